This design comes from an exercise in tuning for small area on the open sky130 flow, not from production work.
At most, simulation tests tie the RTL to the original design; equivalence was not proved.
Runs are listed by start time; runs that overlapped did not see each other's results, and the first one shown may already differ from the original design.
Some runs may be left out. An edit can pass the tests and still lose a function that they never use.
Only the layout flow was run in runs 4, 5, 10, 11, 14, 17, 18, 20, 22, 26 to 28 and 30; the RTL was not checked for function there.

## flow/run.sh

```bash
#!/bin/bash
# synth_recipe.tcl (not shown) runs the flow's synth.tcl, then flattens the netlist and writes it again
# the make line also repeats each setting of config.mk as NAME=value (left out here)
make -C /OpenROAD-flow-scripts/flow DESIGN_CONFIG=/design/flow/config.mk WORK_HOME=/design/flow/orfs CLKGATE_MAP_FILE= SYNTH_SCRIPT=/design/flow/synth_recipe.tcl finish
```

## flow/config.mk

```make
export PLATFORM = sky130hd
export DESIGN_NAME = cordic_dds
export DESIGN_NICKNAME = cordic_dds
export VERILOG_FILES = /design/flow/design.v
export SDC_FILE = /design/flow/constraint.sdc
export NUM_CORES = 4
export LEC_CHECK = 0
export CAP_MARGIN = 20
export CORE_MARGIN = 2
export CORE_UTILIZATION = 40
export SLEW_MARGIN = 20
```

## flow/constraint.sdc

```tcl
create_clock -name core_clock -period 5.0 [get_ports {clk}]
set_input_delay 1.0000 -clock core_clock [delete_from_list [all_inputs] [get_ports {clk}]]
set_output_delay 1.0000 -clock core_clock [all_outputs]
set_load 0.01 [all_outputs]
```

## flow/design.v

```verilog
`timescale 1ns / 1ps
module cordic_sin_cos#(
 parameter OUT_WIDTH = 16,
 parameter OUT_REGISTER_EN = 1,
 parameter K = 16'h4DBA
)(
 input                       clk,
 input                       rst_n,
 input  [19:0]               angle,
 output [OUT_WIDTH-1:0]      cos_o,
 output [OUT_WIDTH-1:0]      sin_o
    );
    localparam OUT_WIDTH_EXP = 4;
    localparam K_EXP = {K,{OUT_WIDTH_EXP{1'b0}}};
    localparam ITERATION_NUM = OUT_WIDTH;
    localparam [16*21-1:0] actan_table =  { 21'h20000,21'h12E40,21'h09FB4,21'h05111,
                                            21'h028B1,21'h0145D,21'h00A2F,21'h00518,
                                            21'h0028C,21'h00146,21'h000A3,21'h00051,
                                            21'h00029,21'h00014,21'h0000A,21'h00005};
    reg  signed [OUT_WIDTH+OUT_WIDTH_EXP:0]   real_x[0:ITERATION_NUM];
    reg  signed [OUT_WIDTH+OUT_WIDTH_EXP:0]   imag_y[0:ITERATION_NUM];
    reg  signed [20:0]                        angl_z[0:ITERATION_NUM];
    wire        [1:0]                         quadrant;
    reg  signed [OUT_WIDTH+OUT_WIDTH_EXP:0]   init_x;
    reg  signed [OUT_WIDTH+OUT_WIDTH_EXP:0]   init_y;
    reg  signed [20:0]                        init_z;
    assign quadrant = angle[19:18];
    always @(quadrant,angle) begin
        case (quadrant)
            2'b00:begin
                init_x = K_EXP;
                init_y = 0;
                init_z = {1'b0,angle};
            end
            2'b01:begin
                init_x = -K_EXP;
                init_y = 0;
                init_z = {3'b111,angle[17:0]};
            end
            2'b10: begin
                init_x = -K_EXP;
                init_y = 0;
                init_z = {3'b000,angle[17:0]};
            end
            2'b11:begin
                init_x = K_EXP;
                init_y = 0;
                init_z = {1'b1,angle};
            end
            default:begin
                init_x = 0;
                init_y = 0;
                init_z = 0;
            end
        endcase
    end
    always@(posedge clk or negedge rst_n)  
    begin
        if(rst_n == 1'b0)begin
            real_x[0] <= 'h0;
            imag_y[0] <= 'h0;
            angl_z[0] <= 'h0;
        end else begin
            real_x[0] <= init_x;
            imag_y[0] <= init_y;
            angl_z[0] <= init_z;
        end
    end
    genvar i;
    generate
        for (i = 1 ; i <= ITERATION_NUM; i= i + 1)
        begin: iter
                always@(posedge clk or negedge rst_n)  
                    begin
                        if(rst_n == 1'b0)begin
                            real_x[i] <= 'h0;
                            imag_y[i] <= 'h0;
                            angl_z[i] <= 'h0;
                        end else if(angl_z[i-1][20]==1'b1)begin  
                            real_x[i] <= real_x[i-1] + ( imag_y[i-1]>>>(i-1) );
                            imag_y[i] <= imag_y[i-1] - ( real_x[i-1]>>>(i-1) );
                            angl_z[i] <= angl_z[i-1] + $signed(actan_table[(21*(16-i+1)-1)-:21]);
                        end else begin
                            real_x[i] <= real_x[i-1] - ( imag_y[i-1]>>>(i-1) );
                            imag_y[i] <= imag_y[i-1] + ( real_x[i-1]>>>(i-1) );
                            angl_z[i] <= angl_z[i-1] - $signed(actan_table[(21*(16-i+1)-1)-:21]);
                        end
                    end
        end
    endgenerate
    wire [OUT_WIDTH:0]   real_x_cut;
    wire [OUT_WIDTH:0]   imag_y_cut;
    reg  [OUT_WIDTH-1:0] cos_over_pro;
    reg  [OUT_WIDTH-1:0] sin_over_pro;
    assign real_x_cut = real_x[ITERATION_NUM][OUT_WIDTH+OUT_WIDTH_EXP:OUT_WIDTH_EXP];
    assign imag_y_cut = imag_y[ITERATION_NUM][OUT_WIDTH+OUT_WIDTH_EXP:OUT_WIDTH_EXP];
    always@(*)begin
            case(real_x_cut[OUT_WIDTH:OUT_WIDTH-1])
                2'b00:cos_over_pro = real_x_cut[OUT_WIDTH-1:0];
                2'b01:cos_over_pro = {1'b0,{(OUT_WIDTH-1){1'b1}}};
                2'b10:cos_over_pro = {1'b1,{(OUT_WIDTH-2){1'b0}},1'b1};
                2'b11:cos_over_pro = real_x_cut[OUT_WIDTH-1:0];
                default:cos_over_pro = real_x_cut[OUT_WIDTH-1:0];
            endcase
    end
    always@(*)begin
            case(imag_y_cut[OUT_WIDTH:OUT_WIDTH-1])
                2'b00:sin_over_pro = imag_y_cut[OUT_WIDTH-1:0];
                2'b01:sin_over_pro = {1'b0,{(OUT_WIDTH-1){1'b1}}};
                2'b10:sin_over_pro = {1'b1,{(OUT_WIDTH-2){1'b0}},1'b1};
                2'b11:sin_over_pro = imag_y_cut[OUT_WIDTH-1:0];
                default:sin_over_pro = imag_y_cut[OUT_WIDTH-1:0];
            endcase
    end
    generate if (OUT_REGISTER_EN == 1'b1) begin:reg_out
        reg [OUT_WIDTH-1:0] cos_r;
        reg [OUT_WIDTH-1:0] sin_r;
        always@(posedge clk or negedge rst_n) begin
            if(rst_n == 1'b0)begin
                cos_r <= 'h0;
                sin_r <= 'h0;
            end else begin
                cos_r <= cos_over_pro;
                sin_r <= sin_over_pro;
            end
        end
        assign cos_o = cos_r;
        assign sin_o = sin_r;
    end else begin:no_reg_out
        assign cos_o = cos_over_pro;
        assign sin_o = sin_over_pro;
    end
    endgenerate
endmodule
`timescale 1ns / 1ps
module cordic_dds #(
 parameter OUT_WIDTH = 16,
 parameter OUT_REGISTER_EN = 1,
 parameter FREQ_WORD_INIITIAL = 32'h6D3A06,  
 parameter PHASE_WORD_INIITIAL = 0,
 parameter K = 16'h4DBA
)(
 input                      clk,
 input                      rst_n,
 input                      cfg_vld,
 input      [31:0]          cfg_freq_word,
 input      [31:0]          cfg_phase_word,
 output reg                 sig_vld_o,
 output     [OUT_WIDTH-1:0] sin_o,
 output     [OUT_WIDTH-1:0] cos_o
    );
 localparam PRO_DELAY = OUT_WIDTH + OUT_REGISTER_EN;
 reg [31:0] phase_accum;  
 reg [31:0] add_freq_wd;
 reg [4:0]  pro_cnt;
 always@(posedge clk or negedge rst_n)  
 begin
     if(rst_n == 1'b0)begin
         phase_accum <= PHASE_WORD_INIITIAL;
         add_freq_wd <= FREQ_WORD_INIITIAL;
     end else if(cfg_vld == 1'b1)begin 
         phase_accum <= cfg_phase_word;
         add_freq_wd <= cfg_freq_word;
     end else begin
         phase_accum <=  phase_accum + add_freq_wd;
     end
 end
 always@(posedge clk or negedge rst_n)  
 begin
     if(rst_n == 1'b0)begin
         pro_cnt <= 'h0;
         sig_vld_o <= 1'b0;
     end else if(pro_cnt == PRO_DELAY) begin
         pro_cnt <=  pro_cnt;
         sig_vld_o <= 1'b1;
     end else begin
         pro_cnt <=  pro_cnt + 1'b1;
         sig_vld_o <= 1'b0;
     end
 end
 cordic_sin_cos #(
 .OUT_WIDTH (OUT_WIDTH),
 .OUT_REGISTER_EN(OUT_REGISTER_EN),
 .K(K)
 )cordic_sin_cos_inst(
 .clk    (clk),
 .rst_n  (rst_n),
 .angle  (phase_accum[31:12]),
 .cos_o  (cos_o),
 .sin_o  (sin_o)
  );
endmodule
```

==> results of run 1 <==
state kept, by name, summed over array words and instances, names as in the netlist:
name                               flops
cordic_sin_cos_inst.reg_out.cos_r     16
sig_vld_o                              1
add_freq_wd                           32
cordic_sin_cos_inst.imag_y           316
pro_cnt                                5
cordic_sin_cos_inst.reg_out.sin_r     16
cordic_sin_cos_inst.real_x           309
phase_accum                           32
cordic_sin_cos_inst.angl_z           314
routing by layer:
metal  global-route usage  vias up  wire, um
li1                     -    29064         -
met2                0.353      942     94300
met5                    0        -         0
met4               0.0633        0      6210
met3               0.0223      290      5520
met1                0.231    27708     79800
layout by cell type, fill, tap and decap left out, types with 64 or more instances in the layout:
cell	synthesis	final
o21bai_1	96	96
nand2b_1	84	84
clkbuf_16	0	119
nand2_1	443	443
and3_1	64	64
ha_1	975	975
mux2_2	79	79
nor2b_1	81	81
nor2_1	669	669
a21o_1	302	302
nand3_1	147	147
xnor2_1	691	691
a31oi_1	78	78
a211oi_1	69	69
o21a_1	81	81
a21oi_1	797	797
xor2_1	326	326
nor3_1	257	257
o21ai_0	396	396
inv_1	457	457
clkdlybuf4s50_1	0	97
dfrtp_1	1030	1030
cells by family (layout without fill, tap and decap cells):
family / Yosys count / in the layout / share of synthesized area
buffers and inverters: 581 / 842 / 0.0291
multiplexers: 139 / 139 / 0.0198
flip-flops: 1041 / 1041 / 0.347
adder cells (fa/ha/maj): 1015 / 1015 / 0.173
AO/OA/AOI/OAI: 2195 / 2195 / 0.183
other: 1 / 2 / 0.0000499
AND/OR/NAND/NOR: 2063 / 2063 / 0.130
XOR/XNOR: 1017 / 1017 / 0.118
layout make-up:
| cell class | instances | area, sq um |
|---|---|---|
| Fill cell | 17761 | 103000 |
| Multi-Input combinational cell | 6430 | 47000 |
| Sequential cell | 1041 | 26100 |
| Clock buffer | 148 | 3250 |
| Tap cell | 2495 | 3120 |
| Inverter | 462 | 1730 |
| Timing Repair Buffer | 156 | 1530 |
| Clock inverter | 76 | 1170 |
| Antenna cell | 1 | 2.50 |
worst max-delay path: stages, from the launching register on:
cell and delay [ns]:
dfrtp_1 0.43, inv_1 0.08, ha_1 0.15, nor3b_1 0.55, nand2_1 0.13, ha_1 0.30
o21ai_0 0.46, ha_1 0.40, a21o_1 0.18, a21o_1 0.17, a21o_1 0.18, a21oi_1 0.20
a21oi_1 0.12, o311ai_0 0.40, nand2b_1 0.09, a21oi_1 0.18, xnor2_1 0.13
worst paths after layout:
| check | from | endpoint | cells past startpoint | slack [ns] |
|---|---|---|---|---|
| max | cordic_sin_cos_inst.imag_y[14][15] | cordic_sin_cos_inst.real_x[15][19] | 16 | 0.76 |
| max reg2reg | cordic_sin_cos_inst.imag_y[14][15] | cordic_sin_cos_inst.real_x[15][19] | 16 | 0.76 |
| min reg2reg | cordic_sin_cos_inst.angl_z[0][8] | cordic_sin_cos_inst.angl_z[1][8] | 0 | 0.34 |
| min | rst_n | cordic_sin_cos_inst.imag_y[16][19] | 1 | 0.16 |
| min in group core_clock | cordic_sin_cos_inst.angl_z[0][8] | cordic_sin_cos_inst.angl_z[1][8] | 0 | 0.34 |
| max in group asynchronous | rst_n | cordic_sin_cos_inst.real_x[6][3] | 3 | 3.51 |
through the flow:
step,utilization,setup slack [ns],std cells,hold slack [ns],area [sq um]
finish,0.448,0.760,10809,0.163,83800
global route,0.448,0.343,10808,0.180,83800
floorplan,-,1.47,8052,0.331,75200
detailed placement,0.424,0.808,10584,0.335,79400
CTS,0.448,0.783,10808,0.135,83800
global placement,0.424,0.856,10584,0.333,79400
==> flow_summary.yaml, run 1 <==
global_route:
  grt_pass1_vias: 58058
  grt_max_degree: 138
  grt_pass1_wl_mm: 302
  antenna_found_initial: 0
  overflow: 0
  gr-usage-all-layers: 0.192
setup_path:
  critical_path.max_fanout: 5
  endpoint_kind: "flop"
  worst_setup_path_start_kind: "flop"
  crit_required_ns: 5.72
  arrival_ns: 4.96
  critPathKind: "flop to flop"
die:
  ios: 100
  core-area_sq_um: 187000
  initial_utilization: 0.402
  die_area_sq_um: 191000
  fp.dieH_um: 438
  rows: 159
  die_w_um: 438
timing:
  final_hold_viol_count: 0
  max_slew.worst_pin.slew_ns: 1.03
  grt_setup_unrepaired: "false"
  slew-limit-headroom: 0.315
  setup_tns_ns: 0
  fin_crit_sh: 0.848
  drv_slew: 0
  finClkSkew_ns: 0.0984
  max_freq_mhz: 236
  fin_crit_ns: 4.24
  setup_violations: 0
flow_run:
  cap_violations: 0
logic_synthesis:
  ys_seq_area_frac: 0.347
  avgSynthCellArea_sq_um: 9.34
  yosysTopAreaCell: "dfrtp_1"
  synth.distinct_cells: 89
  synth.top_cell.area_share: 0.343
  synth_cells: 8052
  synth.cell_area_sq_um: 75200
  synthFlopType: "dfrtp_1"
  yosys-top-cells-area: "dfrtp_1, ha_1, xnor2_1"
  synth_warnings: 5
  synth_common_cells: "dfrtp_1, ha_1, a21oi_1"
  syn_nets: 9134
  synth_edf_count: 0
  ys_ff_latch: 1041
  synth.most_common_cell: "dfrtp_1"
  async_flop_share: 1.00
detailed_routing:
  firstDrtPassIters: 5
  drc_errors: 0
  dr_total_vias: 58004
  final_antenna_net_count: 0
  wl_mm: 186
  vias_per_cell: 5.37
  drt_iter0_markers: 3482
  routedWlPerCell_um: 17.2
finish:
  final_nets: 9292
  final_layout_size_suffix_gt1_frac: 0.0528
  area_growth_pct: 11.5
clock_network:
  cts_resized: 0
  insertion_delay_ns: 0.79
  h-tree-depth: 3
  cts_setup_buffers: 0
  numCtsBuffers: 119
  clkTransAtPathRegs_ns: 0.07
  tritoncts: "done"
  cts_root_buf: "clkbuf_16"
  hold_buffers: 0
  cts_sinks: 1041
  clockBufferDepth: 3
placement:
  port-buffer-count: 99
  place.gp.congestion: 0.886
  dp_hpwl_mm: 148
status:
  run_status: "no timing/DRC/antenna violations"
min_path:
  hp-class: "input pin to asynchronous set/reset pin"
Power of run 1 is not shown: default switching activity piles up to over one toggle a cycle in this logic, so the estimate is an artifact.
==> run 2, diff against run 1 <==
==> flow/design.v (replaced) <==
module cordic_sin_cos (
  input         clk,
  input  [19:0] angle,
  output [15:0] cos_o,
  output [15:0] sin_o
);
  reg        s_1;
  reg signed [18:0] z_0;
  always @(posedge clk) begin
    s_1 <= angle[19] ^ angle[18];
    z_0 <= angle[18:0];
  end
  reg signed [17:0] z_1;
  reg d_1_r2;
  wire signed [18:0] zn_1 = z_0[18] ? z_0 + 19'sd131072 : z_0 - 19'sd131072;
  always @(posedge clk) begin z_1 <= zn_1[17:0]; d_1_r2 <= z_0[18]; end
  reg signed [17:0] z_2;
  reg d_2_r3;
  wire signed [17:0] zn_2 = z_1[17] ? z_1 + 18'sd77376 : z_1 - 18'sd77376;
  always @(posedge clk) begin z_2 <= zn_2[17:0]; d_2_r3 <= z_1[17]; end
  reg signed [16:0] z_3;
  reg d_3_r4;
  wire signed [17:0] zn_3 = z_2[17] ? z_2 + 18'sd40884 : z_2 - 18'sd40884;
  always @(posedge clk) begin z_3 <= zn_3[16:0]; d_3_r4 <= z_2[17]; end
  reg signed [15:0] z_4;
  reg d_4_r5;
  wire signed [16:0] zn_4 = z_3[16] ? z_3 + 17'sd20753 : z_3 - 17'sd20753;
  always @(posedge clk) begin z_4 <= zn_4[15:0]; d_4_r5 <= z_3[16]; end
  reg signed [14:0] z_5;
  reg d_5_r6;
  wire signed [15:0] zn_5 = z_4[15] ? z_4 + 16'sd10417 : z_4 - 16'sd10417;
  always @(posedge clk) begin z_5 <= zn_5[14:0]; d_5_r6 <= z_4[15]; end
  reg signed [13:0] z_6;
  reg d_6_r7;
  wire signed [14:0] zn_6 = z_5[14] ? z_5 + 15'sd5213 : z_5 - 15'sd5213;
  always @(posedge clk) begin z_6 <= zn_6[13:0]; d_6_r7 <= z_5[14]; end
  reg signed [12:0] z_7;
  reg d_7_r8;
  wire signed [13:0] zn_7 = z_6[13] ? z_6 + 14'sd2607 : z_6 - 14'sd2607;
  always @(posedge clk) begin z_7 <= zn_7[12:0]; d_7_r8 <= z_6[13]; end
  reg signed [11:0] z_8;
  reg d_8_r9;
  wire signed [12:0] zn_8 = z_7[12] ? z_7 + 13'sd1304 : z_7 - 13'sd1304;
  always @(posedge clk) begin z_8 <= zn_8[11:0]; d_8_r9 <= z_7[12]; end
  reg signed [10:0] z_9;
  reg d_9_r10;
  wire signed [11:0] zn_9 = z_8[11] ? z_8 + 12'sd652 : z_8 - 12'sd652;
  always @(posedge clk) begin z_9 <= zn_9[10:0]; d_9_r10 <= z_8[11]; end
  reg signed [9:0] z_10;
  reg d_10_r11;
  wire signed [10:0] zn_10 = z_9[10] ? z_9 + 11'sd326 : z_9 - 11'sd326;
  always @(posedge clk) begin z_10 <= zn_10[9:0]; d_10_r11 <= z_9[10]; end
  reg signed [8:0] z_11;
  reg d_11_r12;
  wire signed [9:0] zn_11 = z_10[9] ? z_10 + 10'sd163 : z_10 - 10'sd163;
  always @(posedge clk) begin z_11 <= zn_11[8:0]; d_11_r12 <= z_10[9]; end
  reg signed [7:0] z_12;
  reg d_12_r13;
  wire signed [8:0] zn_12 = z_11[8] ? z_11 + 9'sd81 : z_11 - 9'sd81;
  always @(posedge clk) begin z_12 <= zn_12[7:0]; d_12_r13 <= z_11[8]; end
  reg signed [6:0] z_13;
  reg d_13_r14;
  wire signed [7:0] zn_13 = z_12[7] ? z_12 + 8'sd41 : z_12 - 8'sd41;
  always @(posedge clk) begin z_13 <= zn_13[6:0]; d_13_r14 <= z_12[7]; end
  reg signed [5:0] z_14;
  reg d_14_r15;
  wire signed [6:0] zn_14 = z_13[6] ? z_13 + 7'sd20 : z_13 - 7'sd20;
  always @(posedge clk) begin z_14 <= zn_14[5:0]; d_14_r15 <= z_13[6]; end
  reg signed [4:0] z_15;
  reg d_15_r16;
  wire signed [5:0] zn_15 = z_14[5] ? z_14 + 6'sd10 : z_14 - 6'sd10;
  always @(posedge clk) begin z_15 <= zn_15[4:0]; d_15_r16 <= z_14[5]; end
  reg d_16_r17;
  always @(posedge clk) d_16_r17 <= z_15[4];
  reg s_2; always @(posedge clk) s_2 <= s_1;
  reg s_3; always @(posedge clk) s_3 <= s_2;
  reg s_4; always @(posedge clk) s_4 <= s_3;
  reg s_5; always @(posedge clk) s_5 <= s_4;
  reg d_1_r3; always @(posedge clk) d_1_r3 <= d_1_r2;
  reg d_1_r4; always @(posedge clk) d_1_r4 <= d_1_r3;
  reg d_1_r5; always @(posedge clk) d_1_r5 <= d_1_r4;
  reg d_2_r4; always @(posedge clk) d_2_r4 <= d_2_r3;
  reg d_2_r5; always @(posedge clk) d_2_r5 <= d_2_r4;
  reg d_3_r5; always @(posedge clk) d_3_r5 <= d_3_r4;
  reg signed [19:0] x_4, y_4;
  reg signed [19:0] tx, ty;
  always @* begin
    case ({s_5,d_1_r5,d_2_r5,d_3_r5,d_4_r5})
      5'd0: begin tx = 1023704; ty = 522322; end
      5'd1: begin tx = 104464; ty = 512374; end
      5'd2: begin tx = 223853; ty = 472577; end
      5'd3: begin tx = 333291; ty = 402935; end
      5'd4: begin tx = 402935; ty = 333291; end
      5'd5: begin tx = 472577; ty = 223853; end
      5'd6: begin tx = 512374; ty = 104464; end
      5'd7: begin tx = 522322; ty = 1023704; end
      5'd8: begin tx = 522323; ty = 24872; end
      5'd9: begin tx = 512373; ty = 944112; end
      5'd10: begin tx = 472578; ty = 824723; end
      5'd11: begin tx = 402934; ty = 715285; end
      5'd12: begin tx = 333292; ty = 645641; end
      5'd13: begin tx = 223852; ty = 575999; end
      5'd14: begin tx = 104465; ty = 536202; end
      5'd15: begin tx = 1023703; ty = 526254; end
      5'd16: begin tx = 24873; ty = 526253; end
      5'd17: begin tx = 944111; ty = 536203; end
      5'd18: begin tx = 824724; ty = 575998; end
      5'd19: begin tx = 715284; ty = 645642; end
      5'd20: begin tx = 645642; ty = 715284; end
      5'd21: begin tx = 575998; ty = 824724; end
      5'd22: begin tx = 536203; ty = 944111; end
      5'd23: begin tx = 526253; ty = 24873; end
      5'd24: begin tx = 526254; ty = 1023703; end
      5'd25: begin tx = 536202; ty = 104465; end
      5'd26: begin tx = 575999; ty = 223852; end
      5'd27: begin tx = 645641; ty = 333292; end
      5'd28: begin tx = 715285; ty = 402934; end
      5'd29: begin tx = 824723; ty = 472578; end
      5'd30: begin tx = 944112; ty = 512373; end
      5'd31: begin tx = 24872; ty = 522323; end
      default: begin tx = 20'd0; ty = 20'd0; end
    endcase
  end
  always @(posedge clk) begin x_4 <= tx; y_4 <= ty; end
  reg [19:0] x_5, y_5;
  wire signed [19:0] ys_5 = $signed(y_4) >>> 4;
  wire signed [19:0] xs_5 = $signed(x_4) >>> 4;
  wire [19:0] xn_5 = x_4 + (ys_5 ^ {20{~d_5_r6}}) + {19'd0, ~d_5_r6};
  wire [19:0] yn_5 = y_4 + (xs_5 ^ {20{d_5_r6}}) + {19'd0, d_5_r6};
  always @(posedge clk) begin x_5 <= xn_5[19:0]; y_5 <= yn_5[19:0]; end
  reg [19:0] x_6, y_6;
  wire signed [19:0] ys_6 = $signed(y_5) >>> 5;
  wire signed [19:0] xs_6 = $signed(x_5) >>> 5;
  wire [19:0] xn_6 = x_5 + (ys_6 ^ {20{~d_6_r7}}) + {19'd0, ~d_6_r7};
  wire [19:0] yn_6 = y_5 + (xs_6 ^ {20{d_6_r7}}) + {19'd0, d_6_r7};
  always @(posedge clk) begin x_6 <= xn_6[19:0]; y_6 <= yn_6[19:0]; end
  reg [19:0] x_7, y_7;
  wire signed [19:0] ys_7 = $signed(y_6) >>> 6;
  wire signed [19:0] xs_7 = $signed(x_6) >>> 6;
  wire [19:0] xn_7 = x_6 + (ys_7 ^ {20{~d_7_r8}}) + {19'd0, ~d_7_r8};
  wire [19:0] yn_7 = y_6 + (xs_7 ^ {20{d_7_r8}}) + {19'd0, d_7_r8};
  always @(posedge clk) begin x_7 <= xn_7[19:0]; y_7 <= yn_7[19:0]; end
  reg [19:0] x_8, y_8;
  wire signed [19:0] ys_8 = $signed(y_7) >>> 7;
  wire signed [19:0] xs_8 = $signed(x_7) >>> 7;
  wire [19:0] xn_8 = x_7 + (ys_8 ^ {20{~d_8_r9}}) + {19'd0, ~d_8_r9};
  wire [19:0] yn_8 = y_7 + (xs_8 ^ {20{d_8_r9}}) + {19'd0, d_8_r9};
  always @(posedge clk) begin x_8 <= xn_8[19:0]; y_8 <= yn_8[19:0]; end
  reg [19:0] x_9, y_9;
  wire signed [19:0] ys_9 = $signed(y_8) >>> 8;
  wire signed [19:0] xs_9 = $signed(x_8) >>> 8;
  wire [19:0] xn_9 = x_8 + (ys_9 ^ {20{~d_9_r10}}) + {19'd0, ~d_9_r10};
  wire [19:0] yn_9 = y_8 + (xs_9 ^ {20{d_9_r10}}) + {19'd0, d_9_r10};
  always @(posedge clk) begin x_9 <= xn_9[19:0]; y_9 <= yn_9[19:0]; end
  reg [19:0] x_10, y_10;
  wire signed [19:0] ys_10 = $signed(y_9) >>> 9;
  wire signed [19:0] xs_10 = $signed(x_9) >>> 9;
  wire [19:0] xn_10 = x_9 + (ys_10 ^ {20{~d_10_r11}}) + {19'd0, ~d_10_r11};
  wire [19:0] yn_10 = y_9 + (xs_10 ^ {20{d_10_r11}}) + {19'd0, d_10_r11};
  always @(posedge clk) begin x_10 <= xn_10[19:0]; y_10 <= yn_10[19:0]; end
  reg [19:0] x_11, y_11;
  wire signed [19:0] ys_11 = $signed(y_10) >>> 10;
  wire signed [19:0] xs_11 = $signed(x_10) >>> 10;
  wire [19:0] xn_11 = x_10 + (ys_11 ^ {20{~d_11_r12}}) + {19'd0, ~d_11_r12};
  wire [19:0] yn_11 = y_10 + (xs_11 ^ {20{d_11_r12}}) + {19'd0, d_11_r12};
  always @(posedge clk) begin x_11 <= xn_11[19:0]; y_11 <= yn_11[19:0]; end
  reg [19:0] x_12, y_12;
  wire signed [19:0] ys_12 = $signed(y_11) >>> 11;
  wire signed [19:0] xs_12 = $signed(x_11) >>> 11;
  wire [19:0] xn_12 = x_11 + (ys_12 ^ {20{~d_12_r13}}) + {19'd0, ~d_12_r13};
  wire [19:0] yn_12 = y_11 + (xs_12 ^ {20{d_12_r13}}) + {19'd0, d_12_r13};
  always @(posedge clk) begin x_12 <= xn_12[19:0]; y_12 <= yn_12[19:0]; end
  reg [19:0] x_13, y_13;
  wire signed [19:0] ys_13 = $signed(y_12) >>> 12;
  wire signed [19:0] xs_13 = $signed(x_12) >>> 12;
  wire [19:0] xn_13 = x_12 + (ys_13 ^ {20{~d_13_r14}}) + {19'd0, ~d_13_r14};
  wire [19:0] yn_13 = y_12 + (xs_13 ^ {20{d_13_r14}}) + {19'd0, d_13_r14};
  always @(posedge clk) begin x_13 <= xn_13[19:0]; y_13 <= yn_13[19:0]; end
  reg [19:0] x_14, y_14;
  wire signed [19:0] ys_14 = $signed(y_13) >>> 13;
  wire signed [19:0] xs_14 = $signed(x_13) >>> 13;
  wire [19:0] xn_14 = x_13 + (ys_14 ^ {20{~d_14_r15}}) + {19'd0, ~d_14_r15};
  wire [19:0] yn_14 = y_13 + (xs_14 ^ {20{d_14_r15}}) + {19'd0, d_14_r15};
  always @(posedge clk) begin x_14 <= xn_14[19:0]; y_14 <= yn_14[19:0]; end
  reg [19:0] x_15, y_15;
  wire signed [19:0] ys_15 = $signed(y_14) >>> 14;
  wire signed [19:0] xs_15 = $signed(x_14) >>> 14;
  wire [19:0] xn_15 = x_14 + (ys_15 ^ {20{~d_15_r16}}) + {19'd0, ~d_15_r16};
  wire [19:0] yn_15 = y_14 + (xs_15 ^ {20{d_15_r16}}) + {19'd0, d_15_r16};
  always @(posedge clk) begin x_15 <= xn_15[19:0]; y_15 <= yn_15[19:0]; end
  reg [19:4] x_16, y_16;
  wire signed [19:0] ys_16 = $signed(y_15) >>> 15;
  wire signed [19:0] xs_16 = $signed(x_15) >>> 15;
  wire [19:0] xn_16 = x_15 + (ys_16 ^ {20{~d_16_r17}}) + {19'd0, ~d_16_r17};
  wire [19:0] yn_16 = y_15 + (xs_16 ^ {20{d_16_r17}}) + {19'd0, d_16_r17};
  always @(posedge clk) begin x_16 <= xn_16[19:4]; y_16 <= yn_16[19:4]; end
  assign cos_o = x_16[19:4];
  assign sin_o = y_16[19:4];
endmodule
module cordic_dds (
  input             clk,
  input             rst_n,
  input             cfg_vld,
  input      [31:0] cfg_freq_word,
  input      [31:0] cfg_phase_word,
  output reg        sig_vld_o,
  output     [15:0] sin_o,
  output     [15:0] cos_o
);
  reg [31:0] phase_accum;
  reg [31:0] add_freq_wd;
  reg [4:0]  pro_cnt;
  always @(posedge clk or negedge rst_n) begin
    if (!rst_n) begin
      phase_accum <= 32'd0;
      add_freq_wd <= 32'h006D3A06;
    end else if (cfg_vld) begin
      phase_accum <= cfg_phase_word;
      add_freq_wd <= cfg_freq_word;
    end else begin
      phase_accum <= phase_accum + add_freq_wd;
    end
  end
  always @(posedge clk or negedge rst_n) begin
    if (!rst_n) begin
      pro_cnt   <= 5'd0;
      sig_vld_o <= 1'b0;
    end else if (pro_cnt == 5'd17) begin
      sig_vld_o <= 1'b1;
    end else begin
      pro_cnt   <= pro_cnt + 5'd1;
      sig_vld_o <= 1'b0;
    end
  end
  cordic_sin_cos u_cordic (
    .clk   (clk),
    .angle (phase_accum[31:12]),
    .cos_o (cos_o),
    .sin_o (sin_o)
  );
endmodule
==> run 2 against run 1 <==
Compared with the run above:
- first-iteration DRC count decreased by 43%
- count of clock-buffer cells in the layout down 32
- maximum frequency rose by 9.1%
- sequential share of layout area grew 0.084 points
- critical path type unchanged
- worst hold slack improved by 0.15 ns
- via count down 40%
==> flow_summary.yaml, run 2 <==
status:
  run_status: "no timing/DRC/antenna violations"
logic_synthesis:
  yosysTopAreaCell: "dfxtp_1"
  ys_seq_area_frac: 0.351
  muxShareOfSynthArea: 0.0129
  synthFlopType: "dfxtp_1"
  syn_nets: 5703
  synthAdderAreaFrac: 0.174
  synth_edf_count: 0
  synth.distinct_cells: 82
  synth_cells: 5007
  synth.most_common_cell: "dfxtp_1"
  synth_compound_area_frac: 0.167
  avgSynthCellArea_sq_um: 9.32
  ys_ff_latch: 801
  synth_top_family_by_area: "adder cells"
  synth_warnings: 2
  synth.top_cell.area_share: 0.313
  synth.cell_area_sq_um: 46700
  synth_common_cells: "dfxtp_1, ha_1, xnor2_1"
  async_flop_share: 0.0874
  yosys.area_share.simple: 0.126
  yosys-top-cells-area: "dfxtp_1, ha_1, xnor2_1"
  synth_xor_area_frac: 0.144
placement:
  port-buffer-count: 99
  place_area_sq_um: 49500
  place.gp.congestion: 0.881
  dp_hpwl_mm: 81.7
die:
  rows: 125
  initial_utilization: 0.402
  die_area_sq_um: 119000
  ios: 100
  die_w_um: 346
  fp.dieH_um: 346
  core-area_sq_um: 116000
clock_network:
  clkTransAtPathRegs_ns: 0.06
  cts_root_buf: "clkbuf_16"
  tritoncts: "done"
  cts_setup_buffers: 0
  insertion_delay_ns: 0.66
  clockBufferDepth: 3
  cts_sinks: 801
  h-tree-depth: 3
  hold_buffers: 0
  numCtsBuffers: 90
  cts_resized: 0
global_route:
  grt_pass1_vias: 33189
  antenna_found_initial: 11
  overflow: 0
  grt_max_degree: 95
  grt_pass1_wl_mm: 168
  gr-usage-all-layers: 0.171
setup_path:
  critical_path.max_fanout: 8
  endpoint_kind: "flop"
  critPathKind: "flop to flop"
  crit_required_ns: 5.57
  arrival_ns: 4.46
  worst_setup_path_start_kind: "flop"
timing:
  max_freq_mhz: 257
  grt_setup_unrepaired: "false"
  setup_violations: 0
  setup_tns_ns: 0
  finClkSkew_ns: 0.0280
  fin_crit_ns: 3.89
  drv_slew: 0
  max_slew.worst_pin.slew_ns: 1.05
  final_hold_viol_count: 0
  fin_crit_sh: 0.778
  slew-limit-headroom: 0.302
detailed_routing:
  wl_mm: 104
  routedWlPerCell_um: 15.4
  vias_per_cell: 5.17
  firstDrtPassIters: 5
  drt_iter0_markers: 1982
  dr_total_vias: 34822
  final_antenna_net_count: 0
  drc_errors: 0
finish:
  mostFrequentLayoutCell: "dfxtp_1"
  largestRegisters: "add_freq_wd: 32 flops, phase_accum: 32 flops"
  final_cell_mix: "dfxtp_1, ha_1, xnor2_1, nor2_1, a21oi_1"
  final_nets: 5843
  final_layout_size_suffix_gt1_frac: 0.0531
  area_growth_pct: 12.7
  fin_area_sq_um: 52600
flow_run:
  cap_violations: 0
min_path:
  hp-class: "flop to flop"
-- run 2: changes by cell type in the layout (fill, tap and decap cells not counted), moves of 237 or more --
| cell | previous run | this run |
|---|---|---|
| nor2_1 | 669 | 374 |
| inv_1 | 457 | 220 |
| dfrtp_1 | 1030 | 59 |
| a21oi_1 | 797 | 372 |
| dfxtp_1 | 0 | 730 |
| ha_1 | 975 | 593 |
-- run 2: cell families (layout without fill, tap and decap cells) --
logic type                 Yosys count  count (layout)
and+or+nand+nor                   1253            1253
AOI/OAI and AO/OA                 1205            1205
DFF                                801             801
xor gates and xnor gates           770             770
adders and majority gates          629             629
buffers and inverters              296             504
muxes                               53              53
other                                0               1
-- run 2: per-stage QoR --
stage / instances / worst slack (ns) / hold WS (ns) / utilization
2_1_floorplan: 5007 / 1.32 / 0.310 / -
3_3_place_gp: 6579 / 1.26 / 0.311 / 0.426
3_5_place_dp: 6579 / 1.16 / 0.312 / 0.426
4_1_cts: 6739 / 1.13 / 0.323 / 0.453
5_1_grt: 6739 / 0.732 / 0.325 / 0.453
6_report: 6740 / 1.11 / 0.316 / 0.453
-- run 2: layout make-up --
class	count	area (sq um)
antenna	1	2.50
timing repair buffer	124	1170
inverter	220	826
clock inverter	44	566
multi-input combinational	3910	29200
tap	1524	1910
sequential	801	16400
clock buffer	116	2580
fill	11135	63400
-- run 2: layer usage --
metal  up-vias  part of all wire  wire length, um  track usage
li1      18035                 -                -            -
met1     16023              0.47            48900        0.225
met2       575              0.45            47000        0.281
met3       179             0.041             4310       0.0282
met4        10             0.035             3680       0.0638
met5         -           0.00058               60            0
-- run 2: worst max-delay path, stage by stage, from the launching register on --
cell and delay, ns:
dfxtp_1 0.45, buf_4 0.22, xor2_1 0.58, ha_1 0.41, or3_1 0.35, o21ai_0 0.11
a2111oi_0 0.16, o41a_1 0.43, o21a_1 0.19, o21a_1 0.18, o21a_1 0.18, o41ai_1 0.38
xnor2_1 0.18
-- run 2: path summary, 6_finish.rpt --
| kind | from | endpoint | slack (ns) | cells after the start |
|---|---|---|---|---|
| worst min-delay path | u_cordic.d_3_r4 | u_cordic.d_3_r5 | 0.32 | 0 |
| worst max register to register | u_cordic.d_15_r16 | u_cordic.y_15[18] | 1.11 | 12 |
| max in group asynchronous | rst_n | add_freq_wd[14] | 3.92 | 1 |
| worst max-delay path | u_cordic.d_15_r16 | u_cordic.y_15[18] | 1.11 | 12 |
| worst min register to register | u_cordic.d_3_r4 | u_cordic.d_3_r5 | 0.32 | 0 |
| min in group asynchronous | rst_n | phase_accum[2] | 0.46 | 1 |
Power of run 2 is left out for the same reason.
==> run 3: too many edits to list; what changed since run 2 <==
flow/design.v: 241 -> 2647 lines; modules unchanged: 0
  cordic_sin_cos: edited, 199 -> 2474 lines, shown in part
  cordic_dds: edited, 42 -> 173 lines, not shown
==> module cordic_sin_cos, changes in run 3, first 41 of 2621 lines <==
@@ -4,195 +4,2470 @@
   output [15:0] cos_o,
   output [15:0] sin_o
 );
-  reg        s_1;
-  reg signed [18:0] z_0;
+  reg        s_r1;
+  reg [18:0] z_0;
   always @(posedge clk) begin
-    s_1 <= angle[19] ^ angle[18];
-    z_0 <= angle[18:0];
+    s_r1 <= angle[19] ^ angle[18];
+    z_0  <= angle[18:0];
   end
-  reg signed [17:0] z_1;
+  wire [17:0] zn_1;
+  wire [5:0] zn_1_k0;
+  wire [4:0] zn_1_s0;
+  assign zn_1_k0[0] = ~z_0[18];
+  assign zn_1_s0[0] = z_0[0] ^ ~z_0[18] ^ zn_1_k0[0];
+  assign zn_1_k0[1] = (z_0[0] & ~z_0[18]) | (zn_1_k0[0] & (z_0[0] ^ ~z_0[18]));
+  assign zn_1_s0[1] = z_0[1] ^ ~z_0[18] ^ zn_1_k0[1];
+  assign zn_1_k0[2] = (z_0[1] & ~z_0[18]) | (zn_1_k0[1] & (z_0[1] ^ ~z_0[18]));
+  assign zn_1_s0[2] = z_0[2] ^ ~z_0[18] ^ zn_1_k0[2];
+  assign zn_1_k0[3] = (z_0[2] & ~z_0[18]) | (zn_1_k0[2] & (z_0[2] ^ ~z_0[18]));
+  assign zn_1_s0[3] = z_0[3] ^ ~z_0[18] ^ zn_1_k0[3];
+  assign zn_1_k0[4] = (z_0[3] & ~z_0[18]) | (zn_1_k0[3] & (z_0[3] ^ ~z_0[18]));
+  assign zn_1_s0[4] = z_0[4] ^ ~z_0[18] ^ zn_1_k0[4];
+  assign zn_1_k0[5] = (z_0[4] & ~z_0[18]) | (zn_1_k0[4] & (z_0[4] ^ ~z_0[18]));
+  assign zn_1[4:0] = zn_1_s0;
+  wire zn_1_c0 = zn_1_k0[5];
+  wire [5:0] zn_1_k1;
+  wire [4:0] zn_1_s1;
+  assign zn_1_k1[0] = 1'b0;
+  assign zn_1_s1[0] = z_0[5] ^ ~z_0[18] ^ zn_1_k1[0];
+  assign zn_1_k1[1] = (z_0[5] & ~z_0[18]) | (zn_1_k1[0] & (z_0[5] ^ ~z_0[18]));
+  assign zn_1_s1[1] = z_0[6] ^ ~z_0[18] ^ zn_1_k1[1];
+  assign zn_1_k1[2] = (z_0[6] & ~z_0[18]) | (zn_1_k1[1] & (z_0[6] ^ ~z_0[18]));
+  assign zn_1_s1[2] = z_0[7] ^ ~z_0[18] ^ zn_1_k1[2];
+  assign zn_1_k1[3] = (z_0[7] & ~z_0[18]) | (zn_1_k1[2] & (z_0[7] ^ ~z_0[18]));
+  assign zn_1_s1[3] = z_0[8] ^ ~z_0[18] ^ zn_1_k1[3];
==> run 3 against run 2 <==
Compared with the run above:
- still clean on timing, DRC and antenna
- final area down 7.8%
- global-route usage down 0.25 points
- worst hold slack better by 0.0040 ns
- routed wire length down 12%
- setup slack worse by 0.53 ns
- critical path depth down 3
- sequential share of layout area down 0.15 points
- register-to-register slack worse by 0.53 ns
- via count down 22%
- synthesized area down 8.1%
- flip-flop and latch count down 68
- non-clock buffer count up 47
- critical path type unchanged
==> flow_summary.yaml, run 3 <==
timing:
  grt_setup_unrepaired: "false"
  fin_crit_ns: 4.42
  setup_violations: 0
  slew-limit-headroom: 0.353
  hold_ws_ns: 0.320
  max_freq_mhz: 226
  setup_tns_ns: 0
  fin_crit_sh: 0.883
  drv_slew: 0
  max_slew.worst_pin.slew_ns: 0.970
  final_hold_viol_count: 0
  finClkSkew_ns: 0.0456
setup_path:
  timing.critical_path.slowest_stage_cell: "dfxtp_1"
  arrival_ns: 4.97
  timing.rr.end: "u_cordic.y_9[19]"
  critPathKind: "flop to flop"
  crit_path_max_incr_delay_ns: 0.89
  r2r_slack_ns: 0.58
  critical_path.max_fanout: 18
  path_cells: "xor2_1 > inv_1 > fa_1 > fa_1 > fa_1 > or4_1 > o22a_1 > nor3b_1 > xnor2_1"
  crit_required_ns: 5.55
  endpoint_kind: "flop"
  cpMostUsedCell: "fa_1"
  r2r_start: "u_cordic.d_9_r10"
  worst_setup_path_start_kind: "flop"
  rr_worst_depth: 9
finish:
  fillCellCount: 10003
  largestRegisters: "add_freq_wd: 32 flops, phase_accum: 32 flops"
  fin_area_sq_um: 48500
  multiInputGateArea_sq_um: 25000
  area_growth_pct: 13.1
  final_layout_size_suffix_gt1_frac: 0.0705
  mostFrequentLayoutCell: "dfxtp_1"
  final_cell_mix: "dfxtp_1, inv_1, fa_1, xor2_1, ha_1"
  diodes: 0
  seqCellArea_sq_um: 15100
  final_nets: 4883
min_path:
  worstHoldStart: "u_cordic.d_1_r3"
  whs_path_depth: 0
  hp-class: "flop to flop"
  worstHoldEndpoint: "u_cordic.d_1_r4"
logic_synthesis:
  synth.top_cell.area_share: 0.309
  syn_nets: 4766
  synth_warnings: 2
  async_flop_share: 0.0955
  synth.most_common_cell: "dfxtp_1"
  ys_seq_area_frac: 0.351
  synth_common_cells: "dfxtp_1, inv_1, fa_1"
  ys_ff_latch: 733
  yosys-top-cells-area: "dfxtp_1, fa_1, xor2_1"
  synth.cell_area_sq_um: 42900
  yosysTopAreaCell: "dfxtp_1"
  synth_cells: 4017
  synth.distinct_cells: 88
  synthFlopType: "dfxtp_1"
  synth_edf_count: 0
  avgSynthCellArea_sq_um: 10.7
detailed_routing:
  routedWlPerCell_um: 16.2
  drc_errors: 0
  vias_per_cell: 4.86
  dr_total_vias: 27227
  wl_mm: 90.9
  firstDrtPassIters: 6
  final_antenna_net_count: 0
  drt_iter0_markers: 1914
clock_network:
  numCtsBuffers: 82
  clkTransAtPathRegs_ns: 0.06
  cts_resized: 0
  cts_setup_buffers: 0
  cts_sinks: 733
  insertion_delay_ns: 0.65
  cts_root_buf: "clkbuf_16"
  h-tree-depth: 3
  hold_buffers: 0
  clockBufferDepth: 3
  tritoncts: "done"
flow_run:
  cap_violations: 0
global_route:
  busiest_layer: "met2"
  antenna_found_initial: 1
  use_met2: 0.294
  grt_pass1_wl_mm: 149
  grtUsageMet1: 0.204
  gr-usage-all-layers: 0.168
  grt_max_degree: 56
  grt_pass1_vias: 28182
  use_met3: 0.0308
  overflow: 0
status:
  run_status: "no timing/DRC/antenna violations"
die:
  die_w_um: 331
  initial_utilization: 0.402
  core-area_sq_um: 107000
  fp.dieH_um: 331
  die_area_sq_um: 110000
  rows: 120
  ios: 100
placement:
  dp_hpwl_mm: 70.7
  place_area_sq_um: 45600
  place.gp.congestion: 0.957
  port-buffer-count: 99
## run 3: cell count changes in the layout (fill, tap and decap cells not counted), moves of 130 or more
cell     change
a21oi_1    -286
xnor2_1    -314
inv_1      +393
nand2_1    -130
fa_1       +405
ha_1       -352
nor2_1     -231
nor3_1     -160
## run 3: cell families (layout without fill, tap and decap cells)
logic type,Yosys count,in the layout,synth area share
buffers and inverters,755,939,0.0672
DFF,733,733,0.351
adders and majority gates,682,682,0.276
and+or+nand+nor,641,641,0.0797
xor gates and xnor gates,576,576,0.118
AOI/OAI and AO/OA,556,556,0.0882
muxes,74,74,0.0205
## run 3: worst max path at each step
| stage | start | end | slack, ns | cells past startpoint |
|---|---|---|---|---|
| floorplan | u_cordic.d_16_r17 | u_cordic.x_16[16] | 0.33 | 16 |
| global placement | u_cordic.d_10_r11 | u_cordic.x_10[16] | 0.68 | 12 |
| detailed placement | u_cordic.d_9_r10 | u_cordic.y_9[19] | 0.56 | 9 |
| CTS | u_cordic.d_9_r10 | u_cordic.y_9[19] | 0.56 | 9 |
| global route | u_cordic.d_12_r13 | u_cordic.y_12[16] | 0.25 | 12 |
| finish | u_cordic.d_9_r10 | u_cordic.y_9[19] | 0.58 | 9 |
## run 3: through the flow
| step | instances | utilization | setup slack [ns] |
|---|---|---|---|
| final | 5604 | 0.454 | 0.585 |
| after global routing | 5604 | 0.454 | 0.247 |
| after CTS | 5604 | 0.454 | 0.558 |
| after detailed placement | 5453 | 0.427 | 0.560 |
| after global placement | 5453 | 0.427 | 0.682 |
| after floorplan | 4017 | - | 0.333 |
## run 3: layer usage
layer | vias up | wire [um] | part of all wire
li1 | 13236 | - | -
met1 | 13086 | 37400 | 0.41
met2 | 691 | 45100 | 0.50
met3 | 214 | 4880 | 0.054
met4 | 0 | 3570 | 0.039
met5 | - | 0 | 0
## run 3: final cells by class
type                       count  share of cell area
multi-input combinational   2529               0.515
sequential                   733               0.310
clock buffer                 124              0.0516
inverter                     617              0.0477
tap                         1403              0.0362
timing repair buffer         171              0.0314
clock inverter                27             0.00797
## run 3: worst max-delay path, delay by kind of cell, from the launching register on
family,cells,cell delay (ns)
adders and majority gates,3,1.44
DFF,1,0.89
buffers and inverters,1,0.29
and+or+nand+nor,2,0.76
xor gates and xnor gates,2,0.72
AOI/OAI and AO/OA,1,0.24
Power of run 3 is left out for the same reason.
==> run 4, diff against run 3 <==
--- a/flow/design.v
+++ b/flow/design.v
@@ -10,81 +10,7 @@
     s_r1 <= angle[19] ^ angle[18];
     z_0  <= angle[18:0];
   end
-  wire [17:0] zn_1;
-  wire [5:0] zn_1_k0;
-  wire [4:0] zn_1_s0;
-  assign zn_1_k0[0] = ~z_0[18];
-  assign zn_1_s0[0] = z_0[0] ^ ~z_0[18] ^ zn_1_k0[0];
-  assign zn_1_k0[1] = (z_0[0] & ~z_0[18]) | (zn_1_k0[0] & (z_0[0] ^ ~z_0[18]));
-  assign zn_1_s0[1] = z_0[1] ^ ~z_0[18] ^ zn_1_k0[1];
-  assign zn_1_k0[2] = (z_0[1] & ~z_0[18]) | (zn_1_k0[1] & (z_0[1] ^ ~z_0[18]));
-  assign zn_1_s0[2] = z_0[2] ^ ~z_0[18] ^ zn_1_k0[2];
-  assign zn_1_k0[3] = (z_0[2] & ~z_0[18]) | (zn_1_k0[2] & (z_0[2] ^ ~z_0[18]));
-  assign zn_1_s0[3] = z_0[3] ^ ~z_0[18] ^ zn_1_k0[3];
-  assign zn_1_k0[4] = (z_0[3] & ~z_0[18]) | (zn_1_k0[3] & (z_0[3] ^ ~z_0[18]));
-  assign zn_1_s0[4] = z_0[4] ^ ~z_0[18] ^ zn_1_k0[4];
-  assign zn_1_k0[5] = (z_0[4] & ~z_0[18]) | (zn_1_k0[4] & (z_0[4] ^ ~z_0[18]));
-  assign zn_1[4:0] = zn_1_s0;
-  wire zn_1_c0 = zn_1_k0[5];
-  wire [5:0] zn_1_k1;
-  wire [4:0] zn_1_s1;
-  assign zn_1_k1[0] = 1'b0;
-  assign zn_1_s1[0] = z_0[5] ^ ~z_0[18] ^ zn_1_k1[0];
-  assign zn_1_k1[1] = (z_0[5] & ~z_0[18]) | (zn_1_k1[0] & (z_0[5] ^ ~z_0[18]));
-  assign zn_1_s1[1] = z_0[6] ^ ~z_0[18] ^ zn_1_k1[1];
-  assign zn_1_k1[2] = (z_0[6] & ~z_0[18]) | (zn_1_k1[1] & (z_0[6] ^ ~z_0[18]));
-  assign zn_1_s1[2] = z_0[7] ^ ~z_0[18] ^ zn_1_k1[2];
-  assign zn_1_k1[3] = (z_0[7] & ~z_0[18]) | (zn_1_k1[2] & (z_0[7] ^ ~z_0[18]));
-  assign zn_1_s1[3] = z_0[8] ^ ~z_0[18] ^ zn_1_k1[3];
-  assign zn_1_k1[4] = (z_0[8] & ~z_0[18]) | (zn_1_k1[3] & (z_0[8] ^ ~z_0[18]));
-  assign zn_1_s1[4] = z_0[9] ^ ~z_0[18] ^ zn_1_k1[4];
-  assign zn_1_k1[5] = (z_0[9] & ~z_0[18]) | (zn_1_k1[4] & (z_0[9] ^ ~z_0[18]));
-  wire [5:0] zn_1_p1;
-  assign zn_1_p1[0] = 1'b1;
-  assign zn_1_p1[1] = zn_1_p1[0] & zn_1_s1[0];
-  assign zn_1_p1[2] = zn_1_p1[1] & zn_1_s1[1];
-  assign zn_1_p1[3] = zn_1_p1[2] & zn_1_s1[2];
-  assign zn_1_p1[4] = zn_1_p1[3] & zn_1_s1[3];
-  assign zn_1_p1[5] = zn_1_p1[4] & zn_1_s1[4];
-  assign zn_1[9:5] = zn_1_s1 ^ (zn_1_p1[4:0] & {5{zn_1_c0}});
-  wire zn_1_c1 = zn_1_k1[5] | (zn_1_c0 & zn_1_p1[5]);
-  wire [5:0] zn_1_k2;
-  wire [4:0] zn_1_s2;
-  assign zn_1_k2[0] = 1'b0;
-  assign zn_1_s2[0] = z_0[10] ^ ~z_0[18] ^ zn_1_k2[0];
-  assign zn_1_k2[1] = (z_0[10] & ~z_0[18]) | (zn_1_k2[0] & (z_0[10] ^ ~z_0[18]));
-  assign zn_1_s2[1] = z_0[11] ^ ~z_0[18] ^ zn_1_k2[1];
-  assign zn_1_k2[2] = (z_0[11] & ~z_0[18]) | (zn_1_k2[1] & (z_0[11] ^ ~z_0[18]));
-  assign zn_1_s2[2] = z_0[12] ^ ~z_0[18] ^ zn_1_k2[2];
-  assign zn_1_k2[3] = (z_0[12] & ~z_0[18]) | (zn_1_k2[2] & (z_0[12] ^ ~z_0[18]));
-  assign zn_1_s2[3] = z_0[13] ^ ~z_0[18] ^ zn_1_k2[3];
-  assign zn_1_k2[4] = (z_0[13] & ~z_0[18]) | (zn_1_k2[3] & (z_0[13] ^ ~z_0[18]));
-  assign zn_1_s2[4] = z_0[14] ^ ~z_0[18] ^ zn_1_k2[4];
-  assign zn_1_k2[5] = (z_0[14] & ~z_0[18]) | (zn_1_k2[4] & (z_0[14] ^ ~z_0[18]));
-  wire [5:0] zn_1_p2;
-  assign zn_1_p2[0] = 1'b1;
-  assign zn_1_p2[1] = zn_1_p2[0] & zn_1_s2[0];
-  assign zn_1_p2[2] = zn_1_p2[1] & zn_1_s2[1];
-  assign zn_1_p2[3] = zn_1_p2[2] & zn_1_s2[2];
-  assign zn_1_p2[4] = zn_1_p2[3] & zn_1_s2[3];
-  assign zn_1_p2[5] = zn_1_p2[4] & zn_1_s2[4];
-  assign zn_1[14:10] = zn_1_s2 ^ (zn_1_p2[4:0] & {5{zn_1_c1}});
-  wire zn_1_c2 = zn_1_k2[5] | (zn_1_c1 & zn_1_p2[5]);
-  wire [3:0] zn_1_k3;
-  wire [2:0] zn_1_s3;
-  assign zn_1_k3[0] = 1'b0;
-  assign zn_1_s3[0] = z_0[15] ^ ~z_0[18] ^ zn_1_k3[0];
-  assign zn_1_k3[1] = (z_0[15] & ~z_0[18]) | (zn_1_k3[0] & (z_0[15] ^ ~z_0[18]));
-  assign zn_1_s3[1] = z_0[16] ^ ~z_0[18] ^ zn_1_k3[1];
-  assign zn_1_k3[2] = (z_0[16] & ~z_0[18]) | (zn_1_k3[1] & (z_0[16] ^ ~z_0[18]));
-  assign zn_1_s3[2] = z_0[17] ^ z_0[18] ^ zn_1_k3[2];
-  assign zn_1_k3[3] = (z_0[17] & z_0[18]) | (zn_1_k3[2] & (z_0[17] ^ z_0[18]));
-  wire [3:0] zn_1_p3;
-  assign zn_1_p3[0] = 1'b1;
-  assign zn_1_p3[1] = zn_1_p3[0] & zn_1_s3[0];
-  assign zn_1_p3[2] = zn_1_p3[1] & zn_1_s3[1];
-  assign zn_1_p3[3] = zn_1_p3[2] & zn_1_s3[2];
-  assign zn_1[17:15] = zn_1_s3 ^ (zn_1_p3[2:0] & {3{zn_1_c2}});
+  wire [17:0] zn_1 = {~z_0[17], z_0[16:0]};
   reg [17:0] z_1;
   reg d_1_r2;
   always @(posedge clk) begin z_1 <= zn_1; d_1_r2 <= z_0[18]; end
--- a/flow/config.mk
+++ b/flow/config.mk
@@ -8,4 +8,5 @@
 export CAP_MARGIN = 20
 export CORE_MARGIN = 2
 export CORE_UTILIZATION = 40
+export CTS_BUF_LIST = sky130_fd_sc_hd__clkbuf_4
 export SLEW_MARGIN = 20
==> run 4 against run 3 <==
Compared with the run above:
- routed wire length fell by 1.5%
- flip-flop and latch count did not move
- cell count rose by 1.9%
- first-iteration DRC count fell by 14%
- critical path depth rose by 2
- worst hold slack got worse by 0.0042 ns
- die area fell by 0.95%
==> flow_summary.yaml, run 4 <==
die:
  fp.dieH_um: 330
  rows: 119
  die_w_um: 330
  core-area_sq_um: 105000
  ios: 100
  initial_utilization: 0.403
  die_area_sq_um: 109000
min_path:
  whs_path_depth: 0
  hp-class: "flop to flop"
  worstHoldStart: "u_cordic.s_r5"
finish:
  mostFrequentLayoutCell: "dfxtp_1"
  area_growth_pct: 12.1
  largestRegisters: "add_freq_wd: 32 flops, phase_accum: 32 flops"
  final_layout_size_suffix_gt1_frac: 0.117
  final_cell_mix: "dfxtp_1, inv_1, fa_1, xor2_1, clkbuf_4"
  final_nets: 4886
logic_synthesis:
  synth_edf_count: 0
  synth_warnings: 2
  synthFlopType: "dfxtp_1"
  synth.most_common_cell: "dfxtp_1"
  ys_ff_latch: 733
  synth_common_cells: "dfxtp_1, inv_1, fa_1"
  syn_nets: 4667
  synth_cells: 3939
  yosys-top-cells-area: "dfxtp_1, fa_1, ha_1"
  ys_seq_area_frac: 0.354
  synth.cell_area_sq_um: 42500
  avgSynthCellArea_sq_um: 10.8
  async_flop_share: 0.0955
  yosysTopAreaCell: "dfxtp_1"
  synth.top_cell.area_share: 0.313
  synth.distinct_cells: 94
global_route:
  grt_max_degree: 102
  grt_pass1_vias: 28812
  overflow: 0
  antenna_found_initial: 2
  gr-usage-all-layers: 0.172
  grt_pass1_wl_mm: 148
timing:
  setup_tns_ns: 0
  finClkSkew_ns: 0.0610
  fin_crit_ns: 4.33
  max_freq_mhz: 231
  final_hold_viol_count: 0
  slew-limit-headroom: 0.333
  max_slew.worst_pin.slew_ns: 1.00
  setup_violations: 0
  fin_crit_sh: 0.866
  drv_slew: 0
  grt_setup_unrepaired: "false"
clock_network:
  numCtsBuffers: 197
  clockBufferDepth: 3
  cts_setup_buffers: 0
  tritoncts: "done"
  clkTransAtPathRegs_ns: 0.07
  cts_root_buf: "clkbuf_4"
  cts_sinks: 733
  h-tree-depth: 4
  insertion_delay_ns: 1.11
detailed_routing:
  final_antenna_net_count: 0
  vias_per_cell: 4.79
  dr_total_vias: 27364
  firstDrtPassIters: 6
  drc_errors: 0
  drt_iter0_markers: 1637
  wl_mm: 89.5
  routedWlPerCell_um: 15.7
setup_path:
  worst_setup_path_start_kind: "flop"
  r2r_start: "u_cordic.d_13_r14"
  critPathKind: "flop to flop"
  crit_required_ns: 6.00
  crit_start: "u_cordic.d_13_r14"
  arrival_ns: 5.33
  critical_path.max_fanout: 16
  endpoint_kind: "flop"
  rr_worst_depth: 11
placement:
  dp_hpwl_mm: 68.5
  place.gp.congestion: 0.945
  port-buffer-count: 99
status:
  run_status: "no timing/DRC/antenna violations"
flow_run:
  cap_violations: 0
-- run 4: cell count changes after synthesis, sizes merged, moves of 23 or more --
cell / previous run / this run
and2: 31 / 8
nor3: 24 / 57
o21a: 14 / 39
o21ai: 162 / 127
xnor2: 216 / 248
xor2: 360 / 306
-- run 4: area by class of cell --
type                            instances  area (sq um)
Inverter                              627          2350
Multi-Input combinational cell       2441         24500
Fill cell                            9974         57700
Antenna cell                            9          22.5
Timing Repair Buffer                  158          1440
Clock inverter                         72           422
Tap cell                             1391          1740
Sequential cell                       733         15100
Clock buffer                          279          2090
-- run 4: metal layers --
metal / vias up / GRT usage / wire length, um
met2: 717 / 0.306 / 45800
li1: 13271 / - / -
met1: 13168 / 0.197 / 35500
met5: - / 0 / 0
met3: 208 / 0.0430 / 5290
met4: 0 / 0.0713 / 2950
-- run 4: worst paths after layout --
path	end	slack [ns]
min	u_cordic.s_r6	0.32
min reg2reg	u_cordic.s_r6	0.32
max in group asynchronous	add_freq_wd[1]	3.44
max reg2reg	u_cordic.y_13[19]	0.67
min in group asynchronous	add_freq_wd[17]	0.51
max	u_cordic.y_13[19]	0.67
-- run 4: through the flow --
| stage | setup WS (ns) | hold WS (ns) | cells | utilization | instance area [sq um] |
|---|---|---|---|---|---|
| after detailed placement | 0.638 | 0.312 | 5349 | 0.428 | 45100 |
| after floorplan | 0.640 | 0.310 | 3939 | - | 42500 |
| after global routing | 0.411 | 0.331 | 5706 | 0.452 | 47600 |
| after global placement | 0.690 | 0.310 | 5349 | 0.428 | 45100 |
| after CTS | 0.628 | 0.268 | 5701 | 0.452 | 47600 |
| final | 0.671 | 0.316 | 5710 | 0.452 | 47600 |
-- run 4: worst max-delay path, stage by stage (launching register included) --
cell and delay [ns]:
dfxtp_1 0.86, xor2_1 0.19, buf_4 0.18, inv_1 0.22, fa_1 0.50, fa_1 0.43, fa_1 0.51, nand3b_1 0.18
o32a_1 0.36, o41a_4 0.41, nor4b_4 0.27, xnor2_1 0.14
-- run 4: logic make-up (layout without fill, tap and decap cells) --
| kind of cell | Yosys count | after routing | synth area share |
|---|---|---|---|
| fa+ha+maj | 661 | 661 | 0.270 |
| buf+inv | 765 | 1136 | 0.0696 |
| mux | 100 | 100 | 0.0297 |
| compound gates | 521 | 521 | 0.0863 |
| xor+xnor | 554 | 554 | 0.114 |
| other cells | 0 | 9 | 0 |
| simple gates | 605 | 605 | 0.0757 |
| flops | 733 | 733 | 0.354 |
-- run 4: timing repair --
action                     in CTS  in global routing
hold endpoints to repair       31                  0
resized for setup               0                  0
hold buffers                    1                  0
setup endpoints to repair       0                  0
Power of run 4 is left out for the same reason.
==> run 5, diff against run 4 <==
--- a/flow/config.mk
+++ b/flow/config.mk
@@ -8,5 +8,6 @@
 export CAP_MARGIN = 20
 export CORE_MARGIN = 2
 export CORE_UTILIZATION = 40
-export CTS_BUF_LIST = sky130_fd_sc_hd__clkbuf_4
+export CTS_BUF_LIST = sky130_fd_sc_hd__clkbuf_2 sky130_fd_sc_hd__clkbuf_4 sky130_fd_sc_hd__clkbuf_8
+export CTS_CLUSTER_SIZE = 20
 export SLEW_MARGIN = 20
==> run 5 against run 4 <==
Compared with the run above:
- global-route usage about the same
- routed wire length about the same
- core utilization increased by 0.40 points
- non-clock buffer count decreased by 1
- first-iteration DRC count increased by 2.6%
- maximum frequency about the same
- synthesized cell count unchanged
- flip-flop and latch count unchanged
- critical path type unchanged
- critical endpoint unchanged
- highest routed layer unchanged
==> flow_summary.yaml, run 5 <==
setup_path:
  cp.depth: 11
  critPathKind: "flop to flop"
  worst_setup_path_start_kind: "flop"
  r2r_slack_ns: 0.67
  crit_path_max_incr_delay_ns: 0.86
  critPathBufInv: 2
  endpoint_kind: "flop"
  crit_required_ns: 5.73
  critPathTopFamily: "adder cells"
  cpMostUsedCell: "fa_1"
  critical_path.max_fanout: 16
  r2r_start: "u_cordic.d_13_r14"
  path_cells: "xor2_1 > buf_4 > inv_1 > fa_1 > fa_1 > fa_1 > nand3b_1 > o32a_1 > o41a_4 > nor4b_4 > xnor2_1"
  timing.rr.end: "u_cordic.y_13[19]"
  timing.critical_path.slowest_stage_cell: "dfxtp_1"
  rr_worst_depth: 11
  arrival_ns: 5.05
logic_synthesis:
  synth_warnings: 2
  synth.top_cell.area_share: 0.313
  synth.distinct_cells: 94
  avgSynthCellArea_sq_um: 10.8
  ys_ff_latch: 733
  synth_edf_count: 0
  async_flop_share: 0.0955
  synth.cell_area_sq_um: 42500
  synth.most_common_cell: "dfxtp_1"
  synth_common_cells: "dfxtp_1, inv_1, fa_1"
  synth_cells: 3939
  syn_nets: 4667
  yosysTopAreaCell: "dfxtp_1"
  yosys-top-cells-area: "dfxtp_1, fa_1, ha_1"
  synthFlopType: "dfxtp_1"
  ys_seq_area_frac: 0.354
timing:
  grt_setup_unrepaired: "false"
  max_freq_mhz: 231
  slew-limit-headroom: 0.332
  finClkSkew_ns: 0.0364
  fin_crit_sh: 0.865
  fin_crit_ns: 4.33
  max_slew.worst_pin.slew_ns: 1.00
  setup_tns_ns: 0
  drv_slew: 0
  setup_violations: 0
  fin_ws_ns: 0.674
  final_hold_viol_count: 0
clock_network:
  cts_sinks: 733
  cts_resized: 0
  clockBufferDepth: 3
  cts_root_buf: "clkbuf_8"
  clkTransAtPathRegs_ns: 0.06
  hold_buffers: 0
  insertion_delay_ns: 0.80
  numCtsBuffers: 132
  tritoncts: "done"
  h-tree-depth: 4
  cts_setup_buffers: 0
finish:
  final_cell_mix: "dfxtp_1, inv_1, fa_1, xor2_1, xnor2_1"
  final_nets: 4820
  final_layout_size_suffix_gt1_frac: 0.101
  largestRegisters: "add_freq_wd: 32 flops, phase_accum: 32 flops"
  mostFrequentLayoutCell: "dfxtp_1"
  area_growth_pct: 13.1
flow_run:
  cap_violations: 0
placement:
  port-buffer-count: 99
  dp_hpwl_mm: 68.5
  place_worst_setup_slack_ns: 0.638
  place.gp.congestion: 0.945
global_route:
  gr-usage-all-layers: 0.172
  antenna_found_initial: 3
  grt_max_degree: 102
  overflow: 0
  grt_pass1_vias: 28293
  grt_pass1_wl_mm: 147
detailed_routing:
  final_antenna_net_count: 0
  drc_errors: 0
  wl_mm: 89.6
  drt_iter0_markers: 1680
  firstDrtPassIters: 6
  routedWlPerCell_um: 16.0
  vias_per_cell: 4.81
  dr_total_vias: 26880
die:
  rows: 119
  ios: 100
  die_w_um: 330
  fp.dieH_um: 330
  initial_utilization: 0.403
  die_area_sq_um: 109000
  core-area_sq_um: 105000
status:
  run_status: "no timing/DRC/antenna violations"
min_path:
  hp-class: "input pin to asynchronous set/reset pin"
## run 5: cell count changes in the layout (fill, tap and decap cells not counted), moves of 4 or more
cell        previous run  this run
diode_2                9         4
clkinv_1              43         2
clkbuf_8               0       158
clkbuf_4             279        36
bufinv_16              4        12
clkinv_2              17        11
clkinvlp_4             4         8
## run 5: per-layer routing
layer / GRT usage / up-vias / share of wire
li1: - / 13011 / -
met2: 0.305 / 679 / 0.51
met5: 0 / - / 0
met3: 0.0359 / 199 / 0.056
met1: 0.201 / 12991 / 0.40
met4: 0.0745 / 0 / 0.034
## run 5: logic make-up (layout without fill, tap and decap cells)
kind of cell    count (synthesis)  in the layout  synth area share
buf+inv                       765           1014            0.0696
xor+xnor                      554            554             0.114
compound gates                521            521            0.0863
mux                           100            100            0.0297
flops                         733            733             0.354
simple gates                  605            605            0.0757
fa+ha+maj                     661            661             0.270
other cells                     0              4                 0
## run 5: how the worst max path moves through the flow
stage                                 start                end  slack [ns]
after floorplan           u_cordic.d_13_r14  u_cordic.x_13[19]        0.64
after global placement    u_cordic.d_13_r14  u_cordic.y_13[19]        0.69
after detailed placement  u_cordic.d_13_r14  u_cordic.y_13[19]        0.64
after CTS                 u_cordic.d_13_r14  u_cordic.y_13[19]        0.63
after global routing        u_cordic.d_7_r8   u_cordic.x_7[19]        0.39
final                     u_cordic.d_13_r14  u_cordic.y_13[19]        0.67
## run 5: through the flow
step           hold WS (ns)  cells   util  area (sq um)
6_report              0.284   5583  0.456         48000
5_1_grt               0.280   5583  0.456         48000
4_1_cts               0.217   5579  0.456         48000
3_5_place_dp          0.312   5349  0.428         45100
3_3_place_gp          0.310   5349  0.428         45100
2_1_floorplan         0.310   3939      -         42500
## run 5: cell type report
cell class | count | area [sq um]
well taps | 1391 | 1740
clock buffers | 194 | 2440
repair buffers | 157 | 1430
fillers | 9862 | 57200
diodes | 4 | 10.0
flip-flops and latches | 733 | 15100
clock inverters | 36 | 517
inverters | 627 | 2350
multi-input cells | 2441 | 24500
Power of run 5 is left out for the same reason.
==> run 6, diff against run 5 <==
--- a/flow/design.v
+++ b/flow/design.v
@@ -13,7 +13,7 @@
   wire [17:0] zn_1 = {~z_0[17], z_0[16:0]};
   reg [17:0] z_1;
   reg d_1_r2;
-  always @(posedge clk) begin z_1 <= zn_1; d_1_r2 <= z_0[18]; end
+  always @(posedge clk) begin z_1 <= zn_1[17:0]; d_1_r2 <= z_0[18]; end
   wire [17:0] zn_2;
   wire [5:0] zn_2_k0;
   wire [4:0] zn_2_s0;
@@ -91,7 +91,7 @@
   assign zn_2[17:15] = zn_2_s3 ^ (zn_2_p3[2:0] & {3{zn_2_c2}});
   reg [17:0] z_2;
   reg d_2_r3;
-  always @(posedge clk) begin z_2 <= zn_2; d_2_r3 <= z_1[17]; end
+  always @(posedge clk) begin z_2 <= zn_2[17:0]; d_2_r3 <= z_1[17]; end
   wire [16:0] zn_3;
   wire [5:0] zn_3_k0;
   wire [4:0] zn_3_s0;
@@ -166,7 +166,7 @@
   assign zn_3[16:15] = zn_3_s3 ^ (zn_3_p3[1:0] & {2{zn_3_c2}});
   reg [16:0] z_3;
   reg d_3_r4;
-  always @(posedge clk) begin z_3 <= zn_3; d_3_r4 <= z_2[17]; end
+  always @(posedge clk) begin z_3 <= zn_3[16:0]; d_3_r4 <= z_2[17]; end
   wire [15:0] zn_4;
   wire [5:0] zn_4_k0;
   wire [4:0] zn_4_s0;
@@ -238,7 +238,7 @@
   assign zn_4[15:15] = zn_4_s3 ^ (zn_4_p3[0:0] & {1{zn_4_c2}});
   reg [15:0] z_4;
   reg d_4_r5;
-  always @(posedge clk) begin z_4 <= zn_4; d_4_r5 <= z_3[16]; end
+  always @(posedge clk) begin z_4 <= zn_4[15:0]; d_4_r5 <= z_3[16]; end
   wire [14:0] zn_5;
   wire [5:0] zn_5_k0;
   wire [4:0] zn_5_s0;
@@ -300,7 +300,7 @@
   assign zn_5[14:10] = zn_5_s2 ^ (zn_5_p2[4:0] & {5{zn_5_c1}});
   reg [14:0] z_5;
   reg d_5_r6;
-  always @(posedge clk) begin z_5 <= zn_5; d_5_r6 <= z_4[15]; end
+  always @(posedge clk) begin z_5 <= zn_5[14:0]; d_5_r6 <= z_4[15]; end
   wire [13:0] zn_6;
   wire [5:0] zn_6_k0;
   wire [4:0] zn_6_s0;
@@ -359,7 +359,7 @@
   assign zn_6[13:10] = zn_6_s2 ^ (zn_6_p2[3:0] & {4{zn_6_c1}});
   reg [13:0] z_6;
   reg d_6_r7;
-  always @(posedge clk) begin z_6 <= zn_6; d_6_r7 <= z_5[14]; end
+  always @(posedge clk) begin z_6 <= zn_6[13:0]; d_6_r7 <= z_5[14]; end
   wire [12:0] zn_7;
   wire [5:0] zn_7_k0;
   wire [4:0] zn_7_s0;
@@ -415,7 +415,7 @@
   assign zn_7[12:10] = zn_7_s2 ^ (zn_7_p2[2:0] & {3{zn_7_c1}});
   reg [12:0] z_7;
   reg d_7_r8;
-  always @(posedge clk) begin z_7 <= zn_7; d_7_r8 <= z_6[13]; end
+  always @(posedge clk) begin z_7 <= zn_7[12:0]; d_7_r8 <= z_6[13]; end
   wire [11:0] zn_8;
   wire [5:0] zn_8_k0;
   wire [4:0] zn_8_s0;
@@ -468,7 +468,7 @@
   assign zn_8[11:10] = zn_8_s2 ^ (zn_8_p2[1:0] & {2{zn_8_c1}});
   reg [11:0] z_8;
   reg d_8_r9;
-  always @(posedge clk) begin z_8 <= zn_8; d_8_r9 <= z_7[12]; end
+  always @(posedge clk) begin z_8 <= zn_8[11:0]; d_8_r9 <= z_7[12]; end
   wire [10:0] zn_9;
   wire [5:0] zn_9_k0;
   wire [4:0] zn_9_s0;
@@ -518,7 +518,7 @@
   assign zn_9[10:10] = zn_9_s2 ^ (zn_9_p2[0:0] & {1{zn_9_c1}});
   reg [10:0] z_9;
   reg d_9_r10;
-  always @(posedge clk) begin z_9 <= zn_9; d_9_r10 <= z_8[11]; end
+  always @(posedge clk) begin z_9 <= zn_9[10:0]; d_9_r10 <= z_8[11]; end
   wire [9:0] zn_10;
   wire [5:0] zn_10_k0;
   wire [4:0] zn_10_s0;
@@ -558,7 +558,7 @@
   assign zn_10[9:5] = zn_10_s1 ^ (zn_10_p1[4:0] & {5{zn_10_c0}});
   reg [9:0] z_10;
   reg d_10_r11;
-  always @(posedge clk) begin z_10 <= zn_10; d_10_r11 <= z_9[10]; end
+  always @(posedge clk) begin z_10 <= zn_10[9:0]; d_10_r11 <= z_9[10]; end
   wire [8:0] zn_11;
   wire [5:0] zn_11_k0;
   wire [4:0] zn_11_s0;
@@ -595,7 +595,7 @@
   assign zn_11[8:5] = zn_11_s1 ^ (zn_11_p1[3:0] & {4{zn_11_c0}});
   reg [8:0] z_11;
   reg d_11_r12;
-  always @(posedge clk) begin z_11 <= zn_11; d_11_r12 <= z_10[9]; end
+  always @(posedge clk) begin z_11 <= zn_11[8:0]; d_11_r12 <= z_10[9]; end
   wire [7:0] zn_12;
   wire [5:0] zn_12_k0;
   wire [4:0] zn_12_s0;
@@ -629,7 +629,7 @@
   assign zn_12[7:5] = zn_12_s1 ^ (zn_12_p1[2:0] & {3{zn_12_c0}});
   reg [7:0] z_12;
   reg d_12_r13;
-  always @(posedge clk) begin z_12 <= zn_12; d_12_r13 <= z_11[8]; end
+  always @(posedge clk) begin z_12 <= zn_12[7:0]; d_12_r13 <= z_11[8]; end
   wire [6:0] zn_13;
   wire [5:0] zn_13_k0;
   wire [4:0] zn_13_s0;
@@ -658,55 +658,43 @@
   assign zn_13_p1[1] = zn_13_p1[0] & zn_13_s1[0];
   assign zn_13_p1[2] = zn_13_p1[1] & zn_13_s1[1];
   assign zn_13[6:5] = zn_13_s1 ^ (zn_13_p1[1:0] & {2{zn_13_c0}});
-  reg [6:0] z_13;
+  reg [6:1] z_13;
   reg d_13_r14;
-  always @(posedge clk) begin z_13 <= zn_13; d_13_r14 <= z_12[7]; end
-  wire [5:0] zn_14;
+  always @(posedge clk) begin z_13 <= zn_13[6:1]; d_13_r14 <= z_12[7]; end
+  wire [4:0] zn_14;
   wire [5:0] zn_14_k0;
   wire [4:0] zn_14_s0;
   assign zn_14_k0[0] = ~z_13[6];
-  assign zn_14_s0[0] = z_13[0] ^ ~z_13[6] ^ zn_14_k0[0];
-  assign zn_14_k0[1] = (z_13[0] & ~z_13[6]) | (zn_14_k0[0] & (z_13[0] ^ ~z_13[6]));
-  assign zn_14_s0[1] = z_13[1] ^ ~z_13[6] ^ zn_14_k0[1];
-  assign zn_14_k0[2] = (z_13[1] & ~z_13[6]) | (zn_14_k0[1] & (z_13[1] ^ ~z_13[6]));
-  assign zn_14_s0[2] = z_13[2] ^ z_13[6] ^ zn_14_k0[2];
-  assign zn_14_k0[3] = (z_13[2] & z_13[6]) | (zn_14_k0[2] & (z_13[2] ^ z_13[6]));
-  assign zn_14_s0[3] = z_13[3] ^ ~z_13[6] ^ zn_14_k0[3];
-  assign zn_14_k0[4] = (z_13[3] & ~z_13[6]) | (zn_14_k0[3] & (z_13[3] ^ ~z_13[6]));
-  assign zn_14_s0[4] = z_13[4] ^ z_13[6] ^ zn_14_k0[4];
-  assign zn_14_k0[5] = (z_13[4] & z_13[6]) | (zn_14_k0[4] & (z_13[4] ^ z_13[6]));
+  assign zn_14_s0[0] = z_13[1] ^ ~z_13[6] ^ zn_14_k0[0];
+  assign zn_14_k0[1] = (z_13[1] & ~z_13[6]) | (zn_14_k0[0] & (z_13[1] ^ ~z_13[6]));
+  assign zn_14_s0[1] = z_13[2] ^ z_13[6] ^ zn_14_k0[1];
+  assign zn_14_k0[2] = (z_13[2] & z_13[6]) | (zn_14_k0[1] & (z_13[2] ^ z_13[6]));
+  assign zn_14_s0[2] = z_13[3] ^ ~z_13[6] ^ zn_14_k0[2];
+  assign zn_14_k0[3] = (z_13[3] & ~z_13[6]) | (zn_14_k0[2] & (z_13[3] ^ ~z_13[6]));
+  assign zn_14_s0[3] = z_13[4] ^ z_13[6] ^ zn_14_k0[3];
+  assign zn_14_k0[4] = (z_13[4] & z_13[6]) | (zn_14_k0[3] & (z_13[4] ^ z_13[6]));
+  assign zn_14_s0[4] = z_13[5] ^ ~z_13[6] ^ zn_14_k0[4];
+  assign zn_14_k0[5] = (z_13[5] & ~z_13[6]) | (zn_14_k0[4] & (z_13[5] ^ ~z_13[6]));
   assign zn_14[4:0] = zn_14_s0;
-  wire zn_14_c0 = zn_14_k0[5];
-  wire [1:0] zn_14_k1;
-  wire [0:0] zn_14_s1;
-  assign zn_14_k1[0] = 1'b0;
-  assign zn_14_s1[0] = z_13[5] ^ ~z_13[6] ^ zn_14_k1[0];
-  assign zn_14_k1[1] = (z_13[5] & ~z_13[6]) | (zn_14_k1[0] & (z_13[5] ^ ~z_13[6]));
-  wire [1:0] zn_14_p1;
-  assign zn_14_p1[0] = 1'b1;
-  assign zn_14_p1[1] = zn_14_p1[0] & zn_14_s1[0];
-  assign zn_14[5:5] = zn_14_s1 ^ (zn_14_p1[0:0] & {1{zn_14_c0}});
-  reg [5:0] z_14;
+  reg [5:1] z_14;
   reg d_14_r15;
-  always @(posedge clk) begin z_14 <= zn_14; d_14_r15 <= z_13[6]; end
-  wire [4:0] zn_15;
-  wire [5:0] zn_15_k0;
-  wire [4:0] zn_15_s0;
+  always @(posedge clk) begin z_14 <= zn_14[4:0]; d_14_r15 <= z_13[6]; end
+  wire [3:0] zn_15;
+  wire [4:0] zn_15_k0;
+  wire [3:0] zn_15_s0;
   assign zn_15_k0[0] = ~z_14[5];
-  assign zn_15_s0[0] = z_14[0] ^ ~z_14[5] ^ zn_15_k0[0];
-  assign zn_15_k0[1] = (z_14[0] & ~z_14[5]) | (zn_15_k0[0] & (z_14[0] ^ ~z_14[5]));
-  assign zn_15_s0[1] = z_14[1] ^ z_14[5] ^ zn_15_k0[1];
-  assign zn_15_k0[2] = (z_14[1] & z_14[5]) | (zn_15_k0[1] & (z_14[1] ^ z_14[5]));
-  assign zn_15_s0[2] = z_14[2] ^ ~z_14[5] ^ zn_15_k0[2];
-  assign zn_15_k0[3] = (z_14[2] & ~z_14[5]) | (zn_15_k0[2] & (z_14[2] ^ ~z_14[5]));
-  assign zn_15_s0[3] = z_14[3] ^ z_14[5] ^ zn_15_k0[3];
-  assign zn_15_k0[4] = (z_14[3] & z_14[5]) | (zn_15_k0[3] & (z_14[3] ^ z_14[5]));
-  assign zn_15_s0[4] = z_14[4] ^ ~z_14[5] ^ zn_15_k0[4];
-  assign zn_15_k0[5] = (z_14[4] & ~z_14[5]) | (zn_15_k0[4] & (z_14[4] ^ ~z_14[5]));
-  assign zn_15[4:0] = zn_15_s0;
-  reg [4:0] z_15;
+  assign zn_15_s0[0] = z_14[1] ^ z_14[5] ^ zn_15_k0[0];
+  assign zn_15_k0[1] = (z_14[1] & z_14[5]) | (zn_15_k0[0] & (z_14[1] ^ z_14[5]));
+  assign zn_15_s0[1] = z_14[2] ^ ~z_14[5] ^ zn_15_k0[1];
+  assign zn_15_k0[2] = (z_14[2] & ~z_14[5]) | (zn_15_k0[1] & (z_14[2] ^ ~z_14[5]));
+  assign zn_15_s0[2] = z_14[3] ^ z_14[5] ^ zn_15_k0[2];
+  assign zn_15_k0[3] = (z_14[3] & z_14[5]) | (zn_15_k0[2] & (z_14[3] ^ z_14[5]));
+  assign zn_15_s0[3] = z_14[4] ^ ~z_14[5] ^ zn_15_k0[3];
+  assign zn_15_k0[4] = (z_14[4] & ~z_14[5]) | (zn_15_k0[3] & (z_14[4] ^ ~z_14[5]));
+  assign zn_15[3:0] = zn_15_s0;
+  reg [4:4] z_15;
   reg d_15_r16;
-  always @(posedge clk) begin z_15 <= zn_15; d_15_r16 <= z_14[5]; end
+  always @(posedge clk) begin z_15 <= zn_15[3:3]; d_15_r16 <= z_14[5]; end
   reg d_16_r17;
   always @(posedge clk) d_16_r17 <= z_15[4];
   reg s_r2;
--- a/flow/config.mk
+++ b/flow/config.mk
@@ -8,6 +8,5 @@
 export CAP_MARGIN = 20
 export CORE_MARGIN = 2
 export CORE_UTILIZATION = 40
-export CTS_BUF_LIST = sky130_fd_sc_hd__clkbuf_2 sky130_fd_sc_hd__clkbuf_4 sky130_fd_sc_hd__clkbuf_8
-export CTS_CLUSTER_SIZE = 20
+export CTS_BUF_LIST = sky130_fd_sc_hd__clkbuf_4
 export SLEW_MARGIN = 20
==> run 6 against run 5 <==
Compared with the run above:
- sequential share of layout area is 0.53 points higher
- final area is 1.8% lower
- die area is 1.1% lower
- cell count is 1.3% higher
- count of clock-buffer cells in the layout is 77 higher
- highest routed layer is now met5
- critical path depth is 3 higher
- still clean on timing, DRC and antenna
==> flow_summary.yaml, run 6 <==
logic_synthesis:
  synth_warnings: 2
  synth_common_cells: "dfxtp_1, inv_1, fa_1"
  synth_edf_count: 0
  yosys-top-cells-area: "dfxtp_1, fa_1, ha_1"
  ys_seq_area_frac: 0.357
  synth_cells: 3880
  synth.top_cell.area_share: 0.315
  synth_compound_area_frac: 0.0791
  yosysTopAreaCell: "dfxtp_1"
  avgSynthCellArea_sq_um: 10.8
  synth.most_common_cell: "dfxtp_1"
  synthFlopType: "dfxtp_1"
  synth.distinct_cells: 87
  synthAdderAreaFrac: 0.272
  async_flop_share: 0.0956
  muxShareOfSynthArea: 0.0323
  yosys.area_share.simple: 0.0769
  ys_ff_latch: 732
  syn_nets: 4604
  synth_xor_area_frac: 0.116
  synth.cell_area_sq_um: 42000
  synth_top_family_by_area: "adder cells"
global_route:
  overflow: 0
  grt_pass1_vias: 28484
  antenna_found_initial: 3
  grt_max_degree: 157
  grt_pass1_wl_mm: 146
  gr-usage-all-layers: 0.172
detailed_routing:
  routedWlPerCell_um: 15.8
  wl_mm: 89.4
  vias_per_cell: 4.79
  drc_errors: 0
  firstDrtPassIters: 5
  dr_total_vias: 27124
  drt_iter0_markers: 1610
  final_antenna_net_count: 0
die:
  fp.dieH_um: 328
  core-area_sq_um: 104000
  rows: 118
  initial_utilization: 0.405
  die_area_sq_um: 108000
  die_w_um: 328
  ios: 100
clock_network:
  clockBufferDepth: 3
  cts_setup_buffers: 0
  cts_sinks: 732
  clkTransAtPathRegs_ns: 0.07
  cts_root_buf: "clkbuf_4"
  h-tree-depth: 4
  tritoncts: "done"
  numCtsBuffers: 192
  insertion_delay_ns: 1.05
timing:
  max_freq_mhz: 220
  slew-limit-headroom: 0.327
  fin_crit_sh: 0.909
  setup_violations: 0
  drv_slew: 0
  finClkSkew_ns: 0.0671
  hold_ws_ns: 0.322
  fin_ws_ns: 0.453
  max_slew.worst_pin.slew_ns: 1.01
  final_hold_viol_count: 0
  grt_setup_unrepaired: "false"
  fin_crit_ns: 4.55
  setup_tns_ns: 0
finish:
  final_nets: 4846
  area_growth_pct: 12.3
  final_layout_size_suffix_gt1_frac: 0.114
  final_cell_mix: "dfxtp_1, inv_1, fa_1, xor2_1, clkbuf_4"
  mostFrequentLayoutCell: "dfxtp_1"
  largestRegisters: "add_freq_wd: 32 flops, phase_accum: 32 flops"
  fillCellCount: 9882
setup_path:
  critical_path.max_fanout: 13
  critPathKind: "flop to flop"
  rr_worst_depth: 14
  crit_required_ns: 5.95
  worst_setup_path_start_kind: "flop"
  arrival_ns: 5.50
  endpoint_kind: "flop"
flow_run:
  cap_violations: 0
placement:
  port-buffer-count: 99
  place_worst_setup_slack_ns: 0.278
  place.gp.congestion: 0.960
  dp_hpwl_mm: 69.4
status:
  run_status: "no timing/DRC/antenna violations"
min_path:
  whs_path_depth: 0
  hp-class: "flop to flop"
[run 6: cell types whose count changed after synthesis, sizes merged, moves of 16 or more]
cell / delta
nand2: +40
buf: -31
mux2i: -23
mux4: +18
nor2: +18
nand4: -16
[run 6: path summary, 6_finish.rpt]
kind                                   startpoint  slack [ns]                end
worst max-delay path            u_cordic.d_11_r12        0.45  u_cordic.y_11[16]
worst min-delay path              u_cordic.d_1_r4        0.32    u_cordic.d_1_r5
worst max register to register  u_cordic.d_11_r12        0.45  u_cordic.y_11[16]
worst min register to register    u_cordic.d_1_r4        0.32    u_cordic.d_1_r5
max in group asynchronous                   rst_n        3.64     add_freq_wd[1]
min in group asynchronous                   rst_n        0.50    add_freq_wd[20]
[run 6: cell families after synthesis]
logic type / Yosys count
adders and majority gates: 657
and+or+nand+nor: 629
AOI/OAI and AO/OA: 482
buffers and inverters: 737
DFF: 732
muxes: 88
xor gates and xnor gates: 555
[run 6: per-layer routing]
metal	global-route usage	routed length [um]
met5	0	10
met4	0.0865	4080
met3	0.0421	5440
met2	0.303	45100
met1	0.193	34800
[run 6: final cells by class]
cell class | instances | area, sq um | area share
clock inverter | 70 | 314 | 0.00666
clock buffer | 271 | 2030 | 0.0431
tap | 1380 | 1730 | 0.0366
multi-input combinational | 2411 | 24200 | 0.513
inverter | 615 | 2310 | 0.0489
antenna | 8 | 20.0 | 0.000424
sequential | 732 | 15000 | 0.319
timing repair buffer | 170 | 1530 | 0.0325
[run 6: what timing repair did]
| item | CTS | global route |
|---|---|---|
| hold buffers | 0 | 1 |
| setup endpoints to repair | 0 | 1 |
| gates resized for setup | 0 | 1 |
| endpoints found under the hold margin | 0 | 35 |
[run 6: critical path, cell delays in order (launching register included)]
cell and delay [ns]:
dfxtp_1 0.82, buf_4 0.31, xor2_1 0.23, fa_1 0.20
inv_1 0.05, fa_1 0.42, fa_1 0.43, fa_1 0.52
nand3b_1 0.18, o32ai_1 0.41, nor2b_1 0.26, nand2b_1 0.11
o21ai_0 0.20, ha_1 0.19, xor2_1 0.13
[run 6: through the flow]
| stage | std cells | area [sq um] | utilization |
|---|---|---|---|
| 3_5_place_dp | 5307 | 44800 | 0.431 |
| 3_3_place_gp | 5307 | 44800 | 0.431 |
| 2_1_floorplan | 3880 | 42000 | - |
| 4_1_cts | 5648 | 47100 | 0.454 |
| 6_report | 5657 | 47200 | 0.454 |
| 5_1_grt | 5656 | 47200 | 0.454 |
Power of run 6 is left out for the same reason.
==> run 7, diff against run 6 <==
==> flow/flow/run.sh (new file) <==
#!/bin/bash
# Layout flow: the standard ORFS flow (standard.sh), with these changes:
#  - Yosys's synth runs without its internal "abc -fast" (SYNTH_ARGS=-noabc), so the
#    full adders are extracted from the RTL's own ripple-carry structure, without the
#    inverters that the early ABC pass's polarity choices leave around them;
#  - clock tree synthesis uses clkbuf_4 buffers and inserts no dummy loads;
#  - the port buffers are buf_1 cells.
# Everything else (floorplan, power grid, tap cells, placement, routing, repair) is the
# standard flow. The full output of the ORFS run is in standard.log beside this script's
# work folder, and each ORFS step keeps its own log under orfs/logs/.
set -o pipefail
bash standard.sh \
  SYNTH_ARGS=-noabc \
  "CTS_ARGS=-sink_clustering_enable -repair_clock_nets -dont_use_dummy_load -buf_list sky130_fd_sc_hd__clkbuf_4" \
  "BUFFER_PORTS_ARGS=-buffer_cell sky130_fd_sc_hd__buf_1" \
  finish > standard.log 2>&1
==> flow/standard.sh (new file) <==
#!/bin/bash
# synth_recipe.tcl (not shown) runs the flow's synth.tcl, then flattens the netlist and writes it again
# the make line also repeats each setting of config.mk as NAME=value (left out here)
make -C /OpenROAD-flow-scripts/flow DESIGN_CONFIG=/design/flow/config.mk WORK_HOME=/design/flow/orfs CLKGATE_MAP_FILE= SYNTH_SCRIPT=/design/flow/synth_recipe.tcl "${@:-finish}"
--- a/flow/config.mk
+++ b/flow/config.mk
@@ -8,5 +8,4 @@
 export CAP_MARGIN = 20
 export CORE_MARGIN = 2
 export CORE_UTILIZATION = 40
-export CTS_BUF_LIST = sky130_fd_sc_hd__clkbuf_4
 export SLEW_MARGIN = 20
removed: flow/run.sh
==> run 7 against run 6 <==
Compared with the run above:
- still clean
- via count fell by 9.5%
- cell count fell by 12%
- setup slack improved by 0.22 ns
- synthesized cell count fell by 11%
- die area fell by 5.1%
- core utilization fell by 1.6 points
- highest routed layer is now met4
==> flow_summary.yaml, run 7 <==
status:
  run_status: "no timing/DRC/antenna violations"
clock_network:
  numCtsBuffers: 187
  clkTransAtPathRegs_ns: 0.06
  cts_root_buf: "clkbuf_4"
  cts_setup_buffers: 0
  clockBufferDepth: 3
  insertion_delay_ns: 0.95
  cts_sinks: 732
  h-tree-depth: 4
  tritoncts: "done"
global_route:
  grt_pass1_wl_mm: 130
  gr-usage-all-layers: 0.160
  grt_pass1_vias: 26110
  grt_max_degree: 64
  antenna_found_initial: 3
  overflow: 0
logic_synthesis:
  syn_nets: 4180
  avgSynthCellArea_sq_um: 11.5
  ys_ff_latch: 732
  yosysTopAreaCell: "dfxtp_1"
  ys_seq_area_frac: 0.377
  synth.distinct_cells: 80
  async_flop_share: 0.0956
  synth.top_cell.area_share: 0.333
  synth_warnings: 2
  yosys-top-cells-area: "dfxtp_1, fa_1, xor2_1"
  synth_cells: 3457
  synth.cell_area_sq_um: 39800
  synth.most_common_cell: "dfxtp_1"
  synth_edf_count: 0
  synthFlopType: "dfxtp_1"
  synth_common_cells: "dfxtp_1, fa_1, xor2_1"
detailed_routing:
  dr_total_vias: 24545
  firstDrtPassIters: 6
  wl_mm: 79.0
  drc_errors: 0
  drt_iter0_markers: 1465
  final_antenna_net_count: 0
  routedWlPerCell_um: 15.9
  vias_per_cell: 4.95
timing:
  grt_setup_unrepaired: "false"
  finClkSkew_ns: 0.115
  slew-limit-headroom: 0.257
  drv_slew: 0
  fin_crit_ns: 4.33
  max_slew.worst_pin.slew_ns: 1.11
  max_freq_mhz: 231
  fin_crit_sh: 0.865
  setup_violations: 0
  setup_tns_ns: 0
  final_hold_viol_count: 0
setup_path:
  r2r_slack_ns: 0.67
  crit_start: "u_cordic.z_1[17]"
  critPathKind: "flop to flop"
  arrival_ns: 5.13
  crit_required_ns: 5.80
  worst_setup_path_start_kind: "flop"
  timing.rr.end: "u_cordic.z_2[15]"
  rr_worst_depth: 14
  r2r_start: "u_cordic.z_1[17]"
  critical_path.max_fanout: 6
  endpoint_kind: "flop"
finish:
  final_cell_mix: "dfxtp_1, fa_1, xor2_1, xnor2_1, inv_1"
  final_layout_size_suffix_gt1_frac: 0.0993
  final_nets: 4390
  largestRegisters: "add_freq_wd: 32 flops, phase_accum: 32 flops"
  mostFrequentLayoutCell: "dfxtp_1"
  area_growth_pct: 8.52
die:
  fp.dieH_um: 320
  core-area_sq_um: 98600
  die_w_um: 320
  initial_utilization: 0.404
  rows: 115
  ios: 100
  die_area_sq_um: 102000
placement:
  place.gp.congestion: 0.942
  dp_hpwl_mm: 60.3
  port-buffer-count: 99
min_path:
  worstHoldEndpoint: "phase_accum[22]"
  worstHoldStart: "cfg_phase_word[22]"
  hp-class: "input pin to flop"
  whs_path_depth: 3
flow_run:
  cap_violations: 0
run 7: area by class of cell:
cell class	count	area, sq um
fill	9310	55300
multi-input combinational	2342	23400
inverter	243	912
tap	1287	1610
sequential	732	15000
timing repair buffer	161	857
clock buffer	187	1400
antenna	2	5.00
run 7: through the flow:
step / area (sq um) / util / hold slack [ns] / worst slack (ns) / cells
after floorplan: 39800 / - / 0.310 / 0.278 / 3457
after global placement: 41800 / 0.424 / 0.311 / 0.686 / 4764
after detailed placement: 41800 / 0.424 / 0.312 / 0.632 / 4764
after CTS: 43200 / 0.438 / 0.0555 / 0.625 / 4951
after global routing: 43200 / 0.439 / 0.118 / 0.394 / 4954
final: 43200 / 0.439 / 0.208 / 0.674 / 4954
run 7: what timing repair did:
| item | CTS | global route |
|---|---|---|
| hold buffers | 0 | 1 |
| endpoints found under the hold margin | 0 | 28 |
| resized for setup | 0 | 0 |
| endpoints found under the setup margin | 0 | 0 |
run 7: worst max path at each step:
stage,cells after the start,slack [ns],endpoint
2_1_floorplan,14,0.28,u_cordic.y_11[16]
3_3_place_gp,14,0.69,u_cordic.z_2[15]
3_5_place_dp,14,0.63,u_cordic.z_2[15]
5_1_grt,15,0.39,u_cordic.z_2[16]
4_1_cts,14,0.62,u_cordic.z_2[15]
6_report,14,0.67,u_cordic.z_2[15]
run 7: metal layers:
| metal | GRT usage | part of all wire | up-vias |
|---|---|---|---|
| met5 | 0 | 0 | - |
| met4 | 0.0899 | 0.047 | 0 |
| met3 | 0.0327 | 0.060 | 269 |
| met2 | 0.292 | 0.52 | 756 |
| met1 | 0.172 | 0.37 | 11657 |
| li1 | - | - | 11863 |
run 7: worst max-delay path, stage by stage (launching register included):
cell,delay (ns)
dfxtp_1,0.31
inv_1,0.19
ha_1,0.27
inv_1,0.06
ha_1,0.13
nor2_1,0.05
fa_1,0.44
fa_1,0.47
fa_1,0.48
fa_1,0.44
and4bb_2,0.34
a31o_2,0.19
nand3_1,0.13
o41ai_1,0.40
ha_1,0.31
run 7: kinds of logic after synthesis:
family / synth area share
compound gates: 0.0776
xor+xnor: 0.134
fa+ha+maj: 0.291
buf+inv: 0.0373
flops: 0.377
mux: 0.0127
simple gates: 0.0707
Power of run 7 is left out for the same reason.
--- run 8: outline of the changes from run 7 ---
flow/design.v: 2561 -> 2589 lines; modules unchanged: 1
  cordic_sin_cos: edited, 2388 -> 2416 lines, shown in part
==> module cordic_sin_cos, changes in run 8, first 37 of 810 lines <==
@@ -12,35 +12,37 @@
   end
   wire [17:0] zn_1 = {~z_0[17], z_0[16:0]};
   reg [17:0] z_1;
+  reg zp_1;
+  always @(posedge clk) zp_1 <= ~zn_1[17];
   reg d_1_r2;
   always @(posedge clk) begin z_1 <= zn_1[17:0]; d_1_r2 <= z_0[18]; end
   wire [17:0] zn_2;
   wire [5:0] zn_2_k0;
   wire [4:0] zn_2_s0;
-  assign zn_2_k0[0] = ~z_1[17];
-  assign zn_2_s0[0] = z_1[0] ^ ~z_1[17] ^ zn_2_k0[0];
-  assign zn_2_k0[1] = (z_1[0] & ~z_1[17]) | (zn_2_k0[0] & (z_1[0] ^ ~z_1[17]));
-  assign zn_2_s0[1] = z_1[1] ^ ~z_1[17] ^ zn_2_k0[1];
-  assign zn_2_k0[2] = (z_1[1] & ~z_1[17]) | (zn_2_k0[1] & (z_1[1] ^ ~z_1[17]));
-  assign zn_2_s0[2] = z_1[2] ^ ~z_1[17] ^ zn_2_k0[2];
-  assign zn_2_k0[3] = (z_1[2] & ~z_1[17]) | (zn_2_k0[2] & (z_1[2] ^ ~z_1[17]));
-  assign zn_2_s0[3] = z_1[3] ^ ~z_1[17] ^ zn_2_k0[3];
-  assign zn_2_k0[4] = (z_1[3] & ~z_1[17]) | (zn_2_k0[3] & (z_1[3] ^ ~z_1[17]));
-  assign zn_2_s0[4] = z_1[4] ^ ~z_1[17] ^ zn_2_k0[4];
-  assign zn_2_k0[5] = (z_1[4] & ~z_1[17]) | (zn_2_k0[4] & (z_1[4] ^ ~z_1[17]));
+  assign zn_2_k0[0] = zp_1;
+  assign zn_2_s0[0] = z_1[0] ^ zp_1 ^ zn_2_k0[0];
+  assign zn_2_k0[1] = (z_1[0] & zp_1) | (zn_2_k0[0] & (z_1[0] ^ zp_1));
+  assign zn_2_s0[1] = z_1[1] ^ zp_1 ^ zn_2_k0[1];
+  assign zn_2_k0[2] = (z_1[1] & zp_1) | (zn_2_k0[1] & (z_1[1] ^ zp_1));
+  assign zn_2_s0[2] = z_1[2] ^ zp_1 ^ zn_2_k0[2];
+  assign zn_2_k0[3] = (z_1[2] & zp_1) | (zn_2_k0[2] & (z_1[2] ^ zp_1));
+  assign zn_2_s0[3] = z_1[3] ^ zp_1 ^ zn_2_k0[3];
+  assign zn_2_k0[4] = (z_1[3] & zp_1) | (zn_2_k0[3] & (z_1[3] ^ zp_1));
+  assign zn_2_s0[4] = z_1[4] ^ zp_1 ^ zn_2_k0[4];
+  assign zn_2_k0[5] = (z_1[4] & zp_1) | (zn_2_k0[4] & (z_1[4] ^ zp_1));
   assign zn_2[4:0] = zn_2_s0;
   wire zn_2_c0 = zn_2_k0[5];
   wire [5:0] zn_2_k1;
   wire [4:0] zn_2_s1;
==> run 8 against run 7 <==
Compared with the run above:
- still clean
- non-clock buffer count increased by 2
- critical path depth increased by 3
- die area decreased by 0.37%
- routed wire length decreased by 0.36%
- global-route usage decreased by 0.15 points
- first-iteration DRC count decreased by 15%
- sequential share of layout area increased by 0.89 points
- maximum frequency decreased by 6.8%
- critical path type unchanged
==> flow_summary.yaml, run 8 <==
status:
  run_status: "no timing/DRC/antenna violations"
die:
  die_area_sq_um: 102000
  die_w_um: 319
  ios: 100
  initial_utilization: 0.403
  rows: 115
  core-area_sq_um: 98400
  fp.dieH_um: 319
logic_synthesis:
  syn_nets: 3999
  ys_seq_area_frac: 0.385
  synth.most_common_cell: "dfxtp_1"
  synth.cell_area_sq_um: 39700
  synth_edf_count: 0
  yosysTopAreaCell: "dfxtp_1"
  synth_cells: 3276
  async_flop_share: 0.0938
  avgSynthCellArea_sq_um: 12.1
  synth.distinct_cells: 97
  ys_ff_latch: 746
  synth_common_cells: "dfxtp_1, fa_1, xor2_1"
  yosys-top-cells-area: "dfxtp_1, fa_1, xor2_1"
  synth.top_cell.area_share: 0.341
  synthFlopType: "dfxtp_1"
  synth_warnings: 2
timing:
  fin_crit_ns: 4.64
  slew-limit-headroom: 0.213
  setup_violations: 0
  setup_tns_ns: 0
  fin_crit_sh: 0.928
  grt_setup_unrepaired: "false"
  drv_slew: 0
  finClkSkew_ns: 0.117
  max_slew.worst_pin.slew_ns: 1.18
  final_hold_viol_count: 0
  max_freq_mhz: 215
  fin_ws_ns: 0.358
clock_network:
  clkTransAtPathRegs_ns: 0.06
  tritoncts: "done"
  h-tree-depth: 4
  cts_sinks: 746
  numCtsBuffers: 191
  insertion_delay_ns: 1.03
  clockBufferDepth: 3
  cts_root_buf: "clkbuf_4"
setup_path:
  crit_required_ns: 5.84
  timing.critical_path.slowest_stage_cell: "fa_1"
  critical_path.max_fanout: 4
  r2r_slack_ns: 0.36
  rr_worst_depth: 17
  worst_setup_path_start_kind: "flop"
  path_cells: "ha_1 > inv_1 > ha_1 > or2_2 > fa_1 > fa_2 > fa_2 > fa_1 > and3_1 > and3_1 > a21o_1 > and3_1 > a41o_1 > ha_1 > xor2_2 > xor2_1 > inv_1"
  arrival_ns: 5.48
  critPathKind: "flop to flop"
  crit_path_max_incr_delay_ns: 0.46
  endpoint_kind: "flop"
  timing.rr.end: "u_cordic.z_3[16]"
  r2r_start: "u_cordic.zp_2"
global_route:
  grt_pass1_wl_mm: 129
  grt_pass1_vias: 25603
  gr-usage-all-layers: 0.159
  antenna_found_initial: 3
  grt_max_degree: 74
  overflow: 0
finish:
  largestRegisters: "add_freq_wd: 32 flops, phase_accum: 32 flops"
  fin_cells: 4784
  final_nets: 4219
  final_cell_mix: "dfxtp_1, fa_1, xor2_1, xnor2_1, ha_1"
  final_layout_size_suffix_gt1_frac: 0.116
  mostFrequentLayoutCell: "dfxtp_1"
  fin_area_sq_um: 43000
  area_growth_pct: 8.21
placement:
  place_area_sq_um: 41500
  dp_hpwl_mm: 59.5
  port-buffer-count: 99
  dp.cells: 4589
  place.gp.congestion: 0.964
  place_worst_setup_slack_ns: 0.266
min_path:
  whs_path_depth: 3
  worstHoldEndpoint: "phase_accum[6]"
  hp-class: "input pin to flop"
  worstHoldStart: "cfg_phase_word[6]"
detailed_routing:
  firstDrtPassIters: 9
  drt_iter0_markers: 1248
  drc_errors: 0
  final_antenna_net_count: 0
  routedWlPerCell_um: 16.4
  dr_total_vias: 23919
  vias_per_cell: 5.00
  wl_mm: 78.7
flow_run:
  cap_violations: 0
-- run 8: cell count changes after synthesis, moves of 12 or more --
cell | before | now
clkbuf_1 | 80 | 22
and3_1 | 42 | 60
buf_2 | 37 | 65
xor2_1 | 305 | 337
buf_6 | 0 | 12
inv_1 | 239 | 72
buf_4 | 1 | 20
nor2_1 | 109 | 85
o221ai_1 | 17 | 5
o21ai_1 | 1 | 23
dfxtp_1 | 662 | 676
xnor2_1 | 304 | 277
o21ai_0 | 113 | 93
-- run 8: worst max-delay path: cells and delay by family, from the launching register on --
| family | cells | cell delay (ns) |
|---|---|---|
| compound gates | 2 | 0.44 |
| xor+xnor | 2 | 0.33 |
| flops | 1 | 0.31 |
| fa+ha+maj | 7 | 2.36 |
| simple gates | 4 | 0.91 |
| buf+inv | 2 | 0.09 |
-- run 8: final cells by class --
| type | count | area [sq um] |
|---|---|---|
| clock buffers | 191 | 1430 |
| multi-input cells | 2318 | 23400 |
| diodes | 3 | 7.51 |
| repair buffers | 163 | 870 |
| inverters | 76 | 288 |
| flip-flops and latches | 746 | 15300 |
| fillers | 9318 | 55500 |
| well taps | 1287 | 1610 |
-- run 8: repair_timing --
action | in CTS | in global routing
hold endpoints to repair | 17 | 0
setup endpoints to repair | 0 | 2
hold buffers | 1 | 0
resized for setup | 0 | 3
setup buffers | 0 | 0
-- run 8: per-stage QoR --
| step | utilization | hold slack, ns |
|---|---|---|
| finish | 0.436 | 0.163 |
| detailed placement | 0.421 | 0.312 |
| global route | 0.436 | 0.0838 |
| global placement | 0.421 | 0.310 |
| CTS | 0.436 | 0.00562 |
| floorplan | - | 0.310 |
-- run 8: cell families after synthesis --
| kind of cell | Yosys count | synth area share |
|---|---|---|
| multiplexers | 51 | 0.0146 |
| AND/OR/NAND/NOR | 542 | 0.0705 |
| AO/OA/AOI/OAI | 454 | 0.0750 |
| buffers and inverters | 212 | 0.0267 |
| flip-flops | 746 | 0.385 |
| adder cells (fa/ha/maj) | 656 | 0.292 |
| XOR/XNOR | 615 | 0.136 |
-- run 8: how the worst max path moves through the flow --
| stage | startpoint | to | slack [ns] | depth (start not counted) |
|---|---|---|---|---|
| after global placement | u_cordic.z_2[0] | u_cordic.z_3[16] | 0.24 | 18 |
| after detailed placement | u_cordic.z_2[0] | u_cordic.z_3[16] | 0.27 | 18 |
| after global routing | u_cordic.z_2[0] | u_cordic.z_3[16] | 0.05 | 18 |
| after CTS | u_cordic.zp_2 | u_cordic.z_3[16] | 0.22 | 17 |
| final | u_cordic.zp_2 | u_cordic.z_3[16] | 0.36 | 17 |
| after floorplan | u_cordic.zp_2 | u_cordic.z_3[16] | 0.30 | 17 |
-- run 8: routing by layer --
| metal | GRT usage | share of wire |
|---|---|---|
| met4 | 0.0894 | 0.044 |
| met3 | 0.0356 | 0.067 |
| met5 | 0 | 0.00017 |
| met1 | 0.171 | 0.37 |
| met2 | 0.287 | 0.52 |
Power of run 8 is left out for the same reason.
==> run 9, diff against run 8 <==
--- a/flow/flow/run.sh
+++ b/flow/flow/run.sh
@@ -11,6 +11,6 @@
 set -o pipefail
 bash standard.sh \
   SYNTH_ARGS=-noabc \
-  "CTS_ARGS=-sink_clustering_enable -repair_clock_nets -dont_use_dummy_load -buf_list sky130_fd_sc_hd__clkbuf_4" \
+  "CTS_ARGS=-sink_clustering_enable -repair_clock_nets -dont_use_dummy_load -buf_list sky130_fd_sc_hd__clkbuf_4 -sink_clustering_size 10 -sink_clustering_max_diameter 50" \
   "BUFFER_PORTS_ARGS=-buffer_cell sky130_fd_sc_hd__buf_1" \
   finish > standard.log 2>&1
--- a/flow/config.mk
+++ b/flow/config.mk
@@ -7,5 +7,5 @@
 export LEC_CHECK = 0
 export CAP_MARGIN = 20
 export CORE_MARGIN = 2
-export CORE_UTILIZATION = 40
+export CORE_UTILIZATION = 55
 export SLEW_MARGIN = 20
==> run 9 against run 8 <==
Compared with the run above:
- core utilization up 15 points
- routed wire length is 17% higher
- still clean on timing, DRC and antenna
- highest routed layer is now met4
- sequential share of layout area up 1.0 points
- critical endpoint unchanged
==> flow_summary.yaml, run 9 <==
status:
  run_status: "no timing/DRC/antenna violations"
global_route:
  gr-usage-all-layers: 0.256
  grt_pass1_wl_mm: 147
  overflow: 0
  grt_max_degree: 93
  grt_pass1_vias: 26365
  antenna_found_initial: 3
logic_synthesis:
  syn_nets: 3999
  yosysTopAreaCell: "dfxtp_1"
  yosys-top-cells-area: "dfxtp_1, fa_1, xor2_1"
  avgSynthCellArea_sq_um: 12.1
  synth_cells: 3276
  synth.most_common_cell: "dfxtp_1"
  async_flop_share: 0.0938
  ys_ff_latch: 746
  synth_edf_count: 0
  ys_seq_area_frac: 0.385
  synth.distinct_cells: 97
  synth.cell_area_sq_um: 39700
  synthFlopType: "dfxtp_1"
  synth_common_cells: "dfxtp_1, fa_1, xor2_1"
  synth.top_cell.area_share: 0.341
  synth_warnings: 2
timing:
  slew-limit-headroom: 0.296
  max_slew.worst_pin.slew_ns: 1.05
  fin_crit_sh: 0.948
  max_freq_mhz: 211
  finClkSkew_ns: 0.132
  setup_tns_ns: 0
  drv_slew: 0
  fin_crit_ns: 4.74
  final_hold_viol_count: 0
  grt_setup_unrepaired: "false"
  setup_violations: 0
clock_network:
  cts_sinks: 746
  numCtsBuffers: 97
  cts_resized: 0
  insertion_delay_ns: 0.89
  clkTransAtPathRegs_ns: 0.10
  cts_root_buf: "clkbuf_4"
  hold_buffers: 0
  cts_setup_buffers: 0
  h-tree-depth: 3
  tritoncts: "done"
  clockBufferDepth: 3
detailed_routing:
  wl_mm: 92.2
  firstDrtPassIters: 6
  final_antenna_net_count: 0
  drc_errors: 0
  vias_per_cell: 5.58
  routedWlPerCell_um: 21.2
  drt_iter0_markers: 1234
  dr_total_vias: 24260
finish:
  final_cell_mix: "dfxtp_1, fa_1, xor2_1, xnor2_1, ha_1"
  final_nets: 4119
  fillCellCount: 6056
  mostFrequentLayoutCell: "dfxtp_1"
  final_layout_size_suffix_gt1_frac: 0.0890
  area_growth_pct: 5.22
  largestRegisters: "add_freq_wd: 32 flops, phase_accum: 32 flops"
placement:
  place.gp.congestion: 0.992
  dp_hpwl_mm: 71.3
  port-buffer-count: 99
die:
  die_w_um: 273
  rows: 98
  fp.dieH_um: 273
  ios: 100
  core-area_sq_um: 71500
  die_area_sq_um: 74300
  initial_utilization: 0.555
setup_path:
  endpoint_kind: "flop"
  arrival_ns: 5.54
  worst_setup_path_start_kind: "flop"
  critPathKind: "flop to flop"
  critical_path.max_fanout: 4
  crit_required_ns: 5.80
flow_run:
  cap_violations: 0
min_path:
  hp-class: "input pin to flop"
run 9: worst paths after layout:
path	from	to	slack, ns	cells after the start
max in group asynchronous	rst_n	add_freq_wd[31]	4.04	2
max reg2reg	u_cordic.z_2[0]	u_cordic.z_3[16]	0.26	18
min reg2reg	u_cordic.d_4_r6	u_cordic.d_4_r7	0.31	0
min	cfg_phase_word[6]	phase_accum[6]	0.30	3
max	u_cordic.z_2[0]	u_cordic.z_3[16]	0.26	18
min in group asynchronous	rst_n	phase_accum[22]	0.31	2
run 9: kinds of logic after synthesis:
group / count (synthesis) / synth area share
DFF: 746 / 0.385
adders and majority gates: 656 / 0.292
xor gates and xnor gates: 615 / 0.136
and+or+nand+nor: 542 / 0.0705
AOI/OAI and AO/OA: 454 / 0.0750
buffers and inverters: 212 / 0.0267
muxes: 51 / 0.0146
run 9: per-layer routing:
metal  GRT usage  vias to the layer above  share of wire
met5           0                        -              0
met4       0.116                        0          0.046
met3      0.0399                      237          0.050
met2       0.421                      683           0.48
met1       0.335                    12128           0.42
li1            -                    11212              -
run 9: cell type report:
type | count | area [sq um] | area share
Timing Repair Buffer | 157 | 822 | 0.0197
Tap cell | 950 | 1190 | 0.0285
Clock buffer | 97 | 728 | 0.0174
Sequential cell | 746 | 15300 | 0.367
Antenna cell | 4 | 10.0 | 0.000240
Inverter | 76 | 288 | 0.00689
Multi-Input combinational cell | 2318 | 23400 | 0.561
run 9: critical path: stages, from the launching register on:
cell and delay, ns:
dfxtp_1 0.34, inv_1 0.05, ha_1 0.26, inv_1 0.04
ha_1 0.18, or2_2 0.29, fa_1 0.45, fa_1 0.47
fa_2 0.42, fa_1 0.46, and3_1 0.21, and3_1 0.21
a21o_1 0.19, and3_1 0.23, a41o_1 0.26, ha_1 0.20
xor2_1 0.17, xor2_1 0.19, inv_1 0.05
run 9: through the flow:
stage,hold slack [ns],cells,util,setup slack (ns),instance area [sq um]
final,0.300,4348,0.584,0.262,41800
after global routing,0.209,4346,0.584,0.0274,41800
after CTS,0.193,4344,0.584,0.190,41800
after detailed placement,0.312,4247,0.574,0.139,41000
after global placement,0.310,4247,0.574,0.289,41000
after floorplan,0.310,3276,-,0.304,39700
Power of run 9 is left out for the same reason.
==> run 10: too many edits to list; what changed since run 9 <==
flow/design.v: 2589 -> 2522 lines; modules unchanged: 1
  cordic_sin_cos: edited, 2416 -> 2349 lines, shown in part
==> module cordic_sin_cos, changes in run 10, first 39 of 3296 lines <==
@@ -17,8 +17,8 @@
   reg d_1_r2;
   always @(posedge clk) begin z_1 <= zn_1[17:0]; d_1_r2 <= z_0[18]; end
   wire [17:0] zn_2;
-  wire [5:0] zn_2_k0;
-  wire [4:0] zn_2_s0;
+  wire [6:0] zn_2_k0;
+  wire [5:0] zn_2_s0;
   assign zn_2_k0[0] = zp_1;
   assign zn_2_s0[0] = z_1[0] ^ zp_1 ^ zn_2_k0[0];
   assign zn_2_k0[1] = (z_1[0] & zp_1) | (zn_2_k0[0] & (z_1[0] ^ zp_1));
@@ -30,75 +30,67 @@
   assign zn_2_k0[4] = (z_1[3] & zp_1) | (zn_2_k0[3] & (z_1[3] ^ zp_1));
   assign zn_2_s0[4] = z_1[4] ^ zp_1 ^ zn_2_k0[4];
   assign zn_2_k0[5] = (z_1[4] & zp_1) | (zn_2_k0[4] & (z_1[4] ^ zp_1));
-  assign zn_2[4:0] = zn_2_s0;
-  wire zn_2_c0 = zn_2_k0[5];
-  wire [5:0] zn_2_k1;
-  wire [4:0] zn_2_s1;
+  assign zn_2_s0[5] = z_1[5] ^ zp_1 ^ zn_2_k0[5];
+  assign zn_2_k0[6] = (z_1[5] & zp_1) | (zn_2_k0[5] & (z_1[5] ^ zp_1));
+  assign zn_2[5:0] = zn_2_s0;
+  wire zn_2_c0 = zn_2_k0[6];
+  wire [6:0] zn_2_k1;
+  wire [5:0] zn_2_s1;
   assign zn_2_k1[0] = 1'b0;
-  assign zn_2_s1[0] = z_1[5] ^ zp_1 ^ zn_2_k1[0];
-  assign zn_2_k1[1] = (z_1[5] & zp_1) | (zn_2_k1[0] & (z_1[5] ^ zp_1));
-  assign zn_2_s1[1] = z_1[6] ^ z_1[17] ^ zn_2_k1[1];
-  assign zn_2_k1[2] = (z_1[6] & z_1[17]) | (zn_2_k1[1] & (z_1[6] ^ z_1[17]));
-  assign zn_2_s1[2] = z_1[7] ^ zp_1 ^ zn_2_k1[2];
-  assign zn_2_k1[3] = (z_1[7] & zp_1) | (zn_2_k1[2] & (z_1[7] ^ zp_1));
-  assign zn_2_s1[3] = z_1[8] ^ zp_1 ^ zn_2_k1[3];
-  assign zn_2_k1[4] = (z_1[8] & zp_1) | (zn_2_k1[3] & (z_1[8] ^ zp_1));
-  assign zn_2_s1[4] = z_1[9] ^ z_1[17] ^ zn_2_k1[4];
-  assign zn_2_k1[5] = (z_1[9] & z_1[17]) | (zn_2_k1[4] & (z_1[9] ^ z_1[17]));
-  wire [5:0] zn_2_p1;
+  assign zn_2_s1[0] = z_1[6] ^ z_1[17] ^ zn_2_k1[0];
+  assign zn_2_k1[1] = (z_1[6] & z_1[17]) | (zn_2_k1[0] & (z_1[6] ^ z_1[17]));
==> run 10 against run 9 <==
Compared with the run above:
- still clean on timing, DRC and antenna
- synthesized area shrank 0.66%
- routed wire length shrank 3.3%
- die area shrank 0.64%
- critical path type unchanged
- critical endpoint is now u_cordic.y_13[17]
==> flow_summary.yaml, run 10 <==
detailed_routing:
  final_antenna_net_count: 0
  firstDrtPassIters: 6
  drc_errors: 0
  drt_iter0_markers: 1283
  routedWlPerCell_um: 20.6
  wl_mm: 89.2
  dr_total_vias: 23862
  vias_per_cell: 5.51
logic_synthesis:
  muxShareOfSynthArea: 0.0131
  synth_warnings: 2
  synth.most_common_cell: "dfxtp_1"
  yosys.area_share.simple: 0.0664
  syn_nets: 3973
  synth_common_cells: "dfxtp_1, fa_1, xor2_1"
  synth_edf_count: 0
  synthFlopType: "dfxtp_1"
  ys_ff_latch: 746
  synth_xor_area_frac: 0.130
  yosysTopAreaCell: "dfxtp_1"
  async_flop_share: 0.0938
  synth.distinct_cells: 86
  synth_compound_area_frac: 0.0820
  avgSynthCellArea_sq_um: 12.1
  synth.top_cell.area_share: 0.343
  synth_top_family_by_area: "adder cells"
  synthAdderAreaFrac: 0.293
  synth.cell_area_sq_um: 39400
  yosys-top-cells-area: "dfxtp_1, fa_1, xor2_1"
  synth_cells: 3255
  ys_seq_area_frac: 0.388
finish:
  fillCellCount: 5951
  fin_cells: 4327
  multiInputGateArea_sq_um: 23200
  mostFrequentLayoutCell: "dfxtp_1"
  final_cell_mix: "dfxtp_1, fa_1, xor2_1, xnor2_1, ha_1"
  final_layout_size_suffix_gt1_frac: 0.0910
  seqCellArea_sq_um: 15300
  fin_area_sq_um: 41700
  area_growth_pct: 5.76
  largestRegisters: "add_freq_wd: 32 flops, phase_accum: 32 flops"
  final_nets: 4095
clock_network:
  tritoncts: "done"
  clkTransAtPathRegs_ns: 0.12
  clockBufferDepth: 3
  insertion_delay_ns: 0.88
  cts_sinks: 746
  cts_root_buf: "clkbuf_4"
  h-tree-depth: 3
  numCtsBuffers: 98
setup_path:
  timing.critical_path.slowest_stage_cell: "fa_1"
  endpoint_kind: "flop"
  r2r_slack_ns: 0.23
  crit_path_max_incr_delay_ns: 0.45
  arrival_ns: 5.47
  timing.rr.end: "u_cordic.y_13[17]"
  critPathBufInv: 0
  cpMostUsedCell: "fa_1"
  critical_path.max_fanout: 4
  critPathTopFamily: "adder cells"
  path_cells: "xor2_1 > fa_1 > fa_1 > fa_1 > fa_1 > fa_1 > fa_2 > and4_1 > a31oi_1 > nor2_1 > and4_1 > or2_2 > ha_1 > xor2_1"
  critPathKind: "flop to flop"
  rr_worst_depth: 14
  r2r_start: "u_cordic.d_13_r14"
  cp.depth: 14
  crit_required_ns: 5.69
  worst_setup_path_start_kind: "flop"
placement:
  port-buffer-count: 99
  place.gp.congestion: 0.886
  dp.cells: 4226
  place_area_sq_um: 40900
  place_worst_setup_slack_ns: 0.107
  dp_hpwl_mm: 68.7
global_route:
  gr-usage-all-layers: 0.249
  antenna_found_initial: 2
  overflow: 0
  grt_pass1_vias: 25826
  grt_max_degree: 109
  grt_pass1_wl_mm: 143
die:
  fp.dieH_um: 272
  rows: 98
  core-area_sq_um: 71200
  initial_utilization: 0.554
  die_area_sq_um: 73900
  ios: 100
  die_w_um: 272
timing:
  setup_tns_ns: 0
  fin_crit_sh: 0.955
  max_freq_mhz: 210
  max_slew.worst_pin.slew_ns: 1.06
  fin_crit_ns: 4.77
  slew-limit-headroom: 0.295
  final_hold_viol_count: 0
  fin_ws_ns: 0.227
  setup_violations: 0
  finClkSkew_ns: 0.119
  drv_slew: 0
  grt_setup_unrepaired: "false"
min_path:
  whs_path_depth: 0
  hp-class: "flop to flop"
  worstHoldStart: "u_cordic.z_0[0]"
  worstHoldEndpoint: "u_cordic.z_1[0]"
status:
  run_status: "no timing/DRC/antenna violations"
flow_run:
  cap_violations: 0
==> run 10: changes by cell type in the layout (fill, tap and decap cells not counted), moves of 15 or more <==
cell and delta:
xor2_1 -30, nand2_1 -15, o21ai_0 +22, o211ai_1 +15
a31o_2 -16, and3_1 -27, o21ai_1 -16
==> run 10: kinds of logic (layout without fill, tap and decap cells) <==
| kind of cell | Yosys count | after routing |
|---|---|---|
| muxes | 46 | 46 |
| xor gates and xnor gates | 585 | 585 |
| other | 0 | 2 |
| and+or+nand+nor | 514 | 514 |
| AOI/OAI and AO/OA | 487 | 487 |
| adders and majority gates | 651 | 651 |
| buffers and inverters | 226 | 346 |
| DFF | 746 | 746 |
==> run 10: worst max-delay path by stage <==
stage / end / slack (ns) / start
floorplan: u_cordic.y_9[17] / 0.009 / u_cordic.d_9_r10
global placement: u_cordic.zp_3 / 0.15 / u_cordic.z_2[0]
detailed placement: u_cordic.zp_3 / 0.11 / u_cordic.z_2[0]
CTS: u_cordic.x_13[17] / 0.07 / u_cordic.d_13_r14
global route: u_cordic.y_12[17] / 0.004 / u_cordic.x_11[11]
finish: u_cordic.y_13[17] / 0.23 / u_cordic.d_13_r14
==> run 10: area by class of cell <==
type,instances,share of cell area
timing repair buffer,163,0.0224
tap,950,0.0285
sequential,746,0.367
inverter,85,0.00765
antenna,2,0.000120
clock buffer,98,0.0176
multi-input combinational,2283,0.556
==> run 10: per-stage QoR <==
| stage | hold slack, ns | util |
|---|---|---|
| 2_1_floorplan | 0.310 | - |
| 3_3_place_gp | 0.311 | 0.574 |
| 3_5_place_dp | 0.313 | 0.574 |
| 4_1_cts | 0.210 | 0.584 |
| 5_1_grt | 0.246 | 0.585 |
| 6_report | 0.316 | 0.585 |
==> run 10: layer usage <==
layer / global-route usage / vias up / wire [um]
li1: - / 11167 / -
met4: 0.120 / 0 / 4360
met2: 0.421 / 676 / 44000
met5: 0 / - / 0
met3: 0.0363 / 230 / 4250
met1: 0.316 / 11789 / 36500
==> run 10: what timing repair did <==
| item | in CTS | in global routing |
|---|---|---|
| resized for setup | 0 | 15 |
| hold buffers | 1 | 0 |
| endpoints found under the setup margin | 0 | 14 |
| buffers inserted | 0 | 0 |
| hold endpoints to repair | 4 | 0 |
Power of run 10 is left out for the same reason.
--- run 11: outline of the changes from run 10 ---
flow/design.v: 2522 -> 2235 lines; modules unchanged: 1
  cordic_sin_cos: edited, 2349 -> 2062 lines, shown in part
==> module cordic_sin_cos, changes in run 11, first 39 of 3803 lines <==
@@ -17,8 +17,8 @@
   reg d_1_r2;
   always @(posedge clk) begin z_1 <= zn_1[17:0]; d_1_r2 <= z_0[18]; end
   wire [17:0] zn_2;
-  wire [6:0] zn_2_k0;
-  wire [5:0] zn_2_s0;
+  wire [5:0] zn_2_k0;
+  wire [4:0] zn_2_s0;
   assign zn_2_k0[0] = zp_1;
   assign zn_2_s0[0] = z_1[0] ^ zp_1 ^ zn_2_k0[0];
   assign zn_2_k0[1] = (z_1[0] & zp_1) | (zn_2_k0[0] & (z_1[0] ^ zp_1));
@@ -30,67 +30,75 @@
   assign zn_2_k0[4] = (z_1[3] & zp_1) | (zn_2_k0[3] & (z_1[3] ^ zp_1));
   assign zn_2_s0[4] = z_1[4] ^ zp_1 ^ zn_2_k0[4];
   assign zn_2_k0[5] = (z_1[4] & zp_1) | (zn_2_k0[4] & (z_1[4] ^ zp_1));
-  assign zn_2_s0[5] = z_1[5] ^ zp_1 ^ zn_2_k0[5];
-  assign zn_2_k0[6] = (z_1[5] & zp_1) | (zn_2_k0[5] & (z_1[5] ^ zp_1));
-  assign zn_2[5:0] = zn_2_s0;
-  wire zn_2_c0 = zn_2_k0[6];
-  wire [6:0] zn_2_k1;
-  wire [5:0] zn_2_s1;
+  assign zn_2[4:0] = zn_2_s0;
+  wire zn_2_c0 = zn_2_k0[5];
+  wire [5:0] zn_2_k1;
+  wire [4:0] zn_2_s1;
   assign zn_2_k1[0] = 1'b0;
-  assign zn_2_s1[0] = z_1[6] ^ z_1[17] ^ zn_2_k1[0];
-  assign zn_2_k1[1] = (z_1[6] & z_1[17]) | (zn_2_k1[0] & (z_1[6] ^ z_1[17]));
-  assign zn_2_s1[1] = z_1[7] ^ zp_1 ^ zn_2_k1[1];
-  assign zn_2_k1[2] = (z_1[7] & zp_1) | (zn_2_k1[1] & (z_1[7] ^ zp_1));
-  assign zn_2_s1[2] = z_1[8] ^ zp_1 ^ zn_2_k1[2];
-  assign zn_2_k1[3] = (z_1[8] & zp_1) | (zn_2_k1[2] & (z_1[8] ^ zp_1));
-  assign zn_2_s1[3] = z_1[9] ^ z_1[17] ^ zn_2_k1[3];
-  assign zn_2_k1[4] = (z_1[9] & z_1[17]) | (zn_2_k1[3] & (z_1[9] ^ z_1[17]));
-  assign zn_2_s1[4] = z_1[10] ^ z_1[17] ^ zn_2_k1[4];
-  assign zn_2_k1[5] = (z_1[10] & z_1[17]) | (zn_2_k1[4] & (z_1[10] ^ z_1[17]));
-  assign zn_2_s1[5] = z_1[11] ^ z_1[17] ^ zn_2_k1[5];
-  assign zn_2_k1[6] = (z_1[11] & z_1[17]) | (zn_2_k1[5] & (z_1[11] ^ z_1[17]));
-  wire [6:0] zn_2_p1;
==> run 11 against run 10 <==
Compared with the run above:
- final area decreased by 2.2%
- global-route usage up 2.1 points
- flip-flop and latch count is the same
- cell count grew 8.5%
- critical path depth is 1 lower
- clock skew increased by 0.019 ns
- via count increased by 14%
- routed wire length increased by 9.8%
- sequential share of layout area increased by 0.82 points
- non-clock buffer count decreased by 10
- register-to-register slack is essentially flat
- synthesized area down 1.6%
==> flow_summary.yaml, run 11 <==
logic_synthesis:
  synth.distinct_cells: 90
  ys_ff_latch: 746
  avgSynthCellArea_sq_um: 10.5
  synth_cells: 3695
  synth.cell_area_sq_um: 38800
  synth_edf_count: 0
  synth_warnings: 2
  synth.top_cell.area_share: 0.349
  synth.most_common_cell: "dfxtp_1"
  async_flop_share: 0.0938
  syn_nets: 4166
  ys_seq_area_frac: 0.394
  yosysTopAreaCell: "dfxtp_1"
  synthFlopType: "dfxtp_1"
  yosys-top-cells-area: "dfxtp_1, fa_1, xnor2_1"
  synth_common_cells: "dfxtp_1, xnor2_1, xor2_1"
global_route:
  antenna_found_initial: 2
  grt_pass1_vias: 27722
  grt_pass1_wl_mm: 155
  grt_max_degree: 84
  gr-usage-all-layers: 0.270
  overflow: 0
clock_network:
  cts_sinks: 746
  clkTransAtPathRegs_ns: 0.10
  clockBufferDepth: 3
  tritoncts: "done"
  numCtsBuffers: 96
  cts_root_buf: "clkbuf_4"
  insertion_delay_ns: 0.91
  h-tree-depth: 3
placement:
  dp.cells: 4590
  dp_hpwl_mm: 73.6
  place_worst_setup_slack_ns: 0.0856
  place.gp.congestion: 0.979
  port-buffer-count: 99
timing:
  setup_tns_ns: 0
  fin_crit_sh: 0.958
  drv_slew: 0
  fin_crit_ns: 4.79
  grt_setup_unrepaired: "false"
  final_hold_viol_count: 0
  setup_violations: 0
  finClkSkew_ns: 0.137
  max_freq_mhz: 209
  max_slew.worst_pin.slew_ns: 1.14
  fin_ws_ns: 0.212
  slew-limit-headroom: 0.236
detailed_routing:
  vias_per_cell: 5.79
  drc_errors: 0
  final_antenna_net_count: 0
  wl_mm: 97.9
  dr_total_vias: 27188
  firstDrtPassIters: 5
  drt_iter0_markers: 2276
  routedWlPerCell_um: 20.9
setup_path:
  arrival_ns: 5.59
  critPathKind: "flop to flop"
  crit_path_max_incr_delay_ns: 0.56
  timing.critical_path.slowest_stage_cell: "or4_1"
  cpMostUsedCell: "fa_1"
  crit_required_ns: 5.80
  endpoint_kind: "flop"
  rr_worst_depth: 13
  r2r_slack_ns: 0.21
  critical_path.max_fanout: 6
  timing.rr.end: "u_cordic.y_9[17]"
  r2r_start: "u_cordic.d_9_r10"
  worst_setup_path_start_kind: "flop"
  path_cells: "xor2_1 > fa_1 > fa_1 > fa_1 > fa_1 > fa_1 > and3_1 > a41o_1 > fa_2 > or4_1 > o21ai_4 > o21ai_0 > xnor2_1"
finish:
  multiInputGateArea_sq_um: 22500
  mostFrequentLayoutCell: "dfxtp_1"
  largestRegisters: "add_freq_wd: 32 flops, phase_accum: 32 flops"
  fin_cells: 4693
  fillCellCount: 6098
  final_nets: 4220
  seqCellArea_sq_um: 15300
  final_cell_mix: "dfxtp_1, xnor2_1, xor2_1, fa_1, nand2_1"
  final_layout_size_suffix_gt1_frac: 0.0745
  area_growth_pct: 5.12
min_path:
  hp-class: "input pin to asynchronous set/reset pin"
die:
  die_w_um: 270
  die_area_sq_um: 72700
  fp.dieH_um: 270
  initial_utilization: 0.555
  rows: 97
  ios: 100
  core-area_sq_um: 69900
flow_run:
  cap_violations: 0
status:
  run_status: "no timing/DRC/antenna violations"
[run 11: kinds of logic (layout without fill, tap and decap cells)]
kind of cell             Yosys count  in the layout  share of synthesized area
multiplexers                      76             76                     0.0213
AND/OR/NAND/NOR                  877            877                      0.114
buffers and inverters            270            322                     0.0280
flip-flops                       746            746                      0.394
XOR/XNOR                         674            674                      0.152
other                              0              6                          0
AO/OA/AOI/OAI                    648            648                      0.105
adder cells (fa/ha/maj)          404            404                      0.185
[run 11: area by class of cell]
type	count	share of cell area
inverter	73	0.00672
multi-input combinational	2679	0.551
sequential	746	0.375
antenna	6	0.000368
clock buffer	96	0.0177
tap	940	0.0288
timing repair buffer	153	0.0200
[run 11: per-stage QoR]
stage / instance area [sq um] / hold slack, ns / util
finish: 40800 / 0.305 / 0.584
global placement: 40000 / 0.313 / 0.572
CTS: 40700 / 0.212 / 0.582
floorplan: 38800 / 0.310 / -
global route: 40800 / 0.210 / 0.583
detailed placement: 40000 / 0.312 / 0.572
[run 11: how the worst max path moves through the flow]
stage / to / slack, ns / start
2_1_floorplan: u_cordic.y_11[17] / 0.005 / u_cordic.d_11_r12
3_3_place_gp: u_cordic.y_9[17] / 0.21 / u_cordic.x_8[8]
3_5_place_dp: u_cordic.y_9[16] / 0.09 / u_cordic.x_8[8]
4_1_cts: u_cordic.x_9[15] / 0.08 / u_cordic.d_9_r10
5_1_grt: u_cordic.y_9[17] / 0.02 / u_cordic.d_9_r10
6_report: u_cordic.y_9[17] / 0.21 / u_cordic.d_9_r10
[run 11: repair_timing]
| action | CTS | global route |
|---|---|---|
| hold buffers | 0 | 0 |
| gates resized for setup | 0 | 11 |
| setup buffers | 0 | 1 |
| endpoints found under the setup margin | 0 | 10 |
[run 11: routing by layer]
metal | global-route usage | wire length, um
met5 | 0 | 0
met1 | 0.376 | 44200
met4 | 0.111 | 4160
met3 | 0.0422 | 5400
met2 | 0.421 | 44100
[run 11: critical path, delay by kind of cell, from the launching register on]
kind                       cells  cell delay (ns)
AOI/OAI and AO/OA              3             0.63
xor gates and xnor gates       2             0.32
adders and majority gates      6             2.62
and+or+nand+nor                2             0.78
DFF                            1             0.35
Power of run 11 is left out for the same reason.
==> run 12: too many edits to list; what changed since run 11 <==
flow/design.v: 2235 -> 2569 lines; modules unchanged: 1
  cordic_sin_cos: edited, 2062 -> 2396 lines, shown in part
==> module cordic_sin_cos, changes in run 12, first 40 of 1534 lines <==
@@ -826,25 +826,36 @@
   assign xn_7_lo[12:10] = xn_7_lo_s2 ^ (xn_7_lo_p2[2:0] & {3{xn_7_lo_c1}});
   wire xn_7_lo_c2 = xn_7_lo_k2[3] | (xn_7_lo_c1 & xn_7_lo_p2[3]);
   wire xn_7_bs = (y_6[19] ^ ~d_7_r8);
-  wire [7:0] xn_7_q;
-  assign xn_7_q[0] = 1'b1;
-  assign xn_7_q[1] = xn_7_q[0] & (x_6[13] ^ xn_7_bs);
-  assign xn_7_q[2] = xn_7_q[1] & (x_6[14] ^ xn_7_bs);
-  assign xn_7_q[3] = xn_7_q[2] & (x_6[15] ^ xn_7_bs);
-  assign xn_7_q[4] = xn_7_q[3] & (x_6[16] ^ xn_7_bs);
-  assign xn_7_q[5] = xn_7_q[4] & (x_6[17] ^ xn_7_bs);
-  assign xn_7_q[6] = xn_7_q[5] & (x_6[18] ^ xn_7_bs);
-  assign xn_7_q[7] = xn_7_q[6] & (x_6[19] ^ xn_7_bs);
   wire xn_7_t = xn_7_lo_c2 ^ xn_7_bs;
   wire [19:0] xn_7;
   assign xn_7[12:0] = xn_7_lo;
-  assign xn_7[13] = x_6[13] ^ (xn_7_q[0] & xn_7_t);
-  assign xn_7[14] = x_6[14] ^ (xn_7_q[1] & xn_7_t);
-  assign xn_7[15] = x_6[15] ^ (xn_7_q[2] & xn_7_t);
-  assign xn_7[16] = x_6[16] ^ (xn_7_q[3] & xn_7_t);
-  assign xn_7[17] = x_6[17] ^ (xn_7_q[4] & xn_7_t);
-  assign xn_7[18] = x_6[18] ^ (xn_7_q[5] & xn_7_t);
-  assign xn_7[19] = x_6[19] ^ (xn_7_q[6] & xn_7_t);
+  wire [6:0] xn_7_w;
+  assign xn_7_w[0] = x_6[13] ^ xn_7_bs;
+  assign xn_7_w[1] = x_6[14] ^ xn_7_bs;
+  assign xn_7_w[2] = x_6[15] ^ xn_7_bs;
+  assign xn_7_w[3] = x_6[16] ^ xn_7_bs;
+  assign xn_7_w[4] = x_6[17] ^ xn_7_bs;
+  assign xn_7_w[5] = x_6[18] ^ xn_7_bs;
+  assign xn_7_w[6] = x_6[19] ^ xn_7_bs;
+  wire [6:0] xn_7_u0;
+  assign xn_7_u0[0] = xn_7_t;
+  assign xn_7_u0[1] = xn_7_u0[0] & xn_7_w[0];
+  assign xn_7[13] = x_6[13] ^ xn_7_u0[0];
+  assign xn_7_u0[2] = xn_7_u0[1] & xn_7_w[1];
+  assign xn_7[14] = x_6[14] ^ xn_7_u0[1];
+  assign xn_7_u0[3] = xn_7_u0[2] & xn_7_w[2];
+  assign xn_7[15] = x_6[15] ^ xn_7_u0[2];
+  assign xn_7_u0[4] = xn_7_u0[3] & xn_7_w[3];
==> run 12 against run 11 <==
Compared with the run above:
- still clean on timing, DRC and antenna
- global-route usage is 0.76 points lower
- sequential share of layout area is 0.88 points higher
- register-to-register slack better by 0.03 ns
- largest cell class unchanged
==> flow_summary.yaml, run 12 <==
status:
  run_status: "no timing/DRC/antenna violations"
logic_synthesis:
  synth.most_common_cell: "dfxtp_1"
  synth_common_cells: "dfxtp_1, xnor2_1, xor2_1"
  yosys-top-cells-area: "dfxtp_1, fa_1, xnor2_1"
  async_flop_share: 0.0938
  synth_cells: 3532
  synthFlopType: "dfxtp_1"
  synth.top_cell.area_share: 0.358
  synth_edf_count: 0
  yosysTopAreaCell: "dfxtp_1"
  ys_ff_latch: 746
  syn_nets: 4003
  avgSynthCellArea_sq_um: 10.7
  ys_seq_area_frac: 0.405
  synth.cell_area_sq_um: 37800
  synth.distinct_cells: 86
  synth_warnings: 2
setup_path:
  cpMostUsedCell: "fa_1"
  crit_path_max_incr_delay_ns: 0.51
  timing.rr.end: "u_cordic.y_9[18]"
  critical_path.max_fanout: 11
  arrival_ns: 5.56
  path_cells: "buf_6 > xor2_1 > ha_1 > fa_1 > fa_1 > fa_1 > fa_1 > a41o_1 > fa_2 > or4_1 > nor3_1 > a31oi_1 > a21o_1 > nor3b_2 > xor2_1"
  timing.critical_path.slowest_stage_cell: "fa_1"
  r2r_slack_ns: 0.25
  worst_setup_path_start_kind: "flop"
  endpoint_kind: "flop"
  rr_worst_depth: 15
  critPathKind: "flop to flop"
  crit_required_ns: 5.81
  r2r_start: "u_cordic.d_9_r10"
die:
  fp.dieH_um: 266
  die_area_sq_um: 70900
  ios: 100
  die_w_um: 266
  core-area_sq_um: 68300
  initial_utilization: 0.553
  rows: 96
min_path:
  hp-class: "input pin to asynchronous set/reset pin"
detailed_routing:
  drt_iter0_markers: 2119
  routedWlPerCell_um: 20.5
  drc_errors: 0
  wl_mm: 92.0
  firstDrtPassIters: 7
  final_antenna_net_count: 0
  dr_total_vias: 25579
  vias_per_cell: 5.69
finish:
  seqCellArea_sq_um: 15300
  final_nets: 4082
  multiInputGateArea_sq_um: 21600
  final_layout_size_suffix_gt1_frac: 0.0792
  mostFrequentLayoutCell: "dfxtp_1"
  fillCellCount: 5828
  area_growth_pct: 5.40
  final_cell_mix: "dfxtp_1, xnor2_1, xor2_1, fa_1, nand2_1"
  largestRegisters: "add_freq_wd: 32 flops, phase_accum: 32 flops"
timing:
  setup_violations: 0
  grt_setup_unrepaired: "false"
  drv_slew: 0
  final_hold_viol_count: 0
  slew-limit-headroom: 0.185
  max_freq_mhz: 210
  setup_tns_ns: 0
  fin_crit_ns: 4.75
  max_slew.worst_pin.slew_ns: 1.22
  fin_crit_sh: 0.951
  finClkSkew_ns: 0.0882
global_route:
  gr-usage-all-layers: 0.262
  overflow: 0
  antenna_found_initial: 4
  grt_pass1_wl_mm: 145
  grt_max_degree: 88
  grt_pass1_vias: 26084
clock_network:
  numCtsBuffers: 94
  h-tree-depth: 3
  insertion_delay_ns: 0.87
  cts_root_buf: "clkbuf_4"
  clkTransAtPathRegs_ns: 0.10
  cts_sinks: 746
  tritoncts: "done"
  clockBufferDepth: 3
  hold_buffers: 0
placement:
  dp_hpwl_mm: 69.6
  port-buffer-count: 99
  place.gp.congestion: 0.995
flow_run:
  cap_violations: 0
-- run 12: how the worst max path moves through the flow --
stage,startpoint,endpoint,cells past startpoint
after floorplan,u_cordic.d_9_r10,u_cordic.y_9[18],18
after global placement,u_cordic.d_9_r10,u_cordic.y_9[18],15
after detailed placement,u_cordic.d_14_r15,u_cordic.x_14[18],14
after CTS,u_cordic.d_14_r15,u_cordic.x_14[18],14
after global routing,u_cordic.d_9_r10,u_cordic.y_9[18],15
final,u_cordic.d_9_r10,u_cordic.y_9[18],15
-- run 12: logic make-up (layout without fill, tap and decap cells) --
group	Yosys count	in the layout	share of synthesized area
AO/OA/AOI/OAI	576	576	0.0948
XOR/XNOR	698	698	0.162
adder cells (fa/ha/maj)	404	404	0.190
buffers and inverters	253	330	0.0261
flip-flops	746	746	0.405
multiplexers	63	63	0.0183
other	0	2	0
AND/OR/NAND/NOR	792	792	0.104
-- run 12: worst max-delay path, delay by kind of cell, from the launching register on --
kind,cells,cell delay [ns]
xor gates and xnor gates,2,0.33
AOI/OAI and AO/OA,3,0.63
and+or+nand+nor,3,0.84
DFF,1,0.36
buffers and inverters,1,0.16
adders and majority gates,6,2.40
-- run 12: repair_timing --
| item | in CTS | in global routing |
|---|---|---|
| setup endpoints to repair | 2 | 14 |
| resized for setup | 1 | 11 |
| setup buffers | 0 | 1 |
-- run 12: layout make-up --
type	instances	area share
diodes	2	0.000126
clock buffers	94	0.0177
well taps	882	0.0277
flip-flops and latches	746	0.384
multi-input cells	2533	0.542
repair buffers	165	0.0219
inverters	71	0.00669
-- run 12: per-stage QoR --
step            util  area [sq um]  setup slack, ns  hold slack (ns)  instances
6_report       0.583         39900            0.246            0.188       4493
5_1_grt        0.583         39900           0.0309            0.159       4493
3_3_place_gp   0.572         39100            0.188            0.312       4396
4_1_cts        0.583         39800           0.0865           0.0908       4490
2_1_floorplan      -         37900          0.00186            0.310       3532
3_5_place_dp   0.572         39100           0.0537            0.312       4396
-- run 12: layer usage --
metal  up-vias  track usage  share of wire
li1      12117            -              -
met1     12488        0.364           0.45
met2       775        0.416           0.46
met3       199       0.0394          0.056
met4         0       0.0978          0.038
met5         -            0              0
Power of run 12 is left out for the same reason.
--- run 13: outline of the changes from run 12 ---
flow/design.v: 2569 -> 2255 lines; modules unchanged: 1
  cordic_sin_cos: edited, 2396 -> 2082 lines, shown in part
==> module cordic_sin_cos, changes in run 13, first 57 of 2096 lines <==
@@ -430,6 +430,8 @@
   always @(posedge clk) zp_7 <= ~zn_7[12];
   reg d_7_r8;
   always @(posedge clk) begin z_7 <= zn_7[12:0]; d_7_r8 <= z_6[13]; end
+  reg e_7_r8;
+  always @(posedge clk) e_7_r8 <= ~z_6[13];
   wire [11:0] zn_8;
   wire [5:0] zn_8_k0;
   wire [4:0] zn_8_s0;
@@ -485,6 +487,8 @@
   always @(posedge clk) zp_8 <= ~zn_8[11];
   reg d_8_r9;
   always @(posedge clk) begin z_8 <= zn_8[11:0]; d_8_r9 <= z_7[12]; end
+  reg e_8_r9;
+  always @(posedge clk) e_8_r9 <= ~z_7[12];
   wire [10:0] zn_9;
   wire [5:0] zn_9_k0;
   wire [4:0] zn_9_s0;
@@ -537,6 +541,8 @@
   always @(posedge clk) zp_9 <= ~zn_9[10];
   reg d_9_r10;
   always @(posedge clk) begin z_9 <= zn_9[10:0]; d_9_r10 <= z_8[11]; end
+  reg e_9_r10;
+  always @(posedge clk) e_9_r10 <= ~z_8[11];
   wire [9:0] zn_10;
   wire [5:0] zn_10_k0;
   wire [4:0] zn_10_s0;
@@ -579,6 +585,8 @@
   always @(posedge clk) zp_10 <= ~zn_10[9];
   reg d_10_r11;
   always @(posedge clk) begin z_10 <= zn_10[9:0]; d_10_r11 <= z_9[10]; end
+  reg e_10_r11;
+  always @(posedge clk) e_10_r11 <= ~z_9[10];
   wire [8:0] zn_11;
   wire [5:0] zn_11_k0;
   wire [4:0] zn_11_s0;
@@ -618,6 +626,8 @@
   always @(posedge clk) zp_11 <= ~zn_11[8];
   reg d_11_r12;
   always @(posedge clk) begin z_11 <= zn_11[8:0]; d_11_r12 <= z_10[9]; end
+  reg e_11_r12;
+  always @(posedge clk) e_11_r12 <= ~z_10[9];
   wire [7:0] zn_12;
   wire [5:0] zn_12_k0;
   wire [4:0] zn_12_s0;
@@ -654,6 +664,8 @@
   always @(posedge clk) zp_12 <= ~zn_12[7];
   reg d_12_r13;
   always @(posedge clk) begin z_12 <= zn_12[7:0]; d_12_r13 <= z_11[8]; end
+  reg e_12_r13;
+  always @(posedge clk) e_12_r13 <= ~z_11[8];
   wire [6:0] zn_13;
   wire [5:0] zn_13_k0;
   wire [4:0] zn_13_s0;
@@ -687,6 +699,8 @@
   always @(posedge clk) zp_13 <= ~zn_13[6];
   reg d_13_r14;
==> run 13 against run 12 <==
Compared with the run above:
- sequential share of layout area fell by 0.31 points
- non-clock buffer count fell by 9
- critical endpoint is now u_cordic.x_9[17]
- die area up 2.6%
==> flow_summary.yaml, run 13 <==
setup_path:
  worst_setup_path_start_kind: "flop"
  critPathTopFamily: "adder cells"
  endpoint_kind: "flop"
  rr_worst_depth: 13
  arrival_ns: 5.51
  crit_required_ns: 5.76
  critPathKind: "flop to flop"
  crit_path_max_incr_delay_ns: 0.48
  r2r_slack_ns: 0.25
  path_cells: "xor2_1 > fa_1 > fa_1 > fa_1 > fa_1 > fa_1 > and3_1 > a41o_1 > fa_1 > or2_2 > o22ai_1 > o21ai_0 > xnor2_1"
  critPathBufInv: 0
  r2r_start: "u_cordic.y_8[8]"
  cpMostUsedCell: "fa_1"
  timing.critical_path.slowest_stage_cell: "fa_1"
  crit_start: "u_cordic.y_8[8]"
  timing.rr.end: "u_cordic.x_9[17]"
  critical_path.max_fanout: 4
die:
  die_area_sq_um: 72700
  ios: 100
  initial_utilization: 0.555
  die_w_um: 270
  fp.dieH_um: 270
  rows: 97
  core-area_sq_um: 69900
finish:
  final_nets: 4170
  final_layout_size_suffix_gt1_frac: 0.0757
  utilization: 0.582
  final_cell_mix: "dfxtp_1, xor2_1, fa_1, xnor2_1, nand2_1"
  area_growth_pct: 4.91
  mostFrequentLayoutCell: "dfxtp_1"
  largestRegisters: "add_freq_wd: 32 flops, phase_accum: 32 flops"
  fin_cells: 4642
clock_network:
  cts_root_buf: "clkbuf_4"
  clockBufferDepth: 3
  h-tree-depth: 3
  insertion_delay_ns: 0.89
  numCtsBuffers: 97
  clkTransAtPathRegs_ns: 0.10
  cts_sinks: 756
  tritoncts: "done"
min_path:
  hp-class: "input pin to asynchronous set/reset pin"
timing:
  max_freq_mhz: 210
  final_hold_viol_count: 0
  fin_crit_sh: 0.950
  fin_crit_ns: 4.75
  setup_tns_ns: 0
  max_slew.worst_pin.slew_ns: 1.23
  fin_ws_ns: 0.249
  drv_slew: 0
  setup_violations: 0
  slew-limit-headroom: 0.178
  finClkSkew_ns: 0.129
  grt_setup_unrepaired: "false"
placement:
  place.gp.congestion: 1.00
  port-buffer-count: 99
  place_worst_setup_slack_ns: 0.150
  dp_hpwl_mm: 71.0
  dp.cells: 4540
logic_synthesis:
  synth.top_cell.area_share: 0.354
  synth.distinct_cells: 90
  synth_common_cells: "dfxtp_1, xor2_1, fa_1"
  synth_warnings: 2
  avgSynthCellArea_sq_um: 10.6
  async_flop_share: 0.0926
  synth_cells: 3651
  synth.most_common_cell: "dfxtp_1"
  ys_ff_latch: 756
  yosys-top-cells-area: "dfxtp_1, fa_1, xor2_1"
  syn_nets: 4122
  synthFlopType: "dfxtp_1"
  yosysTopAreaCell: "dfxtp_1"
  synth.cell_area_sq_um: 38800
  ys_seq_area_frac: 0.399
  synth_edf_count: 0
detailed_routing:
  dr_total_vias: 26537
  firstDrtPassIters: 7
  routedWlPerCell_um: 20.5
  final_antenna_net_count: 0
  wl_mm: 94.9
  vias_per_cell: 5.72
  drc_errors: 0
  drt_iter0_markers: 2160
global_route:
  grtUsageMet1: 0.365
  antenna_found_initial: 6
  grt_pass1_wl_mm: 152
  grt_max_degree: 99
  gr-usage-all-layers: 0.263
  overflow: 0
  grt_pass1_vias: 27312
  use_met2: 0.402
  busiest_layer: "met2"
  use_met3: 0.0472
status:
  run_status: "no timing/DRC/antenna violations"
flow_run:
  cap_violations: 0
==> run 13: worst reg2reg max path: stages, from the launching register on <==
cell and delay [ns]:
dfxtp_1 0.35, xor2_1 0.18, fa_1 0.45, fa_1 0.44, fa_1 0.43, fa_1 0.42
fa_1 0.43, and3_1 0.21, a41o_1 0.27, fa_1 0.48, or2_2 0.37, o22ai_1 0.28
o21ai_0 0.18, xnor2_1 0.15
==> run 13: logic make-up after synthesis <==
family                   count (synthesis)  synth area share
AND/OR/NAND/NOR                        856             0.112
multiplexers                            76            0.0216
AO/OA/AOI/OAI                          623             0.101
flip-flops                             756             0.399
buffers and inverters                  256            0.0269
XOR/XNOR                               680             0.155
adder cells (fa/ha/maj)                404             0.185
==> run 13: cell type report <==
class                   count  area, sq um
clock buffers              97          728
diodes                      5         12.5
flip-flops and latches    756        15500
repair buffers            156          815
multi-input cells        2639        22300
inverters                  49          184
well taps                 940         1180
fillers                  6064        29200
==> run 13: worst max path at each step <==
stage                                   end  slack [ns]  depth (start not counted)
after global routing      u_cordic.y_14[19]       0.001                         12
final                      u_cordic.x_9[17]        0.25                         13
after CTS                  u_cordic.y_9[16]        0.13                         14
after global placement     u_cordic.y_9[16]        0.23                         14
after detailed placement   u_cordic.y_9[16]        0.15                         14
after floorplan            u_cordic.x_9[17]        0.02                         14
==> run 13: timing repair <==
| item | CTS | global route |
|---|---|---|
| hold buffers | 0 | 0 |
| resized for setup | 0 | 3 |
| buffers inserted | 0 | 0 |
| endpoints found under the setup margin | 0 | 2 |
==> run 13: layer usage <==
layer  up-vias  share of wire
li1      12562              -
met1     12827           0.45
met2       898           0.44
met3       248          0.063
met4         2          0.046
met5         -        0.00059
==> run 13: through the flow <==
stage	hold WS [ns]	cell area (sq um)
floorplan	0.310	38800
global placement	0.313	40000
detailed placement	0.312	40000
CTS	0.0986	40700
global route	0.150	40700
finish	0.189	40700
Power of run 13 is left out for the same reason.
==> run 14: too many edits to list; what changed since run 13 <==
flow/design.v: 2255 -> 2589 lines; modules unchanged: 1
  cordic_sin_cos: edited, 2082 -> 2416 lines, shown in part
==> module cordic_sin_cos, changes in run 14, first 40 of 1534 lines <==
@@ -846,25 +846,36 @@
   assign xn_7_lo[12:10] = xn_7_lo_s2 ^ (xn_7_lo_p2[2:0] & {3{xn_7_lo_c1}});
   wire xn_7_lo_c2 = xn_7_lo_k2[3] | (xn_7_lo_c1 & xn_7_lo_p2[3]);
   wire xn_7_bs = (y_6[19] ^ e_7_r8);
-  wire [7:0] xn_7_q;
-  assign xn_7_q[0] = 1'b1;
-  assign xn_7_q[1] = xn_7_q[0] & (x_6[13] ^ xn_7_bs);
-  assign xn_7_q[2] = xn_7_q[1] & (x_6[14] ^ xn_7_bs);
-  assign xn_7_q[3] = xn_7_q[2] & (x_6[15] ^ xn_7_bs);
-  assign xn_7_q[4] = xn_7_q[3] & (x_6[16] ^ xn_7_bs);
-  assign xn_7_q[5] = xn_7_q[4] & (x_6[17] ^ xn_7_bs);
-  assign xn_7_q[6] = xn_7_q[5] & (x_6[18] ^ xn_7_bs);
-  assign xn_7_q[7] = xn_7_q[6] & (x_6[19] ^ xn_7_bs);
   wire xn_7_t = xn_7_lo_c2 ^ xn_7_bs;
   wire [19:0] xn_7;
   assign xn_7[12:0] = xn_7_lo;
-  assign xn_7[13] = x_6[13] ^ (xn_7_q[0] & xn_7_t);
-  assign xn_7[14] = x_6[14] ^ (xn_7_q[1] & xn_7_t);
-  assign xn_7[15] = x_6[15] ^ (xn_7_q[2] & xn_7_t);
-  assign xn_7[16] = x_6[16] ^ (xn_7_q[3] & xn_7_t);
-  assign xn_7[17] = x_6[17] ^ (xn_7_q[4] & xn_7_t);
-  assign xn_7[18] = x_6[18] ^ (xn_7_q[5] & xn_7_t);
-  assign xn_7[19] = x_6[19] ^ (xn_7_q[6] & xn_7_t);
+  wire [6:0] xn_7_w;
+  assign xn_7_w[0] = x_6[13] ^ xn_7_bs;
+  assign xn_7_w[1] = x_6[14] ^ xn_7_bs;
+  assign xn_7_w[2] = x_6[15] ^ xn_7_bs;
+  assign xn_7_w[3] = x_6[16] ^ xn_7_bs;
+  assign xn_7_w[4] = x_6[17] ^ xn_7_bs;
+  assign xn_7_w[5] = x_6[18] ^ xn_7_bs;
+  assign xn_7_w[6] = x_6[19] ^ xn_7_bs;
+  wire [6:0] xn_7_u0;
+  assign xn_7_u0[0] = xn_7_t;
+  assign xn_7_u0[1] = xn_7_u0[0] & xn_7_w[0];
+  assign xn_7[13] = x_6[13] ^ xn_7_u0[0];
+  assign xn_7_u0[2] = xn_7_u0[1] & xn_7_w[1];
+  assign xn_7[14] = x_6[14] ^ xn_7_u0[1];
+  assign xn_7_u0[3] = xn_7_u0[2] & xn_7_w[2];
+  assign xn_7[15] = x_6[15] ^ xn_7_u0[2];
+  assign xn_7_u0[4] = xn_7_u0[3] & xn_7_w[3];
==> run 14 against run 13 <==
Compared with the run above:
- still clean on timing, DRC and antenna
- cell count shrank 1.4%
- non-clock buffer count grew 12
- first-iteration DRC count shrank 21%
- largest cell class unchanged
==> flow_summary.yaml, run 14 <==
finish:
  fin_cells: 4577
  mostFrequentLayoutCell: "dfxtp_1"
  largestRegisters: "add_freq_wd: 32 flops, phase_accum: 32 flops"
  area_growth_pct: 5.30
  final_nets: 4105
  final_layout_size_suffix_gt1_frac: 0.0776
  final_cell_mix: "dfxtp_1, xor2_1, xnor2_1, fa_1, nand2_1"
  utilization: 0.582
die:
  initial_utilization: 0.553
  fp.dieH_um: 269
  die_area_sq_um: 72200
  die_w_um: 269
  rows: 97
  ios: 100
  core-area_sq_um: 69700
detailed_routing:
  final_antenna_net_count: 0
  wl_mm: 94.5
  vias_per_cell: 5.68
  drc_errors: 0
  firstDrtPassIters: 8
  dr_total_vias: 26004
  routedWlPerCell_um: 20.6
  drt_iter0_markers: 1701
clock_network:
  numCtsBuffers: 94
  tritoncts: "done"
  cts_sinks: 756
  cts_root_buf: "clkbuf_4"
  clockBufferDepth: 3
  h-tree-depth: 3
  insertion_delay_ns: 0.89
  clkTransAtPathRegs_ns: 0.11
logic_synthesis:
  avgSynthCellArea_sq_um: 10.8
  synth_cells: 3578
  syn_nets: 4049
  ys_ff_latch: 756
  synth_common_cells: "dfxtp_1, xor2_1, xnor2_1"
  synthFlopType: "dfxtp_1"
  async_flop_share: 0.0926
  synth.cell_area_sq_um: 38500
  yosysTopAreaCell: "dfxtp_1"
  synth_edf_count: 0
  synth.distinct_cells: 88
  yosys-top-cells-area: "dfxtp_1, fa_1, xor2_1"
  synth.most_common_cell: "dfxtp_1"
  ys_seq_area_frac: 0.402
  synth.top_cell.area_share: 0.357
  synth_warnings: 2
placement:
  place.gp.congestion: 0.940
  port-buffer-count: 99
  dp_hpwl_mm: 71.4
  place_worst_setup_slack_ns: 0.0540
  dp.cells: 4475
timing:
  max_freq_mhz: 210
  fin_ws_ns: 0.231
  drv_slew: 0
  fin_crit_sh: 0.954
  slew-limit-headroom: 0.268
  setup_violations: 0
  max_slew.worst_pin.slew_ns: 1.10
  fin_crit_ns: 4.77
  final_hold_viol_count: 0
  finClkSkew_ns: 0.0974
  hold_ws_ns: 0.167
global_route:
  gr-usage-all-layers: 0.266
  grt_max_degree: 125
  grt_pass1_wl_mm: 148
  overflow: 0
  grt_pass1_vias: 26948
  antenna_found_initial: 2
setup_path:
  cpMostUsedCell: "fa_1"
  critPathTopFamily: "adder cells"
  endpoint_kind: "flop"
  crit_required_ns: 5.83
  timing.critical_path.slowest_stage_cell: "or4_1"
  critPathKind: "flop to flop"
  crit_path_max_incr_delay_ns: 0.59
  critical_path.max_fanout: 6
  path_cells: "xor2_1 > fa_1 > fa_1 > fa_1 > fa_1 > fa_1 > fa_1 > or4_1 > a22oi_2 > nand2b_1 > a21oi_1 > xor2_1"
  arrival_ns: 5.60
  worst_setup_path_start_kind: "flop"
  critPathBufInv: 0
min_path:
  hp-class: "input pin to asynchronous set/reset pin"
status:
  run_status: "no timing/DRC/antenna violations"
flow_run:
  cap_violations: 0
[run 14: cell count changes in the layout (fill, tap and decap cells not counted), moves of 7 or more]
| cell | change |
|---|---|
| xor2_1 | -22 |
| nand3_1 | -18 |
| and4_1 | +12 |
| o22ai_1 | -10 |
| nand2_1 | -16 |
| a22oi_1 | -9 |
| nor4_1 | +8 |
| nor3_1 | -7 |
| buf_4 | +11 |
| xnor2_1 | +41 |
| o21ai_0 | -21 |
| or2_2 | -12 |
| or3_1 | -19 |
[run 14: per-stage QoR]
stage | area [sq um] | TNS, ns
3_3_place_gp | 39800 | 0
4_1_cts | 40500 | 0
6_report | 40600 | 0
2_1_floorplan | 38500 | 0
3_5_place_dp | 39800 | 0
5_1_grt | 40600 | -0.000367
[run 14: layout make-up]
| type | instances | area, sq um |
|---|---|---|
| repair buffers | 168 | 917 |
| multi-input cells | 2564 | 22000 |
| fillers | 5973 | 29100 |
| clock buffers | 94 | 706 |
| flip-flops and latches | 756 | 15500 |
| diodes | 5 | 12.5 |
| well taps | 940 | 1180 |
| inverters | 50 | 188 |
[run 14: path summary, 6_finish.rpt]
check,start,end,slack (ns),depth (start not counted)
worst max-delay path,u_cordic.x_13[13],u_cordic.y_14[18],0.23,12
worst min-delay path,rst_n,pro_cnt[1],0.17,1
worst max register to register,u_cordic.x_13[13],u_cordic.y_14[18],0.23,12
worst min register to register,u_cordic.d_3_r6,u_cordic.d_3_r7,0.33,0
max in group asynchronous,rst_n,add_freq_wd[16],3.78,2
min in group core_clock,u_cordic.d_3_r6,u_cordic.d_3_r7,0.33,0
[run 14: worst reg2reg max path, stage by stage, from the launching register on]
cell and delay (ns):
dfxtp_1 0.46, xor2_1 0.13, fa_1 0.46, fa_1 0.45, fa_1 0.43, fa_1 0.43, fa_1 0.43, fa_1 0.48
or4_1 0.59, a22oi_2 0.34, nand2b_1 0.18, a21oi_1 0.18, xor2_1 0.17
[run 14: layer usage]
layer | track usage | vias up | wire length (um)
met2 | 0.452 | 678 | 45800
met1 | 0.334 | 12779 | 39900
met5 | 0 | - | 0
li1 | - | 12321 | -
met4 | 0.118 | 0 | 4340
met3 | 0.0428 | 226 | 4500
[run 14: cell families after synthesis]
kind of cell | after synthesis | synth area share
AO/OA/AOI/OAI | 592 | 0.0968
buffers and inverters | 258 | 0.0267
XOR/XNOR | 699 | 0.160
adder cells (fa/ha/maj) | 404 | 0.186
AND/OR/NAND/NOR | 800 | 0.108
flip-flops | 756 | 0.402
multiplexers | 69 | 0.0195
[run 14: repair_timing]
item                                    4_1_cts  5_1_grt
hold buffers                                  0        0
endpoints found under the setup margin        0       21
gates resized for setup                       0        9
setup buffers                                 0        3
hold endpoints to repair                      0        0
Power of run 14 is left out for the same reason.
==> run 15, diff against run 14 <==
==> flow/design.v: back to that of run 12 <==
--- a/flow/config.mk
+++ b/flow/config.mk
@@ -7,5 +7,5 @@
 export LEC_CHECK = 0
 export CAP_MARGIN = 20
 export CORE_MARGIN = 2
-export CORE_UTILIZATION = 55
+export CORE_UTILIZATION = 65
 export SLEW_MARGIN = 20
==> run 15 against run 14 <==
Compared with the run above:
- critical path depth up 3
- synthesized cell count down 1.3%
- clock skew down 0.0052 ns
- register-to-register slack about the same
- die area down 17%
- cell count down 4.6%
- flip-flop and latch count down 10
- global-route usage up 4.2 points
- worst hold slack better by 0.024 ns
- final area down 2.3%
- critical path type unchanged
- via count down 0.63%
==> flow_summary.yaml, run 15 <==
setup_path:
  arrival_ns: 5.57
  endpoint: "u_cordic.y_9[18]"
  critPathKind: "flop to flop"
  crit_path_max_incr_delay_ns: 0.51
  r2r_slack_ns: 0.23
  cpMostUsedCell: "fa_2"
  critPathTopFamily: "adder cells"
  rr_worst_depth: 15
  worst_setup_path_start_kind: "flop"
  timing.rr.end: "u_cordic.y_9[18]"
  path_cells: "xor2_1 > fa_2 > fa_2 > fa_2 > fa_2 > fa_1 > and3_4 > a41o_1 > fa_2 > or4_1 > nor3_1 > a31oi_1 > a21o_1 > nor3b_2 > xor2_1"
  endpoint_kind: "flop"
  critical_path.max_fanout: 8
  r2r_start: "u_cordic.d_9_r10"
  critPathBufInv: 0
  timing.critical_path.slowest_stage_cell: "or4_1"
  crit_start: "u_cordic.d_9_r10"
  crit_required_ns: 5.80
  cp.depth: 15
finish:
  area_growth_pct: 4.79
  final_layout_size_suffix_gt1_frac: 0.0759
  final_cell_mix: "dfxtp_1, xnor2_1, xor2_1, fa_1, nand2_1"
  mostFrequentLayoutCell: "dfxtp_1"
  fin_area_sq_um: 39600
  fillCellCount: 4345
  final_nets: 4071
  largestRegisters: "add_freq_wd: 32 flops, phase_accum: 32 flops"
logic_synthesis:
  synth.top_cell.area_share: 0.358
  ys_ff_latch: 746
  syn_nets: 4003
  synth_common_cells: "dfxtp_1, xnor2_1, xor2_1"
  ys_seq_area_frac: 0.405
  yosys-top-cells-area: "dfxtp_1, fa_1, xnor2_1"
  synth.distinct_cells: 86
  yosysTopAreaCell: "dfxtp_1"
  avgSynthCellArea_sq_um: 10.7
  synth.most_common_cell: "dfxtp_1"
  synth_edf_count: 0
  synth_cells: 3532
  async_flop_share: 0.0938
  synth_warnings: 2
  synth.cell_area_sq_um: 37800
  synthFlopType: "dfxtp_1"
global_route:
  grt_pass1_wl_mm: 145
  overflow: 0
  gr-usage-all-layers: 0.308
  antenna_found_initial: 5
  grt_pass1_vias: 26726
  grt_max_degree: 78
timing:
  fin_crit_ns: 4.77
  max_slew.worst_pin.slew_ns: 1.07
  drv_slew: 0
  fin_crit_sh: 0.954
  final_hold_viol_count: 0
  slew-limit-headroom: 0.276
  finClkSkew_ns: 0.0922
  grt_setup_unrepaired: "false"
  setup_violations: 0
  max_freq_mhz: 210
placement:
  port-buffer-count: 99
  place.gp.congestion: 0.983
  place_area_sq_um: 38900
  dp_hpwl_mm: 68.9
detailed_routing:
  top_layer_used: "met4"
  routedWlPerCell_um: 20.8
  firstDrtPassIters: 6
  drt_iter0_markers: 1988
  wl_met2_mm: 42.0
  drc_errors: 0
  vias_per_cell: 5.92
  final_antenna_net_count: 0
  m1WireLength_mm: 39.5
  wl_mm: 90.8
  route.met3.wl_mm: 5.49
  dr_total_vias: 25840
die:
  die_w_um: 245
  die_area_sq_um: 60100
  initial_utilization: 0.657
  ios: 100
  fp.dieH_um: 245
  rows: 88
  core-area_sq_um: 57600
clock_network:
  insertion_delay_ns: 0.87
  numCtsBuffers: 87
  clkTransAtPathRegs_ns: 0.11
  cts_root_buf: "clkbuf_4"
  cts_sinks: 746
  h-tree-depth: 3
  cts_setup_buffers: 0
  tritoncts: "done"
  cts_resized: 1
  clockBufferDepth: 3
  hold_buffers: 0
min_path:
  hp-class: "input pin to asynchronous set/reset pin"
status:
  run_status: "no timing/DRC/antenna violations"
flow_run:
  cap_violations: 0
## run 15: changes by cell type in the layout (fill, tap and decap cells not counted), moves of 8 or more
| cell | delta |
|---|---|
| inv_1 | +22 |
| nand2b_1 | -11 |
| nand2_1 | +35 |
| xnor2_1 | +74 |
| nor3_1 | -8 |
| dfxtp_1 | -10 |
| xor2_1 | -72 |
| a22oi_1 | -10 |
| a21oi_1 | +13 |
## run 15: final cells by class
class | count | area, sq um | area share
multi-input combinational | 2533 | 21600 | 0.545
sequential | 746 | 15300 | 0.387
tap | 765 | 957 | 0.0242
timing repair buffer | 161 | 843 | 0.0213
clock buffer | 87 | 653 | 0.0165
inverter | 71 | 267 | 0.00672
antenna | 4 | 10.0 | 0.000253
## run 15: worst min-delay path by stage
stage                        end  depth (start not counted)
2_1_floorplan  u_cordic.d_16_r17                          0
4_1_cts               pro_cnt[4]                          1
3_3_place_gp     u_cordic.z_1[3]                          0
6_report              pro_cnt[4]                          1
3_5_place_dp     u_cordic.d_1_r4                          0
5_1_grt               pro_cnt[4]                          1
## run 15: logic make-up (layout without fill, tap and decap cells)
| group | count (synthesis) | after routing | share of synthesized area |
|---|---|---|---|
| AOI/OAI and AO/OA | 576 | 576 | 0.0948 |
| adders and majority gates | 404 | 404 | 0.190 |
| DFF | 746 | 746 | 0.405 |
| other | 0 | 4 | 0 |
| xor gates and xnor gates | 698 | 698 | 0.162 |
| and+or+nand+nor | 792 | 792 | 0.104 |
| muxes | 63 | 63 | 0.0183 |
| buffers and inverters | 253 | 319 | 0.0261 |
## run 15: per-layer routing
| layer | vias to the layer above | global-route usage |
|---|---|---|
| li1 | 12101 | - |
| met1 | 12684 | 0.418 |
| met2 | 842 | 0.493 |
| met3 | 213 | 0.0551 |
| met4 | 0 | 0.120 |
| met5 | - | 0 |
## run 15: through the flow
stage	setup WS (ns)	hold WS [ns]	util	instances	setup TNS (ns)
2_1_floorplan	0.00186	0.310	-	3532	0
3_3_place_gp	0.137	0.311	0.676	4276	0
3_5_place_dp	-0.000122	0.314	0.676	4276	-0.000122
4_1_cts	0.0186	0.137	0.687	4363	0
5_1_grt	0.00330	0.159	0.688	4366	0
6_report	0.231	0.191	0.688	4367	0
Power of run 15 is left out for the same reason.
==> run 16, diff against run 15 <==
--- a/flow/config.mk
+++ b/flow/config.mk
@@ -5,6 +5,7 @@
 export SDC_FILE = /design/flow/constraint.sdc
 export NUM_CORES = 4
 export LEC_CHECK = 0
+export ABC_AREA = 1
 export CAP_MARGIN = 20
 export CORE_MARGIN = 2
 export CORE_UTILIZATION = 65
==> run 16 against run 15 <==
Compared with the run above:
- non-clock buffer count is 32 lower
- critical path type unchanged
- synthesized cell count rose by 5.8%
- maximum frequency is 2.2% higher
- cell count up 6.0%
- routed wire length shrank 14%
- highest routed layer is now met5
- flip-flop and latch count is the same
- synthesized area down 2.0%
- global-route usage fell by 3.3 points
- setup slack better by 0.10 ns
- critical path depth is 2 higher
- final area shrank 1.8%
==> flow_summary.yaml, run 16 <==
global_route:
  grt_pass1_vias: 25869
  grt_pass1_wl_mm: 131
  gr-usage-all-layers: 0.275
  grt_max_degree: 77
  antenna_found_initial: 2
  overflow: 0
setup_path:
  worst_setup_path_start_kind: "flop"
  arrival_ns: 5.41
  rr_worst_depth: 17
  critical_path.max_fanout: 4
  critPathKind: "flop to flop"
  crit_required_ns: 5.74
  endpoint_kind: "flop"
clock_network:
  cts_setup_buffers: 0
  tritoncts: "done"
  h-tree-depth: 3
  cts_root_buf: "clkbuf_4"
  clkTransAtPathRegs_ns: 0.10
  cts_resized: 0
  hold_buffers: 0
  clockBufferDepth: 3
  numCtsBuffers: 88
  insertion_delay_ns: 0.86
  cts_sinks: 746
detailed_routing:
  final_antenna_net_count: 0
  firstDrtPassIters: 5
  routedWlPerCell_um: 16.9
  drt_iter0_markers: 1180
  dr_total_vias: 24360
  vias_per_cell: 5.26
  drc_errors: 0
  wl_mm: 78.2
die:
  die_w_um: 243
  fp.dieH_um: 243
  die_area_sq_um: 58900
  initial_utilization: 0.657
  core-area_sq_um: 56400
  rows: 87
  ios: 100
logic_synthesis:
  synth_common_cells: "dfxtp_1, nand2_1, xor2_1"
  ys_seq_area_frac: 0.413
  synth.cell_area_sq_um: 37100
  synth.most_common_cell: "dfxtp_1"
  synth.distinct_cells: 65
  ys_ff_latch: 746
  yosys-top-cells-area: "dfxtp_1, fa_1, xor2_1"
  synth_cells: 3736
  synth_edf_count: 0
  synth_warnings: 2
  syn_nets: 4207
  synthFlopType: "dfxtp_1"
  yosysTopAreaCell: "dfxtp_1"
  synth.top_cell.area_share: 0.365
  avgSynthCellArea_sq_um: 9.92
  async_flop_share: 0.0938
finish:
  area_growth_pct: 5.00
  utilization: 0.690
  final_layout_size_suffix_gt1_frac: 0.0573
  final_nets: 4344
  final_cell_mix: "dfxtp_1, nand2_1, xor2_1, inv_1, fa_1"
  largestRegisters: "add_freq_wd: 32 flops, phase_accum: 32 flops"
  mostFrequentLayoutCell: "dfxtp_1"
timing:
  drv_slew: 0
  finClkSkew_ns: 0.123
  slew-limit-headroom: 0.334
  fin_crit_sh: 0.934
  max_slew.worst_pin.slew_ns: 0.994
  grt_setup_unrepaired: "false"
  setup_tns_ns: 0
  max_freq_mhz: 214
  fin_ws_ns: 0.332
  setup_violations: 0
  fin_crit_ns: 4.67
  final_hold_viol_count: 0
placement:
  port-buffer-count: 99
  place.gp.congestion: 0.976
  dp_hpwl_mm: 61.7
  place_worst_setup_slack_ns: 0.272
status:
  run_status: "no timing/DRC/antenna violations"
min_path:
  hp-class: "input pin to asynchronous set/reset pin"
flow_run:
  cap_violations: 0
[run 16: cell types whose count changed after synthesis, moves of 47 or more]
cell and delta:
a21oi_1 -110, nand3_1 +84, nand2_1 +423, inv_1 +305, clkbuf_1 -65, and3_1 -56, mux2_2 -47, xnor2_1 -191
xor2_1 +174
[run 16: kinds of logic (layout without fill, tap and decap cells)]
| logic type | after synthesis | after routing | share of synthesized area |
|---|---|---|---|
| xor gates and xnor gates | 687 | 687 | 0.165 |
| other | 0 | 2 | 0 |
| DFF | 746 | 746 | 0.413 |
| and+or+nand+nor | 1131 | 1131 | 0.131 |
| adders and majority gates | 404 | 404 | 0.194 |
| AOI/OAI and AO/OA | 293 | 293 | 0.0463 |
| buffers and inverters | 469 | 604 | 0.0496 |
| muxes | 6 | 6 | 0.00169 |
[run 16: stage by stage]
step | area, sq um | hold slack, ns | instances
floorplan | 37100 | 0.310 | 3736
global placement | 38200 | 0.310 | 4539
detailed placement | 38200 | 0.312 | 4539
CTS | 38900 | 0.158 | 4627
global route | 38900 | 0.217 | 4628
finish | 38900 | 0.218 | 4629
[run 16: final timing paths]
kind,from,to,slack (ns)
worst max-delay path,u_cordic.d_9_r10,u_cordic.y_9[16],0.33
worst min-delay path,rst_n,pro_cnt[1],0.22
worst max register to register,u_cordic.d_9_r10,u_cordic.y_9[16],0.33
worst min register to register,u_cordic.z_0[16],u_cordic.z_1[16],0.32
max in group asynchronous,rst_n,add_freq_wd[30],3.81
min in group core_clock,cfg_freq_word[1],add_freq_wd[1],0.30
[run 16: critical path, stage by stage, from the launching register on]
cell,delay [ns]
dfxtp_1,0.46
xor2_1,0.14
fa_1,0.46
fa_1,0.42
fa_1,0.42
fa_1,0.43
fa_1,0.44
nand3_1,0.12
nor2_1,0.07
nand2_1,0.09
o21bai_1,0.09
fa_1,0.42
xnor2_1,0.18
nor3_1,0.30
nand2_1,0.15
nor2_1,0.18
nand2_1,0.09
xnor2_1,0.13
[run 16: layer usage]
layer / global-route usage / vias to the layer above / part of all wire
li1: - / 11907 / -
met1: 0.337 / 11734 / 0.41
met2: 0.493 / 541 / 0.51
met3: 0.0354 / 176 / 0.037
met4: 0.110 / 2 / 0.035
met5: 0 / - / 0.00017
[run 16: final cells by class]
| cell class | instances | area, sq um |
|---|---|---|
| Multi-Input combinational cell | 2521 | 19900 |
| Fill cell | 4353 | 17500 |
| Sequential cell | 746 | 15300 |
| Inverter | 387 | 1460 |
| Tap cell | 756 | 946 |
| Clock buffer | 88 | 661 |
| Timing Repair Buffer | 129 | 612 |
| Antenna cell | 2 | 5.00 |
Power of run 16 is left out for the same reason.
--- run 17: outline of the changes from run 16 ---
flow/design.v: 2569 -> 2385 lines; modules unchanged: 1
  cordic_sin_cos: edited, 2396 -> 2212 lines, shown in part
==> module cordic_sin_cos, changes in run 17, first 32 of 1718 lines <==
@@ -772,8 +772,8 @@
   reg [19:0] x_6, y_6;
   always @(posedge clk) begin x_6 <= tx; y_6 <= ty; end
   wire [12:0] xn_7_lo;
-  wire [5:0] xn_7_lo_k0;
-  wire [4:0] xn_7_lo_s0;
+  wire [7:0] xn_7_lo_k0;
+  wire [6:0] xn_7_lo_s0;
   assign xn_7_lo_k0[0] = ~d_7_r8;
   assign xn_7_lo_s0[0] = x_6[0] ^ (y_6[6] ^ ~d_7_r8) ^ xn_7_lo_k0[0];
   assign xn_7_lo_k0[1] = (x_6[0] & (y_6[6] ^ ~d_7_r8)) | (xn_7_lo_k0[0] & (x_6[0] ^ (y_6[6] ^ ~d_7_r8)));
@@ -785,48 +785,39 @@
   assign xn_7_lo_k0[4] = (x_6[3] & (y_6[9] ^ ~d_7_r8)) | (xn_7_lo_k0[3] & (x_6[3] ^ (y_6[9] ^ ~d_7_r8)));
   assign xn_7_lo_s0[4] = x_6[4] ^ (y_6[10] ^ ~d_7_r8) ^ xn_7_lo_k0[4];
   assign xn_7_lo_k0[5] = (x_6[4] & (y_6[10] ^ ~d_7_r8)) | (xn_7_lo_k0[4] & (x_6[4] ^ (y_6[10] ^ ~d_7_r8)));
-  assign xn_7_lo[4:0] = xn_7_lo_s0;
-  wire xn_7_lo_c0 = xn_7_lo_k0[5];
-  wire [5:0] xn_7_lo_k1;
-  wire [4:0] xn_7_lo_s1;
+  assign xn_7_lo_s0[5] = x_6[5] ^ (y_6[11] ^ ~d_7_r8) ^ xn_7_lo_k0[5];
+  assign xn_7_lo_k0[6] = (x_6[5] & (y_6[11] ^ ~d_7_r8)) | (xn_7_lo_k0[5] & (x_6[5] ^ (y_6[11] ^ ~d_7_r8)));
+  assign xn_7_lo_s0[6] = x_6[6] ^ (y_6[12] ^ ~d_7_r8) ^ xn_7_lo_k0[6];
+  assign xn_7_lo_k0[7] = (x_6[6] & (y_6[12] ^ ~d_7_r8)) | (xn_7_lo_k0[6] & (x_6[6] ^ (y_6[12] ^ ~d_7_r8)));
+  assign xn_7_lo[6:0] = xn_7_lo_s0;
+  wire xn_7_lo_c0 = xn_7_lo_k0[7];
+  wire [6:0] xn_7_lo_k1;
+  wire [5:0] xn_7_lo_s1;
   assign xn_7_lo_k1[0] = 1'b0;
-  assign xn_7_lo_s1[0] = x_6[5] ^ (y_6[11] ^ ~d_7_r8) ^ xn_7_lo_k1[0];
-  assign xn_7_lo_k1[1] = (x_6[5] & (y_6[11] ^ ~d_7_r8)) | (xn_7_lo_k1[0] & (x_6[5] ^ (y_6[11] ^ ~d_7_r8)));
-  assign xn_7_lo_s1[1] = x_6[6] ^ (y_6[12] ^ ~d_7_r8) ^ xn_7_lo_k1[1];
-  assign xn_7_lo_k1[2] = (x_6[6] & (y_6[12] ^ ~d_7_r8)) | (xn_7_lo_k1[1] & (x_6[6] ^ (y_6[12] ^ ~d_7_r8)));
==> run 17 against run 16 <==
Compared with the run above:
- routed wire length is 3.5% lower
- sequential share of layout area is 0.12 points lower
- worst hold slack better by 0.029 ns
- first-iteration DRC count is 12% higher
- synthesized cell count is 3.6% lower
- via count is 2.4% lower
- final area is 0.60% higher
- synthesized area is 2.2% lower
- critical path depth is 1 higher
- clock skew is 0.010 ns lower
==> flow_summary.yaml, run 17 <==
setup_path:
  critPathKind: "flop to flop"
  timing.critical_path.slowest_stage_cell: "fa_2"
  crit_path_max_incr_delay_ns: 0.40
  endpoint: "u_cordic.y_12[18]"
  path_cells: "buf_4 > xor2_1 > fa_2 > fa_2 > fa_2 > fa_2 > fa_2 > fa_2 > fa_2 > fa_2 > or2_1 > o21ai_2 > nand3_2 > inv_2 > nand3_2 > a21oi_2 > xnor2_1 > inv_1"
  rr_worst_depth: 18
  crit_start: "u_cordic.d_12_r13"
  crit_required_ns: 5.74
  r2r_start: "u_cordic.d_12_r13"
  arrival_ns: 5.60
  worst_setup_path_start_kind: "flop"
  cpMostUsedCell: "fa_2"
  timing.rr.end: "u_cordic.y_12[18]"
  endpoint_kind: "flop"
  r2r_slack_ns: 0.15
  critical_path.max_fanout: 4
logic_synthesis:
  synth.most_common_cell: "dfxtp_1"
  synth_top_family_by_area: "adder cells"
  avgSynthCellArea_sq_um: 10.1
  yosys-top-cells-area: "dfxtp_1, fa_1, xor2_1"
  ys_seq_area_frac: 0.422
  synth.cell_area_sq_um: 36300
  synthAdderAreaFrac: 0.197
  yosysTopAreaCell: "dfxtp_1"
  synth_cells: 3602
  synth_common_cells: "dfxtp_1, nand2_1, xor2_1"
  synth_warnings: 2
  synth_compound_area_frac: 0.0549
  async_flop_share: 0.0938
  synth_edf_count: 0
  synthFlopType: "dfxtp_1"
  muxShareOfSynthArea: 0.00607
  ys_ff_latch: 746
  synth_xor_area_frac: 0.149
  synth.top_cell.area_share: 0.373
  yosys.area_share.simple: 0.124
  syn_nets: 4065
  synth.distinct_cells: 62
die:
  die_w_um: 240
  ios: 100
  rows: 86
  core-area_sq_um: 55100
  initial_utilization: 0.658
  die_area_sq_um: 57700
  fp.dieH_um: 240
global_route:
  overflow: 0
  grt_max_degree: 75
  gr-usage-all-layers: 0.272
  antenna_found_initial: 2
  grt_pass1_vias: 24834
  grt_pass1_wl_mm: 123
detailed_routing:
  routedWlPerCell_um: 16.5
  dr_total_vias: 23770
  vias_per_cell: 5.21
  drt_iter0_markers: 1316
  wl_mm: 75.4
  firstDrtPassIters: 6
  drc_errors: 0
  final_antenna_net_count: 0
clock_network:
  insertion_delay_ns: 0.86
  clockBufferDepth: 3
  cts_root_buf: "clkbuf_4"
  clkTransAtPathRegs_ns: 0.11
  hold_buffers: 0
  numCtsBuffers: 89
  h-tree-depth: 3
  cts_sinks: 746
  tritoncts: "done"
finish:
  utilization: 0.711
  area_growth_pct: 7.97
  final_cell_mix: "dfxtp_1, nand2_1, xor2_1, inv_1, fa_1"
  final_nets: 4273
  mostFrequentLayoutCell: "dfxtp_1"
  final_layout_size_suffix_gt1_frac: 0.128
  fillCellCount: 4017
  largestRegisters: "add_freq_wd: 32 flops, phase_accum: 32 flops"
status:
  run_status: "no timing/DRC/antenna violations"
timing:
  max_freq_mhz: 206
  setup_violations: 0
  drv_slew: 0
  final_hold_viol_count: 0
  slew-limit-headroom: 0.362
  max_slew.worst_pin.slew_ns: 0.948
  fin_crit_sh: 0.971
  hold_ws_ns: 0.247
  finClkSkew_ns: 0.113
  fin_crit_ns: 4.85
  fin_ws_ns: 0.145
flow_run:
  cap_violations: 0
placement:
  place_worst_setup_slack_ns: -0.130
  place.gp.congestion: 0.954
  port-buffer-count: 99
  dp_hpwl_mm: 58.9
min_path:
  hp-class: "flop to flop"
## run 17: cell count changes in the layout (fill, tap and decap cells not counted), moves of 21 or more
cell     delta
a21oi_2    +21
buf_4      +67
fa_1       -67
fa_2       +75
inv_1      -39
nand2_1    -57
nand3_1    -35
xnor2_1    -42
xor2_1     -28
## run 17: worst min-delay path by stage
stage,from,to,slack (ns),depth (start not counted)
finish,u_cordic.d_3_r4,u_cordic.d_3_r5,0.25,0
global placement,u_cordic.s_r3,u_cordic.s_r4,0.31,0
floorplan,u_cordic.z_15,u_cordic.d_16_r17,0.31,0
detailed placement,u_cordic.s_r2,u_cordic.s_r3,0.31,0
CTS,cfg_freq_word[12],add_freq_wd[12],0.25,3
global route,u_cordic.d_3_r4,u_cordic.d_3_r5,0.24,0
## run 17: timing repair
action	CTS	global route
buffers inserted	11	21
pin swaps	7	24
setup endpoints to repair	15	54
gates resized for setup	23	74
## run 17: cells by family after synthesis
family | after synthesis
and+or+nand+nor | 1051
muxes | 20
AOI/OAI and AO/OA | 329
adders and majority gates | 396
buffers and inverters | 445
DFF | 746
xor gates and xnor gates | 615
## run 17: per-layer routing
metal | track usage | part of all wire | wire (um) | vias to the layer above
li1 | - | - | - | 11651
met1 | 0.332 | 0.41 | 30900 | 11398
met2 | 0.489 | 0.52 | 39000 | 580
met3 | 0.0495 | 0.050 | 3750 | 141
met4 | 0.0807 | 0.024 | 1840 | 0
met5 | 0 | 0 | 0 | -
## run 17: final cells by class
type,count,area [sq um],share of cell area
antenna,5,12.5,0.000320
clock buffer,89,668,0.0171
inverter,365,1380,0.0351
multi-input combinational,2411,19700,0.503
sequential,746,15300,0.392
tap,748,936,0.0239
timing repair buffer,197,1130,0.0288
## run 17: worst max-delay path: cells and delay by family (launching register included)
family                     cells  cell delay (ns)
adders and majority gates      8             3.04
and+or+nand+nor                3             0.47
DFF                            1             0.38
xor gates and xnor gates       2             0.32
buffers and inverters          3             0.30
AOI/OAI and AO/OA              2             0.30
## run 17: through the flow
stage / cell area, sq um / instances / setup TNS (ns)
floorplan: 36600 / 3602 / -0.117
global placement: 37900 / 4435 / 0
detailed placement: 37900 / 4435 / -0.550
CTS: 38700 / 4535 / 0
global route: 39100 / 4559 / -0.261
finish: 39100 / 4561 / 0
Power of run 17 is left out for the same reason.
==> run 18: too many edits to list; what changed since run 17 <==
flow/design.v: 2385 -> 2485 lines; modules unchanged: 1
  cordic_sin_cos: edited, 2212 -> 2312 lines, shown in part
==> module cordic_sin_cos, changes in run 18, first 32 of 950 lines <==
@@ -772,8 +772,8 @@
   reg [19:0] x_6, y_6;
   always @(posedge clk) begin x_6 <= tx; y_6 <= ty; end
   wire [12:0] xn_7_lo;
-  wire [7:0] xn_7_lo_k0;
-  wire [6:0] xn_7_lo_s0;
+  wire [5:0] xn_7_lo_k0;
+  wire [4:0] xn_7_lo_s0;
   assign xn_7_lo_k0[0] = ~d_7_r8;
   assign xn_7_lo_s0[0] = x_6[0] ^ (y_6[6] ^ ~d_7_r8) ^ xn_7_lo_k0[0];
   assign xn_7_lo_k0[1] = (x_6[0] & (y_6[6] ^ ~d_7_r8)) | (xn_7_lo_k0[0] & (x_6[0] ^ (y_6[6] ^ ~d_7_r8)));
@@ -785,39 +785,48 @@
   assign xn_7_lo_k0[4] = (x_6[3] & (y_6[9] ^ ~d_7_r8)) | (xn_7_lo_k0[3] & (x_6[3] ^ (y_6[9] ^ ~d_7_r8)));
   assign xn_7_lo_s0[4] = x_6[4] ^ (y_6[10] ^ ~d_7_r8) ^ xn_7_lo_k0[4];
   assign xn_7_lo_k0[5] = (x_6[4] & (y_6[10] ^ ~d_7_r8)) | (xn_7_lo_k0[4] & (x_6[4] ^ (y_6[10] ^ ~d_7_r8)));
-  assign xn_7_lo_s0[5] = x_6[5] ^ (y_6[11] ^ ~d_7_r8) ^ xn_7_lo_k0[5];
-  assign xn_7_lo_k0[6] = (x_6[5] & (y_6[11] ^ ~d_7_r8)) | (xn_7_lo_k0[5] & (x_6[5] ^ (y_6[11] ^ ~d_7_r8)));
-  assign xn_7_lo_s0[6] = x_6[6] ^ (y_6[12] ^ ~d_7_r8) ^ xn_7_lo_k0[6];
-  assign xn_7_lo_k0[7] = (x_6[6] & (y_6[12] ^ ~d_7_r8)) | (xn_7_lo_k0[6] & (x_6[6] ^ (y_6[12] ^ ~d_7_r8)));
-  assign xn_7_lo[6:0] = xn_7_lo_s0;
-  wire xn_7_lo_c0 = xn_7_lo_k0[7];
-  wire [6:0] xn_7_lo_k1;
-  wire [5:0] xn_7_lo_s1;
+  assign xn_7_lo[4:0] = xn_7_lo_s0;
+  wire xn_7_lo_c0 = xn_7_lo_k0[5];
+  wire [5:0] xn_7_lo_k1;
+  wire [4:0] xn_7_lo_s1;
   assign xn_7_lo_k1[0] = 1'b0;
-  assign xn_7_lo_s1[0] = x_6[7] ^ (y_6[13] ^ ~d_7_r8) ^ xn_7_lo_k1[0];
-  assign xn_7_lo_k1[1] = (x_6[7] & (y_6[13] ^ ~d_7_r8)) | (xn_7_lo_k1[0] & (x_6[7] ^ (y_6[13] ^ ~d_7_r8)));
-  assign xn_7_lo_s1[1] = x_6[8] ^ (y_6[14] ^ ~d_7_r8) ^ xn_7_lo_k1[1];
-  assign xn_7_lo_k1[2] = (x_6[8] & (y_6[14] ^ ~d_7_r8)) | (xn_7_lo_k1[1] & (x_6[8] ^ (y_6[14] ^ ~d_7_r8)));
==> run 18 against run 17 <==
Compared with the run above:
- worst hold slack got worse by 0.014 ns
- still clean
- flip-flop and latch count unchanged
- synthesized area up 1.2%
- critical path type unchanged
==> flow_summary.yaml, run 18 <==
setup_path:
  path_cells: "xor2_2 > fa_1 > inv_1 > fa_1 > fa_1 > fa_1 > fa_1 > nand3_1 > nor2_1 > nand2_1 > o21bai_1 > fa_1 > or2_1 > o21ai_4 > nand3_2 > a21oi_2 > nand2_1 > a21oi_2 > nand2_1 > xor2_1"
  crit_path_max_incr_delay_ns: 0.44
  r2r_slack_ns: 0.28
  cpMostUsedCell: "fa_1"
  endpoint_kind: "flop"
  crit_required_ns: 5.69
  arrival_ns: 5.41
  timing.critical_path.slowest_stage_cell: "fa_1"
  critical_path.max_fanout: 4
  critPathKind: "flop to flop"
  worst_setup_path_start_kind: "flop"
clock_network:
  clkTransAtPathRegs_ns: 0.10
  cts_sinks: 746
  hold_buffers: 0
  insertion_delay_ns: 0.84
  numCtsBuffers: 88
  h-tree-depth: 3
  cts_root_buf: "clkbuf_4"
  cts_setup_buffers: 0
  tritoncts: "done"
  clockBufferDepth: 3
logic_synthesis:
  synth.cell_area_sq_um: 36700
  synth_cells: 3659
  yosys-top-cells-area: "dfxtp_1, fa_1, xor2_1"
  yosysTopAreaCell: "dfxtp_1"
  avgSynthCellArea_sq_um: 10.0
  synth_warnings: 2
  async_flop_share: 0.0938
  synth.most_common_cell: "dfxtp_1"
  synth_common_cells: "dfxtp_1, nand2_1, xor2_1"
  synth.distinct_cells: 69
  syn_nets: 4130
  synthFlopType: "dfxtp_1"
  synth_edf_count: 0
  ys_seq_area_frac: 0.417
  synth.top_cell.area_share: 0.369
  ys_ff_latch: 746
min_path:
  hp-class: "flop to flop"
timing:
  drv_slew: 0
  final_hold_viol_count: 0
  max_freq_mhz: 212
  fin_crit_ns: 4.72
  fin_crit_sh: 0.944
  finClkSkew_ns: 0.117
  slew-limit-headroom: 0.452
  fin_ws_ns: 0.278
  setup_violations: 0
  hold_ws_ns: 0.233
  max_slew.worst_pin.slew_ns: 0.821
finish:
  final_layout_size_suffix_gt1_frac: 0.0773
  area_growth_pct: 5.34
  final_cell_mix: "dfxtp_1, nand2_1, xor2_1, inv_1, fa_1"
  fin_area_sq_um: 38600
  final_nets: 4277
  fin_cells: 4563
  mostFrequentLayoutCell: "dfxtp_1"
  largestRegisters: "add_freq_wd: 32 flops, phase_accum: 32 flops"
global_route:
  antenna_found_initial: 4
  grt_pass1_wl_mm: 123
  grt_pass1_vias: 25126
  overflow: 0
  gr-usage-all-layers: 0.261
  grt_max_degree: 61
detailed_routing:
  wl_mm: 73.3
  final_antenna_net_count: 0
  firstDrtPassIters: 7
  drc_errors: 0
  dr_total_vias: 23700
  routedWlPerCell_um: 16.1
  vias_per_cell: 5.19
  drt_iter0_markers: 1124
placement:
  place.gp.congestion: 0.961
  dp_hpwl_mm: 58.3
  place_area_sq_um: 37900
  port-buffer-count: 99
  place_worst_setup_slack_ns: 0.167
  dp.cells: 4472
die:
  ios: 100
  initial_utilization: 0.654
  die_area_sq_um: 58300
  fp.dieH_um: 242
  core-area_sq_um: 56100
  rows: 87
  die_w_um: 242
status:
  run_status: "no timing/DRC/antenna violations"
flow_run:
  cap_violations: 0
-- run 18: cell count changes after synthesis, moves of 7 or more --
cell,delta
fa_1,-8
nand3_1,+16
nor2_1,-13
buf_1,-7
ha_1,+16
xor2_1,+13
or2_2,+8
nand2_1,+13
inv_2,-7
-- run 18: path summary, 6_finish.rpt --
path	startpoint	end	cells past startpoint
min in group asynchronous	rst_n	phase_accum[18]	1
setup / recovery	u_cordic.d_9_r10	u_cordic.x_9[19]	20
max in group asynchronous	rst_n	add_freq_wd[2]	2
hold / removal	u_cordic.d_2_r4	u_cordic.d_2_r5	0
hold reg to reg	u_cordic.d_2_r4	u_cordic.d_2_r5	0
setup reg to reg	u_cordic.d_9_r10	u_cordic.x_9[19]	20
-- run 18: worst max-delay path, delay by kind of cell (launching register included) --
kind,cells,cell delay [ns]
adder cells (fa/ha/maj),6,2.35
AND/OR/NAND/NOR,7,0.89
AO/OA/AOI/OAI,4,0.59
flip-flops,1,0.40
XOR/XNOR,2,0.31
buffers and inverters,1,0.05
-- run 18: cells by family (layout without fill, tap and decap cells) --
family          count (synthesis)  count (layout)  share of synthesized area
compound gates                332             332                     0.0561
xor+xnor                      633             633                      0.151
fa+ha+maj                     404             404                      0.196
buf+inv                       445             590                     0.0471
flops                         746             746                      0.417
mux                            14              14                    0.00416
other cells                     0               3                          0
simple gates                 1085            1085                      0.129
-- run 18: through the flow --
step                      setup TNS (ns)   util
after floorplan                        0      -
after global placement                 0  0.677
after detailed placement               0  0.677
after CTS                              0  0.688
after global routing            -0.00478  0.689
final                                  0  0.689
-- run 18: repair_timing --
action | in CTS | in global routing
setup endpoints to repair | 0 | 8
gates resized for setup | 0 | 12
endpoints found under the hold margin | 0 | 0
-- run 18: final cells by class --
class | count | area [sq um]
inverter | 366 | 1380
timing repair buffer | 136 | 663
sequential | 746 | 15300
multi-input combinational | 2468 | 19700
clock buffer | 88 | 661
antenna | 3 | 7.51
fill | 4231 | 17400
tap | 756 | 946
-- run 18: layer usage --
metal,global-route usage,wire [um]
met5,0.0180,150
met4,0.0904,2450
met3,0.0514,3760
met2,0.471,37400
met1,0.308,29600
Power of run 18 is left out for the same reason.
--- run 19: outline of the changes from run 18 ---
flow/design.v: 2485 -> 2405 lines; modules unchanged: 1
  cordic_sin_cos: edited, 2312 -> 2232 lines, shown in part
==> module cordic_sin_cos, changes in run 19, first 39 of 923 lines <==
@@ -17,8 +17,8 @@
   reg d_1_r2;
   always @(posedge clk) begin z_1 <= zn_1[17:0]; d_1_r2 <= z_0[18]; end
   wire [17:0] zn_2;
-  wire [5:0] zn_2_k0;
-  wire [4:0] zn_2_s0;
+  wire [7:0] zn_2_k0;
+  wire [6:0] zn_2_s0;
   assign zn_2_k0[0] = zp_1;
   assign zn_2_s0[0] = z_1[0] ^ zp_1 ^ zn_2_k0[0];
   assign zn_2_k0[1] = (z_1[0] & zp_1) | (zn_2_k0[0] & (z_1[0] ^ zp_1));
@@ -30,75 +30,66 @@
   assign zn_2_k0[4] = (z_1[3] & zp_1) | (zn_2_k0[3] & (z_1[3] ^ zp_1));
   assign zn_2_s0[4] = z_1[4] ^ zp_1 ^ zn_2_k0[4];
   assign zn_2_k0[5] = (z_1[4] & zp_1) | (zn_2_k0[4] & (z_1[4] ^ zp_1));
-  assign zn_2[4:0] = zn_2_s0;
-  wire zn_2_c0 = zn_2_k0[5];
-  wire [5:0] zn_2_k1;
-  wire [4:0] zn_2_s1;
+  assign zn_2_s0[5] = z_1[5] ^ zp_1 ^ zn_2_k0[5];
+  assign zn_2_k0[6] = (z_1[5] & zp_1) | (zn_2_k0[5] & (z_1[5] ^ zp_1));
+  assign zn_2_s0[6] = z_1[6] ^ z_1[17] ^ zn_2_k0[6];
+  assign zn_2_k0[7] = (z_1[6] & z_1[17]) | (zn_2_k0[6] & (z_1[6] ^ z_1[17]));
+  assign zn_2[6:0] = zn_2_s0;
+  wire zn_2_c0 = zn_2_k0[7];
+  wire [7:0] zn_2_k1;
+  wire [6:0] zn_2_s1;
   assign zn_2_k1[0] = 1'b0;
-  assign zn_2_s1[0] = z_1[5] ^ zp_1 ^ zn_2_k1[0];
-  assign zn_2_k1[1] = (z_1[5] & zp_1) | (zn_2_k1[0] & (z_1[5] ^ zp_1));
-  assign zn_2_s1[1] = z_1[6] ^ z_1[17] ^ zn_2_k1[1];
-  assign zn_2_k1[2] = (z_1[6] & z_1[17]) | (zn_2_k1[1] & (z_1[6] ^ z_1[17]));
-  assign zn_2_s1[2] = z_1[7] ^ zp_1 ^ zn_2_k1[2];
-  assign zn_2_k1[3] = (z_1[7] & zp_1) | (zn_2_k1[2] & (z_1[7] ^ zp_1));
-  assign zn_2_s1[3] = z_1[8] ^ zp_1 ^ zn_2_k1[3];
-  assign zn_2_k1[4] = (z_1[8] & zp_1) | (zn_2_k1[3] & (z_1[8] ^ zp_1));
-  assign zn_2_s1[4] = z_1[9] ^ z_1[17] ^ zn_2_k1[4];
-  assign zn_2_k1[5] = (z_1[9] & z_1[17]) | (zn_2_k1[4] & (z_1[9] ^ z_1[17]));
-  wire [5:0] zn_2_p1;
==> run 19 against run 18 <==
Compared with the run above:
- still clean on timing, DRC and antenna
- non-clock buffer count grew 16
- core utilization grew 0.66 points
- routed wire length grew 2.3%
- global-route usage grew 0.98 points
- first-iteration DRC count grew 12%
- critical path depth is the same
- critical path type unchanged
- highest routed layer unchanged
==> flow_summary.yaml, run 19 <==
logic_synthesis:
  synthFlopType: "dfxtp_1"
  synth_cells: 3650
  syn_nets: 4113
  async_flop_share: 0.0938
  synth.most_common_cell: "dfxtp_1"
  synth_edf_count: 0
  synth.distinct_cells: 65
  ys_ff_latch: 746
  synth_warnings: 2
  avgSynthCellArea_sq_um: 9.95
  synth.cell_area_sq_um: 36300
  yosysTopAreaCell: "dfxtp_1"
  synth.top_cell.area_share: 0.373
  yosys-top-cells-area: "dfxtp_1, fa_1, xor2_1"
  ys_seq_area_frac: 0.421
  synth_common_cells: "dfxtp_1, nand2_1, xor2_1"
flow_run:
  cap_violations: 0
setup_path:
  timing.rr.end: "u_cordic.x_9[19]"
  crit_start: "u_cordic.d_9_r10"
  endpoint: "u_cordic.x_9[19]"
  worst_setup_path_start_kind: "flop"
  cp.depth: 20
  path_cells: "xor2_2 > fa_1 > inv_1 > fa_1 > fa_1 > fa_1 > fa_1 > nand3_1 > nor2_1 > nand2_1 > o21bai_1 > fa_1 > or2_1 > o21ai_2 > nand3_1 > a21oi_2 > nand2_1 > a21oi_2 > nand2_1 > xor2_1"
  r2r_start: "u_cordic.d_9_r10"
  critPathKind: "flop to flop"
  critical_path.max_fanout: 4
  critPathBufInv: 1
  r2r_slack_ns: 0.16
  arrival_ns: 5.53
  crit_required_ns: 5.69
  cpMostUsedCell: "fa_1"
  crit_path_max_incr_delay_ns: 0.46
  timing.critical_path.slowest_stage_cell: "fa_1"
  critPathTopFamily: "adder cells"
  rr_worst_depth: 20
  endpoint_kind: "flop"
detailed_routing:
  final_antenna_net_count: 0
  vias_per_cell: 5.23
  drc_errors: 0
  firstDrtPassIters: 5
  wl_mm: 75.0
  routedWlPerCell_um: 16.5
  dr_total_vias: 23840
  drt_iter0_markers: 1254
finish:
  final_nets: 4271
  final_layout_size_suffix_gt1_frac: 0.0772
  area_growth_pct: 5.75
  fillCellCount: 4262
  mostFrequentLayoutCell: "dfxtp_1"
  largestRegisters: "add_freq_wd: 32 flops, phase_accum: 32 flops"
  fin_cells: 4556
  utilization: 0.696
  final_cell_mix: "dfxtp_1, nand2_1, xor2_1, inv_1, fa_1"
placement:
  place.gp.congestion: 0.957
  port-buffer-count: 99
  dp_hpwl_mm: 59.8
  dp.cells: 4468
global_route:
  gr-usage-all-layers: 0.271
  antenna_found_initial: 3
  grt_pass1_vias: 24881
  grt_max_degree: 75
  grt_pass1_wl_mm: 123
  overflow: 0
clock_network:
  h-tree-depth: 3
  hold_buffers: 0
  tritoncts: "done"
  insertion_delay_ns: 0.84
  clockBufferDepth: 3
  numCtsBuffers: 86
  cts_sinks: 746
  cts_root_buf: "clkbuf_4"
  clkTransAtPathRegs_ns: 0.11
die:
  core-area_sq_um: 55200
  initial_utilization: 0.658
  die_w_um: 240
  fp.dieH_um: 240
  ios: 100
  rows: 86
  die_area_sq_um: 57800
timing:
  setup_violations: 0
  final_hold_viol_count: 0
  finClkSkew_ns: 0.0999
  drv_slew: 0
  max_freq_mhz: 207
  slew-limit-headroom: 0.404
  fin_crit_sh: 0.967
  grt_setup_unrepaired: "true"
  max_slew.worst_pin.slew_ns: 0.893
  fin_crit_ns: 4.84
  hold_ws_ns: 0.246
min_path:
  hp-class: "flop to flop"
status:
  run_status: "no timing/DRC/antenna violations"
## run 19: metal layers
layer	share of wire	up-vias	GRT usage
met5	0.00015	-	0
met4	0.035	2	0.0994
met3	0.043	174	0.0394
met2	0.51	560	0.494
met1	0.41	11409	0.325
li1	-	11695	-
## run 19: cell type report
cell class / count / area (sq um) / share of cell area
Clock buffer: 86 / 646 / 0.0168
Timing Repair Buffer: 152 / 788 / 0.0205
Tap cell: 748 / 936 / 0.0244
Multi-Input combinational cell: 2461 / 19400 / 0.504
Antenna cell: 2 / 5.00 / 0.000130
Inverter: 361 / 1360 / 0.0353
Sequential cell: 746 / 15300 / 0.399
## run 19: through the flow
stage,area [sq um],setup TNS [ns],setup WS [ns]
floorplan,36300,-0.00584,-0.00584
global placement,37700,0,0.0762
detailed placement,37700,-0.0380,-0.0281
CTS,38300,0,0.00693
global route,38400,-0.149,-0.130
finish,38400,0,0.163
## run 19: kinds of logic after synthesis
| family | share of synthesized area |
|---|---|
| mux | 0.00303 |
| buf+inv | 0.0474 |
| fa+ha+maj | 0.197 |
| flops | 0.421 |
| compound gates | 0.0559 |
| simple gates | 0.129 |
| xor+xnor | 0.147 |
## run 19: timing repair
item,4_1_cts,5_1_grt
pin swaps,0,1
resized for setup,2,25
setup buffers,0,0
setup endpoints to repair,1,20
## run 19: how the worst min path moves through the flow
| stage | startpoint | endpoint | slack [ns] | cells past startpoint |
|---|---|---|---|---|
| 6_report | u_cordic.s_r2 | u_cordic.s_r3 | 0.25 | 0 |
| 5_1_grt | u_cordic.s_r2 | u_cordic.s_r3 | 0.26 | 0 |
| 4_1_cts | cfg_freq_word[1] | add_freq_wd[1] | 0.26 | 3 |
| 3_5_place_dp | u_cordic.z_0[16] | u_cordic.z_1[16] | 0.31 | 0 |
| 3_3_place_gp | u_cordic.d_1_r6 | u_cordic.d_1_r7 | 0.31 | 0 |
| 2_1_floorplan | u_cordic.z_15 | u_cordic.d_16_r17 | 0.31 | 0 |
Power of run 19 is left out for the same reason.
## Run 20: large edit since run 19, in outline
flow/design.v: 2405 -> 2438 lines; modules unchanged: 1
  cordic_sin_cos: edited, 2232 -> 2265 lines, shown in part
==> module cordic_sin_cos, changes in run 20, first 38 of 821 lines <==
@@ -17,8 +17,8 @@
   reg d_1_r2;
   always @(posedge clk) begin z_1 <= zn_1[17:0]; d_1_r2 <= z_0[18]; end
   wire [17:0] zn_2;
-  wire [7:0] zn_2_k0;
-  wire [6:0] zn_2_s0;
+  wire [6:0] zn_2_k0;
+  wire [5:0] zn_2_s0;
   assign zn_2_k0[0] = zp_1;
   assign zn_2_s0[0] = z_1[0] ^ zp_1 ^ zn_2_k0[0];
   assign zn_2_k0[1] = (z_1[0] & zp_1) | (zn_2_k0[0] & (z_1[0] ^ zp_1));
@@ -32,28 +32,24 @@
   assign zn_2_k0[5] = (z_1[4] & zp_1) | (zn_2_k0[4] & (z_1[4] ^ zp_1));
   assign zn_2_s0[5] = z_1[5] ^ zp_1 ^ zn_2_k0[5];
   assign zn_2_k0[6] = (z_1[5] & zp_1) | (zn_2_k0[5] & (z_1[5] ^ zp_1));
-  assign zn_2_s0[6] = z_1[6] ^ z_1[17] ^ zn_2_k0[6];
-  assign zn_2_k0[7] = (z_1[6] & z_1[17]) | (zn_2_k0[6] & (z_1[6] ^ z_1[17]));
-  assign zn_2[6:0] = zn_2_s0;
-  wire zn_2_c0 = zn_2_k0[7];
-  wire [7:0] zn_2_k1;
-  wire [6:0] zn_2_s1;
+  assign zn_2[5:0] = zn_2_s0;
+  wire zn_2_c0 = zn_2_k0[6];
+  wire [6:0] zn_2_k1;
+  wire [5:0] zn_2_s1;
   assign zn_2_k1[0] = 1'b0;
-  assign zn_2_s1[0] = z_1[7] ^ zp_1 ^ zn_2_k1[0];
-  assign zn_2_k1[1] = (z_1[7] & zp_1) | (zn_2_k1[0] & (z_1[7] ^ zp_1));
-  assign zn_2_s1[1] = z_1[8] ^ zp_1 ^ zn_2_k1[1];
-  assign zn_2_k1[2] = (z_1[8] & zp_1) | (zn_2_k1[1] & (z_1[8] ^ zp_1));
-  assign zn_2_s1[2] = z_1[9] ^ z_1[17] ^ zn_2_k1[2];
-  assign zn_2_k1[3] = (z_1[9] & z_1[17]) | (zn_2_k1[2] & (z_1[9] ^ z_1[17]));
-  assign zn_2_s1[3] = z_1[10] ^ z_1[17] ^ zn_2_k1[3];
-  assign zn_2_k1[4] = (z_1[10] & z_1[17]) | (zn_2_k1[3] & (z_1[10] ^ z_1[17]));
-  assign zn_2_s1[4] = z_1[11] ^ z_1[17] ^ zn_2_k1[4];
-  assign zn_2_k1[5] = (z_1[11] & z_1[17]) | (zn_2_k1[4] & (z_1[11] ^ z_1[17]));
-  assign zn_2_s1[5] = z_1[12] ^ zp_1 ^ zn_2_k1[5];
-  assign zn_2_k1[6] = (z_1[12] & zp_1) | (zn_2_k1[5] & (z_1[12] ^ zp_1));
==> run 20 against run 19 <==
Compared with the run above:
- first-iteration DRC count shrank 3.6%
- synthesized cell count is the same
- highest routed layer is now met4
- routed wire length shrank 0.84%
- flip-flop and latch count is the same
- core utilization is essentially flat
- clock skew grew 0.019 ns
- register-to-register slack gained 0.06 ns
- setup slack gained 0.058 ns
- die area grew 0.67%
- global-route usage shrank 0.34 points
==> flow_summary.yaml, run 20 <==
logic_synthesis:
  synth.top_cell.area_share: 0.370
  synth_common_cells: "dfxtp_1, nand2_1, xor2_1"
  ys_seq_area_frac: 0.418
  async_flop_share: 0.0938
  avgSynthCellArea_sq_um: 10.0
  synthFlopType: "dfxtp_1"
  yosysTopAreaCell: "dfxtp_1"
  synth_cells: 3650
  yosys-top-cells-area: "dfxtp_1, fa_1, xor2_1"
  syn_nets: 4116
  synth.cell_area_sq_um: 36600
  synth.most_common_cell: "dfxtp_1"
  ys_ff_latch: 746
  synth_warnings: 2
  synth.distinct_cells: 67
  synth_edf_count: 0
timing:
  fin_crit_sh: 0.956
  setup_tns_ns: 0
  finClkSkew_ns: 0.119
  setup_violations: 0
  fin_crit_ns: 4.78
  grt_setup_unrepaired: "false"
  drv_slew: 0
  max_slew.worst_pin.slew_ns: 0.984
  max_freq_mhz: 209
  final_hold_viol_count: 0
  slew-limit-headroom: 0.343
  hold_ws_ns: 0.179
  fin_ws_ns: 0.221
clock_network:
  tritoncts: "done"
  h-tree-depth: 3
  clockBufferDepth: 3
  clkTransAtPathRegs_ns: 0.12
  insertion_delay_ns: 0.87
  cts_root_buf: "clkbuf_4"
  cts_sinks: 746
  numCtsBuffers: 90
  hold_buffers: 0
placement:
  place.gp.congestion: 0.958
  place_worst_setup_slack_ns: 0.0500
  dp_hpwl_mm: 58.9
  dp.cells: 4452
  port-buffer-count: 99
finish:
  final_layout_size_suffix_gt1_frac: 0.0798
  final_nets: 4264
  largestRegisters: "add_freq_wd: 32 flops, phase_accum: 32 flops"
  mostFrequentLayoutCell: "dfxtp_1"
  area_growth_pct: 5.41
  fillCellCount: 4164
  fin_cells: 4546
  final_cell_mix: "dfxtp_1, nand2_1, xor2_1, inv_1, fa_1"
detailed_routing:
  drt_iter0_markers: 1209
  routedWlPerCell_um: 16.4
  drc_errors: 0
  firstDrtPassIters: 6
  vias_per_cell: 5.24
  wl_mm: 74.3
  final_antenna_net_count: 0
  dr_total_vias: 23818
setup_path:
  crit_required_ns: 5.72
  crit_path_max_incr_delay_ns: 0.48
  critPathKind: "flop to flop"
  r2r_start: "u_cordic.d_14_r15"
  cpMostUsedCell: "fa_1"
  arrival_ns: 5.50
  timing.critical_path.slowest_stage_cell: "fa_1"
  endpoint_kind: "flop"
  crit_start: "u_cordic.d_14_r15"
  path_cells: "xor2_1 > fa_1 > fa_1 > fa_1 > fa_1 > fa_1 > fa_1 > or2_1 > o21ai_2 > nand2_1 > inv_2 > nand2_2 > nor2_4 > nand3_1 > a21oi_2 > xnor2_1 > inv_1"
  critical_path.max_fanout: 5
  worst_setup_path_start_kind: "flop"
die:
  fp.dieH_um: 241
  initial_utilization: 0.660
  die_w_um: 241
  rows: 86
  ios: 100
  die_area_sq_um: 58200
  core-area_sq_um: 55400
status:
  run_status: "no timing/DRC/antenna violations"
global_route:
  grt_pass1_wl_mm: 122
  grt_max_degree: 76
  grt_pass1_vias: 25181
  antenna_found_initial: 2
  gr-usage-all-layers: 0.268
  overflow: 0
min_path:
  hp-class: "input pin to asynchronous set/reset pin"
flow_run:
  cap_violations: 0
## run 20: cell types whose count changed after synthesis, sizes merged, moves of 4 or more
cell and delta:
a21oi +6, xor2 +20, o21bai +4, inv +4
nand4 -6, nand3 +4, o31ai +4, nor2 -15
ha +6, mux2 +5, o22ai +6, o21ai -19
a31oi -5, nand2 -16
## run 20: final cells by class
type,instances,area (sq um),area share
clock buffers,90,676,0.0175
multi-input cells,2457,19600,0.508
repair buffers,137,674,0.0175
well taps,748,936,0.0243
diodes,2,5.00,0.000130
inverters,366,1380,0.0358
flip-flops and latches,746,15300,0.397
## run 20: worst paths after layout
check | to | cells past startpoint | slack (ns)
max | u_cordic.y_14[18] | 17 | 0.22
max reg2reg | u_cordic.y_14[18] | 17 | 0.22
min reg2reg | u_cordic.z_1[7] | 0 | 0.24
max in group asynchronous | add_freq_wd[16] | 2 | 3.75
min | phase_accum[4] | 1 | 0.18
min in group core_clock | u_cordic.z_1[7] | 0 | 0.24
## run 20: through the flow
stage | instance area, sq um | util
3_3_place_gp | 37800 | 0.682
3_5_place_dp | 37800 | 0.682
2_1_floorplan | 36600 | -
6_report | 38500 | 0.696
5_1_grt | 38500 | 0.696
4_1_cts | 38500 | 0.694
## run 20: cell families after synthesis
group,count (synthesis),synth area share
xor gates and xnor gates,627,0.150
buffers and inverters,447,0.0471
DFF,746,0.418
muxes,15,0.00455
adders and majority gates,399,0.196
AOI/OAI and AO/OA,344,0.0573
and+or+nand+nor,1072,0.127
## run 20: repair_timing
item | in CTS | in global routing
endpoints found under the hold margin | 0 | 0
resized for setup | 0 | 15
endpoints found under the setup margin | 0 | 8
buffers inserted | 0 | 2
## run 20: metal layers
metal / wire length, um / track usage
met2: 37700 / 0.480
met4: 2870 / 0.110
met3: 3370 / 0.0413
met1: 30400 / 0.321
met5: 0 / 0
## run 20: critical path: cells and delay by family (launching register included)
family,cells,cell delay [ns]
simple gates,5,0.78
fa+ha+maj,6,2.70
buf+inv,2,0.14
compound gates,2,0.33
flops,1,0.39
xor+xnor,2,0.32
Power of run 20 is left out for the same reason.
==> run 21, diff against run 20 <==
==> flow/design.v: back to that of run 19 <==
==> flow/flow/run.sh (replaced) <==
#!/bin/bash
# Layout flow: the standard ORFS flow (standard.sh), with these changes:
#  - clock tree synthesis uses clkbuf_4 buffers in clusters of at most 10 sinks within
#    50 um, and inserts no dummy loads;
#  - the port buffers are buf_1 cells.
# Everything else (floorplan, power grid, tap cells, placement, routing, repair) is the
# standard flow. The full output of the ORFS run goes to standard.log in this work
# folder, and each ORFS step keeps its own log under orfs/logs/.
set -o pipefail
bash standard.sh \
  SYNTH_ARGS=-noabc \
  "CTS_ARGS=-sink_clustering_enable -repair_clock_nets -dont_use_dummy_load -buf_list sky130_fd_sc_hd__clkbuf_4 -sink_clustering_size 10 -sink_clustering_max_diameter 50" \
  "BUFFER_PORTS_ARGS=-buffer_cell sky130_fd_sc_hd__buf_1" \
  finish > standard.log 2>&1
==> run 21 against run 20 <==
Compared with the run above:
- register-to-register slack got worse by 0.06 ns
- via count is essentially flat
- count of clock-buffer cells in the layout decreased by 4
- synthesized area shrank 0.68%
- worst hold slack improved by 0.066 ns
- maximum frequency shrank 1.2%
- cell count grew 0.22%
- sequential share of layout area up 0.15 points
- routed wire length grew 0.85%
- global-route usage up 0.34 points
==> flow_summary.yaml, run 21 <==
flow_run:
  cap_violations: 0
die:
  ios: 100
  initial_utilization: 0.658
  core-area_sq_um: 55200
  die_area_sq_um: 57800
  fp.dieH_um: 240
  die_w_um: 240
  rows: 86
setup_path:
  path_cells: "xor2_2 > fa_1 > inv_1 > fa_1 > fa_1 > fa_1 > fa_1 > nand3_1 > nor2_1 > nand2_1 > o21bai_1 > fa_1 > or2_1 > o21ai_2 > nand3_1 > a21oi_2 > nand2_1 > a21oi_2 > nand2_1 > xor2_1"
  arrival_ns: 5.53
  rr_worst_depth: 20
  worst_setup_path_start_kind: "flop"
  endpoint_kind: "flop"
  r2r_slack_ns: 0.16
  crit_path_max_incr_delay_ns: 0.46
  critical_path.max_fanout: 4
  crit_required_ns: 5.69
  timing.critical_path.slowest_stage_cell: "fa_1"
  critPathKind: "flop to flop"
  cpMostUsedCell: "fa_1"
timing:
  setup_violations: 0
  setup_tns_ns: 0
  fin_crit_ns: 4.84
  max_slew.worst_pin.slew_ns: 0.893
  drv_slew: 0
  max_freq_mhz: 207
  fin_crit_sh: 0.967
  finClkSkew_ns: 0.0999
  grt_setup_unrepaired: "true"
  final_hold_viol_count: 0
  slew-limit-headroom: 0.404
finish:
  multiInputGateArea_sq_um: 19400
  mostFrequentLayoutCell: "dfxtp_1"
  area_growth_pct: 5.75
  final_cell_mix: "dfxtp_1, nand2_1, xor2_1, inv_1, fa_1"
  seqCellArea_sq_um: 15300
  final_nets: 4271
  utilization: 0.696
  fillCellCount: 4262
  largestRegisters: "add_freq_wd: 32 flops, phase_accum: 32 flops"
  fin_area_sq_um: 38400
  final_layout_size_suffix_gt1_frac: 0.0772
clock_network:
  tritoncts: "done"
  cts_setup_buffers: 0
  h-tree-depth: 3
  clkTransAtPathRegs_ns: 0.11
  numCtsBuffers: 86
  clockBufferDepth: 3
  cts_sinks: 746
  hold_buffers: 0
  insertion_delay_ns: 0.84
  cts_root_buf: "clkbuf_4"
global_route:
  grt_max_degree: 75
  grt_pass1_wl_mm: 123
  grt_pass1_vias: 24881
  gr-usage-all-layers: 0.271
  antenna_found_initial: 3
  overflow: 0
logic_synthesis:
  yosysTopAreaCell: "dfxtp_1"
  synth.top_cell.area_share: 0.373
  ys_ff_latch: 746
  synth_cells: 3650
  async_flop_share: 0.0938
  synth_edf_count: 0
  ys_seq_area_frac: 0.421
  synth.distinct_cells: 65
  synthFlopType: "dfxtp_1"
  synth.most_common_cell: "dfxtp_1"
  syn_nets: 4113
  synth_common_cells: "dfxtp_1, nand2_1, xor2_1"
  synth.cell_area_sq_um: 36300
  yosys-top-cells-area: "dfxtp_1, fa_1, xor2_1"
  synth_warnings: 2
  avgSynthCellArea_sq_um: 9.95
placement:
  place.gp.congestion: 0.957
  dp_hpwl_mm: 59.8
  place_area_sq_um: 37700
  port-buffer-count: 99
min_path:
  hp-class: "flop to flop"
  whs_path_depth: 0
detailed_routing:
  final_antenna_net_count: 0
  drc_errors: 0
  routedWlPerCell_um: 16.5
  drt_iter0_markers: 1254
  firstDrtPassIters: 5
  wl_mm: 75.0
  dr_total_vias: 23840
  vias_per_cell: 5.23
status:
  run_status: "no timing/DRC/antenna violations"
==> run 21: per-stage QoR <==
step	cells	hold WS, ns	setup WS (ns)
finish	4556	0.246	0.163
global route	4556	0.262	-0.130
CTS	4554	0.259	0.00693
detailed placement	4468	0.312	-0.0281
global placement	4468	0.311	0.0762
floorplan	3650	0.310	-0.00584
==> run 21: logic make-up after synthesis <==
group                      count (synthesis)  synth area share
adders and majority gates                396             0.197
xor gates and xnor gates                 608             0.147
AOI/OAI and AO/OA                        345            0.0559
DFF                                      746             0.421
muxes                                     10           0.00303
buffers and inverters                    443            0.0474
and+or+nand+nor                         1102             0.129
==> run 21: worst paths after layout <==
| path | end | start |
|---|---|---|
| setup / recovery | u_cordic.x_9[19] | u_cordic.d_9_r10 |
| hold / removal | u_cordic.s_r3 | u_cordic.s_r2 |
| setup reg to reg | u_cordic.x_9[19] | u_cordic.d_9_r10 |
| hold reg to reg | u_cordic.s_r3 | u_cordic.s_r2 |
| max in group asynchronous | phase_accum[19] | rst_n |
| min in group asynchronous | phase_accum[27] | rst_n |
==> run 21: worst max-delay path, delay by kind of cell, from the launching register on <==
family / cells / cell delay, ns
flops: 1 / 0.40
xor+xnor: 2 / 0.31
fa+ha+maj: 6 / 2.38
buf+inv: 1 / 0.06
simple gates: 7 / 0.91
compound gates: 4 / 0.66
==> run 21: metal layers <==
metal	up-vias	routed length [um]	global-route usage	part of all wire
met4	2	2620	0.0994	0.035
met3	174	3250	0.0394	0.043
li1	11695	-	-	-
met1	11409	30700	0.325	0.41
met2	560	38400	0.494	0.51
met5	-	11	0	0.00015
==> run 21: cell type report <==
type / instances / share of cell area
clock buffers: 86 / 0.0168
diodes: 2 / 0.000130
multi-input cells: 2461 / 0.504
inverters: 361 / 0.0353
repair buffers: 152 / 0.0205
flip-flops and latches: 746 / 0.399
well taps: 748 / 0.0244
==> run 21: timing repair <==
item                       in CTS  in global routing
setup endpoints to repair       1                 20
pin swaps                       0                  1
gates resized for setup         2                 25
Power of run 21 is left out for the same reason.
==> run 22, diff against run 21 <==
--- a/flow/design.v
+++ b/flow/design.v
@@ -2244,8 +2244,8 @@
   reg [31:0] add_freq_wd;
   reg [4:0]  pro_cnt;
   wire [31:0] acc_sum;
-  wire [5:0] acc_sum_k0;
-  wire [4:0] acc_sum_s0;
+  wire [8:0] acc_sum_k0;
+  wire [7:0] acc_sum_s0;
   assign acc_sum_k0[0] = 1'b0;
   assign acc_sum_s0[0] = phase_accum[0] ^ add_freq_wd[0] ^ acc_sum_k0[0];
   assign acc_sum_k0[1] = (phase_accum[0] & add_freq_wd[0]) | (acc_sum_k0[0] & (phase_accum[0] ^ add_freq_wd[0]));
@@ -2257,123 +2257,106 @@
   assign acc_sum_k0[4] = (phase_accum[3] & add_freq_wd[3]) | (acc_sum_k0[3] & (phase_accum[3] ^ add_freq_wd[3]));
   assign acc_sum_s0[4] = phase_accum[4] ^ add_freq_wd[4] ^ acc_sum_k0[4];
   assign acc_sum_k0[5] = (phase_accum[4] & add_freq_wd[4]) | (acc_sum_k0[4] & (phase_accum[4] ^ add_freq_wd[4]));
-  assign acc_sum[4:0] = acc_sum_s0;
-  wire acc_sum_c0 = acc_sum_k0[5];
-  wire [5:0] acc_sum_k1;
-  wire [4:0] acc_sum_s1;
+  assign acc_sum_s0[5] = phase_accum[5] ^ add_freq_wd[5] ^ acc_sum_k0[5];
+  assign acc_sum_k0[6] = (phase_accum[5] & add_freq_wd[5]) | (acc_sum_k0[5] & (phase_accum[5] ^ add_freq_wd[5]));
+  assign acc_sum_s0[6] = phase_accum[6] ^ add_freq_wd[6] ^ acc_sum_k0[6];
+  assign acc_sum_k0[7] = (phase_accum[6] & add_freq_wd[6]) | (acc_sum_k0[6] & (phase_accum[6] ^ add_freq_wd[6]));
+  assign acc_sum_s0[7] = phase_accum[7] ^ add_freq_wd[7] ^ acc_sum_k0[7];
+  assign acc_sum_k0[8] = (phase_accum[7] & add_freq_wd[7]) | (acc_sum_k0[7] & (phase_accum[7] ^ add_freq_wd[7]));
+  assign acc_sum[7:0] = acc_sum_s0;
+  wire acc_sum_c0 = acc_sum_k0[8];
+  wire [8:0] acc_sum_k1;
+  wire [7:0] acc_sum_s1;
   assign acc_sum_k1[0] = 1'b0;
-  assign acc_sum_s1[0] = phase_accum[5] ^ add_freq_wd[5] ^ acc_sum_k1[0];
-  assign acc_sum_k1[1] = (phase_accum[5] & add_freq_wd[5]) | (acc_sum_k1[0] & (phase_accum[5] ^ add_freq_wd[5]));
-  assign acc_sum_s1[1] = phase_accum[6] ^ add_freq_wd[6] ^ acc_sum_k1[1];
-  assign acc_sum_k1[2] = (phase_accum[6] & add_freq_wd[6]) | (acc_sum_k1[1] & (phase_accum[6] ^ add_freq_wd[6]));
-  assign acc_sum_s1[2] = phase_accum[7] ^ add_freq_wd[7] ^ acc_sum_k1[2];
-  assign acc_sum_k1[3] = (phase_accum[7] & add_freq_wd[7]) | (acc_sum_k1[2] & (phase_accum[7] ^ add_freq_wd[7]));
-  assign acc_sum_s1[3] = phase_accum[8] ^ add_freq_wd[8] ^ acc_sum_k1[3];
-  assign acc_sum_k1[4] = (phase_accum[8] & add_freq_wd[8]) | (acc_sum_k1[3] & (phase_accum[8] ^ add_freq_wd[8]));
-  assign acc_sum_s1[4] = phase_accum[9] ^ add_freq_wd[9] ^ acc_sum_k1[4];
-  assign acc_sum_k1[5] = (phase_accum[9] & add_freq_wd[9]) | (acc_sum_k1[4] & (phase_accum[9] ^ add_freq_wd[9]));
-  wire [5:0] acc_sum_p1;
+  assign acc_sum_s1[0] = phase_accum[8] ^ add_freq_wd[8] ^ acc_sum_k1[0];
+  assign acc_sum_k1[1] = (phase_accum[8] & add_freq_wd[8]) | (acc_sum_k1[0] & (phase_accum[8] ^ add_freq_wd[8]));
+  assign acc_sum_s1[1] = phase_accum[9] ^ add_freq_wd[9] ^ acc_sum_k1[1];
+  assign acc_sum_k1[2] = (phase_accum[9] & add_freq_wd[9]) | (acc_sum_k1[1] & (phase_accum[9] ^ add_freq_wd[9]));
+  assign acc_sum_s1[2] = phase_accum[10] ^ add_freq_wd[10] ^ acc_sum_k1[2];
+  assign acc_sum_k1[3] = (phase_accum[10] & add_freq_wd[10]) | (acc_sum_k1[2] & (phase_accum[10] ^ add_freq_wd[10]));
+  assign acc_sum_s1[3] = phase_accum[11] ^ add_freq_wd[11] ^ acc_sum_k1[3];
+  assign acc_sum_k1[4] = (phase_accum[11] & add_freq_wd[11]) | (acc_sum_k1[3] & (phase_accum[11] ^ add_freq_wd[11]));
+  assign acc_sum_s1[4] = phase_accum[12] ^ add_freq_wd[12] ^ acc_sum_k1[4];
+  assign acc_sum_k1[5] = (phase_accum[12] & add_freq_wd[12]) | (acc_sum_k1[4] & (phase_accum[12] ^ add_freq_wd[12]));
+  assign acc_sum_s1[5] = phase_accum[13] ^ add_freq_wd[13] ^ acc_sum_k1[5];
+  assign acc_sum_k1[6] = (phase_accum[13] & add_freq_wd[13]) | (acc_sum_k1[5] & (phase_accum[13] ^ add_freq_wd[13]));
+  assign acc_sum_s1[6] = phase_accum[14] ^ add_freq_wd[14] ^ acc_sum_k1[6];
+  assign acc_sum_k1[7] = (phase_accum[14] & add_freq_wd[14]) | (acc_sum_k1[6] & (phase_accum[14] ^ add_freq_wd[14]));
+  assign acc_sum_s1[7] = phase_accum[15] ^ add_freq_wd[15] ^ acc_sum_k1[7];
+  assign acc_sum_k1[8] = (phase_accum[15] & add_freq_wd[15]) | (acc_sum_k1[7] & (phase_accum[15] ^ add_freq_wd[15]));
+  wire [8:0] acc_sum_p1;
   assign acc_sum_p1[0] = 1'b1;
   assign acc_sum_p1[1] = acc_sum_p1[0] & acc_sum_s1[0];
   assign acc_sum_p1[2] = acc_sum_p1[1] & acc_sum_s1[1];
   assign acc_sum_p1[3] = acc_sum_p1[2] & acc_sum_s1[2];
   assign acc_sum_p1[4] = acc_sum_p1[3] & acc_sum_s1[3];
   assign acc_sum_p1[5] = acc_sum_p1[4] & acc_sum_s1[4];
-  assign acc_sum[9:5] = acc_sum_s1 ^ (acc_sum_p1[4:0] & {5{acc_sum_c0}});
-  wire acc_sum_c1 = acc_sum_k1[5] | (acc_sum_c0 & acc_sum_p1[5]);
-  wire [5:0] acc_sum_k2;
-  wire [4:0] acc_sum_s2;
+  assign acc_sum_p1[6] = acc_sum_p1[5] & acc_sum_s1[5];
+  assign acc_sum_p1[7] = acc_sum_p1[6] & acc_sum_s1[6];
+  assign acc_sum_p1[8] = acc_sum_p1[7] & acc_sum_s1[7];
+  assign acc_sum[15:8] = acc_sum_s1 ^ (acc_sum_p1[7:0] & {8{acc_sum_c0}});
+  wire acc_sum_c1 = acc_sum_k1[8] | (acc_sum_c0 & acc_sum_p1[8]);
+  wire [8:0] acc_sum_k2;
+  wire [7:0] acc_sum_s2;
   assign acc_sum_k2[0] = 1'b0;
-  assign acc_sum_s2[0] = phase_accum[10] ^ add_freq_wd[10] ^ acc_sum_k2[0];
-  assign acc_sum_k2[1] = (phase_accum[10] & add_freq_wd[10]) | (acc_sum_k2[0] & (phase_accum[10] ^ add_freq_wd[10]));
-  assign acc_sum_s2[1] = phase_accum[11] ^ add_freq_wd[11] ^ acc_sum_k2[1];
-  assign acc_sum_k2[2] = (phase_accum[11] & add_freq_wd[11]) | (acc_sum_k2[1] & (phase_accum[11] ^ add_freq_wd[11]));
-  assign acc_sum_s2[2] = phase_accum[12] ^ add_freq_wd[12] ^ acc_sum_k2[2];
-  assign acc_sum_k2[3] = (phase_accum[12] & add_freq_wd[12]) | (acc_sum_k2[2] & (phase_accum[12] ^ add_freq_wd[12]));
-  assign acc_sum_s2[3] = phase_accum[13] ^ add_freq_wd[13] ^ acc_sum_k2[3];
-  assign acc_sum_k2[4] = (phase_accum[13] & add_freq_wd[13]) | (acc_sum_k2[3] & (phase_accum[13] ^ add_freq_wd[13]));
-  assign acc_sum_s2[4] = phase_accum[14] ^ add_freq_wd[14] ^ acc_sum_k2[4];
-  assign acc_sum_k2[5] = (phase_accum[14] & add_freq_wd[14]) | (acc_sum_k2[4] & (phase_accum[14] ^ add_freq_wd[14]));
-  wire [5:0] acc_sum_p2;
+  assign acc_sum_s2[0] = phase_accum[16] ^ add_freq_wd[16] ^ acc_sum_k2[0];
+  assign acc_sum_k2[1] = (phase_accum[16] & add_freq_wd[16]) | (acc_sum_k2[0] & (phase_accum[16] ^ add_freq_wd[16]));
+  assign acc_sum_s2[1] = phase_accum[17] ^ add_freq_wd[17] ^ acc_sum_k2[1];
+  assign acc_sum_k2[2] = (phase_accum[17] & add_freq_wd[17]) | (acc_sum_k2[1] & (phase_accum[17] ^ add_freq_wd[17]));
+  assign acc_sum_s2[2] = phase_accum[18] ^ add_freq_wd[18] ^ acc_sum_k2[2];
+  assign acc_sum_k2[3] = (phase_accum[18] & add_freq_wd[18]) | (acc_sum_k2[2] & (phase_accum[18] ^ add_freq_wd[18]));
+  assign acc_sum_s2[3] = phase_accum[19] ^ add_freq_wd[19] ^ acc_sum_k2[3];
+  assign acc_sum_k2[4] = (phase_accum[19] & add_freq_wd[19]) | (acc_sum_k2[3] & (phase_accum[19] ^ add_freq_wd[19]));
+  assign acc_sum_s2[4] = phase_accum[20] ^ add_freq_wd[20] ^ acc_sum_k2[4];
+  assign acc_sum_k2[5] = (phase_accum[20] & add_freq_wd[20]) | (acc_sum_k2[4] & (phase_accum[20] ^ add_freq_wd[20]));
+  assign acc_sum_s2[5] = phase_accum[21] ^ add_freq_wd[21] ^ acc_sum_k2[5];
+  assign acc_sum_k2[6] = (phase_accum[21] & add_freq_wd[21]) | (acc_sum_k2[5] & (phase_accum[21] ^ add_freq_wd[21]));
+  assign acc_sum_s2[6] = phase_accum[22] ^ add_freq_wd[22] ^ acc_sum_k2[6];
+  assign acc_sum_k2[7] = (phase_accum[22] & add_freq_wd[22]) | (acc_sum_k2[6] & (phase_accum[22] ^ add_freq_wd[22]));
+  assign acc_sum_s2[7] = phase_accum[23] ^ add_freq_wd[23] ^ acc_sum_k2[7];
+  assign acc_sum_k2[8] = (phase_accum[23] & add_freq_wd[23]) | (acc_sum_k2[7] & (phase_accum[23] ^ add_freq_wd[23]));
+  wire [8:0] acc_sum_p2;
   assign acc_sum_p2[0] = 1'b1;
   assign acc_sum_p2[1] = acc_sum_p2[0] & acc_sum_s2[0];
   assign acc_sum_p2[2] = acc_sum_p2[1] & acc_sum_s2[1];
   assign acc_sum_p2[3] = acc_sum_p2[2] & acc_sum_s2[2];
   assign acc_sum_p2[4] = acc_sum_p2[3] & acc_sum_s2[3];
   assign acc_sum_p2[5] = acc_sum_p2[4] & acc_sum_s2[4];
-  assign acc_sum[14:10] = acc_sum_s2 ^ (acc_sum_p2[4:0] & {5{acc_sum_c1}});
-  wire acc_sum_c2 = acc_sum_k2[5] | (acc_sum_c1 & acc_sum_p2[5]);
-  wire [5:0] acc_sum_k3;
-  wire [4:0] acc_sum_s3;
+  assign acc_sum_p2[6] = acc_sum_p2[5] & acc_sum_s2[5];
+  assign acc_sum_p2[7] = acc_sum_p2[6] & acc_sum_s2[6];
+  assign acc_sum_p2[8] = acc_sum_p2[7] & acc_sum_s2[7];
+  assign acc_sum[23:16] = acc_sum_s2 ^ (acc_sum_p2[7:0] & {8{acc_sum_c1}});
+  wire acc_sum_c2 = acc_sum_k2[8] | (acc_sum_c1 & acc_sum_p2[8]);
+  wire [8:0] acc_sum_k3;
+  wire [7:0] acc_sum_s3;
   assign acc_sum_k3[0] = 1'b0;
-  assign acc_sum_s3[0] = phase_accum[15] ^ add_freq_wd[15] ^ acc_sum_k3[0];
-  assign acc_sum_k3[1] = (phase_accum[15] & add_freq_wd[15]) | (acc_sum_k3[0] & (phase_accum[15] ^ add_freq_wd[15]));
-  assign acc_sum_s3[1] = phase_accum[16] ^ add_freq_wd[16] ^ acc_sum_k3[1];
-  assign acc_sum_k3[2] = (phase_accum[16] & add_freq_wd[16]) | (acc_sum_k3[1] & (phase_accum[16] ^ add_freq_wd[16]));
-  assign acc_sum_s3[2] = phase_accum[17] ^ add_freq_wd[17] ^ acc_sum_k3[2];
-  assign acc_sum_k3[3] = (phase_accum[17] & add_freq_wd[17]) | (acc_sum_k3[2] & (phase_accum[17] ^ add_freq_wd[17]));
-  assign acc_sum_s3[3] = phase_accum[18] ^ add_freq_wd[18] ^ acc_sum_k3[3];
-  assign acc_sum_k3[4] = (phase_accum[18] & add_freq_wd[18]) | (acc_sum_k3[3] & (phase_accum[18] ^ add_freq_wd[18]));
-  assign acc_sum_s3[4] = phase_accum[19] ^ add_freq_wd[19] ^ acc_sum_k3[4];
-  assign acc_sum_k3[5] = (phase_accum[19] & add_freq_wd[19]) | (acc_sum_k3[4] & (phase_accum[19] ^ add_freq_wd[19]));
-  wire [5:0] acc_sum_p3;
+  assign acc_sum_s3[0] = phase_accum[24] ^ add_freq_wd[24] ^ acc_sum_k3[0];
+  assign acc_sum_k3[1] = (phase_accum[24] & add_freq_wd[24]) | (acc_sum_k3[0] & (phase_accum[24] ^ add_freq_wd[24]));
+  assign acc_sum_s3[1] = phase_accum[25] ^ add_freq_wd[25] ^ acc_sum_k3[1];
+  assign acc_sum_k3[2] = (phase_accum[25] & add_freq_wd[25]) | (acc_sum_k3[1] & (phase_accum[25] ^ add_freq_wd[25]));
+  assign acc_sum_s3[2] = phase_accum[26] ^ add_freq_wd[26] ^ acc_sum_k3[2];
+  assign acc_sum_k3[3] = (phase_accum[26] & add_freq_wd[26]) | (acc_sum_k3[2] & (phase_accum[26] ^ add_freq_wd[26]));
+  assign acc_sum_s3[3] = phase_accum[27] ^ add_freq_wd[27] ^ acc_sum_k3[3];
+  assign acc_sum_k3[4] = (phase_accum[27] & add_freq_wd[27]) | (acc_sum_k3[3] & (phase_accum[27] ^ add_freq_wd[27]));
+  assign acc_sum_s3[4] = phase_accum[28] ^ add_freq_wd[28] ^ acc_sum_k3[4];
+  assign acc_sum_k3[5] = (phase_accum[28] & add_freq_wd[28]) | (acc_sum_k3[4] & (phase_accum[28] ^ add_freq_wd[28]));
+  assign acc_sum_s3[5] = phase_accum[29] ^ add_freq_wd[29] ^ acc_sum_k3[5];
+  assign acc_sum_k3[6] = (phase_accum[29] & add_freq_wd[29]) | (acc_sum_k3[5] & (phase_accum[29] ^ add_freq_wd[29]));
+  assign acc_sum_s3[6] = phase_accum[30] ^ add_freq_wd[30] ^ acc_sum_k3[6];
+  assign acc_sum_k3[7] = (phase_accum[30] & add_freq_wd[30]) | (acc_sum_k3[6] & (phase_accum[30] ^ add_freq_wd[30]));
+  assign acc_sum_s3[7] = phase_accum[31] ^ add_freq_wd[31] ^ acc_sum_k3[7];
+  assign acc_sum_k3[8] = (phase_accum[31] & add_freq_wd[31]) | (acc_sum_k3[7] & (phase_accum[31] ^ add_freq_wd[31]));
+  wire [8:0] acc_sum_p3;
   assign acc_sum_p3[0] = 1'b1;
   assign acc_sum_p3[1] = acc_sum_p3[0] & acc_sum_s3[0];
   assign acc_sum_p3[2] = acc_sum_p3[1] & acc_sum_s3[1];
   assign acc_sum_p3[3] = acc_sum_p3[2] & acc_sum_s3[2];
   assign acc_sum_p3[4] = acc_sum_p3[3] & acc_sum_s3[3];
   assign acc_sum_p3[5] = acc_sum_p3[4] & acc_sum_s3[4];
-  assign acc_sum[19:15] = acc_sum_s3 ^ (acc_sum_p3[4:0] & {5{acc_sum_c2}});
-  wire acc_sum_c3 = acc_sum_k3[5] | (acc_sum_c2 & acc_sum_p3[5]);
-  wire [6:0] acc_sum_k4;
-  wire [5:0] acc_sum_s4;
-  assign acc_sum_k4[0] = 1'b0;
-  assign acc_sum_s4[0] = phase_accum[20] ^ add_freq_wd[20] ^ acc_sum_k4[0];
-  assign acc_sum_k4[1] = (phase_accum[20] & add_freq_wd[20]) | (acc_sum_k4[0] & (phase_accum[20] ^ add_freq_wd[20]));
-  assign acc_sum_s4[1] = phase_accum[21] ^ add_freq_wd[21] ^ acc_sum_k4[1];
-  assign acc_sum_k4[2] = (phase_accum[21] & add_freq_wd[21]) | (acc_sum_k4[1] & (phase_accum[21] ^ add_freq_wd[21]));
-  assign acc_sum_s4[2] = phase_accum[22] ^ add_freq_wd[22] ^ acc_sum_k4[2];
-  assign acc_sum_k4[3] = (phase_accum[22] & add_freq_wd[22]) | (acc_sum_k4[2] & (phase_accum[22] ^ add_freq_wd[22]));
-  assign acc_sum_s4[3] = phase_accum[23] ^ add_freq_wd[23] ^ acc_sum_k4[3];
-  assign acc_sum_k4[4] = (phase_accum[23] & add_freq_wd[23]) | (acc_sum_k4[3] & (phase_accum[23] ^ add_freq_wd[23]));
-  assign acc_sum_s4[4] = phase_accum[24] ^ add_freq_wd[24] ^ acc_sum_k4[4];
-  assign acc_sum_k4[5] = (phase_accum[24] & add_freq_wd[24]) | (acc_sum_k4[4] & (phase_accum[24] ^ add_freq_wd[24]));
-  assign acc_sum_s4[5] = phase_accum[25] ^ add_freq_wd[25] ^ acc_sum_k4[5];
-  assign acc_sum_k4[6] = (phase_accum[25] & add_freq_wd[25]) | (acc_sum_k4[5] & (phase_accum[25] ^ add_freq_wd[25]));
-  wire [6:0] acc_sum_p4;
-  assign acc_sum_p4[0] = 1'b1;
-  assign acc_sum_p4[1] = acc_sum_p4[0] & acc_sum_s4[0];
-  assign acc_sum_p4[2] = acc_sum_p4[1] & acc_sum_s4[1];
-  assign acc_sum_p4[3] = acc_sum_p4[2] & acc_sum_s4[2];
-  assign acc_sum_p4[4] = acc_sum_p4[3] & acc_sum_s4[3];
-  assign acc_sum_p4[5] = acc_sum_p4[4] & acc_sum_s4[4];
-  assign acc_sum_p4[6] = acc_sum_p4[5] & acc_sum_s4[5];
-  assign acc_sum[25:20] = acc_sum_s4 ^ (acc_sum_p4[5:0] & {6{acc_sum_c3}});
-  wire acc_sum_c4 = acc_sum_k4[6] | (acc_sum_c3 & acc_sum_p4[6]);
-  wire [6:0] acc_sum_k5;
-  wire [5:0] acc_sum_s5;
-  assign acc_sum_k5[0] = 1'b0;
-  assign acc_sum_s5[0] = phase_accum[26] ^ add_freq_wd[26] ^ acc_sum_k5[0];
-  assign acc_sum_k5[1] = (phase_accum[26] & add_freq_wd[26]) | (acc_sum_k5[0] & (phase_accum[26] ^ add_freq_wd[26]));
-  assign acc_sum_s5[1] = phase_accum[27] ^ add_freq_wd[27] ^ acc_sum_k5[1];
-  assign acc_sum_k5[2] = (phase_accum[27] & add_freq_wd[27]) | (acc_sum_k5[1] & (phase_accum[27] ^ add_freq_wd[27]));
-  assign acc_sum_s5[2] = phase_accum[28] ^ add_freq_wd[28] ^ acc_sum_k5[2];
-  assign acc_sum_k5[3] = (phase_accum[28] & add_freq_wd[28]) | (acc_sum_k5[2] & (phase_accum[28] ^ add_freq_wd[28]));
-  assign acc_sum_s5[3] = phase_accum[29] ^ add_freq_wd[29] ^ acc_sum_k5[3];
-  assign acc_sum_k5[4] = (phase_accum[29] & add_freq_wd[29]) | (acc_sum_k5[3] & (phase_accum[29] ^ add_freq_wd[29]));
-  assign acc_sum_s5[4] = phase_accum[30] ^ add_freq_wd[30] ^ acc_sum_k5[4];
-  assign acc_sum_k5[5] = (phase_accum[30] & add_freq_wd[30]) | (acc_sum_k5[4] & (phase_accum[30] ^ add_freq_wd[30]));
-  assign acc_sum_s5[5] = phase_accum[31] ^ add_freq_wd[31] ^ acc_sum_k5[5];
-  assign acc_sum_k5[6] = (phase_accum[31] & add_freq_wd[31]) | (acc_sum_k5[5] & (phase_accum[31] ^ add_freq_wd[31]));
-  wire [6:0] acc_sum_p5;
-  assign acc_sum_p5[0] = 1'b1;
-  assign acc_sum_p5[1] = acc_sum_p5[0] & acc_sum_s5[0];
-  assign acc_sum_p5[2] = acc_sum_p5[1] & acc_sum_s5[1];
-  assign acc_sum_p5[3] = acc_sum_p5[2] & acc_sum_s5[2];
-  assign acc_sum_p5[4] = acc_sum_p5[3] & acc_sum_s5[3];
-  assign acc_sum_p5[5] = acc_sum_p5[4] & acc_sum_s5[4];
-  assign acc_sum_p5[6] = acc_sum_p5[5] & acc_sum_s5[5];
-  assign acc_sum[31:26] = acc_sum_s5 ^ (acc_sum_p5[5:0] & {6{acc_sum_c4}});
+  assign acc_sum_p3[6] = acc_sum_p3[5] & acc_sum_s3[5];
+  assign acc_sum_p3[7] = acc_sum_p3[6] & acc_sum_s3[6];
+  assign acc_sum_p3[8] = acc_sum_p3[7] & acc_sum_s3[7];
+  assign acc_sum[31:24] = acc_sum_s3 ^ (acc_sum_p3[7:0] & {8{acc_sum_c2}});
   always @(posedge clk or negedge rst_n) begin
     if (!rst_n) begin
       phase_accum <= 32'd0;
==> run 22 against run 21 <==
Compared with the run above:
- flip-flop and latch count is the same
- global-route usage is 0.26 points lower
- still clean
- critical path type unchanged
- cell count shrank 0.66%
- final area increased by 0.34%
- non-clock buffer count fell by 3
- setup slack lost 0.024 ns
- largest cell class unchanged
- synthesized cell count is 1.0% lower
- first-iteration DRC count up 7.3%
- clock skew increased by 0.027 ns
- critical path depth is 1 lower
- worst hold slack worse by 0.045 ns
- via count is 0.15% lower
==> flow_summary.yaml, run 22 <==
finish:
  mostFrequentLayoutCell: "dfxtp_1"
  seqCellArea_sq_um: 15300
  largestRegisters: "add_freq_wd: 32 flops, phase_accum: 32 flops"
  fillCellCount: 4175
  multiInputGateArea_sq_um: 19500
  area_growth_pct: 5.97
  final_nets: 4237
  fin_cells: 4526
  final_cell_mix: "dfxtp_1, nand2_1, xor2_1, inv_1, fa_1"
  utilization: 0.698
  final_layout_size_suffix_gt1_frac: 0.0872
min_path:
  worstHoldStart: "u_cordic.z_0[1]"
  whs_path_depth: 0
  hp-class: "flop to flop"
  worstHoldEndpoint: "u_cordic.z_1[1]"
logic_synthesis:
  synth_warnings: 2
  synth_edf_count: 0
  synth_cells: 3612
  synth.distinct_cells: 69
  synthFlopType: "dfxtp_1"
  synth.most_common_cell: "dfxtp_1"
  synth.cell_area_sq_um: 36400
  yosysTopAreaCell: "dfxtp_1"
  synth.top_cell.area_share: 0.372
  async_flop_share: 0.0938
  synth_common_cells: "dfxtp_1, nand2_1, xor2_1"
  ys_seq_area_frac: 0.421
  ys_ff_latch: 746
  syn_nets: 4073
  avgSynthCellArea_sq_um: 10.1
  yosys-top-cells-area: "dfxtp_1, fa_1, xor2_1"
placement:
  port-buffer-count: 99
  place.gp.congestion: 0.923
  dp.cells: 4429
  dp_hpwl_mm: 59.2
  place_worst_setup_slack_ns: -0.0445
timing:
  hold_ws_ns: 0.201
  fin_crit_sh: 0.972
  drv_slew: 0
  setup_violations: 0
  fin_ws_ns: 0.139
  final_hold_viol_count: 0
  fin_crit_ns: 4.86
  max_slew.worst_pin.slew_ns: 0.983
  finClkSkew_ns: 0.127
  max_freq_mhz: 206
  slew-limit-headroom: 0.339
global_route:
  antenna_found_initial: 2
  grt_pass1_wl_mm: 122
  overflow: 0
  grt_max_degree: 77
  grt_pass1_vias: 25177
  gr-usage-all-layers: 0.268
flow_run:
  cap_violations: 0
clock_network:
  h-tree-depth: 3
  cts_root_buf: "clkbuf_4"
  insertion_delay_ns: 0.86
  cts_sinks: 746
  tritoncts: "done"
  hold_buffers: 0
  numCtsBuffers: 91
  clockBufferDepth: 3
  clkTransAtPathRegs_ns: 0.11
setup_path:
  endpoint_kind: "flop"
  crit_path_max_incr_delay_ns: 0.47
  timing.rr.end: "u_cordic.z_3[15]"
  timing.critical_path.slowest_stage_cell: "fa_1"
  arrival_ns: 5.61
  r2r_slack_ns: 0.14
  crit_required_ns: 5.75
  cpMostUsedCell: "fa_2"
  path_cells: "inv_1 > ha_1 > inv_1 > ha_1 > or2_2 > fa_1 > fa_2 > fa_2 > fa_2 > fa_2 > fa_1 > nand3_1 > nor2_1 > nand2_1 > inv_1 > nand3_1 > o21bai_1 > ha_1 > xor2_1"
  critPathKind: "flop to flop"
  worst_setup_path_start_kind: "flop"
  r2r_start: "u_cordic.z_2[0]"
  rr_worst_depth: 19
  critical_path.max_fanout: 3
die:
  ios: 100
  initial_utilization: 0.659
  rows: 86
  die_w_um: 241
  die_area_sq_um: 57900
  core-area_sq_um: 55200
  fp.dieH_um: 241
detailed_routing:
  drc_errors: 0
  routedWlPerCell_um: 16.6
  dr_total_vias: 23804
  final_antenna_net_count: 0
  drt_iter0_markers: 1346
  vias_per_cell: 5.26
  wl_mm: 75.1
  firstDrtPassIters: 5
status:
  run_status: "no timing/DRC/antenna violations"
[run 22: cell types whose count changed after synthesis, moves of 5 or more]
| cell | change |
|---|---|
| o21ai_0 | -27 |
| o211ai_1 | +15 |
| nor2_4 | +5 |
| o21ai_2 | -5 |
| xor2_1 | +6 |
| inv_1 | -10 |
| nand2_2 | +11 |
| xnor2_1 | -7 |
| nand2_1 | -50 |
| nor2_1 | +12 |
| mux2_2 | +5 |
| o311ai_0 | -5 |
[run 22: what timing repair did]
action / 4_1_cts / 5_1_grt
endpoints found under the setup margin: 4 / 34
buffers inserted: 0 / 1
gates resized for setup: 3 / 30
pin swaps: 0 / 3
[run 22: how the worst max path moves through the flow]
stage | start | endpoint | slack (ns) | cells past startpoint
floorplan | u_cordic.d_9_r10 | u_cordic.y_9[18] | -0.06 | 21
global placement | u_cordic.z_1[0] | u_cordic.z_2[15] | 0.04 | 21
detailed placement | u_cordic.z_2[0] | u_cordic.z_3[15] | -0.04 | 19
CTS | u_cordic.z_1[0] | u_cordic.z_2[15] | 0.03 | 21
global route | u_cordic.z_2[0] | u_cordic.z_3[15] | -0.08 | 19
finish | u_cordic.z_2[0] | u_cordic.z_3[15] | 0.14 | 19
[run 22: worst max-delay path, delay by kind of cell (launching register included)]
kind / cells / cell delay [ns]
xor gates and xnor gates: 1 / 0.13
adders and majority gates: 9 / 3.26
AOI/OAI and AO/OA: 1 / 0.09
buffers and inverters: 3 / 0.18
DFF: 1 / 0.36
and+or+nand+nor: 5 / 0.73
[run 22: cell type report]
cell class / count / area share
multi-input combinational: 2436 / 0.506
sequential: 746 / 0.397
inverter: 352 / 0.0344
tap: 748 / 0.0243
timing repair buffer: 149 / 0.0203
clock buffer: 91 / 0.0177
antenna: 4 / 0.000260
[run 22: kinds of logic after synthesis]
| kind of cell | count (synthesis) | synth area share |
|---|---|---|
| buffers and inverters | 430 | 0.0459 |
| adder cells (fa/ha/maj) | 394 | 0.196 |
| AND/OR/NAND/NOR | 1085 | 0.129 |
| multiplexers | 16 | 0.00485 |
| flip-flops | 746 | 0.421 |
| AO/OA/AOI/OAI | 334 | 0.0570 |
| XOR/XNOR | 607 | 0.146 |
[run 22: metal layers]
layer  up-vias  share of wire  track usage
met5         -              0            0
met4         0          0.038        0.107
met3       200          0.047       0.0478
met2       564           0.51        0.486
met1     11420           0.40        0.315
li1      11620              -            -
[run 22: stage by stage]
stage / area [sq um] / TNS (ns)
floorplan: 36400 / -0.0628
global placement: 37700 / 0
global route: 38500 / -0.230
detailed placement: 37700 / -0.105
CTS: 38400 / 0
finish: 38500 / 0
Power of run 22 is left out for the same reason.
==> run 23, diff against run 22 <==
==> flow/design.v: back to that of run 19 <==
--- a/flow/flow/run.sh
+++ b/flow/flow/run.sh
@@ -9,6 +9,6 @@
 set -o pipefail
 bash standard.sh \
   SYNTH_ARGS=-noabc \
-  "CTS_ARGS=-sink_clustering_enable -repair_clock_nets -dont_use_dummy_load -buf_list sky130_fd_sc_hd__clkbuf_4 -sink_clustering_size 10 -sink_clustering_max_diameter 50" \
+  "CTS_ARGS=-sink_clustering_enable -repair_clock_nets -dont_use_dummy_load -buf_list {sky130_fd_sc_hd__clkbuf_2 sky130_fd_sc_hd__clkbuf_4} -sink_clustering_size 10 -sink_clustering_max_diameter 50" \
   "BUFFER_PORTS_ARGS=-buffer_cell sky130_fd_sc_hd__buf_1" \
   finish > standard.log 2>&1
==> run 23 against run 22 <==
Compared with the run above:
- still clean on timing, DRC and antenna
- global-route usage rose by 0.26 points
- first-iteration DRC count fell by 6.8%
- maximum frequency up 0.50%
- routed wire length decreased by 0.19%
- critical path depth increased by 1
- worst hold slack improved by 0.045 ns
- count of clock-buffer cells in the layout is 5 lower
- flip-flop and latch count stayed put
- register-to-register slack gained 0.02 ns
- synthesized area fell by 0.13%
- synthesized cell count rose by 1.1%
- die area decreased by 0.13%
==> flow_summary.yaml, run 23 <==
logic_synthesis:
  ys_ff_latch: 746
  synth.most_common_cell: "dfxtp_1"
  synth_common_cells: "dfxtp_1, nand2_1, xor2_1"
  syn_nets: 4113
  synth.distinct_cells: 65
  synth.cell_area_sq_um: 36300
  avgSynthCellArea_sq_um: 9.95
  ys_seq_area_frac: 0.421
  yosysTopAreaCell: "dfxtp_1"
  yosys-top-cells-area: "dfxtp_1, fa_1, xor2_1"
  synth_cells: 3650
  synth.top_cell.area_share: 0.373
  synth_edf_count: 0
  synthFlopType: "dfxtp_1"
  async_flop_share: 0.0938
  synth_warnings: 2
setup_path:
  endpoint_kind: "flop"
  timing.critical_path.slowest_stage_cell: "fa_1"
  critical_path.max_fanout: 4
  crit_path_max_incr_delay_ns: 0.46
  crit_required_ns: 5.69
  critPathKind: "flop to flop"
  cpMostUsedCell: "fa_1"
  arrival_ns: 5.53
  worst_setup_path_start_kind: "flop"
  path_cells: "xor2_2 > fa_1 > inv_1 > fa_1 > fa_1 > fa_1 > fa_1 > nand3_1 > nor2_1 > nand2_1 > o21bai_1 > fa_1 > or2_1 > o21ai_2 > nand3_1 > a21oi_2 > nand2_1 > a21oi_2 > nand2_1 > xor2_1"
finish:
  mostFrequentLayoutCell: "dfxtp_1"
  final_layout_size_suffix_gt1_frac: 0.0772
  multiInputGateArea_sq_um: 19400
  utilization: 0.696
  fin_cells: 4556
  final_nets: 4271
  largestRegisters: "add_freq_wd: 32 flops, phase_accum: 32 flops"
  seqCellArea_sq_um: 15300
  fillCellCount: 4262
  fin_area_sq_um: 38400
  area_growth_pct: 5.75
  final_cell_mix: "dfxtp_1, nand2_1, xor2_1, inv_1, fa_1"
timing:
  setup_violations: 0
  fin_crit_ns: 4.84
  max_slew.worst_pin.slew_ns: 0.893
  slew-limit-headroom: 0.404
  finClkSkew_ns: 0.0999
  drv_slew: 0
  grt_setup_unrepaired: "true"
  hold_ws_ns: 0.246
  final_hold_viol_count: 0
  max_freq_mhz: 207
  fin_crit_sh: 0.967
flow_run:
  cap_violations: 0
die:
  die_w_um: 240
  ios: 100
  fp.dieH_um: 240
  initial_utilization: 0.658
  die_area_sq_um: 57800
  core-area_sq_um: 55200
  rows: 86
placement:
  dp_hpwl_mm: 59.8
  dp.cells: 4468
  port-buffer-count: 99
  place.gp.congestion: 0.957
  place_area_sq_um: 37700
detailed_routing:
  vias_per_cell: 5.23
  final_antenna_net_count: 0
  wl_mm: 75.0
  drc_errors: 0
  drt_iter0_markers: 1254
  routedWlPerCell_um: 16.5
  dr_total_vias: 23840
  firstDrtPassIters: 5
global_route:
  grt_pass1_vias: 24881
  gr-usage-all-layers: 0.271
  grt_pass1_wl_mm: 123
  antenna_found_initial: 3
  overflow: 0
  grt_max_degree: 75
clock_network:
  insertion_delay_ns: 0.84
  hold_buffers: 0
  clkTransAtPathRegs_ns: 0.11
  clockBufferDepth: 3
  cts_sinks: 746
  numCtsBuffers: 86
  cts_root_buf: "clkbuf_4"
  tritoncts: "done"
  h-tree-depth: 3
status:
  run_status: "no timing/DRC/antenna violations"
min_path:
  hp-class: "flop to flop"
run 23: critical path: cells and delay by family, from the launching register on:
kind / cells / cell delay, ns
fa+ha+maj: 6 / 2.38
simple gates: 7 / 0.91
compound gates: 4 / 0.66
flops: 1 / 0.40
xor+xnor: 2 / 0.31
buf+inv: 1 / 0.06
run 23: kinds of logic (layout without fill, tap and decap cells):
group | count (synthesis) | in the layout | synth area share
xor gates and xnor gates | 608 | 608 | 0.147
DFF | 746 | 746 | 0.421
adders and majority gates | 396 | 396 | 0.197
other | 0 | 2 | 0
and+or+nand+nor | 1102 | 1102 | 0.129
muxes | 10 | 10 | 0.00303
AOI/OAI and AO/OA | 345 | 345 | 0.0559
buffers and inverters | 443 | 599 | 0.0474
run 23: final cells by class:
| type | count | share of cell area |
|---|---|---|
| diodes | 2 | 0.000130 |
| well taps | 748 | 0.0244 |
| clock buffers | 86 | 0.0168 |
| repair buffers | 152 | 0.0205 |
| flip-flops and latches | 746 | 0.399 |
| inverters | 361 | 0.0353 |
| multi-input cells | 2461 | 0.504 |
run 23: final timing paths:
path / startpoint / to / slack [ns] / cells after the start
worst max-delay path: u_cordic.d_9_r10 / u_cordic.x_9[19] / 0.16 / 20
worst min-delay path: u_cordic.s_r2 / u_cordic.s_r3 / 0.25 / 0
worst max register to register: u_cordic.d_9_r10 / u_cordic.x_9[19] / 0.16 / 20
worst min register to register: u_cordic.s_r2 / u_cordic.s_r3 / 0.25 / 0
max in group asynchronous: rst_n / phase_accum[19] / 4.02 / 2
min in group asynchronous: rst_n / phase_accum[27] / 0.38 / 2
run 23: what timing repair did:
item / 4_1_cts / 5_1_grt
endpoints found under the setup margin: 1 / 20
buffers inserted: 0 / 0
resized for setup: 2 / 25
pin swaps: 0 / 1
run 23: metal layers:
layer / share of wire / vias to the layer above / GRT usage
met3: 0.043 / 174 / 0.0394
met2: 0.51 / 560 / 0.494
met1: 0.41 / 11409 / 0.325
met5: 0.00015 / - / 0
li1: - / 11695 / -
met4: 0.035 / 2 / 0.0994
run 23: through the flow:
| step | TNS (ns) | setup slack (ns) |
|---|---|---|
| floorplan | -0.00584 | -0.00584 |
| global placement | 0 | 0.0762 |
| CTS | 0 | 0.00693 |
| global route | -0.149 | -0.130 |
| detailed placement | -0.0380 | -0.0281 |
| finish | 0 | 0.163 |
Power of run 23 is left out for the same reason.
==> run 24, diff against run 23 <==
--- a/flow/flow/run.sh
+++ b/flow/flow/run.sh
@@ -9,6 +9,6 @@
 set -o pipefail
 bash standard.sh \
   SYNTH_ARGS=-noabc \
-  "CTS_ARGS=-sink_clustering_enable -repair_clock_nets -dont_use_dummy_load -buf_list {sky130_fd_sc_hd__clkbuf_2 sky130_fd_sc_hd__clkbuf_4} -sink_clustering_size 10 -sink_clustering_max_diameter 50" \
+  "CTS_ARGS=-sink_clustering_enable -repair_clock_nets -dont_use_dummy_load -buf_list sky130_fd_sc_hd__clkbuf_4 -sink_clustering_size 10 -sink_clustering_max_diameter 50" \
   "BUFFER_PORTS_ARGS=-buffer_cell sky130_fd_sc_hd__buf_1" \
   finish > standard.log 2>&1
--- a/flow/config.mk
+++ b/flow/config.mk
@@ -9,4 +9,5 @@
 export CAP_MARGIN = 20
 export CORE_MARGIN = 2
 export CORE_UTILIZATION = 65
+export GPL_TIMING_DRIVEN = 0
 export SLEW_MARGIN = 20
==> run 24 against run 23 <==
Compared with the run above:
- critical path depth is 3 lower
- core utilization is 1.1 points higher
- sequential share of layout area is 0.54 points lower
- global-route usage is 1.1 points higher
- flip-flop and latch count stayed put
- synthesized cell count stayed put
- count of clock-buffer cells in the layout is 2 higher
- setup slack worse by 0.049 ns
==> flow_summary.yaml, run 24 <==
finish:
  fillCellCount: 4046
  largestRegisters: "add_freq_wd: 32 flops, phase_accum: 32 flops"
  final_cell_mix: "dfxtp_1, nand2_1, xor2_1, inv_1, fa_1"
  final_nets: 4329
  area_growth_pct: 7.44
  mostFrequentLayoutCell: "dfxtp_1"
  final_layout_size_suffix_gt1_frac: 0.0906
logic_synthesis:
  synth_common_cells: "dfxtp_1, nand2_1, xor2_1"
  synth_edf_count: 0
  ys_seq_area_frac: 0.421
  avgSynthCellArea_sq_um: 9.95
  async_flop_share: 0.0938
  synth.distinct_cells: 65
  syn_nets: 4113
  synth_warnings: 2
  synthFlopType: "dfxtp_1"
  synth.cell_area_sq_um: 36300
  synth_cells: 3650
  yosysTopAreaCell: "dfxtp_1"
  yosys-top-cells-area: "dfxtp_1, fa_1, xor2_1"
  synth.most_common_cell: "dfxtp_1"
  ys_ff_latch: 746
  synth.top_cell.area_share: 0.373
detailed_routing:
  firstDrtPassIters: 9
  final_antenna_net_count: 0
  drt_iter0_markers: 1245
  drc_errors: 0
  vias_per_cell: 5.31
  wl_mm: 79.9
  routedWlPerCell_um: 17.3
  dr_total_vias: 24488
flow_run:
  cap_violations: 0
setup_path:
  arrival_ns: 5.64
  critPathTopFamily: "adder cells"
  crit_path_max_incr_delay_ns: 0.48
  crit_required_ns: 5.75
  critPathBufInv: 2
  critPathKind: "flop to flop"
  endpoint_kind: "flop"
  cpMostUsedCell: "fa_1"
  worst_setup_path_start_kind: "flop"
  critical_path.max_fanout: 6
  timing.critical_path.slowest_stage_cell: "fa_1"
  path_cells: "fa_1 > fa_1 > fa_1 > fa_1 > fa_2 > fa_2 > fa_2 > nand3_1 > nor2_1 > nand2_1 > inv_1 > nand3_1 > o21bai_1 > ha_1 > xor2_2 > xor2_1 > inv_1"
placement:
  port-buffer-count: 99
  dp_hpwl_mm: 62.6
  place.gp.congestion: 0.997
  place_worst_setup_slack_ns: -0.860
die:
  die_area_sq_um: 57800
  fp.dieH_um: 240
  ios: 100
  die_w_um: 240
  core-area_sq_um: 55200
  rows: 86
  initial_utilization: 0.658
status:
  run_status: "no timing/DRC/antenna violations"
global_route:
  overflow: 0
  grt_pass1_wl_mm: 127
  antenna_found_initial: 2
  gr-usage-all-layers: 0.282
  grt_max_degree: 33
  grt_pass1_vias: 25557
timing:
  max_freq_mhz: 205
  setup_violations: 0
  fin_crit_ns: 4.89
  fin_ws_ns: 0.114
  setup_tns_ns: 0
  fin_crit_sh: 0.977
  hold_ws_ns: 0.159
  final_hold_viol_count: 0
  max_slew.worst_pin.slew_ns: 0.845
  slew-limit-headroom: 0.437
  finClkSkew_ns: 0.0892
  drv_slew: 0
clock_network:
  cts_sinks: 746
  hold_buffers: 0
  clkTransAtPathRegs_ns: 0.10
  insertion_delay_ns: 0.87
  h-tree-depth: 3
  cts_root_buf: "clkbuf_4"
  clockBufferDepth: 3
  tritoncts: "done"
  numCtsBuffers: 88
min_path:
  hp-class: "input pin to asynchronous set/reset pin"
-- run 24: cell counts after synthesis --
No cell type changed its count.
-- run 24: cell type report --
| type | instances | area [sq um] | share of cell area |
|---|---|---|---|
| clock buffer | 88 | 661 | 0.0169 |
| buffer | 77 | 477 | 0.0122 |
| multi-input combinational | 2461 | 19600 | 0.502 |
| timing repair buffer | 131 | 646 | 0.0165 |
| antenna | 3 | 7.51 | 0.000192 |
| tap | 748 | 936 | 0.0240 |
| inverter | 361 | 1360 | 0.0348 |
| sequential | 746 | 15300 | 0.393 |
-- run 24: kinds of logic (layout without fill, tap and decap cells) --
group                      Yosys count  after routing  synth area share
other                                0              3                 0
adders and majority gates          396            396             0.197
xor gates and xnor gates           608            608             0.147
DFF                                746            746             0.421
muxes                               10             10           0.00303
buffers and inverters              443            657            0.0474
and+or+nand+nor                   1102           1102             0.129
AOI/OAI and AO/OA                  345            345            0.0559
-- run 24: worst paths after layout --
kind,startpoint,to,slack (ns),cells past startpoint
setup / recovery,u_cordic.zp_3,u_cordic.z_4[15],0.11,17
hold reg to reg,u_cordic.z_0[6],u_cordic.z_1[6],0.25,0
max in group asynchronous,rst_n,add_freq_wd[21],4.02,3
setup reg to reg,u_cordic.zp_3,u_cordic.z_4[15],0.11,17
hold / removal,rst_n,phase_accum[13],0.16,1
min in group core_clock,u_cordic.z_0[6],u_cordic.z_1[6],0.25,0
-- run 24: worst register-to-register path, stage by stage (launching register included) --
cell	delay [ns]
dfxtp_4	0.38
fa_1	0.45
fa_1	0.48
fa_1	0.47
fa_1	0.48
fa_2	0.42
fa_2	0.40
fa_2	0.40
nand3_1	0.14
nor2_1	0.09
nand2_1	0.11
inv_1	0.09
nand3_1	0.11
o21bai_1	0.08
ha_1	0.21
xor2_2	0.18
xor2_1	0.19
inv_1	0.07
-- run 24: metrics by stage --
stage / instance area [sq um] / instances / util
5_1_grt: 39000 / 4615 / 0.707
3_5_place_dp: 37700 / 4499 / 0.683
3_3_place_gp: 37600 / 4497 / 0.682
2_1_floorplan: 36300 / 3650 / -
6_report: 39000 / 4615 / 0.707
4_1_cts: 38600 / 4591 / 0.699
-- run 24: what timing repair did --
item / CTS / global route
resized for setup: 70 / 71
pin swaps: 5 / 10
setup buffers: 7 / 23
setup endpoints to repair: 127 / 63
-- run 24: layer usage --
layer / wire, um / vias to the layer above / global-route usage / part of all wire
met4: 3730 / 0 / 0.122 / 0.047
met2: 40300 / 689 / 0.501 / 0.50
li1: - / 11812 / - / -
met1: 31200 / 11750 / 0.333 / 0.39
met5: 0 / - / 0 / 0
met3: 4650 / 237 / 0.0550 / 0.058
Power of run 24 is left out for the same reason.
==> run 25, diff against run 24 <==
--- a/flow/config.mk
+++ b/flow/config.mk
@@ -8,6 +8,5 @@
 export ABC_AREA = 1
 export CAP_MARGIN = 20
 export CORE_MARGIN = 2
-export CORE_UTILIZATION = 65
-export GPL_TIMING_DRIVEN = 0
+export CORE_UTILIZATION = 60
 export SLEW_MARGIN = 20
==> run 25 against run 24 <==
Compared with the run above:
- count of clock-buffer cells in the layout increased by 3
- worst hold slack improved by 0.072 ns
- cell count decreased by 0.59%
- critical path type unchanged
- critical endpoint is now u_cordic.y_9[19]
- largest cell class unchanged
==> flow_summary.yaml, run 25 <==
logic_synthesis:
  synth.top_cell.area_share: 0.373
  synth_edf_count: 0
  synth_warnings: 2
  synth.most_common_cell: "dfxtp_1"
  synth.cell_area_sq_um: 36300
  avgSynthCellArea_sq_um: 9.95
  yosys-top-cells-area: "dfxtp_1, fa_1, xor2_1"
  synth_common_cells: "dfxtp_1, nand2_1, xor2_1"
  synthFlopType: "dfxtp_1"
  synth.distinct_cells: 65
  async_flop_share: 0.0938
  ys_seq_area_frac: 0.421
  yosysTopAreaCell: "dfxtp_1"
  ys_ff_latch: 746
  synth_cells: 3650
  syn_nets: 4113
timing:
  finClkSkew_ns: 0.128
  final_hold_viol_count: 0
  drv_slew: 0
  slew-limit-headroom: 0.393
  fin_crit_sh: 0.956
  hold_ws_ns: 0.231
  max_freq_mhz: 209
  setup_violations: 0
  fin_crit_ns: 4.78
  fin_ws_ns: 0.220
  max_slew.worst_pin.slew_ns: 0.910
finish:
  multiInputGateArea_sq_um: 19400
  fin_cells: 4588
  final_cell_mix: "dfxtp_1, nand2_1, xor2_1, inv_1, fa_1"
  fin_area_sq_um: 38500
  final_layout_size_suffix_gt1_frac: 0.0788
  fillCellCount: 5031
  mostFrequentLayoutCell: "dfxtp_1"
  final_nets: 4270
  area_growth_pct: 5.95
  seqCellArea_sq_um: 15300
  largestRegisters: "add_freq_wd: 32 flops, phase_accum: 32 flops"
placement:
  place.gp.congestion: 0.937
  port-buffer-count: 99
  place_worst_setup_slack_ns: -0.0163
  dp.cells: 4495
  dp_hpwl_mm: 59.1
  place_area_sq_um: 37700
status:
  run_status: "no timing/DRC/antenna violations"
clock_network:
  insertion_delay_ns: 0.90
  cts_sinks: 746
  clockBufferDepth: 3
  h-tree-depth: 3
  cts_root_buf: "clkbuf_4"
  tritoncts: "done"
  numCtsBuffers: 91
  clkTransAtPathRegs_ns: 0.11
  hold_buffers: 0
detailed_routing:
  final_antenna_net_count: 0
  wl_mm: 74.5
  drc_errors: 0
  dr_total_vias: 23551
  routedWlPerCell_um: 16.2
  drt_iter0_markers: 1238
  vias_per_cell: 5.13
  firstDrtPassIters: 7
die:
  core-area_sq_um: 60100
  initial_utilization: 0.604
  die_w_um: 250
  ios: 100
  rows: 90
  die_area_sq_um: 62500
  fp.dieH_um: 250
setup_path:
  critical_path.max_fanout: 4
  cpMostUsedCell: "fa_1"
  r2r_slack_ns: 0.22
  timing.rr.end: "u_cordic.y_9[19]"
  crit_path_max_incr_delay_ns: 0.47
  rr_worst_depth: 17
  worst_setup_path_start_kind: "flop"
  critPathKind: "flop to flop"
  r2r_start: "u_cordic.d_9_r10"
  timing.critical_path.slowest_stage_cell: "fa_1"
  arrival_ns: 5.51
  path_cells: "xor2_1 > fa_1 > fa_1 > fa_1 > fa_1 > fa_1 > nand3_1 > nor2_1 > nand2_1 > o21bai_1 > fa_2 > or2_2 > o21ai_4 > nand3_2 > a21oi_2 > nand4_1 > xor2_1"
  crit_required_ns: 5.74
  endpoint_kind: "flop"
min_path:
  hp-class: "input pin to asynchronous set/reset pin"
global_route:
  antenna_found_initial: 4
  gr-usage-all-layers: 0.248
  grt_pass1_vias: 25006
  grt_pass1_wl_mm: 124
  grt_max_degree: 75
  overflow: 0
flow_run:
  cap_violations: 0
run 25: cell counts after synthesis:
Identical to the previous run, type by type.
run 25: cell families (layout without fill, tap and decap cells):
| kind of cell | Yosys count | after routing | synth area share |
|---|---|---|---|
| AOI/OAI and AO/OA | 345 | 345 | 0.0559 |
| and+or+nand+nor | 1102 | 1102 | 0.129 |
| DFF | 746 | 746 | 0.421 |
| other | 0 | 1 | 0 |
| adders and majority gates | 396 | 396 | 0.197 |
| xor gates and xnor gates | 608 | 608 | 0.147 |
| buffers and inverters | 443 | 598 | 0.0474 |
| muxes | 10 | 10 | 0.00303 |
run 25: metal layers:
metal	track usage	up-vias	wire, um
met1	0.292	11258	30100
met4	0.0903	2	2530
met2	0.448	442	38200
li1	-	11699	-
met5	0	-	13
met3	0.0523	150	3680
run 25: worst max-delay path by stage:
stage / cells after the start / to / from
6_report: 17 / u_cordic.y_9[19] / u_cordic.d_9_r10
5_1_grt: 20 / u_cordic.x_9[19] / u_cordic.d_9_r10
4_1_cts: 19 / u_cordic.z_3[15] / u_cordic.z_2[0]
3_5_place_dp: 17 / u_cordic.y_9[19] / u_cordic.d_9_r10
3_3_place_gp: 21 / u_cordic.z_2[15] / u_cordic.z_1[0]
2_1_floorplan: 19 / u_cordic.y_9[19] / u_cordic.d_9_r10
run 25: worst max-delay path, delay by kind of cell, from the launching register on:
kind | cells | cell delay (ns)
simple gates | 6 | 0.88
xor+xnor | 2 | 0.33
flops | 1 | 0.39
fa+ha+maj | 6 | 2.60
compound gates | 3 | 0.48
run 25: through the flow:
stage	TNS, ns	util
6_report	0	0.640
2_1_floorplan	-0.00584	-
4_1_cts	0	0.638
3_3_place_gp	0	0.626
5_1_grt	-0.00232	0.640
3_5_place_dp	-0.0358	0.626
run 25: layout make-up:
type	instances	share of cell area
repair buffers	146	0.0197
diodes	1	0.0000650
flip-flops and latches	746	0.398
multi-input cells	2461	0.504
clock buffers	91	0.0178
well taps	782	0.0254
inverters	361	0.0353
run 25: repair_timing:
item | in CTS | in global routing
setup endpoints to repair | 5 | 19
hold endpoints to repair | 0 | 0
setup buffers | 0 | 1
gates resized for setup | 4 | 29
Power of run 25 is left out for the same reason.
==> run 26, diff against run 25 <==
--- a/flow/design.v
+++ b/flow/design.v
@@ -54,7 +54,7 @@
   assign zn_2_s1[6] = z_1[13] ^ z_1[17] ^ zn_2_k1[6];
   assign zn_2_k1[7] = (z_1[13] & z_1[17]) | (zn_2_k1[6] & (z_1[13] ^ z_1[17]));
   wire [7:0] zn_2_p1;
-  assign zn_2_p1[0] = 1'b1;
+  assign zn_2_p1[0] = zn_2_c0;
   assign zn_2_p1[1] = zn_2_p1[0] & zn_2_s1[0];
   assign zn_2_p1[2] = zn_2_p1[1] & zn_2_s1[1];
   assign zn_2_p1[3] = zn_2_p1[2] & zn_2_s1[2];
@@ -62,8 +62,8 @@
   assign zn_2_p1[5] = zn_2_p1[4] & zn_2_s1[4];
   assign zn_2_p1[6] = zn_2_p1[5] & zn_2_s1[5];
   assign zn_2_p1[7] = zn_2_p1[6] & zn_2_s1[6];
-  assign zn_2[13:7] = zn_2_s1 ^ (zn_2_p1[6:0] & {7{zn_2_c0}});
-  wire zn_2_c1 = zn_2_k1[7] | (zn_2_c0 & zn_2_p1[7]);
+  assign zn_2[13:7] = zn_2_s1 ^ zn_2_p1[6:0];
+  wire zn_2_c1 = zn_2_k1[7] | (zn_2_c0 & (&zn_2_s1));
   wire [4:0] zn_2_k2;
   wire [3:0] zn_2_s2;
   assign zn_2_k2[0] = 1'b0;
@@ -76,12 +76,12 @@
   assign zn_2_s2[3] = z_1[17] ^ zp_1 ^ zn_2_k2[3];
   assign zn_2_k2[4] = (z_1[17] & zp_1) | (zn_2_k2[3] & (z_1[17] ^ zp_1));
   wire [4:0] zn_2_p2;
-  assign zn_2_p2[0] = 1'b1;
+  assign zn_2_p2[0] = zn_2_c1;
   assign zn_2_p2[1] = zn_2_p2[0] & zn_2_s2[0];
   assign zn_2_p2[2] = zn_2_p2[1] & zn_2_s2[1];
   assign zn_2_p2[3] = zn_2_p2[2] & zn_2_s2[2];
   assign zn_2_p2[4] = zn_2_p2[3] & zn_2_s2[3];
-  assign zn_2[17:14] = zn_2_s2 ^ (zn_2_p2[3:0] & {4{zn_2_c1}});
+  assign zn_2[17:14] = zn_2_s2 ^ zn_2_p2[3:0];
   reg [17:0] z_2;
   reg zp_2;
   always @(posedge clk) zp_2 <= ~zn_2[17];
@@ -125,7 +125,7 @@
   assign zn_3_s1[6] = z_2[13] ^ zp_2 ^ zn_3_k1[6];
   assign zn_3_k1[7] = (z_2[13] & zp_2) | (zn_3_k1[6] & (z_2[13] ^ zp_2));
   wire [7:0] zn_3_p1;
-  assign zn_3_p1[0] = 1'b1;
+  assign zn_3_p1[0] = zn_3_c0;
   assign zn_3_p1[1] = zn_3_p1[0] & zn_3_s1[0];
   assign zn_3_p1[2] = zn_3_p1[1] & zn_3_s1[1];
   assign zn_3_p1[3] = zn_3_p1[2] & zn_3_s1[2];
@@ -133,8 +133,8 @@
   assign zn_3_p1[5] = zn_3_p1[4] & zn_3_s1[4];
   assign zn_3_p1[6] = zn_3_p1[5] & zn_3_s1[5];
   assign zn_3_p1[7] = zn_3_p1[6] & zn_3_s1[6];
-  assign zn_3[13:7] = zn_3_s1 ^ (zn_3_p1[6:0] & {7{zn_3_c0}});
-  wire zn_3_c1 = zn_3_k1[7] | (zn_3_c0 & zn_3_p1[7]);
+  assign zn_3[13:7] = zn_3_s1 ^ zn_3_p1[6:0];
+  wire zn_3_c1 = zn_3_k1[7] | (zn_3_c0 & (&zn_3_s1));
   wire [3:0] zn_3_k2;
   wire [2:0] zn_3_s2;
   assign zn_3_k2[0] = 1'b0;
@@ -145,11 +145,11 @@
   assign zn_3_s2[2] = z_2[16] ^ zp_2 ^ zn_3_k2[2];
   assign zn_3_k2[3] = (z_2[16] & zp_2) | (zn_3_k2[2] & (z_2[16] ^ zp_2));
   wire [3:0] zn_3_p2;
-  assign zn_3_p2[0] = 1'b1;
+  assign zn_3_p2[0] = zn_3_c1;
   assign zn_3_p2[1] = zn_3_p2[0] & zn_3_s2[0];
   assign zn_3_p2[2] = zn_3_p2[1] & zn_3_s2[1];
   assign zn_3_p2[3] = zn_3_p2[2] & zn_3_s2[2];
-  assign zn_3[16:14] = zn_3_s2 ^ (zn_3_p2[2:0] & {3{zn_3_c1}});
+  assign zn_3[16:14] = zn_3_s2 ^ zn_3_p2[2:0];
   reg [16:0] z_3;
   reg zp_3;
   always @(posedge clk) zp_3 <= ~zn_3[16];
@@ -193,7 +193,7 @@
   assign zn_4_s1[6] = z_3[13] ^ zp_3 ^ zn_4_k1[6];
   assign zn_4_k1[7] = (z_3[13] & zp_3) | (zn_4_k1[6] & (z_3[13] ^ zp_3));
   wire [7:0] zn_4_p1;
-  assign zn_4_p1[0] = 1'b1;
+  assign zn_4_p1[0] = zn_4_c0;
   assign zn_4_p1[1] = zn_4_p1[0] & zn_4_s1[0];
   assign zn_4_p1[2] = zn_4_p1[1] & zn_4_s1[1];
   assign zn_4_p1[3] = zn_4_p1[2] & zn_4_s1[2];
@@ -201,8 +201,8 @@
   assign zn_4_p1[5] = zn_4_p1[4] & zn_4_s1[4];
   assign zn_4_p1[6] = zn_4_p1[5] & zn_4_s1[5];
   assign zn_4_p1[7] = zn_4_p1[6] & zn_4_s1[6];
-  assign zn_4[13:7] = zn_4_s1 ^ (zn_4_p1[6:0] & {7{zn_4_c0}});
-  wire zn_4_c1 = zn_4_k1[7] | (zn_4_c0 & zn_4_p1[7]);
+  assign zn_4[13:7] = zn_4_s1 ^ zn_4_p1[6:0];
+  wire zn_4_c1 = zn_4_k1[7] | (zn_4_c0 & (&zn_4_s1));
   wire [2:0] zn_4_k2;
   wire [1:0] zn_4_s2;
   assign zn_4_k2[0] = 1'b0;
@@ -211,10 +211,10 @@
   assign zn_4_s2[1] = z_3[15] ^ zp_3 ^ zn_4_k2[1];
   assign zn_4_k2[2] = (z_3[15] & zp_3) | (zn_4_k2[1] & (z_3[15] ^ zp_3));
   wire [2:0] zn_4_p2;
-  assign zn_4_p2[0] = 1'b1;
+  assign zn_4_p2[0] = zn_4_c1;
   assign zn_4_p2[1] = zn_4_p2[0] & zn_4_s2[0];
   assign zn_4_p2[2] = zn_4_p2[1] & zn_4_s2[1];
-  assign zn_4[15:14] = zn_4_s2 ^ (zn_4_p2[1:0] & {2{zn_4_c1}});
+  assign zn_4[15:14] = zn_4_s2 ^ zn_4_p2[1:0];
   reg [15:0] z_4;
   reg zp_4;
   always @(posedge clk) zp_4 <= ~zn_4[15];
@@ -258,7 +258,7 @@
   assign zn_5_s1[6] = z_4[13] ^ z_4[15] ^ zn_5_k1[6];
   assign zn_5_k1[7] = (z_4[13] & z_4[15]) | (zn_5_k1[6] & (z_4[13] ^ z_4[15]));
   wire [7:0] zn_5_p1;
-  assign zn_5_p1[0] = 1'b1;
+  assign zn_5_p1[0] = zn_5_c0;
   assign zn_5_p1[1] = zn_5_p1[0] & zn_5_s1[0];
   assign zn_5_p1[2] = zn_5_p1[1] & zn_5_s1[1];
   assign zn_5_p1[3] = zn_5_p1[2] & zn_5_s1[2];
@@ -266,17 +266,17 @@
   assign zn_5_p1[5] = zn_5_p1[4] & zn_5_s1[4];
   assign zn_5_p1[6] = zn_5_p1[5] & zn_5_s1[5];
   assign zn_5_p1[7] = zn_5_p1[6] & zn_5_s1[6];
-  assign zn_5[13:7] = zn_5_s1 ^ (zn_5_p1[6:0] & {7{zn_5_c0}});
-  wire zn_5_c1 = zn_5_k1[7] | (zn_5_c0 & zn_5_p1[7]);
+  assign zn_5[13:7] = zn_5_s1 ^ zn_5_p1[6:0];
+  wire zn_5_c1 = zn_5_k1[7] | (zn_5_c0 & (&zn_5_s1));
   wire [1:0] zn_5_k2;
   wire [0:0] zn_5_s2;
   assign zn_5_k2[0] = 1'b0;
   assign zn_5_s2[0] = z_4[14] ^ zp_4 ^ zn_5_k2[0];
   assign zn_5_k2[1] = (z_4[14] & zp_4) | (zn_5_k2[0] & (z_4[14] ^ zp_4));
   wire [1:0] zn_5_p2;
-  assign zn_5_p2[0] = 1'b1;
+  assign zn_5_p2[0] = zn_5_c1;
   assign zn_5_p2[1] = zn_5_p2[0] & zn_5_s2[0];
-  assign zn_5[14:14] = zn_5_s2 ^ (zn_5_p2[0:0] & {1{zn_5_c1}});
+  assign zn_5[14:14] = zn_5_s2 ^ zn_5_p2[0:0];
   reg [14:0] z_5;
   reg zp_5;
   always @(posedge clk) zp_5 <= ~zn_5[14];
@@ -320,7 +320,7 @@
   assign zn_6_s1[6] = z_5[13] ^ zp_5 ^ zn_6_k1[6];
   assign zn_6_k1[7] = (z_5[13] & zp_5) | (zn_6_k1[6] & (z_5[13] ^ zp_5));
   wire [7:0] zn_6_p1;
-  assign zn_6_p1[0] = 1'b1;
+  assign zn_6_p1[0] = zn_6_c0;
   assign zn_6_p1[1] = zn_6_p1[0] & zn_6_s1[0];
   assign zn_6_p1[2] = zn_6_p1[1] & zn_6_s1[1];
   assign zn_6_p1[3] = zn_6_p1[2] & zn_6_s1[2];
@@ -328,7 +328,7 @@
   assign zn_6_p1[5] = zn_6_p1[4] & zn_6_s1[4];
   assign zn_6_p1[6] = zn_6_p1[5] & zn_6_s1[5];
   assign zn_6_p1[7] = zn_6_p1[6] & zn_6_s1[6];
-  assign zn_6[13:7] = zn_6_s1 ^ (zn_6_p1[6:0] & {7{zn_6_c0}});
+  assign zn_6[13:7] = zn_6_s1 ^ zn_6_p1[6:0];
   reg [13:0] z_6;
   reg zp_6;
   always @(posedge clk) zp_6 <= ~zn_6[13];
@@ -370,14 +370,14 @@
   assign zn_7_s1[5] = z_6[12] ^ zp_6 ^ zn_7_k1[5];
   assign zn_7_k1[6] = (z_6[12] & zp_6) | (zn_7_k1[5] & (z_6[12] ^ zp_6));
   wire [6:0] zn_7_p1;
-  assign zn_7_p1[0] = 1'b1;
+  assign zn_7_p1[0] = zn_7_c0;
   assign zn_7_p1[1] = zn_7_p1[0] & zn_7_s1[0];
   assign zn_7_p1[2] = zn_7_p1[1] & zn_7_s1[1];
   assign zn_7_p1[3] = zn_7_p1[2] & zn_7_s1[2];
   assign zn_7_p1[4] = zn_7_p1[3] & zn_7_s1[3];
   assign zn_7_p1[5] = zn_7_p1[4] & zn_7_s1[4];
   assign zn_7_p1[6] = zn_7_p1[5] & zn_7_s1[5];
-  assign zn_7[12:7] = zn_7_s1 ^ (zn_7_p1[5:0] & {6{zn_7_c0}});
+  assign zn_7[12:7] = zn_7_s1 ^ zn_7_p1[5:0];
   reg [12:0] z_7;
   reg zp_7;
   always @(posedge clk) zp_7 <= ~zn_7[12];
@@ -417,13 +417,13 @@
   assign zn_8_s1[4] = z_7[11] ^ zp_7 ^ zn_8_k1[4];
   assign zn_8_k1[5] = (z_7[11] & zp_7) | (zn_8_k1[4] & (z_7[11] ^ zp_7));
   wire [5:0] zn_8_p1;
-  assign zn_8_p1[0] = 1'b1;
+  assign zn_8_p1[0] = zn_8_c0;
   assign zn_8_p1[1] = zn_8_p1[0] & zn_8_s1[0];
   assign zn_8_p1[2] = zn_8_p1[1] & zn_8_s1[1];
   assign zn_8_p1[3] = zn_8_p1[2] & zn_8_s1[2];
   assign zn_8_p1[4] = zn_8_p1[3] & zn_8_s1[3];
   assign zn_8_p1[5] = zn_8_p1[4] & zn_8_s1[4];
-  assign zn_8[11:7] = zn_8_s1 ^ (zn_8_p1[4:0] & {5{zn_8_c0}});
+  assign zn_8[11:7] = zn_8_s1 ^ zn_8_p1[4:0];
   reg [11:0] z_8;
   reg zp_8;
   always @(posedge clk) zp_8 <= ~zn_8[11];
@@ -461,12 +461,12 @@
   assign zn_9_s1[3] = z_8[10] ^ zp_8 ^ zn_9_k1[3];
   assign zn_9_k1[4] = (z_8[10] & zp_8) | (zn_9_k1[3] & (z_8[10] ^ zp_8));
   wire [4:0] zn_9_p1;
-  assign zn_9_p1[0] = 1'b1;
+  assign zn_9_p1[0] = zn_9_c0;
   assign zn_9_p1[1] = zn_9_p1[0] & zn_9_s1[0];
   assign zn_9_p1[2] = zn_9_p1[1] & zn_9_s1[1];
   assign zn_9_p1[3] = zn_9_p1[2] & zn_9_s1[2];
   assign zn_9_p1[4] = zn_9_p1[3] & zn_9_s1[3];
-  assign zn_9[10:7] = zn_9_s1 ^ (zn_9_p1[3:0] & {4{zn_9_c0}});
+  assign zn_9[10:7] = zn_9_s1 ^ zn_9_p1[3:0];
   reg [10:0] z_9;
   reg zp_9;
   always @(posedge clk) zp_9 <= ~zn_9[10];
@@ -502,11 +502,11 @@
   assign zn_10_s1[2] = z_9[9] ^ zp_9 ^ zn_10_k1[2];
   assign zn_10_k1[3] = (z_9[9] & zp_9) | (zn_10_k1[2] & (z_9[9] ^ zp_9));
   wire [3:0] zn_10_p1;
-  assign zn_10_p1[0] = 1'b1;
+  assign zn_10_p1[0] = zn_10_c0;
   assign zn_10_p1[1] = zn_10_p1[0] & zn_10_s1[0];
   assign zn_10_p1[2] = zn_10_p1[1] & zn_10_s1[1];
   assign zn_10_p1[3] = zn_10_p1[2] & zn_10_s1[2];
-  assign zn_10[9:7] = zn_10_s1 ^ (zn_10_p1[2:0] & {3{zn_10_c0}});
+  assign zn_10[9:7] = zn_10_s1 ^ zn_10_p1[2:0];
   reg [9:0] z_10;
   reg zp_10;
   always @(posedge clk) zp_10 <= ~zn_10[9];
@@ -540,10 +540,10 @@
   assign zn_11_s1[1] = z_10[8] ^ zp_10 ^ zn_11_k1[1];
   assign zn_11_k1[2] = (z_10[8] & zp_10) | (zn_11_k1[1] & (z_10[8] ^ zp_10));
   wire [2:0] zn_11_p1;
-  assign zn_11_p1[0] = 1'b1;
+  assign zn_11_p1[0] = zn_11_c0;
   assign zn_11_p1[1] = zn_11_p1[0] & zn_11_s1[0];
   assign zn_11_p1[2] = zn_11_p1[1] & zn_11_s1[1];
-  assign zn_11[8:7] = zn_11_s1 ^ (zn_11_p1[1:0] & {2{zn_11_c0}});
+  assign zn_11[8:7] = zn_11_s1 ^ zn_11_p1[1:0];
   reg [8:0] z_11;
   reg zp_11;
   always @(posedge clk) zp_11 <= ~zn_11[8];
@@ -575,9 +575,9 @@
   assign zn_12_s1[0] = z_11[7] ^ zp_11 ^ zn_12_k1[0];
   assign zn_12_k1[1] = (z_11[7] & zp_11) | (zn_12_k1[0] & (z_11[7] ^ zp_11));
   wire [1:0] zn_12_p1;
-  assign zn_12_p1[0] = 1'b1;
+  assign zn_12_p1[0] = zn_12_c0;
   assign zn_12_p1[1] = zn_12_p1[0] & zn_12_s1[0];
-  assign zn_12[7:7] = zn_12_s1 ^ (zn_12_p1[0:0] & {1{zn_12_c0}});
+  assign zn_12[7:7] = zn_12_s1 ^ zn_12_p1[0:0];
   reg [7:0] z_12;
   reg zp_12;
   always @(posedge clk) zp_12 <= ~zn_12[7];
@@ -721,14 +721,14 @@
   assign xn_7_lo_s1[4] = x_6[9] ^ (y_6[15] ^ ~d_7_r8) ^ xn_7_lo_k1[4];
   assign xn_7_lo_k1[5] = (x_6[9] & (y_6[15] ^ ~d_7_r8)) | (xn_7_lo_k1[4] & (x_6[9] ^ (y_6[15] ^ ~d_7_r8)));
   wire [5:0] xn_7_lo_p1;
-  assign xn_7_lo_p1[0] = 1'b1;
+  assign xn_7_lo_p1[0] = xn_7_lo_c0;
   assign xn_7_lo_p1[1] = xn_7_lo_p1[0] & xn_7_lo_s1[0];
   assign xn_7_lo_p1[2] = xn_7_lo_p1[1] & xn_7_lo_s1[1];
   assign xn_7_lo_p1[3] = xn_7_lo_p1[2] & xn_7_lo_s1[2];
   assign xn_7_lo_p1[4] = xn_7_lo_p1[3] & xn_7_lo_s1[3];
   assign xn_7_lo_p1[5] = xn_7_lo_p1[4] & xn_7_lo_s1[4];
-  assign xn_7_lo[9:5] = xn_7_lo_s1 ^ (xn_7_lo_p1[4:0] & {5{xn_7_lo_c0}});
-  wire xn_7_lo_c1 = xn_7_lo_k1[5] | (xn_7_lo_c0 & xn_7_lo_p1[5]);
+  assign xn_7_lo[9:5] = xn_7_lo_s1 ^ xn_7_lo_p1[4:0];
+  wire xn_7_lo_c1 = xn_7_lo_k1[5] | (xn_7_lo_c0 & (&xn_7_lo_s1));
   wire [3:0] xn_7_lo_k2;
   wire [2:0] xn_7_lo_s2;
   assign xn_7_lo_k2[0] = 1'b0;
@@ -739,12 +739,12 @@
   assign xn_7_lo_s2[2] = x_6[12] ^ (y_6[18] ^ ~d_7_r8) ^ xn_7_lo_k2[2];
   assign xn_7_lo_k2[3] = (x_6[12] & (y_6[18] ^ ~d_7_r8)) | (xn_7_lo_k2[2] & (x_6[12] ^ (y_6[18] ^ ~d_7_r8)));
   wire [3:0] xn_7_lo_p2;
-  assign xn_7_lo_p2[0] = 1'b1;
+  assign xn_7_lo_p2[0] = xn_7_lo_c1;
   assign xn_7_lo_p2[1] = xn_7_lo_p2[0] & xn_7_lo_s2[0];
   assign xn_7_lo_p2[2] = xn_7_lo_p2[1] & xn_7_lo_s2[1];
   assign xn_7_lo_p2[3] = xn_7_lo_p2[2] & xn_7_lo_s2[2];
-  assign xn_7_lo[12:10] = xn_7_lo_s2 ^ (xn_7_lo_p2[2:0] & {3{xn_7_lo_c1}});
-  wire xn_7_lo_c2 = xn_7_lo_k2[3] | (xn_7_lo_c1 & xn_7_lo_p2[3]);
+  assign xn_7_lo[12:10] = xn_7_lo_s2 ^ xn_7_lo_p2[2:0];
+  wire xn_7_lo_c2 = xn_7_lo_k2[3] | (xn_7_lo_c1 & (&xn_7_lo_s2));
   wire xn_7_bs = (y_6[19] ^ ~d_7_r8);
   wire xn_7_t = xn_7_lo_c2 ^ xn_7_bs;
   wire [19:0] xn_7;
@@ -803,14 +803,14 @@
   assign yn_7_lo_s1[4] = y_6[9] ^ (x_6[15] ^ d_7_r8) ^ yn_7_lo_k1[4];
   assign yn_7_lo_k1[5] = (y_6[9] & (x_6[15] ^ d_7_r8)) | (yn_7_lo_k1[4] & (y_6[9] ^ (x_6[15] ^ d_7_r8)));
   wire [5:0] yn_7_lo_p1;
-  assign yn_7_lo_p1[0] = 1'b1;
+  assign yn_7_lo_p1[0] = yn_7_lo_c0;
   assign yn_7_lo_p1[1] = yn_7_lo_p1[0] & yn_7_lo_s1[0];
   assign yn_7_lo_p1[2] = yn_7_lo_p1[1] & yn_7_lo_s1[1];
   assign yn_7_lo_p1[3] = yn_7_lo_p1[2] & yn_7_lo_s1[2];
   assign yn_7_lo_p1[4] = yn_7_lo_p1[3] & yn_7_lo_s1[3];
   assign yn_7_lo_p1[5] = yn_7_lo_p1[4] & yn_7_lo_s1[4];
-  assign yn_7_lo[9:5] = yn_7_lo_s1 ^ (yn_7_lo_p1[4:0] & {5{yn_7_lo_c0}});
-  wire yn_7_lo_c1 = yn_7_lo_k1[5] | (yn_7_lo_c0 & yn_7_lo_p1[5]);
+  assign yn_7_lo[9:5] = yn_7_lo_s1 ^ yn_7_lo_p1[4:0];
+  wire yn_7_lo_c1 = yn_7_lo_k1[5] | (yn_7_lo_c0 & (&yn_7_lo_s1));
   wire [3:0] yn_7_lo_k2;
   wire [2:0] yn_7_lo_s2;
   assign yn_7_lo_k2[0] = 1'b0;
@@ -821,12 +821,12 @@
   assign yn_7_lo_s2[2] = y_6[12] ^ (x_6[18] ^ d_7_r8) ^ yn_7_lo_k2[2];
   assign yn_7_lo_k2[3] = (y_6[12] & (x_6[18] ^ d_7_r8)) | (yn_7_lo_k2[2] & (y_6[12] ^ (x_6[18] ^ d_7_r8)));
   wire [3:0] yn_7_lo_p2;
-  assign yn_7_lo_p2[0] = 1'b1;
+  assign yn_7_lo_p2[0] = yn_7_lo_c1;
   assign yn_7_lo_p2[1] = yn_7_lo_p2[0] & yn_7_lo_s2[0];
   assign yn_7_lo_p2[2] = yn_7_lo_p2[1] & yn_7_lo_s2[1];
   assign yn_7_lo_p2[3] = yn_7_lo_p2[2] & yn_7_lo_s2[2];
-  assign yn_7_lo[12:10] = yn_7_lo_s2 ^ (yn_7_lo_p2[2:0] & {3{yn_7_lo_c1}});
-  wire yn_7_lo_c2 = yn_7_lo_k2[3] | (yn_7_lo_c1 & yn_7_lo_p2[3]);
+  assign yn_7_lo[12:10] = yn_7_lo_s2 ^ yn_7_lo_p2[2:0];
+  wire yn_7_lo_c2 = yn_7_lo_k2[3] | (yn_7_lo_c1 & (&yn_7_lo_s2));
   wire yn_7_bs = (x_6[19] ^ d_7_r8);
   wire yn_7_t = yn_7_lo_c2 ^ yn_7_bs;
   wire [19:0] yn_7;
@@ -887,14 +887,14 @@
   assign xn_8_lo_s1[4] = x_7[9] ^ (y_7[16] ^ ~d_8_r9) ^ xn_8_lo_k1[4];
   assign xn_8_lo_k1[5] = (x_7[9] & (y_7[16] ^ ~d_8_r9)) | (xn_8_lo_k1[4] & (x_7[9] ^ (y_7[16] ^ ~d_8_r9)));
   wire [5:0] xn_8_lo_p1;
-  assign xn_8_lo_p1[0] = 1'b1;
+  assign xn_8_lo_p1[0] = xn_8_lo_c0;
   assign xn_8_lo_p1[1] = xn_8_lo_p1[0] & xn_8_lo_s1[0];
   assign xn_8_lo_p1[2] = xn_8_lo_p1[1] & xn_8_lo_s1[1];
   assign xn_8_lo_p1[3] = xn_8_lo_p1[2] & xn_8_lo_s1[2];
   assign xn_8_lo_p1[4] = xn_8_lo_p1[3] & xn_8_lo_s1[3];
   assign xn_8_lo_p1[5] = xn_8_lo_p1[4] & xn_8_lo_s1[4];
-  assign xn_8_lo[9:5] = xn_8_lo_s1 ^ (xn_8_lo_p1[4:0] & {5{xn_8_lo_c0}});
-  wire xn_8_lo_c1 = xn_8_lo_k1[5] | (xn_8_lo_c0 & xn_8_lo_p1[5]);
+  assign xn_8_lo[9:5] = xn_8_lo_s1 ^ xn_8_lo_p1[4:0];
+  wire xn_8_lo_c1 = xn_8_lo_k1[5] | (xn_8_lo_c0 & (&xn_8_lo_s1));
   wire [2:0] xn_8_lo_k2;
   wire [1:0] xn_8_lo_s2;
   assign xn_8_lo_k2[0] = 1'b0;
@@ -903,11 +903,11 @@
   assign xn_8_lo_s2[1] = x_7[11] ^ (y_7[18] ^ ~d_8_r9) ^ xn_8_lo_k2[1];
   assign xn_8_lo_k2[2] = (x_7[11] & (y_7[18] ^ ~d_8_r9)) | (xn_8_lo_k2[1] & (x_7[11] ^ (y_7[18] ^ ~d_8_r9)));
   wire [2:0] xn_8_lo_p2;
-  assign xn_8_lo_p2[0] = 1'b1;
+  assign xn_8_lo_p2[0] = xn_8_lo_c1;
   assign xn_8_lo_p2[1] = xn_8_lo_p2[0] & xn_8_lo_s2[0];
   assign xn_8_lo_p2[2] = xn_8_lo_p2[1] & xn_8_lo_s2[1];
-  assign xn_8_lo[11:10] = xn_8_lo_s2 ^ (xn_8_lo_p2[1:0] & {2{xn_8_lo_c1}});
-  wire xn_8_lo_c2 = xn_8_lo_k2[2] | (xn_8_lo_c1 & xn_8_lo_p2[2]);
+  assign xn_8_lo[11:10] = xn_8_lo_s2 ^ xn_8_lo_p2[1:0];
+  wire xn_8_lo_c2 = xn_8_lo_k2[2] | (xn_8_lo_c1 & (&xn_8_lo_s2));
   wire xn_8_bs = (y_7[19] ^ ~d_8_r9);
   wire xn_8_t = xn_8_lo_c2 ^ xn_8_bs;
   wire [19:0] xn_8;
@@ -969,14 +969,14 @@
   assign yn_8_lo_s1[4] = y_7[9] ^ (x_7[16] ^ d_8_r9) ^ yn_8_lo_k1[4];
   assign yn_8_lo_k1[5] = (y_7[9] & (x_7[16] ^ d_8_r9)) | (yn_8_lo_k1[4] & (y_7[9] ^ (x_7[16] ^ d_8_r9)));
   wire [5:0] yn_8_lo_p1;
-  assign yn_8_lo_p1[0] = 1'b1;
+  assign yn_8_lo_p1[0] = yn_8_lo_c0;
   assign yn_8_lo_p1[1] = yn_8_lo_p1[0] & yn_8_lo_s1[0];
   assign yn_8_lo_p1[2] = yn_8_lo_p1[1] & yn_8_lo_s1[1];
   assign yn_8_lo_p1[3] = yn_8_lo_p1[2] & yn_8_lo_s1[2];
   assign yn_8_lo_p1[4] = yn_8_lo_p1[3] & yn_8_lo_s1[3];
   assign yn_8_lo_p1[5] = yn_8_lo_p1[4] & yn_8_lo_s1[4];
-  assign yn_8_lo[9:5] = yn_8_lo_s1 ^ (yn_8_lo_p1[4:0] & {5{yn_8_lo_c0}});
-  wire yn_8_lo_c1 = yn_8_lo_k1[5] | (yn_8_lo_c0 & yn_8_lo_p1[5]);
+  assign yn_8_lo[9:5] = yn_8_lo_s1 ^ yn_8_lo_p1[4:0];
+  wire yn_8_lo_c1 = yn_8_lo_k1[5] | (yn_8_lo_c0 & (&yn_8_lo_s1));
   wire [2:0] yn_8_lo_k2;
   wire [1:0] yn_8_lo_s2;
   assign yn_8_lo_k2[0] = 1'b0;
@@ -985,11 +985,11 @@
   assign yn_8_lo_s2[1] = y_7[11] ^ (x_7[18] ^ d_8_r9) ^ yn_8_lo_k2[1];
   assign yn_8_lo_k2[2] = (y_7[11] & (x_7[18] ^ d_8_r9)) | (yn_8_lo_k2[1] & (y_7[11] ^ (x_7[18] ^ d_8_r9)));
   wire [2:0] yn_8_lo_p2;
-  assign yn_8_lo_p2[0] = 1'b1;
+  assign yn_8_lo_p2[0] = yn_8_lo_c1;
   assign yn_8_lo_p2[1] = yn_8_lo_p2[0] & yn_8_lo_s2[0];
   assign yn_8_lo_p2[2] = yn_8_lo_p2[1] & yn_8_lo_s2[1];
-  assign yn_8_lo[11:10] = yn_8_lo_s2 ^ (yn_8_lo_p2[1:0] & {2{yn_8_lo_c1}});
-  wire yn_8_lo_c2 = yn_8_lo_k2[2] | (yn_8_lo_c1 & yn_8_lo_p2[2]);
+  assign yn_8_lo[11:10] = yn_8_lo_s2 ^ yn_8_lo_p2[1:0];
+  wire yn_8_lo_c2 = yn_8_lo_k2[2] | (yn_8_lo_c1 & (&yn_8_lo_s2));
   wire yn_8_bs = (x_7[19] ^ d_8_r9);
   wire yn_8_t = yn_8_lo_c2 ^ yn_8_bs;
   wire [19:0] yn_8;
@@ -1053,24 +1053,24 @@
   assign xn_9_lo_s1[4] = x_8[9] ^ (y_8[17] ^ ~d_9_r10) ^ xn_9_lo_k1[4];
   assign xn_9_lo_k1[5] = (x_8[9] & (y_8[17] ^ ~d_9_r10)) | (xn_9_lo_k1[4] & (x_8[9] ^ (y_8[17] ^ ~d_9_r10)));
   wire [5:0] xn_9_lo_p1;
-  assign xn_9_lo_p1[0] = 1'b1;
+  assign xn_9_lo_p1[0] = xn_9_lo_c0;
   assign xn_9_lo_p1[1] = xn_9_lo_p1[0] & xn_9_lo_s1[0];
   assign xn_9_lo_p1[2] = xn_9_lo_p1[1] & xn_9_lo_s1[1];
   assign xn_9_lo_p1[3] = xn_9_lo_p1[2] & xn_9_lo_s1[2];
   assign xn_9_lo_p1[4] = xn_9_lo_p1[3] & xn_9_lo_s1[3];
   assign xn_9_lo_p1[5] = xn_9_lo_p1[4] & xn_9_lo_s1[4];
-  assign xn_9_lo[9:5] = xn_9_lo_s1 ^ (xn_9_lo_p1[4:0] & {5{xn_9_lo_c0}});
-  wire xn_9_lo_c1 = xn_9_lo_k1[5] | (xn_9_lo_c0 & xn_9_lo_p1[5]);
+  assign xn_9_lo[9:5] = xn_9_lo_s1 ^ xn_9_lo_p1[4:0];
+  wire xn_9_lo_c1 = xn_9_lo_k1[5] | (xn_9_lo_c0 & (&xn_9_lo_s1));
   wire [1:0] xn_9_lo_k2;
   wire [0:0] xn_9_lo_s2;
   assign xn_9_lo_k2[0] = 1'b0;
   assign xn_9_lo_s2[0] = x_8[10] ^ (y_8[18] ^ ~d_9_r10) ^ xn_9_lo_k2[0];
   assign xn_9_lo_k2[1] = (x_8[10] & (y_8[18] ^ ~d_9_r10)) | (xn_9_lo_k2[0] & (x_8[10] ^ (y_8[18] ^ ~d_9_r10)));
   wire [1:0] xn_9_lo_p2;
-  assign xn_9_lo_p2[0] = 1'b1;
+  assign xn_9_lo_p2[0] = xn_9_lo_c1;
   assign xn_9_lo_p2[1] = xn_9_lo_p2[0] & xn_9_lo_s2[0];
-  assign xn_9_lo[10:10] = xn_9_lo_s2 ^ (xn_9_lo_p2[0:0] & {1{xn_9_lo_c1}});
-  wire xn_9_lo_c2 = xn_9_lo_k2[1] | (xn_9_lo_c1 & xn_9_lo_p2[1]);
+  assign xn_9_lo[10:10] = xn_9_lo_s2 ^ xn_9_lo_p2[0:0];
+  wire xn_9_lo_c2 = xn_9_lo_k2[1] | (xn_9_lo_c1 & (&xn_9_lo_s2));
   wire xn_9_bs = (y_8[19] ^ ~d_9_r10);
   wire xn_9_t = xn_9_lo_c2 ^ xn_9_bs;
   wire [19:0] xn_9;
@@ -1135,24 +1135,24 @@
   assign yn_9_lo_s1[4] = y_8[9] ^ (x_8[17] ^ d_9_r10) ^ yn_9_lo_k1[4];
   assign yn_9_lo_k1[5] = (y_8[9] & (x_8[17] ^ d_9_r10)) | (yn_9_lo_k1[4] & (y_8[9] ^ (x_8[17] ^ d_9_r10)));
   wire [5:0] yn_9_lo_p1;
-  assign yn_9_lo_p1[0] = 1'b1;
+  assign yn_9_lo_p1[0] = yn_9_lo_c0;
   assign yn_9_lo_p1[1] = yn_9_lo_p1[0] & yn_9_lo_s1[0];
   assign yn_9_lo_p1[2] = yn_9_lo_p1[1] & yn_9_lo_s1[1];
   assign yn_9_lo_p1[3] = yn_9_lo_p1[2] & yn_9_lo_s1[2];
   assign yn_9_lo_p1[4] = yn_9_lo_p1[3] & yn_9_lo_s1[3];
   assign yn_9_lo_p1[5] = yn_9_lo_p1[4] & yn_9_lo_s1[4];
-  assign yn_9_lo[9:5] = yn_9_lo_s1 ^ (yn_9_lo_p1[4:0] & {5{yn_9_lo_c0}});
-  wire yn_9_lo_c1 = yn_9_lo_k1[5] | (yn_9_lo_c0 & yn_9_lo_p1[5]);
+  assign yn_9_lo[9:5] = yn_9_lo_s1 ^ yn_9_lo_p1[4:0];
+  wire yn_9_lo_c1 = yn_9_lo_k1[5] | (yn_9_lo_c0 & (&yn_9_lo_s1));
   wire [1:0] yn_9_lo_k2;
   wire [0:0] yn_9_lo_s2;
   assign yn_9_lo_k2[0] = 1'b0;
   assign yn_9_lo_s2[0] = y_8[10] ^ (x_8[18] ^ d_9_r10) ^ yn_9_lo_k2[0];
   assign yn_9_lo_k2[1] = (y_8[10] & (x_8[18] ^ d_9_r10)) | (yn_9_lo_k2[0] & (y_8[10] ^ (x_8[18] ^ d_9_r10)));
   wire [1:0] yn_9_lo_p2;
-  assign yn_9_lo_p2[0] = 1'b1;
+  assign yn_9_lo_p2[0] = yn_9_lo_c1;
   assign yn_9_lo_p2[1] = yn_9_lo_p2[0] & yn_9_lo_s2[0];
-  assign yn_9_lo[10:10] = yn_9_lo_s2 ^ (yn_9_lo_p2[0:0] & {1{yn_9_lo_c1}});
-  wire yn_9_lo_c2 = yn_9_lo_k2[1] | (yn_9_lo_c1 & yn_9_lo_p2[1]);
+  assign yn_9_lo[10:10] = yn_9_lo_s2 ^ yn_9_lo_p2[0:0];
+  wire yn_9_lo_c2 = yn_9_lo_k2[1] | (yn_9_lo_c1 & (&yn_9_lo_s2));
   wire yn_9_bs = (x_8[19] ^ d_9_r10);
   wire yn_9_t = yn_9_lo_c2 ^ yn_9_bs;
   wire [19:0] yn_9;
@@ -1219,14 +1219,14 @@
   assign xn_10_lo_s1[4] = x_9[9] ^ (y_9[18] ^ ~d_10_r11) ^ xn_10_lo_k1[4];
   assign xn_10_lo_k1[5] = (x_9[9] & (y_9[18] ^ ~d_10_r11)) | (xn_10_lo_k1[4] & (x_9[9] ^ (y_9[18] ^ ~d_10_r11)));
   wire [5:0] xn_10_lo_p1;
-  assign xn_10_lo_p1[0] = 1'b1;
+  assign xn_10_lo_p1[0] = xn_10_lo_c0;
   assign xn_10_lo_p1[1] = xn_10_lo_p1[0] & xn_10_lo_s1[0];
   assign xn_10_lo_p1[2] = xn_10_lo_p1[1] & xn_10_lo_s1[1];
   assign xn_10_lo_p1[3] = xn_10_lo_p1[2] & xn_10_lo_s1[2];
   assign xn_10_lo_p1[4] = xn_10_lo_p1[3] & xn_10_lo_s1[3];
   assign xn_10_lo_p1[5] = xn_10_lo_p1[4] & xn_10_lo_s1[4];
-  assign xn_10_lo[9:5] = xn_10_lo_s1 ^ (xn_10_lo_p1[4:0] & {5{xn_10_lo_c0}});
-  wire xn_10_lo_c1 = xn_10_lo_k1[5] | (xn_10_lo_c0 & xn_10_lo_p1[5]);
+  assign xn_10_lo[9:5] = xn_10_lo_s1 ^ xn_10_lo_p1[4:0];
+  wire xn_10_lo_c1 = xn_10_lo_k1[5] | (xn_10_lo_c0 & (&xn_10_lo_s1));
   wire xn_10_bs = (y_9[19] ^ ~d_10_r11);
   wire xn_10_t = xn_10_lo_c1 ^ xn_10_bs;
   wire [19:0] xn_10;
@@ -1294,14 +1294,14 @@
   assign yn_10_lo_s1[4] = y_9[9] ^ (x_9[18] ^ d_10_r11) ^ yn_10_lo_k1[4];
   assign yn_10_lo_k1[5] = (y_9[9] & (x_9[18] ^ d_10_r11)) | (yn_10_lo_k1[4] & (y_9[9] ^ (x_9[18] ^ d_10_r11)));
   wire [5:0] yn_10_lo_p1;
-  assign yn_10_lo_p1[0] = 1'b1;
+  assign yn_10_lo_p1[0] = yn_10_lo_c0;
   assign yn_10_lo_p1[1] = yn_10_lo_p1[0] & yn_10_lo_s1[0];
   assign yn_10_lo_p1[2] = yn_10_lo_p1[1] & yn_10_lo_s1[1];
   assign yn_10_lo_p1[3] = yn_10_lo_p1[2] & yn_10_lo_s1[2];
   assign yn_10_lo_p1[4] = yn_10_lo_p1[3] & yn_10_lo_s1[3];
   assign yn_10_lo_p1[5] = yn_10_lo_p1[4] & yn_10_lo_s1[4];
-  assign yn_10_lo[9:5] = yn_10_lo_s1 ^ (yn_10_lo_p1[4:0] & {5{yn_10_lo_c0}});
-  wire yn_10_lo_c1 = yn_10_lo_k1[5] | (yn_10_lo_c0 & yn_10_lo_p1[5]);
+  assign yn_10_lo[9:5] = yn_10_lo_s1 ^ yn_10_lo_p1[4:0];
+  wire yn_10_lo_c1 = yn_10_lo_k1[5] | (yn_10_lo_c0 & (&yn_10_lo_s1));
   wire yn_10_bs = (x_9[19] ^ d_10_r11);
   wire yn_10_t = yn_10_lo_c1 ^ yn_10_bs;
   wire [19:0] yn_10;
@@ -1369,13 +1369,13 @@
   assign xn_11_lo_s1[3] = x_10[8] ^ (y_10[18] ^ ~d_11_r12) ^ xn_11_lo_k1[3];
   assign xn_11_lo_k1[4] = (x_10[8] & (y_10[18] ^ ~d_11_r12)) | (xn_11_lo_k1[3] & (x_10[8] ^ (y_10[18] ^ ~d_11_r12)));
   wire [4:0] xn_11_lo_p1;
-  assign xn_11_lo_p1[0] = 1'b1;
+  assign xn_11_lo_p1[0] = xn_11_lo_c0;
   assign xn_11_lo_p1[1] = xn_11_lo_p1[0] & xn_11_lo_s1[0];
   assign xn_11_lo_p1[2] = xn_11_lo_p1[1] & xn_11_lo_s1[1];
   assign xn_11_lo_p1[3] = xn_11_lo_p1[2] & xn_11_lo_s1[2];
   assign xn_11_lo_p1[4] = xn_11_lo_p1[3] & xn_11_lo_s1[3];
-  assign xn_11_lo[8:5] = xn_11_lo_s1 ^ (xn_11_lo_p1[3:0] & {4{xn_11_lo_c0}});
-  wire xn_11_lo_c1 = xn_11_lo_k1[4] | (xn_11_lo_c0 & xn_11_lo_p1[4]);
+  assign xn_11_lo[8:5] = xn_11_lo_s1 ^ xn_11_lo_p1[3:0];
+  wire xn_11_lo_c1 = xn_11_lo_k1[4] | (xn_11_lo_c0 & (&xn_11_lo_s1));
   wire xn_11_bs = (y_10[19] ^ ~d_11_r12);
   wire xn_11_t = xn_11_lo_c1 ^ xn_11_bs;
   wire [19:0] xn_11;
@@ -1444,13 +1444,13 @@
   assign yn_11_lo_s1[3] = y_10[8] ^ (x_10[18] ^ d_11_r12) ^ yn_11_lo_k1[3];
   assign yn_11_lo_k1[4] = (y_10[8] & (x_10[18] ^ d_11_r12)) | (yn_11_lo_k1[3] & (y_10[8] ^ (x_10[18] ^ d_11_r12)));
   wire [4:0] yn_11_lo_p1;
-  assign yn_11_lo_p1[0] = 1'b1;
+  assign yn_11_lo_p1[0] = yn_11_lo_c0;
   assign yn_11_lo_p1[1] = yn_11_lo_p1[0] & yn_11_lo_s1[0];
   assign yn_11_lo_p1[2] = yn_11_lo_p1[1] & yn_11_lo_s1[1];
   assign yn_11_lo_p1[3] = yn_11_lo_p1[2] & yn_11_lo_s1[2];
   assign yn_11_lo_p1[4] = yn_11_lo_p1[3] & yn_11_lo_s1[3];
-  assign yn_11_lo[8:5] = yn_11_lo_s1 ^ (yn_11_lo_p1[3:0] & {4{yn_11_lo_c0}});
-  wire yn_11_lo_c1 = yn_11_lo_k1[4] | (yn_11_lo_c0 & yn_11_lo_p1[4]);
+  assign yn_11_lo[8:5] = yn_11_lo_s1 ^ yn_11_lo_p1[3:0];
+  wire yn_11_lo_c1 = yn_11_lo_k1[4] | (yn_11_lo_c0 & (&yn_11_lo_s1));
   wire yn_11_bs = (x_10[19] ^ d_11_r12);
   wire yn_11_t = yn_11_lo_c1 ^ yn_11_bs;
   wire [19:0] yn_11;
@@ -1519,12 +1519,12 @@
   assign xn_12_lo_s1[2] = x_11[7] ^ (y_11[18] ^ ~d_12_r13) ^ xn_12_lo_k1[2];
   assign xn_12_lo_k1[3] = (x_11[7] & (y_11[18] ^ ~d_12_r13)) | (xn_12_lo_k1[2] & (x_11[7] ^ (y_11[18] ^ ~d_12_r13)));
   wire [3:0] xn_12_lo_p1;
-  assign xn_12_lo_p1[0] = 1'b1;
+  assign xn_12_lo_p1[0] = xn_12_lo_c0;
   assign xn_12_lo_p1[1] = xn_12_lo_p1[0] & xn_12_lo_s1[0];
   assign xn_12_lo_p1[2] = xn_12_lo_p1[1] & xn_12_lo_s1[1];
   assign xn_12_lo_p1[3] = xn_12_lo_p1[2] & xn_12_lo_s1[2];
-  assign xn_12_lo[7:5] = xn_12_lo_s1 ^ (xn_12_lo_p1[2:0] & {3{xn_12_lo_c0}});
-  wire xn_12_lo_c1 = xn_12_lo_k1[3] | (xn_12_lo_c0 & xn_12_lo_p1[3]);
+  assign xn_12_lo[7:5] = xn_12_lo_s1 ^ xn_12_lo_p1[2:0];
+  wire xn_12_lo_c1 = xn_12_lo_k1[3] | (xn_12_lo_c0 & (&xn_12_lo_s1));
   wire xn_12_bs = (y_11[19] ^ ~d_12_r13);
   wire xn_12_t = xn_12_lo_c1 ^ xn_12_bs;
   wire [19:0] xn_12;
@@ -1594,12 +1594,12 @@
   assign yn_12_lo_s1[2] = y_11[7] ^ (x_11[18] ^ d_12_r13) ^ yn_12_lo_k1[2];
   assign yn_12_lo_k1[3] = (y_11[7] & (x_11[18] ^ d_12_r13)) | (yn_12_lo_k1[2] & (y_11[7] ^ (x_11[18] ^ d_12_r13)));
   wire [3:0] yn_12_lo_p1;
-  assign yn_12_lo_p1[0] = 1'b1;
+  assign yn_12_lo_p1[0] = yn_12_lo_c0;
   assign yn_12_lo_p1[1] = yn_12_lo_p1[0] & yn_12_lo_s1[0];
   assign yn_12_lo_p1[2] = yn_12_lo_p1[1] & yn_12_lo_s1[1];
   assign yn_12_lo_p1[3] = yn_12_lo_p1[2] & yn_12_lo_s1[2];
-  assign yn_12_lo[7:5] = yn_12_lo_s1 ^ (yn_12_lo_p1[2:0] & {3{yn_12_lo_c0}});
-  wire yn_12_lo_c1 = yn_12_lo_k1[3] | (yn_12_lo_c0 & yn_12_lo_p1[3]);
+  assign yn_12_lo[7:5] = yn_12_lo_s1 ^ yn_12_lo_p1[2:0];
+  wire yn_12_lo_c1 = yn_12_lo_k1[3] | (yn_12_lo_c0 & (&yn_12_lo_s1));
   wire yn_12_bs = (x_11[19] ^ d_12_r13);
   wire yn_12_t = yn_12_lo_c1 ^ yn_12_bs;
   wire [19:0] yn_12;
@@ -1669,11 +1669,11 @@
   assign xn_13_lo_s1[1] = x_12[6] ^ (y_12[18] ^ ~d_13_r14) ^ xn_13_lo_k1[1];
   assign xn_13_lo_k1[2] = (x_12[6] & (y_12[18] ^ ~d_13_r14)) | (xn_13_lo_k1[1] & (x_12[6] ^ (y_12[18] ^ ~d_13_r14)));
   wire [2:0] xn_13_lo_p1;
-  assign xn_13_lo_p1[0] = 1'b1;
+  assign xn_13_lo_p1[0] = xn_13_lo_c0;
   assign xn_13_lo_p1[1] = xn_13_lo_p1[0] & xn_13_lo_s1[0];
   assign xn_13_lo_p1[2] = xn_13_lo_p1[1] & xn_13_lo_s1[1];
-  assign xn_13_lo[6:5] = xn_13_lo_s1 ^ (xn_13_lo_p1[1:0] & {2{xn_13_lo_c0}});
-  wire xn_13_lo_c1 = xn_13_lo_k1[2] | (xn_13_lo_c0 & xn_13_lo_p1[2]);
+  assign xn_13_lo[6:5] = xn_13_lo_s1 ^ xn_13_lo_p1[1:0];
+  wire xn_13_lo_c1 = xn_13_lo_k1[2] | (xn_13_lo_c0 & (&xn_13_lo_s1));
   wire xn_13_bs = (y_12[19] ^ ~d_13_r14);
   wire xn_13_t = xn_13_lo_c1 ^ xn_13_bs;
   wire [19:0] xn_13;
@@ -1744,11 +1744,11 @@
   assign yn_13_lo_s1[1] = y_12[6] ^ (x_12[18] ^ d_13_r14) ^ yn_13_lo_k1[1];
   assign yn_13_lo_k1[2] = (y_12[6] & (x_12[18] ^ d_13_r14)) | (yn_13_lo_k1[1] & (y_12[6] ^ (x_12[18] ^ d_13_r14)));
   wire [2:0] yn_13_lo_p1;
-  assign yn_13_lo_p1[0] = 1'b1;
+  assign yn_13_lo_p1[0] = yn_13_lo_c0;
   assign yn_13_lo_p1[1] = yn_13_lo_p1[0] & yn_13_lo_s1[0];
   assign yn_13_lo_p1[2] = yn_13_lo_p1[1] & yn_13_lo_s1[1];
-  assign yn_13_lo[6:5] = yn_13_lo_s1 ^ (yn_13_lo_p1[1:0] & {2{yn_13_lo_c0}});
-  wire yn_13_lo_c1 = yn_13_lo_k1[2] | (yn_13_lo_c0 & yn_13_lo_p1[2]);
+  assign yn_13_lo[6:5] = yn_13_lo_s1 ^ yn_13_lo_p1[1:0];
+  wire yn_13_lo_c1 = yn_13_lo_k1[2] | (yn_13_lo_c0 & (&yn_13_lo_s1));
   wire yn_13_bs = (x_12[19] ^ d_13_r14);
   wire yn_13_t = yn_13_lo_c1 ^ yn_13_bs;
   wire [19:0] yn_13;
@@ -1819,10 +1819,10 @@
   assign xn_14_lo_s1[0] = x_13[5] ^ (y_13[18] ^ ~d_14_r15) ^ xn_14_lo_k1[0];
   assign xn_14_lo_k1[1] = (x_13[5] & (y_13[18] ^ ~d_14_r15)) | (xn_14_lo_k1[0] & (x_13[5] ^ (y_13[18] ^ ~d_14_r15)));
   wire [1:0] xn_14_lo_p1;
-  assign xn_14_lo_p1[0] = 1'b1;
+  assign xn_14_lo_p1[0] = xn_14_lo_c0;
   assign xn_14_lo_p1[1] = xn_14_lo_p1[0] & xn_14_lo_s1[0];
-  assign xn_14_lo[5:5] = xn_14_lo_s1 ^ (xn_14_lo_p1[0:0] & {1{xn_14_lo_c0}});
-  wire xn_14_lo_c1 = xn_14_lo_k1[1] | (xn_14_lo_c0 & xn_14_lo_p1[1]);
+  assign xn_14_lo[5:5] = xn_14_lo_s1 ^ xn_14_lo_p1[0:0];
+  wire xn_14_lo_c1 = xn_14_lo_k1[1] | (xn_14_lo_c0 & (&xn_14_lo_s1));
   wire xn_14_bs = (y_13[19] ^ ~d_14_r15);
   wire xn_14_t = xn_14_lo_c1 ^ xn_14_bs;
   wire [19:0] xn_14;
@@ -1894,10 +1894,10 @@
   assign yn_14_lo_s1[0] = y_13[5] ^ (x_13[18] ^ d_14_r15) ^ yn_14_lo_k1[0];
   assign yn_14_lo_k1[1] = (y_13[5] & (x_13[18] ^ d_14_r15)) | (yn_14_lo_k1[0] & (y_13[5] ^ (x_13[18] ^ d_14_r15)));
   wire [1:0] yn_14_lo_p1;
-  assign yn_14_lo_p1[0] = 1'b1;
+  assign yn_14_lo_p1[0] = yn_14_lo_c0;
   assign yn_14_lo_p1[1] = yn_14_lo_p1[0] & yn_14_lo_s1[0];
-  assign yn_14_lo[5:5] = yn_14_lo_s1 ^ (yn_14_lo_p1[0:0] & {1{yn_14_lo_c0}});
-  wire yn_14_lo_c1 = yn_14_lo_k1[1] | (yn_14_lo_c0 & yn_14_lo_p1[1]);
+  assign yn_14_lo[5:5] = yn_14_lo_s1 ^ yn_14_lo_p1[0:0];
+  wire yn_14_lo_c1 = yn_14_lo_k1[1] | (yn_14_lo_c0 & (&yn_14_lo_s1));
   wire yn_14_bs = (x_13[19] ^ d_14_r15);
   wire yn_14_t = yn_14_lo_c1 ^ yn_14_bs;
   wire [19:0] yn_14;
@@ -2273,14 +2273,14 @@
   assign acc_sum_s1[4] = phase_accum[9] ^ add_freq_wd[9] ^ acc_sum_k1[4];
   assign acc_sum_k1[5] = (phase_accum[9] & add_freq_wd[9]) | (acc_sum_k1[4] & (phase_accum[9] ^ add_freq_wd[9]));
   wire [5:0] acc_sum_p1;
-  assign acc_sum_p1[0] = 1'b1;
+  assign acc_sum_p1[0] = acc_sum_c0;
   assign acc_sum_p1[1] = acc_sum_p1[0] & acc_sum_s1[0];
   assign acc_sum_p1[2] = acc_sum_p1[1] & acc_sum_s1[1];
   assign acc_sum_p1[3] = acc_sum_p1[2] & acc_sum_s1[2];
   assign acc_sum_p1[4] = acc_sum_p1[3] & acc_sum_s1[3];
   assign acc_sum_p1[5] = acc_sum_p1[4] & acc_sum_s1[4];
-  assign acc_sum[9:5] = acc_sum_s1 ^ (acc_sum_p1[4:0] & {5{acc_sum_c0}});
-  wire acc_sum_c1 = acc_sum_k1[5] | (acc_sum_c0 & acc_sum_p1[5]);
+  assign acc_sum[9:5] = acc_sum_s1 ^ acc_sum_p1[4:0];
+  wire acc_sum_c1 = acc_sum_k1[5] | (acc_sum_c0 & (&acc_sum_s1));
   wire [5:0] acc_sum_k2;
   wire [4:0] acc_sum_s2;
   assign acc_sum_k2[0] = 1'b0;
@@ -2295,14 +2295,14 @@
   assign acc_sum_s2[4] = phase_accum[14] ^ add_freq_wd[14] ^ acc_sum_k2[4];
   assign acc_sum_k2[5] = (phase_accum[14] & add_freq_wd[14]) | (acc_sum_k2[4] & (phase_accum[14] ^ add_freq_wd[14]));
   wire [5:0] acc_sum_p2;
-  assign acc_sum_p2[0] = 1'b1;
+  assign acc_sum_p2[0] = acc_sum_c1;
   assign acc_sum_p2[1] = acc_sum_p2[0] & acc_sum_s2[0];
   assign acc_sum_p2[2] = acc_sum_p2[1] & acc_sum_s2[1];
   assign acc_sum_p2[3] = acc_sum_p2[2] & acc_sum_s2[2];
   assign acc_sum_p2[4] = acc_sum_p2[3] & acc_sum_s2[3];
   assign acc_sum_p2[5] = acc_sum_p2[4] & acc_sum_s2[4];
-  assign acc_sum[14:10] = acc_sum_s2 ^ (acc_sum_p2[4:0] & {5{acc_sum_c1}});
-  wire acc_sum_c2 = acc_sum_k2[5] | (acc_sum_c1 & acc_sum_p2[5]);
+  assign acc_sum[14:10] = acc_sum_s2 ^ acc_sum_p2[4:0];
+  wire acc_sum_c2 = acc_sum_k2[5] | (acc_sum_c1 & (&acc_sum_s2));
   wire [5:0] acc_sum_k3;
   wire [4:0] acc_sum_s3;
   assign acc_sum_k3[0] = 1'b0;
@@ -2317,14 +2317,14 @@
   assign acc_sum_s3[4] = phase_accum[19] ^ add_freq_wd[19] ^ acc_sum_k3[4];
   assign acc_sum_k3[5] = (phase_accum[19] & add_freq_wd[19]) | (acc_sum_k3[4] & (phase_accum[19] ^ add_freq_wd[19]));
   wire [5:0] acc_sum_p3;
-  assign acc_sum_p3[0] = 1'b1;
+  assign acc_sum_p3[0] = acc_sum_c2;
   assign acc_sum_p3[1] = acc_sum_p3[0] & acc_sum_s3[0];
   assign acc_sum_p3[2] = acc_sum_p3[1] & acc_sum_s3[1];
   assign acc_sum_p3[3] = acc_sum_p3[2] & acc_sum_s3[2];
   assign acc_sum_p3[4] = acc_sum_p3[3] & acc_sum_s3[3];
   assign acc_sum_p3[5] = acc_sum_p3[4] & acc_sum_s3[4];
-  assign acc_sum[19:15] = acc_sum_s3 ^ (acc_sum_p3[4:0] & {5{acc_sum_c2}});
-  wire acc_sum_c3 = acc_sum_k3[5] | (acc_sum_c2 & acc_sum_p3[5]);
+  assign acc_sum[19:15] = acc_sum_s3 ^ acc_sum_p3[4:0];
+  wire acc_sum_c3 = acc_sum_k3[5] | (acc_sum_c2 & (&acc_sum_s3));
   wire [6:0] acc_sum_k4;
   wire [5:0] acc_sum_s4;
   assign acc_sum_k4[0] = 1'b0;
@@ -2341,15 +2341,15 @@
   assign acc_sum_s4[5] = phase_accum[25] ^ add_freq_wd[25] ^ acc_sum_k4[5];
   assign acc_sum_k4[6] = (phase_accum[25] & add_freq_wd[25]) | (acc_sum_k4[5] & (phase_accum[25] ^ add_freq_wd[25]));
   wire [6:0] acc_sum_p4;
-  assign acc_sum_p4[0] = 1'b1;
+  assign acc_sum_p4[0] = acc_sum_c3;
   assign acc_sum_p4[1] = acc_sum_p4[0] & acc_sum_s4[0];
   assign acc_sum_p4[2] = acc_sum_p4[1] & acc_sum_s4[1];
   assign acc_sum_p4[3] = acc_sum_p4[2] & acc_sum_s4[2];
   assign acc_sum_p4[4] = acc_sum_p4[3] & acc_sum_s4[3];
   assign acc_sum_p4[5] = acc_sum_p4[4] & acc_sum_s4[4];
   assign acc_sum_p4[6] = acc_sum_p4[5] & acc_sum_s4[5];
-  assign acc_sum[25:20] = acc_sum_s4 ^ (acc_sum_p4[5:0] & {6{acc_sum_c3}});
-  wire acc_sum_c4 = acc_sum_k4[6] | (acc_sum_c3 & acc_sum_p4[6]);
+  assign acc_sum[25:20] = acc_sum_s4 ^ acc_sum_p4[5:0];
+  wire acc_sum_c4 = acc_sum_k4[6] | (acc_sum_c3 & (&acc_sum_s4));
   wire [6:0] acc_sum_k5;
   wire [5:0] acc_sum_s5;
   assign acc_sum_k5[0] = 1'b0;
@@ -2366,14 +2366,14 @@
   assign acc_sum_s5[5] = phase_accum[31] ^ add_freq_wd[31] ^ acc_sum_k5[5];
   assign acc_sum_k5[6] = (phase_accum[31] & add_freq_wd[31]) | (acc_sum_k5[5] & (phase_accum[31] ^ add_freq_wd[31]));
   wire [6:0] acc_sum_p5;
-  assign acc_sum_p5[0] = 1'b1;
+  assign acc_sum_p5[0] = acc_sum_c4;
   assign acc_sum_p5[1] = acc_sum_p5[0] & acc_sum_s5[0];
   assign acc_sum_p5[2] = acc_sum_p5[1] & acc_sum_s5[1];
   assign acc_sum_p5[3] = acc_sum_p5[2] & acc_sum_s5[2];
   assign acc_sum_p5[4] = acc_sum_p5[3] & acc_sum_s5[3];
   assign acc_sum_p5[5] = acc_sum_p5[4] & acc_sum_s5[4];
   assign acc_sum_p5[6] = acc_sum_p5[5] & acc_sum_s5[5];
-  assign acc_sum[31:26] = acc_sum_s5 ^ (acc_sum_p5[5:0] & {6{acc_sum_c4}});
+  assign acc_sum[31:26] = acc_sum_s5 ^ acc_sum_p5[5:0];
   always @(posedge clk or negedge rst_n) begin
     if (!rst_n) begin
       phase_accum <= 32'd0;
--- a/flow/config.mk
+++ b/flow/config.mk
@@ -8,5 +8,5 @@
 export ABC_AREA = 1
 export CAP_MARGIN = 20
 export CORE_MARGIN = 2
-export CORE_UTILIZATION = 60
+export CORE_UTILIZATION = 65
 export SLEW_MARGIN = 20
==> run 26 against run 25 <==
Compared with the run above:
- count of clock-buffer cells in the layout is 3 lower
- highest routed layer is now met4
- first-iteration DRC count shrank 5.2%
- routed wire length increased by 0.46%
- sequential share of layout area is essentially flat
- cell count shrank 6.3%
- largest cell class unchanged
- setup slack got worse by 0.12 ns
- critical endpoint is now u_cordic.z_3[13]
==> flow_summary.yaml, run 26 <==
logic_synthesis:
  synth_edf_count: 0
  async_flop_share: 0.0938
  ys_ff_latch: 746
  synthFlopType: "dfxtp_1"
  yosys-top-cells-area: "dfxtp_1, fa_1, xor2_1"
  synth.cell_area_sq_um: 36400
  ys_seq_area_frac: 0.420
  syn_nets: 3945
  synth_cells: 3395
  synth.distinct_cells: 69
  yosysTopAreaCell: "dfxtp_1"
  synth.most_common_cell: "dfxtp_1"
  synth.top_cell.area_share: 0.372
  synth_warnings: 2
  synth_common_cells: "dfxtp_1, nand2_1, xor2_1"
  avgSynthCellArea_sq_um: 10.7
placement:
  dp_hpwl_mm: 59.8
  place_worst_setup_slack_ns: -0.241
  port-buffer-count: 99
  place.gp.congestion: 0.940
  dp.cells: 4210
  place_area_sq_um: 37700
timing:
  drv_slew: 0
  fin_crit_ns: 4.90
  fin_ws_ns: 0.0996
  finClkSkew_ns: 0.151
  max_freq_mhz: 204
  max_slew.worst_pin.slew_ns: 0.960
  fin_crit_sh: 0.980
  setup_violations: 0
  final_hold_viol_count: 0
  slew-limit-headroom: 0.359
setup_path:
  endpoint_kind: "flop"
  timing.rr.end: "u_cordic.z_3[13]"
  critPathKind: "flop to flop"
  crit_required_ns: 5.79
  crit_start: "u_cordic.z_2[0]"
  r2r_slack_ns: 0.1
  rr_worst_depth: 18
  critical_path.max_fanout: 2
  worst_setup_path_start_kind: "flop"
  r2r_start: "u_cordic.z_2[0]"
  arrival_ns: 5.69
  endpoint: "u_cordic.z_3[13]"
detailed_routing:
  wl_mm: 74.9
  drc_errors: 0
  firstDrtPassIters: 6
  routedWlPerCell_um: 17.4
  drt_iter0_markers: 1174
  vias_per_cell: 5.27
  dr_total_vias: 22664
  final_antenna_net_count: 0
finish:
  area_growth_pct: 5.85
  final_layout_size_suffix_gt1_frac: 0.112
  multiInputGateArea_sq_um: 19700
  fin_cells: 4300
  final_nets: 4102
  seqCellArea_sq_um: 15300
  largestRegisters: "add_freq_wd: 32 flops, phase_accum: 32 flops"
  fillCellCount: 3990
  mostFrequentLayoutCell: "dfxtp_1"
  fin_area_sq_um: 38500
  final_cell_mix: "dfxtp_1, nand2_1, xor2_1, inv_1, fa_1"
die:
  die_w_um: 241
  ios: 100
  initial_utilization: 0.659
  core-area_sq_um: 55200
  fp.dieH_um: 241
  rows: 86
  die_area_sq_um: 57900
min_path:
  hp-class: "flop to flop"
clock_network:
  insertion_delay_ns: 0.89
  clockBufferDepth: 3
  cts_sinks: 746
  h-tree-depth: 3
  numCtsBuffers: 88
  cts_root_buf: "clkbuf_4"
  tritoncts: "done"
  cts_setup_buffers: 0
  clkTransAtPathRegs_ns: 0.10
global_route:
  grt_max_degree: 71
  grt_pass1_wl_mm: 121
  gr-usage-all-layers: 0.269
  grt_pass1_vias: 24201
  antenna_found_initial: 3
  overflow: 0
status:
  run_status: "no timing/DRC/antenna violations"
flow_run:
  cap_violations: 0
## run 26: changes by cell type in the layout (fill, tap and decap cells not counted), sizes merged, moves of 37 or more
cell | before | now
mux2 | 8 | 69
ha | 105 | 192
inv | 357 | 302
nor2 | 221 | 184
nand2 | 664 | 456
## run 26: cell type report
type | count | share of cell area
clock buffers | 88 | 0.0172
diodes | 2 | 0.000130
inverters | 305 | 0.0299
well taps | 748 | 0.0243
repair buffers | 142 | 0.0187
multi-input cells | 2269 | 0.512
flip-flops and latches | 746 | 0.398
## run 26: layer usage
layer	track usage	up-vias	wire (um)
met1	0.318	10834	29800
li1	-	11105	-
met5	0	-	0
met3	0.0491	180	3930
met2	0.480	545	38000
met4	0.117	0	3130
## run 26: critical path, stage by stage (launching register included)
cell	delay, ns
dfxtp_2	0.34
inv_1	0.04
ha_1	0.27
inv_1	0.05
ha_1	0.18
or2_2	0.29
fa_2	0.41
fa_2	0.42
fa_2	0.41
fa_2	0.38
fa_2	0.37
fa_2	0.39
ha_4	0.17
ha_1	0.20
ha_2	0.18
ha_2	0.17
ha_2	0.18
ha_1	0.20
xor2_1	0.14
## run 26: how the worst min path moves through the flow
stage / startpoint / to / slack [ns] / depth (start not counted)
3_3_place_gp: u_cordic.z_0[2] / u_cordic.z_1[2] / 0.31 / 0
5_1_grt: u_cordic.z_0[18] / u_cordic.d_1_r2 / 0.25 / 0
6_report: u_cordic.z_0[18] / u_cordic.d_1_r2 / 0.26 / 0
3_5_place_dp: u_cordic.z_0[5] / u_cordic.z_1[5] / 0.31 / 0
2_1_floorplan: u_cordic.z_15 / u_cordic.d_16_r17 / 0.31 / 0
4_1_cts: rst_n / add_freq_wd[17] / 0.24 / 2
## run 26: kinds of logic after synthesis
group	after synthesis	synth area share
xor gates and xnor gates	553	0.134
muxes	71	0.0219
DFF	746	0.420
buffers and inverters	380	0.0412
and+or+nand+nor	842	0.103
adders and majority gates	483	0.226
AOI/OAI and AO/OA	320	0.0534
## run 26: stage by stage
stage | hold WS [ns] | util | TNS [ns]
6_report | 0.256 | 0.698 | 0
5_1_grt | 0.252 | 0.698 | -0.0376
4_1_cts | 0.239 | 0.696 | 0
3_5_place_dp | 0.312 | 0.684 | -0.983
3_3_place_gp | 0.310 | 0.684 | -0.177
2_1_floorplan | 0.310 | - | -0.0202
## run 26: repair_timing
action | 4_1_cts | 5_1_grt
resized for setup | 13 | 33
pin swaps | 3 | 11
setup endpoints to repair | 12 | 26
hold buffers | 0 | 0
Power of run 26 is left out for the same reason.
## Run 27: large edit since run 26, in outline
flow/design.v: 2405 -> 2314 lines; modules unchanged: 0
  cordic_sin_cos: edited, 2232 -> 2141 lines, not shown
  cordic_dds: edited, 173 -> 173 lines, not shown
--- a/flow/config.mk
+++ b/flow/config.mk
@@ -8,5 +8,5 @@
 export ABC_AREA = 1
 export CAP_MARGIN = 20
 export CORE_MARGIN = 2
-export CORE_UTILIZATION = 65
+export CORE_UTILIZATION = 60
 export SLEW_MARGIN = 20
==> run 27 against run 26 <==
Compared with the run above:
- non-clock buffer count is 7 higher
- highest routed layer unchanged
- cell count is 8.1% higher
- critical path type unchanged
- core utilization is 5.3 points lower
- largest cell class unchanged
- clock skew is 0.019 ns lower
==> flow_summary.yaml, run 27 <==
clock_network:
  tritoncts: "done"
  cts_root_buf: "clkbuf_4"
  clkTransAtPathRegs_ns: 0.11
  clockBufferDepth: 3
  h-tree-depth: 3
  numCtsBuffers: 90
  cts_sinks: 727
  insertion_delay_ns: 0.85
detailed_routing:
  vias_per_cell: 5.23
  drt_iter0_markers: 1287
  final_antenna_net_count: 0
  drc_errors: 0
  firstDrtPassIters: 6
  routedWlPerCell_um: 16.5
  wl_mm: 76.8
  dr_total_vias: 24319
logic_synthesis:
  ys_ff_latch: 727
  synth.most_common_cell: "dfxtp_1"
  synth.cell_area_sq_um: 36100
  avgSynthCellArea_sq_um: 9.70
  yosysTopAreaCell: "dfxtp_1"
  synth.top_cell.area_share: 0.365
  ys_seq_area_frac: 0.414
  yosys-top-cells-area: "dfxtp_1, fa_1, xor2_1"
  synthFlopType: "dfxtp_1"
  synth_cells: 3720
  synth_edf_count: 0
  synth_warnings: 2
  async_flop_share: 0.0963
  synth_common_cells: "dfxtp_1, nand2_1, xor2_1"
  syn_nets: 4152
  synth.distinct_cells: 66
placement:
  dp_hpwl_mm: 60.3
  place.gp.congestion: 0.947
  place_area_sq_um: 37400
  port-buffer-count: 99
setup_path:
  endpoint_kind: "flop"
  crit_required_ns: 5.71
  r2r_start: "u_cordic.d_9_r10"
  arrival_ns: 5.46
  worst_setup_path_start_kind: "flop"
  critical_path.max_fanout: 4
  critPathKind: "flop to flop"
  crit_start: "u_cordic.d_9_r10"
timing:
  fin_crit_sh: 0.949
  drv_slew: 0
  fin_crit_ns: 4.74
  grt_setup_unrepaired: "true"
  max_freq_mhz: 211
  setup_violations: 0
  max_slew.worst_pin.slew_ns: 0.989
  slew-limit-headroom: 0.340
  finClkSkew_ns: 0.132
  final_hold_viol_count: 0
global_route:
  overflow: 0
  grtUsageMet1: 0.302
  use_met2: 0.464
  busiest_layer: "met2"
  grt_max_degree: 76
  use_met3: 0.0379
  gr-usage-all-layers: 0.253
  antenna_found_initial: 3
  grt_pass1_vias: 25477
  grt_pass1_wl_mm: 127
finish:
  area_growth_pct: 5.95
  largestRegisters: "add_freq_wd: 32 flops, phase_accum: 32 flops"
  fillCellCount: 4855
  final_cell_mix: "nand2_1, dfxtp_1, xor2_1, inv_1, fa_1"
  mostFrequentLayoutCell: "nand2_1"
  final_nets: 4306
  fin_area_sq_um: 38200
  final_layout_size_suffix_gt1_frac: 0.0847
min_path:
  hp-class: "flop to flop"
  worstHoldStart: "u_cordic.d_2_r5"
die:
  die_w_um: 249
  core-area_sq_um: 59200
  ios: 100
  initial_utilization: 0.609
  rows: 89
  fp.dieH_um: 249
  die_area_sq_um: 62100
status:
  run_status: "no timing/DRC/antenna violations"
flow_run:
  cap_violations: 0
run 27: cell types whose count changed after synthesis, sizes merged, moves of 12 or more:
cell / previous run / this run
clkbuf: 37 / 53
dfxtp: 676 / 657
fa: 291 / 269
ha: 192 / 96
inv: 302 / 368
mux2: 69 / 12
nand2: 456 / 696
nand3: 106 / 150
nand4: 40 / 22
nor2: 184 / 244
o211ai: 6 / 18
o21ai: 155 / 177
xnor2: 144 / 159
xor2: 409 / 446
run 27: worst max-delay path: stages (launching register included):
cell and delay (ns):
dfxtp_4 0.39, xor2_1 0.20, fa_2 0.41, fa_1 0.42
fa_1 0.42, fa_1 0.42, fa_1 0.42, nand3_1 0.12
nor2_1 0.08, nand2_1 0.12, o21bai_1 0.11, fa_2 0.39
nor2_2 0.12, or2_1 0.15, nand3_2 0.10, a21oi_2 0.16
nand2_1 0.13, a21oi_2 0.18, nand2_1 0.11, xnor2_2 0.14
run 27: layout make-up:
class / instances / area (sq um) / share of cell area
Antenna cell: 3 / 7.51 / 0.000196
Clock buffer: 90 / 676 / 0.0177
Multi-Input combinational cell: 2534 / 19400 / 0.509
Tap cell: 773 / 967 / 0.0253
Inverter: 372 / 1400 / 0.0367
Sequential cell: 727 / 14900 / 0.391
Timing Repair Buffer: 149 / 778 / 0.0204
run 27: worst paths after layout:
path	slack, ns	to	depth (start not counted)
hold reg to reg	0.19	u_cordic.d_2_r6	0
min in group asynchronous	0.37	pro_cnt[1]	2
setup reg to reg	0.26	u_cordic.y_9[18]	19
max in group asynchronous	3.98	add_freq_wd[5]	2
setup / recovery	0.26	u_cordic.y_9[18]	19
hold / removal	0.19	u_cordic.d_2_r6	0
run 27: cells by family after synthesis:
family | after synthesis | share of synthesized area
and+or+nand+nor | 1179 | 0.141
DFF | 727 | 0.414
buffers and inverters | 459 | 0.0494
muxes | 14 | 0.00430
AOI/OAI and AO/OA | 371 | 0.0625
xor gates and xnor gates | 605 | 0.147
adders and majority gates | 365 | 0.183
run 27: routing by layer:
layer | wire length (um) | share of wire
met5 | 0 | 0
met2 | 39200 | 0.51
met4 | 2590 | 0.034
met3 | 2950 | 0.038
met1 | 32000 | 0.42
run 27: timing repair:
action                                  CTS  global route
endpoints found under the setup margin    1            21
pin swaps                                 0             0
hold buffers                              0             0
buffers inserted                          0             1
gates cloned                              0             0
gates resized for setup                   1            32
run 27: through the flow:
stage | setup WS (ns) | std cells | util | hold slack (ns) | setup TNS (ns)
3_3_place_gp | 0.0436 | 4554 | 0.632 | 0.311 | 0
3_5_place_dp | -0.0279 | 4554 | 0.632 | 0.312 | -0.0409
6_report | 0.255 | 4648 | 0.645 | 0.190 | 0
4_1_cts | 0.0311 | 4644 | 0.643 | 0.190 | 0
2_1_floorplan | -0.106 | 3720 | - | 0.310 | -0.106
5_1_grt | -0.0279 | 4648 | 0.645 | 0.214 | -0.0375
Power of run 27 is left out for the same reason.
==> run 28, diff against run 27 <==
--- a/flow/flow/run.sh
+++ b/flow/flow/run.sh
@@ -9,6 +9,6 @@
 set -o pipefail
 bash standard.sh \
   SYNTH_ARGS=-noabc \
-  "CTS_ARGS=-sink_clustering_enable -repair_clock_nets -dont_use_dummy_load -buf_list sky130_fd_sc_hd__clkbuf_4 -sink_clustering_size 10 -sink_clustering_max_diameter 50" \
+  "CTS_ARGS=-sink_clustering_enable -repair_clock_nets -dont_use_dummy_load -buf_list sky130_fd_sc_hd__clkbuf_4 -sink_clustering_size 9 -sink_clustering_max_diameter 45" \
   "BUFFER_PORTS_ARGS=-buffer_cell sky130_fd_sc_hd__buf_1" \
   finish > standard.log 2>&1
==> run 28 against run 27 <==
Compared with the run above:
- count of clock-buffer cells in the layout rose by 8
- largest cell class unchanged
- critical path type unchanged
- final area rose by 0.13%
- critical endpoint unchanged
- global-route usage fell by 0.093 points
==> flow_summary.yaml, run 28 <==
detailed_routing:
  firstDrtPassIters: 5
  vias_per_cell: 5.23
  drt_iter0_markers: 1233
  drc_errors: 0
  routedWlPerCell_um: 16.4
  dr_total_vias: 24360
  wl_mm: 76.4
  final_antenna_net_count: 0
placement:
  dp.cells: 4554
  dp_hpwl_mm: 60.3
  port-buffer-count: 99
  place.gp.congestion: 0.947
finish:
  fin_cells: 4656
  final_cell_mix: "nand2_1, dfxtp_1, xor2_1, inv_1, fa_1"
  largestRegisters: "add_freq_wd: 32 flops, phase_accum: 32 flops"
  final_layout_size_suffix_gt1_frac: 0.0861
  final_nets: 4314
  area_growth_pct: 6.08
  mostFrequentLayoutCell: "nand2_1"
timing:
  grt_setup_unrepaired: "true"
  max_freq_mhz: 211
  finClkSkew_ns: 0.136
  drv_slew: 0
  setup_violations: 0
  fin_crit_ns: 4.74
  slew-limit-headroom: 0.354
  fin_crit_sh: 0.949
  final_hold_viol_count: 0
  max_slew.worst_pin.slew_ns: 0.957
setup_path:
  endpoint_kind: "flop"
  timing.rr.end: "u_cordic.y_9[18]"
  critPathKind: "flop to flop"
  worst_setup_path_start_kind: "flop"
  rr_worst_depth: 19
  r2r_slack_ns: 0.26
  critical_path.max_fanout: 4
  crit_required_ns: 5.72
  arrival_ns: 5.46
  r2r_start: "u_cordic.d_9_r10"
logic_synthesis:
  synth.most_common_cell: "dfxtp_1"
  ys_seq_area_frac: 0.414
  synth_common_cells: "dfxtp_1, nand2_1, xor2_1"
  async_flop_share: 0.0963
  synth_cells: 3720
  ys_ff_latch: 727
  synth.top_cell.area_share: 0.365
  synth_warnings: 2
  syn_nets: 4152
  synth_edf_count: 0
  synth.cell_area_sq_um: 36100
  avgSynthCellArea_sq_um: 9.70
  yosys-top-cells-area: "dfxtp_1, fa_1, xor2_1"
  synthFlopType: "dfxtp_1"
  yosysTopAreaCell: "dfxtp_1"
  synth.distinct_cells: 66
global_route:
  grt_pass1_wl_mm: 126
  gr-usage-all-layers: 0.252
  grt_max_degree: 76
  antenna_found_initial: 2
  grt_pass1_vias: 25497
  overflow: 0
clock_network:
  hold_buffers: 0
  cts_root_buf: "clkbuf_4"
  cts_sinks: 727
  clkTransAtPathRegs_ns: 0.09
  insertion_delay_ns: 0.85
  clockBufferDepth: 3
  h-tree-depth: 3
  numCtsBuffers: 98
  tritoncts: "done"
die:
  fp.dieH_um: 249
  die_w_um: 249
  rows: 89
  core-area_sq_um: 59200
  ios: 100
  initial_utilization: 0.609
  die_area_sq_um: 62100
min_path:
  worstHoldStart: "u_cordic.d_2_r5"
  hp-class: "flop to flop"
  worstHoldEndpoint: "u_cordic.d_2_r6"
  whs_path_depth: 0
flow_run:
  cap_violations: 0
status:
  run_status: "no timing/DRC/antenna violations"
## run 28: cell counts after synthesis
No cell type changed its count.
## run 28: how the worst max path moves through the flow
stage | slack [ns] | from | cells past startpoint | to
after CTS | 0.03 | u_cordic.d_9_r10 | 21 | u_cordic.x_9[19]
after floorplan | -0.11 | u_cordic.d_10_r11 | 24 | u_cordic.y_10[19]
final | 0.26 | u_cordic.d_9_r10 | 19 | u_cordic.y_9[18]
after global routing | -0.03 | u_cordic.d_9_r10 | 21 | u_cordic.x_9[19]
after global placement | 0.04 | u_cordic.z_1[0] | 21 | u_cordic.z_2[15]
after detailed placement | -0.03 | u_cordic.d_9_r10 | 21 | u_cordic.x_9[19]
## run 28: worst max-delay path, cell delays in order, from the launching register on
cell      delay, ns
dfxtp_4        0.38
xor2_1         0.20
fa_2           0.41
fa_1           0.42
fa_1           0.42
fa_1           0.42
fa_1           0.42
nand3_1        0.12
nor2_1         0.08
nand2_1        0.12
o21bai_1       0.14
fa_2           0.40
nor2_2         0.12
or2_1          0.15
nand3_2        0.10
a21oi_2        0.15
nand2_1        0.13
a21oi_2        0.18
nand2_1        0.11
xnor2_2        0.14
## run 28: area by class of cell
| cell class | instances | area, sq um |
|---|---|---|
| diodes | 3 | 7.51 |
| clock buffers | 98 | 736 |
| fillers | 4854 | 21000 |
| inverters | 372 | 1400 |
| multi-input cells | 2534 | 19400 |
| flip-flops and latches | 727 | 14900 |
| well taps | 773 | 967 |
| repair buffers | 149 | 778 |
## run 28: kinds of logic (layout without fill, tap and decap cells)
| group | count (synthesis) | count (layout) | synth area share |
|---|---|---|---|
| simple gates | 1179 | 1179 | 0.141 |
| flops | 727 | 727 | 0.414 |
| xor+xnor | 605 | 605 | 0.147 |
| buf+inv | 459 | 619 | 0.0494 |
| compound gates | 371 | 371 | 0.0625 |
| fa+ha+maj | 365 | 365 | 0.183 |
| mux | 14 | 14 | 0.00430 |
| other cells | 0 | 3 | 0 |
## run 28: metrics by stage
stage / utilization / worst slack, ns / TNS (ns) / cell area [sq um] / hold slack, ns
after global routing: 0.646 / -0.0251 / -0.0251 / 38300 / 0.203
final: 0.646 / 0.255 / 0 / 38300 / 0.192
after global placement: 0.632 / 0.0436 / 0 / 37400 / 0.311
after CTS: 0.644 / 0.0297 / 0 / 38200 / 0.181
after floorplan: - / -0.106 / -0.106 / 36100 / 0.310
after detailed placement: 0.632 / -0.0279 / -0.0409 / 37400 / 0.312
## run 28: repair_timing
item                       CTS  global route
gates resized for setup      1            30
pin swaps                    0             0
setup endpoints to repair    1            22
setup buffers                0             1
## run 28: per-layer routing
metal,part of all wire,track usage
met1,0.41,0.299
met2,0.51,0.462
met3,0.044,0.0398
met4,0.034,0.0883
met5,0,0
Power of run 28 is left out for the same reason.
==> run 29, diff against run 28 <==
--- a/flow/design.v
+++ b/flow/design.v
@@ -512,40 +512,65 @@
   always @(posedge clk) zp_10 <= ~zn_10[9];
   reg d_10_r11;
   always @(posedge clk) begin z_10 <= zn_10[9:0]; d_10_r11 <= z_9[10]; end
+  wire [8:0] zn_11;
+  wire [7:0] zn_11_k0;
+  wire [6:0] zn_11_s0;
+  assign zn_11_k0[0] = zp_10;
+  assign zn_11_s0[0] = z_10[0] ^ z_10[9] ^ zn_11_k0[0];
+  assign zn_11_k0[1] = (z_10[0] & z_10[9]) | (zn_11_k0[0] & (z_10[0] ^ z_10[9]));
+  assign zn_11_s0[1] = z_10[1] ^ z_10[9] ^ zn_11_k0[1];
+  assign zn_11_k0[2] = (z_10[1] & z_10[9]) | (zn_11_k0[1] & (z_10[1] ^ z_10[9]));
+  assign zn_11_s0[2] = z_10[2] ^ zp_10 ^ zn_11_k0[2];
+  assign zn_11_k0[3] = (z_10[2] & zp_10) | (zn_11_k0[2] & (z_10[2] ^ zp_10));
+  assign zn_11_s0[3] = z_10[3] ^ zp_10 ^ zn_11_k0[3];
+  assign zn_11_k0[4] = (z_10[3] & zp_10) | (zn_11_k0[3] & (z_10[3] ^ zp_10));
+  assign zn_11_s0[4] = z_10[4] ^ zp_10 ^ zn_11_k0[4];
+  assign zn_11_k0[5] = (z_10[4] & zp_10) | (zn_11_k0[4] & (z_10[4] ^ zp_10));
+  assign zn_11_s0[5] = z_10[5] ^ z_10[9] ^ zn_11_k0[5];
+  assign zn_11_k0[6] = (z_10[5] & z_10[9]) | (zn_11_k0[5] & (z_10[5] ^ z_10[9]));
+  assign zn_11_s0[6] = z_10[6] ^ zp_10 ^ zn_11_k0[6];
+  assign zn_11_k0[7] = (z_10[6] & zp_10) | (zn_11_k0[6] & (z_10[6] ^ zp_10));
+  assign zn_11[6:0] = zn_11_s0;
+  wire zn_11_c0 = zn_11_k0[7];
+  wire [2:0] zn_11_k1;
+  wire [1:0] zn_11_s1;
+  assign zn_11_k1[0] = 1'b0;
+  assign zn_11_s1[0] = z_10[7] ^ z_10[9] ^ zn_11_k1[0];
+  assign zn_11_k1[1] = (z_10[7] & z_10[9]) | (zn_11_k1[0] & (z_10[7] ^ z_10[9]));
+  assign zn_11_s1[1] = z_10[8] ^ zp_10 ^ zn_11_k1[1];
+  assign zn_11_k1[2] = (z_10[8] & zp_10) | (zn_11_k1[1] & (z_10[8] ^ zp_10));
+  wire [2:0] zn_11_p1;
+  assign zn_11_p1[0] = 1'b1;
+  assign zn_11_p1[1] = zn_11_p1[0] & zn_11_s1[0];
+  assign zn_11_p1[2] = zn_11_p1[1] & zn_11_s1[1];
+  assign zn_11[8:7] = zn_11_s1 ^ (zn_11_p1[1:0] & {2{zn_11_c0}});
+  reg [8:0] z_11;
+  reg zp_11;
+  always @(posedge clk) zp_11 <= ~zn_11[8];
   reg d_11_r12;
-  always @(posedge clk) d_11_r12 <= z_10[9];
-  reg d_12_r12;
-  always @(posedge clk) d_12_r12 <= (z_10[9] ? (z_10[8] ? (z_10[7] ? 1'b0 : (z_10[6] ? (z_10[5] ? 1'b0 : (z_10[4] ? (z_10[3] ? (z_10[2] ? (z_10[1] ? 1'b0 : (z_10[0] ? 1'b0 : 1'b1)) : 1'b1) : 1'b1) : 1'b1)) : 1'b1)) : 1'b1) : (z_10[8] ? 1'b0 : (z_10[7] ? (z_10[6] ? 1'b0 : (z_10[5] ? (z_10[4] ? 1'b0 : (z_10[3] ? 1'b0 : (z_10[2] ? 1'b0 : (z_10[1] ? (z_10[0] ? 1'b0 : 1'b1) : 1'b1)))) : 1'b1)) : 1'b1)));
+  always @(posedge clk) begin z_11 <= zn_11[8:0]; d_11_r12 <= z_10[9]; end
   reg d_12_r13;
-  always @(posedge clk) d_12_r13 <= d_12_r12;
-  reg d_13_r12;
-  always @(posedge clk) d_13_r12 <= (z_10[9] ? (z_10[8] ? (z_10[7] ? (z_10[6] ? 1'b0 : (z_10[5] ? (z_10[4] ? 1'b0 : (z_10[3] ? (z_10[2] ? (z_10[1] ? 1'b0 : 1'b1) : 1'b1) : 1'b1)) : 1'b1)) : (z_10[6] ? (z_10[5] ? 1'b1 : (z_10[4] ? (z_10[3] ? (z_10[2] ? (z_10[1] ? 1'b1 : (z_10[0] ? 1'b1 : 1'b0)) : 1'b0) : 1'b0) : 1'b0)) : (z_10[5] ? 1'b0 : (z_10[4] ? 1'b0 : (z_10[3] ? (z_10[2] ? 1'b0 : 1'b1) : 1'b1))))) : 1'b1) : (z_10[8] ? 1'b0 : (z_10[7] ? (z_10[6] ? (z_10[5] ? (z_10[4] ? (z_10[3] ? 1'b0 : (z_10[2] ? 1'b0 : 1'b1)) : 1'b1) : 1'b1) : (z_10[5] ? (z_10[4] ? 1'b1 : (z_10[3] ? 1'b1 : (z_10[2] ? 1'b1 : (z_10[1] ? (z_10[0] ? 1'b1 : 1'b0) : 1'b0)))) : 1'b0)) : (z_10[6] ? (z_10[5] ? 1'b0 : (z_10[4] ? (z_10[3] ? 1'b0 : (z_10[2] ? 1'b0 : (z_10[1] ? 1'b0 : 1'b1))) : 1'b1)) : 1'b1))));
+  always @(posedge clk) d_12_r13 <= z_11[8];
   reg d_13_r13;
-  always @(posedge clk) d_13_r13 <= d_13_r12;
+  always @(posedge clk) d_13_r13 <= (z_11[8] ? (z_11[7] ? (z_11[6] ? 1'b0 : (z_11[5] ? (z_11[4] ? 1'b0 : (z_11[3] ? (z_11[2] ? (z_11[1] ? (z_11[0] ? 1'b0 : 1'b1) : 1'b1) : 1'b1) : 1'b1)) : 1'b1)) : 1'b1) : (z_11[7] ? 1'b0 : (z_11[6] ? (z_11[5] ? 1'b0 : (z_11[4] ? (z_11[3] ? 1'b0 : (z_11[2] ? 1'b0 : (z_11[1] ? 1'b0 : (z_11[0] ? 1'b0 : 1'b1)))) : 1'b1)) : 1'b1)));
   reg d_13_r14;
   always @(posedge clk) d_13_r14 <= d_13_r13;
-  reg d_14_r12;
-  always @(posedge clk) d_14_r12 <= (z_10[9] ? (z_10[8] ? (z_10[7] ? (z_10[6] ? (z_10[5] ? 1'b0 : (z_10[4] ? (z_10[3] ? 1'b0 : (z_10[2] ? (z_10[1] ? (z_10[0] ? 1'b0 : 1'b1) : 1'b1) : 1'b1)) : 1'b1)) : (z_10[5] ? (z_10[4] ? 1'b1 : (z_10[3] ? (z_10[2] ? (z_10[1] ? 1'b1 : 1'b0) : 1'b0) : 1'b0)) : (z_10[4] ? 1'b0 : (z_10[3] ? 1'b0 : (z_10[2] ? (z_10[1] ? 1'b0 : (z_10[0] ? 1'b0 : 1'b1)) : 1'b1))))) : (z_10[6] ? (z_10[5] ? 1'b1 : (z_10[4] ? (z_10[3] ? (z_10[2] ? (z_10[1] ? 1'b1 : (z_10[0] ? 1'b1 : 1'b0)) : 1'b0) : 1'b0) : 1'b0)) : (z_10[5] ? (z_10[4] ? (z_10[3] ? 1'b0 : (z_10[2] ? (z_10[1] ? 1'b0 : (z_10[0] ? 1'b0 : 1'b1)) : 1'b1)) : 1'b1) : (z_10[4] ? 1'b1 : (z_10[3] ? (z_10[2] ? 1'b1 : 1'b0) : 1'b0))))) : (z_10[7] ? (z_10[6] ? (z_10[5] ? (z_10[4] ? 1'b0 : (z_10[3] ? 1'b0 : (z_10[2] ? 1'b0 : (z_10[1] ? (z_10[0] ? 1'b0 : 1'b1) : 1'b1)))) : 1'b1) : 1'b1) : 1'b1)) : (z_10[8] ? (z_10[7] ? 1'b0 : (z_10[6] ? 1'b0 : (z_10[5] ? 1'b0 : (z_10[4] ? (z_10[3] ? (z_10[2] ? (z_10[1] ? 1'b0 : (z_10[0] ? 1'b0 : 1'b1)) : 1'b1) : 1'b1) : 1'b1)))) : (z_10[7] ? (z_10[6] ? (z_10[5] ? (z_10[4] ? (z_10[3] ? 1'b1 : (z_10[2] ? 1'b1 : 1'b0)) : 1'b0) : (z_10[4] ? 1'b0 : (z_10[3] ? (z_10[2] ? 1'b0 : (z_10[1] ? (z_10[0] ? 1'b0 : 1'b1) : 1'b1)) : 1'b1))) : (z_10[5] ? (z_10[4] ? 1'b1 : (z_10[3] ? 1'b1 : (z_10[2] ? 1'b1 : (z_10[1] ? (z_10[0] ? 1'b1 : 1'b0) : 1'b0)))) : 1'b0)) : (z_10[6] ? (z_10[5] ? (z_10[4] ? (z_10[3] ? (z_10[2] ? 1'b0 : (z_10[1] ? (z_10[0] ? 1'b0 : 1'b1) : 1'b1)) : 1'b1) : 1'b1) : (z_10[4] ? (z_10[3] ? 1'b1 : (z_10[2] ? 1'b1 : (z_10[1] ? 1'b1 : 1'b0))) : 1'b0)) : (z_10[5] ? (z_10[4] ? 1'b0 : (z_10[3] ? (z_10[2] ? 1'b0 : (z_10[1] ? 1'b0 : (z_10[0] ? 1'b0 : 1'b1))) : 1'b1)) : 1'b1)))));
   reg d_14_r13;
-  always @(posedge clk) d_14_r13 <= d_14_r12;
+  always @(posedge clk) d_14_r13 <= (z_11[8] ? (z_11[7] ? (z_11[6] ? (z_11[5] ? 1'b0 : (z_11[4] ? (z_11[3] ? 1'b0 : 1'b1) : 1'b1)) : (z_11[5] ? (z_11[4] ? 1'b1 : (z_11[3] ? (z_11[2] ? (z_11[1] ? (z_11[0] ? 1'b1 : 1'b0) : 1'b0) : 1'b0) : 1'b0)) : (z_11[4] ? 1'b0 : (z_11[3] ? 1'b0 : (z_11[2] ? (z_11[1] ? 1'b0 : 1'b1) : 1'b1))))) : 1'b1) : (z_11[7] ? 1'b0 : (z_11[6] ? (z_11[5] ? (z_11[4] ? (z_11[3] ? (z_11[2] ? 1'b0 : (z_11[1] ? 1'b0 : 1'b1)) : 1'b1) : 1'b1) : (z_11[4] ? (z_11[3] ? 1'b1 : (z_11[2] ? 1'b1 : (z_11[1] ? 1'b1 : (z_11[0] ? 1'b1 : 1'b0)))) : 1'b0)) : (z_11[5] ? (z_11[4] ? 1'b0 : (z_11[3] ? 1'b0 : 1'b1)) : 1'b1))));
   reg d_14_r14;
   always @(posedge clk) d_14_r14 <= d_14_r13;
   reg d_14_r15;
   always @(posedge clk) d_14_r15 <= d_14_r14;
-  reg d_15_r12;
-  always @(posedge clk) d_15_r12 <= (z_10[9] ? (z_10[8] ? (z_10[7] ? (z_10[6] ? (z_10[5] ? (z_10[4] ? 1'b0 : (z_10[3] ? (z_10[2] ? 1'b0 : (z_10[1] ? (z_10[0] ? 1'b0 : 1'b1) : 1'b1)) : 1'b1)) : (z_10[4] ? (z_10[3] ? 1'b1 : (z_10[2] ? (z_10[1] ? (z_10[0] ? 1'b1 : 1'b0) : 1'b0) : 1'b0)) : (z_10[3] ? 1'b0 : (z_10[2] ? 1'b0 : (z_10[1] ? (z_10[0] ? 1'b0 : 1'b1) : 1'b1))))) : (z_10[5] ? (z_10[4] ? 1'b1 : (z_10[3] ? (z_10[2] ? (z_10[1] ? 1'b1 : 1'b0) : 1'b0) : 1'b0)) : (z_10[4] ? (z_10[3] ? (z_10[2] ? 1'b0 : (z_10[1] ? 1'b0 : (z_10[0] ? 1'b0 : 1'b1))) : 1'b1) : (z_10[3] ? 1'b1 : (z_10[2] ? (z_10[1] ? 1'b1 : (z_10[0] ? 1'b1 : 1'b0)) : 1'b0))))) : (z_10[6] ? (z_10[5] ? (z_10[4] ? (z_10[3] ? 1'b0 : (z_10[2] ? 1'b0 : (z_10[1] ? 1'b0 : (z_10[0] ? 1'b0 : 1'b1)))) : 1'b1) : (z_10[4] ? (z_10[3] ? (z_10[2] ? (z_10[1] ? 1'b1 : (z_10[0] ? 1'b1 : 1'b0)) : 1'b0) : 1'b0) : (z_10[3] ? (z_10[2] ? 1'b0 : (z_10[1] ? 1'b0 : (z_10[0] ? 1'b0 : 1'b1))) : 1'b1))) : (z_10[5] ? (z_10[4] ? (z_10[3] ? 1'b1 : (z_10[2] ? (z_10[1] ? 1'b1 : (z_10[0] ? 1'b1 : 1'b0)) : 1'b0)) : (z_10[3] ? 1'b0 : (z_10[2] ? 1'b0 : (z_10[1] ? 1'b0 : (z_10[0] ? 1'b0 : 1'b1))))) : (z_10[4] ? 1'b1 : (z_10[3] ? (z_10[2] ? 1'b1 : 1'b0) : 1'b0))))) : (z_10[7] ? (z_10[6] ? (z_10[5] ? (z_10[4] ? (z_10[3] ? 1'b0 : (z_10[2] ? (z_10[1] ? (z_10[0] ? 1'b0 : 1'b1) : 1'b1) : 1'b1)) : (z_10[3] ? 1'b1 : (z_10[2] ? 1'b1 : (z_10[1] ? (z_10[0] ? 1'b1 : 1'b0) : 1'b0)))) : (z_10[4] ? 1'b0 : (z_10[3] ? (z_10[2] ? (z_10[1] ? (z_10[0] ? 1'b0 : 1'b1) : 1'b1) : 1'b1) : 1'b1))) : 1'b1) : 1'b1)) : (z_10[8] ? (z_10[7] ? 1'b0 : (z_10[6] ? 1'b0 : (z_10[5] ? (z_10[4] ? (z_10[3] ? 1'b0 : (z_10[2] ? 1'b0 : (z_10[1] ? 1'b0 : (z_10[0] ? 1'b0 : 1'b1)))) : 1'b1) : (z_10[4] ? (z_10[3] ? (z_10[2] ? (z_10[1] ? 1'b1 : (z_10[0] ? 1'b1 : 1'b0)) : 1'b0) : 1'b0) : (z_10[3] ? (z_10[2] ? 1'b0 : (z_10[1] ? 1'b0 : (z_10[0] ? 1'b0 : 1'b1))) : 1'b1))))) : (z_10[7] ? (z_10[6] ? (z_10[5] ? (z_10[4] ? (z_10[3] ? 1'b1 : (z_10[2] ? 1'b1 : 1'b0)) : 1'b0) : (z_10[4] ? (z_10[3] ? (z_10[2] ? (z_10[1] ? (z_10[0] ? 1'b0 : 1'b1) : 1'b1) : 1'b1) : 1'b1) : (z_10[3] ? (z_10[2] ? 1'b1 : (z_10[1] ? (z_10[0] ? 1'b1 : 1'b0) : 1'b0)) : 1'b0))) : (z_10[5] ? (z_10[4] ? (z_10[3] ? 1'b0 : (z_10[2] ? (z_10[1] ? (z_10[0] ? 1'b0 : 1'b1) : 1'b1) : 1'b1)) : (z_10[3] ? 1'b1 : (z_10[2] ? 1'b1 : (z_10[1] ? (z_10[0] ? 1'b1 : 1'b0) : 1'b0)))) : (z_10[4] ? 1'b0 : (z_10[3] ? (z_10[2] ? (z_10[1] ? (z_10[0] ? 1'b0 : 1'b1) : 1'b1) : 1'b1) : 1'b1)))) : (z_10[6] ? (z_10[5] ? (z_10[4] ? (z_10[3] ? (z_10[2] ? 1'b1 : (z_10[1] ? (z_10[0] ? 1'b1 : 1'b0) : 1'b0)) : 1'b0) : (z_10[3] ? 1'b0 : (z_10[2] ? (z_10[1] ? (z_10[0] ? 1'b0 : 1'b1) : 1'b1) : 1'b1))) : (z_10[4] ? (z_10[3] ? 1'b1 : (z_10[2] ? 1'b1 : (z_10[1] ? 1'b1 : 1'b0))) : 1'b0)) : (z_10[5] ? (z_10[4] ? (z_10[3] ? (z_10[2] ? (z_10[1] ? 1'b0 : (z_10[0] ? 1'b0 : 1'b1)) : 1'b1) : 1'b1) : (z_10[3] ? (z_10[2] ? 1'b1 : (z_10[1] ? 1'b1 : (z_10[0] ? 1'b1 : 1'b0))) : 1'b0)) : (z_10[4] ? (z_10[3] ? 1'b0 : (z_10[2] ? (z_10[1] ? 1'b0 : (z_10[0] ? 1'b0 : 1'b1)) : 1'b1)) : 1'b1))))));
   reg d_15_r13;
-  always @(posedge clk) d_15_r13 <= d_15_r12;
+  always @(posedge clk) d_15_r13 <= (z_11[8] ? (z_11[7] ? (z_11[6] ? (z_11[5] ? (z_11[4] ? 1'b0 : (z_11[3] ? (z_11[2] ? 1'b0 : 1'b1) : 1'b1)) : (z_11[4] ? (z_11[3] ? 1'b1 : 1'b0) : (z_11[3] ? 1'b0 : (z_11[2] ? 1'b0 : 1'b1)))) : (z_11[5] ? (z_11[4] ? 1'b1 : (z_11[3] ? (z_11[2] ? (z_11[1] ? (z_11[0] ? 1'b1 : 1'b0) : 1'b0) : 1'b0) : 1'b0)) : (z_11[4] ? (z_11[3] ? (z_11[2] ? 1'b0 : (z_11[1] ? 1'b0 : 1'b1)) : 1'b1) : (z_11[3] ? 1'b1 : (z_11[2] ? (z_11[1] ? 1'b1 : 1'b0) : 1'b0))))) : (z_11[6] ? (z_11[5] ? (z_11[4] ? (z_11[3] ? 1'b0 : (z_11[2] ? 1'b0 : (z_11[1] ? 1'b0 : 1'b1))) : 1'b1) : 1'b1) : 1'b1)) : (z_11[7] ? (z_11[6] ? 1'b0 : (z_11[5] ? 1'b0 : (z_11[4] ? 1'b0 : (z_11[3] ? (z_11[2] ? (z_11[1] ? 1'b0 : 1'b1) : 1'b1) : 1'b1)))) : (z_11[6] ? (z_11[5] ? (z_11[4] ? (z_11[3] ? (z_11[2] ? 1'b1 : (z_11[1] ? 1'b1 : 1'b0)) : 1'b0) : (z_11[3] ? 1'b0 : (z_11[2] ? (z_11[1] ? 1'b0 : 1'b1) : 1'b1))) : (z_11[4] ? (z_11[3] ? 1'b1 : (z_11[2] ? 1'b1 : (z_11[1] ? 1'b1 : (z_11[0] ? 1'b1 : 1'b0)))) : 1'b0)) : (z_11[5] ? (z_11[4] ? (z_11[3] ? (z_11[2] ? 1'b0 : 1'b1) : 1'b1) : (z_11[3] ? 1'b1 : 1'b0)) : (z_11[4] ? (z_11[3] ? 1'b0 : (z_11[2] ? 1'b0 : 1'b1)) : 1'b1)))));
   reg d_15_r14;
   always @(posedge clk) d_15_r14 <= d_15_r13;
   reg d_15_r15;
   always @(posedge clk) d_15_r15 <= d_15_r14;
   reg d_15_r16;
   always @(posedge clk) d_15_r16 <= d_15_r15;
-  reg d_16_r12;
-  always @(posedge clk) d_16_r12 <= (z_10[9] ? (z_10[8] ? (z_10[7] ? (z_10[6] ? (z_10[5] ? (z_10[4] ? (z_10[3] ? 1'b0 : (z_10[2] ? (z_10[1] ? 1'b0 : (z_10[0] ? 1'b0 : 1'b1)) : 1'b1)) : (z_10[3] ? (z_10[2] ? 1'b1 : (z_10[1] ? (z_10[0] ? 1'b1 : 1'b0) : 1'b0)) : (z_10[2] ? 1'b0 : (z_10[1] ? 1'b0 : (z_10[0] ? 1'b0 : 1'b1))))) : (z_10[4] ? (z_10[3] ? 1'b1 : (z_10[2] ? (z_10[1] ? (z_10[0] ? 1'b1 : 1'b0) : 1'b0) : 1'b0)) : (z_10[3] ? (z_10[2] ? (z_10[1] ? 1'b0 : (z_10[0] ? 1'b0 : 1'b1)) : 1'b1) : (z_10[2] ? 1'b1 : (z_10[1] ? (z_10[0] ? 1'b1 : 1'b0) : 1'b0))))) : (z_10[5] ? (z_10[4] ? (z_10[3] ? (z_10[2] ? 1'b0 : (z_10[1] ? 1'b0 : (z_10[0] ? 1'b0 : 1'b1))) : 1'b1) : (z_10[3] ? (z_10[2] ? (z_10[1] ? 1'b1 : 1'b0) : 1'b0) : (z_10[2] ? 1'b0 : (z_10[1] ? (z_10[0] ? 1'b0 : 1'b1) : 1'b1)))) : (z_10[4] ? (z_10[3] ? (z_10[2] ? 1'b1 : (z_10[1] ? 1'b1 : (z_10[0] ? 1'b1 : 1'b0))) : 1'b0) : (z_10[3] ? (z_10[2] ? (z_10[1] ? (z_10[0] ? 1'b0 : 1'b1) : 1'b1) : 1'b1) : (z_10[2] ? (z_10[1] ? 1'b1 : (z_10[0] ? 1'b1 : 1'b0)) : 1'b0))))) : (z_10[6] ? (z_10[5] ? (z_10[4] ? (z_10[3] ? (z_10[2] ? 1'b0 : (z_10[1] ? (z_10[0] ? 1'b0 : 1'b1) : 1'b1)) : (z_10[2] ? 1'b1 : (z_10[1] ? 1'b1 : (z_10[0] ? 1'b1 : 1'b0)))) : (z_10[3] ? 1'b0 : (z_10[2] ? (z_10[1] ? (z_10[0] ? 1'b0 : 1'b1) : 1'b1) : 1'b1))) : (z_10[4] ? (z_10[3] ? (z_10[2] ? (z_10[1] ? 1'b1 : (z_10[0] ? 1'b1 : 1'b0)) : 1'b0) : (z_10[2] ? 1'b0 : (z_10[1] ? (z_10[0] ? 1'b0 : 1'b1) : 1'b1))) : (z_10[3] ? (z_10[2] ? 1'b1 : (z_10[1] ? 1'b1 : (z_10[0] ? 1'b1 : 1'b0))) : 1'b0))) : (z_10[5] ? (z_10[4] ? (z_10[3] ? (z_10[2] ? (z_10[1] ? (z_10[0] ? 1'b0 : 1'b1) : 1'b1) : 1'b1) : (z_10[2] ? (z_10[1] ? 1'b1 : (z_10[0] ? 1'b1 : 1'b0)) : 1'b0)) : (z_10[3] ? (z_10[2] ? 1'b0 : (z_10[1] ? (z_10[0] ? 1'b0 : 1'b1) : 1'b1)) : (z_10[2] ? 1'b1 : (z_10[1] ? 1'b1 : (z_10[0] ? 1'b1 : 1'b0))))) : (z_10[4] ? (z_10[3] ? 1'b0 : (z_10[2] ? (z_10[1] ? (z_10[0] ? 1'b0 : 1'b1) : 1'b1) : 1'b1)) : (z_10[3] ? (z_10[2] ? 1'b1 : 1'b0) : (z_10[2] ? 1'b0 : (z_10[1] ? 1'b0 : (z_10[0] ? 1'b0 : 1'b1)))))))) : (z_10[7] ? (z_10[6] ? (z_10[5] ? (z_10[4] ? (z_10[3] ? 1'b1 : (z_10[2] ? (z_10[1] ? (z_10[0] ? 1'b1 : 1'b0) : 1'b0) : 1'b0)) : (z_10[3] ? (z_10[2] ? (z_10[1] ? 1'b0 : (z_10[0] ? 1'b0 : 1'b1)) : 1'b1) : (z_10[2] ? 1'b1 : (z_10[1] ? (z_10[0] ? 1'b1 : 1'b0) : 1'b0)))) : (z_10[4] ? (z_10[3] ? (z_10[2] ? 1'b0 : (z_10[1] ? 1'b0 : (z_10[0] ? 1'b0 : 1'b1))) : 1'b1) : (z_10[3] ? (z_10[2] ? (z_10[1] ? (z_10[0] ? 1'b1 : 1'b0) : 1'b0) : 1'b0) : (z_10[2] ? (z_10[1] ? 1'b0 : (z_10[0] ? 1'b0 : 1'b1)) : 1'b1)))) : 1'b1) : 1'b1)) : (z_10[8] ? (z_10[7] ? 1'b0 : (z_10[6] ? 1'b0 : (z_10[5] ? (z_10[4] ? (z_10[3] ? (z_10[2] ? 1'b0 : (z_10[1] ? (z_10[0] ? 1'b0 : 1'b1) : 1'b1)) : (z_10[2] ? 1'b1 : (z_10[1] ? 1'b1 : (z_10[0] ? 1'b1 : 1'b0)))) : (z_10[3] ? 1'b0 : (z_10[2] ? (z_10[1] ? (z_10[0] ? 1'b0 : 1'b1) : 1'b1) : 1'b1))) : (z_10[4] ? (z_10[3] ? (z_10[2] ? (z_10[1] ? 1'b1 : (z_10[0] ? 1'b1 : 1'b0)) : 1'b0) : (z_10[2] ? 1'b0 : (z_10[1] ? (z_10[0] ? 1'b0 : 1'b1) : 1'b1))) : (z_10[3] ? (z_10[2] ? 1'b1 : (z_10[1] ? 1'b1 : (z_10[0] ? 1'b1 : 1'b0))) : 1'b0))))) : (z_10[7] ? (z_10[6] ? (z_10[5] ? (z_10[4] ? (z_10[3] ? (z_10[2] ? (z_10[1] ? (z_10[0] ? 1'b0 : 1'b1) : 1'b1) : 1'b1) : (z_10[2] ? 1'b1 : 1'b0)) : (z_10[3] ? (z_10[2] ? 1'b0 : (z_10[1] ? 1'b0 : (z_10[0] ? 1'b0 : 1'b1))) : 1'b1)) : (z_10[4] ? (z_10[3] ? (z_10[2] ? (z_10[1] ? (z_10[0] ? 1'b1 : 1'b0) : 1'b0) : 1'b0) : (z_10[2] ? (z_10[1] ? 1'b0 : (z_10[0] ? 1'b0 : 1'b1)) : 1'b1)) : (z_10[3] ? (z_10[2] ? 1'b1 : (z_10[1] ? (z_10[0] ? 1'b1 : 1'b0) : 1'b0)) : (z_10[2] ? 1'b0 : (z_10[1] ? 1'b0 : (z_10[0] ? 1'b0 : 1'b1)))))) : (z_10[5] ? (z_10[4] ? (z_10[3] ? 1'b1 : (z_10[2] ? (z_10[1] ? (z_10[0] ? 1'b1 : 1'b0) : 1'b0) : 1'b0)) : (z_10[3] ? (z_10[2] ? (z_10[1] ? 1'b0 : (z_10[0] ? 1'b0 : 1'b1)) : 1'b1) : (z_10[2] ? 1'b1 : (z_10[1] ? (z_10[0] ? 1'b1 : 1'b0) : 1'b0)))) : (z_10[4] ? (z_10[3] ? (z_10[2] ? 1'b0 : (z_10[1] ? 1'b0 : (z_10[0] ? 1'b0 : 1'b1))) : 1'b1) : (z_10[3] ? (z_10[2] ? (z_10[1] ? (z_10[0] ? 1'b1 : 1'b0) : 1'b0) : 1'b0) : (z_10[2] ? (z_10[1] ? 1'b0 : (z_10[0] ? 1'b0 : 1'b1)) : 1'b1))))) : (z_10[6] ? (z_10[5] ? (z_10[4] ? (z_10[3] ? (z_10[2] ? 1'b1 : (z_10[1] ? (z_10[0] ? 1'b1 : 1'b0) : 1'b0)) : (z_10[2] ? 1'b0 : (z_10[1] ? 1'b0 : (z_10[0] ? 1'b0 : 1'b1)))) : (z_10[3] ? 1'b1 : (z_10[2] ? (z_10[1] ? (z_10[0] ? 1'b1 : 1'b0) : 1'b0) : 1'b0))) : (z_10[4] ? (z_10[3] ? (z_10[2] ? (z_10[1] ? 1'b0 : (z_10[0] ? 1'b0 : 1'b1)) : 1'b1) : (z_10[2] ? 1'b1 : (z_10[1] ? 1'b1 : 1'b0))) : (z_10[3] ? 1'b0 : (z_10[2] ? (z_10[1] ? (z_10[0] ? 1'b0 : 1'b1) : 1'b1) : 1'b1)))) : (z_10[5] ? (z_10[4] ? (z_10[3] ? (z_10[2] ? (z_10[1] ? 1'b1 : (z_10[0] ? 1'b1 : 1'b0)) : 1'b0) : (z_10[2] ? 1'b0 : (z_10[1] ? (z_10[0] ? 1'b0 : 1'b1) : 1'b1))) : (z_10[3] ? (z_10[2] ? 1'b1 : (z_10[1] ? 1'b1 : (z_10[0] ? 1'b1 : 1'b0))) : 1'b0)) : (z_10[4] ? (z_10[3] ? (z_10[2] ? (z_10[1] ? (z_10[0] ? 1'b0 : 1'b1) : 1'b1) : 1'b1) : (z_10[2] ? (z_10[1] ? 1'b1 : (z_10[0] ? 1'b1 : 1'b0)) : 1'b0)) : (z_10[3] ? (z_10[2] ? 1'b0 : (z_10[1] ? (z_10[0] ? 1'b0 : 1'b1) : 1'b1)) : 1'b1)))))));
   reg d_16_r13;
-  always @(posedge clk) d_16_r13 <= d_16_r12;
+  always @(posedge clk) d_16_r13 <= (z_11[8] ? (z_11[7] ? (z_11[6] ? (z_11[5] ? (z_11[4] ? (z_11[3] ? 1'b0 : (z_11[2] ? (z_11[1] ? 1'b0 : 1'b1) : 1'b1)) : (z_11[3] ? (z_11[2] ? 1'b1 : 1'b0) : (z_11[2] ? 1'b0 : (z_11[1] ? 1'b0 : 1'b1)))) : (z_11[4] ? (z_11[3] ? 1'b1 : 1'b0) : (z_11[3] ? (z_11[2] ? (z_11[1] ? 1'b0 : 1'b1) : 1'b1) : (z_11[2] ? 1'b1 : 1'b0)))) : (z_11[5] ? (z_11[4] ? (z_11[3] ? (z_11[2] ? 1'b0 : (z_11[1] ? 1'b0 : 1'b1)) : 1'b1) : (z_11[3] ? (z_11[2] ? (z_11[1] ? (z_11[0] ? 1'b1 : 1'b0) : 1'b0) : 1'b0) : (z_11[2] ? 1'b0 : 1'b1))) : (z_11[4] ? (z_11[3] ? (z_11[2] ? 1'b1 : (z_11[1] ? 1'b1 : 1'b0)) : 1'b0) : (z_11[3] ? 1'b1 : (z_11[2] ? (z_11[1] ? 1'b1 : 1'b0) : 1'b0))))) : (z_11[6] ? (z_11[5] ? (z_11[4] ? (z_11[3] ? (z_11[2] ? 1'b0 : 1'b1) : (z_11[2] ? 1'b1 : (z_11[1] ? 1'b1 : 1'b0))) : (z_11[3] ? 1'b0 : 1'b1)) : 1'b1) : 1'b1)) : (z_11[7] ? (z_11[6] ? 1'b0 : (z_11[5] ? 1'b0 : (z_11[4] ? (z_11[3] ? 1'b0 : 1'b1) : (z_11[3] ? (z_11[2] ? (z_11[1] ? 1'b1 : 1'b0) : 1'b0) : (z_11[2] ? 1'b0 : 1'b1))))) : (z_11[6] ? (z_11[5] ? (z_11[4] ? (z_11[3] ? (z_11[2] ? 1'b1 : (z_11[1] ? 1'b1 : 1'b0)) : 1'b0) : (z_11[3] ? 1'b1 : (z_11[2] ? (z_11[1] ? 1'b1 : 1'b0) : 1'b0))) : (z_11[4] ? (z_11[3] ? (z_11[2] ? 1'b0 : 1'b1) : (z_11[2] ? 1'b1 : (z_11[1] ? 1'b1 : (z_11[0] ? 1'b1 : 1'b0)))) : (z_11[3] ? 1'b0 : (z_11[2] ? (z_11[1] ? 1'b0 : 1'b1) : 1'b1)))) : (z_11[5] ? (z_11[4] ? (z_11[3] ? (z_11[2] ? 1'b1 : 1'b0) : (z_11[2] ? 1'b0 : (z_11[1] ? 1'b0 : 1'b1))) : (z_11[3] ? 1'b1 : 1'b0)) : (z_11[4] ? (z_11[3] ? (z_11[2] ? (z_11[1] ? 1'b0 : 1'b1) : 1'b1) : (z_11[2] ? 1'b1 : 1'b0)) : (z_11[3] ? (z_11[2] ? 1'b0 : (z_11[1] ? 1'b0 : 1'b1)) : 1'b1))))));
   reg d_16_r14;
   always @(posedge clk) d_16_r14 <= d_16_r13;
   reg d_16_r15;
--- a/flow/flow/run.sh
+++ b/flow/flow/run.sh
@@ -9,6 +9,6 @@
 set -o pipefail
 bash standard.sh \
   SYNTH_ARGS=-noabc \
-  "CTS_ARGS=-sink_clustering_enable -repair_clock_nets -dont_use_dummy_load -buf_list sky130_fd_sc_hd__clkbuf_4 -sink_clustering_size 9 -sink_clustering_max_diameter 45" \
+  "CTS_ARGS=-sink_clustering_enable -repair_clock_nets -dont_use_dummy_load -buf_list sky130_fd_sc_hd__clkbuf_4 -sink_clustering_size 10 -sink_clustering_max_diameter 50" \
   "BUFFER_PORTS_ARGS=-buffer_cell sky130_fd_sc_hd__buf_1" \
   finish > standard.log 2>&1
==> run 29 against run 28 <==
Compared with the run above:
- largest cell class unchanged
- still clean
- synthesized cell count shrank 1.9%
- cell count shrank 1.5%
- via count shrank 2.6%
- routed wire length shrank 1.5%
- count of clock-buffer cells in the layout shrank 9
- die area shrank 0.34%
- synthesized area shrank 0.35%
- non-clock buffer count grew 1
- flip-flop and latch count grew 5
- setup slack lost 0.0045 ns
- first-iteration DRC count grew 6.9%
==> flow_summary.yaml, run 29 <==
min_path:
  hp-class: "input pin to asynchronous set/reset pin"
timing:
  setup_tns_ns: 0
  slew-limit-headroom: 0.278
  final_hold_viol_count: 0
  fin_crit_sh: 0.950
  grt_setup_unrepaired: "false"
  max_slew.worst_pin.slew_ns: 1.08
  fin_crit_ns: 4.75
  hold_ws_ns: 0.163
  setup_violations: 0
  fin_ws_ns: 0.251
  finClkSkew_ns: 0.110
  max_freq_mhz: 211
  drv_slew: 0
clock_network:
  cts_setup_buffers: 0
  clockBufferDepth: 3
  h-tree-depth: 3
  tritoncts: "done"
  insertion_delay_ns: 0.86
  cts_sinks: 732
  numCtsBuffers: 89
  hold_buffers: 0
  cts_root_buf: "clkbuf_4"
  clkTransAtPathRegs_ns: 0.11
detailed_routing:
  firstDrtPassIters: 21
  drc_errors: 0
  routedWlPerCell_um: 16.4
  vias_per_cell: 5.17
  final_antenna_net_count: 0
  dr_total_vias: 23726
  drt_iter0_markers: 1318
  wl_mm: 75.2
die:
  ios: 100
  die_area_sq_um: 61900
  initial_utilization: 0.608
  fp.dieH_um: 249
  die_w_um: 249
  rows: 89
  core-area_sq_um: 59100
placement:
  dp_hpwl_mm: 59.1
  place.gp.congestion: 0.948
  port-buffer-count: 99
  place_area_sq_um: 37300
  place_worst_setup_slack_ns: -0.0342
logic_synthesis:
  syn_nets: 4092
  ys_seq_area_frac: 0.418
  synth.most_common_cell: "dfxtp_1"
  ys_ff_latch: 732
  synthFlopType: "dfxtp_1"
  synth.cell_area_sq_um: 35900
  synth_cells: 3651
  avgSynthCellArea_sq_um: 9.84
  synth_edf_count: 0
  synth.distinct_cells: 66
  synth.top_cell.area_share: 0.369
  synth_warnings: 2
  async_flop_share: 0.0956
  yosys-top-cells-area: "dfxtp_1, fa_1, xor2_1"
  yosysTopAreaCell: "dfxtp_1"
  synth_common_cells: "dfxtp_1, nand2_1, xor2_1"
finish:
  final_layout_size_suffix_gt1_frac: 0.0837
  final_cell_mix: "dfxtp_1, nand2_1, xor2_1, inv_1, fa_1"
  mostFrequentLayoutCell: "dfxtp_1"
  fillCellCount: 4761
  fin_area_sq_um: 38100
  largestRegisters: "add_freq_wd: 32 flops, phase_accum: 32 flops"
  area_growth_pct: 5.98
  final_nets: 4253
setup_path:
  critical_path.max_fanout: 3
  r2r_start: "u_cordic.x_8[8]"
  endpoint_kind: "flop"
  timing.critical_path.slowest_stage_cell: "fa_1"
  arrival_ns: 5.45
  cpMostUsedCell: "fa_1"
  rr_worst_depth: 19
  critPathKind: "flop to flop"
  r2r_slack_ns: 0.25
  crit_start: "u_cordic.x_8[8]"
  crit_path_max_incr_delay_ns: 0.45
  worst_setup_path_start_kind: "flop"
  critPathBufInv: 0
  critPathTopFamily: "adder cells"
  path_cells: "xor2_1 > fa_1 > fa_1 > fa_1 > fa_1 > fa_1 > nand3_1 > nor2_1 > nand2_1 > o21bai_1 > fa_2 > nor2_2 > or2_1 > nand3_1 > a21oi_2 > nand2_2 > a21oi_4 > nand2_1 > xnor2_1"
  timing.rr.end: "u_cordic.y_9[18]"
  crit_required_ns: 5.70
global_route:
  antenna_found_initial: 3
  overflow: 0
  grt_pass1_wl_mm: 124
  gr-usage-all-layers: 0.250
  grt_max_degree: 77
  grt_pass1_vias: 24934
status:
  run_status: "no timing/DRC/antenna violations"
flow_run:
  cap_violations: 0
-- run 29: worst max-delay path by stage --
| stage | endpoint | slack [ns] | cells after the start |
|---|---|---|---|
| after global routing | u_cordic.zp_3 | 0.0008 | 22 |
| final | u_cordic.y_9[18] | 0.25 | 19 |
| after CTS | u_cordic.zp_3 | 0.03 | 22 |
| after detailed placement | u_cordic.z_2[15] | -0.03 | 21 |
| after floorplan | u_cordic.y_14[18] | 0.02 | 19 |
| after global placement | u_cordic.z_2[15] | 0.1 | 21 |
-- run 29: cell type report --
class                      count  area, sq um  area share
clock buffer                  89          668      0.0175
antenna                        4         10.0    0.000263
multi-input combinational   2473        19300       0.506
timing repair buffer         150          767      0.0201
sequential                   732        15000       0.395
inverter                     366         1380      0.0362
tap                          773          967      0.0254
-- run 29: metal layers --
metal	up-vias	global-route usage	wire, um
met4	2	0.0899	2520
li1	11749	-	-
met3	167	0.0412	3540
met5	-	0	13
met1	11256	0.311	31600
met2	552	0.441	37600
-- run 29: cell families (layout without fill, tap and decap cells) --
logic type      count (synthesis)  after routing  synth area share
xor+xnor                      607            607             0.148
compound gates                365            365            0.0618
other cells                     0              4                 0
flops                         732            732             0.418
fa+ha+maj                     374            374             0.188
mux                            12             12           0.00369
buf+inv                       446            605            0.0479
simple gates                 1115           1115             0.133
-- run 29: through the flow --
stage | utilization | std cells
2_1_floorplan | - | 3651
3_3_place_gp | 0.631 | 4494
3_5_place_dp | 0.631 | 4494
4_1_cts | 0.643 | 4583
5_1_grt | 0.644 | 4587
6_report | 0.644 | 4587
-- run 29: repair_timing --
item                       in CTS  in global routing
gates resized for setup         2                 27
setup endpoints to repair       3                 24
pin swaps                       0                  0
Power of run 29 is left out for the same reason.
==> run 30, diff against run 29 <==
--- a/flow/design.v
+++ b/flow/design.v
@@ -54,7 +54,7 @@
   assign zn_2_s1[6] = z_1[13] ^ z_1[17] ^ zn_2_k1[6];
   assign zn_2_k1[7] = (z_1[13] & z_1[17]) | (zn_2_k1[6] & (z_1[13] ^ z_1[17]));
   wire [7:0] zn_2_p1;
-  assign zn_2_p1[0] = 1'b1;
+  assign zn_2_p1[0] = zn_2_c0;
   assign zn_2_p1[1] = zn_2_p1[0] & zn_2_s1[0];
   assign zn_2_p1[2] = zn_2_p1[1] & zn_2_s1[1];
   assign zn_2_p1[3] = zn_2_p1[2] & zn_2_s1[2];
@@ -62,8 +62,8 @@
   assign zn_2_p1[5] = zn_2_p1[4] & zn_2_s1[4];
   assign zn_2_p1[6] = zn_2_p1[5] & zn_2_s1[5];
   assign zn_2_p1[7] = zn_2_p1[6] & zn_2_s1[6];
-  assign zn_2[13:7] = zn_2_s1 ^ (zn_2_p1[6:0] & {7{zn_2_c0}});
-  wire zn_2_c1 = zn_2_k1[7] | (zn_2_c0 & zn_2_p1[7]);
+  assign zn_2[13:7] = zn_2_s1 ^ zn_2_p1[6:0];
+  wire zn_2_c1 = zn_2_k1[7] | (zn_2_c0 & (&zn_2_s1));
   wire [4:0] zn_2_k2;
   wire [3:0] zn_2_s2;
   assign zn_2_k2[0] = 1'b0;
@@ -76,12 +76,12 @@
   assign zn_2_s2[3] = z_1[17] ^ zp_1 ^ zn_2_k2[3];
   assign zn_2_k2[4] = (z_1[17] & zp_1) | (zn_2_k2[3] & (z_1[17] ^ zp_1));
   wire [4:0] zn_2_p2;
-  assign zn_2_p2[0] = 1'b1;
+  assign zn_2_p2[0] = zn_2_c1;
   assign zn_2_p2[1] = zn_2_p2[0] & zn_2_s2[0];
   assign zn_2_p2[2] = zn_2_p2[1] & zn_2_s2[1];
   assign zn_2_p2[3] = zn_2_p2[2] & zn_2_s2[2];
   assign zn_2_p2[4] = zn_2_p2[3] & zn_2_s2[3];
-  assign zn_2[17:14] = zn_2_s2 ^ (zn_2_p2[3:0] & {4{zn_2_c1}});
+  assign zn_2[17:14] = zn_2_s2 ^ zn_2_p2[3:0];
   reg [17:0] z_2;
   reg zp_2;
   always @(posedge clk) zp_2 <= ~zn_2[17];
@@ -125,7 +125,7 @@
   assign zn_3_s1[6] = z_2[13] ^ zp_2 ^ zn_3_k1[6];
   assign zn_3_k1[7] = (z_2[13] & zp_2) | (zn_3_k1[6] & (z_2[13] ^ zp_2));
   wire [7:0] zn_3_p1;
-  assign zn_3_p1[0] = 1'b1;
+  assign zn_3_p1[0] = zn_3_c0;
   assign zn_3_p1[1] = zn_3_p1[0] & zn_3_s1[0];
   assign zn_3_p1[2] = zn_3_p1[1] & zn_3_s1[1];
   assign zn_3_p1[3] = zn_3_p1[2] & zn_3_s1[2];
@@ -133,8 +133,8 @@
   assign zn_3_p1[5] = zn_3_p1[4] & zn_3_s1[4];
   assign zn_3_p1[6] = zn_3_p1[5] & zn_3_s1[5];
   assign zn_3_p1[7] = zn_3_p1[6] & zn_3_s1[6];
-  assign zn_3[13:7] = zn_3_s1 ^ (zn_3_p1[6:0] & {7{zn_3_c0}});
-  wire zn_3_c1 = zn_3_k1[7] | (zn_3_c0 & zn_3_p1[7]);
+  assign zn_3[13:7] = zn_3_s1 ^ zn_3_p1[6:0];
+  wire zn_3_c1 = zn_3_k1[7] | (zn_3_c0 & (&zn_3_s1));
   wire [3:0] zn_3_k2;
   wire [2:0] zn_3_s2;
   assign zn_3_k2[0] = 1'b0;
@@ -145,11 +145,11 @@
   assign zn_3_s2[2] = z_2[16] ^ zp_2 ^ zn_3_k2[2];
   assign zn_3_k2[3] = (z_2[16] & zp_2) | (zn_3_k2[2] & (z_2[16] ^ zp_2));
   wire [3:0] zn_3_p2;
-  assign zn_3_p2[0] = 1'b1;
+  assign zn_3_p2[0] = zn_3_c1;
   assign zn_3_p2[1] = zn_3_p2[0] & zn_3_s2[0];
   assign zn_3_p2[2] = zn_3_p2[1] & zn_3_s2[1];
   assign zn_3_p2[3] = zn_3_p2[2] & zn_3_s2[2];
-  assign zn_3[16:14] = zn_3_s2 ^ (zn_3_p2[2:0] & {3{zn_3_c1}});
+  assign zn_3[16:14] = zn_3_s2 ^ zn_3_p2[2:0];
   reg [16:0] z_3;
   reg zp_3;
   always @(posedge clk) zp_3 <= ~zn_3[16];
@@ -193,7 +193,7 @@
   assign zn_4_s1[6] = z_3[13] ^ zp_3 ^ zn_4_k1[6];
   assign zn_4_k1[7] = (z_3[13] & zp_3) | (zn_4_k1[6] & (z_3[13] ^ zp_3));
   wire [7:0] zn_4_p1;
-  assign zn_4_p1[0] = 1'b1;
+  assign zn_4_p1[0] = zn_4_c0;
   assign zn_4_p1[1] = zn_4_p1[0] & zn_4_s1[0];
   assign zn_4_p1[2] = zn_4_p1[1] & zn_4_s1[1];
   assign zn_4_p1[3] = zn_4_p1[2] & zn_4_s1[2];
@@ -201,8 +201,8 @@
   assign zn_4_p1[5] = zn_4_p1[4] & zn_4_s1[4];
   assign zn_4_p1[6] = zn_4_p1[5] & zn_4_s1[5];
   assign zn_4_p1[7] = zn_4_p1[6] & zn_4_s1[6];
-  assign zn_4[13:7] = zn_4_s1 ^ (zn_4_p1[6:0] & {7{zn_4_c0}});
-  wire zn_4_c1 = zn_4_k1[7] | (zn_4_c0 & zn_4_p1[7]);
+  assign zn_4[13:7] = zn_4_s1 ^ zn_4_p1[6:0];
+  wire zn_4_c1 = zn_4_k1[7] | (zn_4_c0 & (&zn_4_s1));
   wire [2:0] zn_4_k2;
   wire [1:0] zn_4_s2;
   assign zn_4_k2[0] = 1'b0;
@@ -211,10 +211,10 @@
   assign zn_4_s2[1] = z_3[15] ^ zp_3 ^ zn_4_k2[1];
   assign zn_4_k2[2] = (z_3[15] & zp_3) | (zn_4_k2[1] & (z_3[15] ^ zp_3));
   wire [2:0] zn_4_p2;
-  assign zn_4_p2[0] = 1'b1;
+  assign zn_4_p2[0] = zn_4_c1;
   assign zn_4_p2[1] = zn_4_p2[0] & zn_4_s2[0];
   assign zn_4_p2[2] = zn_4_p2[1] & zn_4_s2[1];
-  assign zn_4[15:14] = zn_4_s2 ^ (zn_4_p2[1:0] & {2{zn_4_c1}});
+  assign zn_4[15:14] = zn_4_s2 ^ zn_4_p2[1:0];
   reg [15:0] z_4;
   reg zp_4;
   always @(posedge clk) zp_4 <= ~zn_4[15];
@@ -258,7 +258,7 @@
   assign zn_5_s1[6] = z_4[13] ^ z_4[15] ^ zn_5_k1[6];
   assign zn_5_k1[7] = (z_4[13] & z_4[15]) | (zn_5_k1[6] & (z_4[13] ^ z_4[15]));
   wire [7:0] zn_5_p1;
-  assign zn_5_p1[0] = 1'b1;
+  assign zn_5_p1[0] = zn_5_c0;
   assign zn_5_p1[1] = zn_5_p1[0] & zn_5_s1[0];
   assign zn_5_p1[2] = zn_5_p1[1] & zn_5_s1[1];
   assign zn_5_p1[3] = zn_5_p1[2] & zn_5_s1[2];
@@ -266,17 +266,17 @@
   assign zn_5_p1[5] = zn_5_p1[4] & zn_5_s1[4];
   assign zn_5_p1[6] = zn_5_p1[5] & zn_5_s1[5];
   assign zn_5_p1[7] = zn_5_p1[6] & zn_5_s1[6];
-  assign zn_5[13:7] = zn_5_s1 ^ (zn_5_p1[6:0] & {7{zn_5_c0}});
-  wire zn_5_c1 = zn_5_k1[7] | (zn_5_c0 & zn_5_p1[7]);
+  assign zn_5[13:7] = zn_5_s1 ^ zn_5_p1[6:0];
+  wire zn_5_c1 = zn_5_k1[7] | (zn_5_c0 & (&zn_5_s1));
   wire [1:0] zn_5_k2;
   wire [0:0] zn_5_s2;
   assign zn_5_k2[0] = 1'b0;
   assign zn_5_s2[0] = z_4[14] ^ zp_4 ^ zn_5_k2[0];
   assign zn_5_k2[1] = (z_4[14] & zp_4) | (zn_5_k2[0] & (z_4[14] ^ zp_4));
   wire [1:0] zn_5_p2;
-  assign zn_5_p2[0] = 1'b1;
+  assign zn_5_p2[0] = zn_5_c1;
   assign zn_5_p2[1] = zn_5_p2[0] & zn_5_s2[0];
-  assign zn_5[14:14] = zn_5_s2 ^ (zn_5_p2[0:0] & {1{zn_5_c1}});
+  assign zn_5[14:14] = zn_5_s2 ^ zn_5_p2[0:0];
   reg [14:0] z_5;
   reg zp_5;
   always @(posedge clk) zp_5 <= ~zn_5[14];
@@ -320,7 +320,7 @@
   assign zn_6_s1[6] = z_5[13] ^ zp_5 ^ zn_6_k1[6];
   assign zn_6_k1[7] = (z_5[13] & zp_5) | (zn_6_k1[6] & (z_5[13] ^ zp_5));
   wire [7:0] zn_6_p1;
-  assign zn_6_p1[0] = 1'b1;
+  assign zn_6_p1[0] = zn_6_c0;
   assign zn_6_p1[1] = zn_6_p1[0] & zn_6_s1[0];
   assign zn_6_p1[2] = zn_6_p1[1] & zn_6_s1[1];
   assign zn_6_p1[3] = zn_6_p1[2] & zn_6_s1[2];
@@ -328,7 +328,7 @@
   assign zn_6_p1[5] = zn_6_p1[4] & zn_6_s1[4];
   assign zn_6_p1[6] = zn_6_p1[5] & zn_6_s1[5];
   assign zn_6_p1[7] = zn_6_p1[6] & zn_6_s1[6];
-  assign zn_6[13:7] = zn_6_s1 ^ (zn_6_p1[6:0] & {7{zn_6_c0}});
+  assign zn_6[13:7] = zn_6_s1 ^ zn_6_p1[6:0];
   reg [13:0] z_6;
   reg zp_6;
   always @(posedge clk) zp_6 <= ~zn_6[13];
@@ -370,14 +370,14 @@
   assign zn_7_s1[5] = z_6[12] ^ zp_6 ^ zn_7_k1[5];
   assign zn_7_k1[6] = (z_6[12] & zp_6) | (zn_7_k1[5] & (z_6[12] ^ zp_6));
   wire [6:0] zn_7_p1;
-  assign zn_7_p1[0] = 1'b1;
+  assign zn_7_p1[0] = zn_7_c0;
   assign zn_7_p1[1] = zn_7_p1[0] & zn_7_s1[0];
   assign zn_7_p1[2] = zn_7_p1[1] & zn_7_s1[1];
   assign zn_7_p1[3] = zn_7_p1[2] & zn_7_s1[2];
   assign zn_7_p1[4] = zn_7_p1[3] & zn_7_s1[3];
   assign zn_7_p1[5] = zn_7_p1[4] & zn_7_s1[4];
   assign zn_7_p1[6] = zn_7_p1[5] & zn_7_s1[5];
-  assign zn_7[12:7] = zn_7_s1 ^ (zn_7_p1[5:0] & {6{zn_7_c0}});
+  assign zn_7[12:7] = zn_7_s1 ^ zn_7_p1[5:0];
   reg [12:0] z_7;
   reg zp_7;
   always @(posedge clk) zp_7 <= ~zn_7[12];
@@ -417,13 +417,13 @@
   assign zn_8_s1[4] = z_7[11] ^ zp_7 ^ zn_8_k1[4];
   assign zn_8_k1[5] = (z_7[11] & zp_7) | (zn_8_k1[4] & (z_7[11] ^ zp_7));
   wire [5:0] zn_8_p1;
-  assign zn_8_p1[0] = 1'b1;
+  assign zn_8_p1[0] = zn_8_c0;
   assign zn_8_p1[1] = zn_8_p1[0] & zn_8_s1[0];
   assign zn_8_p1[2] = zn_8_p1[1] & zn_8_s1[1];
   assign zn_8_p1[3] = zn_8_p1[2] & zn_8_s1[2];
   assign zn_8_p1[4] = zn_8_p1[3] & zn_8_s1[3];
   assign zn_8_p1[5] = zn_8_p1[4] & zn_8_s1[4];
-  assign zn_8[11:7] = zn_8_s1 ^ (zn_8_p1[4:0] & {5{zn_8_c0}});
+  assign zn_8[11:7] = zn_8_s1 ^ zn_8_p1[4:0];
   reg [11:0] z_8;
   reg zp_8;
   always @(posedge clk) zp_8 <= ~zn_8[11];
@@ -461,12 +461,12 @@
   assign zn_9_s1[3] = z_8[10] ^ zp_8 ^ zn_9_k1[3];
   assign zn_9_k1[4] = (z_8[10] & zp_8) | (zn_9_k1[3] & (z_8[10] ^ zp_8));
   wire [4:0] zn_9_p1;
-  assign zn_9_p1[0] = 1'b1;
+  assign zn_9_p1[0] = zn_9_c0;
   assign zn_9_p1[1] = zn_9_p1[0] & zn_9_s1[0];
   assign zn_9_p1[2] = zn_9_p1[1] & zn_9_s1[1];
   assign zn_9_p1[3] = zn_9_p1[2] & zn_9_s1[2];
   assign zn_9_p1[4] = zn_9_p1[3] & zn_9_s1[3];
-  assign zn_9[10:7] = zn_9_s1 ^ (zn_9_p1[3:0] & {4{zn_9_c0}});
+  assign zn_9[10:7] = zn_9_s1 ^ zn_9_p1[3:0];
   reg [10:0] z_9;
   reg zp_9;
   always @(posedge clk) zp_9 <= ~zn_9[10];
@@ -502,11 +502,11 @@
   assign zn_10_s1[2] = z_9[9] ^ zp_9 ^ zn_10_k1[2];
   assign zn_10_k1[3] = (z_9[9] & zp_9) | (zn_10_k1[2] & (z_9[9] ^ zp_9));
   wire [3:0] zn_10_p1;
-  assign zn_10_p1[0] = 1'b1;
+  assign zn_10_p1[0] = zn_10_c0;
   assign zn_10_p1[1] = zn_10_p1[0] & zn_10_s1[0];
   assign zn_10_p1[2] = zn_10_p1[1] & zn_10_s1[1];
   assign zn_10_p1[3] = zn_10_p1[2] & zn_10_s1[2];
-  assign zn_10[9:7] = zn_10_s1 ^ (zn_10_p1[2:0] & {3{zn_10_c0}});
+  assign zn_10[9:7] = zn_10_s1 ^ zn_10_p1[2:0];
   reg [9:0] z_10;
   reg zp_10;
   always @(posedge clk) zp_10 <= ~zn_10[9];
@@ -540,10 +540,10 @@
   assign zn_11_s1[1] = z_10[8] ^ zp_10 ^ zn_11_k1[1];
   assign zn_11_k1[2] = (z_10[8] & zp_10) | (zn_11_k1[1] & (z_10[8] ^ zp_10));
   wire [2:0] zn_11_p1;
-  assign zn_11_p1[0] = 1'b1;
+  assign zn_11_p1[0] = zn_11_c0;
   assign zn_11_p1[1] = zn_11_p1[0] & zn_11_s1[0];
   assign zn_11_p1[2] = zn_11_p1[1] & zn_11_s1[1];
-  assign zn_11[8:7] = zn_11_s1 ^ (zn_11_p1[1:0] & {2{zn_11_c0}});
+  assign zn_11[8:7] = zn_11_s1 ^ zn_11_p1[1:0];
   reg [8:0] z_11;
   reg zp_11;
   always @(posedge clk) zp_11 <= ~zn_11[8];
@@ -655,14 +655,14 @@
   assign xn_7_lo_s1[4] = x_6[9] ^ (y_6[15] ^ ~d_7_r8) ^ xn_7_lo_k1[4];
   assign xn_7_lo_k1[5] = (x_6[9] & (y_6[15] ^ ~d_7_r8)) | (xn_7_lo_k1[4] & (x_6[9] ^ (y_6[15] ^ ~d_7_r8)));
   wire [5:0] xn_7_lo_p1;
-  assign xn_7_lo_p1[0] = 1'b1;
+  assign xn_7_lo_p1[0] = xn_7_lo_c0;
   assign xn_7_lo_p1[1] = xn_7_lo_p1[0] & xn_7_lo_s1[0];
   assign xn_7_lo_p1[2] = xn_7_lo_p1[1] & xn_7_lo_s1[1];
   assign xn_7_lo_p1[3] = xn_7_lo_p1[2] & xn_7_lo_s1[2];
   assign xn_7_lo_p1[4] = xn_7_lo_p1[3] & xn_7_lo_s1[3];
   assign xn_7_lo_p1[5] = xn_7_lo_p1[4] & xn_7_lo_s1[4];
-  assign xn_7_lo[9:5] = xn_7_lo_s1 ^ (xn_7_lo_p1[4:0] & {5{xn_7_lo_c0}});
-  wire xn_7_lo_c1 = xn_7_lo_k1[5] | (xn_7_lo_c0 & xn_7_lo_p1[5]);
+  assign xn_7_lo[9:5] = xn_7_lo_s1 ^ xn_7_lo_p1[4:0];
+  wire xn_7_lo_c1 = xn_7_lo_k1[5] | (xn_7_lo_c0 & (&xn_7_lo_s1));
   wire [3:0] xn_7_lo_k2;
   wire [2:0] xn_7_lo_s2;
   assign xn_7_lo_k2[0] = 1'b0;
@@ -673,12 +673,12 @@
   assign xn_7_lo_s2[2] = x_6[12] ^ (y_6[18] ^ ~d_7_r8) ^ xn_7_lo_k2[2];
   assign xn_7_lo_k2[3] = (x_6[12] & (y_6[18] ^ ~d_7_r8)) | (xn_7_lo_k2[2] & (x_6[12] ^ (y_6[18] ^ ~d_7_r8)));
   wire [3:0] xn_7_lo_p2;
-  assign xn_7_lo_p2[0] = 1'b1;
+  assign xn_7_lo_p2[0] = xn_7_lo_c1;
   assign xn_7_lo_p2[1] = xn_7_lo_p2[0] & xn_7_lo_s2[0];
   assign xn_7_lo_p2[2] = xn_7_lo_p2[1] & xn_7_lo_s2[1];
   assign xn_7_lo_p2[3] = xn_7_lo_p2[2] & xn_7_lo_s2[2];
-  assign xn_7_lo[12:10] = xn_7_lo_s2 ^ (xn_7_lo_p2[2:0] & {3{xn_7_lo_c1}});
-  wire xn_7_lo_c2 = xn_7_lo_k2[3] | (xn_7_lo_c1 & xn_7_lo_p2[3]);
+  assign xn_7_lo[12:10] = xn_7_lo_s2 ^ xn_7_lo_p2[2:0];
+  wire xn_7_lo_c2 = xn_7_lo_k2[3] | (xn_7_lo_c1 & (&xn_7_lo_s2));
   wire xn_7_bs = (y_6[19] ^ ~d_7_r8);
   wire xn_7_t = xn_7_lo_c2 ^ xn_7_bs;
   wire [19:0] xn_7;
@@ -737,14 +737,14 @@
   assign yn_7_lo_s1[4] = y_6[9] ^ (x_6[15] ^ d_7_r8) ^ yn_7_lo_k1[4];
   assign yn_7_lo_k1[5] = (y_6[9] & (x_6[15] ^ d_7_r8)) | (yn_7_lo_k1[4] & (y_6[9] ^ (x_6[15] ^ d_7_r8)));
   wire [5:0] yn_7_lo_p1;
-  assign yn_7_lo_p1[0] = 1'b1;
+  assign yn_7_lo_p1[0] = yn_7_lo_c0;
   assign yn_7_lo_p1[1] = yn_7_lo_p1[0] & yn_7_lo_s1[0];
   assign yn_7_lo_p1[2] = yn_7_lo_p1[1] & yn_7_lo_s1[1];
   assign yn_7_lo_p1[3] = yn_7_lo_p1[2] & yn_7_lo_s1[2];
   assign yn_7_lo_p1[4] = yn_7_lo_p1[3] & yn_7_lo_s1[3];
   assign yn_7_lo_p1[5] = yn_7_lo_p1[4] & yn_7_lo_s1[4];
-  assign yn_7_lo[9:5] = yn_7_lo_s1 ^ (yn_7_lo_p1[4:0] & {5{yn_7_lo_c0}});
-  wire yn_7_lo_c1 = yn_7_lo_k1[5] | (yn_7_lo_c0 & yn_7_lo_p1[5]);
+  assign yn_7_lo[9:5] = yn_7_lo_s1 ^ yn_7_lo_p1[4:0];
+  wire yn_7_lo_c1 = yn_7_lo_k1[5] | (yn_7_lo_c0 & (&yn_7_lo_s1));
   wire [3:0] yn_7_lo_k2;
   wire [2:0] yn_7_lo_s2;
   assign yn_7_lo_k2[0] = 1'b0;
@@ -755,12 +755,12 @@
   assign yn_7_lo_s2[2] = y_6[12] ^ (x_6[18] ^ d_7_r8) ^ yn_7_lo_k2[2];
   assign yn_7_lo_k2[3] = (y_6[12] & (x_6[18] ^ d_7_r8)) | (yn_7_lo_k2[2] & (y_6[12] ^ (x_6[18] ^ d_7_r8)));
   wire [3:0] yn_7_lo_p2;
-  assign yn_7_lo_p2[0] = 1'b1;
+  assign yn_7_lo_p2[0] = yn_7_lo_c1;
   assign yn_7_lo_p2[1] = yn_7_lo_p2[0] & yn_7_lo_s2[0];
   assign yn_7_lo_p2[2] = yn_7_lo_p2[1] & yn_7_lo_s2[1];
   assign yn_7_lo_p2[3] = yn_7_lo_p2[2] & yn_7_lo_s2[2];
-  assign yn_7_lo[12:10] = yn_7_lo_s2 ^ (yn_7_lo_p2[2:0] & {3{yn_7_lo_c1}});
-  wire yn_7_lo_c2 = yn_7_lo_k2[3] | (yn_7_lo_c1 & yn_7_lo_p2[3]);
+  assign yn_7_lo[12:10] = yn_7_lo_s2 ^ yn_7_lo_p2[2:0];
+  wire yn_7_lo_c2 = yn_7_lo_k2[3] | (yn_7_lo_c1 & (&yn_7_lo_s2));
   wire yn_7_bs = (x_6[19] ^ d_7_r8);
   wire yn_7_t = yn_7_lo_c2 ^ yn_7_bs;
   wire [19:0] yn_7;
@@ -821,14 +821,14 @@
   assign xn_8_lo_s1[4] = x_7[9] ^ (y_7[16] ^ ~d_8_r9) ^ xn_8_lo_k1[4];
   assign xn_8_lo_k1[5] = (x_7[9] & (y_7[16] ^ ~d_8_r9)) | (xn_8_lo_k1[4] & (x_7[9] ^ (y_7[16] ^ ~d_8_r9)));
   wire [5:0] xn_8_lo_p1;
-  assign xn_8_lo_p1[0] = 1'b1;
+  assign xn_8_lo_p1[0] = xn_8_lo_c0;
   assign xn_8_lo_p1[1] = xn_8_lo_p1[0] & xn_8_lo_s1[0];
   assign xn_8_lo_p1[2] = xn_8_lo_p1[1] & xn_8_lo_s1[1];
   assign xn_8_lo_p1[3] = xn_8_lo_p1[2] & xn_8_lo_s1[2];
   assign xn_8_lo_p1[4] = xn_8_lo_p1[3] & xn_8_lo_s1[3];
   assign xn_8_lo_p1[5] = xn_8_lo_p1[4] & xn_8_lo_s1[4];
-  assign xn_8_lo[9:5] = xn_8_lo_s1 ^ (xn_8_lo_p1[4:0] & {5{xn_8_lo_c0}});
-  wire xn_8_lo_c1 = xn_8_lo_k1[5] | (xn_8_lo_c0 & xn_8_lo_p1[5]);
+  assign xn_8_lo[9:5] = xn_8_lo_s1 ^ xn_8_lo_p1[4:0];
+  wire xn_8_lo_c1 = xn_8_lo_k1[5] | (xn_8_lo_c0 & (&xn_8_lo_s1));
   wire [2:0] xn_8_lo_k2;
   wire [1:0] xn_8_lo_s2;
   assign xn_8_lo_k2[0] = 1'b0;
@@ -837,11 +837,11 @@
   assign xn_8_lo_s2[1] = x_7[11] ^ (y_7[18] ^ ~d_8_r9) ^ xn_8_lo_k2[1];
   assign xn_8_lo_k2[2] = (x_7[11] & (y_7[18] ^ ~d_8_r9)) | (xn_8_lo_k2[1] & (x_7[11] ^ (y_7[18] ^ ~d_8_r9)));
   wire [2:0] xn_8_lo_p2;
-  assign xn_8_lo_p2[0] = 1'b1;
+  assign xn_8_lo_p2[0] = xn_8_lo_c1;
   assign xn_8_lo_p2[1] = xn_8_lo_p2[0] & xn_8_lo_s2[0];
   assign xn_8_lo_p2[2] = xn_8_lo_p2[1] & xn_8_lo_s2[1];
-  assign xn_8_lo[11:10] = xn_8_lo_s2 ^ (xn_8_lo_p2[1:0] & {2{xn_8_lo_c1}});
-  wire xn_8_lo_c2 = xn_8_lo_k2[2] | (xn_8_lo_c1 & xn_8_lo_p2[2]);
+  assign xn_8_lo[11:10] = xn_8_lo_s2 ^ xn_8_lo_p2[1:0];
+  wire xn_8_lo_c2 = xn_8_lo_k2[2] | (xn_8_lo_c1 & (&xn_8_lo_s2));
   wire xn_8_bs = (y_7[19] ^ ~d_8_r9);
   wire xn_8_t = xn_8_lo_c2 ^ xn_8_bs;
   wire [19:0] xn_8;
@@ -903,14 +903,14 @@
   assign yn_8_lo_s1[4] = y_7[9] ^ (x_7[16] ^ d_8_r9) ^ yn_8_lo_k1[4];
   assign yn_8_lo_k1[5] = (y_7[9] & (x_7[16] ^ d_8_r9)) | (yn_8_lo_k1[4] & (y_7[9] ^ (x_7[16] ^ d_8_r9)));
   wire [5:0] yn_8_lo_p1;
-  assign yn_8_lo_p1[0] = 1'b1;
+  assign yn_8_lo_p1[0] = yn_8_lo_c0;
   assign yn_8_lo_p1[1] = yn_8_lo_p1[0] & yn_8_lo_s1[0];
   assign yn_8_lo_p1[2] = yn_8_lo_p1[1] & yn_8_lo_s1[1];
   assign yn_8_lo_p1[3] = yn_8_lo_p1[2] & yn_8_lo_s1[2];
   assign yn_8_lo_p1[4] = yn_8_lo_p1[3] & yn_8_lo_s1[3];
   assign yn_8_lo_p1[5] = yn_8_lo_p1[4] & yn_8_lo_s1[4];
-  assign yn_8_lo[9:5] = yn_8_lo_s1 ^ (yn_8_lo_p1[4:0] & {5{yn_8_lo_c0}});
-  wire yn_8_lo_c1 = yn_8_lo_k1[5] | (yn_8_lo_c0 & yn_8_lo_p1[5]);
+  assign yn_8_lo[9:5] = yn_8_lo_s1 ^ yn_8_lo_p1[4:0];
+  wire yn_8_lo_c1 = yn_8_lo_k1[5] | (yn_8_lo_c0 & (&yn_8_lo_s1));
   wire [2:0] yn_8_lo_k2;
   wire [1:0] yn_8_lo_s2;
   assign yn_8_lo_k2[0] = 1'b0;
@@ -919,11 +919,11 @@
   assign yn_8_lo_s2[1] = y_7[11] ^ (x_7[18] ^ d_8_r9) ^ yn_8_lo_k2[1];
   assign yn_8_lo_k2[2] = (y_7[11] & (x_7[18] ^ d_8_r9)) | (yn_8_lo_k2[1] & (y_7[11] ^ (x_7[18] ^ d_8_r9)));
   wire [2:0] yn_8_lo_p2;
-  assign yn_8_lo_p2[0] = 1'b1;
+  assign yn_8_lo_p2[0] = yn_8_lo_c1;
   assign yn_8_lo_p2[1] = yn_8_lo_p2[0] & yn_8_lo_s2[0];
   assign yn_8_lo_p2[2] = yn_8_lo_p2[1] & yn_8_lo_s2[1];
-  assign yn_8_lo[11:10] = yn_8_lo_s2 ^ (yn_8_lo_p2[1:0] & {2{yn_8_lo_c1}});
-  wire yn_8_lo_c2 = yn_8_lo_k2[2] | (yn_8_lo_c1 & yn_8_lo_p2[2]);
+  assign yn_8_lo[11:10] = yn_8_lo_s2 ^ yn_8_lo_p2[1:0];
+  wire yn_8_lo_c2 = yn_8_lo_k2[2] | (yn_8_lo_c1 & (&yn_8_lo_s2));
   wire yn_8_bs = (x_7[19] ^ d_8_r9);
   wire yn_8_t = yn_8_lo_c2 ^ yn_8_bs;
   wire [19:0] yn_8;
@@ -987,24 +987,24 @@
   assign xn_9_lo_s1[4] = x_8[9] ^ (y_8[17] ^ ~d_9_r10) ^ xn_9_lo_k1[4];
   assign xn_9_lo_k1[5] = (x_8[9] & (y_8[17] ^ ~d_9_r10)) | (xn_9_lo_k1[4] & (x_8[9] ^ (y_8[17] ^ ~d_9_r10)));
   wire [5:0] xn_9_lo_p1;
-  assign xn_9_lo_p1[0] = 1'b1;
+  assign xn_9_lo_p1[0] = xn_9_lo_c0;
   assign xn_9_lo_p1[1] = xn_9_lo_p1[0] & xn_9_lo_s1[0];
   assign xn_9_lo_p1[2] = xn_9_lo_p1[1] & xn_9_lo_s1[1];
   assign xn_9_lo_p1[3] = xn_9_lo_p1[2] & xn_9_lo_s1[2];
   assign xn_9_lo_p1[4] = xn_9_lo_p1[3] & xn_9_lo_s1[3];
   assign xn_9_lo_p1[5] = xn_9_lo_p1[4] & xn_9_lo_s1[4];
-  assign xn_9_lo[9:5] = xn_9_lo_s1 ^ (xn_9_lo_p1[4:0] & {5{xn_9_lo_c0}});
-  wire xn_9_lo_c1 = xn_9_lo_k1[5] | (xn_9_lo_c0 & xn_9_lo_p1[5]);
+  assign xn_9_lo[9:5] = xn_9_lo_s1 ^ xn_9_lo_p1[4:0];
+  wire xn_9_lo_c1 = xn_9_lo_k1[5] | (xn_9_lo_c0 & (&xn_9_lo_s1));
   wire [1:0] xn_9_lo_k2;
   wire [0:0] xn_9_lo_s2;
   assign xn_9_lo_k2[0] = 1'b0;
   assign xn_9_lo_s2[0] = x_8[10] ^ (y_8[18] ^ ~d_9_r10) ^ xn_9_lo_k2[0];
   assign xn_9_lo_k2[1] = (x_8[10] & (y_8[18] ^ ~d_9_r10)) | (xn_9_lo_k2[0] & (x_8[10] ^ (y_8[18] ^ ~d_9_r10)));
   wire [1:0] xn_9_lo_p2;
-  assign xn_9_lo_p2[0] = 1'b1;
+  assign xn_9_lo_p2[0] = xn_9_lo_c1;
   assign xn_9_lo_p2[1] = xn_9_lo_p2[0] & xn_9_lo_s2[0];
-  assign xn_9_lo[10:10] = xn_9_lo_s2 ^ (xn_9_lo_p2[0:0] & {1{xn_9_lo_c1}});
-  wire xn_9_lo_c2 = xn_9_lo_k2[1] | (xn_9_lo_c1 & xn_9_lo_p2[1]);
+  assign xn_9_lo[10:10] = xn_9_lo_s2 ^ xn_9_lo_p2[0:0];
+  wire xn_9_lo_c2 = xn_9_lo_k2[1] | (xn_9_lo_c1 & (&xn_9_lo_s2));
   wire xn_9_bs = (y_8[19] ^ ~d_9_r10);
   wire xn_9_t = xn_9_lo_c2 ^ xn_9_bs;
   wire [19:0] xn_9;
@@ -1069,24 +1069,24 @@
   assign yn_9_lo_s1[4] = y_8[9] ^ (x_8[17] ^ d_9_r10) ^ yn_9_lo_k1[4];
   assign yn_9_lo_k1[5] = (y_8[9] & (x_8[17] ^ d_9_r10)) | (yn_9_lo_k1[4] & (y_8[9] ^ (x_8[17] ^ d_9_r10)));
   wire [5:0] yn_9_lo_p1;
-  assign yn_9_lo_p1[0] = 1'b1;
+  assign yn_9_lo_p1[0] = yn_9_lo_c0;
   assign yn_9_lo_p1[1] = yn_9_lo_p1[0] & yn_9_lo_s1[0];
   assign yn_9_lo_p1[2] = yn_9_lo_p1[1] & yn_9_lo_s1[1];
   assign yn_9_lo_p1[3] = yn_9_lo_p1[2] & yn_9_lo_s1[2];
   assign yn_9_lo_p1[4] = yn_9_lo_p1[3] & yn_9_lo_s1[3];
   assign yn_9_lo_p1[5] = yn_9_lo_p1[4] & yn_9_lo_s1[4];
-  assign yn_9_lo[9:5] = yn_9_lo_s1 ^ (yn_9_lo_p1[4:0] & {5{yn_9_lo_c0}});
-  wire yn_9_lo_c1 = yn_9_lo_k1[5] | (yn_9_lo_c0 & yn_9_lo_p1[5]);
+  assign yn_9_lo[9:5] = yn_9_lo_s1 ^ yn_9_lo_p1[4:0];
+  wire yn_9_lo_c1 = yn_9_lo_k1[5] | (yn_9_lo_c0 & (&yn_9_lo_s1));
   wire [1:0] yn_9_lo_k2;
   wire [0:0] yn_9_lo_s2;
   assign yn_9_lo_k2[0] = 1'b0;
   assign yn_9_lo_s2[0] = y_8[10] ^ (x_8[18] ^ d_9_r10) ^ yn_9_lo_k2[0];
   assign yn_9_lo_k2[1] = (y_8[10] & (x_8[18] ^ d_9_r10)) | (yn_9_lo_k2[0] & (y_8[10] ^ (x_8[18] ^ d_9_r10)));
   wire [1:0] yn_9_lo_p2;
-  assign yn_9_lo_p2[0] = 1'b1;
+  assign yn_9_lo_p2[0] = yn_9_lo_c1;
   assign yn_9_lo_p2[1] = yn_9_lo_p2[0] & yn_9_lo_s2[0];
-  assign yn_9_lo[10:10] = yn_9_lo_s2 ^ (yn_9_lo_p2[0:0] & {1{yn_9_lo_c1}});
-  wire yn_9_lo_c2 = yn_9_lo_k2[1] | (yn_9_lo_c1 & yn_9_lo_p2[1]);
+  assign yn_9_lo[10:10] = yn_9_lo_s2 ^ yn_9_lo_p2[0:0];
+  wire yn_9_lo_c2 = yn_9_lo_k2[1] | (yn_9_lo_c1 & (&yn_9_lo_s2));
   wire yn_9_bs = (x_8[19] ^ d_9_r10);
   wire yn_9_t = yn_9_lo_c2 ^ yn_9_bs;
   wire [19:0] yn_9;
@@ -1153,14 +1153,14 @@
   assign xn_10_lo_s1[4] = x_9[9] ^ (y_9[18] ^ ~d_10_r11) ^ xn_10_lo_k1[4];
   assign xn_10_lo_k1[5] = (x_9[9] & (y_9[18] ^ ~d_10_r11)) | (xn_10_lo_k1[4] & (x_9[9] ^ (y_9[18] ^ ~d_10_r11)));
   wire [5:0] xn_10_lo_p1;
-  assign xn_10_lo_p1[0] = 1'b1;
+  assign xn_10_lo_p1[0] = xn_10_lo_c0;
   assign xn_10_lo_p1[1] = xn_10_lo_p1[0] & xn_10_lo_s1[0];
   assign xn_10_lo_p1[2] = xn_10_lo_p1[1] & xn_10_lo_s1[1];
   assign xn_10_lo_p1[3] = xn_10_lo_p1[2] & xn_10_lo_s1[2];
   assign xn_10_lo_p1[4] = xn_10_lo_p1[3] & xn_10_lo_s1[3];
   assign xn_10_lo_p1[5] = xn_10_lo_p1[4] & xn_10_lo_s1[4];
-  assign xn_10_lo[9:5] = xn_10_lo_s1 ^ (xn_10_lo_p1[4:0] & {5{xn_10_lo_c0}});
-  wire xn_10_lo_c1 = xn_10_lo_k1[5] | (xn_10_lo_c0 & xn_10_lo_p1[5]);
+  assign xn_10_lo[9:5] = xn_10_lo_s1 ^ xn_10_lo_p1[4:0];
+  wire xn_10_lo_c1 = xn_10_lo_k1[5] | (xn_10_lo_c0 & (&xn_10_lo_s1));
   wire xn_10_bs = (y_9[19] ^ ~d_10_r11);
   wire xn_10_t = xn_10_lo_c1 ^ xn_10_bs;
   wire [19:0] xn_10;
@@ -1228,14 +1228,14 @@
   assign yn_10_lo_s1[4] = y_9[9] ^ (x_9[18] ^ d_10_r11) ^ yn_10_lo_k1[4];
   assign yn_10_lo_k1[5] = (y_9[9] & (x_9[18] ^ d_10_r11)) | (yn_10_lo_k1[4] & (y_9[9] ^ (x_9[18] ^ d_10_r11)));
   wire [5:0] yn_10_lo_p1;
-  assign yn_10_lo_p1[0] = 1'b1;
+  assign yn_10_lo_p1[0] = yn_10_lo_c0;
   assign yn_10_lo_p1[1] = yn_10_lo_p1[0] & yn_10_lo_s1[0];
   assign yn_10_lo_p1[2] = yn_10_lo_p1[1] & yn_10_lo_s1[1];
   assign yn_10_lo_p1[3] = yn_10_lo_p1[2] & yn_10_lo_s1[2];
   assign yn_10_lo_p1[4] = yn_10_lo_p1[3] & yn_10_lo_s1[3];
   assign yn_10_lo_p1[5] = yn_10_lo_p1[4] & yn_10_lo_s1[4];
-  assign yn_10_lo[9:5] = yn_10_lo_s1 ^ (yn_10_lo_p1[4:0] & {5{yn_10_lo_c0}});
-  wire yn_10_lo_c1 = yn_10_lo_k1[5] | (yn_10_lo_c0 & yn_10_lo_p1[5]);
+  assign yn_10_lo[9:5] = yn_10_lo_s1 ^ yn_10_lo_p1[4:0];
+  wire yn_10_lo_c1 = yn_10_lo_k1[5] | (yn_10_lo_c0 & (&yn_10_lo_s1));
   wire yn_10_bs = (x_9[19] ^ d_10_r11);
   wire yn_10_t = yn_10_lo_c1 ^ yn_10_bs;
   wire [19:0] yn_10;
@@ -1303,13 +1303,13 @@
   assign xn_11_lo_s1[3] = x_10[8] ^ (y_10[18] ^ ~d_11_r12) ^ xn_11_lo_k1[3];
   assign xn_11_lo_k1[4] = (x_10[8] & (y_10[18] ^ ~d_11_r12)) | (xn_11_lo_k1[3] & (x_10[8] ^ (y_10[18] ^ ~d_11_r12)));
   wire [4:0] xn_11_lo_p1;
-  assign xn_11_lo_p1[0] = 1'b1;
+  assign xn_11_lo_p1[0] = xn_11_lo_c0;
   assign xn_11_lo_p1[1] = xn_11_lo_p1[0] & xn_11_lo_s1[0];
   assign xn_11_lo_p1[2] = xn_11_lo_p1[1] & xn_11_lo_s1[1];
   assign xn_11_lo_p1[3] = xn_11_lo_p1[2] & xn_11_lo_s1[2];
   assign xn_11_lo_p1[4] = xn_11_lo_p1[3] & xn_11_lo_s1[3];
-  assign xn_11_lo[8:5] = xn_11_lo_s1 ^ (xn_11_lo_p1[3:0] & {4{xn_11_lo_c0}});
-  wire xn_11_lo_c1 = xn_11_lo_k1[4] | (xn_11_lo_c0 & xn_11_lo_p1[4]);
+  assign xn_11_lo[8:5] = xn_11_lo_s1 ^ xn_11_lo_p1[3:0];
+  wire xn_11_lo_c1 = xn_11_lo_k1[4] | (xn_11_lo_c0 & (&xn_11_lo_s1));
   wire xn_11_bs = (y_10[19] ^ ~d_11_r12);
   wire xn_11_t = xn_11_lo_c1 ^ xn_11_bs;
   wire [19:0] xn_11;
@@ -1378,13 +1378,13 @@
   assign yn_11_lo_s1[3] = y_10[8] ^ (x_10[18] ^ d_11_r12) ^ yn_11_lo_k1[3];
   assign yn_11_lo_k1[4] = (y_10[8] & (x_10[18] ^ d_11_r12)) | (yn_11_lo_k1[3] & (y_10[8] ^ (x_10[18] ^ d_11_r12)));
   wire [4:0] yn_11_lo_p1;
-  assign yn_11_lo_p1[0] = 1'b1;
+  assign yn_11_lo_p1[0] = yn_11_lo_c0;
   assign yn_11_lo_p1[1] = yn_11_lo_p1[0] & yn_11_lo_s1[0];
   assign yn_11_lo_p1[2] = yn_11_lo_p1[1] & yn_11_lo_s1[1];
   assign yn_11_lo_p1[3] = yn_11_lo_p1[2] & yn_11_lo_s1[2];
   assign yn_11_lo_p1[4] = yn_11_lo_p1[3] & yn_11_lo_s1[3];
-  assign yn_11_lo[8:5] = yn_11_lo_s1 ^ (yn_11_lo_p1[3:0] & {4{yn_11_lo_c0}});
-  wire yn_11_lo_c1 = yn_11_lo_k1[4] | (yn_11_lo_c0 & yn_11_lo_p1[4]);
+  assign yn_11_lo[8:5] = yn_11_lo_s1 ^ yn_11_lo_p1[3:0];
+  wire yn_11_lo_c1 = yn_11_lo_k1[4] | (yn_11_lo_c0 & (&yn_11_lo_s1));
   wire yn_11_bs = (x_10[19] ^ d_11_r12);
   wire yn_11_t = yn_11_lo_c1 ^ yn_11_bs;
   wire [19:0] yn_11;
@@ -1453,12 +1453,12 @@
   assign xn_12_lo_s1[2] = x_11[7] ^ (y_11[18] ^ ~d_12_r13) ^ xn_12_lo_k1[2];
   assign xn_12_lo_k1[3] = (x_11[7] & (y_11[18] ^ ~d_12_r13)) | (xn_12_lo_k1[2] & (x_11[7] ^ (y_11[18] ^ ~d_12_r13)));
   wire [3:0] xn_12_lo_p1;
-  assign xn_12_lo_p1[0] = 1'b1;
+  assign xn_12_lo_p1[0] = xn_12_lo_c0;
   assign xn_12_lo_p1[1] = xn_12_lo_p1[0] & xn_12_lo_s1[0];
   assign xn_12_lo_p1[2] = xn_12_lo_p1[1] & xn_12_lo_s1[1];
   assign xn_12_lo_p1[3] = xn_12_lo_p1[2] & xn_12_lo_s1[2];
-  assign xn_12_lo[7:5] = xn_12_lo_s1 ^ (xn_12_lo_p1[2:0] & {3{xn_12_lo_c0}});
-  wire xn_12_lo_c1 = xn_12_lo_k1[3] | (xn_12_lo_c0 & xn_12_lo_p1[3]);
+  assign xn_12_lo[7:5] = xn_12_lo_s1 ^ xn_12_lo_p1[2:0];
+  wire xn_12_lo_c1 = xn_12_lo_k1[3] | (xn_12_lo_c0 & (&xn_12_lo_s1));
   wire xn_12_bs = (y_11[19] ^ ~d_12_r13);
   wire xn_12_t = xn_12_lo_c1 ^ xn_12_bs;
   wire [19:0] xn_12;
@@ -1528,12 +1528,12 @@
   assign yn_12_lo_s1[2] = y_11[7] ^ (x_11[18] ^ d_12_r13) ^ yn_12_lo_k1[2];
   assign yn_12_lo_k1[3] = (y_11[7] & (x_11[18] ^ d_12_r13)) | (yn_12_lo_k1[2] & (y_11[7] ^ (x_11[18] ^ d_12_r13)));
   wire [3:0] yn_12_lo_p1;
-  assign yn_12_lo_p1[0] = 1'b1;
+  assign yn_12_lo_p1[0] = yn_12_lo_c0;
   assign yn_12_lo_p1[1] = yn_12_lo_p1[0] & yn_12_lo_s1[0];
   assign yn_12_lo_p1[2] = yn_12_lo_p1[1] & yn_12_lo_s1[1];
   assign yn_12_lo_p1[3] = yn_12_lo_p1[2] & yn_12_lo_s1[2];
-  assign yn_12_lo[7:5] = yn_12_lo_s1 ^ (yn_12_lo_p1[2:0] & {3{yn_12_lo_c0}});
-  wire yn_12_lo_c1 = yn_12_lo_k1[3] | (yn_12_lo_c0 & yn_12_lo_p1[3]);
+  assign yn_12_lo[7:5] = yn_12_lo_s1 ^ yn_12_lo_p1[2:0];
+  wire yn_12_lo_c1 = yn_12_lo_k1[3] | (yn_12_lo_c0 & (&yn_12_lo_s1));
   wire yn_12_bs = (x_11[19] ^ d_12_r13);
   wire yn_12_t = yn_12_lo_c1 ^ yn_12_bs;
   wire [19:0] yn_12;
@@ -1603,11 +1603,11 @@
   assign xn_13_lo_s1[1] = x_12[6] ^ (y_12[18] ^ ~d_13_r14) ^ xn_13_lo_k1[1];
   assign xn_13_lo_k1[2] = (x_12[6] & (y_12[18] ^ ~d_13_r14)) | (xn_13_lo_k1[1] & (x_12[6] ^ (y_12[18] ^ ~d_13_r14)));
   wire [2:0] xn_13_lo_p1;
-  assign xn_13_lo_p1[0] = 1'b1;
+  assign xn_13_lo_p1[0] = xn_13_lo_c0;
   assign xn_13_lo_p1[1] = xn_13_lo_p1[0] & xn_13_lo_s1[0];
   assign xn_13_lo_p1[2] = xn_13_lo_p1[1] & xn_13_lo_s1[1];
-  assign xn_13_lo[6:5] = xn_13_lo_s1 ^ (xn_13_lo_p1[1:0] & {2{xn_13_lo_c0}});
-  wire xn_13_lo_c1 = xn_13_lo_k1[2] | (xn_13_lo_c0 & xn_13_lo_p1[2]);
+  assign xn_13_lo[6:5] = xn_13_lo_s1 ^ xn_13_lo_p1[1:0];
+  wire xn_13_lo_c1 = xn_13_lo_k1[2] | (xn_13_lo_c0 & (&xn_13_lo_s1));
   wire xn_13_bs = (y_12[19] ^ ~d_13_r14);
   wire xn_13_t = xn_13_lo_c1 ^ xn_13_bs;
   wire [19:0] xn_13;
@@ -1678,11 +1678,11 @@
   assign yn_13_lo_s1[1] = y_12[6] ^ (x_12[18] ^ d_13_r14) ^ yn_13_lo_k1[1];
   assign yn_13_lo_k1[2] = (y_12[6] & (x_12[18] ^ d_13_r14)) | (yn_13_lo_k1[1] & (y_12[6] ^ (x_12[18] ^ d_13_r14)));
   wire [2:0] yn_13_lo_p1;
-  assign yn_13_lo_p1[0] = 1'b1;
+  assign yn_13_lo_p1[0] = yn_13_lo_c0;
   assign yn_13_lo_p1[1] = yn_13_lo_p1[0] & yn_13_lo_s1[0];
   assign yn_13_lo_p1[2] = yn_13_lo_p1[1] & yn_13_lo_s1[1];
-  assign yn_13_lo[6:5] = yn_13_lo_s1 ^ (yn_13_lo_p1[1:0] & {2{yn_13_lo_c0}});
-  wire yn_13_lo_c1 = yn_13_lo_k1[2] | (yn_13_lo_c0 & yn_13_lo_p1[2]);
+  assign yn_13_lo[6:5] = yn_13_lo_s1 ^ yn_13_lo_p1[1:0];
+  wire yn_13_lo_c1 = yn_13_lo_k1[2] | (yn_13_lo_c0 & (&yn_13_lo_s1));
   wire yn_13_bs = (x_12[19] ^ d_13_r14);
   wire yn_13_t = yn_13_lo_c1 ^ yn_13_bs;
   wire [19:0] yn_13;
@@ -1753,10 +1753,10 @@
   assign xn_14_lo_s1[0] = x_13[5] ^ (y_13[18] ^ ~d_14_r15) ^ xn_14_lo_k1[0];
   assign xn_14_lo_k1[1] = (x_13[5] & (y_13[18] ^ ~d_14_r15)) | (xn_14_lo_k1[0] & (x_13[5] ^ (y_13[18] ^ ~d_14_r15)));
   wire [1:0] xn_14_lo_p1;
-  assign xn_14_lo_p1[0] = 1'b1;
+  assign xn_14_lo_p1[0] = xn_14_lo_c0;
   assign xn_14_lo_p1[1] = xn_14_lo_p1[0] & xn_14_lo_s1[0];
-  assign xn_14_lo[5:5] = xn_14_lo_s1 ^ (xn_14_lo_p1[0:0] & {1{xn_14_lo_c0}});
-  wire xn_14_lo_c1 = xn_14_lo_k1[1] | (xn_14_lo_c0 & xn_14_lo_p1[1]);
+  assign xn_14_lo[5:5] = xn_14_lo_s1 ^ xn_14_lo_p1[0:0];
+  wire xn_14_lo_c1 = xn_14_lo_k1[1] | (xn_14_lo_c0 & (&xn_14_lo_s1));
   wire xn_14_bs = (y_13[19] ^ ~d_14_r15);
   wire xn_14_t = xn_14_lo_c1 ^ xn_14_bs;
   wire [19:0] xn_14;
@@ -1828,10 +1828,10 @@
   assign yn_14_lo_s1[0] = y_13[5] ^ (x_13[18] ^ d_14_r15) ^ yn_14_lo_k1[0];
   assign yn_14_lo_k1[1] = (y_13[5] & (x_13[18] ^ d_14_r15)) | (yn_14_lo_k1[0] & (y_13[5] ^ (x_13[18] ^ d_14_r15)));
   wire [1:0] yn_14_lo_p1;
-  assign yn_14_lo_p1[0] = 1'b1;
+  assign yn_14_lo_p1[0] = yn_14_lo_c0;
   assign yn_14_lo_p1[1] = yn_14_lo_p1[0] & yn_14_lo_s1[0];
-  assign yn_14_lo[5:5] = yn_14_lo_s1 ^ (yn_14_lo_p1[0:0] & {1{yn_14_lo_c0}});
-  wire yn_14_lo_c1 = yn_14_lo_k1[1] | (yn_14_lo_c0 & yn_14_lo_p1[1]);
+  assign yn_14_lo[5:5] = yn_14_lo_s1 ^ yn_14_lo_p1[0:0];
+  wire yn_14_lo_c1 = yn_14_lo_k1[1] | (yn_14_lo_c0 & (&yn_14_lo_s1));
   wire yn_14_bs = (x_13[19] ^ d_14_r15);
   wire yn_14_t = yn_14_lo_c1 ^ yn_14_bs;
   wire [19:0] yn_14;
@@ -2207,14 +2207,14 @@
   assign acc_sum_s1[4] = phase_accum[9] ^ add_freq_wd[9] ^ acc_sum_k1[4];
   assign acc_sum_k1[5] = (phase_accum[9] & add_freq_wd[9]) | (acc_sum_k1[4] & (phase_accum[9] ^ add_freq_wd[9]));
   wire [5:0] acc_sum_p1;
-  assign acc_sum_p1[0] = 1'b1;
+  assign acc_sum_p1[0] = acc_sum_c0;
   assign acc_sum_p1[1] = acc_sum_p1[0] & acc_sum_s1[0];
   assign acc_sum_p1[2] = acc_sum_p1[1] & acc_sum_s1[1];
   assign acc_sum_p1[3] = acc_sum_p1[2] & acc_sum_s1[2];
   assign acc_sum_p1[4] = acc_sum_p1[3] & acc_sum_s1[3];
   assign acc_sum_p1[5] = acc_sum_p1[4] & acc_sum_s1[4];
-  assign acc_sum[9:5] = acc_sum_s1 ^ (acc_sum_p1[4:0] & {5{acc_sum_c0}});
-  wire acc_sum_c1 = acc_sum_k1[5] | (acc_sum_c0 & acc_sum_p1[5]);
+  assign acc_sum[9:5] = acc_sum_s1 ^ acc_sum_p1[4:0];
+  wire acc_sum_c1 = acc_sum_k1[5] | (acc_sum_c0 & (&acc_sum_s1));
   wire [5:0] acc_sum_k2;
   wire [4:0] acc_sum_s2;
   assign acc_sum_k2[0] = 1'b0;
@@ -2229,14 +2229,14 @@
   assign acc_sum_s2[4] = phase_accum[14] ^ add_freq_wd[14] ^ acc_sum_k2[4];
   assign acc_sum_k2[5] = (phase_accum[14] & add_freq_wd[14]) | (acc_sum_k2[4] & (phase_accum[14] ^ add_freq_wd[14]));
   wire [5:0] acc_sum_p2;
-  assign acc_sum_p2[0] = 1'b1;
+  assign acc_sum_p2[0] = acc_sum_c1;
   assign acc_sum_p2[1] = acc_sum_p2[0] & acc_sum_s2[0];
   assign acc_sum_p2[2] = acc_sum_p2[1] & acc_sum_s2[1];
   assign acc_sum_p2[3] = acc_sum_p2[2] & acc_sum_s2[2];
   assign acc_sum_p2[4] = acc_sum_p2[3] & acc_sum_s2[3];
   assign acc_sum_p2[5] = acc_sum_p2[4] & acc_sum_s2[4];
-  assign acc_sum[14:10] = acc_sum_s2 ^ (acc_sum_p2[4:0] & {5{acc_sum_c1}});
-  wire acc_sum_c2 = acc_sum_k2[5] | (acc_sum_c1 & acc_sum_p2[5]);
+  assign acc_sum[14:10] = acc_sum_s2 ^ acc_sum_p2[4:0];
+  wire acc_sum_c2 = acc_sum_k2[5] | (acc_sum_c1 & (&acc_sum_s2));
   wire [5:0] acc_sum_k3;
   wire [4:0] acc_sum_s3;
   assign acc_sum_k3[0] = 1'b0;
@@ -2251,14 +2251,14 @@
   assign acc_sum_s3[4] = phase_accum[19] ^ add_freq_wd[19] ^ acc_sum_k3[4];
   assign acc_sum_k3[5] = (phase_accum[19] & add_freq_wd[19]) | (acc_sum_k3[4] & (phase_accum[19] ^ add_freq_wd[19]));
   wire [5:0] acc_sum_p3;
-  assign acc_sum_p3[0] = 1'b1;
+  assign acc_sum_p3[0] = acc_sum_c2;
   assign acc_sum_p3[1] = acc_sum_p3[0] & acc_sum_s3[0];
   assign acc_sum_p3[2] = acc_sum_p3[1] & acc_sum_s3[1];
   assign acc_sum_p3[3] = acc_sum_p3[2] & acc_sum_s3[2];
   assign acc_sum_p3[4] = acc_sum_p3[3] & acc_sum_s3[3];
   assign acc_sum_p3[5] = acc_sum_p3[4] & acc_sum_s3[4];
-  assign acc_sum[19:15] = acc_sum_s3 ^ (acc_sum_p3[4:0] & {5{acc_sum_c2}});
-  wire acc_sum_c3 = acc_sum_k3[5] | (acc_sum_c2 & acc_sum_p3[5]);
+  assign acc_sum[19:15] = acc_sum_s3 ^ acc_sum_p3[4:0];
+  wire acc_sum_c3 = acc_sum_k3[5] | (acc_sum_c2 & (&acc_sum_s3));
   wire [6:0] acc_sum_k4;
   wire [5:0] acc_sum_s4;
   assign acc_sum_k4[0] = 1'b0;
@@ -2275,15 +2275,15 @@
   assign acc_sum_s4[5] = phase_accum[25] ^ add_freq_wd[25] ^ acc_sum_k4[5];
   assign acc_sum_k4[6] = (phase_accum[25] & add_freq_wd[25]) | (acc_sum_k4[5] & (phase_accum[25] ^ add_freq_wd[25]));
   wire [6:0] acc_sum_p4;
-  assign acc_sum_p4[0] = 1'b1;
+  assign acc_sum_p4[0] = acc_sum_c3;
   assign acc_sum_p4[1] = acc_sum_p4[0] & acc_sum_s4[0];
   assign acc_sum_p4[2] = acc_sum_p4[1] & acc_sum_s4[1];
   assign acc_sum_p4[3] = acc_sum_p4[2] & acc_sum_s4[2];
   assign acc_sum_p4[4] = acc_sum_p4[3] & acc_sum_s4[3];
   assign acc_sum_p4[5] = acc_sum_p4[4] & acc_sum_s4[4];
   assign acc_sum_p4[6] = acc_sum_p4[5] & acc_sum_s4[5];
-  assign acc_sum[25:20] = acc_sum_s4 ^ (acc_sum_p4[5:0] & {6{acc_sum_c3}});
-  wire acc_sum_c4 = acc_sum_k4[6] | (acc_sum_c3 & acc_sum_p4[6]);
+  assign acc_sum[25:20] = acc_sum_s4 ^ acc_sum_p4[5:0];
+  wire acc_sum_c4 = acc_sum_k4[6] | (acc_sum_c3 & (&acc_sum_s4));
   wire [6:0] acc_sum_k5;
   wire [5:0] acc_sum_s5;
   assign acc_sum_k5[0] = 1'b0;
@@ -2300,14 +2300,14 @@
   assign acc_sum_s5[5] = phase_accum[31] ^ add_freq_wd[31] ^ acc_sum_k5[5];
   assign acc_sum_k5[6] = (phase_accum[31] & add_freq_wd[31]) | (acc_sum_k5[5] & (phase_accum[31] ^ add_freq_wd[31]));
   wire [6:0] acc_sum_p5;
-  assign acc_sum_p5[0] = 1'b1;
+  assign acc_sum_p5[0] = acc_sum_c4;
   assign acc_sum_p5[1] = acc_sum_p5[0] & acc_sum_s5[0];
   assign acc_sum_p5[2] = acc_sum_p5[1] & acc_sum_s5[1];
   assign acc_sum_p5[3] = acc_sum_p5[2] & acc_sum_s5[2];
   assign acc_sum_p5[4] = acc_sum_p5[3] & acc_sum_s5[3];
   assign acc_sum_p5[5] = acc_sum_p5[4] & acc_sum_s5[4];
   assign acc_sum_p5[6] = acc_sum_p5[5] & acc_sum_s5[5];
-  assign acc_sum[31:26] = acc_sum_s5 ^ (acc_sum_p5[5:0] & {6{acc_sum_c4}});
+  assign acc_sum[31:26] = acc_sum_s5 ^ acc_sum_p5[5:0];
   always @(posedge clk or negedge rst_n) begin
     if (!rst_n) begin
       phase_accum <= 32'd0;
==> run 30 against run 29 <==
Compared with the run above:
- still clean
- core utilization barely moved
- synthesized area fell by 0.17%
- global-route usage fell by 0.51 points
- cell count fell by 5.8%
- routed wire length fell by 1.3%
- count of clock-buffer cells in the layout rose by 2
- critical endpoint is now u_cordic.z_5[13]
==> flow_summary.yaml, run 30 <==
logic_synthesis:
  synth_common_cells: "dfxtp_1, nand2_1, xor2_1"
  synth.distinct_cells: 67
  ys_seq_area_frac: 0.419
  synth_edf_count: 0
  muxShareOfSynthArea: 0.0234
  synth_cells: 3384
  yosysTopAreaCell: "dfxtp_1"
  syn_nets: 3912
  synth.top_cell.area_share: 0.369
  yosys-top-cells-area: "dfxtp_1, fa_1, xor2_1"
  synth_warnings: 2
  synth_compound_area_frac: 0.0572
  synth_top_family_by_area: "adder cells"
  ys_ff_latch: 732
  synthFlopType: "dfxtp_1"
  yosys.area_share.simple: 0.103
  avgSynthCellArea_sq_um: 10.6
  async_flop_share: 0.0956
  synth.cell_area_sq_um: 35900
  synthAdderAreaFrac: 0.219
  synth_xor_area_frac: 0.136
  synth.most_common_cell: "dfxtp_1"
setup_path:
  critical_path.max_fanout: 2
  worst_setup_path_start_kind: "flop"
  rr_worst_depth: 14
  arrival_ns: 5.58
  crit_required_ns: 5.73
  endpoint_kind: "flop"
  r2r_slack_ns: 0.15
  crit_path_max_incr_delay_ns: 0.47
  timing.critical_path.slowest_stage_cell: "fa_1"
  r2r_start: "u_cordic.zp_4"
  path_cells: "fa_1 > fa_1 > fa_2 > fa_2 > fa_2 > fa_1 > fa_2 > ha_1 > ha_1 > ha_1 > ha_1 > ha_1 > ha_1 > xor2_1"
  timing.rr.end: "u_cordic.z_5[13]"
  cpMostUsedCell: "ha_1"
  critPathKind: "flop to flop"
global_route:
  busiest_layer: "met2"
  use_met3: 0.0395
  antenna_found_initial: 2
  grt_max_degree: 67
  overflow: 0
  gr-usage-all-layers: 0.245
  use_met2: 0.447
  grt_pass1_vias: 24117
  grtUsageMet1: 0.289
  grt_pass1_wl_mm: 121
finish:
  mostFrequentLayoutCell: "dfxtp_1"
  final_layout_size_suffix_gt1_frac: 0.111
  final_nets: 4074
  largestRegisters: "add_freq_wd: 32 flops, phase_accum: 32 flops"
  final_cell_mix: "dfxtp_1, nand2_1, xor2_1, inv_1, fa_1"
  area_growth_pct: 6.03
clock_network:
  h-tree-depth: 3
  clockBufferDepth: 3
  hold_buffers: 0
  clkTransAtPathRegs_ns: 0.10
  tritoncts: "done"
  cts_root_buf: "clkbuf_4"
  insertion_delay_ns: 0.88
  numCtsBuffers: 91
  cts_sinks: 732
placement:
  port-buffer-count: 99
  dp_hpwl_mm: 59.3
  place_worst_setup_slack_ns: -0.136
  place.gp.congestion: 0.954
die:
  fp.dieH_um: 249
  die_w_um: 249
  core-area_sq_um: 59000
  initial_utilization: 0.608
  ios: 100
  rows: 89
  die_area_sq_um: 61800
timing:
  finClkSkew_ns: 0.106
  max_slew.worst_pin.slew_ns: 1.01
  drv_slew: 0
  final_hold_viol_count: 0
  slew-limit-headroom: 0.330
  fin_ws_ns: 0.153
  grt_setup_unrepaired: "false"
  hold_ws_ns: 0.240
  max_freq_mhz: 206
  fin_crit_ns: 4.85
  fin_crit_sh: 0.969
  setup_violations: 0
detailed_routing:
  vias_per_cell: 5.23
  final_antenna_net_count: 0
  drc_errors: 0
  wl_mm: 74.2
  firstDrtPassIters: 6
  dr_total_vias: 22586
  routedWlPerCell_um: 17.2
  drt_iter0_markers: 1076
min_path:
  hp-class: "flop to flop"
  worstHoldEndpoint: "u_cordic.d_2_r6"
  worstHoldStart: "u_cordic.d_2_r5"
  whs_path_depth: 0
flow_run:
  cap_violations: 0
status:
  run_status: "no timing/DRC/antenna violations"
==> run 30: metrics by stage <==
| stage | utilization | cells | TNS, ns | area, sq um |
|---|---|---|---|---|
| 6_report | 0.645 | 4319 | 0 | 38000 |
| 5_1_grt | 0.645 | 4319 | 0 | 38000 |
| 4_1_cts | 0.643 | 4316 | 0 | 38000 |
| 3_5_place_dp | 0.631 | 4225 | -0.576 | 37300 |
| 3_3_place_gp | 0.631 | 4225 | -0.0569 | 37300 |
| 2_1_floorplan | - | 3384 | -0.00460 | 35900 |
==> run 30: worst max-delay path: cells and delay by family (launching register included) <==
family     cells  cell delay, ns
xor+xnor       1            0.15
flops          1            0.34
fa+ha+maj     13            4.26
==> run 30: routing by layer <==
| metal | share of wire | vias up |
|---|---|---|
| met5 | 0 | - |
| met4 | 0.029 | 0 |
| met3 | 0.044 | 131 |
| met2 | 0.52 | 465 |
| met1 | 0.41 | 10877 |
| li1 | - | 11113 |
==> run 30: final cells by class <==
type | count | area, sq um
Antenna cell | 2 | 5.00
Clock buffer | 91 | 683
Fill cell | 4745 | 21000
Inverter | 308 | 1160
Multi-Input combinational cell | 2265 | 19400
Sequential cell | 732 | 15000
Tap cell | 773 | 967
Timing Repair Buffer | 148 | 767
==> run 30: what timing repair did <==
action / CTS / global route
pin swaps: 4 / 12
gates resized for setup: 11 / 25
setup endpoints to repair: 10 / 24
buffers inserted: 0 / 1
hold endpoints to repair: 0 / 0
==> run 30: worst max-delay path by stage <==
| stage | start | end | slack, ns | cells after the start |
|---|---|---|---|---|
| 3_3_place_gp | u_cordic.zp_5 | u_cordic.z_6[13] | -0.03 | 16 |
| 5_1_grt | u_cordic.d_14_r15 | u_cordic.x_14[19] | 0.009 | 22 |
| 2_1_floorplan | u_cordic.d_9_r10 | u_cordic.x_9[19] | -0.005 | 21 |
| 4_1_cts | u_cordic.zp_6 | u_cordic.z_7[12] | 0.0006 | 15 |
| 3_5_place_dp | u_cordic.z_2[0] | u_cordic.z_3[13] | -0.14 | 18 |
| 6_report | u_cordic.zp_4 | u_cordic.z_5[13] | 0.15 | 14 |
==> run 30: cell families after synthesis <==
kind of cell / count (synthesis)
AO/OA/AOI/OAI: 338
XOR/XNOR: 555
adder cells (fa/ha/maj): 461
buffers and inverters: 387
flip-flops: 732
multiplexers: 75
AND/OR/NAND/NOR: 836
Power of run 30 is left out for the same reason.

-- re-timing with driven ports --
How much do the figures lean on ideal ports? The routed layouts below were timed once more, with nothing changed but the port constraints.
Step 1, drivers: a clkbuf_16 drives clk and a buf_2 each remaining input, both assumed.
Step 2, shift: input delay + t, output delay - t, t = (earliest + latest rising clock arrival at the registers) / 2. This alone moves slack from input paths to output paths.
Slacks: ideal ports / drivers / drivers and shift; pairs: ideal ports / drivers.
run | t (ns) | slack for setup (ns) | clock arrival spread, ns
run 1 | 0.829 | 0.760 / 0.760 / 0.760 | 0.109 / 0.109
run 2 | 0.718 | 1.112 / 1.112 / 1.112 | 0.028 / 0.028
run 3 | 0.693 | 0.585 / 0.585 / 0.585 | 0.047 / 0.046
run 4 | 1.139 | 0.671 / 0.671 / 0.671 | 0.064 / 0.063
run 5 | 0.847 | 0.674 / 0.674 / 0.674 | 0.038 / 0.038
run 6 | 1.081 | 0.453 / 0.453 / 0.453 | 0.072 / 0.072
run 7 | 0.984 | 0.674 / 0.674 / 0.674 | 0.159 / 0.159
run 8 | 1.030 | 0.358 / 0.358 / 0.358 | 0.159 / 0.158
run 9 | 0.905 | 0.262 / 0.262 / 0.262 | 0.152 / 0.152
run 10 | 0.881 | 0.227 / 0.227 / 0.227 | 0.120 / 0.121
run 11 | 0.911 | 0.212 / 0.212 / 0.212 | 0.138 / 0.138
run 12 | 0.877 | 0.246 / 0.246 / 0.246 | 0.104 / 0.105
run 13 | 0.902 | 0.249 / 0.249 / 0.249 | 0.133 / 0.134
run 14 | 0.903 | 0.231 / 0.231 / 0.231 | 0.103 / 0.102
run 15 | 0.874 | 0.231 / 0.231 / 0.231 | 0.116 / 0.116
run 16 | 0.849 | 0.332 / 0.332 / 0.332 | 0.150 / 0.151
run 17 | 0.851 | 0.145 / 0.145 / 0.145 | 0.169 / 0.169
run 18 | 0.847 | 0.278 / 0.278 / 0.278 | 0.128 / 0.128
run 19 | 0.851 | 0.163 / 0.163 / 0.163 | 0.101 / 0.100
run 20 | 0.875 | 0.221 / 0.221 / 0.221 | 0.119 / 0.119
run 21 | 0.851 | 0.163 / 0.163 / 0.163 | 0.101 / 0.100
run 22 | 0.865 | 0.139 / 0.139 / 0.139 | 0.155 / 0.155
run 23 | 0.851 | 0.163 / 0.163 / 0.163 | 0.101 / 0.100
run 24 | 0.875 | 0.114 / 0.114 / 0.114 | 0.105 / 0.105
run 25 | 0.885 | 0.220 / 0.220 / 0.220 | 0.151 / 0.151
run 26 | 0.865 | 0.100 / 0.100 / 0.100 | 0.152 / 0.152
run 27 | 0.847 | 0.255 / 0.255 / 0.255 | 0.137 / 0.137
run 28 | 0.849 | 0.255 / 0.255 / 0.255 | 0.152 / 0.152
run 29 | 0.861 | 0.251 / 0.251 / 0.251 | 0.110 / 0.110
run 30 | 0.885 | 0.153 / 0.153 / 0.153 | 0.106 / 0.106
After both steps every run listed still meets setup and hold.
